This is an optimization exercise on Yosys and OpenROAD, whose aim is small area, a short achievable clock period and few clock cycles, not a production implementation. At most, simulation tests tie the RTL to the original design; equivalence was not proved. The runs stand in the order in which they began. Some may have run side by side, so a run need not build on the results above it, and the first need not be the original design. Not every run is shown, and edits may drop behaviour that the tests do not exercise. Only the layout flow was run in runs 1 to 9; the RTL was not checked for function there. Power figures rest on the tool's default switching activity, not on a simulated workload.

### config.mk
export PLATFORM = sky130hd
export DESIGN_NAME = proc
export DESIGN_NICKNAME = proc
export VERILOG_FILES = /design/flow/design.v
export SDC_FILE = /design/flow/constraint.sdc
export NUM_CORES = 4
export LEC_CHECK = 0
export CAP_MARGIN = 20
export CORE_MARGIN = 2
export CORE_UTILIZATION = 40
export SLEW_MARGIN = 20
### constraint.sdc
create_clock -name core_clock -period 12.0 [get_ports {clk}]
set_input_delay 2.4000 -clock core_clock [delete_from_list [all_inputs] [get_ports {clk}]]
set_output_delay 2.4000 -clock core_clock [all_outputs]
set_load 0.01 [all_outputs]
### design.v
`default_nettype none
module dff (q, d, clk, rst);
    output wire        q;
    input wire         d;
    input wire         clk;
    input wire         rst;
    reg            state;
    assign q = state;
    always @(posedge clk) begin
      state <= rst? 1'b0 : d;
    end
endmodule
`default_nettype wire
module and2 (out,in1,in2);
    output out;
    input in1,in2;
    assign out = (in1 & in2);
endmodule
module dec3_to_8 (in, out);
    input [2:0] in;
    output [7:0] out;
    assign out = (in == 3'b000) ? 8'b00000001 :
	         (in == 3'b001) ? 8'b00000010 :
		 (in == 3'b010) ? 8'b00000100 :
		 (in == 3'b011) ? 8'b00001000 :
	  	 (in == 3'b100) ? 8'b00010000 :
		 (in == 3'b101) ? 8'b00100000 :
		 (in == 3'b110) ? 8'b01000000 :
		 (in == 3'b111) ? 8'b10000000 :
		 8'bxxxxxxxx;
endmodule
module mux8_1_16b(out, in1, in2, in3, in4, in5, in6, in7, in8, s);
    parameter N = 16;
    output [N-1:0]  out;
    input [N-1:0]   in1, in2, in3, in4, in5, in6, in7, in8;
    input [2:0]     s;
    assign out = (s == 3'b000) ? in1 :
	         (s == 3'b001) ? in2 :
		 (s == 3'b010) ? in3 :
		 (s == 3'b011) ? in4 :
		 (s == 3'b100) ? in5 :
		 (s == 3'b101) ? in6 :
		 (s == 3'b110) ? in7 :
		 (s == 3'b111) ? in8 :
		 16'b0000000000000000;
endmodule
module reg_16b (q_16b, d_16b, clk, rst, write);
    parameter N = 16;
    output [N - 1:0] q_16b;
    input [N -1:0] d_16b;
    input clk, rst, write;
    wire new_clk, not_clk2, new_clk2;
    wire [15:0] write_d;
    assign write_d = write ? d_16b : q_16b;
    dff flop0(.q(q_16b[0]), .d(write_d[0]), .clk(clk), .rst(rst));
    dff flop1(.q(q_16b[1]), .d(write_d[1]), .clk(clk), .rst(rst));
    dff flop2(.q(q_16b[2]), .d(write_d[2]), .clk(clk), .rst(rst));
    dff flop3(.q(q_16b[3]), .d(write_d[3]), .clk(clk), .rst(rst));
    dff flop4(.q(q_16b[4]), .d(write_d[4]), .clk(clk), .rst(rst));
    dff flop5(.q(q_16b[5]), .d(write_d[5]), .clk(clk), .rst(rst));
    dff flop6(.q(q_16b[6]), .d(write_d[6]), .clk(clk), .rst(rst));
    dff flop7(.q(q_16b[7]), .d(write_d[7]), .clk(clk), .rst(rst));
    dff flop8(.q(q_16b[8]), .d(write_d[8]), .clk(clk), .rst(rst));
    dff flop9(.q(q_16b[9]), .d(write_d[9]), .clk(clk), .rst(rst));
    dff flop10(.q(q_16b[10]), .d(write_d[10]), .clk(clk), .rst(rst));
    dff flop11(.q(q_16b[11]), .d(write_d[11]), .clk(clk), .rst(rst));
    dff flop12(.q(q_16b[12]), .d(write_d[12]), .clk(clk), .rst(rst));
    dff flop13(.q(q_16b[13]), .d(write_d[13]), .clk(clk), .rst(rst));
    dff flop14(.q(q_16b[14]), .d(write_d[14]), .clk(clk), .rst(rst));
    dff flop15(.q(q_16b[15]), .d(write_d[15]), .clk(clk), .rst(rst));
endmodule
module regFile (
                read1Data, read2Data, err,
                clk, rst, read1RegSel, read2RegSel, writeRegSel, writeData, writeEn
                );
   input        clk, rst;
   input [2:0]  read1RegSel;
   input [2:0]  read2RegSel;
   input [2:0]  writeRegSel;
   input [15:0] writeData;
   input        writeEn;
   output [15:0] read1Data;
   output [15:0] read2Data;
   output        err;
   wire [7:0] one_hot_sel;
   dec3_to_8 write_dec(.in(writeRegSel), .out(one_hot_sel));
   wire w_reg0, w_reg1, w_reg2, w_reg3, w_reg4, w_reg5, w_reg6, w_reg7;
   and2 reg0_and(.out(w_reg0), .in1(one_hot_sel[0]), .in2(writeEn));
   and2 reg1_and(.out(w_reg1), .in1(one_hot_sel[1]), .in2(writeEn));
   and2 reg2_and(.out(w_reg2), .in1(one_hot_sel[2]), .in2(writeEn));
   and2 reg3_and(.out(w_reg3), .in1(one_hot_sel[3]), .in2(writeEn));
   and2 reg4_and(.out(w_reg4), .in1(one_hot_sel[4]), .in2(writeEn));
   and2 reg5_and(.out(w_reg5), .in1(one_hot_sel[5]), .in2(writeEn));
   and2 reg6_and(.out(w_reg6), .in1(one_hot_sel[6]), .in2(writeEn));
   and2 reg7_and(.out(w_reg7), .in1(one_hot_sel[7]), .in2(writeEn));  
   wire [15:0] reg0_q, reg1_q, reg2_q, reg3_q, reg4_q, reg5_q, reg6_q, reg7_q;
   reg_16b reg0(.q_16b(reg0_q), .d_16b(writeData), .clk(clk), .rst(rst), .write(w_reg0));
   reg_16b reg1(.q_16b(reg1_q), .d_16b(writeData), .clk(clk), .rst(rst), .write(w_reg1));
   reg_16b reg2(.q_16b(reg2_q), .d_16b(writeData), .clk(clk), .rst(rst), .write(w_reg2));
   reg_16b reg3(.q_16b(reg3_q), .d_16b(writeData), .clk(clk), .rst(rst), .write(w_reg3));
   reg_16b reg4(.q_16b(reg4_q), .d_16b(writeData), .clk(clk), .rst(rst), .write(w_reg4));
   reg_16b reg5(.q_16b(reg5_q), .d_16b(writeData), .clk(clk), .rst(rst), .write(w_reg5));
   reg_16b reg6(.q_16b(reg6_q), .d_16b(writeData), .clk(clk), .rst(rst), .write(w_reg6));
   reg_16b reg7(.q_16b(reg7_q), .d_16b(writeData), .clk(clk), .rst(rst), .write(w_reg7));
   mux8_1_16b read1_mux(.out(read1Data), .in1(reg0_q), .in2(reg1_q), .in3(reg2_q), .in4(reg3_q), .in5(reg4_q), .in6(reg5_q), .in7(reg6_q), .in8(reg7_q), .s(read1RegSel));
   mux8_1_16b read2_mux(.out(read2Data), .in1(reg0_q), .in2(reg1_q), .in3(reg2_q), .in4(reg3_q), .in5(reg4_q), .in6(reg5_q), .in7(reg6_q), .in8(reg7_q), .s(read2RegSel));
endmodule
`default_nettype none
module fullAdder_1b(s, c_out, p, g, a, b, c_in);
    output wire s;
    output wire c_out, p, g;
    input  wire a, b;
    input  wire c_in;
    assign s = (a ^ b ^ c_in);
    assign c_out = ~( (~(a&b)) & (~((a^b)&c_in)) );
    assign p = a | b;
    assign g = a & b;
endmodule
`default_nettype wire
`default_nettype none
module carrylogic(c_in, c_in1, c_in2, c_in3, c_out, p0, p1, p2, p3, g0, g1, g2, g3);
    input  wire c_in, p0, p1, p2, p3, g0, g1, g2, g3;
    output wire c_in1, c_in2, c_in3, c_out;
    assign c_in1 = g0 | (p0 & c_in);
    assign c_in2 = g1 | (g0 & p1) | (p1 & p0 & c_in);
    assign c_in3 = g2 | (g1 & p2) | (g0 & p2 & p1) |(p2 & p1 & p0 & c_in);
    assign c_out = g3 | (g2 & p3) | (g1 & p3 & p2) | (g0 & p3 & p2 & p1) |(p3 & p2 & p1 & p0 & c_in);
endmodule
`default_nettype wire
`default_nettype none
module cla_4b(sum, c_out, G, P, a, b, c_in);
    parameter   N = 4;
    output wire [N-1:0] sum;
    output wire         c_out, G, P;
    input  wire [N-1:0] a, b;
    input  wire         c_in;
    wire c_in1, c_in2, c_in3;
    wire p0, p1, p2, p3;
    wire g0, g1, g2, g3;
    carrylogic carryBlock(  .c_in(c_in), .c_in1(c_in1), .c_in2(c_in2), .c_in3(c_in3), .c_out(c_out),
                            .p0(p0), .p1(p1), .p2(p2), .p3(p3), 
                            .g0(g0), .g1(g1), .g2(g2), .g3(g3));
    fullAdder_1b fa0( .s(sum[0]), .c_out(), .p(p0), .g(g0), .a(a[0]), .b(b[0]), .c_in(c_in));
    fullAdder_1b fa1( .s(sum[1]), .c_out(), .p(p1), .g(g1), .a(a[1]), .b(b[1]), .c_in(c_in1));
    fullAdder_1b fa2( .s(sum[2]), .c_out(), .p(p2), .g(g2), .a(a[2]), .b(b[2]), .c_in(c_in2));
    fullAdder_1b fa3( .s(sum[3]), .c_out(), .p(p3), .g(g3), .a(a[3]), .b(b[3]), .c_in(c_in3));
    assign G = g3 | (p3 & g2) | (p3 & p2 & g1) | (p3 & p2 & p1 & g0);
    assign P = p3 & p2 & p1 & p0;
endmodule
`default_nettype wire
`default_nettype none
module cla_16b(sum, c_out, a, b, c_in);
    parameter   N = 16;
    output wire [N-1:0] sum;
    output wire         c_out;
    input  wire [N-1:0] a, b;
    input  wire         c_in;
    wire C_in1, C_in2, C_in3;
    wire G0, G1, G2, G3;
    wire P0, P1, P2, P3;
    carrylogic carryBlock(  .c_in(c_in), .c_in1(C_in1), .c_in2(C_in2), .c_in3(C_in3), .c_out(c_out),
                            .p0(P0), .p1(P1), .p2(P2), .p3(P3), 
                            .g0(G0), .g1(G1), .g2(G2), .g3(G3));
    cla_4b cla0_3  ( .sum(sum[3:0]),   .c_out(),      .G(G0), .P(P0), .a(a[3:0]),   .b(b[3:0]),   .c_in(c_in) );
    cla_4b cla4_7  ( .sum(sum[7:4]),   .c_out(),      .G(G1), .P(P1), .a(a[7:4]),   .b(b[7:4]),   .c_in(C_in1) );
    cla_4b cla8_11 ( .sum(sum[11:8]),  .c_out(),      .G(G2), .P(P2), .a(a[11:8]),  .b(b[11:8]),  .c_in(C_in2) );
    cla_4b cla12_15( .sum(sum[15:12]), .c_out(c_out), .G(G3), .P(P3), .a(a[15:12]), .b(b[15:12]), .c_in(C_in3) );
endmodule
`default_nettype wire
module alu (InA, InB, Cin, Oper, invA, invB, sign, Out, Zero, Ofl, Neg, Cout);
    parameter OPERAND_WIDTH = 16;    
    parameter NUM_OPERATIONS = 3;
    input  [OPERAND_WIDTH -1:0] InA ;  
    input  [OPERAND_WIDTH -1:0] InB ;  
    input                       Cin ;  
    input  [NUM_OPERATIONS-1:0] Oper;  
    input                       invA;  
    input                       invB;  
    input                       sign;  
    output [OPERAND_WIDTH -1:0] Out ;  
    output                      Ofl ;  
    output                      Zero;  
    output 			Neg;
    output 			Cout;
    wire [15:0] newA, newB, ArotL, AshftL, ArotR, AshftR, AsumB, AandB, AorB, AxorB;
    wire Cout, Neg, Ofl;
    assign newA = (invA) ? ~InA : InA;
    assign newB = (invB) ? ~InB : InB;
    wire [15:0] tmpLR[2:0];
    assign tmpLR[2] = newB[3] ? { newA[7:0], newA[15:8] } : newA;
    assign tmpLR[1] = newB[2] ? { tmpLR[2][11:0], tmpLR[2][15:12] } : tmpLR[2];
    assign tmpLR[0] = newB[1] ? { tmpLR[1][13:0], tmpLR[1][15:14] } : tmpLR[1];
    assign ArotL  = newB[0] ? { tmpLR[0][14:0], tmpLR[0][15] } : tmpLR[0];
    wire [15:0] tmpLS[2:0];
    assign tmpLS[2] = newB[3] ? { newA[7:0], 8'h00 } : newA;
    assign tmpLS[1] = newB[2] ? { tmpLS[2][11:0], 4'h0 } : tmpLS[2];
    assign tmpLS[0] = newB[1] ? { tmpLS[1][13:0], 2'b00 } : tmpLS[1];
    assign AshftL  = newB[0] ? { tmpLS[0][14:0], 1'b0 } : tmpLS[0];
    wire [15:0] tmpRR[2:0];
    assign tmpRR[2] = newB[3] ? { newA[7:0], newA[15:8] } : newA;
    assign tmpRR[1] = newB[2] ? { tmpRR[2][3:0], tmpRR[2][15:4] } : tmpRR[2];
    assign tmpRR[0] = newB[1] ? { tmpRR[1][1:0], tmpRR[1][15:2] } : tmpRR[1];
    assign ArotR  = newB[0] ? { tmpRR[0][0], tmpRR[0][15:1] } : tmpRR[0];
    wire [15:0] tmpRS[2:0];
    assign tmpRS[2] = newB[3] ? { 8'h00, newA[15:8] } : newA;
    assign tmpRS[1] = newB[2] ? { 4'h0, tmpRS[2][15:4] } : tmpRS[2];
    assign tmpRS[0] = newB[1] ? { 2'b00, tmpRS[1][15:2] } : tmpRS[1];
    assign AshftR  = newB[0] ? { 1'b0, tmpRS[0][15:1] } : tmpRS[0];
    cla_16b adder(.sum(AsumB), .c_out(Cout), .a(newA), .b(newB), .c_in(Cin));
    assign AandB = newA & newB;
    assign AorB = newA | newB;
    assign AxorB = newA ^ newB;
    assign Out = (Oper == 3'b000) ? ArotL :
	         (Oper == 3'b001) ? AshftL :
	         (Oper == 3'b010) ? ArotR :
	         (Oper == 3'b011) ? AshftR :
	         (Oper == 3'b100) ? AsumB :
	         (Oper == 3'b101) ? AandB :
	         (Oper == 3'b110) ? AorB :
	         (Oper == 3'b111) ? AxorB:
		 16'h0000;
    assign Zero = ~|Out;
    assign Neg = Out[15];
    assign Ofl = (Oper != 3'b100) ? 1'b0 :
	         (sign) ? ((Out[15] & ~newA[15] & ~newB[15]) | (~Out[15] & newA[15] & newB[15])) : Cout;  
endmodule
module control(inst_op, inst_op2,
               RegDst, ReadData2_sel, RegWrite, PC_cntrl, Imm_cntrl, Link_cntrl,
	       AluSrc1, AluSrc2, inv1, inv2, Cin, Branch, Jump, AluOp, R_sel, B_sel, shft_cntrl, BTR_signal,
	       MemWrite, MemRead, MemReg, Set_cntrl, halt);
  input [4:0] inst_op;     
  input [1:0] inst_op2;
  output reg [1:0] RegDst;
  output reg ReadData2_sel;
  output reg RegWrite;
  output reg PC_cntrl;
  output reg [2:0] Imm_cntrl;   
  output reg Link_cntrl;
  output reg AluSrc1;
  output reg AluSrc2;
  output reg Branch;
  output reg Jump;
  output reg Cin;
  output reg inv1;
  output reg inv2;
  output reg [2:0] AluOp;
  output reg R_sel;
  output reg [1:0] B_sel;
  output reg shft_cntrl;
  output reg BTR_signal;
  output reg MemWrite;
  output reg MemRead;
  output reg MemReg;
  output reg [2:0] Set_cntrl;
  output reg halt;
  wire [6:0] full_inst;
  assign full_inst = {inst_op, inst_op2};
  always @(full_inst)
  begin
    RegDst   = 2'b00;
    ReadData2_sel  = 1'b0;
    RegWrite = 1'b1;
    Imm_cntrl = 3'b000;
    PC_cntrl = 1'b0;
    Link_cntrl = 1'b0;
    AluSrc1 = 1'b0;
    AluSrc2 = 1'b0;
    Branch  = 1'b0;
    Jump    = 1'b0;
    Cin     = 1'b0;
    inv1    = 1'b0;
    inv2    = 1'b0;
    AluOp   = 3'b100;    
    R_sel = 1'b0;
    B_sel = 2'b00;
    shft_cntrl = 1'b0;
    BTR_signal = 1'b0;
    MemWrite = 1'b0;
    MemRead  = 1'b0;
    MemReg   = 1'b0;
    Set_cntrl = 3'b000;
    halt = 1'b0;
    casex(full_inst)
      7'b00000xx:  
        begin
          halt = 1'b1;
	  PC_cntrl = 1'b1;
	  RegWrite = 1'b0;
        end
      7'b00001xx:  
        begin
          RegWrite = 1'b0;
        end
      7'b01000xx:  
        begin
	  RegDst = 2'b01;
	  Imm_cntrl = 3'b000;
	  AluSrc2 = 1'b1;
        end
      7'b01001xx:  
        begin
          RegDst = 2'b01;
	  Imm_cntrl = 3'b000;
	  AluSrc2 = 1'b1;
	  Cin = 1'b1;
	  inv1 = 1'b1;   
        end
      7'b01010xx:  
        begin
          RegDst = 2'b01;
          Imm_cntrl = 3'b001;
          AluSrc2 = 1'b1;
	  AluOp = 3'b111;
        end
      7'b01011xx:  
        begin
          RegDst = 2'b01;
          Imm_cntrl = 3'b001;
          AluSrc2 = 1'b1;
	  inv2 = 1'b1;
	  AluOp = 3'b101;
        end
      7'b10100xx:  
        begin
          RegDst = 2'b01;
          Imm_cntrl = 3'b001;
          AluSrc2 = 1'b1;
	  AluOp = 3'b000;
        end
      7'b10101xx:  
        begin
          RegDst = 2'b01;
          Imm_cntrl = 3'b001;
          AluSrc2 = 1'b1;
          AluOp = 3'b001;
        end
      7'b10110xx:  
        begin
          RegDst = 2'b01;
          Imm_cntrl = 3'b001;
          AluSrc2 = 1'b1;
          AluOp = 3'b010;
        end
      7'b10111xx:  
        begin
          RegDst = 2'b01;
          Imm_cntrl = 3'b001;
          AluSrc2 = 1'b1;
          AluOp = 3'b011;
        end
      7'b10000xx:  
        begin
          RegWrite = 1'b0;
	  Imm_cntrl = 3'b000;
	  AluSrc2 = 1'b1;
          MemWrite = 1'b1;
        end
      7'b10001xx:  
        begin
	  RegDst = 2'b01;
          Imm_cntrl = 3'b000;
	  AluSrc2 = 1'b1;
	  MemRead = 1'b1;
	  MemReg = 1'b1;
        end
      7'b10011xx:  
        begin
          RegDst = 2'b10;
	  Imm_cntrl = 3'b000;
	  AluSrc2 = 1'b1;
	  MemWrite = 1'b1;
        end
      7'b11001xx:  
        begin
	  BTR_signal = 1'b1;
        end
      7'b1101100:  
        begin
          AluOp = 3'b100;
        end
      7'b1101101:  
        begin
          Cin = 1'b1;
	  inv1 = 1'b1;  
        end
      7'b1101110:  
        begin
          AluOp = 3'b111;
        end
      7'b1101111:  
        begin
          AluOp = 3'b101;
	  inv2 = 1'b1;  
        end
      7'b1101000:  
        begin
	  AluOp = 3'b000;
        end
      7'b1101001:  
        begin
          AluOp = 3'b001;
        end
      7'b1101010:  
        begin
          AluOp = 3'b010;
        end
      7'b1101011:  
        begin
          AluOp = 3'b011;
        end
      7'b11100xx:  
        begin
          Cin = 1'b1;
	  inv2 = 1'b1;
	  Set_cntrl = 3'b001;
        end
      7'b11101xx:  
        begin
          Cin = 1'b1;
	  inv2 = 1'b1;
          Set_cntrl = 3'b010;
        end
      7'b11110xx:  
        begin
          Cin = 1'b1;
	  inv2 = 1'b1;
	  Set_cntrl = 3'b011;
        end
      7'b11111xx:  
        begin
	  Set_cntrl = 3'b100;
        end
      7'b01100xx:  
        begin
          Branch = 1'b1;
	  ReadData2_sel = 1'b1;
	  Imm_cntrl = 3'b010;
	  AluOp = 3'b101;
	  B_sel = 2'b00;
	  RegWrite = 1'b0;
        end
      7'b01101xx:  
        begin
          Branch = 1'b1;
	  ReadData2_sel = 1'b1;
	  Imm_cntrl = 3'b010;
	  AluOp = 3'b101;
	  B_sel = 2'b01;
          RegWrite = 1'b0;
        end
      7'b01110xx:  
        begin
          Branch = 1'b1;
	  ReadData2_sel = 1'b1;
	  Imm_cntrl = 3'b010;
	  AluOp = 3'b101;
	  B_sel = 2'b10;
	  RegWrite = 1'b0;
        end
      7'b01111xx:  
        begin
          Branch = 1'b1;
	  ReadData2_sel = 1'b1;
	  Imm_cntrl = 3'b010;
	  AluOp = 3'b101;
	  B_sel = 2'b11;
	  RegWrite = 1'b0;
        end
      7'b11000xx:  
        begin
	  RegDst = 2'b10;
	  shft_cntrl = 1'b1;
	  Imm_cntrl = 3'b010;
	  AluSrc1 = 1'b1;
	  AluSrc2 = 1'b1;
        end
      7'b10010xx:  
        begin
          RegDst = 2'b10;
	  Imm_cntrl = 3'b011;
	  AluSrc1 = 1'b1;
	  AluSrc2 = 1'b1;
	  AluOp = 3'b110;
        end
      7'b00100xx:  
        begin
          Jump = 1'b1;
	  Imm_cntrl = 3'b100;
	  RegWrite = 1'b0;
        end
      7'b00101xx:  
        begin
	  AluSrc2 = 1'b1;
          Jump = 1'b1;
	  Imm_cntrl = 3'b010;
	  R_sel = 1'b1;
	  RegWrite = 1'b0;
        end
      7'b00110xx:  
        begin
          Jump = 1'b1;
          RegDst = 2'b11;
	  Imm_cntrl = 3'b100;
	  Link_cntrl = 1'b1;
        end
      7'b00111xx:  
        begin
          AluSrc2 = 1'b1;
	  Jump = 1'b1;
          RegDst = 2'b11;
	  Imm_cntrl = 3'b010;
	  Link_cntrl = 1'b1;
          R_sel = 1'b1;
        end
      7'b00010xx:  
        begin
        end
      7'b00011xx:  
        begin
        end
      default:
        begin
        end
    endcase
  end
endmodule
`default_nettype none
module fetch (pc_in, clk, rst, halt, inst, pc_out, pc_inc, imem_data);  
   input wire [15:0] pc_in;
   input wire clk, rst, halt;
   output wire [15:0] inst, pc_out, pc_inc;
   input wire [15:0] imem_data;   
   dff pc_b0(.q(pc_out[0]), .d(pc_in[0]), .clk(clk), .rst(rst));
   dff pc_b1(.q(pc_out[1]), .d(pc_in[1]), .clk(clk), .rst(rst));
   dff pc_b2(.q(pc_out[2]), .d(pc_in[2]), .clk(clk), .rst(rst));
   dff pc_b3(.q(pc_out[3]), .d(pc_in[3]), .clk(clk), .rst(rst));
   dff pc_b4(.q(pc_out[4]), .d(pc_in[4]), .clk(clk), .rst(rst));
   dff pc_b5(.q(pc_out[5]), .d(pc_in[5]), .clk(clk), .rst(rst));
   dff pc_b6(.q(pc_out[6]), .d(pc_in[6]), .clk(clk), .rst(rst));
   dff pc_b7(.q(pc_out[7]), .d(pc_in[7]), .clk(clk), .rst(rst));
   dff pc_b8(.q(pc_out[8]), .d(pc_in[8]), .clk(clk), .rst(rst));
   dff pc_b9(.q(pc_out[9]), .d(pc_in[9]), .clk(clk), .rst(rst));
   dff pc_b10(.q(pc_out[10]), .d(pc_in[10]), .clk(clk), .rst(rst));
   dff pc_b11(.q(pc_out[11]), .d(pc_in[11]), .clk(clk), .rst(rst));
   dff pc_b12(.q(pc_out[12]), .d(pc_in[12]), .clk(clk), .rst(rst));
   dff pc_b13(.q(pc_out[13]), .d(pc_in[13]), .clk(clk), .rst(rst));
   dff pc_b14(.q(pc_out[14]), .d(pc_in[14]), .clk(clk), .rst(rst));
   dff pc_b15(.q(pc_out[15]), .d(pc_in[15]), .clk(clk), .rst(rst));
   wire [15:0] two;
   wire cin;
   assign two = 16'h0002;
   assign cin = 1'b0;
   wire err;
   cla_16b adder(.sum(pc_inc), .c_out(err), .a(pc_out), .b(two), .c_in(cin));
   assign inst = imem_data;
endmodule
`default_nettype wire
`default_nettype none
module decode (clk, rst,
	       curr_PC, inc_PC, inst,   
	       WB_out,		        
	       RegDst, RegWrite, PC_cntrl, Imm_cntrl, Link_cntrl, RD2_sel,  
	       ReadData1, ReadData2, Imm, PC_cntrl_out); 	   
    input wire clk, rst;
    input wire [15:0] curr_PC, inc_PC, inst, WB_out;  
    input wire [1:0] RegDst;
    input wire RegWrite, PC_cntrl, Link_cntrl, RD2_sel;
    input wire [2:0] Imm_cntrl;
    output wire [15:0] ReadData1, ReadData2, Imm, PC_cntrl_out;
    assign PC_cntrl_out = PC_cntrl ? curr_PC : inc_PC;
    wire [15:0] WriteData;
    wire [2:0]  WriteReg;
    assign WriteData = Link_cntrl ? PC_cntrl_out : WB_out;
    assign WriteReg = (RegDst == 2'b00) ? inst[4:2] :  
	              (RegDst == 2'b01) ? inst[7:5] :  
		      (RegDst == 2'b10) ? inst[10:8] :  
		      (RegDst == 2'b11) ? 3'b111 :   
		      3'bxxx;
    wire [2:0] read2_sel, read1_sel;
    assign read2_sel = (RD2_sel) ? inst[10:8] : inst[7:5];
    assign read1_sel = inst[10:8];
    wire err;   
    regFile RegiterFile(.read1Data(ReadData1), .read2Data(ReadData2), .err(err), .clk(clk), .rst(rst), .writeEn(RegWrite),
	                .read1RegSel(read1_sel), .read2RegSel(read2_sel), .writeRegSel(WriteReg), .writeData(WriteData));
    wire [15:0] s_ext_11b, s_ext_8b, z_ext_8b, s_ext_5b, z_ext_5b;
    assign s_ext_11b = { {5{inst[10]}}, inst[10:0] };
    assign s_ext_8b = { {8{inst[7]}}, inst[7:0] };
    assign z_ext_8b = { {8{1'b0}}, inst[7:0] };
    assign s_ext_5b = { {11{inst[4]}}, inst[4:0] };
    assign z_ext_5b = { {11{1'b0}}, inst[4:0] };
   assign Imm = (Imm_cntrl == 3'b000) ? s_ext_5b :
	        (Imm_cntrl == 3'b001) ? z_ext_5b :
	        (Imm_cntrl == 3'b010) ? s_ext_8b :
	        (Imm_cntrl == 3'b011) ? z_ext_8b :
	        (Imm_cntrl == 3'b100) ? s_ext_11b :
	        16'b0000000000000000;	
endmodule
`default_nettype wire
`default_nettype none
module execute (clk, rst,
	        ReadData1, ReadData2, Imm, PC_cntrl_out,    
		AluSrc1, AluSrc2, Branch, Jump, AluOp, Cin, inv1, inv2, B_sel, R_sel, shft_cntrl, BTR_signal,      
		PC_out, Alu_out, c_out, zero, neg, ltz, ovf);   
   input wire clk, rst;
   input wire [15:0] ReadData1, ReadData2, Imm, PC_cntrl_out;
   input wire AluSrc1, AluSrc2, shft_cntrl, Branch, Jump, Cin, inv1, inv2, R_sel, BTR_signal;
   input wire [1:0] B_sel;
   input wire [2:0] AluOp;
   output wire [15:0] PC_out, Alu_out;
   output wire c_out, zero, neg, ltz, ovf;  
   wire [15:0] RD1_lshift, Alu_in1, Alu_in2;
   assign RD1_lshift = shft_cntrl ? {16'h0000} : {ReadData1[7:0], 8'h00};  
   assign Alu_in1 = AluSrc1 ? RD1_lshift : ReadData1;
   assign Alu_in2 = AluSrc2 ? Imm : ReadData2;
   wire [15:0] temp_Alu_out, BTR_val; 
   assign BTR_val = {ReadData1[0], ReadData1[1], ReadData1[2], ReadData1[3], ReadData1[4], ReadData1[5], ReadData1[6], ReadData1[7],
	         ReadData1[8], ReadData1[9], ReadData1[10], ReadData1[11], ReadData1[12], ReadData1[13], ReadData1[14], ReadData1[15]};
   alu ALU(.InA(Alu_in1), .InB(Alu_in2), .Cin(Cin), .Oper(AluOp), .invA(inv1), .invB(inv2), .sign(1'b1), .Out(temp_Alu_out), .Zero(zero), .Ofl(ovf), .Neg(neg), .Cout(c_out));
   assign Alu_out = (BTR_signal) ? BTR_val : temp_Alu_out;
   assign ltz = (ovf & (Alu_out[15] ^ (Alu_in1[15] ^ inv1))) ? ~neg : neg;
   wire [15:0] PC_Imm;
   wire useless;
   cla_16b PC_plus_Imm(.sum(PC_Imm), .c_out(useless), .a(PC_cntrl_out), .b(Imm), .c_in(1'b0));
   wire [1:0] PC_sel;
   wire b_out, BorJ;
   assign b_out = (B_sel == 2'b00) ? Branch & zero :
	          (B_sel == 2'b01) ? Branch & ~zero :
		  (B_sel == 2'b10) ? Branch & neg :
		  (B_sel == 2'b11) ? Branch & (!neg | zero) :
		  1'b0;
   assign BorJ = b_out | Jump;
   assign PC_sel = {R_sel, BorJ}; 
   assign PC_out = (PC_sel == 2'b00) ? PC_cntrl_out :
	           (PC_sel == 2'b01) ? PC_Imm : 
		   (PC_sel == 2'b10) ? Alu_out:
		   (PC_sel == 2'b11) ? Alu_out:
		   2'b00;
endmodule
`default_nettype wire
`default_nettype none
module memory (clk, rst,
	       Addr, WriteData, zero, neg, c_out, ltz, ovf,  
	       MemWrite, MemRead, MemReg, Set_cntrl, halt,  
               WB_out, dmem_rdata);
   input wire clk, rst;
   input wire [15:0] Addr, WriteData;
   input wire zero, neg, c_out, ltz, ovf;  
   input wire MemWrite, MemRead, MemReg, halt;
   input wire [2:0] Set_cntrl;
   output wire [15:0] WB_out;
   input wire [15:0] dmem_rdata;   
   wire [15:0] mem_out;
   wire MemReadorWrite;
   assign MemReadorWrite = MemRead | MemWrite;
   assign mem_out = (MemReadorWrite & ~MemWrite) ? dmem_rdata : 16'h0000;
   wire [15:0] WB_temp;
   assign WB_temp = MemReg ? mem_out : Addr;
   assign WB_out = (Set_cntrl == 3'b000) ? WB_temp :
	           (Set_cntrl == 3'b001) ? { 15'h0000, zero} :
		   (Set_cntrl == 3'b010) ? { 15'h0000, ltz} :
		   (Set_cntrl == 3'b011) ? { 15'h0000, zero | ltz } : 
		   (Set_cntrl == 3'b100) ? { 15'h0000, c_out} :
		   16'hxxxx;
endmodule
`default_nettype wire
`default_nettype none
module proc ( 
   imem_addr, dmem_addr, dmem_wdata, dmem_wr, halt,
   clk, rst, imem_data, dmem_rdata
   );
   input wire clk;
   input wire rst;
   output wire [15:0] imem_addr;
   input wire [15:0]  imem_data;
   output wire [15:0] dmem_addr;
   output wire [15:0] dmem_wdata;
   output wire        dmem_wr;
   input wire [15:0]  dmem_rdata;
   output wire        halt;
   wire ReadData2_sel, RegWrite, PC_cntrl, Link_cntrl;
   wire [1:0] RegDst;
   wire [2:0] Imm_cntrl;
   wire AluSrc1, AluSrc2, Branch, Jump, Cin, inv1, inv2, R_sel, shft_cntrl, BTR_signal;
   wire [1:0] B_sel;
   wire [2:0] AluOp;
   wire MemWrite, MemRead, MemReg;
   wire [2:0] Set_cntrl;
   wire [15:0] inst, pc_f_out, pc_inc;
   wire [15:0] ReadData1, ReadData2, Imm, PC_cntrl_out;
   wire [15:0] PC_out, Alu_out;
   wire c_out, zero, neg, ltz, ovf;  
   wire [15:0] WB_out;
   fetch IF(.pc_in(PC_out), .clk(clk), .rst(rst), .halt(halt),  
	    .inst(inst), .pc_out(pc_f_out), .pc_inc(pc_inc), .imem_data(imem_data));   
   decode ID(.clk(clk), .rst(rst), .curr_PC(pc_f_out), .inc_PC(pc_inc), .inst(inst), .WB_out(WB_out),   
	     .RegDst(RegDst), .RegWrite(RegWrite), .PC_cntrl(PC_cntrl), .Imm_cntrl(Imm_cntrl), .Link_cntrl(Link_cntrl), .RD2_sel(ReadData2_sel),  
	     .ReadData1(ReadData1), .ReadData2(ReadData2), .Imm(Imm), .PC_cntrl_out(PC_cntrl_out));   
   execute EX(.clk(clk), .rst(rst), .ReadData1(ReadData1), .ReadData2(ReadData2), .Imm(Imm), .PC_cntrl_out(PC_cntrl_out),  
	      .AluSrc1(AluSrc1), .AluSrc2(AluSrc2), .Branch(Branch), .Jump(Jump), .AluOp(AluOp), .Cin(Cin), .inv1(inv1), .inv2(inv2), .B_sel(B_sel), .R_sel(R_sel), .shft_cntrl(shft_cntrl), .BTR_signal(BTR_signal), 
	      .PC_out(PC_out), .Alu_out(Alu_out), .c_out(c_out), .zero(zero), .neg(neg), .ltz(ltz), .ovf(ovf)); 
   memory MEMWB(.clk(clk), .rst(rst), .Addr(Alu_out), .WriteData(ReadData2), .zero(zero), .neg(neg), .c_out(c_out), .ltz(ltz), .ovf(ovf),  
	        .MemWrite(MemWrite), .MemRead(MemRead), .MemReg(MemReg), .Set_cntrl(Set_cntrl), .halt(halt), 
		.WB_out(WB_out), .dmem_rdata(dmem_rdata));   
   control CNTRL(.inst_op(inst[15:11]), .inst_op2(inst[1:0]),  
	         .RegDst(RegDst), .ReadData2_sel(ReadData2_sel), .RegWrite(RegWrite), .PC_cntrl(PC_cntrl), .Imm_cntrl(Imm_cntrl), .Link_cntrl(Link_cntrl),  
		 .AluSrc1(AluSrc1), .AluSrc2(AluSrc2), .inv1(inv1), .inv2(inv2), .Cin(Cin), .Branch(Branch), .Jump(Jump), .AluOp(AluOp), .R_sel(R_sel), .B_sel(B_sel), .shft_cntrl(shft_cntrl), .BTR_signal(BTR_signal),  
	         .MemWrite(MemWrite), .MemRead(MemRead), .MemReg(MemReg), .Set_cntrl(Set_cntrl), .halt(halt));   
   assign imem_addr  = pc_f_out;
   assign dmem_addr  = Alu_out;
   assign dmem_wdata = ReadData2;
   assign dmem_wr    = MemWrite;
endmodule  
`default_nettype wire
### run.sh
#!/bin/bash
# synth_recipe.tcl (not shown) runs the flow's synth.tcl, then flattens the netlist and writes it again
# the make line also repeats each setting of config.mk as NAME=value (left out here)
make -C /OpenROAD-flow-scripts/flow DESIGN_CONFIG=/design/flow/config.mk WORK_HOME=/design/flow/orfs CLKGATE_MAP_FILE= SYNTH_SCRIPT=/design/flow/synth_recipe.tcl finish
==> impl_metrics.prom, run 1 <==
# TYPE chip_impl_metric gauge
chip_impl_metric{name="syn2layout_area_growth",unit="%"} 13.5
chip_impl_metric{name="synth.net_count",unit=""} 2323
chip_impl_metric{name="syn-mean-instance-area",unit="um2"} 7.32
chip_impl_metric{name="maxcap_violations",unit=""} 0
chip_impl_metric{name="detailroute.via_count",unit=""} 19200
chip_impl_metric{name="fin_total_pwr",unit="mW"} 2.81
chip_impl_metric{name="antenna_violating_nets_post_route",unit=""} 0
chip_impl_metric{name="start_util",unit="%"} 40.6
chip_impl_info{name="hold_path_startpoint",value="ID.RegiterFile.reg4.flop8.state"} 1
chip_impl_metric{name="period_minus_slack",unit="ns"} 11.65
chip_impl_metric{name="period_utilization_post_route",unit="%"} 97.1
chip_impl_metric{name="setup-violations-final",unit=""} 0
chip_impl_metric{name="largest_net_degree_at_the_start_of_global_routing",unit=""} 101
chip_impl_metric{name="die_x",unit="um"} 205
chip_impl_metric{name="clk_latency",unit="ns"} 0.46
chip_impl_info{name="rsz_0062_raised_after_global_routing",value="no"} 1
chip_impl_info{name="tritoncts_clock_tree",value="done"} 1
chip_impl_metric{name="holdPathStages",unit=""} 2
chip_impl_info{name="status",value="timing/DRC/antenna clean"} 1
chip_impl_metric{name="cts_h_tree_depth",unit=""} 4
chip_impl_metric{name="synth_area",unit="um2"} 16200
chip_impl_metric{name="port-buffer-count",unit=""} 83
chip_impl_metric{name="holdWs",unit="ns"} 0.496
chip_impl_metric{name="cts.reportedPaths.clkPinSlew",unit="ns"} 0.06
chip_impl_metric{name="first_global_vias",unit=""} 17600
chip_impl_metric{name="p_leak",unit="nW"} 6.96
chip_impl_metric{name="multi_input_comb_area",unit="um2"} 12100
chip_impl_metric{name="clkSinkCount",unit=""} 144
chip_impl_metric{name="detailedRoute.firstPassIterationCount",unit=""} 6
chip_impl_metric{name="number_of_endpoints_with_negative_hold_slack_in_the_final_report",unit=""} 0
chip_impl_info{name="r2r-start",value="ID.RegiterFile.reg5.flop1.state"} 1
chip_impl_info{name="synth_top_flop_cell",value="sky130_fd_sc_hd__dfxtp_1"} 1
chip_impl_metric{name="grt_overflow_total",unit=""} 0
chip_impl_metric{name="detailed_place_hpwl",unit="mm"} 63.3
chip_impl_metric{name="design_area",unit="um2"} 18400
chip_impl_metric{name="postSynthRegisterBits",unit=""} 144
chip_impl_metric{name="ctsLongestPathBuffers",unit=""} 2
chip_impl_info{name="worstReg2RegEnd",value="IF.pc_b15.state"} 1
chip_impl_metric{name="antenna_found_initial",unit=""} 3
chip_impl_metric{name="post_cts.repair.setup_buffers",unit=""} 0
chip_impl_metric{name="first_iter_violations",unit=""} 3060
chip_impl_metric{name="die_height",unit="um"} 205
chip_impl_metric{name="worst_ir_drop_on_vdd",unit="V"} 0.000135
chip_impl_metric{name="worst_slew_pin_slew",unit="ns"} 1.24
chip_impl_metric{name="timing.critical_path.fanout_max",unit=""} 20
chip_impl_metric{name="design.die.area",unit="um2"} 42200
chip_impl_metric{name="setup_tns",unit="ns"} 0
chip_impl_info{name="timing.critical_path.slowest_stage_cell",value="sky130_fd_sc_hd__clkdlybuf4s50_1"} 1
chip_impl_metric{name="drc",unit=""} 0
chip_impl_metric{name="async_reset_ff_share",unit="%"} 0
chip_impl_metric{name="max_stage_delay",unit="ns"} 0.75
chip_impl_metric{name="routed_wl",unit="mm"} 82.3
chip_impl_metric{name="grt_usage",unit="%"} 38.5
chip_impl_metric{name="synthesis.yosys.warnings",unit=""} 4
chip_impl_metric{name="layout.nets",unit=""} 2364
chip_impl_metric{name="design.core.area",unit="um2"} 39900
chip_impl_metric{name="crit_arrival",unit="ns"} 9.25
chip_impl_metric{name="antenna_cells",unit=""} 0
chip_impl_metric{name="routed_via_density",unit=""} 6.86
chip_impl_metric{name="placement.cell_area",unit="um2"} 17800
chip_impl_metric{name="synth-edff-count",unit=""} 0
chip_impl_info{name="layout_common_cells",value="sky130_fd_sc_hd__nand2_1, sky130_fd_sc_hd__nor2_1, sky130_fd_sc_hd__a21oi_1"} 1
chip_impl_metric{name="layout-drive-gt1-share",unit="%"} 13.3
chip_impl_metric{name="timing.critical_path.required",unit="ns"} 9.60
chip_impl_info{name="worstSetupEndpointType",value="primary output"} 1
chip_impl_metric{name="timing.reg2reg.worst_path_depth",unit=""} 24
chip_impl_metric{name="slew_headroom",unit="%"} 16.9
chip_impl_metric{name="design.portCount",unit=""} 84
chip_impl_metric{name="clock-skew-final",unit="ns"} 0.0160
chip_impl_metric{name="globalplace.congestion",unit=""} 1.06
chip_impl_info{name="startpoint_type",value="input port"} 1
chip_impl_metric{name="postSynthCellCount",unit=""} 2216
chip_impl_info{name="critPathMostFrequentCell",value="sky130_fd_sc_hd__a21oi_1"} 1
chip_impl_info{name="cts.root.buffer_cell",value="sky130_fd_sc_hd__clkbuf_16"} 1
chip_impl_info{name="hp-class",value="flop to flop"} 1
chip_impl_metric{name="routed_wire_length_per_instance",unit="um"} 29.4
chip_impl_metric{name="num_rows",unit=""} 73
chip_impl_metric{name="synth_cell_types",unit=""} 113
chip_impl_info{name="critPathKind",value="input port to primary output"} 1
chip_impl_info{name="layout_commonest_cell",value="sky130_fd_sc_hd__nand2_1"} 1
chip_impl_metric{name="max_freq",unit="MHz"} 85.8
chip_impl_metric{name="nFillCells",unit=""} 4054
chip_impl_metric{name="synth_sequential_area_ratio",unit="%"} 17.8
chip_impl_info{name="holdPathEnd",value="ID.RegiterFile.reg4.flop8.state"} 1
chip_impl_metric{name="sequential_area",unit="um2"} 2880
chip_impl_metric{name="num_cts_buffers",unit=""} 17
chip_impl_metric{name="ff2ff_setup_slack",unit="ns"} 4.83
chip_impl_metric{name="grt_pass1_wl",unit="mm"} 120
chip_impl_metric{name="power_per_standard_cell_area",unit="nW/um2"} 153
chip_impl_metric{name="maxSlewViolCount",unit=""} 0
metal layers:
| layer | wire, um | GRT usage, % | up-vias |
|---|---|---|---|
| met1 | 32000 | 49.4 | 9148 |
| met2 | 35700 | 59.1 | 1408 |
| met3 | 9670 | 9.66 | 271 |
| li1 | - | - | 8338 |
| met4 | 4900 | 20.7 | 2 |
| met5 | 13 | 0 | - |
final cells by class:
class,count,area share [%]
Tap cell,525,3.57
Multi-Input combinational cell,1793,65.7
Timing Repair Buffer,214,9.83
Inverter,87,1.77
Clock buffer,17,2.31
Clock inverter,15,1.13
Sequential cell,144,15.7
where the power goes:
group          switching [mW]  leakage [nW]  internal [mW]
logic                    1.10          5.48          0.559
clock network           0.237         0.309          0.351
registers              0.0427          1.17          0.520
total                    1.38          6.96           1.43
repair_timing:
item	in CTS	in global routing
gates resized for setup	0	1
setup endpoints to repair	0	1
hold buffers	0	0
worst max-delay path: cells and delay by family:
kind / cells / cell delay, ns
adder cells (fa/ha/maj): 1 / 0.22
buffers and inverters: 6 / 2.02
AO/OA/AOI/OAI: 12 / 2.00
XOR/XNOR: 2 / 0.47
multiplexers: 1 / 0.22
AND/OR/NAND/NOR: 7 / 1.90
cell families after synthesis:
kind of cell               share of synthesized area, %
muxes                                              9.41
buffers and inverters                              8.01
and+or+nand+nor                                    21.8
AOI/OAI and AO/OA                                  33.5
adders and majority gates                          5.96
xor gates and xnor gates                           3.58
DFF                                                17.8
metrics by stage:
step	utilization (%)	std cells	worst slack (ns)
global route	46.1	2795	0.0386
finish	46.1	2795	0.350
detailed placement	44.5	2763	0.680
global placement	44.5	2763	0.714
floorplan	-	2216	1.99
CTS	46.1	2795	0.639
synth_stat cells, types with 11 or more instances:
cell / n / share of area [%]
sky130_fd_sc_hd__nand2_1: 231 / 5.3
sky130_fd_sc_hd__nor2_1: 217 / 5.0
sky130_fd_sc_hd__a21oi_1: 170 / 5.2
sky130_fd_sc_hd__o21ai_0: 157 / 4.8
sky130_fd_sc_hd__dfxtp_1: 144 / 18
sky130_fd_sc_hd__mux2i_1: 90 / 5.6
sky130_fd_sc_hd__clkbuf_1: 89 / 2.1
sky130_fd_sc_hd__a211oi_1: 86 / 4.0
sky130_fd_sc_hd__inv_1: 77 / 1.8
sky130_fd_sc_hd__ha_1: 66 / 5.1
sky130_fd_sc_hd__nand3_1: 63 / 1.9
sky130_fd_sc_hd__nor3_1: 56 / 1.7
sky130_fd_sc_hd__o22ai_1: 46 / 1.8
sky130_fd_sc_hd__buf_2: 45 / 1.4
sky130_fd_sc_hd__xnor2_1: 41 / 2.2
sky130_fd_sc_hd__buf_4: 29 / 1.3
sky130_fd_sc_hd__mux2_2: 26 / 1.8
sky130_fd_sc_hd__o211ai_1: 26 / 1.2
sky130_fd_sc_hd__a221oi_1: 22 / 1.2
sky130_fd_sc_hd__nand2b_1: 21 / 0.81
sky130_fd_sc_hd__a31oi_1: 20 / 0.77
sky130_fd_sc_hd__o21ai_1: 20 / 0.62
sky130_fd_sc_hd__and2_1: 18 / 0.69
sky130_fd_sc_hd__buf_1: 18 / 0.42
sky130_fd_sc_hd__a22oi_1: 17 / 0.79
sky130_fd_sc_hd__nor2b_1: 17 / 0.66
sky130_fd_sc_hd__xor2_1: 16 / 0.86
sky130_fd_sc_hd__o21a_1: 15 / 0.69
sky130_fd_sc_hd__nand4_1: 14 / 0.54
sky130_fd_sc_hd__o221ai_1: 14 / 0.76
sky130_fd_sc_hd__a32oi_1: 13 / 0.70
sky130_fd_sc_hd__and3_1: 13 / 0.50
sky130_fd_sc_hd__a311oi_1: 11 / 0.59
sky130_fd_sc_hd__mux4_2: 11 / 1.5
worst max path at each step:
stage | from | endpoint | slack [ns]
floorplan | imem_data[15] | dmem_addr[13] | 1.99
global placement | imem_data[14] | dmem_addr[8] | 0.71
detailed placement | imem_data[14] | dmem_addr[8] | 0.68
CTS | imem_data[14] | dmem_addr[8] | 0.64
global route | imem_data[14] | dmem_addr[8] | 0.04
finish | imem_data[14] | dmem_addr[10] | 0.35
==> run 2, diff against run 1 <==
==> design.v (replaced) <==
`default_nettype none
module regFile (clk, rst, ra, rb, rdata_a, rdata_b, we, waddr, wdata);
   input wire        clk, rst;
   input wire [2:0]  ra, rb;
   output wire [15:0] rdata_a, rdata_b;
   input wire        we;
   input wire [2:0]  waddr;
   input wire [15:0] wdata;
   reg [7:0]  valid;
   wire [7:0] wsel = we ? (8'd1 << waddr) : 8'd0;
   wire [15:0] r [0:7];
   genvar g;
   generate
      for (g = 0; g < 8; g = g + 1) begin : rg
         reg [15:0] q;
         always @(posedge clk)
            if (wsel[g]) q <= wdata;
         assign r[g] = q;
      end
   endgenerate
   always @(posedge clk)
      if (rst) valid <= 8'd0;
      else     valid <= valid | wsel;
   wire [7:0] sa = (8'd1 << ra) & valid;
   wire [7:0] sb = (8'd1 << rb) & valid;
   reg [15:0] oa, ob;
   integer i;
   always @(*) begin
      oa = 16'd0; ob = 16'd0;
      for (i = 0; i < 8; i = i + 1) begin
         oa = oa | ({16{sa[i]}} & r[i]);
         ob = ob | ({16{sb[i]}} & r[i]);
      end
   end
   assign rdata_a = oa;
   assign rdata_b = ob;
endmodule
`default_nettype wire
`default_nettype none
module alu (a, b, inv_a, sh_op, sel_add, sel_xor, sel_andn, sel_sh, sel_set,
            set_op, sum, res);
   input wire [15:0] a;        
   input wire [15:0] b;        
   input wire        inv_a;    
   input wire [1:0]  sh_op;    
   input wire        sel_add, sel_xor, sel_andn, sel_sh, sel_set;
   input wire [1:0]  set_op;   
   output wire [15:0] sum;
   output wire [15:0] res;
   wire [15:0] x = a ^ {16{inv_a}};
   wire [16:0] s17 = {1'b0, x} + {1'b0, b} + {16'd0, inv_a};
   assign sum = s17[15:0];
   wire cout = s17[16];
   wire b_ge_a = (a[15] ^ b[15]) ? b[15] == 1'b0 : ~sum[15];
   wire eq = (a == b);
   wire setbit = (set_op == 2'b00) ? eq :
                 (set_op == 2'b01) ? (b_ge_a & ~eq) :
                 (set_op == 2'b10) ? b_ge_a :
                                     cout;
   wire [3:0] s = b[3:0];
   wire       right = sh_op[1];
   wire [3:0] amt = right ? (4'd0 - s) : s;
   wire [15:0] r0 = amt[0] ? {a[14:0], a[15]}     : a;
   wire [15:0] r1 = amt[1] ? {r0[13:0], r0[15:14]} : r0;
   wire [15:0] r2 = amt[2] ? {r1[11:0], r1[15:12]} : r1;
   wire [15:0] r3 = amt[3] ? {r2[7:0], r2[15:8]}   : r2;
   reg [15:0] keep_l;    
   integer i;
   always @(*)
      for (i = 0; i < 16; i = i + 1) keep_l[i] = (i >= s);
   wire [15:0] keep_r;   
   genvar g;
   generate for (g = 0; g < 16; g = g + 1) begin : rv
      assign keep_r[g] = keep_l[15 - g];
   end endgenerate
   wire [15:0] mask = ~sh_op[0] ? 16'hffff : right ? keep_r : keep_l;
   wire [15:0] shres = r3 & mask;
   assign res = ({16{sel_add}}  & sum) |
                ({16{sel_xor}}  & (a ^ b)) |
                ({16{sel_andn}} & (a & ~b)) |
                ({16{sel_sh}}   & shres) |
                {15'd0, sel_set & setbit};
endmodule
`default_nettype wire
`default_nettype none
module proc ( 
   imem_addr, dmem_addr, dmem_wdata, dmem_wr, halt,
   clk, rst, imem_data, dmem_rdata
   );
   input wire clk;
   input wire rst;
   output wire [15:0] imem_addr;
   input wire [15:0]  imem_data;
   output wire [15:0] dmem_addr;
   output wire [15:0] dmem_wdata;
   output wire        dmem_wr;
   input wire [15:0]  dmem_rdata;
   output wire        halt;
   reg [15:0] pc;         
   reg [15:0] ir;         
   reg        ev;         
   reg        halted;
   reg [15:0] m_addr, m_wdata;
   reg        m_wr, m_ld;
   reg [2:0]  m_rd;
   wire [4:0] op = ir[15:11];
   wire [1:0] fn = ir[1:0];
   wire [2:0] rs = ir[10:8];
   wire [2:0] rt = ir[7:5];
   wire [2:0] rd = ir[4:2];
   wire is_halt = (op == 5'b00000);
   wire is_j    = (op == 5'b00100);
   wire is_jr   = (op == 5'b00101);
   wire is_jal  = (op == 5'b00110);
   wire is_jalr = (op == 5'b00111);
   wire is_alui = (op[4:2] == 3'b010);
   wire is_br   = (op[4:2] == 3'b011);
   wire is_st   = (op == 5'b10000);
   wire is_ld   = (op == 5'b10001);
   wire is_slbi = (op == 5'b10010);
   wire is_stu  = (op == 5'b10011);
   wire is_shi  = (op[4:2] == 3'b101);
   wire is_lbi  = (op == 5'b11000);
   wire is_btr  = (op == 5'b11001);
   wire is_shr  = (op == 5'b11010);
   wire is_alur = (op == 5'b11011);
   wire is_set  = (op[4:2] == 3'b111);
   wire [1:0] aop = is_alur ? fn : op[1:0];    
   wire alu_grp = is_alui | is_alur;
   wire wr_rt = is_alui | is_shi | is_ld;
   wire wr_rs = is_lbi | is_slbi | is_stu;
   wire wr_rd = is_btr | is_shr | is_alur | is_set;
   wire wr_r7 = is_jal | is_jalr;
   wire e_we  = ev & (wr_rt | wr_rs | wr_rd | wr_r7) & ~is_ld;
   wire [2:0] e_dst = wr_rt ? rt : wr_rs ? rs : wr_rd ? rd : 3'd7;
   wire use_imm = ~(op[4] & op[3]);
   wire sx5 = (is_alui & ~op[1]) | (op[4:2] == 3'b100);    
   wire ihi = sx5 & ir[4];
   wire is_jrx = is_jr | is_jalr;
   wire [15:0] imm = is_jrx ? {{8{ir[7]}}, ir[7:0]} : {{11{ihi}}, ir[4:0]};
   wire [15:0] ra_d, rb_d;
   wire        rf_we;
   wire [2:0]  rf_wa;
   wire [15:0] rf_wd;
   regFile RF(.clk(clk), .rst(rst), .ra(rs), .rb(rt), .rdata_a(ra_d), .rdata_b(rb_d),
              .we(rf_we), .waddr(rf_wa), .wdata(rf_wd));
   wire [15:0] opb = use_imm ? imm : rb_d;
   wire inv_a = (alu_grp & (aop == 2'b01)) | (is_set & (op[1] ^ op[0]));
   wire [1:0] sh_op = is_shi ? op[1:0] : fn;
   wire sel_add = (alu_grp & (aop == 2'b00)) | (alu_grp & (aop == 2'b01)) | is_stu;
   wire sel_xor = alu_grp & (aop == 2'b10);
   wire sel_andn = alu_grp & (aop == 2'b11);
   wire sel_sh  = is_shi | is_shr;
   wire [15:0] sum, alu_res;
   alu ALU(.a(ra_d), .b(opb), .inv_a(inv_a), .sh_op(sh_op), .sel_add(sel_add),
           .sel_xor(sel_xor), .sel_andn(sel_andn), .sel_sh(sel_sh), .sel_set(is_set),
           .set_op(op[1:0]), .sum(sum), .res(alu_res));
   wire [15:0] btr;
   genvar g;
   generate for (g = 0; g < 16; g = g + 1) begin : bt
      assign btr[g] = ra_d[15 - g];
   end endgenerate
   wire [15:0] e_res = alu_res |
                       ({16{is_btr}}  & btr) |
                       ({16{is_lbi}}  & {{8{ir[7]}}, ir[7:0]}) |
                       ({16{is_slbi}} & {ra_d[7:0], ir[7:0]}) |
                       ({16{wr_r7}}   & pc);
   wire zero = (ra_d == 16'd0);
   wire cond = (op[1:0] == 2'b00) ? zero :
               (op[1:0] == 2'b01) ? ~zero :
               (op[1:0] == 2'b10) ? ra_d[15] : ~ra_d[15];
   wire taken = ev & (is_j | is_jal | is_jrx | (is_br & cond));
   wire [15:0] boff = (is_j | is_jal) ? {{5{ir[10]}}, ir[10:0]} : {{8{ir[7]}}, ir[7:0]};
   wire [15:0] btgt = pc + boff;
   wire [15:0] target = is_jrx ? sum : btgt;
   wire e_halt = ev & is_halt;
   wire replay = ev & is_ld;
   wire stop   = replay | e_halt | halted;
   assign rf_we = m_ld | e_we;
   assign rf_wa = m_ld ? m_rd : e_dst;
   assign rf_wd = m_ld ? dmem_rdata : e_res;
   always @(posedge clk) begin
      ir     <= imem_data;
      m_addr <= sum;
      m_wdata <= rb_d;
      m_rd   <= rt;
      if (rst) begin
         pc     <= 16'd0;
         ev     <= 1'b0;
         halted <= 1'b0;
         m_wr   <= 1'b0;
         m_ld   <= 1'b0;
      end else begin
         pc     <= taken ? target : pc + {14'd0, ~stop, 1'b0};
         ev     <= ~taken & ~stop;
         halted <= halted | e_halt;
         m_wr   <= ev & (is_st | is_stu);
         m_ld   <= ev & is_ld;
      end
   end
   assign imem_addr  = pc;
   assign dmem_addr  = m_addr;
   assign dmem_wdata = m_wdata;
   assign dmem_wr    = m_wr;
   assign halt       = e_halt | halted;
endmodule  
`default_nettype wire
==> run 2 against run 1 <==
Net effect: still clean; via count down 41%; combinational power down 77%; synthesized area down 22%; sequential power up 48%; sequential share of layout area up 21 points; first-iteration DRC count down 54%; critical endpoint is now RF.rg[4].q[10].
==> impl_metrics.prom, run 2 <==
# TYPE chip_impl_metric gauge
chip_impl_metric{name="num_cts_buffers",unit=""} 23
chip_impl_metric{name="worst_slew_pin_slew",unit="ns"} 1.13
chip_impl_metric{name="p_leak",unit="nW"} 5.59
chip_impl_metric{name="grt_pass1_wl",unit="mm"} 68.9
chip_impl_metric{name="power_per_standard_cell_area",unit="nW/um2"} 129
chip_impl_metric{name="routed_via_density",unit=""} 6.37
chip_impl_info{name="post-synth-top-count-cell",value="sky130_fd_sc_hd__edfxtp_1"} 1
chip_impl_metric{name="detailed_place_hpwl",unit="mm"} 33.4
chip_impl_metric{name="timing.final.ws_setup",unit="ns"} 6.13
chip_impl_metric{name="synth_cell_types",unit=""} 82
chip_impl_metric{name="yosys.area.top_type_share",unit="%"} 30.4
chip_impl_metric{name="synth.net_count",unit=""} 1399
chip_impl_metric{name="design.die.area",unit="um2"} 33100
chip_impl_metric{name="design_area",unit="um2"} 14800
chip_impl_info{name="post_synth_main_area_contributors",value="sky130_fd_sc_hd__edfxtp_1, sky130_fd_sc_hd__dfxtp_1, sky130_fd_sc_hd__a22oi_1"} 1
chip_impl_info{name="status",value="timing/DRC/antenna clean"} 1
chip_impl_metric{name="async_reset_ff_share",unit="%"} 0
chip_impl_metric{name="cts.reportedPaths.clkPinSlew",unit="ns"} 0.06
chip_impl_metric{name="largest_reg_flops",unit=""} 128
chip_impl_metric{name="antenna_violating_nets_post_route",unit=""} 0
chip_impl_metric{name="die_x",unit="um"} 182
chip_impl_info{name="synth_common_cells",value="sky130_fd_sc_hd__edfxtp_1, sky130_fd_sc_hd__nor2_1, sky130_fd_sc_hd__a22oi_1, sky130_fd_sc_hd__nand2_1, sky130_fd_sc_hd__dfxtp_1"} 1
chip_impl_metric{name="placed_cells",unit=""} 1748
chip_impl_metric{name="antenna_found_initial",unit=""} 0
chip_impl_metric{name="synth_area",unit="um2"} 12700
chip_impl_info{name="launch_point_of_the_worst_path",value="ir[14]"} 1
chip_impl_metric{name="routed_wire_length_per_instance",unit="um"} 26.5
chip_impl_metric{name="clkSinkCount",unit=""} 207
chip_impl_metric{name="detailroute.via_count",unit=""} 11400
chip_impl_metric{name="synth-compound-area-share",unit="%"} 23.7
chip_impl_metric{name="design.core.area",unit="um2"} 31300
chip_impl_metric{name="syn2layout_area_growth",unit="%"} 16.8
chip_impl_metric{name="design.portCount",unit=""} 84
chip_impl_info{name="worstSetupEndpointType",value="flop"} 1
chip_impl_metric{name="start_util",unit="%"} 40.4
chip_impl_info{name="r2r-start",value="ir[14]"} 1
chip_impl_metric{name="die_height",unit="um"} 182
chip_impl_metric{name="synthesis.yosys.warnings",unit=""} 3
chip_impl_metric{name="yosys.area_share.simple",unit="%"} 14.8
chip_impl_metric{name="clock-skew-final",unit="ns"} 0.0233
chip_impl_info{name="tritoncts_clock_tree",value="done"} 1
chip_impl_metric{name="layout.nets",unit=""} 1462
chip_impl_metric{name="setup-violations-final",unit=""} 0
chip_impl_metric{name="first_iter_violations",unit=""} 1400
chip_impl_metric{name="nFillCells",unit=""} 2927
chip_impl_metric{name="timing.critical_path.required",unit="ns"} 12.21
chip_impl_metric{name="holdWs",unit="ns"} 0.490
chip_impl_metric{name="syn-mean-instance-area",unit="um2"} 9.67
chip_impl_info{name="hp-class",value="flop to flop"} 1
chip_impl_metric{name="postCtsHoldBufs",unit=""} 0
chip_impl_metric{name="drc",unit=""} 0
chip_impl_metric{name="period_utilization_post_route",unit="%"} 48.9
chip_impl_metric{name="ff2ff_setup_slack",unit="ns"} 6.13
chip_impl_metric{name="grt_usage",unit="%"} 27.9
chip_impl_info{name="worstReg2RegEnd",value="RF.rg[4].q[10]"} 1
chip_impl_metric{name="synth_sequential_area_ratio",unit="%"} 42.9
chip_impl_metric{name="detailedRoute.firstPassIterationCount",unit=""} 6
chip_impl_info{name="worstSetupEndpoint",value="RF.rg[4].q[10]"} 1
chip_impl_metric{name="postLayoutCoreUtil",unit="%"} 47.2
chip_impl_metric{name="fin_total_pwr",unit="mW"} 1.91
chip_impl_metric{name="maxcap_violations",unit=""} 0
chip_impl_metric{name="antenna_cells",unit=""} 0
chip_impl_metric{name="largest_net_degree_at_the_start_of_global_routing",unit=""} 34
chip_impl_metric{name="maxSlewViolCount",unit=""} 0
chip_impl_metric{name="postSynthCellCount",unit=""} 1308
chip_impl_metric{name="post_cts_resized",unit=""} 0
chip_impl_metric{name="share_of_synthesized_area_spent_on_multiplexers",unit="%"} 4.46
chip_impl_metric{name="synthAdderAreaFrac",unit="%"} 5.76
chip_impl_metric{name="crit_arrival",unit="ns"} 6.08
chip_impl_metric{name="synthXorXnorAreaFrac",unit="%"} 3.93
chip_impl_metric{name="cts_h_tree_depth",unit=""} 1
chip_impl_metric{name="routed_wl",unit="mm"} 47.5
chip_impl_info{name="layout_common_cells",value="sky130_fd_sc_hd__edfxtp_1, sky130_fd_sc_hd__a22oi_1, sky130_fd_sc_hd__nand2_1"} 1
chip_impl_metric{name="placement.cell_area",unit="um2"} 14000
chip_impl_info{name="layout_commonest_cell",value="sky130_fd_sc_hd__edfxtp_1"} 1
chip_impl_metric{name="number_of_endpoints_with_negative_hold_slack_in_the_final_report",unit=""} 0
chip_impl_metric{name="port-buffer-count",unit=""} 83
chip_impl_metric{name="setup_tns",unit="ns"} 0
chip_impl_metric{name="post_cts.repair.setup_buffers",unit=""} 0
chip_impl_metric{name="synth-edff-count",unit=""} 128
chip_impl_info{name="startpoint_type",value="flop"} 1
chip_impl_metric{name="final_cell_count_no_fill",unit=""} 1789
chip_impl_metric{name="globalplace.congestion",unit=""} 0.992
chip_impl_info{name="critPathKind",value="flop to flop"} 1
chip_impl_metric{name="dpl_worst_slack",unit="ns"} 6.33
chip_impl_metric{name="worst_ir_drop_on_vdd",unit="V"} 0.000131
chip_impl_info{name="cts.root.buffer_cell",value="sky130_fd_sc_hd__clkbuf_16"} 1
chip_impl_metric{name="num_rows",unit=""} 65
chip_impl_metric{name="grt_overflow_total",unit=""} 0
chip_impl_metric{name="period_minus_slack",unit="ns"} 5.87
chip_impl_metric{name="max_freq",unit="MHz"} 170
chip_impl_info{name="synth_top_flop_cell",value="sky130_fd_sc_hd__edfxtp_1"} 1
chip_impl_metric{name="ctsLongestPathBuffers",unit=""} 3
chip_impl_metric{name="first_global_vias",unit=""} 10700
chip_impl_metric{name="postSynthRegisterBits",unit=""} 207
chip_impl_info{name="rsz_0062_raised_after_global_routing",value="no"} 1
chip_impl_metric{name="timing.reg2reg.worst_path_depth",unit=""} 17
chip_impl_info{name="synthDominantAreaCellType",value="sky130_fd_sc_hd__edfxtp_1"} 1
chip_impl_info{name="largest_register",value="RF.rg.q"} 1
chip_impl_info{name="synth_top_family_by_area",value="compound AO/OA/AOI/OAI gates"} 1
chip_impl_metric{name="timing.critical_path.fanout_max",unit=""} 33
chip_impl_metric{name="layout-drive-gt1-share",unit="%"} 9.59
chip_impl_metric{name="clk_latency",unit="ns"} 0.54
chip_impl_metric{name="slew_headroom",unit="%"} 25.0
run 2: changes by cell type after synthesis, sizes merged, moves of 46 or more:
cell,delta
nor3,-46
o21ai,-128
a211oi,-66
dfxtp,-65
edfxtp,+128
a22oi,+94
nand3,-49
mux2i,-50
buf,-79
nor2,-109
nand2,-124
a21oi,-95
run 2: worst max-delay path, cell delays in order, from the launching register on:
cell	delay (ns)
sky130_fd_sc_hd__dfxtp_1	0.54
sky130_fd_sc_hd__nor2b_1	0.45
sky130_fd_sc_hd__nand3_1	0.14
sky130_fd_sc_hd__mux2_2	0.70
sky130_fd_sc_hd__a21oi_2	0.14
sky130_fd_sc_hd__buf_4	0.26
sky130_fd_sc_hd__mux2i_2	0.25
sky130_fd_sc_hd__inv_1	0.08
sky130_fd_sc_hd__fa_1	0.41
sky130_fd_sc_hd__nor2b_1	0.11
sky130_fd_sc_hd__o21ai_0	0.10
sky130_fd_sc_hd__a21boi_0	0.42
sky130_fd_sc_hd__nor2_1	0.12
sky130_fd_sc_hd__o31ai_1	0.28
sky130_fd_sc_hd__a21oi_1	0.12
sky130_fd_sc_hd__xnor2_1	0.48
sky130_fd_sc_hd__a211oi_1	0.23
sky130_fd_sc_hd__a2bb2oi_1	0.69
run 2: worst min path at each step:
stage | from | slack, ns | end | cells after the start
6_report | RF.valid[0] | 0.49 | RF.valid[0] | 1
3_3_place_gp | RF.valid[7] | 0.48 | RF.valid[7] | 1
5_1_grt | RF.valid[7] | 0.53 | RF.valid[7] | 1
4_1_cts | RF.valid[0] | 0.49 | RF.valid[0] | 1
3_5_place_dp | RF.valid[0] | 0.48 | RF.valid[0] | 1
2_1_floorplan | ir[5] | 0.36 | m_rd[0] | 0
run 2: final cells by class:
type | count | area (um2) | area share (%)
multi-input cells | 962 | 6770 | 45.8
flip-flops and latches | 207 | 5430 | 36.7
repair buffers | 121 | 1120 | 7.55
clock buffers | 33 | 647 | 4.38
well taps | 402 | 503 | 3.40
inverters | 56 | 210 | 1.42
clock inverters | 8 | 104 | 0.703
run 2: cell families (layout without fill, tap and decap cells):
family / count (synthesis) / in the layout
AOI/OAI and AO/OA: 423 / 423
xor gates and xnor gates: 55 / 55
adders and majority gates: 57 / 57
buffers and inverters: 139 / 218
DFF: 207 / 207
muxes: 52 / 52
and+or+nand+nor: 375 / 375
run 2: report_power, final:
part	total (mW)	switching, mW	leakage (nW)	internal (mW)
clock	0.709	0.290	0.367	0.419
combinational	0.374	0.228	3.38	0.146
sequential	0.829	0.0315	1.84	0.797
total	1.91	0.549	5.59	1.36
run 2: per-layer routing:
layer / share of wire [%] / up-vias / global-route usage [%] / routed length (um)
met5: 0 / - / 0 / 0
li1: - / 5099 / - / -
met1: 41 / 5503 / 37.5 / 19600
met2: 46 / 654 / 45.2 / 21900
met3: 7.9 / 133 / 3.43 / 3740
met4: 4.9 / 0 / 12.4 / 2310
==> run 3, diff against run 2 <==
--- a/design.v
+++ b/design.v
@@ -102,5 +102,2 @@
    reg        halted;
-   reg [15:0] m_addr, m_wdata;
-   reg        m_wr, m_ld;
-   reg [2:0]  m_rd;
    wire [4:0] op = ir[15:11];
@@ -133,3 +130,3 @@
    wire wr_r7 = is_jal | is_jalr;
-   wire e_we  = ev & (wr_rt | wr_rs | wr_rd | wr_r7) & ~is_ld;
+   wire e_we  = ev & (wr_rt | wr_rs | wr_rd | wr_r7) & 1'b1;
    wire [2:0] e_dst = wr_rt ? rt : wr_rs ? rs : wr_rd ? rd : 3'd7;
@@ -176,12 +173,8 @@
    wire e_halt = ev & is_halt;
-   wire replay = ev & is_ld;
-   wire stop   = replay | e_halt | halted;
-   assign rf_we = m_ld | e_we;
-   assign rf_wa = m_ld ? m_rd : e_dst;
-   assign rf_wd = m_ld ? dmem_rdata : e_res;
+   wire stop   = e_halt | halted;
+   assign rf_we = e_we;
+   assign rf_wa = e_dst;
+   assign rf_wd = is_ld ? dmem_rdata : e_res;
    always @(posedge clk) begin
       ir     <= imem_data;
-      m_addr <= sum;
-      m_wdata <= rb_d;
-      m_rd   <= rt;
       if (rst) begin
@@ -190,4 +183,2 @@
          halted <= 1'b0;
-         m_wr   <= 1'b0;
-         m_ld   <= 1'b0;
       end else begin
@@ -196,4 +187,2 @@
          halted <= halted | e_halt;
-         m_wr   <= ev & (is_st | is_stu);
-         m_ld   <= ev & is_ld;
       end
@@ -201,5 +190,5 @@
    assign imem_addr  = pc;
-   assign dmem_addr  = m_addr;
-   assign dmem_wdata = m_wdata;
-   assign dmem_wr    = m_wr;
+   assign dmem_addr  = sum;
+   assign dmem_wdata = rb_d;
+   assign dmem_wr    = ev & (is_st | is_stu);
    assign halt       = e_halt | halted;
==> run 3 against run 2 <==
Net effect: worst hold slack better by 0.011 ns; total power is 12% lower; synthesized cell count is 1.1% lower; highest routed layer is now met5; synthesized area is 4.1% lower; critical path type is now flop to primary output; critical endpoint is now dmem_addr[14]; global-route usage is 0.087 points lower.
==> impl_metrics.prom, run 3 <==
# TYPE chip_impl_metric gauge
chip_impl_info{name="status",value="timing/DRC/antenna clean"} 1
chip_impl_metric{name="globalplace.congestion",unit=""} 1.02
chip_impl_metric{name="num_cts_buffers",unit=""} 17
chip_impl_info{name="synth_top_flop_cell",value="sky130_fd_sc_hd__edfxtp_1"} 1
chip_impl_metric{name="post_cts.repair.setup_buffers",unit=""} 0
chip_impl_metric{name="grt_usage",unit="%"} 27.8
chip_impl_metric{name="cts_h_tree_depth",unit=""} 4
chip_impl_metric{name="multi_input_comb_area",unit="um2"} 6890
chip_impl_metric{name="period_minus_slack",unit="ns"} 8.32
chip_impl_info{name="layout_common_cells",value="sky130_fd_sc_hd__edfxtp_1, sky130_fd_sc_hd__nor2_1, sky130_fd_sc_hd__a22oi_1"} 1
chip_impl_info{name="cts.root.buffer_cell",value="sky130_fd_sc_hd__clkbuf_16"} 1
chip_impl_metric{name="largest_reg_flops",unit=""} 128
chip_impl_metric{name="max_freq",unit="MHz"} 120
chip_impl_metric{name="design.portCount",unit=""} 84
chip_impl_metric{name="routed_wire_length_per_instance",unit="um"} 25.8
chip_impl_metric{name="setup_tns",unit="ns"} 0
chip_impl_metric{name="clkSinkCount",unit=""} 170
chip_impl_metric{name="layout-drive-gt1-share",unit="%"} 9.83
chip_impl_metric{name="holdWs",unit="ns"} 0.501
chip_impl_info{name="reg.largest.list",value="RF.rg.q (128), ir (16), pc (16)"} 1
chip_impl_metric{name="detailed_place_hpwl",unit="mm"} 32.1
chip_impl_metric{name="post_cts_resized",unit=""} 0
chip_impl_metric{name="antenna_violating_nets_post_route",unit=""} 0
chip_impl_metric{name="wl_met2",unit="mm"} 20.5
chip_impl_metric{name="first_global_vias",unit=""} 10200
chip_impl_info{name="post-synth-top-count-cell",value="sky130_fd_sc_hd__edfxtp_1"} 1
chip_impl_metric{name="grt_pass1_wl",unit="mm"} 65.1
chip_impl_info{name="worstSetupEndpointType",value="primary output"} 1
chip_impl_metric{name="detailedRoute.firstPassIterationCount",unit=""} 8
chip_impl_metric{name="route.met3.wl",unit="mm"} 4.06
chip_impl_metric{name="route.layer.met1.wl",unit="mm"} 18.4
chip_impl_info{name="synth_common_cells",value="sky130_fd_sc_hd__edfxtp_1, sky130_fd_sc_hd__nor2_1, sky130_fd_sc_hd__a22oi_1, sky130_fd_sc_hd__nand2_1, sky130_fd_sc_hd__a21oi_1"} 1
chip_impl_metric{name="worst_slew_pin_slew",unit="ns"} 1.20
chip_impl_metric{name="async_reset_ff_share",unit="%"} 0
chip_impl_metric{name="postSynthRegisterBits",unit=""} 170
chip_impl_metric{name="worst_ir_drop_on_vdd",unit="V"} 0.000106
chip_impl_metric{name="routed_via_density",unit=""} 6.46
chip_impl_info{name="startpoint_type",value="flop"} 1
chip_impl_metric{name="postCtsHoldBufs",unit=""} 0
chip_impl_metric{name="largest_net_degree_at_the_start_of_global_routing",unit=""} 34
chip_impl_metric{name="postSynthCellCount",unit=""} 1293
chip_impl_metric{name="cts.reportedPaths.clkPinSlew",unit="ns"} 0.07
chip_impl_metric{name="first_iter_violations",unit=""} 1454
chip_impl_metric{name="detailroute.via_count",unit=""} 11200
chip_impl_metric{name="synth.net_count",unit=""} 1384
chip_impl_metric{name="number_of_endpoints_with_negative_hold_slack_in_the_final_report",unit=""} 0
chip_impl_metric{name="p_leak",unit="nW"} 5.11
chip_impl_metric{name="synthesis.yosys.warnings",unit=""} 3
chip_impl_metric{name="period_utilization_post_route",unit="%"} 69.3
chip_impl_metric{name="maxSlewViolCount",unit=""} 0
chip_impl_metric{name="design.die.area",unit="um2"} 31700
chip_impl_info{name="hp-class",value="flop to flop"} 1
chip_impl_metric{name="synth_cell_types",unit=""} 88
chip_impl_metric{name="start_util",unit="%"} 40.8
chip_impl_metric{name="timing.critical_path.required",unit="ns"} 9.60
chip_impl_metric{name="num_rows",unit=""} 63
chip_impl_info{name="rsz_0062_raised_after_global_routing",value="no"} 1
chip_impl_metric{name="placed_cells",unit=""} 1701
chip_impl_metric{name="timing.critical_path.fanout_max",unit=""} 21
chip_impl_metric{name="synth_sequential_area_ratio",unit="%"} 38.6
chip_impl_info{name="tritoncts_clock_tree",value="done"} 1
chip_impl_info{name="post_synth_main_area_contributors",value="sky130_fd_sc_hd__edfxtp_1, sky130_fd_sc_hd__dfxtp_1, sky130_fd_sc_hd__a22oi_1"} 1
chip_impl_metric{name="routed_wl",unit="mm"} 44.7
chip_impl_metric{name="nFillCells",unit=""} 2797
chip_impl_metric{name="drc",unit=""} 0
chip_impl_metric{name="maxcap_violations",unit=""} 0
chip_impl_info{name="critPathKind",value="flop to primary output"} 1
chip_impl_metric{name="yosys.area.top_type_share",unit="%"} 31.7
chip_impl_metric{name="layout.nets",unit=""} 1421
chip_impl_metric{name="antenna_found_initial",unit=""} 1
chip_impl_metric{name="slew_headroom",unit="%"} 19.8
chip_impl_metric{name="power_per_standard_cell_area",unit="nW/um2"} 121
chip_impl_metric{name="design.core.area",unit="um2"} 29700
chip_impl_metric{name="placement.cell_area",unit="um2"} 13300
chip_impl_metric{name="ctsLongestPathBuffers",unit=""} 2
chip_impl_metric{name="port-buffer-count",unit=""} 83
chip_impl_metric{name="synth_area",unit="um2"} 12100
chip_impl_metric{name="syn2layout_area_growth",unit="%"} 14.7
chip_impl_info{name="synthDominantAreaCellType",value="sky130_fd_sc_hd__edfxtp_1"} 1
chip_impl_info{name="layout_commonest_cell",value="sky130_fd_sc_hd__edfxtp_1"} 1
chip_impl_info{name="highest_layer",value="met5"} 1
chip_impl_metric{name="setup-violations-final",unit=""} 0
chip_impl_metric{name="clock-skew-final",unit="ns"} 0.0268
chip_impl_metric{name="synth-edff-count",unit=""} 128
chip_impl_metric{name="final_cell_count_no_fill",unit=""} 1734
chip_impl_metric{name="sequential_area",unit="um2"} 4680
chip_impl_metric{name="clk_latency",unit="ns"} 0.45
chip_impl_metric{name="grt_overflow_total",unit=""} 0
chip_impl_metric{name="crit_arrival",unit="ns"} 5.92
chip_impl_info{name="largest_register",value="RF.rg.q"} 1
chip_impl_metric{name="die_height",unit="um"} 178
chip_impl_metric{name="syn-mean-instance-area",unit="um2"} 9.38
chip_impl_metric{name="design_area",unit="um2"} 13900
chip_impl_metric{name="die_x",unit="um"} 178
[run 3: cell count changes in the layout (fill, tap and decap cells not counted), moves of 11 or more]
cell | before | now
sky130_fd_sc_hd__nor2_1 | 104 | 118
sky130_fd_sc_hd__a21oi_1 | 77 | 96
sky130_fd_sc_hd__dfxtp_1 | 79 | 42
sky130_fd_sc_hd__mux2i_1 | 39 | 20
sky130_fd_sc_hd__o21a_1 | 29 | 12
sky130_fd_sc_hd__buf_4 | 38 | 27
[run 3: cell type report]
cell class / count / share of cell area, %
clock inverters: 15 / 1.38
clock buffers: 17 / 3.06
flip-flops and latches: 170 / 33.7
repair buffers: 110 / 7.43
inverters: 53 / 1.43
diodes: 1 / 0.0180
multi-input cells: 978 / 49.5
well taps: 390 / 3.51
[run 3: worst paths after layout]
kind	start	endpoint	slack [ns]	cells past startpoint
max	ir[7]	dmem_addr[14]	3.68	13
max reg2reg	ir[7]	RF.rg[5].q[13]	5.20	14
min	halted	halted	0.50	2
min reg2reg	halted	halted	0.50	2
[run 3: stage by stage]
stage | worst slack, ns | power, mW | utilization [%]
after floorplan | 5.61 | 0.963 | -
after global placement | 4.49 | 1.11 | 44.7
after detailed placement | 4.38 | 1.11 | 44.7
after CTS | 3.87 | 1.68 | 46.8
after global routing | 3.32 | 1.74 | 46.8
final | 3.68 | 1.68 | 46.8
[run 3: power breakdown]
part	leakage (nW)	switching, mW	internal [mW]
logic	3.29	0.257	0.159
clock network	0.298	0.288	0.285
registers	1.52	0.0262	0.665
total	5.11	0.571	1.11
[run 3: kinds of logic after synthesis]
group / after synthesis / share of synthesized area, %
adders and majority gates: 57 / 6.00
muxes: 33 / 3.41
buffers and inverters: 145 / 5.48
xor gates and xnor gates: 55 / 4.27
AOI/OAI and AO/OA: 457 / 26.7
and+or+nand+nor: 376 / 15.5
DFF: 170 / 38.6
[run 3: layer usage]
layer	GRT usage [%]	vias up
met5	0	-
met4	10.6	2
met3	4.90	96
met2	44.6	670
met1	37.4	5390
li1	-	5036
[run 3: critical path, cell delays in order, from the launching register on]
cell and delay (ns):
sky130_fd_sc_hd__dfxtp_1 0.76, sky130_fd_sc_hd__and4_1 0.92, sky130_fd_sc_hd__a22o_1 0.26, sky130_fd_sc_hd__a221oi_1 0.07, sky130_fd_sc_hd__a31oi_2 0.98, sky130_fd_sc_hd__ha_1 0.46, sky130_fd_sc_hd__nand3_1 0.11, sky130_fd_sc_hd__o221ai_1 0.15
sky130_fd_sc_hd__a21oi_1 0.24, sky130_fd_sc_hd__o21bai_1 0.11, sky130_fd_sc_hd__a2111oi_0 0.41, sky130_fd_sc_hd__nor2_1 0.13, sky130_fd_sc_hd__xor2_1 0.31, sky130_fd_sc_hd__clkdlybuf4s50_1 0.60
==> run 4, diff against run 3 <==
--- a/design.v
+++ b/design.v
@@ -102,2 +102,5 @@
    reg        halted;
+   reg [15:0] m_addr, m_wdata;
+   reg        m_wr, m_ld;
+   reg [2:0]  m_rd;
    wire [4:0] op = ir[15:11];
@@ -130,3 +133,3 @@
    wire wr_r7 = is_jal | is_jalr;
-   wire e_we  = ev & (wr_rt | wr_rs | wr_rd | wr_r7) & 1'b1;
+   wire e_we  = ev & (wr_rt | wr_rs | wr_rd | wr_r7) & ~is_ld;
    wire [2:0] e_dst = wr_rt ? rt : wr_rs ? rs : wr_rd ? rd : 3'd7;
@@ -173,8 +176,12 @@
    wire e_halt = ev & is_halt;
-   wire stop   = e_halt | halted;
-   assign rf_we = e_we;
-   assign rf_wa = e_dst;
-   assign rf_wd = is_ld ? dmem_rdata : e_res;
+   wire replay = ev & is_ld;
+   wire stop   = replay | e_halt | halted;
+   assign rf_we = m_ld | e_we;
+   assign rf_wa = m_ld ? m_rd : e_dst;
+   assign rf_wd = m_ld ? dmem_rdata : e_res;
    always @(posedge clk) begin
       ir     <= imem_data;
+      m_addr <= sum;
+      m_wdata <= rb_d;
+      m_rd   <= rt;
       if (rst) begin
@@ -183,2 +190,4 @@
          halted <= 1'b0;
+         m_wr   <= 1'b0;
+         m_ld   <= 1'b0;
       end else begin
@@ -187,2 +196,4 @@
          halted <= halted | e_halt;
+         m_wr   <= ev & (is_st | is_stu);
+         m_ld   <= ev & is_ld;
       end
@@ -190,5 +201,5 @@
    assign imem_addr  = pc;
-   assign dmem_addr  = sum;
-   assign dmem_wdata = rb_d;
-   assign dmem_wr    = ev & (is_st | is_stu);
+   assign dmem_addr  = m_addr;
+   assign dmem_wdata = m_wdata;
+   assign dmem_wr    = m_wr;
    assign halt       = e_halt | halted;
--- a/config.mk
+++ b/config.mk
@@ -7,2 +7,3 @@
 export LEC_CHECK = 0
+export ABC_AREA = 1
 export CAP_MARGIN = 20
==> run 4 against run 3 <==
Net effect: register-to-register slack better by 0.93 ns; routed wire length rose by 15%; largest power group unchanged; clock skew fell by 0.011 ns; design area grew 7.4%; synthesized area grew 6.1%; critical path depth up 7; utilization up 0.43 points; still clean; sequential power is about 20% higher; critical endpoint is now RF.rg[3].q[15]; synthesized cell count is 26% higher; flip-flop and latch count up 37.
==> impl_metrics.prom, run 4 <==
# TYPE chip_impl_metric gauge
chip_impl_info{name="status",value="timing/DRC/antenna clean"} 1
chip_impl_info{name="layout_common_cells",value="sky130_fd_sc_hd__nand2_1, sky130_fd_sc_hd__inv_1, sky130_fd_sc_hd__nor2_1"} 1
chip_impl_metric{name="timing.critical_path.required",unit="ns"} 12.26
chip_impl_metric{name="holdPathStages",unit=""} 2
chip_impl_metric{name="die_height",unit="um"} 183
chip_impl_metric{name="maxSlewViolCount",unit=""} 0
chip_impl_metric{name="routed_wire_length_per_instance",unit="um"} 24.1
chip_impl_metric{name="largest_net_degree_at_the_start_of_global_routing",unit=""} 28
chip_impl_metric{name="max_freq",unit="MHz"} 170
chip_impl_metric{name="synth-edff-count",unit=""} 128
chip_impl_metric{name="power_per_standard_cell_area",unit="nW/um2"} 132
chip_impl_metric{name="cts.reportedPaths.clkPinSlew",unit="ns"} 0.06
chip_impl_metric{name="first_global_vias",unit=""} 11900
chip_impl_info{name="worstSetupEndpointType",value="flop"} 1
chip_impl_info{name="largest_register",value="RF.rg.q"} 1
chip_impl_metric{name="clk_latency",unit="ns"} 0.55
chip_impl_metric{name="synth_cell_types",unit=""} 60
chip_impl_info{name="synth_common_cells",value="sky130_fd_sc_hd__nand2_1, sky130_fd_sc_hd__inv_1, sky130_fd_sc_hd__nor2_1, sky130_fd_sc_hd__edfxtp_1, sky130_fd_sc_hd__o21ai_0"} 1
chip_impl_metric{name="clock-skew-final",unit="ns"} 0.0161
chip_impl_metric{name="grt_pass1_wl",unit="mm"} 75.7
chip_impl_metric{name="worst_ir_drop_on_vdd",unit="V"} 0.000133
chip_impl_metric{name="postSynthRegisterBits",unit=""} 207
chip_impl_metric{name="first_iter_violations",unit=""} 1699
chip_impl_metric{name="number_of_endpoints_with_negative_hold_slack_in_the_final_report",unit=""} 0
chip_impl_metric{name="drc",unit=""} 0
chip_impl_metric{name="design.portCount",unit=""} 84
chip_impl_metric{name="design.core.area",unit="um2"} 31600
chip_impl_metric{name="p_leak",unit="nW"} 6.54
chip_impl_metric{name="design.die.area",unit="um2"} 33600
chip_impl_metric{name="grt_overflow_total",unit=""} 0
chip_impl_metric{name="sequential_area",unit="um2"} 5430
chip_impl_metric{name="post_cts.repair.setup_buffers",unit=""} 0
chip_impl_metric{name="antenna_found_initial",unit=""} 3
chip_impl_info{name="synthDominantAreaCellType",value="sky130_fd_sc_hd__edfxtp_1"} 1
chip_impl_metric{name="fin_total_pwr",unit="mW"} 1.98
chip_impl_metric{name="yosys.area.top_type_share",unit="%"} 29.8
chip_impl_metric{name="cts_h_tree_depth",unit=""} 1
chip_impl_metric{name="maxcap_violations",unit=""} 0
chip_impl_info{name="layout_commonest_cell",value="sky130_fd_sc_hd__nand2_1"} 1
chip_impl_metric{name="multi_input_comb_area",unit="um2"} 6290
chip_impl_metric{name="detailroute.via_count",unit=""} 12500
chip_impl_metric{name="period_utilization_post_route",unit="%"} 48.9
chip_impl_metric{name="num_rows",unit=""} 65
chip_impl_info{name="hp-class",value="flop to flop"} 1
chip_impl_metric{name="period_minus_slack",unit="ns"} 5.87
chip_impl_metric{name="timing.critical_path.fanout_max",unit=""} 11
chip_impl_metric{name="clkSinkCount",unit=""} 207
chip_impl_metric{name="port-buffer-count",unit=""} 83
chip_impl_info{name="post-synth-top-count-cell",value="sky130_fd_sc_hd__nand2_1"} 1
chip_impl_metric{name="ctsLongestPathBuffers",unit=""} 3
chip_impl_metric{name="num_cts_buffers",unit=""} 23
chip_impl_metric{name="postLayoutCoreUtil",unit="%"} 47.3
chip_impl_metric{name="detailedRoute.firstPassIterationCount",unit=""} 6
chip_impl_metric{name="synth_sequential_area_ratio",unit="%"} 42.1
chip_impl_info{name="rsz_0062_raised_after_global_routing",value="no"} 1
chip_impl_info{name="post_synth_main_area_contributors",value="sky130_fd_sc_hd__edfxtp_1, sky130_fd_sc_hd__dfxtp_1, sky130_fd_sc_hd__nand2_1"} 1
chip_impl_metric{name="worst_slew_pin_slew",unit="ns"} 1.12
chip_impl_metric{name="synth.net_count",unit=""} 1719
chip_impl_metric{name="layout.nets",unit=""} 1806
chip_impl_metric{name="grt_usage",unit="%"} 30.5
chip_impl_metric{name="synthesis.yosys.warnings",unit=""} 3
chip_impl_metric{name="post_cts_resized",unit=""} 0
chip_impl_metric{name="detailed_place_hpwl",unit="mm"} 38.3
chip_impl_metric{name="setup-violations-final",unit=""} 0
chip_impl_metric{name="syn-mean-instance-area",unit="um2"} 7.91
chip_impl_info{name="startpoint_type",value="flop"} 1
chip_impl_metric{name="nFillCells",unit=""} 3096
chip_impl_metric{name="globalplace.congestion",unit=""} 1.04
chip_impl_info{name="cts.root.buffer_cell",value="sky130_fd_sc_hd__clkbuf_16"} 1
chip_impl_metric{name="crit_arrival",unit="ns"} 6.12
chip_impl_metric{name="slew_headroom",unit="%"} 23.4
chip_impl_metric{name="postSynthCellCount",unit=""} 1628
chip_impl_metric{name="routed_wl",unit="mm"} 51.4
chip_impl_metric{name="antenna_violating_nets_post_route",unit=""} 0
chip_impl_metric{name="syn2layout_area_growth",unit="%"} 16.1
chip_impl_info{name="critPathKind",value="flop to flop"} 1
chip_impl_metric{name="largest_reg_flops",unit=""} 128
chip_impl_metric{name="die_x",unit="um"} 183
chip_impl_metric{name="timing.reg2reg.worst_path_depth",unit=""} 20
chip_impl_metric{name="postCtsHoldBufs",unit=""} 0
chip_impl_metric{name="async_reset_ff_share",unit="%"} 0
chip_impl_info{name="synth_top_flop_cell",value="sky130_fd_sc_hd__edfxtp_1"} 1
chip_impl_metric{name="routed_via_density",unit=""} 5.83
chip_impl_metric{name="layout-drive-gt1-share",unit="%"} 8.37
chip_impl_info{name="tritoncts_clock_tree",value="done"} 1
chip_impl_metric{name="synth_area",unit="um2"} 12900
chip_impl_metric{name="setup_tns",unit="ns"} 0
chip_impl_metric{name="start_util",unit="%"} 40.7
[run 4: cell count changes in the layout (fill, tap and decap cells not counted), sizes merged, moves of 17 or more]
cell / before / now
a211oi: 38 / 15
a22oi: 108 / 1
and3: 18 / 0
dfxtp: 42 / 79
inv: 59 / 244
mux2i: 20 / 0
nand2: 103 / 358
nand3: 27 / 89
nor2: 122 / 165
o21ai: 61 / 136
o22ai: 16 / 56
xnor2: 32 / 11
xor2: 22 / 39
[run 4: final timing paths]
check / startpoint / to / slack, ns
min reg2reg: halted / halted / 0.47
max: ir[6] / RF.rg[3].q[15] / 6.13
min: halted / halted / 0.47
max reg2reg: ir[6] / RF.rg[3].q[15] / 6.13
[run 4: report_power, final]
part	total, mW	internal [mW]	leakage (nW)	switching [mW]
clock	0.773	0.462	0.401	0.312
sequential	0.827	0.800	1.83	0.0268
combinational	0.377	0.127	4.31	0.250
[run 4: layer usage]
layer | GRT usage (%) | wire (um)
met5 | 0 | 0
met3 | 6.22 | 5290
met4 | 11.0 | 2020
met2 | 46.4 | 22200
met1 | 43.0 | 21900
[run 4: logic make-up after synthesis]
group	after synthesis	share of synthesized area, %
xor+xnor	50	3.46
fa+ha+maj	57	5.65
simple gates	664	22.4
buf+inv	285	9.05
compound gates	365	17.3
flops	207	42.1
[run 4: critical path, cell delays in order (launching register included)]
cell,delay (ns)
sky130_fd_sc_hd__dfxtp_1,0.67
sky130_fd_sc_hd__inv_2,0.08
sky130_fd_sc_hd__nor2_2,0.54
sky130_fd_sc_hd__nand2_1,0.55
sky130_fd_sc_hd__inv_1,0.52
sky130_fd_sc_hd__a221oi_1,0.17
sky130_fd_sc_hd__nand3_1,0.09
sky130_fd_sc_hd__a31oi_1,0.05
sky130_fd_sc_hd__nand3_1,0.16
sky130_fd_sc_hd__nand2_1,0.10
sky130_fd_sc_hd__inv_1,0.10
sky130_fd_sc_hd__ha_1,0.30
sky130_fd_sc_hd__nand2_1,0.14
sky130_fd_sc_hd__inv_1,0.09
sky130_fd_sc_hd__nand2_1,0.07
sky130_fd_sc_hd__a21oi_1,0.05
sky130_fd_sc_hd__a2111oi_0,0.88
sky130_fd_sc_hd__nand3_1,0.20
sky130_fd_sc_hd__nand2_1,0.16
sky130_fd_sc_hd__nand2_1,0.06
sky130_fd_sc_hd__a31oi_1,0.58
[run 4: through the flow]
stage	setup WS (ns)	cells	hold slack [ns]	instance area, um2
2_1_floorplan	8.17	1628	0.379	12900
3_3_place_gp	6.47	2092	0.445	14100
3_5_place_dp	6.38	2092	0.465	14100
4_1_cts	6.33	2134	0.479	14900
5_1_grt	5.92	2134	0.504	14900
6_report	6.13	2136	0.471	14900
[run 4: final cells by class]
class	count	share of cell area, %
Timing Repair Buffer	102	6.51
Clock buffer	28	4.18
Multi-Input combinational cell	1136	42.1
Clock inverter	14	1.32
Inverter	245	6.22
Sequential cell	207	36.3
Tap cell	402	3.36
Antenna cell	2	0.0335
==> run 5, diff against run 4 <==
--- a/config.mk
+++ b/config.mk
@@ -7,6 +7,5 @@
 export LEC_CHECK = 0
-export ABC_AREA = 1
-export CAP_MARGIN = 20
+export CAP_MARGIN = 60
 export CORE_MARGIN = 2
 export CORE_UTILIZATION = 40
-export SLEW_MARGIN = 20
+export SLEW_MARGIN = 80
==> run 5 against run 4 <==
Net effect: critical path depth is 2 lower; final cell count is 13% lower; register-to-register slack better by 0.69 ns; routed wire length decreased by 6.2%; clock skew grew 0.0098 ns; non-clock buffer count up 92; synthesized area shrank 1.8%; global-route usage is 2.2 points lower; sequential power rose by 0.6%; design area increased by 11%; combinational power increased by 22%.
==> impl_metrics.prom, run 5 <==
# TYPE chip_impl_metric gauge
chip_impl_metric{name="die_height",unit="um"} 182
chip_impl_metric{name="antenna_found_initial",unit=""} 0
chip_impl_info{name="synth_top_flop_cell",value="sky130_fd_sc_hd__edfxtp_1"} 1
chip_impl_metric{name="number_of_endpoints_with_negative_hold_slack_in_the_final_report",unit=""} 0
chip_impl_metric{name="maxSlewViolCount",unit=""} 0
chip_impl_metric{name="postSynthCellCount",unit=""} 1308
chip_impl_metric{name="design.portCount",unit=""} 84
chip_impl_metric{name="design.core.area",unit="um2"} 31300
chip_impl_metric{name="detailed_place_hpwl",unit="mm"} 34.4
chip_impl_info{name="global_route.peak_usage_layer",value="met2"} 1
chip_impl_metric{name="use_met1",unit="%"} 37.0
chip_impl_metric{name="power_frac_seq",unit="%"} 40.6
chip_impl_info{name="layout_commonest_cell",value="sky130_fd_sc_hd__edfxtp_1"} 1
chip_impl_metric{name="max_freq",unit="MHz"} 193
chip_impl_metric{name="async_reset_ff_share",unit="%"} 0
chip_impl_metric{name="num_cts_buffers",unit=""} 24
chip_impl_metric{name="grt_pass1_wl",unit="mm"} 70.8
chip_impl_metric{name="antenna_violating_nets_post_route",unit=""} 0
chip_impl_metric{name="clkSinkCount",unit=""} 207
chip_impl_info{name="timing.critical_path.slowest_stage_cell",value="sky130_fd_sc_hd__dfxtp_4"} 1
chip_impl_metric{name="setup_tns",unit="ns"} 0
chip_impl_info{name="critical_path.cell_chain",value="and4b_1, buf_4, a22oi_1, nand2_1, o31ai_4, buf_8, buf_12, ha_1, and2_1, a31oi_4, nand2_4, mux2i_1, mux2i_1, nor2_1, a2111oi_4, clkdlybuf4s50_1, clkdlybuf4s50_1, o32a_2"} 1
chip_impl_metric{name="largest_reg_flops",unit=""} 128
chip_impl_metric{name="slew_headroom",unit="%"} 74.7
chip_impl_metric{name="antenna_cells",unit=""} 0
chip_impl_metric{name="globalplace.congestion",unit=""} 0.992
chip_impl_metric{name="first_iter_violations",unit=""} 1264
chip_impl_metric{name="design.die.area",unit="um2"} 33100
chip_impl_metric{name="detailroute.via_count",unit=""} 11800
chip_impl_metric{name="switching_power_as_a_share_of_total_power",unit="%"} 28.9
chip_impl_info{name="hold_path_startpoint",value="RF.valid[0]"} 1
chip_impl_metric{name="syn-mean-instance-area",unit="um2"} 9.67
chip_impl_metric{name="timing.critical_path.fanout_max",unit=""} 20
chip_impl_info{name="cts.root.buffer_cell",value="sky130_fd_sc_hd__clkbuf_16"} 1
chip_impl_metric{name="drc",unit=""} 0
chip_impl_info{name="holdPathEnd",value="RF.valid[0]"} 1
chip_impl_metric{name="total_switching_power",unit="mW"} 0.592
chip_impl_metric{name="setup-violations-final",unit=""} 0
chip_impl_info{name="rsz_0062_raised_after_global_routing",value="no"} 1
chip_impl_info{name="worstSetupEndpointType",value="flop"} 1
chip_impl_info{name="post_synth_main_area_contributors",value="sky130_fd_sc_hd__edfxtp_1, sky130_fd_sc_hd__dfxtp_1, sky130_fd_sc_hd__a22oi_1"} 1
chip_impl_metric{name="post_cts_resized",unit=""} 0
chip_impl_metric{name="nFillCells",unit=""} 2727
chip_impl_metric{name="layout-drive-gt1-share",unit="%"} 23.3
chip_impl_metric{name="synth-edff-count",unit=""} 128
chip_impl_info{name="largest_register",value="RF.rg.q"} 1
chip_impl_metric{name="use_met2",unit="%"} 45.3
chip_impl_metric{name="ctsLongestPathBuffers",unit=""} 3
chip_impl_metric{name="period_minus_slack",unit="ns"} 5.17
chip_impl_metric{name="routed_wl",unit="mm"} 48.2
chip_impl_info{name="launch_point_of_the_worst_path",value="ir[7]"} 1
chip_impl_metric{name="synth_sequential_area_ratio",unit="%"} 42.9
chip_impl_metric{name="power_report.internal_total",unit="mW"} 1.45
chip_impl_metric{name="clk_latency",unit="ns"} 0.54
chip_impl_metric{name="maxcap_violations",unit=""} 0
chip_impl_metric{name="period_utilization_post_route",unit="%"} 43.1
chip_impl_metric{name="synth.net_count",unit=""} 1399
chip_impl_metric{name="grt_overflow_total",unit=""} 0
chip_impl_metric{name="crit_arrival",unit="ns"} 5.41
chip_impl_metric{name="routed_via_density",unit=""} 6.35
chip_impl_metric{name="synth_cell_types",unit=""} 82
chip_impl_metric{name="timing.critical_path.required",unit="ns"} 12.24
chip_impl_info{name="synthDominantAreaCellType",value="sky130_fd_sc_hd__edfxtp_1"} 1
chip_impl_info{name="tritoncts_clock_tree",value="done"} 1
chip_impl_metric{name="grt_usage",unit="%"} 28.3
chip_impl_info{name="status",value="timing/DRC/antenna clean"} 1
chip_impl_metric{name="clock_power_share",unit="%"} 36.9
chip_impl_metric{name="worst_slew_pin_slew",unit="ns"} 0.376
chip_impl_metric{name="max_stage_delay",unit="ns"} 0.50
chip_impl_metric{name="cts.reportedPaths.clkPinSlew",unit="ns"} 0.06
chip_impl_metric{name="ff2ff_setup_slack",unit="ns"} 6.83
chip_impl_metric{name="timing.final.ws_setup",unit="ns"} 6.83
chip_impl_info{name="layout_common_cells",value="sky130_fd_sc_hd__edfxtp_1, sky130_fd_sc_hd__a22oi_1, sky130_fd_sc_hd__nand2_1"} 1
chip_impl_metric{name="grt_use_met3",unit="%"} 5.09
chip_impl_metric{name="postSynthRegisterBits",unit=""} 207
chip_impl_metric{name="die_x",unit="um"} 182
chip_impl_metric{name="first_global_vias",unit=""} 11100
chip_impl_info{name="hp-class",value="flop to flop"} 1
chip_impl_metric{name="synthesis.yosys.warnings",unit=""} 3
chip_impl_metric{name="detailedRoute.firstPassIterationCount",unit=""} 6
chip_impl_metric{name="p_leak",unit="nW"} 6.16
chip_impl_metric{name="port-buffer-count",unit=""} 83
chip_impl_metric{name="largest_net_degree_at_the_start_of_global_routing",unit=""} 34
chip_impl_metric{name="power_per_standard_cell_area",unit="nW/um2"} 123
chip_impl_metric{name="worst_ir_drop_on_vdd",unit="V"} 0.000120
chip_impl_metric{name="layout.nets",unit=""} 1536
chip_impl_metric{name="yosys.area.top_type_share",unit="%"} 30.4
chip_impl_info{name="worstReg2RegEnd",value="RF.rg[6].q[2]"} 1
chip_impl_metric{name="routed_wire_length_per_instance",unit="um"} 25.9
chip_impl_metric{name="clock-skew-final",unit="ns"} 0.0259
chip_impl_metric{name="dpl_worst_slack",unit="ns"} 6.94
chip_impl_metric{name="start_util",unit="%"} 40.4
chip_impl_metric{name="num_rows",unit=""} 65
chip_impl_info{name="synth_common_cells",value="sky130_fd_sc_hd__edfxtp_1, sky130_fd_sc_hd__nor2_1, sky130_fd_sc_hd__a22oi_1, sky130_fd_sc_hd__nand2_1, sky130_fd_sc_hd__dfxtp_1"} 1
chip_impl_info{name="post-synth-top-count-cell",value="sky130_fd_sc_hd__edfxtp_1"} 1
chip_impl_metric{name="power_frac_comb",unit="%"} 22.4
chip_impl_metric{name="timing.reg2reg.worst_path_depth",unit=""} 18
chip_impl_info{name="r2r-start",value="ir[7]"} 1
chip_impl_info{name="critPathKind",value="flop to flop"} 1
chip_impl_metric{name="post_cts.repair.setup_buffers",unit=""} 0
chip_impl_metric{name="synth_area",unit="um2"} 12700
chip_impl_info{name="startpoint_type",value="flop"} 1
chip_impl_metric{name="syn2layout_area_growth",unit="%"} 31.3
chip_impl_metric{name="holdPathStages",unit=""} 1
chip_impl_metric{name="postCtsHoldBufs",unit=""} 0
chip_impl_metric{name="cts_h_tree_depth",unit=""} 1
==> run 5: cell types whose count changed after synthesis, moves of 50 or more <==
cell                      before  now
sky130_fd_sc_hd__nand2_1     338  107
sky130_fd_sc_hd__o21ai_0     100   47
sky130_fd_sc_hd__nand3_1      83   17
sky130_fd_sc_hd__a22oi_1       1  111
sky130_fd_sc_hd__o22ai_1      56    6
sky130_fd_sc_hd__inv_1       220   54
==> run 5: stage by stage <==
stage | hold slack [ns] | power (mW) | instances | cell area [um2] | utilization (%)
2_1_floorplan | 0.360 | 1.06 | 1308 | 12700 | -
3_3_place_gp | 0.477 | 1.21 | 1748 | 14000 | 44.8
3_5_place_dp | 0.478 | 1.27 | 1802 | 15400 | 49.1
4_1_cts | 0.491 | 2.03 | 1845 | 16200 | 51.8
5_1_grt | 0.506 | 2.12 | 1864 | 16600 | 53.1
6_report | 0.488 | 2.05 | 1864 | 16600 | 53.1
==> run 5: critical path, delay by kind of cell (launching register included) <==
| kind | cells | cell delay [ns] |
|---|---|---|
| AO/OA/AOI/OAI | 5 | 1.19 |
| buffers and inverters | 5 | 1.51 |
| adder cells (fa/ha/maj) | 1 | 0.27 |
| AND/OR/NAND/NOR | 5 | 0.95 |
| flip-flops | 1 | 0.50 |
| multiplexers | 2 | 0.44 |
==> run 5: cells by family (layout without fill, tap and decap cells) <==
| kind of cell | after synthesis | count (layout) | share of synthesized area [%] |
|---|---|---|---|
| compound gates | 423 | 423 | 23.7 |
| simple gates | 375 | 375 | 14.8 |
| flops | 207 | 207 | 42.9 |
| buf+inv | 139 | 293 | 4.55 |
| fa+ha+maj | 57 | 57 | 5.76 |
| xor+xnor | 55 | 55 | 3.93 |
| mux | 52 | 52 | 4.46 |
==> run 5: layout make-up <==
cell class                      count  area, um2  share of cell area (%)
Timing Repair Buffer              194       1640                    9.87
Multi-Input combinational cell    962       7940                    47.8
Tap cell                          402        503                    3.03
Inverter                           56        218                    1.31
Clock inverter                      6       90.1                   0.542
Clock buffer                       37        733                    4.41
Sequential cell                   207       5490                    33.0
==> run 5: worst max-delay path by stage <==
stage,to,slack (ns),cells past startpoint
after global placement,RF.rg[7].q[10],6.34,17
after global routing,RF.rg[6].q[0],6.67,17
final,RF.rg[6].q[2],6.83,18
after CTS,RF.rg[7].q[2],6.90,17
after detailed placement,RF.rg[3].q[2],6.94,17
after floorplan,RF.rg[0].q[0],7.54,16
==> run 5: power groups by stage <==
stage                     sequential (mW)  combinational, mW  clock (mW)
after floorplan                     0.836              0.223           0
after global placement              0.843              0.365           0
after detailed placement            0.846              0.428           0
after CTS                           0.831              0.430       0.767
after global routing                0.834              0.487       0.797
final                               0.832              0.459       0.756
==> run 5: layer usage <==
metal	up-vias	part of all wire (%)
li1	5258	-
met1	5716	40
met2	706	46
met3	156	9.0
met4	0	5.5
met5	-	0
==> run 6, diff against run 5 <==
--- a/design.v
+++ b/design.v
@@ -102,41 +102,70 @@
    reg        halted;
-   reg [15:0] m_addr, m_wdata;
-   reg        m_wr, m_ld;
+   reg [15:0] m_res, m_wdata;    
+   reg        m_wr, m_ld, m_we;
    reg [2:0]  m_rd;
-   wire [4:0] op = ir[15:11];
-   wire [1:0] fn = ir[1:0];
+   wire [4:0] op = imem_data[15:11];
+   wire [1:0] fn = imem_data[1:0];
+   wire f_halt = (op == 5'b00000);
+   wire f_jmp  = (op == 5'b00100) | (op == 5'b00110);    
+   wire f_jrx  = (op == 5'b00101) | (op == 5'b00111);    
+   wire f_link = (op == 5'b00110) | (op == 5'b00111);    
+   wire f_alui = (op[4:2] == 3'b010);
+   wire f_br   = (op[4:2] == 3'b011);
+   wire f_st   = (op == 5'b10000) | (op == 5'b10011);    
+   wire f_ld   = (op == 5'b10001);
+   wire f_slbi = (op == 5'b10010);
+   wire f_stu  = (op == 5'b10011);
+   wire f_shi  = (op[4:2] == 3'b101);
+   wire f_lbi  = (op == 5'b11000);
+   wire f_btr  = (op == 5'b11001);
+   wire f_shr  = (op == 5'b11010);
+   wire f_alur = (op == 5'b11011);
+   wire f_set  = (op[4:2] == 3'b111);
+   wire [1:0] f_aop = f_alur ? fn : op[1:0];    
+   wire f_alu = f_alui | f_alur;
+   wire f_wr_rt = f_alui | f_shi;
+   wire f_wr_rs = f_lbi | f_slbi | f_stu;
+   wire f_wr_rd = f_btr | f_shr | f_alur | f_set;
+   wire [2:0] f_dst = f_wr_rt ? imem_data[7:5] : f_wr_rs ? imem_data[10:8] :
+                      f_wr_rd ? imem_data[4:2] : 3'd7;
+   wire f_sx5 = (f_alui & ~op[1]) | (op[4:2] == 3'b100);    
+   wire f_ihi = f_sx5 & imem_data[4];
+   reg        d_use_imm, d_inv_a, d_add, d_xor, d_andn, d_sh, d_set, d_btr, d_lbi,
+              d_slbi, d_link, d_we, d_ld, d_st, d_halt, d_br, d_jmp, d_jrx;
+   reg [1:0]  d_sh_op;
+   reg [2:0]  d_dst;
+   reg [2:0]  d_imm75;    
+   reg        d_imms;     
+   reg [2:0]  d_bo108;    
+   reg        d_bos;      
+   always @(posedge clk) begin
+      ir        <= imem_data;
+      d_use_imm <= ~(op[4] & op[3]);
+      d_inv_a   <= (f_alu & (f_aop == 2'b01)) | (f_set & (op[1] ^ op[0]));
+      d_add     <= (f_alu & ~f_aop[1]) | (op[4:2] == 3'b100 & ~(op[1] & ~op[0]));
+      d_xor     <= f_alu & (f_aop == 2'b10);
+      d_andn    <= f_alu & (f_aop == 2'b11);
+      d_sh      <= f_shi | f_shr;
+      d_sh_op   <= f_shi ? op[1:0] : fn;
+      d_set     <= f_set;
+      d_btr     <= f_btr;
+      d_lbi     <= f_lbi;
+      d_slbi    <= f_slbi;
+      d_link    <= f_link;
+      d_we      <= f_wr_rt | f_wr_rs | f_wr_rd | f_link | f_ld;
+      d_dst     <= f_ld ? imem_data[7:5] : f_dst;
+      d_ld      <= f_ld;
+      d_st      <= f_st;
+      d_halt    <= f_halt;
+      d_br      <= f_br;
+      d_jmp     <= f_jmp;
+      d_jrx     <= f_jrx;
+      d_imm75   <= f_jrx ? imem_data[7:5] : {3{f_ihi}};
+      d_imms    <= f_jrx ? imem_data[7] : f_ihi;
+      d_bo108   <= f_jmp ? imem_data[10:8] : {3{imem_data[7]}};
+      d_bos     <= f_jmp ? imem_data[10] : imem_data[7];
+   end
    wire [2:0] rs = ir[10:8];
    wire [2:0] rt = ir[7:5];
-   wire [2:0] rd = ir[4:2];
-   wire is_halt = (op == 5'b00000);
-   wire is_j    = (op == 5'b00100);
-   wire is_jr   = (op == 5'b00101);
-   wire is_jal  = (op == 5'b00110);
-   wire is_jalr = (op == 5'b00111);
-   wire is_alui = (op[4:2] == 3'b010);
-   wire is_br   = (op[4:2] == 3'b011);
-   wire is_st   = (op == 5'b10000);
-   wire is_ld   = (op == 5'b10001);
-   wire is_slbi = (op == 5'b10010);
-   wire is_stu  = (op == 5'b10011);
-   wire is_shi  = (op[4:2] == 3'b101);
-   wire is_lbi  = (op == 5'b11000);
-   wire is_btr  = (op == 5'b11001);
-   wire is_shr  = (op == 5'b11010);
-   wire is_alur = (op == 5'b11011);
-   wire is_set  = (op[4:2] == 3'b111);
-   wire [1:0] aop = is_alur ? fn : op[1:0];    
-   wire alu_grp = is_alui | is_alur;
-   wire wr_rt = is_alui | is_shi | is_ld;
-   wire wr_rs = is_lbi | is_slbi | is_stu;
-   wire wr_rd = is_btr | is_shr | is_alur | is_set;
-   wire wr_r7 = is_jal | is_jalr;
-   wire e_we  = ev & (wr_rt | wr_rs | wr_rd | wr_r7) & ~is_ld;
-   wire [2:0] e_dst = wr_rt ? rt : wr_rs ? rs : wr_rd ? rd : 3'd7;
-   wire use_imm = ~(op[4] & op[3]);
-   wire sx5 = (is_alui & ~op[1]) | (op[4:2] == 3'b100);    
-   wire ihi = sx5 & ir[4];
-   wire is_jrx = is_jr | is_jalr;
-   wire [15:0] imm = is_jrx ? {{8{ir[7]}}, ir[7:0]} : {{11{ihi}}, ir[4:0]};
-   wire [15:0] ra_d, rb_d;
+   wire [15:0] rfa, rfb;
    wire        rf_we;
@@ -144,15 +173,14 @@
    wire [15:0] rf_wd;
-   regFile RF(.clk(clk), .rst(rst), .ra(rs), .rb(rt), .rdata_a(ra_d), .rdata_b(rb_d),
+   regFile RF(.clk(clk), .rst(rst), .ra(rs), .rb(rt), .rdata_a(rfa), .rdata_b(rfb),
               .we(rf_we), .waddr(rf_wa), .wdata(rf_wd));
-   wire [15:0] opb = use_imm ? imm : rb_d;
-   wire inv_a = (alu_grp & (aop == 2'b01)) | (is_set & (op[1] ^ op[0]));
-   wire [1:0] sh_op = is_shi ? op[1:0] : fn;
-   wire sel_add = (alu_grp & (aop == 2'b00)) | (alu_grp & (aop == 2'b01)) | is_stu;
-   wire sel_xor = alu_grp & (aop == 2'b10);
-   wire sel_andn = alu_grp & (aop == 2'b11);
-   wire sel_sh  = is_shi | is_shr;
+   wire fwd_a = m_we & ~m_ld & (m_rd == rs);
+   wire fwd_b = m_we & ~m_ld & (m_rd == rt);
+   wire [15:0] ra_d = fwd_a ? m_res : rfa;
+   wire [15:0] rb_d = fwd_b ? m_res : rfb;
+   wire [15:0] imm = {{8{d_imms}}, d_imm75, ir[4:0]};
+   wire [15:0] opb = d_use_imm ? imm : rb_d;
    wire [15:0] sum, alu_res;
-   alu ALU(.a(ra_d), .b(opb), .inv_a(inv_a), .sh_op(sh_op), .sel_add(sel_add),
-           .sel_xor(sel_xor), .sel_andn(sel_andn), .sel_sh(sel_sh), .sel_set(is_set),
-           .set_op(op[1:0]), .sum(sum), .res(alu_res));
+   alu ALU(.a(ra_d), .b(opb), .inv_a(d_inv_a), .sh_op(d_sh_op), .sel_add(d_add),
+           .sel_xor(d_xor), .sel_andn(d_andn), .sel_sh(d_sh), .sel_set(d_set),
+           .set_op(ir[12:11]), .sum(sum), .res(alu_res));
    wire [15:0] btr;
@@ -163,25 +191,25 @@
    wire [15:0] e_res = alu_res |
-                       ({16{is_btr}}  & btr) |
-                       ({16{is_lbi}}  & {{8{ir[7]}}, ir[7:0]}) |
-                       ({16{is_slbi}} & {ra_d[7:0], ir[7:0]}) |
-                       ({16{wr_r7}}   & pc);
+                       ({16{d_btr}}  & btr) |
+                       ({16{d_lbi}}  & {{8{ir[7]}}, ir[7:0]}) |
+                       ({16{d_slbi}} & {ra_d[7:0], ir[7:0]}) |
+                       ({16{d_link}} & pc);
    wire zero = (ra_d == 16'd0);
-   wire cond = (op[1:0] == 2'b00) ? zero :
-               (op[1:0] == 2'b01) ? ~zero :
-               (op[1:0] == 2'b10) ? ra_d[15] : ~ra_d[15];
-   wire taken = ev & (is_j | is_jal | is_jrx | (is_br & cond));
-   wire [15:0] boff = (is_j | is_jal) ? {{5{ir[10]}}, ir[10:0]} : {{8{ir[7]}}, ir[7:0]};
+   wire cond = (ir[12:11] == 2'b00) ? zero :
+               (ir[12:11] == 2'b01) ? ~zero :
+               (ir[12:11] == 2'b10) ? ra_d[15] : ~ra_d[15];
+   wire taken = ev & (d_jmp | d_jrx | (d_br & cond));
+   wire [15:0] boff = {{5{d_bos}}, d_bo108, ir[7:0]};
    wire [15:0] btgt = pc + boff;
-   wire [15:0] target = is_jrx ? sum : btgt;
-   wire e_halt = ev & is_halt;
-   wire replay = ev & is_ld;
-   wire stop   = replay | e_halt | halted;
-   assign rf_we = m_ld | e_we;
-   assign rf_wa = m_ld ? m_rd : e_dst;
-   assign rf_wd = m_ld ? dmem_rdata : e_res;
+   wire [15:0] target = d_jrx ? sum : btgt;
+   wire e_halt = ev & d_halt;
+   wire f_hz = (imem_data[10:8] == rt) | (imem_data[7:5] == rt);
+   wire stop = (ev & ((d_ld & f_hz) | d_halt)) | halted;
+   wire [15:0] pc_inc = pc + 16'd2;
+   assign rf_we = m_we;
+   assign rf_wa = m_rd;
+   assign rf_wd = m_ld ? dmem_rdata : m_res;
    always @(posedge clk) begin
-      ir     <= imem_data;
-      m_addr <= sum;
+      m_res   <= e_res;
       m_wdata <= rb_d;
-      m_rd   <= rt;
+      m_rd    <= d_dst;
       if (rst) begin
@@ -192,8 +220,10 @@
          m_ld   <= 1'b0;
+         m_we   <= 1'b0;
       end else begin
-         pc     <= taken ? target : pc + {14'd0, ~stop, 1'b0};
+         pc     <= taken ? target : stop ? pc : pc_inc;
          ev     <= ~taken & ~stop;
          halted <= halted | e_halt;
-         m_wr   <= ev & (is_st | is_stu);
-         m_ld   <= ev & is_ld;
+         m_wr   <= ev & d_st;
+         m_ld   <= ev & d_ld;
+         m_we   <= ev & d_we;
       end
@@ -201,3 +231,3 @@
    assign imem_addr  = pc;
-   assign dmem_addr  = m_addr;
+   assign dmem_addr  = m_res;
    assign dmem_wdata = m_wdata;
--- a/config.mk
+++ b/config.mk
@@ -7,5 +7,5 @@
 export LEC_CHECK = 0
-export CAP_MARGIN = 60
+export CAP_MARGIN = 20
 export CORE_MARGIN = 2
 export CORE_UTILIZATION = 40
-export SLEW_MARGIN = 80
+export SLEW_MARGIN = 20
==> run 6 against run 5 <==
Net effect: largest cell class unchanged; largest power group unchanged; still clean on timing, DRC and antenna; non-clock buffer count shrank 85; sequential share of layout area grew 5.2 points; first-iteration DRC count grew 8.1%; setup slack lost 0.37 ns; maximum frequency shrank 6.6%.
==> impl_metrics.prom, run 6 <==
# TYPE chip_impl_metric gauge
chip_impl_info{name="post-synth-top-count-cell",value="sky130_fd_sc_hd__edfxtp_1"} 1
chip_impl_metric{name="maxcap_violations",unit=""} 0
chip_impl_metric{name="cts.reportedPaths.clkPinSlew",unit="ns"} 0.06
chip_impl_metric{name="largest_net_degree_at_the_start_of_global_routing",unit=""} 36
chip_impl_metric{name="routed_via_density",unit=""} 6.32
chip_impl_metric{name="synth-edff-count",unit=""} 128
chip_impl_metric{name="post_cts_resized",unit=""} 0
chip_impl_metric{name="detailedRoute.firstPassIterationCount",unit=""} 8
chip_impl_metric{name="design.portCount",unit=""} 84
chip_impl_metric{name="max_stage_delay",unit="ns"} 0.80
chip_impl_metric{name="design.die.area",unit="um2"} 35000
chip_impl_info{name="post_synth_main_area_contributors",value="sky130_fd_sc_hd__edfxtp_1, sky130_fd_sc_hd__dfxtp_1, sky130_fd_sc_hd__ha_1"} 1
chip_impl_metric{name="placement.cell_area",unit="um2"} 14700
chip_impl_metric{name="worst_slew_pin_slew",unit="ns"} 1.03
chip_impl_metric{name="antenna_found_initial",unit=""} 1
chip_impl_metric{name="syn-mean-instance-area",unit="um2"} 10.4
chip_impl_info{name="largest_register",value="RF.rg.q"} 1
chip_impl_info{name="timing.critical_path.max_delay_family",value="compound AO/OA/AOI/OAI gates"} 1
chip_impl_info{name="timing.critical_path.slowest_stage_cell",value="sky130_fd_sc_hd__dfxtp_1"} 1
chip_impl_metric{name="die_x",unit="um"} 187
chip_impl_metric{name="grt_usage",unit="%"} 26.5
chip_impl_metric{name="clk_latency",unit="ns"} 0.56
chip_impl_metric{name="globalplace.congestion",unit=""} 0.960
chip_impl_info{name="startpoint_type",value="flop"} 1
chip_impl_metric{name="layout.nets",unit=""} 1438
chip_impl_info{name="critical_path.cell_chain",value="and4b_1, a22o_1, a221oi_1, a41oi_1, mux2i_2, inv_1, ha_1, nand4_1, a211oi_1, o21ai_1, a21oi_1, o31ai_2, o21ai_0, a211o_1, o211ai_1"} 1
chip_impl_metric{name="port-buffer-count",unit=""} 83
chip_impl_info{name="cts.root.buffer_cell",value="sky130_fd_sc_hd__clkbuf_16"} 1
chip_impl_metric{name="worst_ir_drop_on_vdd",unit="V"} 0.000117
chip_impl_metric{name="cts_h_tree_depth",unit=""} 1
chip_impl_metric{name="period_utilization_post_route",unit="%"} 46.2
chip_impl_metric{name="synth.net_count",unit=""} 1384
chip_impl_metric{name="num_cts_buffers",unit=""} 27
chip_impl_metric{name="design_area",unit="um2"} 15600
chip_impl_metric{name="routed_wire_length_per_instance",unit="um"} 26.2
chip_impl_metric{name="timing.critical_path.required",unit="ns"} 12.48
chip_impl_info{name="synth_common_cells",value="sky130_fd_sc_hd__edfxtp_1, sky130_fd_sc_hd__dfxtp_1, sky130_fd_sc_hd__nor2_1, sky130_fd_sc_hd__a22oi_1, sky130_fd_sc_hd__nand2_1"} 1
chip_impl_info{name="rsz_0062_raised_after_global_routing",value="no"} 1
chip_impl_metric{name="async_reset_ff_share",unit="%"} 0
chip_impl_metric{name="postCtsHoldBufs",unit=""} 0
chip_impl_info{name="tritoncts_clock_tree",value="done"} 1
chip_impl_metric{name="power_per_standard_cell_area",unit="nW/um2"} 131
chip_impl_metric{name="post_cts.repair.setup_buffers",unit=""} 0
chip_impl_metric{name="detailroute.via_count",unit=""} 11500
chip_impl_metric{name="grt_pass1_wl",unit="mm"} 70.6
chip_impl_metric{name="p_leak",unit="nW"} 5.91
chip_impl_metric{name="period_minus_slack",unit="ns"} 5.54
chip_impl_metric{name="number_of_endpoints_with_negative_hold_slack_in_the_final_report",unit=""} 0
chip_impl_metric{name="postSynthCellCount",unit=""} 1294
chip_impl_metric{name="postSynthRegisterBits",unit=""} 234
chip_impl_metric{name="maxSlewViolCount",unit=""} 0
chip_impl_metric{name="yosys.area.top_type_share",unit="%"} 28.6
chip_impl_info{name="critPathKind",value="flop to flop"} 1
chip_impl_metric{name="num_rows",unit=""} 67
chip_impl_info{name="status",value="timing/DRC/antenna clean"} 1
chip_impl_metric{name="grt_overflow_total",unit=""} 0
chip_impl_metric{name="synth_cell_types",unit=""} 85
chip_impl_info{name="layout_commonest_cell",value="sky130_fd_sc_hd__edfxtp_1"} 1
chip_impl_info{name="synthDominantAreaCellType",value="sky130_fd_sc_hd__edfxtp_1"} 1
chip_impl_metric{name="max_freq",unit="MHz"} 181
chip_impl_metric{name="clock-skew-final",unit="ns"} 0.0286
chip_impl_metric{name="first_global_vias",unit=""} 11100
chip_impl_metric{name="first_iter_violations",unit=""} 1366
chip_impl_metric{name="design.core.area",unit="um2"} 33300
chip_impl_metric{name="timing.critical_path.fanout_max",unit=""} 19
chip_impl_metric{name="clkSinkCount",unit=""} 234
chip_impl_info{name="synth_top_flop_cell",value="sky130_fd_sc_hd__edfxtp_1"} 1
chip_impl_metric{name="fin_total_pwr",unit="mW"} 2.05
chip_impl_metric{name="synth_sequential_area_ratio",unit="%"} 44.5
chip_impl_info{name="worstSetupEndpointType",value="flop"} 1
chip_impl_metric{name="crit_arrival",unit="ns"} 6.01
chip_impl_metric{name="ctsLongestPathBuffers",unit=""} 3
chip_impl_metric{name="slew_headroom",unit="%"} 30.8
chip_impl_metric{name="syn2layout_area_growth",unit="%"} 16.4
chip_impl_metric{name="drc",unit=""} 0
chip_impl_metric{name="routed_wl",unit="mm"} 47.5
chip_impl_metric{name="synthesis.yosys.warnings",unit=""} 3
chip_impl_metric{name="detailed_place_hpwl",unit="mm"} 34.0
chip_impl_metric{name="layout-drive-gt1-share",unit="%"} 9.28
chip_impl_metric{name="synth_area",unit="um2"} 13400
chip_impl_metric{name="start_util",unit="%"} 40.3
chip_impl_info{name="layout_common_cells",value="sky130_fd_sc_hd__edfxtp_1, sky130_fd_sc_hd__dfxtp_1, sky130_fd_sc_hd__nor2_1"} 1
chip_impl_metric{name="die_height",unit="um"} 187
chip_impl_metric{name="setup-violations-final",unit=""} 0
chip_impl_metric{name="cp.buffers_inverters",unit=""} 1
chip_impl_info{name="hp-class",value="flop to flop"} 1
chip_impl_metric{name="setup_tns",unit="ns"} 0
chip_impl_metric{name="largest_reg_flops",unit=""} 128
chip_impl_metric{name="antenna_violating_nets_post_route",unit=""} 0
run 6: cell types whose count changed after synthesis, moves of 13 or more:
cell / change
sky130_fd_sc_hd__dfxtp_1: +27
sky130_fd_sc_hd__mux2_2: +13
sky130_fd_sc_hd__a21oi_1: -15
sky130_fd_sc_hd__nor2_1: -16
sky130_fd_sc_hd__xnor2_1: +14
sky130_fd_sc_hd__nand2_1: -36
sky130_fd_sc_hd__o21a_1: -21
sky130_fd_sc_hd__a222oi_1: +17
sky130_fd_sc_hd__mux2i_1: +18
sky130_fd_sc_hd__a22oi_1: -38
run 6: worst reg2reg max path, cell delays in order (launching register included):
cell and delay (ns):
sky130_fd_sc_hd__dfxtp_1 0.80, sky130_fd_sc_hd__and4b_1 0.60, sky130_fd_sc_hd__a22o_1 0.32, sky130_fd_sc_hd__a221oi_1 0.21, sky130_fd_sc_hd__a41oi_1 0.25, sky130_fd_sc_hd__mux2i_2 0.79, sky130_fd_sc_hd__inv_1 0.21, sky130_fd_sc_hd__ha_1 0.41
sky130_fd_sc_hd__nand4_1 0.17, sky130_fd_sc_hd__a211oi_1 0.07, sky130_fd_sc_hd__o21ai_1 0.27, sky130_fd_sc_hd__a21oi_1 0.19, sky130_fd_sc_hd__o31ai_2 0.53, sky130_fd_sc_hd__o21ai_0 0.24, sky130_fd_sc_hd__a211o_1 0.34, sky130_fd_sc_hd__o211ai_1 0.08
run 6: final timing paths:
check	from	end	slack [ns]	depth (start not counted)
setup reg to reg	ir[5]	m_res[0]	6.46	15
setup / recovery	ir[5]	m_res[0]	6.46	15
hold / removal	d_dst[0]	m_rd[0]	0.32	0
hold reg to reg	d_dst[0]	m_rd[0]	0.32	0
run 6: cell type report:
| cell class | instances | area, um2 |
|---|---|---|
| sequential | 234 | 5970 |
| multi-input combinational | 924 | 6980 |
| inverter | 52 | 198 |
| clock buffer | 38 | 738 |
| tap | 448 | 561 |
| clock inverter | 11 | 139 |
| timing repair buffer | 109 | 1030 |
| antenna | 1 | 2.50 |
| fill | 3150 | 17700 |
run 6: routing by layer:
| layer | wire length (um) | global-route usage (%) | vias to the layer above |
|---|---|---|---|
| li1 | - | - | 5104 |
| met1 | 20400 | 37.3 | 5564 |
| met2 | 20700 | 40.6 | 702 |
| met3 | 4910 | 6.14 | 119 |
| met4 | 1450 | 8.03 | 0 |
| met5 | 0 | 0 | - |
run 6: stage by stage:
stage	worst slack [ns]	util [%]	hold slack [ns]	std cells
floorplan	7.81	-	0.310	1294
global placement	6.55	44.2	0.310	1765
detailed placement	6.50	44.3	0.313	1766
CTS	6.48	46.9	0.325	1815
global route	6.18	46.9	0.330	1816
finish	6.46	46.9	0.320	1817
run 6: kinds of logic after synthesis:
kind of cell | share of synthesized area [%]
xor+xnor | 4.56
mux | 7.54
fa+ha+maj | 5.33
simple gates | 12.3
compound gates | 21.5
flops | 44.5
buf+inv | 4.26
run 6: power by group:
| part | internal [mW] | total, mW | switching [mW] |
|---|---|---|---|
| combinational | 0.129 | 0.309 | 0.180 |
| clock | 0.492 | 0.817 | 0.325 |
| sequential | 0.878 | 0.926 | 0.0484 |
| total | 1.50 | 2.05 | 0.553 |
==> run 7, diff against run 6 <==
==> flow/run.sh (new file) <==
#!/bin/bash
# Own layout flow: the standard layout (standard.sh, unchanged synthesis,
# floorplan, power grid and routing), with two settings changed:
#  - the port buffers are buf_2 cells (the standard flow picks clkdlybuf4s50_1);
#  - timing repair aims for SETUP_MARGIN ns of setup slack at the design's
#    clock period (the constraints themselves are unchanged).
# The make output goes to flow_make.log; each ORFS step logs under orfs/logs.
set -euo pipefail
SETUP_MARGIN=$(cat flow/margin.txt)
bash standard.sh "BUFFER_PORTS_ARGS=-buffer_cell sky130_fd_sc_hd__buf_2" \
     "SETUP_SLACK_MARGIN=$SETUP_MARGIN" finish > flow_make.log 2>&1
==> flow/margin.txt (new file) <==
7.5
==> standard.sh (new file) <==
#!/bin/bash
# synth_recipe.tcl (not shown) runs the flow's synth.tcl, then flattens the netlist and writes it again
# the make line also repeats each setting of config.mk as NAME=value (left out here)
make -C /OpenROAD-flow-scripts/flow DESIGN_CONFIG=/design/flow/config.mk WORK_HOME=/design/flow/orfs CLKGATE_MAP_FILE= SYNTH_SCRIPT=/design/flow/synth_recipe.tcl "${@:-finish}"
removed: run.sh
==> run 7 against run 6 <==
Net effect: maximum frequency increased by 26%; die area unchanged; largest power group unchanged; setup slack improved by 1.2 ns; non-clock buffer count increased by 17; critical endpoint unchanged; still clean.
==> impl_metrics.prom, run 7 <==
# TYPE chip_impl_metric gauge
chip_impl_info{name="status",value="timing/DRC/antenna clean"} 1
chip_impl_metric{name="antenna_violating_nets_post_route",unit=""} 0
chip_impl_metric{name="timing.reg2reg.worst_path_depth",unit=""} 16
chip_impl_info{name="layout_common_cells",value="sky130_fd_sc_hd__edfxtp_1, sky130_fd_sc_hd__dfxtp_1, sky130_fd_sc_hd__nor2_1"} 1
chip_impl_metric{name="setup-violations-final",unit=""} 0
chip_impl_info{name="worstSetupEndpoint",value="m_res[0]"} 1
chip_impl_metric{name="drc",unit=""} 0
chip_impl_metric{name="layout.nets",unit=""} 1455
chip_impl_metric{name="power_per_standard_cell_area",unit="nW/um2"} 133
chip_impl_metric{name="number_of_endpoints_with_negative_hold_slack_in_the_final_report",unit=""} 0
chip_impl_metric{name="synth.net_count",unit=""} 1384
chip_impl_info{name="worstReg2RegEnd",value="m_res[0]"} 1
chip_impl_info{name="synth_common_cells",value="sky130_fd_sc_hd__edfxtp_1, sky130_fd_sc_hd__dfxtp_1, sky130_fd_sc_hd__nor2_1, sky130_fd_sc_hd__a22oi_1, sky130_fd_sc_hd__nand2_1"} 1
chip_impl_metric{name="die_x",unit="um"} 187
chip_impl_metric{name="cts_h_tree_depth",unit=""} 1
chip_impl_metric{name="postSynthCellCount",unit=""} 1294
chip_impl_info{name="launch_point_of_the_worst_path",value="ir[7]"} 1
chip_impl_metric{name="setup_tns",unit="ns"} 0
chip_impl_metric{name="nFillCells",unit=""} 3099
chip_impl_info{name="startpoint_type",value="flop"} 1
chip_impl_metric{name="grt_usage",unit="%"} 26.4
chip_impl_info{name="synthDominantAreaCellType",value="sky130_fd_sc_hd__edfxtp_1"} 1
chip_impl_metric{name="clkSinkCount",unit=""} 234
chip_impl_info{name="worstSetupEndpointType",value="flop"} 1
chip_impl_metric{name="die_height",unit="um"} 187
chip_impl_metric{name="grt_overflow_total",unit=""} 0
chip_impl_metric{name="num_rows",unit=""} 67
chip_impl_info{name="post_synth_main_area_contributors",value="sky130_fd_sc_hd__edfxtp_1, sky130_fd_sc_hd__dfxtp_1, sky130_fd_sc_hd__ha_1"} 1
chip_impl_metric{name="postSynthRegisterBits",unit=""} 234
chip_impl_info{name="synth_top_flop_cell",value="sky130_fd_sc_hd__edfxtp_1"} 1
chip_impl_info{name="largest_register",value="RF.rg.q"} 1
chip_impl_metric{name="globalplace.congestion",unit=""} 0.990
chip_impl_metric{name="maxSlewViolCount",unit=""} 0
chip_impl_metric{name="first_global_vias",unit=""} 11100
chip_impl_metric{name="syn2layout_area_growth",unit="%"} 15.9
chip_impl_metric{name="port-buffer-count",unit=""} 83
chip_impl_metric{name="maxcap_violations",unit=""} 0
chip_impl_metric{name="largest_reg_flops",unit=""} 128
chip_impl_metric{name="first_iter_violations",unit=""} 1299
chip_impl_metric{name="syn-mean-instance-area",unit="um2"} 10.4
chip_impl_metric{name="slew_headroom",unit="%"} 46.1
chip_impl_metric{name="clk_latency",unit="ns"} 0.56
chip_impl_metric{name="antenna_cells",unit=""} 0
chip_impl_metric{name="clock-skew-final",unit="ns"} 0.0273
chip_impl_metric{name="num_cts_buffers",unit=""} 27
chip_impl_metric{name="dpl_worst_slack",unit="ns"} 6.55
chip_impl_metric{name="grt_pass1_wl",unit="mm"} 71.0
chip_impl_info{name="r2r-start",value="ir[7]"} 1
chip_impl_metric{name="max_freq",unit="MHz"} 228
chip_impl_metric{name="worst_ir_drop_on_vdd",unit="V"} 0.0000968
chip_impl_metric{name="layout-drive-gt1-share",unit="%"} 18.8
chip_impl_metric{name="crit_arrival",unit="ns"} 4.81
chip_impl_metric{name="detailroute.via_count",unit=""} 11600
chip_impl_metric{name="async_reset_ff_share",unit="%"} 0
chip_impl_metric{name="antenna_found_initial",unit=""} 0
chip_impl_info{name="post-synth-top-count-cell",value="sky130_fd_sc_hd__edfxtp_1"} 1
chip_impl_metric{name="timing.critical_path.required",unit="ns"} 12.43
chip_impl_metric{name="start_util",unit="%"} 40.3
chip_impl_metric{name="holdWs",unit="ns"} 0.328
chip_impl_metric{name="synth_area",unit="um2"} 13400
chip_impl_metric{name="period_utilization_post_route",unit="%"} 36.6
chip_impl_info{name="critPathKind",value="flop to flop"} 1
chip_impl_metric{name="timing.critical_path.fanout_max",unit=""} 16
chip_impl_metric{name="postCtsHoldBufs",unit=""} 0
chip_impl_metric{name="synth_sequential_area_ratio",unit="%"} 44.5
chip_impl_metric{name="routed_via_density",unit=""} 6.33
chip_impl_metric{name="routed_wire_length_per_instance",unit="um"} 25.8
chip_impl_metric{name="worst_slew_pin_slew",unit="ns"} 0.808
chip_impl_info{name="tritoncts_clock_tree",value="done"} 1
chip_impl_metric{name="synth-edff-count",unit=""} 128
chip_impl_info{name="rsz_0062_raised_after_global_routing",value="yes"} 1
chip_impl_metric{name="cts.reportedPaths.clkPinSlew",unit="ns"} 0.07
chip_impl_metric{name="ctsLongestPathBuffers",unit=""} 3
chip_impl_metric{name="largest_net_degree_at_the_start_of_global_routing",unit=""} 37
chip_impl_metric{name="routed_wl",unit="mm"} 47.4
chip_impl_info{name="hp-class",value="flop to flop"} 1
chip_impl_metric{name="p_leak",unit="nW"} 6.11
chip_impl_metric{name="timing.final.ws_setup",unit="ns"} 7.61
chip_impl_metric{name="yosys.area.top_type_share",unit="%"} 28.6
chip_impl_info{name="layout_commonest_cell",value="sky130_fd_sc_hd__edfxtp_1"} 1
chip_impl_info{name="cts.root.buffer_cell",value="sky130_fd_sc_hd__clkbuf_16"} 1
chip_impl_metric{name="design.portCount",unit=""} 84
chip_impl_metric{name="synth_cell_types",unit=""} 85
chip_impl_metric{name="detailedRoute.firstPassIterationCount",unit=""} 6
chip_impl_metric{name="design.core.area",unit="um2"} 33300
chip_impl_metric{name="period_minus_slack",unit="ns"} 4.39
chip_impl_metric{name="design.die.area",unit="um2"} 35000
chip_impl_metric{name="ff2ff_setup_slack",unit="ns"} 7.61
chip_impl_metric{name="synthesis.yosys.warnings",unit=""} 3
chip_impl_metric{name="detailed_place_hpwl",unit="mm"} 33.0
-- run 7: cell types whose count changed in the layout (fill, tap and decap cells not counted), moves of 4 or more --
cell                              previous run  this run
sky130_fd_sc_hd__and4b_1                     6         0
sky130_fd_sc_hd__and4b_4                     0         6
sky130_fd_sc_hd__buf_2                       0        83
sky130_fd_sc_hd__buf_4                      24        36
sky130_fd_sc_hd__clkdlybuf4s50_1            83         0
sky130_fd_sc_hd__dfxtp_1                   106        99
sky130_fd_sc_hd__dfxtp_4                     0         6
sky130_fd_sc_hd__inv_6                       1         5
sky130_fd_sc_hd__mux2i_1                    57        53
sky130_fd_sc_hd__nor2_1                     94        90
sky130_fd_sc_hd__nor2_2                      2         6
-- run 7: power by group --
group	total [mW]	leakage, nW	switching, mW	internal [mW]
logic	0.304	3.60	0.183	0.121
clock network	0.841	0.451	0.349	0.492
registers	0.925	2.06	0.0483	0.877
-- run 7: layer usage --
| layer | part of all wire [%] | wire length, um | track usage [%] | vias up |
|---|---|---|---|---|
| met1 | 43 | 20300 | 37.2 | 5599 |
| met2 | 43 | 20200 | 39.9 | 729 |
| met4 | 3.8 | 1790 | 9.49 | 0 |
| met5 | 0 | 0 | 0 | - |
| li1 | - | - | - | 5157 |
| met3 | 11 | 5000 | 5.95 | 128 |
-- run 7: logic make-up after synthesis --
group	Yosys count	share of synthesized area, %
adder cells (fa/ha/maj)	56	5.33
AND/OR/NAND/NOR	320	12.3
buffers and inverters	136	4.26
XOR/XNOR	69	4.56
AO/OA/AOI/OAI	391	21.5
multiplexers	88	7.54
flip-flops	234	44.5
-- run 7: worst max-delay path: stages, from the launching register on --
cell and delay [ns]:
sky130_fd_sc_hd__dfxtp_4 0.50, sky130_fd_sc_hd__nor4bb_4 0.37, sky130_fd_sc_hd__buf_6 0.26, sky130_fd_sc_hd__a22o_1 0.17, sky130_fd_sc_hd__a221oi_1 0.04, sky130_fd_sc_hd__a41oi_1 0.46, sky130_fd_sc_hd__mux2i_4 0.16, sky130_fd_sc_hd__buf_4 0.20
sky130_fd_sc_hd__ha_1 0.31, sky130_fd_sc_hd__nand4_1 0.11, sky130_fd_sc_hd__or4_1 0.57, sky130_fd_sc_hd__and3b_1 0.21, sky130_fd_sc_hd__o21ai_0 0.27, sky130_fd_sc_hd__or3_1 0.15, sky130_fd_sc_hd__o311ai_0 0.11, sky130_fd_sc_hd__a221oi_1 0.23
sky130_fd_sc_hd__o211ai_1 0.13
-- run 7: per-stage QoR --
stage | total power [mW] | utilization, % | std cells | area [um2]
after detailed placement | 1.23 | 43.0 | 1765 | 14300
after floorplan | 1.12 | - | 1294 | 13400
final | 2.07 | 46.7 | 1834 | 15600
after CTS | 2.06 | 46.2 | 1824 | 15400
after global routing | 2.14 | 46.7 | 1834 | 15600
after global placement | 1.23 | 43.0 | 1765 | 14300
-- run 7: layout make-up --
type                       instances  area, um2  share of cell area, %
sequential                       234       5990                   38.5
multi-input combinational        924       7110                   45.7
timing repair buffer             126        782                   5.03
tap                              448        561                   3.60
clock buffer                      38        800                   5.14
clock inverter                    12        116                  0.748
inverter                          52        198                   1.27
-- run 7: worst min path at each step --
stage | start | endpoint | slack [ns] | cells past startpoint
CTS | d_dst[0] | m_rd[0] | 0.33 | 0
global route | d_dst[0] | m_rd[0] | 0.33 | 0
finish | d_dst[0] | m_rd[0] | 0.33 | 0
global placement | d_dst[2] | m_rd[2] | 0.31 | 0
floorplan | d_dst[0] | m_rd[0] | 0.31 | 0
detailed placement | d_dst[0] | m_rd[0] | 0.31 | 0
-- run 7: what timing repair did --
action                                  4_1_cts  5_1_grt
pin swaps                                     2        4
gates resized for setup                      27       22
endpoints found under the setup margin       29       19
buffers inserted                              9       10
==> run 8, diff against run 7 <==
==> flow/margin.txt (replaced) <==
9.5
==> run 8 against run 7 <==
Net effect: design area is 22% higher; final cell count rose by 8.2%; clock power grew 6.8%; die area did not move; critical path type unchanged; largest cell class unchanged.
==> impl_metrics.prom, run 8 <==
# TYPE chip_impl_metric gauge
chip_impl_info{name="status",value="timing/DRC/antenna clean"} 1
chip_impl_metric{name="synthesis.yosys.warnings",unit=""} 3
chip_impl_metric{name="worst_ir_drop_on_vdd",unit="V"} 0.0000963
chip_impl_metric{name="p_leak",unit="nW"} 7.35
chip_impl_metric{name="max_freq",unit="MHz"} 245
chip_impl_metric{name="grt_overflow_total",unit=""} 0
chip_impl_metric{name="start_util",unit="%"} 40.3
chip_impl_metric{name="postLayoutCoreUtil",unit="%"} 57.0
chip_impl_metric{name="clock-skew-final",unit="ns"} 0.0129
chip_impl_metric{name="design_area",unit="um2"} 19000
chip_impl_metric{name="cp_num_cells",unit=""} 19
chip_impl_metric{name="fin_total_pwr",unit="mW"} 2.26
chip_impl_metric{name="dpl_worst_slack",unit="ns"} 6.78
chip_impl_metric{name="power_per_standard_cell_area",unit="nW/um2"} 119
chip_impl_metric{name="synth_cell_types",unit=""} 85
chip_impl_info{name="hold_path_startpoint",value="d_dst[1]"} 1
chip_impl_metric{name="detailedRoute.firstPassIterationCount",unit=""} 6
chip_impl_info{name="layout_commonest_cell",value="sky130_fd_sc_hd__buf_4"} 1
chip_impl_metric{name="synth_area",unit="um2"} 13400
chip_impl_metric{name="globalplace.congestion",unit=""} 0.969
chip_impl_info{name="hp-class",value="flop to flop"} 1
chip_impl_metric{name="ff2ff_setup_slack",unit="ns"} 7.92
chip_impl_metric{name="final_cell_count_no_fill",unit=""} 1985
chip_impl_metric{name="largest_reg_flops",unit=""} 128
chip_impl_metric{name="num_rows",unit=""} 67
chip_impl_info{name="synthDominantAreaCellType",value="sky130_fd_sc_hd__edfxtp_1"} 1
chip_impl_metric{name="max_stage_delay",unit="ns"} 0.39
chip_impl_metric{name="number_of_endpoints_with_negative_hold_slack_in_the_final_report",unit=""} 0
chip_impl_info{name="layout_common_cells",value="sky130_fd_sc_hd__buf_4, sky130_fd_sc_hd__edfxtp_1, sky130_fd_sc_hd__buf_6"} 1
chip_impl_metric{name="maxcap_violations",unit=""} 0
chip_impl_metric{name="largest_net_degree_at_the_start_of_global_routing",unit=""} 37
chip_impl_metric{name="synth.net_count",unit=""} 1384
chip_impl_metric{name="grt_usage",unit="%"} 29.1
chip_impl_metric{name="timing.critical_path.fanout_max",unit=""} 6
chip_impl_metric{name="power_frac_seq",unit="%"} 40.4
chip_impl_metric{name="first_iter_violations",unit=""} 1481
chip_impl_metric{name="clkSinkCount",unit=""} 234
chip_impl_info{name="cts.root.buffer_cell",value="sky130_fd_sc_hd__clkbuf_16"} 1
chip_impl_metric{name="die_height",unit="um"} 187
chip_impl_metric{name="antenna_violating_nets_post_route",unit=""} 0
chip_impl_metric{name="timing.reg2reg.worst_path_depth",unit=""} 19
chip_impl_metric{name="holdWs",unit="ns"} 0.327
chip_impl_info{name="timing.critical_path.max_delay_family",value="compound AO/OA/AOI/OAI gates"} 1
chip_impl_metric{name="routed_wl",unit="mm"} 53.1
chip_impl_info{name="largest_register",value="RF.rg.q"} 1
chip_impl_metric{name="worst_slew_pin_slew",unit="ns"} 0.823
chip_impl_metric{name="total_switching_power",unit="mW"} 0.627
chip_impl_metric{name="crit_arrival",unit="ns"} 4.50
chip_impl_metric{name="syn-mean-instance-area",unit="um2"} 10.4
chip_impl_info{name="synth_top_flop_cell",value="sky130_fd_sc_hd__edfxtp_1"} 1
chip_impl_info{name="holdPathEnd",value="m_rd[1]"} 1
chip_impl_metric{name="routed_via_density",unit=""} 6.27
chip_impl_metric{name="timing.final.ws_setup",unit="ns"} 7.92
chip_impl_info{name="worstReg2RegEnd",value="m_res[13]"} 1
chip_impl_metric{name="ctsLongestPathBuffers",unit=""} 3
chip_impl_metric{name="die_x",unit="um"} 187
chip_impl_metric{name="placement.cell_area",unit="um2"} 14900
chip_impl_metric{name="num_cts_buffers",unit=""} 26
chip_impl_metric{name="period_utilization_post_route",unit="%"} 34.0
chip_impl_metric{name="cts.reportedPaths.clkPinSlew",unit="ns"} 0.06
chip_impl_metric{name="switching_power_as_a_share_of_total_power",unit="%"} 27.7
chip_impl_metric{name="slew_headroom",unit="%"} 45.1
chip_impl_metric{name="power_frac_comb",unit="%"} 19.9
chip_impl_metric{name="synth-edff-count",unit=""} 128
chip_impl_metric{name="first_global_vias",unit=""} 12100
chip_impl_metric{name="grt_pass1_wl",unit="mm"} 77.3
chip_impl_metric{name="antenna_cells",unit=""} 0
chip_impl_metric{name="synth_sequential_area_ratio",unit="%"} 44.5
chip_impl_metric{name="maxSlewViolCount",unit=""} 0
chip_impl_metric{name="design.die.area",unit="um2"} 35000
chip_impl_metric{name="syn2layout_area_growth",unit="%"} 41.4
chip_impl_info{name="post_synth_main_area_contributors",value="sky130_fd_sc_hd__edfxtp_1, sky130_fd_sc_hd__dfxtp_1, sky130_fd_sc_hd__ha_1"} 1
chip_impl_metric{name="antenna_found_initial",unit=""} 0
chip_impl_metric{name="postSynthRegisterBits",unit=""} 234
chip_impl_metric{name="clock_power_share",unit="%"} 39.7
chip_impl_metric{name="period_minus_slack",unit="ns"} 4.08
chip_impl_info{name="post-synth-top-count-cell",value="sky130_fd_sc_hd__edfxtp_1"} 1
chip_impl_metric{name="layout.nets",unit=""} 1609
chip_impl_metric{name="setup-violations-final",unit=""} 0
chip_impl_info{name="r2r-start",value="ir[5]"} 1
chip_impl_info{name="tritoncts_clock_tree",value="done"} 1
chip_impl_info{name="critPathKind",value="flop to flop"} 1
chip_impl_metric{name="port-buffer-count",unit=""} 83
chip_impl_info{name="timing.critical_path.slowest_stage_cell",value="sky130_fd_sc_hd__a221oi_2"} 1
chip_impl_metric{name="design.core.area",unit="um2"} 33300
chip_impl_metric{name="cp.buffers_inverters",unit=""} 5
chip_impl_metric{name="cts_h_tree_depth",unit=""} 1
chip_impl_metric{name="holdPathStages",unit=""} 0
chip_impl_metric{name="placed_cells",unit=""} 1765
chip_impl_metric{name="design.portCount",unit=""} 84
chip_impl_metric{name="power_report.internal_total",unit="mW"} 1.63
chip_impl_metric{name="async_reset_ff_share",unit="%"} 0
chip_impl_metric{name="detailroute.via_count",unit=""} 12400
chip_impl_metric{name="postSynthCellCount",unit=""} 1294
chip_impl_metric{name="setup_tns",unit="ns"} 0
chip_impl_info{name="rsz_0062_raised_after_global_routing",value="yes"} 1
chip_impl_info{name="synth_common_cells",value="sky130_fd_sc_hd__edfxtp_1, sky130_fd_sc_hd__dfxtp_1, sky130_fd_sc_hd__nor2_1, sky130_fd_sc_hd__a22oi_1, sky130_fd_sc_hd__nand2_1"} 1
chip_impl_metric{name="drc",unit=""} 0
chip_impl_metric{name="timing.critical_path.required",unit="ns"} 12.42
chip_impl_metric{name="layout-drive-gt1-share",unit="%"} 41.4
chip_impl_info{name="worstSetupEndpointType",value="flop"} 1
chip_impl_metric{name="yosys.area.top_type_share",unit="%"} 28.6
chip_impl_metric{name="detailed_place_hpwl",unit="mm"} 34.3
chip_impl_metric{name="postCtsHoldBufs",unit=""} 0
chip_impl_metric{name="clk_latency",unit="ns"} 0.56
chip_impl_info{name="critical_path.cell_chain",value="buf_6, nor4bb_4, buf_4, buf_8, a22o_1, a221oi_2, a41oi_2, mux2i_4, inv_2, ha_4, buf_6, nand4_1, a211oi_2, o21ai_2, a21oi_4, o31ai_4, xnor2_2, a221oi_2, nand3_1"} 1
chip_impl_info{name="startpoint_type",value="flop"} 1
chip_impl_metric{name="routed_wire_length_per_instance",unit="um"} 26.8
[run 8: cell counts after synthesis]
Identical to the previous run, type by type.
[run 8: kinds of logic (layout without fill, tap and decap cells)]
family	count (synthesis)	count (layout)	share of synthesized area [%]
XOR/XNOR	69	69	4.56
buffers and inverters	136	378	4.26
adder cells (fa/ha/maj)	56	56	5.33
multiplexers	88	88	7.54
AND/OR/NAND/NOR	320	321	12.3
flip-flops	234	234	44.5
AO/OA/AOI/OAI	391	391	21.5
[run 8: per-layer routing]
| layer | share of wire [%] | global-route usage (%) | up-vias |
|---|---|---|---|
| li1 | - | - | 5468 |
| met1 | 42 | 41.0 | 6052 |
| met2 | 45 | 45.5 | 772 |
| met3 | 10 | 4.97 | 153 |
| met4 | 3.5 | 9.55 | 0 |
| met5 | 0 | 0 | - |
[run 8: final cells by class]
cell class	count	area, um2
fill	2757	14300
multi-input combinational	925	8360
sequential	234	6140
timing repair buffer	280	2700
clock buffer	32	716
tap	448	561
clock inverter	14	250
inverter	52	244
[run 8: worst max path at each step]
stage | start | end | slack [ns]
CTS | ir[7] | m_res[0] | 8.00
detailed placement | ir[5] | m_res[13] | 6.78
global route | ir[7] | m_res[0] | 7.78
global placement | ir[5] | m_res[13] | 6.75
floorplan | imem_data[9] | pc[15] | 8.02
finish | ir[5] | m_res[13] | 7.92
[run 8: power by group through the flow]
| stage | Sequential, mW | Clock [mW] | Combinational, mW |
|---|---|---|---|
| after floorplan | 0.920 | 0 | 0.225 |
| after global placement | 0.943 | 0 | 0.306 |
| after detailed placement | 0.944 | 0 | 0.306 |
| after CTS | 0.913 | 0.903 | 0.404 |
| after global routing | 0.915 | 0.936 | 0.475 |
| final | 0.913 | 0.898 | 0.450 |
[run 8: worst register-to-register path, cell delays in order, from the launching register on]
cell and delay (ns):
sky130_fd_sc_hd__dfxtp_4 0.37, sky130_fd_sc_hd__buf_6 0.14, sky130_fd_sc_hd__nor4bb_4 0.15, sky130_fd_sc_hd__buf_4 0.17, sky130_fd_sc_hd__buf_8 0.15, sky130_fd_sc_hd__a22o_1 0.23, sky130_fd_sc_hd__a221oi_2 0.19, sky130_fd_sc_hd__a41oi_2 0.20
sky130_fd_sc_hd__mux2i_4 0.23, sky130_fd_sc_hd__inv_2 0.08, sky130_fd_sc_hd__ha_4 0.33, sky130_fd_sc_hd__buf_6 0.12, sky130_fd_sc_hd__nand4_1 0.15, sky130_fd_sc_hd__a211oi_2 0.22, sky130_fd_sc_hd__o21ai_2 0.16, sky130_fd_sc_hd__a21oi_4 0.25
sky130_fd_sc_hd__o31ai_4 0.10, sky130_fd_sc_hd__xnor2_2 0.18, sky130_fd_sc_hd__a221oi_2 0.39, sky130_fd_sc_hd__nand3_1 0.15
[run 8: repair_timing]
item / CTS / global route
pin swaps: 78 / 70
gates cloned: 4 / 1
endpoints found under the hold margin: 0 / 0
endpoints found under the setup margin: 131 / 163
gates resized for setup: 261 / 105
buffers inserted: 123 / 46
==> run 9, diff against run 8 <==
==> flow/margin.txt (replaced) <==
8.5
==> run 9 against run 8 <==
Net effect: final cell count decreased by 1.5%; design area fell by 7.5%; critical endpoint is now m_res[0]; register-to-register slack about the same; largest cell class unchanged; via count down 1.2%; critical path depth fell by 1; worst hold slack hardly changed.
==> impl_metrics.prom, run 9 <==
# TYPE chip_impl_metric gauge
chip_impl_info{name="status",value="timing/DRC/antenna clean"} 1
chip_impl_metric{name="routed_via_density",unit=""} 6.29
chip_impl_metric{name="globalplace.congestion",unit=""} 0.957
chip_impl_info{name="layout_common_cells",value="sky130_fd_sc_hd__buf_4, sky130_fd_sc_hd__edfxtp_1, sky130_fd_sc_hd__nor2_1"} 1
chip_impl_info{name="synth_top_flop_cell",value="sky130_fd_sc_hd__edfxtp_1"} 1
chip_impl_metric{name="timing.critical_path.required",unit="ns"} 12.42
chip_impl_metric{name="detailroute.via_count",unit=""} 12300
chip_impl_metric{name="synthesis.yosys.warnings",unit=""} 3
chip_impl_metric{name="first_iter_violations",unit=""} 1570
chip_impl_metric{name="antenna_found_initial",unit=""} 1
chip_impl_metric{name="grt_usage",unit="%"} 28.2
chip_impl_info{name="hp-class",value="flop to flop"} 1
chip_impl_metric{name="multi_input_comb_area",unit="um2"} 7860
chip_impl_info{name="synthDominantAreaCellType",value="sky130_fd_sc_hd__edfxtp_1"} 1
chip_impl_info{name="worstSetupEndpointType",value="flop"} 1
chip_impl_metric{name="holdPathStages",unit=""} 0
chip_impl_metric{name="synth_area",unit="um2"} 13400
chip_impl_metric{name="start_util",unit="%"} 40.3
chip_impl_info{name="highest_layer",value="met5"} 1
chip_impl_info{name="cts.root.buffer_cell",value="sky130_fd_sc_hd__clkbuf_16"} 1
chip_impl_metric{name="largest_reg_flops",unit=""} 128
chip_impl_info{name="largest_register",value="RF.rg.q"} 1
chip_impl_metric{name="nFillCells",unit=""} 2938
chip_impl_metric{name="async_reset_ff_share",unit="%"} 0
chip_impl_metric{name="antenna_violating_nets_post_route",unit=""} 0
chip_impl_metric{name="period_utilization_post_route",unit="%"} 33.9
chip_impl_info{name="post-synth-top-count-cell",value="sky130_fd_sc_hd__edfxtp_1"} 1
chip_impl_metric{name="cts.reportedPaths.clkPinSlew",unit="ns"} 0.07
chip_impl_metric{name="route.layer.met1.wl",unit="mm"} 21.5
chip_impl_info{name="holdPathEnd",value="m_rd[2]"} 1
chip_impl_metric{name="grt_overflow_total",unit=""} 0
chip_impl_metric{name="design.core.area",unit="um2"} 33300
chip_impl_metric{name="maxSlewViolCount",unit=""} 0
chip_impl_metric{name="synth.net_count",unit=""} 1384
chip_impl_metric{name="ff2ff_setup_slack",unit="ns"} 7.93
chip_impl_metric{name="fin_total_pwr",unit="mW"} 2.11
chip_impl_metric{name="worst_ir_drop_on_vdd",unit="V"} 0.000103
chip_impl_metric{name="wl_met2",unit="mm"} 22.3
chip_impl_metric{name="postLayoutCoreUtil",unit="%"} 52.7
chip_impl_metric{name="detailed_place_hpwl",unit="mm"} 33.7
chip_impl_metric{name="slew_headroom",unit="%"} 40.2
chip_impl_metric{name="synth_cell_types",unit=""} 85
chip_impl_info{name="tritoncts_clock_tree",value="done"} 1
chip_impl_info{name="post_synth_main_area_contributors",value="sky130_fd_sc_hd__edfxtp_1, sky130_fd_sc_hd__dfxtp_1, sky130_fd_sc_hd__ha_1"} 1
chip_impl_info{name="startpoint_type",value="flop"} 1
chip_impl_metric{name="drc",unit=""} 0
chip_impl_info{name="layout_commonest_cell",value="sky130_fd_sc_hd__buf_4"} 1
chip_impl_metric{name="die_height",unit="um"} 187
chip_impl_metric{name="yosys.area.top_type_share",unit="%"} 28.6
chip_impl_metric{name="detailedRoute.firstPassIterationCount",unit=""} 6
chip_impl_metric{name="synth-edff-count",unit=""} 128
chip_impl_metric{name="first_global_vias",unit=""} 11800
chip_impl_info{name="synth_common_cells",value="sky130_fd_sc_hd__edfxtp_1, sky130_fd_sc_hd__dfxtp_1, sky130_fd_sc_hd__nor2_1, sky130_fd_sc_hd__a22oi_1, sky130_fd_sc_hd__nand2_1"} 1
chip_impl_metric{name="antenna_cells",unit=""} 0
chip_impl_metric{name="postSynthCellCount",unit=""} 1294
chip_impl_metric{name="postSynthRegisterBits",unit=""} 234
chip_impl_metric{name="layout.nets",unit=""} 1579
chip_impl_info{name="critPathKind",value="flop to flop"} 1
chip_impl_metric{name="p_leak",unit="nW"} 6.91
chip_impl_metric{name="die_x",unit="um"} 187
chip_impl_metric{name="clock-skew-final",unit="ns"} 0.0305
chip_impl_info{name="worstReg2RegEnd",value="m_res[0]"} 1
chip_impl_metric{name="clkSinkCount",unit=""} 234
chip_impl_metric{name="number_of_endpoints_with_negative_hold_slack_in_the_final_report",unit=""} 0
chip_impl_metric{name="clk_latency",unit="ns"} 0.57
chip_impl_metric{name="num_cts_buffers",unit=""} 26
chip_impl_metric{name="syn2layout_area_growth",unit="%"} 30.8
chip_impl_info{name="rsz_0062_raised_after_global_routing",value="yes"} 1
chip_impl_metric{name="crit_arrival",unit="ns"} 4.49
chip_impl_metric{name="power_per_standard_cell_area",unit="nW/um2"} 120
chip_impl_metric{name="routed_wire_length_per_instance",unit="um"} 26.0
chip_impl_info{name="r2r-start",value="ir[5]"} 1
chip_impl_metric{name="timing.reg2reg.worst_path_depth",unit=""} 18
chip_impl_metric{name="design.die.area",unit="um2"} 35000
chip_impl_metric{name="setup_tns",unit="ns"} 0
chip_impl_metric{name="max_freq",unit="MHz"} 246
chip_impl_metric{name="ctsLongestPathBuffers",unit=""} 3
chip_impl_metric{name="route.met3.wl",unit="mm"} 4.83
chip_impl_metric{name="sequential_area",unit="um2"} 6110
chip_impl_metric{name="synth_sequential_area_ratio",unit="%"} 44.5
chip_impl_metric{name="syn-mean-instance-area",unit="um2"} 10.4
chip_impl_metric{name="period_minus_slack",unit="ns"} 4.07
chip_impl_metric{name="dpl_worst_slack",unit="ns"} 6.78
chip_impl_metric{name="cts_h_tree_depth",unit=""} 1
chip_impl_metric{name="layout-drive-gt1-share",unit="%"} 35.5
chip_impl_metric{name="port-buffer-count",unit=""} 83
chip_impl_info{name="hold_path_startpoint",value="d_dst[2]"} 1
chip_impl_metric{name="worst_slew_pin_slew",unit="ns"} 0.896
chip_impl_metric{name="timing.final.ws_setup",unit="ns"} 7.93
chip_impl_metric{name="num_rows",unit=""} 67
chip_impl_metric{name="timing.critical_path.fanout_max",unit=""} 11
chip_impl_metric{name="setup-violations-final",unit=""} 0
chip_impl_metric{name="maxcap_violations",unit=""} 0
chip_impl_metric{name="largest_net_degree_at_the_start_of_global_routing",unit=""} 37
chip_impl_metric{name="design.portCount",unit=""} 84
chip_impl_metric{name="grt_pass1_wl",unit="mm"} 75.5
chip_impl_metric{name="holdWs",unit="ns"} 0.327
chip_impl_metric{name="routed_wl",unit="mm"} 50.8
==> run 9: repair_timing <==
| item | in CTS | in global routing |
|---|---|---|
| setup buffers | 122 | 22 |
| gates cloned | 1 | 0 |
| pin swaps | 59 | 43 |
| resized for setup | 207 | 53 |
| setup endpoints to repair | 66 | 44 |
| hold buffers | 0 | 0 |
==> run 9: layer usage <==
metal | global-route usage, % | vias to the layer above
li1 | - | 5382
met1 | 40.0 | 5972
met2 | 42.9 | 791
met3 | 4.71 | 150
met4 | 11.7 | 2
met5 | 0 | -
==> run 9: critical path: stages (launching register included) <==
cell	delay, ns
sky130_fd_sc_hd__dfxtp_4	0.39
sky130_fd_sc_hd__buf_6	0.13
sky130_fd_sc_hd__and4b_4	0.23
sky130_fd_sc_hd__buf_12	0.15
sky130_fd_sc_hd__a222oi_1	0.26
sky130_fd_sc_hd__nand3_1	0.13
sky130_fd_sc_hd__a21oi_2	0.21
sky130_fd_sc_hd__a21oi_1	0.13
sky130_fd_sc_hd__a21o_1	0.26
sky130_fd_sc_hd__ha_1	0.40
sky130_fd_sc_hd__and2_1	0.25
sky130_fd_sc_hd__a21boi_2	0.18
sky130_fd_sc_hd__a311oi_2	0.13
sky130_fd_sc_hd__o21ai_1	0.22
sky130_fd_sc_hd__a21oi_1	0.11
sky130_fd_sc_hd__o211ai_1	0.18
sky130_fd_sc_hd__o31ai_1	0.10
sky130_fd_sc_hd__a221oi_1	0.32
sky130_fd_sc_hd__o211ai_1	0.13
==> run 9: report_power, final <==
| group | switching (mW) | total [mW] | internal (mW) |
|---|---|---|---|
| logic | 0.231 | 0.396 | 0.165 |
| clock network | 0.343 | 0.804 | 0.461 |
| registers | 0.0357 | 0.913 | 0.877 |
| total | 0.610 | 2.11 | 1.50 |
==> run 9: worst max path at each step <==
stage                       startpoint   endpoint  slack, ns  cells past startpoint
final                            ir[5]   m_res[0]       7.93                     18
after CTS                        ir[5]  m_res[13]       8.08                     18
after global placement           ir[7]  m_res[13]       6.68                     16
after detailed placement         ir[5]  m_res[13]       6.78                     15
after floorplan           imem_data[9]     pc[15]       8.00                     10
after global routing             ir[6]     pc[12]       7.84                     21
==> run 9: cell families after synthesis <==
logic type	synth area share [%]
flops	44.5
xor+xnor	4.56
mux	7.54
fa+ha+maj	5.33
simple gates	12.3
compound gates	21.5
buf+inv	4.26
==> run 9: area by class of cell <==
class                           instances  share of cell area, %
Tap cell                              448                   3.19
Inverter                               52                   1.16
Timing Repair Buffer                  251                   11.2
Multi-Input combinational cell        924                   44.8
Clock buffer                           36                   4.04
Clock inverter                         10                  0.784
Sequential cell                       234                   34.8
==> run 9: metrics by stage <==
| step | instances | area (um2) |
|---|---|---|
| 6_report | 1955 | 17600 |
| 5_1_grt | 1955 | 17600 |
| 4_1_cts | 1933 | 17100 |
| 3_5_place_dp | 1764 | 14500 |
| 3_3_place_gp | 1762 | 14500 |
| 2_1_floorplan | 1294 | 13700 |
==> run 10, diff against run 9 <==
--- a/design.v
+++ b/design.v
@@ -1,5 +1,5 @@
 `default_nettype none
-module regFile (clk, rst, ra, rb, rdata_a, rdata_b, we, waddr, wdata);
+module regFile (clk, rst, sa, sb, rdata_a, rdata_b, we, waddr, wdata);
    input wire        clk, rst;
-   input wire [2:0]  ra, rb;
+   input wire [7:0]  sa, sb;
    output wire [15:0] rdata_a, rdata_b;
@@ -8,4 +8,4 @@
    input wire [15:0] wdata;
-   reg [7:0]  valid;
-   wire [7:0] wsel = we ? (8'd1 << waddr) : 8'd0;
+   wire [7:0]  wsel = we ? (8'd1 << waddr) : 8'd0;
+   wire [15:0] wd = rst ? 16'd0 : wdata;
    wire [15:0] r [0:7];
@@ -16,3 +16,3 @@
          always @(posedge clk)
-            if (wsel[g]) q <= wdata;
+            if (wsel[g] | rst) q <= wd;
          assign r[g] = q;
@@ -20,7 +20,2 @@
    endgenerate
-   always @(posedge clk)
-      if (rst) valid <= 8'd0;
-      else     valid <= valid | wsel;
-   wire [7:0] sa = (8'd1 << ra) & valid;
-   wire [7:0] sb = (8'd1 << rb) & valid;
    reg [15:0] oa, ob;
@@ -61,4 +56,5 @@
    wire       right = sh_op[1];
-   wire [3:0] amt = right ? (4'd0 - s) : s;
-   wire [15:0] r0 = amt[0] ? {a[14:0], a[15]}     : a;
+   wire [15:0] a1 = right ? {a[14:0], a[15]} : a;
+   wire [3:0] amt = s ^ {4{right}};
+   wire [15:0] r0 = amt[0] ? {a1[14:0], a1[15]}   : a1;
    wire [15:0] r1 = amt[1] ? {r0[13:0], r0[15:14]} : r0;
@@ -132,10 +128,19 @@
    wire f_ihi = f_sx5 & imem_data[4];
+   wire f_ctl = f_jmp | f_jrx | f_br;    
+   wire f_apc = f_jmp | f_br;            
+   wire [2:0] f_rs = imem_data[10:8];
+   wire [2:0] f_rb = f_br ? imem_data[10:8] : imem_data[7:5];
+   wire f_fw = ev & d_we & ~d_ld;
+   wire f_fa = f_fw & (d_dst == f_rs);
+   wire f_fb = f_fw & (d_dst == f_rb);
    reg        d_use_imm, d_inv_a, d_add, d_xor, d_andn, d_sh, d_set, d_btr, d_lbi,
-              d_slbi, d_link, d_we, d_ld, d_st, d_halt, d_br, d_jmp, d_jrx;
+              d_slbi, d_link, d_we, d_ld, d_st, d_halt, d_br, d_jmp, d_jrx, d_apc;
    reg [1:0]  d_sh_op;
    reg [2:0]  d_dst;
+   reg [2:0]  d_rb;       
+   reg [7:0]  d_sa, d_sb;   
+   reg        d_fa, d_fb;   
    reg [2:0]  d_imm75;    
+   reg [2:0]  d_imm108;   
    reg        d_imms;     
-   reg [2:0]  d_bo108;    
-   reg        d_bos;      
    always @(posedge clk) begin
@@ -162,8 +167,12 @@
       d_jrx     <= f_jrx;
-      d_imm75   <= f_jrx ? imem_data[7:5] : {3{f_ihi}};
-      d_imms    <= f_jrx ? imem_data[7] : f_ihi;
-      d_bo108   <= f_jmp ? imem_data[10:8] : {3{imem_data[7]}};
-      d_bos     <= f_jmp ? imem_data[10] : imem_data[7];
+      d_apc     <= f_apc;
+      d_rb      <= f_rb;
+      d_sa      <= (8'd1 << f_rs) & {8{~f_fa & ~f_apc}};
+      d_sb      <= (8'd1 << f_rb) & {8{~f_fb}};
+      d_fa      <= f_fa & ~f_apc;
+      d_fb      <= f_fb;
+      d_imm75   <= f_ctl ? imem_data[7:5] : {3{f_ihi}};
+      d_imm108  <= f_jmp ? imem_data[10:8] : f_ctl ? {3{imem_data[7]}} : {3{f_ihi}};
+      d_imms    <= f_jmp ? imem_data[10] : f_ctl ? imem_data[7] : f_ihi;
    end
-   wire [2:0] rs = ir[10:8];
    wire [2:0] rt = ir[7:5];
@@ -173,9 +182,7 @@
    wire [15:0] rf_wd;
-   regFile RF(.clk(clk), .rst(rst), .ra(rs), .rb(rt), .rdata_a(rfa), .rdata_b(rfb),
+   regFile RF(.clk(clk), .rst(rst), .sa(d_sa), .sb(d_sb), .rdata_a(rfa), .rdata_b(rfb),
               .we(rf_we), .waddr(rf_wa), .wdata(rf_wd));
-   wire fwd_a = m_we & ~m_ld & (m_rd == rs);
-   wire fwd_b = m_we & ~m_ld & (m_rd == rt);
-   wire [15:0] ra_d = fwd_a ? m_res : rfa;
-   wire [15:0] rb_d = fwd_b ? m_res : rfb;
-   wire [15:0] imm = {{8{d_imms}}, d_imm75, ir[4:0]};
+   wire [15:0] ra_d = rfa | ({16{d_fa}} & m_res) | ({16{d_apc}} & pc);
+   wire [15:0] rb_d = rfb | ({16{d_fb}} & m_res);
+   wire [15:0] imm = {{5{d_imms}}, d_imm108, d_imm75, ir[4:0]};
    wire [15:0] opb = d_use_imm ? imm : rb_d;
@@ -195,10 +202,8 @@
                        ({16{d_link}} & pc);
-   wire zero = (ra_d == 16'd0);
+   wire zero = (rb_d == 16'd0);
    wire cond = (ir[12:11] == 2'b00) ? zero :
                (ir[12:11] == 2'b01) ? ~zero :
-               (ir[12:11] == 2'b10) ? ra_d[15] : ~ra_d[15];
+               (ir[12:11] == 2'b10) ? rb_d[15] : ~rb_d[15];
    wire taken = ev & (d_jmp | d_jrx | (d_br & cond));
-   wire [15:0] boff = {{5{d_bos}}, d_bo108, ir[7:0]};
-   wire [15:0] btgt = pc + boff;
-   wire [15:0] target = d_jrx ? sum : btgt;
+   wire [15:0] target = sum;
    wire e_halt = ev & d_halt;
==> flow/margin.txt (replaced) <==
7.0
==> run 10 against run 9 <==
Net effect: register-to-register slack got worse by 0.37 ns; synthesized cell count fell by 6.6%; setup slack got worse by 0.37 ns; clock power fell by 0.5%; non-clock buffer count fell by 146; synthesized area fell by 3.5%; flip-flop and latch count rose by 8; critical path depth fell by 4; clock skew fell by 0.012 ns.
==> impl_metrics.prom, run 10 <==
# TYPE chip_impl_metric gauge
chip_impl_info{name="status",value="timing/DRC/antenna clean"} 1
chip_impl_metric{name="port-buffer-count",unit=""} 83
chip_impl_info{name="rsz_0062_raised_after_global_routing",value="no"} 1
chip_impl_metric{name="routed_wire_length_per_instance",unit="um"} 28.0
chip_impl_info{name="critPathKind",value="flop to flop"} 1
chip_impl_metric{name="routed_wl",unit="mm"} 47.0
chip_impl_metric{name="async_reset_ff_share",unit="%"} 0
chip_impl_metric{name="globalplace.congestion",unit=""} 0.989
chip_impl_metric{name="num_rows",unit=""} 65
chip_impl_metric{name="antenna_violating_nets_post_route",unit=""} 0
chip_impl_metric{name="detailed_place_hpwl",unit="mm"} 32.6
chip_impl_info{name="cts.root.buffer_cell",value="sky130_fd_sc_hd__clkbuf_16"} 1
chip_impl_info{name="post-synth-top-count-cell",value="sky130_fd_sc_hd__edfxtp_1"} 1
chip_impl_metric{name="postSynthCellCount",unit=""} 1208
chip_impl_metric{name="worst_slew_pin_slew",unit="ns"} 1.10
chip_impl_info{name="synthDominantAreaCellType",value="sky130_fd_sc_hd__edfxtp_1"} 1
chip_impl_metric{name="design_area",unit="um2"} 14500
chip_impl_metric{name="num_cts_buffers",unit=""} 25
chip_impl_metric{name="design.die.area",unit="um2"} 33800
chip_impl_metric{name="sequential_area",unit="um2"} 6130
chip_impl_metric{name="holdPathStages",unit=""} 0
chip_impl_metric{name="yosys.area.top_type_share",unit="%"} 29.7
chip_impl_metric{name="synth.net_count",unit=""} 1279
chip_impl_info{name="timing.critical_path.max_delay_family",value="compound AO/OA/AOI/OAI gates"} 1
chip_impl_metric{name="clock-skew-final",unit="ns"} 0.0189
chip_impl_metric{name="placement.cell_area",unit="um2"} 13600
chip_impl_metric{name="grt_overflow_total",unit=""} 0
chip_impl_metric{name="clkSinkCount",unit=""} 242
chip_impl_metric{name="detailedRoute.firstPassIterationCount",unit=""} 8
chip_impl_metric{name="start_util",unit="%"} 40.8
chip_impl_info{name="critPathMostFrequentCell",value="sky130_fd_sc_hd__a21o_1"} 1
chip_impl_metric{name="setup_tns",unit="ns"} 0
chip_impl_metric{name="maxSlewViolCount",unit=""} 0
chip_impl_metric{name="cts.reportedPaths.clkPinSlew",unit="ns"} 0.07
chip_impl_metric{name="design.portCount",unit=""} 84
chip_impl_metric{name="synthesis.yosys.warnings",unit=""} 3
chip_impl_metric{name="period_utilization_post_route",unit="%"} 37.0
chip_impl_metric{name="largest_reg_flops",unit=""} 128
chip_impl_metric{name="multi_input_comb_area",unit="um2"} 6230
chip_impl_metric{name="cts_h_tree_depth",unit=""} 1
chip_impl_metric{name="post_cts_resized",unit=""} 0
chip_impl_metric{name="synth_area",unit="um2"} 12900
chip_impl_metric{name="antenna_found_initial",unit=""} 0
chip_impl_metric{name="timing.critical_path.fanout_max",unit=""} 16
chip_impl_metric{name="timing.reg2reg.worst_path_depth",unit=""} 14
chip_impl_metric{name="drc",unit=""} 0
chip_impl_metric{name="maxcap_violations",unit=""} 0
chip_impl_info{name="tritoncts_clock_tree",value="done"} 1
chip_impl_info{name="worstSetupEndpointType",value="flop"} 1
chip_impl_info{name="startpoint_type",value="flop"} 1
chip_impl_metric{name="power_per_standard_cell_area",unit="nW/um2"} 173
chip_impl_metric{name="p_leak",unit="nW"} 5.72
chip_impl_metric{name="ctsLongestPathBuffers",unit=""} 3
chip_impl_metric{name="antenna_cells",unit=""} 0
chip_impl_metric{name="die_x",unit="um"} 184
chip_impl_metric{name="layout-drive-gt1-share",unit="%"} 17.3
chip_impl_metric{name="syn-mean-instance-area",unit="um2"} 10.7
chip_impl_metric{name="first_iter_violations",unit=""} 1638
chip_impl_metric{name="fin_total_pwr",unit="mW"} 2.50
chip_impl_metric{name="timing.critical_path.required",unit="ns"} 12.33
chip_impl_info{name="layout_commonest_cell",value="sky130_fd_sc_hd__edfxtp_1"} 1
chip_impl_metric{name="number_of_endpoints_with_negative_hold_slack_in_the_final_report",unit=""} 0
chip_impl_info{name="timing.critical_path.slowest_stage_cell",value="sky130_fd_sc_hd__dfxtp_1"} 1
chip_impl_info{name="synth_common_cells",value="sky130_fd_sc_hd__edfxtp_1, sky130_fd_sc_hd__dfxtp_1, sky130_fd_sc_hd__nor2_1, sky130_fd_sc_hd__nand2_1"} 1
chip_impl_metric{name="layout.nets",unit=""} 1327
chip_impl_info{name="hp-class",value="flop to flop"} 1
chip_impl_metric{name="slew_headroom",unit="%"} 26.3
chip_impl_metric{name="grt_usage",unit="%"} 27.1
chip_impl_info{name="layout_common_cells",value="sky130_fd_sc_hd__edfxtp_1, sky130_fd_sc_hd__dfxtp_1, sky130_fd_sc_hd__nor2_1"} 1
chip_impl_metric{name="worst_ir_drop_on_vdd",unit="V"} 0.000110
chip_impl_info{name="largest_register",value="RF.rg.q"} 1
chip_impl_metric{name="largest_net_degree_at_the_start_of_global_routing",unit=""} 44
chip_impl_info{name="synth_top_flop_cell",value="sky130_fd_sc_hd__edfxtp_1"} 1
chip_impl_info{name="post_synth_main_area_contributors",value="sky130_fd_sc_hd__edfxtp_1, sky130_fd_sc_hd__dfxtp_1, sky130_fd_sc_hd__mux2i_1"} 1
chip_impl_metric{name="postCtsHoldBufs",unit=""} 0
chip_impl_metric{name="routed_via_density",unit=""} 6.43
chip_impl_metric{name="die_height",unit="um"} 184
chip_impl_metric{name="postSynthRegisterBits",unit=""} 242
chip_impl_metric{name="cp.buffers_inverters",unit=""} 1
chip_impl_metric{name="detailroute.via_count",unit=""} 10800
chip_impl_metric{name="crit_arrival",unit="ns"} 4.77
chip_impl_metric{name="design.core.area",unit="um2"} 31700
chip_impl_metric{name="period_minus_slack",unit="ns"} 4.44
chip_impl_metric{name="first_global_vias",unit=""} 10200
chip_impl_metric{name="clk_latency",unit="ns"} 0.53
chip_impl_metric{name="syn2layout_area_growth",unit="%"} 11.8
chip_impl_metric{name="synth_cell_types",unit=""} 75
chip_impl_metric{name="post_cts.repair.setup_buffers",unit=""} 0
chip_impl_info{name="critical_path.cell_chain",value="a22oi_1, and3_1, a31o_2, inv_1, ha_1, a21o_1, a21o_1, a21oi_1, o21ai_2, o2111ai_1, a31oi_2, a31oi_1, xor2_1, o221ai_1"} 1
chip_impl_metric{name="grt_pass1_wl",unit="mm"} 67.0
chip_impl_metric{name="max_stage_delay",unit="ns"} 0.96
chip_impl_metric{name="cp_num_cells",unit=""} 14
chip_impl_metric{name="postLayoutCoreUtil",unit="%"} 45.6
chip_impl_metric{name="setup-violations-final",unit=""} 0
chip_impl_metric{name="max_freq",unit="MHz"} 225
chip_impl_metric{name="nFillCells",unit=""} 2986
chip_impl_metric{name="synth_sequential_area_ratio",unit="%"} 47.3
chip_impl_metric{name="synth-edff-count",unit=""} 128
-- run 10: cell count changes in the layout (fill, tap and decap cells not counted), moves of 11 or more --
cell	previous run	this run
sky130_fd_sc_hd__dfxtp_4	36	0
sky130_fd_sc_hd__buf_4	133	22
sky130_fd_sc_hd__a41o_2	11	0
sky130_fd_sc_hd__nand2_1	69	82
sky130_fd_sc_hd__buf_6	20	0
sky130_fd_sc_hd__a22o_1	13	30
sky130_fd_sc_hd__dfxtp_1	63	114
sky130_fd_sc_hd__nand4_1	23	7
sky130_fd_sc_hd__a21oi_2	22	2
sky130_fd_sc_hd__mux2i_1	42	76
sky130_fd_sc_hd__a211oi_2	14	0
sky130_fd_sc_hd__a221oi_1	18	30
sky130_fd_sc_hd__ha_1	47	36
sky130_fd_sc_hd__buf_12	12	0
-- run 10: kinds of logic after synthesis --
kind of cell | after synthesis | share of synthesized area [%]
adders and majority gates | 37 | 3.64
AOI/OAI and AO/OA | 335 | 19.9
and+or+nand+nor | 300 | 11.7
xor gates and xnor gates | 60 | 4.26
DFF | 242 | 47.3
muxes | 104 | 8.52
buffers and inverters | 130 | 4.59
-- run 10: final timing paths --
path            start        end  slack, ns
max reg2reg   d_sb[3]  m_res[13]       7.56
min reg2reg  d_dst[0]    m_rd[0]       0.42
max           d_sb[3]  m_res[13]       7.56
min          d_dst[0]    m_rd[0]       0.42
-- run 10: per-stage QoR --
| stage | cells | setup WS, ns | hold slack [ns] |
|---|---|---|---|
| 2_1_floorplan | 1208 | 7.86 | 0.374 |
| 3_3_place_gp | 1631 | 7.58 | 0.412 |
| 3_5_place_dp | 1631 | 7.56 | 0.418 |
| 4_1_cts | 1677 | 7.70 | 0.425 |
| 5_1_grt | 1677 | 7.45 | 0.427 |
| 6_report | 1677 | 7.56 | 0.424 |
-- run 10: final cells by class --
cell class / instances / share of cell area [%]
multi-input combinational: 836 / 43.1
sequential: 242 / 42.3
clock buffer: 37 / 5.35
timing repair buffer: 105 / 4.01
tap: 402 / 3.48
inverter: 46 / 1.19
clock inverter: 9 / 0.562
-- run 10: routing by layer --
metal,up-vias,wire length (um),part of all wire [%],GRT usage (%)
li1,4697,-,-,-
met1,5179,19500,42,38.1
met2,757,19400,41,39.6
met3,150,5520,12,6.12
met4,0,2490,5.3,12.7
met5,-,0,0,0
-- run 10: where the power goes --
| part | leakage, nW | switching (mW) | internal, mW |
|---|---|---|---|
| sequential | 2.26 | 0.0912 | 0.975 |
| clock | 0.419 | 0.330 | 0.470 |
| combinational | 3.04 | 0.411 | 0.222 |
-- run 10: worst register-to-register path, stage by stage (launching register included) --
cell and delay (ns):
sky130_fd_sc_hd__dfxtp_1 0.96, sky130_fd_sc_hd__a22oi_1 0.15, sky130_fd_sc_hd__and3_1 0.24, sky130_fd_sc_hd__a31o_2 0.36, sky130_fd_sc_hd__inv_1 0.17, sky130_fd_sc_hd__ha_1 0.31
sky130_fd_sc_hd__a21o_1 0.21, sky130_fd_sc_hd__a21o_1 0.17, sky130_fd_sc_hd__a21oi_1 0.16, sky130_fd_sc_hd__o21ai_2 0.09, sky130_fd_sc_hd__o2111ai_1 0.25, sky130_fd_sc_hd__a31oi_2 0.21
sky130_fd_sc_hd__a31oi_1 0.26, sky130_fd_sc_hd__xor2_1 0.39, sky130_fd_sc_hd__o221ai_1 0.30
Testbench counts for the RTL of run 10, summed over its fixed seeds: cycles 68,275.
==> run 11, diff against run 10 <==
==> flow/margin.txt (replaced) <==
7.5
==> run 11 against run 10 <==
Net effect: worst hold slack gained 0.0026 ns; synthesized cell count unchanged; register-to-register slack gained 0.04 ns; highest routed layer unchanged.
==> impl_metrics.prom, run 11 <==
# TYPE chip_impl_metric gauge
chip_impl_metric{name="cp.buffers_inverters",unit=""} 0
chip_impl_metric{name="grt_pass1_wl",unit="mm"} 67.0
chip_impl_metric{name="period_utilization_post_route",unit="%"} 36.7
chip_impl_metric{name="layout.nets",unit=""} 1330
chip_impl_metric{name="grt_usage",unit="%"} 27.1
chip_impl_info{name="critPathKind",value="flop to flop"} 1
chip_impl_metric{name="grt_overflow_total",unit=""} 0
chip_impl_info{name="hp-class",value="flop to flop"} 1
chip_impl_metric{name="postSynthCellCount",unit=""} 1208
chip_impl_metric{name="antenna_violating_nets_post_route",unit=""} 0
chip_impl_metric{name="first_global_vias",unit=""} 10200
chip_impl_metric{name="num_rows",unit=""} 65
chip_impl_metric{name="detailedRoute.firstPassIterationCount",unit=""} 6
chip_impl_metric{name="maxcap_violations",unit=""} 0
chip_impl_metric{name="async_reset_ff_share",unit="%"} 0
chip_impl_metric{name="routed_via_density",unit=""} 6.48
chip_impl_metric{name="p_leak",unit="nW"} 5.73
chip_impl_metric{name="design.portCount",unit=""} 84
chip_impl_metric{name="worst_ir_drop_on_vdd",unit="V"} 0.000110
chip_impl_info{name="critPathMostFrequentCell",value="sky130_fd_sc_hd__xor2_1"} 1
chip_impl_metric{name="cts_h_tree_depth",unit=""} 1
chip_impl_metric{name="setup_tns",unit="ns"} 0
chip_impl_info{name="rsz_0062_raised_after_global_routing",value="no"} 1
chip_impl_metric{name="synth_area",unit="um2"} 12900
chip_impl_metric{name="antenna_found_initial",unit=""} 0
chip_impl_metric{name="max_freq",unit="MHz"} 227
chip_impl_info{name="timing.critical_path.max_delay_family",value="compound AO/OA/AOI/OAI gates"} 1
chip_impl_metric{name="num_cts_buffers",unit=""} 25
chip_impl_metric{name="timing.critical_path.fanout_max",unit=""} 16
chip_impl_metric{name="synth-edff-count",unit=""} 128
chip_impl_info{name="global_route.peak_usage_layer",value="met2"} 1
chip_impl_metric{name="die_height",unit="um"} 184
chip_impl_info{name="worstSetupEndpointType",value="flop"} 1
chip_impl_metric{name="largest_reg_flops",unit=""} 128
chip_impl_info{name="layout_commonest_cell",value="sky130_fd_sc_hd__edfxtp_1"} 1
chip_impl_metric{name="postCtsHoldBufs",unit=""} 0
chip_impl_metric{name="design.die.area",unit="um2"} 33800
chip_impl_metric{name="routed_wl",unit="mm"} 47.0
chip_impl_metric{name="period_minus_slack",unit="ns"} 4.41
chip_impl_info{name="status",value="timing/DRC/antenna clean"} 1
chip_impl_metric{name="power_per_standard_cell_area",unit="nW/um2"} 173
chip_impl_metric{name="number_of_endpoints_with_negative_hold_slack_in_the_final_report",unit=""} 0
chip_impl_metric{name="clkSinkCount",unit=""} 242
chip_impl_info{name="largest_register",value="RF.rg.q"} 1
chip_impl_metric{name="slew_headroom",unit="%"} 26.7
chip_impl_metric{name="detailed_place_hpwl",unit="mm"} 32.6
chip_impl_metric{name="ctsLongestPathBuffers",unit=""} 3
chip_impl_metric{name="crit_arrival",unit="ns"} 4.74
chip_impl_metric{name="routed_wire_length_per_instance",unit="um"} 27.9
chip_impl_metric{name="first_iter_violations",unit=""} 1688
chip_impl_metric{name="setup-violations-final",unit=""} 0
chip_impl_metric{name="start_util",unit="%"} 40.8
chip_impl_metric{name="maxSlewViolCount",unit=""} 0
chip_impl_metric{name="die_x",unit="um"} 184
chip_impl_metric{name="drc",unit=""} 0
chip_impl_metric{name="port-buffer-count",unit=""} 83
chip_impl_metric{name="worst_slew_pin_slew",unit="ns"} 1.10
chip_impl_metric{name="use_met1",unit="%"} 38.1
chip_impl_info{name="synthDominantAreaCellType",value="sky130_fd_sc_hd__edfxtp_1"} 1
chip_impl_metric{name="use_met2",unit="%"} 39.6
chip_impl_info{name="tritoncts_clock_tree",value="done"} 1
chip_impl_metric{name="timing.critical_path.required",unit="ns"} 12.33
chip_impl_info{name="layout_common_cells",value="sky130_fd_sc_hd__edfxtp_1, sky130_fd_sc_hd__dfxtp_1, sky130_fd_sc_hd__nor2_1"} 1
chip_impl_info{name="synth_common_cells",value="sky130_fd_sc_hd__edfxtp_1, sky130_fd_sc_hd__dfxtp_1, sky130_fd_sc_hd__nor2_1, sky130_fd_sc_hd__nand2_1"} 1
chip_impl_metric{name="cts.reportedPaths.clkPinSlew",unit="ns"} 0.06
chip_impl_info{name="cts.root.buffer_cell",value="sky130_fd_sc_hd__clkbuf_16"} 1
chip_impl_metric{name="synth_cell_types",unit=""} 75
chip_impl_metric{name="detailroute.via_count",unit=""} 10900
chip_impl_metric{name="synthesis.yosys.warnings",unit=""} 3
chip_impl_metric{name="grt_use_met3",unit="%"} 6.12
chip_impl_metric{name="clock-skew-final",unit="ns"} 0.0180
chip_impl_info{name="synth_top_flop_cell",value="sky130_fd_sc_hd__edfxtp_1"} 1
chip_impl_info{name="startpoint_type",value="flop"} 1
chip_impl_metric{name="synth.net_count",unit=""} 1279
chip_impl_metric{name="design.core.area",unit="um2"} 31700
chip_impl_info{name="timing.critical_path.slowest_stage_cell",value="sky130_fd_sc_hd__dfxtp_1"} 1
chip_impl_metric{name="max_stage_delay",unit="ns"} 0.67
chip_impl_metric{name="globalplace.congestion",unit=""} 0.989
chip_impl_metric{name="syn-mean-instance-area",unit="um2"} 10.7
chip_impl_info{name="post-synth-top-count-cell",value="sky130_fd_sc_hd__edfxtp_1"} 1
chip_impl_metric{name="postSynthRegisterBits",unit=""} 242
chip_impl_metric{name="holdWs",unit="ns"} 0.427
chip_impl_metric{name="nFillCells",unit=""} 2988
chip_impl_metric{name="yosys.area.top_type_share",unit="%"} 29.7
chip_impl_metric{name="layout-drive-gt1-share",unit="%"} 17.5
chip_impl_metric{name="synth_sequential_area_ratio",unit="%"} 47.3
chip_impl_info{name="post_synth_main_area_contributors",value="sky130_fd_sc_hd__edfxtp_1, sky130_fd_sc_hd__dfxtp_1, sky130_fd_sc_hd__mux2i_1"} 1
chip_impl_metric{name="syn2layout_area_growth",unit="%"} 12.0
chip_impl_metric{name="largest_net_degree_at_the_start_of_global_routing",unit=""} 44
chip_impl_metric{name="clk_latency",unit="ns"} 0.53
chip_impl_info{name="critical_path.cell_chain",value="a22o_1, a221oi_2, nand4_2, xor2_1, ha_1, and3_1, nand2_1, nor3_1, o2111ai_1, a31oi_2, a31oi_1, xor2_1, o221ai_1"} 1
-- run 11: cell counts after synthesis --
Identical to the previous run, type by type.
-- run 11: power breakdown --
group          internal, mW  total, mW  switching (mW)
Combinational         0.224      0.636           0.412
Clock                 0.470      0.799           0.330
Sequential            0.975       1.07          0.0911
Total                  1.67       2.50           0.833
-- run 11: worst register-to-register path, delay by kind of cell, from the launching register on --
kind	cells	cell delay, ns
xor gates and xnor gates	2	0.68
adders and majority gates	1	0.38
and+or+nand+nor	4	0.91
AOI/OAI and AO/OA	6	1.56
DFF	1	0.67
-- run 11: repair_timing --
item                       in CTS  in global routing
setup endpoints to repair       0                  1
setup buffers                   0                  3
resized for setup               0                  1
-- run 11: cell families (layout without fill, tap and decap cells) --
group	count (synthesis)	in the layout	synth area share, %
flip-flops	242	242	47.3
adder cells (fa/ha/maj)	37	37	3.64
AO/OA/AOI/OAI	335	335	19.9
buffers and inverters	130	200	4.59
AND/OR/NAND/NOR	300	300	11.7
XOR/XNOR	60	60	4.26
multiplexers	104	104	8.52
other	0	1	0
-- run 11: worst paths after layout --
path / cells after the start / endpoint / start / slack, ns
min reg2reg: 0 / m_rd[1] / d_dst[1] / 0.43
max: 13 / m_res[13] / d_sa[6] / 7.59
min: 0 / m_rd[1] / d_dst[1] / 0.43
max reg2reg: 13 / m_res[13] / d_sa[6] / 7.59
-- run 11: area by class of cell --
type | instances | area (um2) | share of cell area [%]
clock inverter | 9 | 81.3 | 0.561
clock buffer | 37 | 773 | 5.34
sequential | 242 | 6130 | 42.3
inverter | 46 | 173 | 1.19
tap | 402 | 503 | 3.47
multi-input combinational | 836 | 6230 | 43.0
timing repair buffer | 108 | 603 | 4.16
antenna | 1 | 2.50 | 0.0173
-- run 11: layer usage --
layer,up-vias,share of wire (%)
met5,-,0
met4,0,5.1
met3,158,11
met2,762,42
met1,5255,41
li1,4713,-
-- run 11: through the flow --
step | std cells | total power [mW] | instance area [um2] | worst slack [ns] | utilization (%)
2_1_floorplan | 1208 | 1.44 | 12900 | 7.86 | -
3_3_place_gp | 1631 | 1.69 | 13600 | 7.58 | 42.9
3_5_place_dp | 1631 | 1.69 | 13600 | 7.56 | 42.9
4_1_cts | 1677 | 2.48 | 14500 | 7.70 | 45.6
5_1_grt | 1680 | 2.57 | 14500 | 7.54 | 45.7
6_report | 1681 | 2.50 | 14500 | 7.59 | 45.7
==> run 12, diff against run 11 <==
==> flow/margin.txt (replaced) <==
8.0
==> run 12 against run 11 <==
Net effect: sequential share of layout area down 0.45 points; design area grew 1.1%; synthesized cell count did not move; sequential power about the same; die area stayed put; combinational power rose by 0.8%.
==> impl_metrics.prom, run 12 <==
# TYPE chip_impl_metric gauge
chip_impl_info{name="post-synth-top-count-cell",value="sky130_fd_sc_hd__edfxtp_1"} 1
chip_impl_metric{name="crit_arrival",unit="ns"} 4.31
chip_impl_info{name="layout_commonest_cell",value="sky130_fd_sc_hd__edfxtp_1"} 1
chip_impl_metric{name="grt_overflow_total",unit=""} 0
chip_impl_info{name="post_synth_main_area_contributors",value="sky130_fd_sc_hd__edfxtp_1, sky130_fd_sc_hd__dfxtp_1, sky130_fd_sc_hd__mux2i_1"} 1
chip_impl_info{name="status",value="timing/DRC/antenna clean"} 1
chip_impl_metric{name="detailroute.via_count",unit=""} 10900
chip_impl_metric{name="clock-skew-final",unit="ns"} 0.0137
chip_impl_info{name="rsz_0062_raised_after_global_routing",value="yes"} 1
chip_impl_metric{name="design.die.area",unit="um2"} 33800
chip_impl_metric{name="worst_slew_pin_slew",unit="ns"} 1.13
chip_impl_metric{name="ctsLongestPathBuffers",unit=""} 3
chip_impl_metric{name="detailed_place_hpwl",unit="mm"} 32.3
chip_impl_metric{name="timing.final.ws_setup",unit="ns"} 8.12
chip_impl_info{name="tritoncts_clock_tree",value="done"} 1
chip_impl_metric{name="die_height",unit="um"} 184
chip_impl_metric{name="routed_wl",unit="mm"} 46.6
chip_impl_metric{name="largest_net_degree_at_the_start_of_global_routing",unit=""} 44
chip_impl_metric{name="period_minus_slack",unit="ns"} 3.88
chip_impl_metric{name="design.core.area",unit="um2"} 31700
chip_impl_info{name="synth_common_cells",value="sky130_fd_sc_hd__edfxtp_1, sky130_fd_sc_hd__dfxtp_1, sky130_fd_sc_hd__nor2_1, sky130_fd_sc_hd__nand2_1"} 1
chip_impl_metric{name="syn-mean-instance-area",unit="um2"} 10.7
chip_impl_metric{name="maxSlewViolCount",unit=""} 0
chip_impl_metric{name="nFillCells",unit=""} 2963
chip_impl_metric{name="first_global_vias",unit=""} 10200
chip_impl_metric{name="synth.net_count",unit=""} 1279
chip_impl_metric{name="timing.critical_path.required",unit="ns"} 12.42
chip_impl_metric{name="num_rows",unit=""} 65
chip_impl_metric{name="p_leak",unit="nW"} 5.81
chip_impl_metric{name="dpl_worst_slack",unit="ns"} 7.57
chip_impl_metric{name="globalplace.congestion",unit=""} 0.974
chip_impl_metric{name="cts_h_tree_depth",unit=""} 1
chip_impl_metric{name="setup_tns",unit="ns"} 0
chip_impl_info{name="cts.root.buffer_cell",value="sky130_fd_sc_hd__clkbuf_16"} 1
chip_impl_metric{name="worst_ir_drop_on_vdd",unit="V"} 0.000105
chip_impl_metric{name="synth-edff-count",unit=""} 128
chip_impl_info{name="largest_register",value="RF.rg.q"} 1
chip_impl_metric{name="first_iter_violations",unit=""} 1492
chip_impl_info{name="layout_common_cells",value="sky130_fd_sc_hd__edfxtp_1, sky130_fd_sc_hd__dfxtp_1, sky130_fd_sc_hd__nor2_1"} 1
chip_impl_info{name="synthDominantAreaCellType",value="sky130_fd_sc_hd__edfxtp_1"} 1
chip_impl_info{name="hp-class",value="flop to flop"} 1
chip_impl_metric{name="fin_total_pwr",unit="mW"} 2.51
chip_impl_metric{name="synth_sequential_area_ratio",unit="%"} 47.3
chip_impl_metric{name="design.portCount",unit=""} 84
chip_impl_metric{name="async_reset_ff_share",unit="%"} 0
chip_impl_metric{name="grt_pass1_wl",unit="mm"} 66.8
chip_impl_metric{name="synth_area",unit="um2"} 12900
chip_impl_metric{name="holdWs",unit="ns"} 0.410
chip_impl_metric{name="postSynthCellCount",unit=""} 1208
chip_impl_metric{name="port-buffer-count",unit=""} 83
chip_impl_metric{name="drc",unit=""} 0
chip_impl_metric{name="antenna_found_initial",unit=""} 1
chip_impl_info{name="synth_top_flop_cell",value="sky130_fd_sc_hd__edfxtp_1"} 1
chip_impl_info{name="critPathKind",value="flop to flop"} 1
chip_impl_metric{name="number_of_endpoints_with_negative_hold_slack_in_the_final_report",unit=""} 0
chip_impl_metric{name="postSynthRegisterBits",unit=""} 242
chip_impl_metric{name="routed_via_density",unit=""} 6.46
chip_impl_info{name="worstSetupEndpointType",value="flop"} 1
chip_impl_metric{name="layout.nets",unit=""} 1337
chip_impl_metric{name="num_cts_buffers",unit=""} 25
chip_impl_metric{name="max_freq",unit="MHz"} 258
chip_impl_metric{name="maxcap_violations",unit=""} 0
chip_impl_metric{name="routed_wire_length_per_instance",unit="um"} 27.6
chip_impl_metric{name="largest_reg_flops",unit=""} 128
chip_impl_metric{name="slew_headroom",unit="%"} 24.5
chip_impl_metric{name="clkSinkCount",unit=""} 242
chip_impl_metric{name="syn2layout_area_growth",unit="%"} 13.3
chip_impl_metric{name="timing.critical_path.fanout_max",unit=""} 16
chip_impl_metric{name="antenna_cells",unit=""} 0
chip_impl_metric{name="power_per_standard_cell_area",unit="nW/um2"} 171
chip_impl_metric{name="detailedRoute.firstPassIterationCount",unit=""} 8
chip_impl_metric{name="period_utilization_post_route",unit="%"} 32.4
chip_impl_metric{name="synth_cell_types",unit=""} 75
chip_impl_info{name="startpoint_type",value="flop"} 1
chip_impl_metric{name="antenna_violating_nets_post_route",unit=""} 0
chip_impl_metric{name="die_x",unit="um"} 184
chip_impl_metric{name="setup-violations-final",unit=""} 0
chip_impl_metric{name="start_util",unit="%"} 40.8
chip_impl_metric{name="synthesis.yosys.warnings",unit=""} 3
chip_impl_metric{name="yosys.area.top_type_share",unit="%"} 29.7
chip_impl_metric{name="clk_latency",unit="ns"} 0.53
chip_impl_metric{name="layout-drive-gt1-share",unit="%"} 19.3
chip_impl_metric{name="grt_usage",unit="%"} 26.9
chip_impl_metric{name="cts.reportedPaths.clkPinSlew",unit="ns"} 0.07
==> run 12: cell counts after synthesis <==
Identical to the previous run, type by type.
==> run 12: path summary, 6_finish.rpt <==
check / start / endpoint / slack, ns / cells past startpoint
max: d_sa[4] / m_res[0] / 8.12 / 14
min: d_dst[2] / m_rd[2] / 0.41 / 0
max reg2reg: d_sa[4] / m_res[0] / 8.12 / 14
min reg2reg: d_dst[2] / m_rd[2] / 0.41 / 0
==> run 12: metrics by stage <==
step | std cells | utilization, % | cell area [um2]
3_3_place_gp | 1630 | 42.9 | 13600
6_report | 1687 | 46.2 | 14700
3_5_place_dp | 1630 | 42.9 | 13600
4_1_cts | 1679 | 45.7 | 14500
5_1_grt | 1687 | 46.2 | 14700
2_1_floorplan | 1208 | - | 12900
==> run 12: cell families after synthesis <==
kind of cell / after synthesis / share of synthesized area [%]
compound gates: 335 / 19.9
simple gates: 300 / 11.7
flops: 242 / 47.3
buf+inv: 130 / 4.59
mux: 104 / 8.52
xor+xnor: 60 / 4.26
fa+ha+maj: 37 / 3.64
==> run 12: metal layers <==
layer,vias up,GRT usage [%],part of all wire [%]
met1,5265,37.6,42
li1,4731,-,-
met4,2,10.8,4.1
met5,-,0,0.021
met3,138,6.64,12
met2,758,39.9,42
==> run 12: repair_timing <==
action                     4_1_cts  5_1_grt
setup endpoints to repair       10       18
hold buffers                     0        0
setup buffers                    3        8
pin swaps                        1        5
resized for setup                5       22
==> run 12: cell type report <==
cell class | instances | area, um2 | area share, %
clock inverter | 11 | 111 | 0.760
inverter | 46 | 173 | 1.18
clock buffer | 35 | 746 | 5.09
timing repair buffer | 115 | 668 | 4.56
sequential | 242 | 6130 | 41.8
tap | 402 | 503 | 3.43
multi-input combinational | 836 | 6320 | 43.2
==> run 12: critical path, cell delays in order (launching register included) <==
cell and delay, ns:
sky130_fd_sc_hd__dfxtp_1 0.30, sky130_fd_sc_hd__buf_4 0.23, sky130_fd_sc_hd__a22o_1 0.28, sky130_fd_sc_hd__a221oi_2 0.20, sky130_fd_sc_hd__nand4_2 0.41, sky130_fd_sc_hd__xor2_1 0.27
sky130_fd_sc_hd__ha_1 0.39, sky130_fd_sc_hd__and3_1 0.22, sky130_fd_sc_hd__nand3_1 0.10, sky130_fd_sc_hd__o21ai_2 0.18, sky130_fd_sc_hd__o2111ai_1 0.15, sky130_fd_sc_hd__a31oi_2 0.37
sky130_fd_sc_hd__a221oi_2 0.11, sky130_fd_sc_hd__xor2_1 0.21, sky130_fd_sc_hd__a311o_1 0.33
==> run 12: report_power, final <==
| part | switching [mW] | total, mW | internal (mW) |
|---|---|---|---|
| clock network | 0.325 | 0.802 | 0.477 |
| logic | 0.408 | 0.641 | 0.233 |
| registers | 0.0934 | 1.07 | 0.975 |
| total | 0.827 | 2.51 | 1.69 |
==> run 13, diff against run 12 <==
--- a/design.v
+++ b/design.v
@@ -56,5 +56,4 @@
    wire       right = sh_op[1];
-   wire [15:0] a1 = right ? {a[14:0], a[15]} : a;
-   wire [3:0] amt = s ^ {4{right}};
-   wire [15:0] r0 = amt[0] ? {a1[14:0], a1[15]}   : a1;
+   wire [3:0] amt = right ? (4'd0 - s) : s;
+   wire [15:0] r0 = amt[0] ? {a[14:0], a[15]}     : a;
    wire [15:0] r1 = amt[1] ? {r0[13:0], r0[15:14]} : r0;
@@ -128,3 +127,3 @@
    wire f_ihi = f_sx5 & imem_data[4];
-   wire f_ctl = f_jmp | f_jrx | f_br;    
+   wire f_ctl = f_jmp | f_jrx | f_br | f_lbi;    
    wire f_apc = f_jmp | f_br;            
@@ -135,3 +134,3 @@
    wire f_fb = f_fw & (d_dst == f_rb);
-   reg        d_use_imm, d_inv_a, d_add, d_xor, d_andn, d_sh, d_set, d_btr, d_lbi,
+   reg        d_use_imm, d_inv_a, d_add, d_xor, d_andn, d_sh, d_set, d_btr,
               d_slbi, d_link, d_we, d_ld, d_st, d_halt, d_br, d_jmp, d_jrx, d_apc;
@@ -147,5 +146,5 @@
       ir        <= imem_data;
-      d_use_imm <= ~(op[4] & op[3]);
+      d_use_imm <= ~(op[4] & op[3]) | f_lbi;
       d_inv_a   <= (f_alu & (f_aop == 2'b01)) | (f_set & (op[1] ^ op[0]));
-      d_add     <= (f_alu & ~f_aop[1]) | (op[4:2] == 3'b100 & ~(op[1] & ~op[0]));
+      d_add     <= (f_alu & ~f_aop[1]) | (op[4:2] == 3'b100 & ~(op[1] & ~op[0])) | f_lbi;
       d_xor     <= f_alu & (f_aop == 2'b10);
@@ -156,3 +155,2 @@
       d_btr     <= f_btr;
-      d_lbi     <= f_lbi;
       d_slbi    <= f_slbi;
@@ -169,5 +167,5 @@
       d_rb      <= f_rb;
-      d_sa      <= (8'd1 << f_rs) & {8{~f_fa & ~f_apc}};
+      d_sa      <= (8'd1 << f_rs) & {8{~f_fa & ~f_apc & ~f_lbi}};
       d_sb      <= (8'd1 << f_rb) & {8{~f_fb}};
-      d_fa      <= f_fa & ~f_apc;
+      d_fa      <= f_fa & ~f_apc & ~f_lbi;
       d_fb      <= f_fb;
@@ -199,3 +197,2 @@
                        ({16{d_btr}}  & btr) |
-                       ({16{d_lbi}}  & {{8{ir[7]}}, ir[7:0]}) |
                        ({16{d_slbi}} & {ra_d[7:0], ir[7:0]}) |
==> flow/margin.txt (replaced) <==
8.5
==> run 13 against run 12 <==
Net effect: critical path type is now flop to primary output; final cell count up 5.6%; setup slack better by 0.28 ns; sequential share of layout area down 3.2 points; worst hold slack better by 0.017 ns; count of clock-buffer cells in the layout down 5; first-iteration DRC count up 19%; die area down 1.2%; largest cell class unchanged.
==> impl_metrics.prom, run 13 <==
# TYPE chip_impl_metric gauge
chip_impl_metric{name="synth_area",unit="um2"} 12800
chip_impl_metric{name="drc",unit=""} 0
chip_impl_metric{name="largest_reg_flops",unit=""} 128
chip_impl_metric{name="antenna_violating_nets_post_route",unit=""} 0
chip_impl_metric{name="cp.buffers_inverters",unit=""} 2
chip_impl_metric{name="period_minus_slack",unit="ns"} 3.60
chip_impl_metric{name="nFillCells",unit=""} 2754
chip_impl_metric{name="postSynthRegisterBits",unit=""} 241
chip_impl_metric{name="detailroute.via_count",unit=""} 11400
chip_impl_metric{name="cts_h_tree_depth",unit=""} 1
chip_impl_metric{name="period_utilization_post_route",unit="%"} 30.0
chip_impl_info{name="layout_commonest_cell",value="sky130_fd_sc_hd__edfxtp_1"} 1
chip_impl_info{name="startpoint_type",value="flop"} 1
chip_impl_metric{name="multi_input_comb_area",unit="um2"} 6810
chip_impl_metric{name="antenna_cells",unit=""} 0
chip_impl_metric{name="timing.final.ws_setup",unit="ns"} 8.40
chip_impl_info{name="synth_top_flop_cell",value="sky130_fd_sc_hd__edfxtp_1"} 1
chip_impl_info{name="post-synth-top-count-cell",value="sky130_fd_sc_hd__edfxtp_1"} 1
chip_impl_metric{name="detailed_place_hpwl",unit="mm"} 32.7
chip_impl_info{name="worstSetupEndpointType",value="primary output"} 1
chip_impl_metric{name="grt_usage",unit="%"} 28.4
chip_impl_metric{name="power_per_standard_cell_area",unit="nW/um2"} 167
chip_impl_metric{name="maxcap_violations",unit=""} 0
chip_impl_metric{name="clkSinkCount",unit=""} 241
chip_impl_metric{name="setup_tns",unit="ns"} 0
chip_impl_metric{name="layout.nets",unit=""} 1435
chip_impl_metric{name="dpl_worst_slack",unit="ns"} 7.62
chip_impl_info{name="largest_register",value="RF.rg.q"} 1
chip_impl_metric{name="sequential_area",unit="um2"} 6250
chip_impl_metric{name="start_util",unit="%"} 40.5
chip_impl_metric{name="synth.net_count",unit=""} 1296
chip_impl_metric{name="globalplace.congestion",unit=""} 0.918
chip_impl_metric{name="crit_arrival",unit="ns"} 1.20
chip_impl_metric{name="design.die.area",unit="um2"} 33400
chip_impl_metric{name="design.portCount",unit=""} 84
chip_impl_info{name="hp-class",value="flop to flop"} 1
chip_impl_metric{name="die_x",unit="um"} 183
chip_impl_metric{name="worst_ir_drop_on_vdd",unit="V"} 0.0000975
chip_impl_info{name="rsz_0062_raised_after_global_routing",value="yes"} 1
chip_impl_info{name="critical_path.cell_chain",value="a21oi_4, inv_1, buf_2"} 1
chip_impl_metric{name="max_freq",unit="MHz"} 277
chip_impl_info{name="tritoncts_clock_tree",value="done"} 1
chip_impl_info{name="layout_common_cells",value="sky130_fd_sc_hd__edfxtp_1, sky130_fd_sc_hd__buf_4, sky130_fd_sc_hd__nand2_1"} 1
chip_impl_metric{name="number_of_endpoints_with_negative_hold_slack_in_the_final_report",unit=""} 0
chip_impl_metric{name="grt_pass1_wl",unit="mm"} 70.0
chip_impl_metric{name="routed_wire_length_per_instance",unit="um"} 27.3
chip_impl_metric{name="num_rows",unit=""} 65
chip_impl_info{name="synth_common_cells",value="sky130_fd_sc_hd__edfxtp_1, sky130_fd_sc_hd__dfxtp_1, sky130_fd_sc_hd__nand2_1, sky130_fd_sc_hd__nor2_1, sky130_fd_sc_hd__a22oi_1"} 1
chip_impl_metric{name="yosys.area.top_type_share",unit="%"} 30.1
chip_impl_metric{name="maxSlewViolCount",unit=""} 0
chip_impl_metric{name="clock-skew-final",unit="ns"} 0.0237
chip_impl_metric{name="synth_cell_types",unit=""} 70
chip_impl_metric{name="postSynthCellCount",unit=""} 1222
chip_impl_info{name="critPathKind",value="flop to primary output"} 1
chip_impl_metric{name="detailedRoute.firstPassIterationCount",unit=""} 9
chip_impl_metric{name="placed_cells",unit=""} 1635
chip_impl_metric{name="first_iter_violations",unit=""} 1782
chip_impl_metric{name="fin_total_pwr",unit="mW"} 2.70
chip_impl_metric{name="holdWs",unit="ns"} 0.427
chip_impl_metric{name="layout-drive-gt1-share",unit="%"} 32.5
chip_impl_info{name="timing.critical_path.max_delay_family",value="flip-flops"} 1
chip_impl_metric{name="routed_wl",unit="mm"} 48.7
chip_impl_metric{name="max_stage_delay",unit="ns"} 0.33
chip_impl_metric{name="timing.critical_path.required",unit="ns"} 9.60
chip_impl_metric{name="ctsLongestPathBuffers",unit=""} 3
chip_impl_metric{name="port-buffer-count",unit=""} 83
chip_impl_metric{name="p_leak",unit="nW"} 6.49
chip_impl_metric{name="syn-mean-instance-area",unit="um2"} 10.5
chip_impl_metric{name="worst_slew_pin_slew",unit="ns"} 0.853
chip_impl_metric{name="design.core.area",unit="um2"} 31600
chip_impl_metric{name="slew_headroom",unit="%"} 43.0
chip_impl_info{name="status",value="timing/DRC/antenna clean"} 1
chip_impl_metric{name="first_global_vias",unit=""} 10400
chip_impl_metric{name="async_reset_ff_share",unit="%"} 0
chip_impl_metric{name="num_cts_buffers",unit=""} 25
chip_impl_metric{name="die_height",unit="um"} 183
chip_impl_metric{name="cts.reportedPaths.clkPinSlew",unit="ns"} 0.06
chip_impl_metric{name="grt_overflow_total",unit=""} 0
chip_impl_metric{name="routed_via_density",unit=""} 6.41
chip_impl_info{name="timing.critical_path.slowest_stage_cell",value="sky130_fd_sc_hd__dfxtp_2"} 1
chip_impl_metric{name="antenna_found_initial",unit=""} 1
chip_impl_metric{name="synth-edff-count",unit=""} 128
chip_impl_metric{name="synth_sequential_area_ratio",unit="%"} 47.8
chip_impl_info{name="post_synth_main_area_contributors",value="sky130_fd_sc_hd__edfxtp_1, sky130_fd_sc_hd__dfxtp_1, sky130_fd_sc_hd__mux2i_1"} 1
chip_impl_info{name="cts.root.buffer_cell",value="sky130_fd_sc_hd__clkbuf_16"} 1
chip_impl_metric{name="timing.critical_path.fanout_max",unit=""} 2
chip_impl_metric{name="syn2layout_area_growth",unit="%"} 26.4
chip_impl_metric{name="final_cell_count_no_fill",unit=""} 1782
chip_impl_metric{name="largest_net_degree_at_the_start_of_global_routing",unit=""} 44
chip_impl_metric{name="clk_latency",unit="ns"} 0.55
chip_impl_metric{name="setup-violations-final",unit=""} 0
chip_impl_info{name="synthDominantAreaCellType",value="sky130_fd_sc_hd__edfxtp_1"} 1
chip_impl_metric{name="synthesis.yosys.warnings",unit=""} 3
[run 13: what timing repair did]
action / in CTS / in global routing
hold buffers: 0 / 0
buffers inserted: 50 / 48
gates resized for setup: 165 / 97
pin swaps: 30 / 52
setup endpoints to repair: 181 / 45
cloned: 3 / 0
[run 13: cell families (layout without fill, tap and decap cells)]
group | count (synthesis) | in the layout | share of synthesized area [%]
xor+xnor | 59 | 59 | 4.04
mux | 88 | 88 | 7.43
buf+inv | 139 | 297 | 4.48
simple gates | 305 | 305 | 11.8
flops | 241 | 241 | 47.8
fa+ha+maj | 40 | 40 | 3.97
compound gates | 350 | 350 | 20.6
[run 13: routing by layer]
layer | vias to the layer above | routed length (um) | GRT usage, % | share of wire, %
met4 | 2 | 2500 | 11.7 | 5.1
met3 | 176 | 5690 | 7.05 | 12
met1 | 5506 | 20000 | 39.7 | 41
li1 | 4939 | - | - | -
met5 | - | 11 | 0 | 0.023
met2 | 807 | 20600 | 42.1 | 42
[run 13: cell type report]
class,count,share of cell area (%)
clock buffer,30,4.24
clock inverter,16,0.975
inverter,49,1.26
multi-input combinational,842,42.1
sequential,241,38.7
tap,402,3.11
timing repair buffer,202,9.64
[run 13: final timing paths]
kind / start / endpoint / slack (ns) / cells after the start
worst max-delay path: d_halt / halt / 8.40 / 3
worst max register to register: d_sb[1] / m_res[15] / 8.45 / 15
worst min register to register: d_dst[0] / m_rd[0] / 0.43 / 0
worst min-delay path: d_dst[0] / m_rd[0] / 0.43 / 0
[run 13: where the power goes]
| part | internal (mW) | switching [mW] |
|---|---|---|
| combinational | 0.334 | 0.486 |
| sequential | 0.983 | 0.102 |
| clock | 0.455 | 0.339 |
| total | 1.77 | 0.927 |
[run 13: metrics by stage]
stage	instance area, um2	utilization [%]
detailed placement	13600	43.0
floorplan	13000	-
finish	16200	51.2
global placement	13600	43.0
global route	16200	51.2
CTS	15400	48.7
Testbench counts for the RTL of run 13, summed over its fixed seeds: cycles 68,275.
==> run 14, diff against run 13 <==
--- a/config.mk
+++ b/config.mk
@@ -10,2 +10,3 @@
 export CORE_UTILIZATION = 40
+export CTS_BUF_LIST = sky130_fd_sc_hd__clkbuf_4 sky130_fd_sc_hd__clkbuf_8
 export SLEW_MARGIN = 20
==> run 14 against run 13 <==
Net effect: synthesized cell count did not move; synthesized area did not move; sequential power barely moved; maximum frequency rose by 0.25%; count of clock-buffer cells in the layout rose by 29; clock skew barely moved; flip-flop and latch count did not move; design area rose by 1.2%; utilization rose by 0.63 points; routed wire length rose by 0.90%; critical path type unchanged.
==> impl_metrics.prom, run 14 <==
# TYPE chip_impl_metric gauge
chip_impl_info{name="status",value="timing/DRC/antenna clean"} 1
chip_impl_info{name="timing.critical_path.max_delay_family",value="flip-flops"} 1
chip_impl_metric{name="design.core.area",unit="um2"} 31600
chip_impl_info{name="rsz_0062_raised_after_global_routing",value="yes"} 1
chip_impl_metric{name="largest_reg_flops",unit=""} 128
chip_impl_metric{name="yosys.area.top_type_share",unit="%"} 30.1
chip_impl_metric{name="holdPathStages",unit=""} 0
chip_impl_metric{name="routed_wl",unit="mm"} 49.2
chip_impl_metric{name="first_global_vias",unit=""} 10700
chip_impl_info{name="synthDominantAreaCellType",value="sky130_fd_sc_hd__edfxtp_1"} 1
chip_impl_metric{name="number_of_endpoints_with_negative_hold_slack_in_the_final_report",unit=""} 0
chip_impl_info{name="critPathKind",value="flop to primary output"} 1
chip_impl_metric{name="period_utilization_post_route",unit="%"} 30.0
chip_impl_metric{name="syn-mean-instance-area",unit="um2"} 10.5
chip_impl_metric{name="setup_tns",unit="ns"} 0
chip_impl_metric{name="max_stage_delay",unit="ns"} 0.33
chip_impl_metric{name="slew_headroom",unit="%"} 41.0
chip_impl_metric{name="timing.critical_path.fanout_max",unit=""} 2
chip_impl_info{name="post-synth-top-count-cell",value="sky130_fd_sc_hd__edfxtp_1"} 1
chip_impl_metric{name="synth_area",unit="um2"} 12800
chip_impl_info{name="cts.root.buffer_cell",value="sky130_fd_sc_hd__clkbuf_8"} 1
chip_impl_info{name="r2r-start",value="d_sb[6]"} 1
chip_impl_info{name="tritoncts_clock_tree",value="done"} 1
chip_impl_metric{name="detailed_place_hpwl",unit="mm"} 32.7
chip_impl_metric{name="synth.net_count",unit=""} 1296
chip_impl_metric{name="num_rows",unit=""} 65
chip_impl_metric{name="design.die.area",unit="um2"} 33400
chip_impl_metric{name="globalplace.congestion",unit=""} 0.918
chip_impl_metric{name="postLayoutCoreUtil",unit="%"} 51.9
chip_impl_metric{name="clkSinkCount",unit=""} 241
chip_impl_metric{name="num_cts_buffers",unit=""} 40
chip_impl_metric{name="die_height",unit="um"} 183
chip_impl_metric{name="postCtsHoldBufs",unit=""} 0
chip_impl_metric{name="largest_net_degree_at_the_start_of_global_routing",unit=""} 44
chip_impl_metric{name="grt_usage",unit="%"} 28.7
chip_impl_metric{name="layout-drive-gt1-share",unit="%"} 33.6
chip_impl_info{name="hp-class",value="flop to flop"} 1
chip_impl_metric{name="design.portCount",unit=""} 84
chip_impl_info{name="critical_path.cell_chain",value="a21oi_4, inv_1, buf_2"} 1
chip_impl_metric{name="async_reset_ff_share",unit="%"} 0
chip_impl_metric{name="ff2ff_setup_slack",unit="ns"} 8.41
chip_impl_metric{name="ctsLongestPathBuffers",unit=""} 3
chip_impl_metric{name="routed_via_density",unit=""} 6.38
chip_impl_info{name="timing.critical_path.slowest_stage_cell",value="sky130_fd_sc_hd__dfxtp_2"} 1
chip_impl_info{name="post_synth_main_area_contributors",value="sky130_fd_sc_hd__edfxtp_1, sky130_fd_sc_hd__dfxtp_1, sky130_fd_sc_hd__mux2i_1"} 1
chip_impl_info{name="layout_common_cells",value="sky130_fd_sc_hd__edfxtp_1, sky130_fd_sc_hd__buf_4, sky130_fd_sc_hd__nand2_1"} 1
chip_impl_metric{name="worst_slew_pin_slew",unit="ns"} 0.884
chip_impl_metric{name="cts_h_tree_depth",unit=""} 2
chip_impl_metric{name="timing.reg2reg.worst_path_depth",unit=""} 15
chip_impl_metric{name="antenna_violating_nets_post_route",unit=""} 0
chip_impl_metric{name="synth-edff-count",unit=""} 128
chip_impl_metric{name="synth_sequential_area_ratio",unit="%"} 47.8
chip_impl_metric{name="period_minus_slack",unit="ns"} 3.60
chip_impl_info{name="synth_top_flop_cell",value="sky130_fd_sc_hd__edfxtp_1"} 1
chip_impl_metric{name="crit_arrival",unit="ns"} 1.20
chip_impl_metric{name="cts.reportedPaths.clkPinSlew",unit="ns"} 0.06
chip_impl_info{name="worstReg2RegEnd",value="m_res[15]"} 1
chip_impl_metric{name="postSynthRegisterBits",unit=""} 241
chip_impl_info{name="startpoint_type",value="flop"} 1
chip_impl_metric{name="first_iter_violations",unit=""} 1635
chip_impl_metric{name="clock-skew-final",unit="ns"} 0.0241
chip_impl_metric{name="die_x",unit="um"} 183
chip_impl_metric{name="postSynthCellCount",unit=""} 1222
chip_impl_metric{name="maxSlewViolCount",unit=""} 0
chip_impl_metric{name="synth_cell_types",unit=""} 70
chip_impl_metric{name="clk_latency",unit="ns"} 0.55
chip_impl_info{name="largest_register",value="RF.rg.q"} 1
chip_impl_metric{name="start_util",unit="%"} 40.5
chip_impl_metric{name="grt_pass1_wl",unit="mm"} 70.7
chip_impl_metric{name="detailedRoute.firstPassIterationCount",unit=""} 8
chip_impl_metric{name="routed_wire_length_per_instance",unit="um"} 27.1
chip_impl_metric{name="syn2layout_area_growth",unit="%"} 28.0
chip_impl_info{name="synth_common_cells",value="sky130_fd_sc_hd__edfxtp_1, sky130_fd_sc_hd__dfxtp_1, sky130_fd_sc_hd__nand2_1, sky130_fd_sc_hd__nor2_1, sky130_fd_sc_hd__a22oi_1"} 1
chip_impl_metric{name="antenna_found_initial",unit=""} 0
chip_impl_metric{name="setup-violations-final",unit=""} 0
chip_impl_metric{name="power_per_standard_cell_area",unit="nW/um2"} 169
chip_impl_metric{name="max_freq",unit="MHz"} 278
chip_impl_metric{name="cp.buffers_inverters",unit=""} 2
chip_impl_metric{name="worst_ir_drop_on_vdd",unit="V"} 0.000108
chip_impl_metric{name="holdWs",unit="ns"} 0.416
chip_impl_metric{name="synthesis.yosys.warnings",unit=""} 3
chip_impl_metric{name="maxcap_violations",unit=""} 0
chip_impl_info{name="holdPathEnd",value="m_rd[1]"} 1
chip_impl_metric{name="layout.nets",unit=""} 1454
chip_impl_info{name="hold_path_startpoint",value="d_dst[1]"} 1
chip_impl_metric{name="drc",unit=""} 0
chip_impl_info{name="layout_commonest_cell",value="sky130_fd_sc_hd__edfxtp_1"} 1
chip_impl_metric{name="timing.critical_path.required",unit="ns"} 9.60
chip_impl_metric{name="detailroute.via_count",unit=""} 11600
chip_impl_info{name="worstSetupEndpointType",value="primary output"} 1
chip_impl_metric{name="p_leak",unit="nW"} 6.60
chip_impl_metric{name="port-buffer-count",unit=""} 83
chip_impl_metric{name="grt_overflow_total",unit=""} 0
[run 14: cell counts after synthesis]
Identical to the previous run, type by type.
[run 14: worst max-delay path by stage]
stage	startpoint	slack, ns	to	cells after the start
after floorplan	imem_data[10]	8.11	pc[13]	10
after CTS	ev	8.36	halt	3
after global routing	d_sa[3]	8.34	m_res[11]	16
after global placement	rst	7.65	RF.rg[5].q[11]	2
final	d_halt	8.40	halt	3
after detailed placement	rst	7.62	RF.rg[5].q[11]	2
[run 14: worst register-to-register path: stages (launching register included)]
cell and delay, ns:
sky130_fd_sc_hd__dfxtp_4 0.37, sky130_fd_sc_hd__buf_12 0.15, sky130_fd_sc_hd__a222oi_1 0.40, sky130_fd_sc_hd__nand3_2 0.24, sky130_fd_sc_hd__mux2_4 0.36, sky130_fd_sc_hd__ha_4 0.26
sky130_fd_sc_hd__a21o_1 0.18, sky130_fd_sc_hd__a21o_1 0.18, sky130_fd_sc_hd__a21o_1 0.18, sky130_fd_sc_hd__a21o_1 0.19, sky130_fd_sc_hd__nor3_2 0.22, sky130_fd_sc_hd__a31oi_4 0.14
sky130_fd_sc_hd__a21oi_2 0.18, sky130_fd_sc_hd__xor2_1 0.16, sky130_fd_sc_hd__buf_4 0.16, sky130_fd_sc_hd__o221ai_2 0.09
[run 14: through the flow]
stage	instance area, um2	total power [mW]	instances	setup WS [ns]
final	16400	2.77	1814	8.40
after global routing	16400	2.86	1813	8.34
after global placement	13600	1.72	1635	7.65
after floorplan	13000	1.47	1222	8.11
after detailed placement	13600	1.72	1635	7.62
after CTS	15500	2.67	1764	8.36
[run 14: cells by family after synthesis]
group / after synthesis / share of synthesized area [%]
muxes: 88 / 7.43
DFF: 241 / 47.8
and+or+nand+nor: 305 / 11.8
xor gates and xnor gates: 59 / 4.04
buffers and inverters: 139 / 4.48
adders and majority gates: 40 / 3.97
AOI/OAI and AO/OA: 350 / 20.6
[run 14: layer usage]
metal | part of all wire [%] | GRT usage (%) | vias to the layer above | routed length [um]
met4 | 4.3 | 11.4 | 0 | 2130
met2 | 42 | 42.9 | 875 | 20900
met3 | 13 | 7.74 | 160 | 6320
met5 | 0 | 0 | - | 0
li1 | - | - | 4983 | -
met1 | 40 | 39.7 | 5550 | 19800
[run 14: layout make-up]
| cell class | count | area, um2 |
|---|---|---|
| Fill cell | 2735 | 15200 |
| Antenna cell | 1 | 2.50 |
| Clock inverter | 14 | 191 |
| Multi-Input combinational cell | 842 | 6820 |
| Sequential cell | 241 | 6260 |
| Clock buffer | 59 | 749 |
| Timing Repair Buffer | 206 | 1640 |
| Tap cell | 402 | 503 |
| Inverter | 49 | 204 |
[run 14: repair_timing]
item	4_1_cts	5_1_grt
gates cloned	3	0
gates resized for setup	175	93
pin swaps	38	56
setup endpoints to repair	181	47
hold endpoints to repair	0	0
buffers inserted	53	49
[run 14: power breakdown]
part	internal (mW)	total (mW)	leakage, nW	switching (mW)
Clock	0.509	0.849	0.491	0.340
Combinational	0.340	0.833	3.83	0.493
Sequential	0.984	1.08	2.28	0.100
==> run 15, diff against run 14 <==
==> flow/margin.txt (replaced) <==
8.0
--- a/config.mk
+++ b/config.mk
@@ -10,3 +10,2 @@
 export CORE_UTILIZATION = 40
-export CTS_BUF_LIST = sky130_fd_sc_hd__clkbuf_4 sky130_fd_sc_hd__clkbuf_8
 export SLEW_MARGIN = 20
==> run 15 against run 14 <==
Net effect: still clean; clock skew is 0.013 ns lower; die area stayed put; count of clock-buffer cells in the layout is 26 lower; utilization is 5.8 points lower; critical path depth is 12 higher; synthesized area stayed put; combinational power is 22% lower; non-clock buffer count is 99 lower; global-route usage is 1.7 points lower; largest cell class unchanged; largest power group unchanged.
==> impl_metrics.prom, run 15 <==
# TYPE chip_impl_metric gauge
chip_impl_info{name="status",value="timing/DRC/antenna clean"} 1
chip_impl_metric{name="synth_cell_types",unit=""} 70
chip_impl_info{name="rsz_0062_raised_after_global_routing",value="yes"} 1
chip_impl_info{name="tritoncts_clock_tree",value="done"} 1
chip_impl_metric{name="max_stage_delay",unit="ns"} 0.45
chip_impl_info{name="post_synth_main_area_contributors",value="sky130_fd_sc_hd__edfxtp_1, sky130_fd_sc_hd__dfxtp_1, sky130_fd_sc_hd__mux2i_1"} 1
chip_impl_metric{name="num_rows",unit=""} 65
chip_impl_metric{name="design.core.area",unit="um2"} 31600
chip_impl_info{name="cts.root.buffer_cell",value="sky130_fd_sc_hd__clkbuf_16"} 1
chip_impl_info{name="synth_common_cells",value="sky130_fd_sc_hd__edfxtp_1, sky130_fd_sc_hd__dfxtp_1, sky130_fd_sc_hd__nand2_1, sky130_fd_sc_hd__nor2_1, sky130_fd_sc_hd__a22oi_1"} 1
chip_impl_metric{name="async_reset_ff_share",unit="%"} 0
chip_impl_metric{name="timing.critical_path.required",unit="ns"} 12.38
chip_impl_metric{name="grt_usage",unit="%"} 27.0
chip_impl_metric{name="cts.reportedPaths.clkPinSlew",unit="ns"} 0.06
chip_impl_metric{name="routed_wl",unit="mm"} 45.9
chip_impl_metric{name="num_cts_buffers",unit=""} 25
chip_impl_metric{name="drc",unit=""} 0
chip_impl_metric{name="synth-edff-count",unit=""} 128
chip_impl_info{name="critical_path.cell_chain",value="a222oi_1, nand4_2, mux2i_4, buf_8, nor2_1, a21oi_1, fa_1, nor2b_1, o21a_1, o21ai_1, a21oi_1, a21oi_2, xnor2_1, a221oi_2, o21ai_0"} 1
chip_impl_metric{name="maxSlewViolCount",unit=""} 0
chip_impl_info{name="timing.critical_path.slowest_stage_cell",value="sky130_fd_sc_hd__dfxtp_2"} 1
chip_impl_metric{name="design.die.area",unit="um2"} 33400
chip_impl_metric{name="clock-skew-final",unit="ns"} 0.0108
chip_impl_metric{name="design_area",unit="um2"} 14500
chip_impl_metric{name="antenna_cells",unit=""} 0
chip_impl_metric{name="power_per_standard_cell_area",unit="nW/um2"} 177
chip_impl_metric{name="first_iter_violations",unit=""} 1621
chip_impl_info{name="startpoint_type",value="flop"} 1
chip_impl_metric{name="dpl_worst_slack",unit="ns"} 7.57
chip_impl_metric{name="placement.cell_area",unit="um2"} 13400
chip_impl_metric{name="clkSinkCount",unit=""} 241
chip_impl_info{name="critPathKind",value="flop to flop"} 1
chip_impl_metric{name="layout-drive-gt1-share",unit="%"} 17.6
chip_impl_info{name="largest_register",value="RF.rg.q"} 1
chip_impl_metric{name="start_util",unit="%"} 40.5
chip_impl_metric{name="slew_headroom",unit="%"} 29.2
chip_impl_metric{name="detailroute.via_count",unit=""} 10800
chip_impl_info{name="layout_commonest_cell",value="sky130_fd_sc_hd__edfxtp_1"} 1
chip_impl_metric{name="cts_h_tree_depth",unit=""} 1
chip_impl_info{name="hold_path_startpoint",value="d_dst[1]"} 1
chip_impl_metric{name="setup-violations-final",unit=""} 0
chip_impl_metric{name="fin_total_pwr",unit="mW"} 2.57
chip_impl_metric{name="grt_pass1_wl",unit="mm"} 67.1
chip_impl_metric{name="synth.net_count",unit=""} 1296
chip_impl_metric{name="routed_wire_length_per_instance",unit="um"} 27.2
chip_impl_metric{name="holdWs",unit="ns"} 0.394
chip_impl_info{name="r2r-start",value="d_sb[1]"} 1
chip_impl_info{name="worstSetupEndpointType",value="flop"} 1
chip_impl_metric{name="worst_slew_pin_slew",unit="ns"} 1.06
chip_impl_metric{name="postSynthCellCount",unit=""} 1222
chip_impl_metric{name="timing.final.ws_setup",unit="ns"} 8.10
chip_impl_metric{name="antenna_found_initial",unit=""} 1
chip_impl_metric{name="largest_reg_flops",unit=""} 128
chip_impl_metric{name="detailedRoute.firstPassIterationCount",unit=""} 6
chip_impl_metric{name="clk_latency",unit="ns"} 0.54
chip_impl_metric{name="number_of_endpoints_with_negative_hold_slack_in_the_final_report",unit=""} 0
chip_impl_metric{name="globalplace.congestion",unit=""} 0.963
chip_impl_info{name="launch_point_of_the_worst_path",value="d_sb[1]"} 1
chip_impl_metric{name="max_freq",unit="MHz"} 256
chip_impl_metric{name="syn-mean-instance-area",unit="um2"} 10.5
chip_impl_metric{name="postSynthRegisterBits",unit=""} 241
chip_impl_metric{name="antenna_violating_nets_post_route",unit=""} 0
chip_impl_metric{name="ctsLongestPathBuffers",unit=""} 3
chip_impl_metric{name="p_leak",unit="nW"} 5.80
chip_impl_metric{name="port-buffer-count",unit=""} 83
chip_impl_info{name="layout_common_cells",value="sky130_fd_sc_hd__edfxtp_1, sky130_fd_sc_hd__dfxtp_1, sky130_fd_sc_hd__buf_2"} 1
chip_impl_metric{name="synth_sequential_area_ratio",unit="%"} 47.8
chip_impl_info{name="synth_top_flop_cell",value="sky130_fd_sc_hd__edfxtp_1"} 1
chip_impl_metric{name="maxcap_violations",unit=""} 0
chip_impl_metric{name="period_utilization_post_route",unit="%"} 32.5
chip_impl_metric{name="synthesis.yosys.warnings",unit=""} 3
chip_impl_metric{name="syn2layout_area_growth",unit="%"} 13.6
chip_impl_info{name="post-synth-top-count-cell",value="sky130_fd_sc_hd__edfxtp_1"} 1
chip_impl_metric{name="largest_net_degree_at_the_start_of_global_routing",unit=""} 44
chip_impl_metric{name="detailed_place_hpwl",unit="mm"} 32.6
chip_impl_metric{name="timing.critical_path.fanout_max",unit=""} 25
chip_impl_metric{name="crit_arrival",unit="ns"} 4.28
chip_impl_info{name="hp-class",value="flop to flop"} 1
chip_impl_info{name="critPathMostFrequentCell",value="sky130_fd_sc_hd__a21oi_1"} 1
chip_impl_metric{name="setup_tns",unit="ns"} 0
chip_impl_metric{name="die_height",unit="um"} 183
chip_impl_metric{name="die_x",unit="um"} 183
chip_impl_metric{name="nFillCells",unit=""} 2940
chip_impl_metric{name="grt_overflow_total",unit=""} 0
chip_impl_metric{name="routed_via_density",unit=""} 6.42
chip_impl_metric{name="first_global_vias",unit=""} 10100
chip_impl_metric{name="worst_ir_drop_on_vdd",unit="V"} 0.000132
chip_impl_metric{name="design.portCount",unit=""} 84
chip_impl_metric{name="synth_area",unit="um2"} 12800
chip_impl_info{name="synthDominantAreaCellType",value="sky130_fd_sc_hd__edfxtp_1"} 1
chip_impl_metric{name="yosys.area.top_type_share",unit="%"} 30.1
chip_impl_metric{name="layout.nets",unit=""} 1341
chip_impl_metric{name="period_minus_slack",unit="ns"} 3.90
[run 15: report_power, final]
| group | internal, mW | total [mW] | switching [mW] |
|---|---|---|---|
| Clock | 0.484 | 0.827 | 0.343 |
| Sequential | 0.979 | 1.10 | 0.117 |
| Combinational | 0.243 | 0.647 | 0.405 |
| Total | 1.71 | 2.57 | 0.864 |
[run 15: worst max-delay path, delay by kind of cell (launching register included)]
| family | cells | cell delay (ns) |
|---|---|---|
| mux | 1 | 0.20 |
| flops | 1 | 0.45 |
| simple gates | 3 | 0.38 |
| fa+ha+maj | 1 | 0.27 |
| compound gates | 8 | 2.00 |
| xor+xnor | 1 | 0.19 |
| buf+inv | 1 | 0.25 |
[run 15: cells by family after synthesis]
| logic type | after synthesis | synth area share (%) |
|---|---|---|
| buffers and inverters | 139 | 4.48 |
| AO/OA/AOI/OAI | 350 | 20.6 |
| XOR/XNOR | 59 | 4.04 |
| AND/OR/NAND/NOR | 305 | 11.8 |
| flip-flops | 241 | 47.8 |
| adder cells (fa/ha/maj) | 40 | 3.97 |
| multiplexers | 88 | 7.43 |
[run 15: per-stage QoR]
step	std cells	utilization (%)
global route	1688	46.0
global placement	1627	42.5
finish	1688	46.0
floorplan	1222	-
CTS	1673	45.5
detailed placement	1627	42.5
[run 15: final timing paths]
check / endpoint / slack [ns] / cells after the start
worst max-delay path: m_res[8] / 8.10 / 15
worst min-delay path: m_rd[1] / 0.39 / 0
worst max register to register: m_res[8] / 8.10 / 15
worst min register to register: m_rd[1] / 0.39 / 0
[run 15: repair_timing]
item,in CTS,in global routing
resized for setup,11,21
setup endpoints to repair,10,27
hold buffers,0,0
cloned,0,1
pin swaps,0,6
buffers inserted,0,14
[run 15: routing by layer]
layer / global-route usage, % / vias to the layer above / share of wire (%)
li1: - / 4751 / -
met2: 41.0 / 716 / 43
met3: 6.43 / 152 / 11
met5: 0 / - / 0.035
met1: 38.0 / 5209 / 42
met4: 9.18 / 2 / 4.0
[run 15: cell type report]
class / instances / area, um2 / area share, %
well taps: 402 / 503 / 3.46
flip-flops and latches: 241 / 6130 / 42.2
inverters: 49 / 185 / 1.27
clock inverters: 13 / 111 / 0.766
clock buffers: 33 / 781 / 5.37
repair buffers: 107 / 606 / 4.17
multi-input cells: 843 / 6220 / 42.8
==> run 16, diff against run 15 <==
--- a/config.mk
+++ b/config.mk
@@ -9,3 +9,3 @@
 export CORE_MARGIN = 2
-export CORE_UTILIZATION = 40
+export CORE_UTILIZATION = 60
 export SLEW_MARGIN = 20
==> run 16 against run 15 <==
Net effect: sequential share of layout area up 0.77 points; critical path depth shrank 3; final cell count decreased by 8.0%.
==> impl_metrics.prom, run 16 <==
# TYPE chip_impl_metric gauge
chip_impl_info{name="synth_top_flop_cell",value="sky130_fd_sc_hd__edfxtp_1"} 1
chip_impl_metric{name="largest_reg_flops",unit=""} 128
chip_impl_info{name="cts.root.buffer_cell",value="sky130_fd_sc_hd__clkbuf_16"} 1
chip_impl_metric{name="period_utilization_post_route",unit="%"} 32.4
chip_impl_metric{name="max_freq",unit="MHz"} 257
chip_impl_metric{name="globalplace.congestion",unit=""} 1.01
chip_impl_metric{name="cp.buffers_inverters",unit=""} 0
chip_impl_info{name="worstReg2RegEnd",value="m_res[0]"} 1
chip_impl_metric{name="cts.reportedPaths.clkPinSlew",unit="ns"} 0.06
chip_impl_metric{name="postSynthCellCount",unit=""} 1222
chip_impl_metric{name="clock-skew-final",unit="ns"} 0.0164
chip_impl_metric{name="maxcap_violations",unit=""} 0
chip_impl_info{name="status",value="timing/DRC/antenna clean"} 1
chip_impl_metric{name="num_cts_buffers",unit=""} 25
chip_impl_info{name="tritoncts_clock_tree",value="done"} 1
chip_impl_metric{name="synth_sequential_area_ratio",unit="%"} 47.8
chip_impl_metric{name="port-buffer-count",unit=""} 83
chip_impl_metric{name="worst_ir_drop_on_vdd",unit="V"} 0.000141
chip_impl_metric{name="p_leak",unit="nW"} 5.73
chip_impl_metric{name="route.met3.wl",unit="mm"} 6.13
chip_impl_metric{name="routed_wire_length_per_instance",unit="um"} 28.3
chip_impl_metric{name="syn2layout_area_growth",unit="%"} 11.6
chip_impl_info{name="r2r-start",value="d_apc"} 1
chip_impl_metric{name="design.die.area",unit="um2"} 22500
chip_impl_metric{name="synth_cell_types",unit=""} 70
chip_impl_metric{name="drc",unit=""} 0
chip_impl_info{name="timing.critical_path.max_delay_family",value="compound AO/OA/AOI/OAI gates"} 1
chip_impl_info{name="synth_common_cells",value="sky130_fd_sc_hd__edfxtp_1, sky130_fd_sc_hd__dfxtp_1, sky130_fd_sc_hd__nand2_1, sky130_fd_sc_hd__nor2_1, sky130_fd_sc_hd__a22oi_1"} 1
chip_impl_metric{name="crit_arrival",unit="ns"} 4.29
chip_impl_metric{name="final_cell_count_no_fill",unit=""} 1553
chip_impl_info{name="post-synth-top-count-cell",value="sky130_fd_sc_hd__edfxtp_1"} 1
chip_impl_metric{name="max_stage_delay",unit="ns"} 0.85
chip_impl_info{name="hold_path_startpoint",value="d_dst[0]"} 1
chip_impl_metric{name="num_rows",unit=""} 53
chip_impl_info{name="layout_common_cells",value="sky130_fd_sc_hd__edfxtp_1, sky130_fd_sc_hd__dfxtp_1, sky130_fd_sc_hd__buf_2"} 1
chip_impl_metric{name="start_util",unit="%"} 61.0
chip_impl_metric{name="slew_headroom",unit="%"} 30.3
chip_impl_metric{name="placed_cells",unit=""} 1500
chip_impl_info{name="critPathKind",value="flop to flop"} 1
chip_impl_info{name="layout_commonest_cell",value="sky130_fd_sc_hd__edfxtp_1"} 1
chip_impl_metric{name="ff2ff_setup_slack",unit="ns"} 8.11
chip_impl_metric{name="holdPathStages",unit=""} 0
chip_impl_metric{name="antenna_cells",unit=""} 0
chip_impl_metric{name="postSynthRegisterBits",unit=""} 241
chip_impl_metric{name="first_iter_violations",unit=""} 1669
chip_impl_info{name="launch_point_of_the_worst_path",value="d_apc"} 1
chip_impl_metric{name="routed_wl",unit="mm"} 43.9
chip_impl_metric{name="number_of_endpoints_with_negative_hold_slack_in_the_final_report",unit=""} 0
chip_impl_metric{name="routed_via_density",unit=""} 7.05
chip_impl_info{name="hp-class",value="flop to flop"} 1
chip_impl_metric{name="synth-edff-count",unit=""} 128
chip_impl_metric{name="maxSlewViolCount",unit=""} 0
chip_impl_metric{name="detailed_place_hpwl",unit="mm"} 30.5
chip_impl_metric{name="grt_overflow_total",unit=""} 0
chip_impl_info{name="worstSetupEndpointType",value="flop"} 1
chip_impl_metric{name="synth_area",unit="um2"} 12800
chip_impl_metric{name="timing.critical_path.fanout_max",unit=""} 16
chip_impl_metric{name="yosys.area.top_type_share",unit="%"} 30.1
chip_impl_metric{name="setup-violations-final",unit=""} 0
chip_impl_metric{name="clkSinkCount",unit=""} 241
chip_impl_metric{name="detailedRoute.firstPassIterationCount",unit=""} 6
chip_impl_info{name="startpoint_type",value="flop"} 1
chip_impl_metric{name="die_x",unit="um"} 150
chip_impl_metric{name="wl_met2",unit="mm"} 18.7
chip_impl_metric{name="timing.critical_path.required",unit="ns"} 12.40
chip_impl_metric{name="synthesis.yosys.warnings",unit=""} 3
chip_impl_metric{name="design.portCount",unit=""} 84
chip_impl_metric{name="detailroute.via_count",unit=""} 11000
chip_impl_metric{name="async_reset_ff_share",unit="%"} 0
chip_impl_metric{name="layout-drive-gt1-share",unit="%"} 17.1
chip_impl_metric{name="design.core.area",unit="um2"} 21000
chip_impl_metric{name="nFillCells",unit=""} 1684
chip_impl_info{name="holdPathEnd",value="m_rd[0]"} 1
chip_impl_info{name="rsz_0062_raised_after_global_routing",value="no"} 1
chip_impl_metric{name="cts_h_tree_depth",unit=""} 1
chip_impl_info{name="critPathMostFrequentCell",value="sky130_fd_sc_hd__a21o_1"} 1
chip_impl_info{name="timing.critical_path.slowest_stage_cell",value="sky130_fd_sc_hd__dfxtp_1"} 1
chip_impl_metric{name="grt_pass1_wl",unit="mm"} 64.0
chip_impl_metric{name="fin_total_pwr",unit="mW"} 2.51
chip_impl_metric{name="antenna_violating_nets_post_route",unit=""} 0
chip_impl_metric{name="route.layer.met1.wl",unit="mm"} 16.9
chip_impl_metric{name="synth.net_count",unit=""} 1296
chip_impl_metric{name="grt_usage",unit="%"} 38.8
chip_impl_metric{name="setup_tns",unit="ns"} 0
chip_impl_metric{name="worst_slew_pin_slew",unit="ns"} 1.05
chip_impl_metric{name="layout.nets",unit=""} 1334
chip_impl_metric{name="antenna_found_initial",unit=""} 1
chip_impl_metric{name="first_global_vias",unit=""} 9981
chip_impl_info{name="critical_path.cell_chain",value="a22oi_1, and4_1, xnor2_1, ha_1, a21o_1, a21o_1, a21o_1, a21o_1, o21a_1, nor3_1, o21ai_0, a221o_1"} 1
chip_impl_metric{name="largest_net_degree_at_the_start_of_global_routing",unit=""} 44
chip_impl_metric{name="ctsLongestPathBuffers",unit=""} 3
chip_impl_metric{name="power_per_standard_cell_area",unit="nW/um2"} 176
chip_impl_info{name="post_synth_main_area_contributors",value="sky130_fd_sc_hd__edfxtp_1, sky130_fd_sc_hd__dfxtp_1, sky130_fd_sc_hd__mux2i_1"} 1
chip_impl_metric{name="timing.reg2reg.worst_path_depth",unit=""} 12
chip_impl_metric{name="period_minus_slack",unit="ns"} 3.89
chip_impl_info{name="largest_register",value="RF.rg.q"} 1
chip_impl_metric{name="clk_latency",unit="ns"} 0.54
chip_impl_info{name="highest_layer",value="met4"} 1
chip_impl_metric{name="postCtsHoldBufs",unit=""} 0
chip_impl_metric{name="syn-mean-instance-area",unit="um2"} 10.5
chip_impl_metric{name="die_height",unit="um"} 150
chip_impl_info{name="synthDominantAreaCellType",value="sky130_fd_sc_hd__edfxtp_1"} 1
-- run 16: cell counts after synthesis --
No cell type changed its count.
-- run 16: worst max-delay path by stage --
stage | depth (start not counted) | endpoint | slack [ns]
final | 12 | m_res[0] | 8.11
after detailed placement | 9 | d_sb[0] | 7.55
after global placement | 9 | d_sb[2] | 7.68
after CTS | 14 | m_res[8] | 7.97
after floorplan | 9 | d_sb[0] | 8.01
after global routing | 16 | m_res[13] | 7.97
-- run 16: stage by stage --
stage / worst slack, ns / util [%] / area (um2) / hold WS (ns)
final: 8.11 / 68.1 / 14300 / 0.409
after detailed placement: 7.55 / 63.3 / 13300 / 0.405
after global placement: 7.68 / 63.3 / 13300 / 0.401
after global routing: 7.97 / 68.1 / 14300 / 0.421
after floorplan: 8.01 / - / 12800 / 0.374
after CTS: 7.97 / 67.4 / 14100 / 0.409
-- run 16: cell families (layout without fill, tap and decap cells) --
logic type,count (synthesis),count (layout),synth area share (%)
buffers and inverters,139,195,4.48
AND/OR/NAND/NOR,305,305,11.8
XOR/XNOR,59,59,4.04
adder cells (fa/ha/maj),40,40,3.97
AO/OA/AOI/OAI,350,350,20.6
multiplexers,88,88,7.43
flip-flops,241,241,47.8
-- run 16: where the power goes --
part           internal, mW  switching (mW)  total (mW)
clock network         0.447           0.330       0.777
registers             0.979           0.116        1.10
logic                 0.237           0.399       0.636
total                  1.66           0.845        2.51
-- run 16: final cells by class --
class	instances	area [um2]	share of cell area (%)
Multi-Input combinational cell	842	6230	43.7
Sequential cell	241	6130	42.9
Clock buffer	37	767	5.38
Timing Repair Buffer	101	554	3.88
Tap cell	275	344	2.41
Inverter	49	185	1.30
Clock inverter	8	63.8	0.447
-- run 16: what timing repair did --
| action | 4_1_cts | 5_1_grt |
|---|---|---|
| endpoints found under the setup margin | 10 | 27 |
| setup buffers | 0 | 8 |
| gates resized for setup | 13 | 22 |
| pin swaps | 0 | 7 |
-- run 16: layer usage --
layer  global-route usage, %  vias up
met4                    14.8        0
li1                        -     4742
met5                       0        -
met2                    57.1      881
met3                    9.30      166
met1                    55.7     5167
==> run 17, diff against run 16 <==
==> flow/margin.txt (replaced) <==
8.25
--- a/config.mk
+++ b/config.mk
@@ -9,3 +9,3 @@
 export CORE_MARGIN = 2
-export CORE_UTILIZATION = 60
+export CORE_UTILIZATION = 70
 export SLEW_MARGIN = 20
==> run 17 against run 16 <==
Net effect: register-to-register slack better by 0.13 ns; setup slack better by 0.075 ns; global-route usage is 5.4 points higher; total power is 1.2% higher; flip-flop and latch count stayed put; clock power is 2% lower; first-iteration DRC count is 43% higher; die area is 14% lower; count of clock-buffer cells in the layout is 4 lower.
==> impl_metrics.prom, run 17 <==
# TYPE chip_impl_metric gauge
chip_impl_info{name="status",value="timing/DRC/antenna clean"} 1
chip_impl_info{name="critPathKind",value="flop to primary output"} 1
chip_impl_metric{name="antenna_cells",unit=""} 0
chip_impl_metric{name="maxSlewViolCount",unit=""} 0
chip_impl_metric{name="routed_wl",unit="mm"} 44.9
chip_impl_metric{name="async_reset_ff_share",unit="%"} 0
chip_impl_info{name="timing.critical_path.max_delay_family",value="flip-flops"} 1
chip_impl_metric{name="slew_headroom",unit="%"} 23.7
chip_impl_metric{name="port-buffer-count",unit=""} 83
chip_impl_metric{name="synth-edff-count",unit=""} 128
chip_impl_info{name="startpoint_type",value="flop"} 1
chip_impl_metric{name="start_util",unit="%"} 71.2
chip_impl_metric{name="cts.reportedPaths.clkPinSlew",unit="ns"} 0.06
chip_impl_info{name="largest_register",value="RF.rg.q"} 1
chip_impl_metric{name="yosys.area.top_type_share",unit="%"} 30.1
chip_impl_metric{name="maxcap_violations",unit=""} 0
chip_impl_metric{name="synth.net_count",unit=""} 1296
chip_impl_metric{name="synth_area",unit="um2"} 12800
chip_impl_metric{name="setup-violations-final",unit=""} 0
chip_impl_metric{name="crit_arrival",unit="ns"} 1.41
chip_impl_metric{name="detailedRoute.firstPassIterationCount",unit=""} 10
chip_impl_metric{name="design.die.area",unit="um2"} 19400
chip_impl_metric{name="clkSinkCount",unit=""} 241
chip_impl_metric{name="layout.nets",unit=""} 1350
chip_impl_metric{name="timing.critical_path.required",unit="ns"} 9.60
chip_impl_info{name="synth_top_flop_cell",value="sky130_fd_sc_hd__edfxtp_1"} 1
chip_impl_metric{name="routed_wire_length_per_instance",unit="um"} 29.4
chip_impl_info{name="timing.critical_path.slowest_stage_cell",value="sky130_fd_sc_hd__dfxtp_1"} 1
chip_impl_metric{name="worst_ir_drop_on_vdd",unit="V"} 0.000167
chip_impl_metric{name="detailroute.via_count",unit=""} 11500
chip_impl_metric{name="postSynthRegisterBits",unit=""} 241
chip_impl_metric{name="grt_pass1_wl",unit="mm"} 64.6
chip_impl_metric{name="postCtsHoldBufs",unit=""} 0
chip_impl_metric{name="largest_reg_flops",unit=""} 128
chip_impl_metric{name="routed_via_density",unit=""} 7.55
chip_impl_info{name="cts.root.buffer_cell",value="sky130_fd_sc_hd__clkbuf_16"} 1
chip_impl_metric{name="grt_overflow_total",unit=""} 0
chip_impl_info{name="critical_path.cell_chain",value="buf_2"} 1
chip_impl_info{name="layout_common_cells",value="sky130_fd_sc_hd__edfxtp_1, sky130_fd_sc_hd__dfxtp_1, sky130_fd_sc_hd__nand2_1"} 1
chip_impl_metric{name="cp.buffers_inverters",unit=""} 1
chip_impl_metric{name="clk_latency",unit="ns"} 0.55
chip_impl_metric{name="design.core.area",unit="um2"} 18000
chip_impl_metric{name="grt_usage",unit="%"} 44.2
chip_impl_metric{name="detailed_place_hpwl",unit="mm"} 29.9
chip_impl_metric{name="antenna_violating_nets_post_route",unit=""} 0
chip_impl_metric{name="power_per_standard_cell_area",unit="nW/um2"} 175
chip_impl_metric{name="die_height",unit="um"} 139
chip_impl_metric{name="period_minus_slack",unit="ns"} 3.81
chip_impl_metric{name="synth_cell_types",unit=""} 70
chip_impl_info{name="hp-class",value="flop to flop"} 1
chip_impl_metric{name="holdWs",unit="ns"} 0.427
chip_impl_info{name="tritoncts_clock_tree",value="done"} 1
chip_impl_metric{name="ctsLongestPathBuffers",unit=""} 3
chip_impl_metric{name="synthesis.yosys.warnings",unit=""} 3
chip_impl_info{name="worstSetupEndpointType",value="primary output"} 1
chip_impl_metric{name="cts_h_tree_depth",unit=""} 1
chip_impl_info{name="post_synth_main_area_contributors",value="sky130_fd_sc_hd__edfxtp_1, sky130_fd_sc_hd__dfxtp_1, sky130_fd_sc_hd__mux2i_1"} 1
chip_impl_metric{name="drc",unit=""} 0
chip_impl_metric{name="postLayoutCoreUtil",unit="%"} 80.7
chip_impl_metric{name="design.portCount",unit=""} 84
chip_impl_info{name="layout_commonest_cell",value="sky130_fd_sc_hd__edfxtp_1"} 1
chip_impl_metric{name="first_global_vias",unit=""} 10600
chip_impl_metric{name="fin_total_pwr",unit="mW"} 2.54
chip_impl_info{name="rsz_0062_raised_after_global_routing",value="yes"} 1
chip_impl_metric{name="syn-mean-instance-area",unit="um2"} 10.5
chip_impl_metric{name="p_leak",unit="nW"} 5.84
chip_impl_metric{name="globalplace.congestion",unit=""} 1.03
chip_impl_metric{name="first_iter_violations",unit=""} 2394
chip_impl_metric{name="number_of_endpoints_with_negative_hold_slack_in_the_final_report",unit=""} 0
chip_impl_metric{name="clock-skew-final",unit="ns"} 0.0297
chip_impl_metric{name="setup_tns",unit="ns"} 0
chip_impl_metric{name="timing.critical_path.fanout_max",unit=""} 6
chip_impl_metric{name="period_utilization_post_route",unit="%"} 31.8
chip_impl_metric{name="die_x",unit="um"} 139
chip_impl_metric{name="syn2layout_area_growth",unit="%"} 13.4
chip_impl_metric{name="postSynthCellCount",unit=""} 1222
chip_impl_metric{name="synth_sequential_area_ratio",unit="%"} 47.8
chip_impl_metric{name="placement.cell_area",unit="um2"} 13200
chip_impl_metric{name="max_freq",unit="MHz"} 262
chip_impl_info{name="synthDominantAreaCellType",value="sky130_fd_sc_hd__edfxtp_1"} 1
chip_impl_metric{name="worst_slew_pin_slew",unit="ns"} 1.14
chip_impl_metric{name="layout-drive-gt1-share",unit="%"} 20.4
chip_impl_metric{name="antenna_found_initial",unit=""} 1
chip_impl_metric{name="design_area",unit="um2"} 14500
chip_impl_info{name="post-synth-top-count-cell",value="sky130_fd_sc_hd__edfxtp_1"} 1
chip_impl_metric{name="max_stage_delay",unit="ns"} 0.66
chip_impl_metric{name="num_rows",unit=""} 49
chip_impl_info{name="synth_common_cells",value="sky130_fd_sc_hd__edfxtp_1, sky130_fd_sc_hd__dfxtp_1, sky130_fd_sc_hd__nand2_1, sky130_fd_sc_hd__nor2_1, sky130_fd_sc_hd__a22oi_1"} 1
chip_impl_metric{name="num_cts_buffers",unit=""} 25
chip_impl_metric{name="largest_net_degree_at_the_start_of_global_routing",unit=""} 44
-- run 17: final cells by class --
| class | instances | area [um2] |
|---|---|---|
| clock buffer | 33 | 707 |
| clock inverter | 13 | 105 |
| fill | 1106 | 3460 |
| inverter | 49 | 190 |
| multi-input combinational | 843 | 6380 |
| sequential | 241 | 6140 |
| tap | 229 | 287 |
| timing repair buffer | 116 | 688 |
-- run 17: power by group --
group,total (mW),internal [mW],switching (mW)
sequential,1.10,0.979,0.118
combinational,0.678,0.259,0.420
clock,0.764,0.439,0.325
-- run 17: metrics by stage --
step	instances	setup slack, ns
2_1_floorplan	1222	8.11
6_report	1524	8.19
5_1_grt	1524	8.17
4_1_cts	1511	8.25
3_3_place_gp	1454	7.73
3_5_place_dp	1454	7.58
-- run 17: kinds of logic (layout without fill, tap and decap cells) --
group	count (synthesis)	count (layout)	share of synthesized area, %
AO/OA/AOI/OAI	350	350	20.6
XOR/XNOR	59	59	4.04
adder cells (fa/ha/maj)	40	40	3.97
buffers and inverters	139	211	4.48
flip-flops	241	241	47.8
multiplexers	88	89	7.43
AND/OR/NAND/NOR	305	305	11.8
-- run 17: path summary, 6_finish.rpt --
kind	end	from	depth (start not counted)	slack (ns)
max reg2reg	m_res[15]	d_sb[5]	14	8.24
min reg2reg	m_rd[2]	d_dst[2]	0	0.43
min	m_rd[2]	d_dst[2]	0	0.43
max	imem_addr[3]	pc[3]	1	8.19
-- run 17: layer usage --
metal,track usage (%),vias to the layer above,share of wire (%)
met4,21.8,2,6.8
li1,-,4770,-
met3,10.9,266,16
met1,61.1,5326,35
met2,65.6,1137,43
met5,0,-,0.036
-- run 17: timing repair --
item	in CTS	in global routing
pin swaps	8	22
setup buffers	10	13
gates cloned	1	0
resized for setup	34	50
setup endpoints to repair	86	32
==> run 18, diff against run 17 <==
==> flow/margin.txt (replaced) <==
8.0
--- a/config.mk
+++ b/config.mk
@@ -9,3 +9,5 @@
 export CORE_MARGIN = 2
-export CORE_UTILIZATION = 70
+export CORE_UTILIZATION = 60
+export CTS_CLUSTER_DIAMETER = 100
+export CTS_CLUSTER_SIZE = 25
 export SLEW_MARGIN = 20
==> run 18 against run 17 <==
Net effect: largest cell class unchanged; worst hold slack lost 0.012 ns; highest routed layer is now met4; clock skew is 0.0018 ns higher; synthesized cell count unchanged; final cell count up 0.66%; design area fell by 4.3%.
==> impl_metrics.prom, run 18 <==
# TYPE chip_impl_metric gauge
chip_impl_info{name="launch_point_of_the_worst_path",value="imem_data[8]"} 1
chip_impl_metric{name="cts.reportedPaths.clkPinSlew",unit="ns"} 0.09
chip_impl_metric{name="synth_cell_types",unit=""} 70
chip_impl_metric{name="syn2layout_area_growth",unit="%"} 8.59
chip_impl_metric{name="slew_headroom",unit="%"} 29.0
chip_impl_metric{name="synth-edff-count",unit=""} 128
chip_impl_metric{name="ctsLongestPathBuffers",unit=""} 3
chip_impl_metric{name="holdPathStages",unit=""} 0
chip_impl_metric{name="antenna_found_initial",unit=""} 1
chip_impl_metric{name="largest_reg_flops",unit=""} 128
chip_impl_metric{name="dpl_worst_slack",unit="ns"} 7.55
chip_impl_metric{name="async_reset_ff_share",unit="%"} 0
chip_impl_info{name="rsz_0062_raised_after_global_routing",value="no"} 1
chip_impl_metric{name="cp.buffers_inverters",unit=""} 1
chip_impl_metric{name="antenna_cells",unit=""} 0
chip_impl_metric{name="cts_h_tree_depth",unit=""} 1
chip_impl_info{name="layout_commonest_cell",value="sky130_fd_sc_hd__edfxtp_1"} 1
chip_impl_metric{name="layout-drive-gt1-share",unit="%"} 15.8
chip_impl_metric{name="synth_sequential_area_ratio",unit="%"} 47.8
chip_impl_metric{name="first_global_vias",unit=""} 9849
chip_impl_metric{name="postLayoutCoreUtil",unit="%"} 66.3
chip_impl_metric{name="grt_overflow_total",unit=""} 0
chip_impl_metric{name="max_stage_delay",unit="ns"} 0.33
chip_impl_info{name="critical_path.cell_chain",value="buf_2, xor2_1, nor3_1, o211ai_1, and4_1, and2_1, nand3_1, xnor2_1, nor2_1, a211oi_1"} 1
chip_impl_metric{name="ff2ff_setup_slack",unit="ns"} 8.10
chip_impl_metric{name="clkSinkCount",unit=""} 241
chip_impl_info{name="critPathKind",value="input port to flop"} 1
chip_impl_metric{name="max_freq",unit="MHz"} 253
chip_impl_metric{name="design.die.area",unit="um2"} 22500
chip_impl_metric{name="grt_pass1_wl",unit="mm"} 63.1
chip_impl_info{name="hold_path_startpoint",value="d_dst[0]"} 1
chip_impl_info{name="status",value="timing/DRC/antenna clean"} 1
chip_impl_info{name="synthDominantAreaCellType",value="sky130_fd_sc_hd__edfxtp_1"} 1
chip_impl_metric{name="routed_wl",unit="mm"} 43.6
chip_impl_info{name="startpoint_type",value="input port"} 1
chip_impl_info{name="post_synth_main_area_contributors",value="sky130_fd_sc_hd__edfxtp_1, sky130_fd_sc_hd__dfxtp_1, sky130_fd_sc_hd__mux2i_1"} 1
chip_impl_info{name="cts.root.buffer_cell",value="sky130_fd_sc_hd__clkbuf_16"} 1
chip_impl_metric{name="design.portCount",unit=""} 84
chip_impl_metric{name="postSynthCellCount",unit=""} 1222
chip_impl_metric{name="p_leak",unit="nW"} 5.53
chip_impl_info{name="post-synth-top-count-cell",value="sky130_fd_sc_hd__edfxtp_1"} 1
chip_impl_info{name="largest_register",value="RF.rg.q"} 1
chip_impl_metric{name="num_rows",unit=""} 53
chip_impl_metric{name="clock-skew-final",unit="ns"} 0.0316
chip_impl_metric{name="synth_area",unit="um2"} 12800
chip_impl_metric{name="port-buffer-count",unit=""} 83
chip_impl_metric{name="design_area",unit="um2"} 13900
chip_impl_metric{name="first_iter_violations",unit=""} 1376
chip_impl_info{name="synth_common_cells",value="sky130_fd_sc_hd__edfxtp_1, sky130_fd_sc_hd__dfxtp_1, sky130_fd_sc_hd__nand2_1, sky130_fd_sc_hd__nor2_1, sky130_fd_sc_hd__a22oi_1"} 1
chip_impl_metric{name="syn-mean-instance-area",unit="um2"} 10.5
chip_impl_metric{name="synth.net_count",unit=""} 1296
chip_impl_info{name="layout_common_cells",value="sky130_fd_sc_hd__edfxtp_1, sky130_fd_sc_hd__dfxtp_1, sky130_fd_sc_hd__buf_2"} 1
chip_impl_metric{name="routed_wire_length_per_instance",unit="um"} 28.4
chip_impl_metric{name="timing.reg2reg.worst_path_depth",unit=""} 12
chip_impl_metric{name="num_cts_buffers",unit=""} 14
chip_impl_metric{name="antenna_violating_nets_post_route",unit=""} 0
chip_impl_info{name="timing.critical_path.slowest_stage_cell",value="sky130_fd_sc_hd__and4_1"} 1
chip_impl_info{name="worstSetupEndpointType",value="flop"} 1
chip_impl_info{name="hp-class",value="flop to flop"} 1
chip_impl_metric{name="setup-violations-final",unit=""} 0
chip_impl_metric{name="drc",unit=""} 0
chip_impl_metric{name="number_of_endpoints_with_negative_hold_slack_in_the_final_report",unit=""} 0
chip_impl_metric{name="start_util",unit="%"} 61.0
chip_impl_metric{name="crit_arrival",unit="ns"} 4.35
chip_impl_metric{name="power_per_standard_cell_area",unit="nW/um2"} 162
chip_impl_metric{name="synthesis.yosys.warnings",unit=""} 3
chip_impl_metric{name="detailroute.via_count",unit=""} 10800
chip_impl_metric{name="grt_usage",unit="%"} 38.3
chip_impl_metric{name="largest_net_degree_at_the_start_of_global_routing",unit=""} 44
chip_impl_metric{name="worst_ir_drop_on_vdd",unit="V"} 0.000120
chip_impl_metric{name="period_utilization_post_route",unit="%"} 32.9
chip_impl_metric{name="layout.nets",unit=""} 1325
chip_impl_metric{name="timing.final.ws_setup",unit="ns"} 8.05
chip_impl_metric{name="nFillCells",unit=""} 1722
chip_impl_metric{name="worst_slew_pin_slew",unit="ns"} 1.07
chip_impl_metric{name="period_minus_slack",unit="ns"} 3.95
chip_impl_metric{name="maxSlewViolCount",unit=""} 0
chip_impl_metric{name="yosys.area.top_type_share",unit="%"} 30.1
chip_impl_info{name="synth_top_flop_cell",value="sky130_fd_sc_hd__edfxtp_1"} 1
chip_impl_metric{name="routed_via_density",unit=""} 7.06
chip_impl_metric{name="placement.cell_area",unit="um2"} 13300
chip_impl_metric{name="postSynthRegisterBits",unit=""} 241
chip_impl_metric{name="timing.critical_path.fanout_max",unit=""} 10
chip_impl_metric{name="timing.critical_path.required",unit="ns"} 12.40
chip_impl_metric{name="clk_latency",unit="ns"} 0.51
chip_impl_metric{name="detailedRoute.firstPassIterationCount",unit=""} 8
chip_impl_info{name="r2r-start",value="d_apc"} 1
chip_impl_metric{name="postCtsHoldBufs",unit=""} 0
chip_impl_metric{name="design.core.area",unit="um2"} 21000
chip_impl_info{name="worstReg2RegEnd",value="m_res[0]"} 1
chip_impl_metric{name="die_x",unit="um"} 150
chip_impl_info{name="holdPathEnd",value="m_rd[0]"} 1
chip_impl_metric{name="globalplace.congestion",unit=""} 1.01
chip_impl_metric{name="setup_tns",unit="ns"} 0
chip_impl_metric{name="die_height",unit="um"} 150
chip_impl_info{name="tritoncts_clock_tree",value="done"} 1
chip_impl_metric{name="detailed_place_hpwl",unit="mm"} 30.5
chip_impl_info{name="timing.critical_path.max_delay_family",value="simple AND/OR/NAND/NOR gates"} 1
chip_impl_metric{name="maxcap_violations",unit=""} 0
[run 18: kinds of logic after synthesis]
family | share of synthesized area (%)
simple gates | 11.8
mux | 7.43
flops | 47.8
xor+xnor | 4.04
compound gates | 20.6
fa+ha+maj | 3.97
buf+inv | 4.48
[run 18: area by class of cell]
type	instances	area (um2)	share of cell area, %
flip-flops and latches	241	6130	44.1
clock buffers	20	373	2.69
multi-input cells	842	6230	44.9
well taps	275	344	2.48
clock inverters	4	57.6	0.415
repair buffers	103	569	4.10
inverters	49	185	1.33
[run 18: per-stage QoR]
stage / std cells / hold slack (ns) / power (mW)
finish: 1534 / 0.414 / 2.25
global placement: 1500 / 0.401 / 1.70
global route: 1534 / 0.431 / 2.32
floorplan: 1222 / 0.374 / 1.46
detailed placement: 1500 / 0.405 / 1.70
CTS: 1524 / 0.415 / 2.20
[run 18: worst max path at each step]
stage	to	cells after the start
finish	pc[15]	10
global route	pc[13]	17
CTS	m_res[8]	15
detailed placement	d_sb[0]	9
global placement	d_sb[2]	9
floorplan	d_sb[0]	9
[run 18: power breakdown]
part | switching, mW | internal, mW | leakage (nW)
clock network | 0.286 | 0.229 | 0.205
registers | 0.116 | 0.977 | 2.26
logic | 0.397 | 0.241 | 3.06
total | 0.799 | 1.45 | 5.53
[run 18: routing by layer]
metal  vias up  global-route usage [%]  wire, um
li1       4703                       -         -
met1      5123                    55.6     17100
met2       867                    56.1     18300
met3       144                    8.02      6050
met4         0                    15.3      2150
met5         -                       0         0
[run 18: what timing repair did]
| item | 4_1_cts | 5_1_grt |
|---|---|---|
| pin swaps | 0 | 10 |
| endpoints found under the setup margin | 11 | 25 |
| gates resized for setup | 15 | 21 |
| buffers inserted | 0 | 10 |
==> run 19, diff against run 18 <==
==> flow/run.sh (replaced) <==
#!/bin/bash
# Own layout flow: the standard layout (standard.sh, unchanged synthesis,
# floorplan, power grid and routing), with two settings changed:
#  - the port buffers are the cell named in flow/iobuf.txt (the standard flow
#    picks clkdlybuf4s50_1);
set -euo pipefail
SETUP_MARGIN=$(cat flow/margin.txt)
IOBUF=$(cat flow/iobuf.txt)
bash standard.sh "BUFFER_PORTS_ARGS=-buffer_cell $IOBUF" \
     "SETUP_SLACK_MARGIN=$SETUP_MARGIN" finish > flow_make.log 2>&1
==> flow/iobuf.txt (new file) <==
sky130_fd_sc_hd__buf_1
==> flow/margin.txt (replaced) <==
8.25
--- a/config.mk
+++ b/config.mk
@@ -9,3 +9,3 @@
 export CORE_MARGIN = 2
-export CORE_UTILIZATION = 60
+export CORE_UTILIZATION = 70
 export CTS_CLUSTER_DIAMETER = 100
==> run 19 against run 18 <==
Net effect: worst hold slack worse by 0.0021 ns; largest power group unchanged; die area down 14%; sequential share of layout area down 0.48 points; register-to-register slack better by 0.14 ns; still clean on timing, DRC and antenna; flip-flop and latch count unchanged.
==> impl_metrics.prom, run 19 <==
# TYPE chip_impl_metric gauge
chip_impl_info{name="status",value="timing/DRC/antenna clean"} 1
chip_impl_metric{name="first_iter_violations",unit=""} 2084
chip_impl_info{name="synth_common_cells",value="sky130_fd_sc_hd__edfxtp_1, sky130_fd_sc_hd__dfxtp_1, sky130_fd_sc_hd__nand2_1, sky130_fd_sc_hd__nor2_1, sky130_fd_sc_hd__a22oi_1"} 1
chip_impl_info{name="startpoint_type",value="flop"} 1
chip_impl_metric{name="routed_wl",unit="mm"} 43.7
chip_impl_metric{name="detailroute.via_count",unit=""} 11400
chip_impl_metric{name="globalplace.congestion",unit=""} 1.02
chip_impl_metric{name="nFillCells",unit=""} 1209
chip_impl_metric{name="largest_net_degree_at_the_start_of_global_routing",unit=""} 44
chip_impl_metric{name="die_x",unit="um"} 139
chip_impl_metric{name="num_rows",unit=""} 49
chip_impl_metric{name="synth-compound-area-share",unit="%"} 20.6
chip_impl_metric{name="switching_power_as_a_share_of_total_power",unit="%"} 35.9
chip_impl_metric{name="setup_tns",unit="ns"} 0
chip_impl_info{name="post_synth_main_area_contributors",value="sky130_fd_sc_hd__edfxtp_1, sky130_fd_sc_hd__dfxtp_1, sky130_fd_sc_hd__mux2i_1"} 1
chip_impl_metric{name="max_freq",unit="MHz"} 266
chip_impl_metric{name="syn-mean-instance-area",unit="um2"} 10.5
chip_impl_metric{name="synthAdderAreaFrac",unit="%"} 3.97
chip_impl_metric{name="grt_usage",unit="%"} 43.4
chip_impl_info{name="layout_commonest_cell",value="sky130_fd_sc_hd__edfxtp_1"} 1
chip_impl_metric{name="design.core.area",unit="um2"} 18000
chip_impl_metric{name="synth_area",unit="um2"} 12800
chip_impl_metric{name="layout-drive-gt1-share",unit="%"} 13.9
chip_impl_metric{name="layout.nets",unit=""} 1352
chip_impl_metric{name="yosys.area_share.simple",unit="%"} 11.8
chip_impl_metric{name="antenna_cells",unit=""} 0
chip_impl_metric{name="antenna_found_initial",unit=""} 1
chip_impl_metric{name="timing.critical_path.fanout_max",unit=""} 16
chip_impl_metric{name="synth.net_count",unit=""} 1296
chip_impl_metric{name="die_height",unit="um"} 139
chip_impl_info{name="rsz_0062_raised_after_global_routing",value="yes"} 1
chip_impl_metric{name="timing.critical_path.required",unit="ns"} 12.37
chip_impl_metric{name="clock_power_share",unit="%"} 21.0
chip_impl_metric{name="grt_pass1_wl",unit="mm"} 63.7
chip_impl_metric{name="detailed_place_hpwl",unit="mm"} 29.9
chip_impl_metric{name="syn2layout_area_growth",unit="%"} 10.0
chip_impl_metric{name="placement.cell_area",unit="um2"} 13100
chip_impl_metric{name="design.portCount",unit=""} 84
chip_impl_metric{name="routed_via_density",unit=""} 7.52
chip_impl_metric{name="crit_arrival",unit="ns"} 4.13
chip_impl_metric{name="yosys.area.top_type_share",unit="%"} 30.1
chip_impl_metric{name="power_report.internal_total",unit="mW"} 1.44
chip_impl_metric{name="p_leak",unit="nW"} 5.42
chip_impl_metric{name="ctsLongestPathBuffers",unit=""} 3
chip_impl_metric{name="setup-violations-final",unit=""} 0
chip_impl_metric{name="postSynthCellCount",unit=""} 1222
chip_impl_metric{name="async_reset_ff_share",unit="%"} 0
chip_impl_metric{name="total_switching_power",unit="mW"} 0.806
chip_impl_metric{name="number_of_endpoints_with_negative_hold_slack_in_the_final_report",unit=""} 0
chip_impl_metric{name="design_area",unit="um2"} 14100
chip_impl_info{name="synth_top_family_by_area",value="compound AO/OA/AOI/OAI gates"} 1
chip_impl_metric{name="worst_slew_pin_slew",unit="ns"} 1.02
chip_impl_metric{name="period_utilization_post_route",unit="%"} 31.4
chip_impl_metric{name="period_minus_slack",unit="ns"} 3.76
chip_impl_metric{name="port-buffer-count",unit=""} 83
chip_impl_info{name="layout_common_cells",value="sky130_fd_sc_hd__edfxtp_1, sky130_fd_sc_hd__dfxtp_1, sky130_fd_sc_hd__nand2_1"} 1
chip_impl_metric{name="clock-skew-final",unit="ns"} 0.0271
chip_impl_info{name="hp-class",value="flop to flop"} 1
chip_impl_metric{name="postCtsHoldBufs",unit=""} 0
chip_impl_metric{name="design.die.area",unit="um2"} 19400
chip_impl_metric{name="detailedRoute.firstPassIterationCount",unit=""} 6
chip_impl_info{name="worstSetupEndpointType",value="flop"} 1
chip_impl_metric{name="power_frac_seq",unit="%"} 48.7
chip_impl_metric{name="routed_wire_length_per_instance",unit="um"} 28.9
chip_impl_info{name="largest_register",value="RF.rg.q"} 1
chip_impl_metric{name="drc",unit=""} 0
chip_impl_info{name="synthDominantAreaCellType",value="sky130_fd_sc_hd__edfxtp_1"} 1
chip_impl_metric{name="clkSinkCount",unit=""} 241
chip_impl_metric{name="num_cts_buffers",unit=""} 13
chip_impl_metric{name="cts.reportedPaths.clkPinSlew",unit="ns"} 0.10
chip_impl_metric{name="synthXorXnorAreaFrac",unit="%"} 4.04
chip_impl_metric{name="grt_overflow_total",unit=""} 0
chip_impl_info{name="tritoncts_clock_tree",value="done"} 1
chip_impl_info{name="post-synth-top-count-cell",value="sky130_fd_sc_hd__edfxtp_1"} 1
chip_impl_info{name="cts.root.buffer_cell",value="sky130_fd_sc_hd__clkbuf_16"} 1
chip_impl_metric{name="share_of_synthesized_area_spent_on_multiplexers",unit="%"} 7.43
chip_impl_metric{name="synth-edff-count",unit=""} 128
chip_impl_metric{name="maxcap_violations",unit=""} 0
chip_impl_metric{name="clk_latency",unit="ns"} 0.50
chip_impl_metric{name="synthesis.yosys.warnings",unit=""} 3
chip_impl_metric{name="power_per_standard_cell_area",unit="nW/um2"} 160
chip_impl_metric{name="largest_reg_flops",unit=""} 128
chip_impl_metric{name="cts_h_tree_depth",unit=""} 1
chip_impl_metric{name="synth_cell_types",unit=""} 70
chip_impl_metric{name="postSynthRegisterBits",unit=""} 241
chip_impl_metric{name="start_util",unit="%"} 71.2
chip_impl_metric{name="first_global_vias",unit=""} 10400
chip_impl_metric{name="worst_ir_drop_on_vdd",unit="V"} 0.000190
chip_impl_info{name="synth_top_flop_cell",value="sky130_fd_sc_hd__edfxtp_1"} 1
chip_impl_metric{name="antenna_violating_nets_post_route",unit=""} 0
chip_impl_metric{name="slew_headroom",unit="%"} 32.0
chip_impl_metric{name="power_frac_comb",unit="%"} 30.3
chip_impl_metric{name="maxSlewViolCount",unit=""} 0
chip_impl_metric{name="synth_sequential_area_ratio",unit="%"} 47.8
chip_impl_info{name="critPathKind",value="flop to flop"} 1
run 19: what timing repair did:
item                       4_1_cts  5_1_grt
setup buffers                   14       22
pin swaps                        7       18
resized for setup               37       45
setup endpoints to repair       38       38
cloned                           1        0
run 19: cell families after synthesis:
logic type / Yosys count
buf+inv: 139
xor+xnor: 59
mux: 88
flops: 241
simple gates: 305
compound gates: 350
fa+ha+maj: 40
run 19: path summary, 6_finish.rpt:
kind	endpoint	start	cells past startpoint	slack, ns
hold / removal	m_rd[1]	d_dst[1]	0	0.41
setup reg to reg	pc[15]	d_sb[0]	15	8.24
hold reg to reg	m_rd[1]	d_dst[1]	0	0.41
setup / recovery	pc[15]	d_sb[0]	15	8.24
run 19: critical path, cell delays in order (launching register included):
cell and delay (ns):
sky130_fd_sc_hd__dfxtp_2 0.48, sky130_fd_sc_hd__a22o_1 0.26, sky130_fd_sc_hd__a221oi_1 0.30, sky130_fd_sc_hd__nand3_1 0.26, sky130_fd_sc_hd__mux2_2 0.37, sky130_fd_sc_hd__ha_1 0.22, sky130_fd_sc_hd__a21o_1 0.16, sky130_fd_sc_hd__a21o_1 0.16
sky130_fd_sc_hd__a21o_1 0.20, sky130_fd_sc_hd__a21o_1 0.21, sky130_fd_sc_hd__nor3_2 0.19, sky130_fd_sc_hd__a31oi_4 0.14, sky130_fd_sc_hd__a21oi_2 0.21, sky130_fd_sc_hd__xor2_2 0.26, sky130_fd_sc_hd__buf_4 0.16, sky130_fd_sc_hd__a211oi_1 0.05
run 19: layout make-up:
class | instances | area (um2) | area share [%]
repair buffers | 130 | 684 | 4.86
well taps | 229 | 287 | 2.04
inverters | 49 | 191 | 1.36
clock inverters | 3 | 22.5 | 0.160
flip-flops and latches | 241 | 6140 | 43.6
multi-input cells | 843 | 6400 | 45.5
clock buffers | 19 | 348 | 2.47
run 19: layer usage:
layer,global-route usage [%],share of wire [%]
met3,10.3,16
met2,66.3,42
met1,59.7,35
met5,0,0.016
met4,19.2,6.7
run 19: per-stage QoR:
| step | util [%] | hold slack (ns) | instances | power, mW | worst slack, ns |
|---|---|---|---|---|---|
| 5_1_grt | 78.3 | 0.430 | 1514 | 2.29 | 8.15 |
| 3_5_place_dp | 73.2 | 0.402 | 1455 | 1.69 | 7.55 |
| 3_3_place_gp | 73.2 | 0.410 | 1455 | 1.68 | 7.66 |
| 6_report | 78.3 | 0.412 | 1514 | 2.24 | 8.24 |
| 4_1_cts | 76.4 | 0.421 | 1492 | 2.16 | 8.21 |
| 2_1_floorplan | - | 0.374 | 1222 | 1.47 | 8.11 |
run 19: power by group through the flow:
stage          Combinational (mW)  Sequential (mW)  Clock, mW
2_1_floorplan               0.412             1.05          0
3_3_place_gp                0.582             1.10          0
3_5_place_dp                0.591             1.10          0
4_1_cts                     0.618             1.08      0.463
5_1_grt                     0.711             1.10      0.487
6_report                    0.680             1.09      0.470
==> run 20, diff against run 19 <==
==> flow/iobuf.txt (replaced) <==
sky130_fd_sc_hd__buf_2
==> run 20 against run 19 <==
Net effect: total power about the same; combinational power is 0.9% lower; still clean; final cell count fell by 0.86%; sequential share of layout area down 0.10 points; critical path type is now input port to flop; design area rose by 0.26%; utilization increased by 0.20 points.
==> impl_metrics.prom, run 20 <==
# TYPE chip_impl_metric gauge
chip_impl_metric{name="syn2layout_area_growth",unit="%"} 10.3
chip_impl_metric{name="worst_ir_drop_on_vdd",unit="V"} 0.000194
chip_impl_metric{name="synth.net_count",unit=""} 1296
chip_impl_metric{name="timing.critical_path.required",unit="ns"} 12.12
chip_impl_metric{name="grt_pass1_wl",unit="mm"} 63.5
chip_impl_metric{name="synth_area",unit="um2"} 12800
chip_impl_metric{name="holdPathStages",unit=""} 0
chip_impl_metric{name="slew_headroom",unit="%"} 29.1
chip_impl_info{name="launch_point_of_the_worst_path",value="rst"} 1
chip_impl_info{name="post-synth-top-count-cell",value="sky130_fd_sc_hd__edfxtp_1"} 1
chip_impl_metric{name="setup_tns",unit="ns"} 0
chip_impl_info{name="synth_top_flop_cell",value="sky130_fd_sc_hd__edfxtp_1"} 1
chip_impl_info{name="largest_register",value="RF.rg.q"} 1
chip_impl_metric{name="clock-skew-final",unit="ns"} 0.0256
chip_impl_info{name="worstSetupEndpoint",value="RF.rg[4].q[4]"} 1
chip_impl_metric{name="maxSlewViolCount",unit=""} 0
chip_impl_info{name="timing.critical_path.slowest_stage_cell",value="sky130_fd_sc_hd__buf_2"} 1
chip_impl_metric{name="die_height",unit="um"} 139
chip_impl_info{name="timing.critical_path.max_delay_family",value="buffers and inverters"} 1
chip_impl_info{name="r2r-start",value="d_sb[5]"} 1
chip_impl_metric{name="drc",unit=""} 0
chip_impl_metric{name="synthesis.yosys.warnings",unit=""} 3
chip_impl_metric{name="cp.buffers_inverters",unit=""} 1
chip_impl_metric{name="num_cts_buffers",unit=""} 13
chip_impl_metric{name="grt_usage",unit="%"} 43.4
chip_impl_metric{name="power_per_standard_cell_area",unit="nW/um2"} 159
chip_impl_metric{name="ctsLongestPathBuffers",unit=""} 3
chip_impl_info{name="tritoncts_clock_tree",value="done"} 1
chip_impl_metric{name="synth_sequential_area_ratio",unit="%"} 47.8
chip_impl_info{name="post_synth_main_area_contributors",value="sky130_fd_sc_hd__edfxtp_1, sky130_fd_sc_hd__dfxtp_1, sky130_fd_sc_hd__mux2i_1"} 1
chip_impl_metric{name="max_freq",unit="MHz"} 264
chip_impl_info{name="critPathKind",value="input port to flop"} 1
chip_impl_metric{name="largest_reg_flops",unit=""} 128
chip_impl_metric{name="antenna_violating_nets_post_route",unit=""} 0
chip_impl_info{name="rsz_0062_raised_after_global_routing",value="yes"} 1
chip_impl_metric{name="routed_wl",unit="mm"} 44.1
chip_impl_metric{name="first_global_vias",unit=""} 10400
chip_impl_metric{name="detailedRoute.firstPassIterationCount",unit=""} 7
chip_impl_metric{name="syn-mean-instance-area",unit="um2"} 10.5
chip_impl_metric{name="yosys.area.top_type_share",unit="%"} 30.1
chip_impl_metric{name="first_iter_violations",unit=""} 2299
chip_impl_metric{name="num_rows",unit=""} 49
chip_impl_metric{name="setup-violations-final",unit=""} 0
chip_impl_metric{name="grt_overflow_total",unit=""} 0
chip_impl_metric{name="cts_h_tree_depth",unit=""} 1
chip_impl_info{name="synth_common_cells",value="sky130_fd_sc_hd__edfxtp_1, sky130_fd_sc_hd__dfxtp_1, sky130_fd_sc_hd__nand2_1, sky130_fd_sc_hd__nor2_1, sky130_fd_sc_hd__a22oi_1"} 1
chip_impl_metric{name="detailroute.via_count",unit=""} 11400
chip_impl_metric{name="detailed_place_hpwl",unit="mm"} 29.9
chip_impl_metric{name="holdWs",unit="ns"} 0.433
chip_impl_info{name="status",value="timing/DRC/antenna clean"} 1
chip_impl_metric{name="clk_latency",unit="ns"} 0.50
chip_impl_metric{name="clkSinkCount",unit=""} 241
chip_impl_info{name="layout_common_cells",value="sky130_fd_sc_hd__edfxtp_1, sky130_fd_sc_hd__dfxtp_1, sky130_fd_sc_hd__nand2_1"} 1
chip_impl_metric{name="postSynthCellCount",unit=""} 1222
chip_impl_metric{name="design.core.area",unit="um2"} 18000
chip_impl_info{name="layout_commonest_cell",value="sky130_fd_sc_hd__edfxtp_1"} 1
chip_impl_metric{name="postSynthRegisterBits",unit=""} 241
chip_impl_metric{name="synth_cell_types",unit=""} 70
chip_impl_metric{name="period_minus_slack",unit="ns"} 3.78
chip_impl_metric{name="p_leak",unit="nW"} 5.62
chip_impl_metric{name="layout.nets",unit=""} 1339
chip_impl_metric{name="timing.critical_path.fanout_max",unit=""} 43
chip_impl_info{name="critical_path.cell_chain",value="buf_2, a31o_2"} 1
chip_impl_info{name="cts.root.buffer_cell",value="sky130_fd_sc_hd__clkbuf_16"} 1
chip_impl_info{name="worstReg2RegEnd",value="m_res[13]"} 1
chip_impl_metric{name="cts.reportedPaths.clkPinSlew",unit="ns"} 0.10
chip_impl_metric{name="start_util",unit="%"} 71.2
chip_impl_metric{name="design.portCount",unit=""} 84
chip_impl_metric{name="design.die.area",unit="um2"} 19400
chip_impl_info{name="worstSetupEndpointType",value="flop"} 1
chip_impl_metric{name="number_of_endpoints_with_negative_hold_slack_in_the_final_report",unit=""} 0
chip_impl_info{name="synthDominantAreaCellType",value="sky130_fd_sc_hd__edfxtp_1"} 1
chip_impl_metric{name="maxcap_violations",unit=""} 0
chip_impl_metric{name="layout-drive-gt1-share",unit="%"} 18.9
chip_impl_metric{name="largest_net_degree_at_the_start_of_global_routing",unit=""} 44
chip_impl_metric{name="die_x",unit="um"} 139
chip_impl_metric{name="antenna_found_initial",unit=""} 0
chip_impl_metric{name="synth-edff-count",unit=""} 128
chip_impl_metric{name="crit_arrival",unit="ns"} 3.90
chip_impl_metric{name="routed_via_density",unit=""} 7.59
chip_impl_metric{name="globalplace.congestion",unit=""} 1.03
chip_impl_metric{name="worst_slew_pin_slew",unit="ns"} 1.06
chip_impl_metric{name="ff2ff_setup_slack",unit="ns"} 8.24
chip_impl_metric{name="async_reset_ff_share",unit="%"} 0
chip_impl_info{name="hp-class",value="flop to flop"} 1
chip_impl_metric{name="period_utilization_post_route",unit="%"} 31.5
chip_impl_metric{name="cp_num_cells",unit=""} 2
chip_impl_info{name="startpoint_type",value="input port"} 1
chip_impl_metric{name="port-buffer-count",unit=""} 83
chip_impl_metric{name="max_stage_delay",unit="ns"} 0.79
chip_impl_metric{name="routed_wire_length_per_instance",unit="um"} 29.4
chip_impl_metric{name="timing.reg2reg.worst_path_depth",unit=""} 14
[run 20: what timing repair did]
item                                   CTS  global route
buffers inserted                        10            14
cloned                                   1             0
pin swaps                               10            31
setup endpoints to repair               91            32
hold buffers                             0             0
resized for setup                       33            64
endpoints found under the hold margin    0             0
[run 20: logic make-up after synthesis]
kind of cell,after synthesis,synth area share (%)
compound gates,350,20.6
xor+xnor,59,4.04
fa+ha+maj,40,3.97
buf+inv,139,4.48
flops,241,47.8
mux,88,7.43
simple gates,305,11.8
[run 20: final cells by class]
type | count | area, um2
fillers | 1169 | 3860
clock inverters | 2 | 20.0
repair buffers | 117 | 739
multi-input cells | 843 | 6380
flip-flops and latches | 241 | 6140
diodes | 1 | 2.50
clock buffers | 19 | 348
inverters | 49 | 190
well taps | 229 | 287
[run 20: per-layer routing]
metal  part of all wire (%)  up-vias  track usage, %
met5                      0        -               0
met1                     35     5277            60.4
met3                     16      219            11.4
met4                    6.3        0            19.5
met2                     42     1163            64.6
li1                       -     4739               -
[run 20: worst min-delay path by stage]
stage,from,endpoint,slack (ns)
2_1_floorplan,d_dst[0],m_rd[0],0.37
3_3_place_gp,d_dst[0],m_rd[0],0.42
3_5_place_dp,d_st,m_wr,0.42
4_1_cts,d_dst[0],m_rd[0],0.43
5_1_grt,d_dst[2],m_rd[2],0.44
6_report,d_dst[0],m_rd[0],0.43
[run 20: power by group]
group | internal, mW | switching (mW)
Sequential | 0.977 | 0.118
Combinational | 0.258 | 0.416
Clock | 0.208 | 0.267
Total | 1.44 | 0.801
[run 20: metrics by stage]
step | worst slack [ns] | cells | instance area, um2 | util (%) | power (mW)
2_1_floorplan | 8.11 | 1222 | 12900 | - | 1.47
3_3_place_gp | 7.73 | 1454 | 13200 | 73.7 | 1.68
3_5_place_dp | 7.58 | 1454 | 13200 | 73.7 | 1.69
4_1_cts | 8.24 | 1486 | 13800 | 76.7 | 2.16
5_1_grt | 8.16 | 1500 | 14100 | 78.5 | 2.30
6_report | 8.22 | 1501 | 14100 | 78.5 | 2.24
==> run 21, diff against run 20 <==
==> flow/margin.txt (replaced) <==
8.5
==> run 21 against run 20 <==
Net effect: still clean; first-iteration DRC count rose by 2.1%; combinational power rose by 18%; die area did not move; sequential share of layout area fell by 3.2 points; synthesized area did not move; register-to-register slack barely moved; critical path type unchanged; critical endpoint is now pc[13]; highest routed layer is now met5.
==> impl_metrics.prom, run 21 <==
# TYPE chip_impl_metric gauge
chip_impl_info{name="status",value="timing/DRC/antenna clean"} 1
chip_impl_metric{name="ctsLongestPathBuffers",unit=""} 3
chip_impl_metric{name="design.core.area",unit="um2"} 18000
chip_impl_info{name="critPathKind",value="input port to flop"} 1
chip_impl_metric{name="syn2layout_area_growth",unit="%"} 20.8
chip_impl_metric{name="timing.critical_path.required",unit="ns"} 12.43
chip_impl_metric{name="detailroute.via_count",unit=""} 12300
chip_impl_metric{name="detailed_place_hpwl",unit="mm"} 30.0
chip_impl_metric{name="synth_area",unit="um2"} 12800
chip_impl_metric{name="detailedRoute.firstPassIterationCount",unit=""} 19
chip_impl_metric{name="layout-drive-gt1-share",unit="%"} 30.6
chip_impl_metric{name="postSynthCellCount",unit=""} 1222
chip_impl_metric{name="die_x",unit="um"} 139
chip_impl_metric{name="layout.nets",unit=""} 1409
chip_impl_info{name="cts.root.buffer_cell",value="sky130_fd_sc_hd__clkbuf_16"} 1
chip_impl_metric{name="antenna_violating_nets_post_route",unit=""} 0
chip_impl_metric{name="first_global_vias",unit=""} 11100
chip_impl_metric{name="grt_overflow_total",unit=""} 0
chip_impl_metric{name="start_util",unit="%"} 71.2
chip_impl_metric{name="p_leak",unit="nW"} 6.23
chip_impl_metric{name="synthesis.yosys.warnings",unit=""} 3
chip_impl_metric{name="synth-edff-count",unit=""} 128
chip_impl_metric{name="cts_h_tree_depth",unit=""} 1
chip_impl_metric{name="async_reset_ff_share",unit="%"} 0
chip_impl_metric{name="die_height",unit="um"} 139
chip_impl_info{name="startpoint_type",value="input port"} 1
chip_impl_metric{name="max_freq",unit="MHz"} 254
chip_impl_metric{name="period_minus_slack",unit="ns"} 3.93
chip_impl_info{name="rsz_0062_raised_after_global_routing",value="yes"} 1
chip_impl_info{name="synthDominantAreaCellType",value="sky130_fd_sc_hd__edfxtp_1"} 1
chip_impl_metric{name="drc",unit=""} 0
chip_impl_metric{name="grt_pass1_wl",unit="mm"} 68.8
chip_impl_metric{name="routed_wire_length_per_instance",unit="um"} 32.2
chip_impl_metric{name="worst_ir_drop_on_vdd",unit="V"} 0.000140
chip_impl_metric{name="slew_headroom",unit="%"} 44.4
chip_impl_metric{name="grt_usage",unit="%"} 47.1
chip_impl_metric{name="design.portCount",unit=""} 84
chip_impl_metric{name="synth.net_count",unit=""} 1296
chip_impl_metric{name="clkSinkCount",unit=""} 241
chip_impl_metric{name="maxSlewViolCount",unit=""} 0
chip_impl_metric{name="design.die.area",unit="um2"} 19400
chip_impl_metric{name="synth_sequential_area_ratio",unit="%"} 47.8
chip_impl_metric{name="first_iter_violations",unit=""} 2348
chip_impl_info{name="layout_common_cells",value="sky130_fd_sc_hd__edfxtp_1, sky130_fd_sc_hd__buf_4, sky130_fd_sc_hd__nand2_1, sky130_fd_sc_hd__nor2_1, sky130_fd_sc_hd__buf_2"} 1
chip_impl_metric{name="placement.cell_area",unit="um2"} 13300
chip_impl_metric{name="nFillCells",unit=""} 871
chip_impl_metric{name="antenna_found_initial",unit=""} 1
chip_impl_metric{name="yosys.area.top_type_share",unit="%"} 30.1
chip_impl_metric{name="fin_total_pwr",unit="mW"} 2.43
chip_impl_info{name="hp-class",value="flop to flop"} 1
chip_impl_metric{name="design_area",unit="um2"} 15400
chip_impl_metric{name="timing.critical_path.fanout_max",unit=""} 7
chip_impl_metric{name="period_utilization_post_route",unit="%"} 32.8
chip_impl_metric{name="clk_latency",unit="ns"} 0.52
chip_impl_metric{name="power_per_standard_cell_area",unit="nW/um2"} 157
chip_impl_metric{name="final_cell_count_no_fill",unit=""} 1570
chip_impl_info{name="layout_commonest_cell",value="sky130_fd_sc_hd__edfxtp_1"} 1
chip_impl_metric{name="syn-mean-instance-area",unit="um2"} 10.5
chip_impl_metric{name="maxcap_violations",unit=""} 0
chip_impl_metric{name="globalplace.congestion",unit=""} 1.03
chip_impl_metric{name="num_rows",unit=""} 49
chip_impl_info{name="tritoncts_clock_tree",value="done"} 1
chip_impl_info{name="post-synth-top-count-cell",value="sky130_fd_sc_hd__edfxtp_1"} 1
chip_impl_info{name="synth_common_cells",value="sky130_fd_sc_hd__edfxtp_1, sky130_fd_sc_hd__dfxtp_1, sky130_fd_sc_hd__nand2_1, sky130_fd_sc_hd__nor2_1, sky130_fd_sc_hd__a22oi_1"} 1
chip_impl_metric{name="synth_cell_types",unit=""} 70
chip_impl_metric{name="ff2ff_setup_slack",unit="ns"} 8.23
chip_impl_metric{name="postLayoutCoreUtil",unit="%"} 86.0
chip_impl_info{name="largest_register",value="RF.rg.q"} 1
chip_impl_metric{name="largest_reg_flops",unit=""} 128
chip_impl_metric{name="routed_via_density",unit=""} 7.84
chip_impl_metric{name="number_of_endpoints_with_negative_hold_slack_in_the_final_report",unit=""} 0
chip_impl_metric{name="setup_tns",unit="ns"} 0
chip_impl_metric{name="routed_wl",unit="mm"} 50.6
chip_impl_metric{name="holdWs",unit="ns"} 0.417
chip_impl_metric{name="placed_cells",unit=""} 1455
chip_impl_info{name="post_synth_main_area_contributors",value="sky130_fd_sc_hd__edfxtp_1, sky130_fd_sc_hd__dfxtp_1, sky130_fd_sc_hd__mux2i_1"} 1
chip_impl_metric{name="num_cts_buffers",unit=""} 14
chip_impl_metric{name="postSynthRegisterBits",unit=""} 241
chip_impl_metric{name="timing.final.ws_setup",unit="ns"} 8.07
chip_impl_metric{name="dpl_worst_slack",unit="ns"} 7.67
chip_impl_metric{name="port-buffer-count",unit=""} 83
chip_impl_metric{name="postCtsHoldBufs",unit=""} 0
chip_impl_metric{name="antenna_cells",unit=""} 0
chip_impl_metric{name="worst_slew_pin_slew",unit="ns"} 0.832
chip_impl_info{name="synth_top_flop_cell",value="sky130_fd_sc_hd__edfxtp_1"} 1
chip_impl_metric{name="clock-skew-final",unit="ns"} 0.0490
chip_impl_metric{name="largest_net_degree_at_the_start_of_global_routing",unit=""} 44
chip_impl_metric{name="setup-violations-final",unit=""} 0
chip_impl_info{name="worstSetupEndpointType",value="flop"} 1
chip_impl_metric{name="crit_arrival",unit="ns"} 4.37
chip_impl_metric{name="cts.reportedPaths.clkPinSlew",unit="ns"} 0.10
[run 21: cell counts after synthesis]
Identical to the previous run, type by type.
[run 21: cells by family (layout without fill, tap and decap cells)]
logic type	after synthesis	after routing	share of synthesized area, %
AO/OA/AOI/OAI	350	350	20.6
XOR/XNOR	59	59	4.04
adder cells (fa/ha/maj)	40	40	3.97
buffers and inverters	139	258	4.48
flip-flops	241	241	47.8
multiplexers	88	88	7.43
AND/OR/NAND/NOR	305	305	11.8
[run 21: worst max-delay path, cell delays in order]
cell	delay, ns
sky130_fd_sc_hd__buf_12	0.12
sky130_fd_sc_hd__xor2_2	0.19
sky130_fd_sc_hd__nor3_2	0.08
sky130_fd_sc_hd__o211ai_1	0.42
sky130_fd_sc_hd__and4_4	0.31
sky130_fd_sc_hd__and2_4	0.14
sky130_fd_sc_hd__nand4_1	0.16
sky130_fd_sc_hd__xnor2_1	0.25
sky130_fd_sc_hd__nor2_1	0.09
sky130_fd_sc_hd__a211oi_1	0.19
[run 21: final timing paths]
path / start / end / depth (start not counted)
max: imem_data[9] / pc[13] / 10
min: d_dst[0] / m_rd[0] / 0
max reg2reg: d_sb[5] / m_res[15] / 16
min reg2reg: d_dst[0] / m_rd[0] / 0
[run 21: where the power goes]
part / total, mW / internal [mW] / switching (mW)
Combinational: 0.797 / 0.320 / 0.477
Sequential: 1.10 / 0.981 / 0.120
Clock: 0.527 / 0.233 / 0.294
Total: 2.43 / 1.53 / 0.892
[run 21: area by class of cell]
| type | count | area (um2) | area share, % |
|---|---|---|---|
| Clock inverter | 3 | 57.6 | 0.373 |
| Inverter | 49 | 201 | 1.30 |
| Clock buffer | 19 | 379 | 2.45 |
| Tap cell | 229 | 287 | 1.85 |
| Multi-Input combinational cell | 842 | 6830 | 44.2 |
| Sequential cell | 241 | 6240 | 40.4 |
| Timing Repair Buffer | 187 | 1460 | 9.45 |
[run 21: metal layers]
| layer | up-vias | share of wire, % | GRT usage [%] |
|---|---|---|---|
| met5 | - | 0.030 | 0 |
| met4 | 2 | 9.4 | 23.3 |
| met3 | 425 | 17 | 16.9 |
| met2 | 1401 | 42 | 71.0 |
| met1 | 5603 | 32 | 60.5 |
| li1 | 4874 | - | - |
[run 21: what timing repair did]
| item | CTS | global route |
|---|---|---|
| endpoints found under the setup margin | 182 | 49 |
| gates cloned | 2 | 0 |
| pin swaps | 36 | 64 |
| buffers inserted | 39 | 52 |
| endpoints found under the hold margin | 0 | 0 |
| gates resized for setup | 159 | 100 |
==> run 22, diff against run 21 <==
--- a/config.mk
+++ b/config.mk
@@ -13 +13,2 @@
 export SLEW_MARGIN = 20
+export TNS_END_PERCENT = 10
==> run 22 against run 21 <==
Net effect: register-to-register slack better by 0.10 ns; final cell count fell by 2.2%; global-route usage is 3.4 points lower; still clean on timing, DRC and antenna; clock power decreased by 8.5%; sequential power hardly changed; critical path type is now flop to primary output; combinational power decreased by 9.0%; count of clock-buffer cells in the layout is 1 higher.
==> impl_metrics.prom, run 22 <==
# TYPE chip_impl_metric gauge
chip_impl_info{name="status",value="timing/DRC/antenna clean"} 1
chip_impl_metric{name="setup-violations-final",unit=""} 0
chip_impl_metric{name="setup_tns",unit="ns"} 0
chip_impl_metric{name="postSynthCellCount",unit=""} 1222
chip_impl_metric{name="cts_h_tree_depth",unit=""} 1
chip_impl_info{name="layout_commonest_cell",value="sky130_fd_sc_hd__edfxtp_1"} 1
chip_impl_info{name="layout_common_cells",value="sky130_fd_sc_hd__edfxtp_1, sky130_fd_sc_hd__dfxtp_1, sky130_fd_sc_hd__nand2_1"} 1
chip_impl_metric{name="die_x",unit="um"} 139
chip_impl_metric{name="final_cell_count_no_fill",unit=""} 1535
chip_impl_metric{name="syn-mean-instance-area",unit="um2"} 10.5
chip_impl_info{name="synth_top_flop_cell",value="sky130_fd_sc_hd__edfxtp_1"} 1
chip_impl_metric{name="slew_headroom",unit="%"} 29.3
chip_impl_metric{name="worst_slew_pin_slew",unit="ns"} 1.06
chip_impl_metric{name="period_minus_slack",unit="ns"} 3.78
chip_impl_info{name="timing.critical_path.max_delay_family",value="flip-flops"} 1
chip_impl_metric{name="syn2layout_area_growth",unit="%"} 13.8
chip_impl_metric{name="first_iter_violations",unit=""} 2265
chip_impl_metric{name="antenna_violating_nets_post_route",unit=""} 0
chip_impl_info{name="critical_path.cell_chain",value="buf_2"} 1
chip_impl_metric{name="first_global_vias",unit=""} 10500
chip_impl_metric{name="postSynthRegisterBits",unit=""} 241
chip_impl_metric{name="ctsLongestPathBuffers",unit=""} 3
chip_impl_metric{name="design_area",unit="um2"} 14600
chip_impl_info{name="worstSetupEndpointType",value="primary output"} 1
chip_impl_metric{name="layout-drive-gt1-share",unit="%"} 21.5
chip_impl_metric{name="layout.nets",unit=""} 1371
chip_impl_info{name="largest_register",value="RF.rg.q"} 1
chip_impl_metric{name="clk_latency",unit="ns"} 0.50
chip_impl_metric{name="design.core.area",unit="um2"} 18000
chip_impl_metric{name="detailroute.via_count",unit=""} 11500
chip_impl_metric{name="maxcap_violations",unit=""} 0
chip_impl_metric{name="route.layer.met1.wl",unit="mm"} 15.3
chip_impl_metric{name="cp.buffers_inverters",unit=""} 1
chip_impl_metric{name="cts.reportedPaths.clkPinSlew",unit="ns"} 0.09
chip_impl_info{name="tritoncts_clock_tree",value="done"} 1
chip_impl_metric{name="worst_ir_drop_on_vdd",unit="V"} 0.000199
chip_impl_info{name="highest_layer",value="met4"} 1
chip_impl_metric{name="async_reset_ff_share",unit="%"} 0
chip_impl_metric{name="design.die.area",unit="um2"} 19400
chip_impl_metric{name="power_per_standard_cell_area",unit="nW/um2"} 158
chip_impl_metric{name="start_util",unit="%"} 71.2
chip_impl_metric{name="drc",unit=""} 0
chip_impl_metric{name="number_of_endpoints_with_negative_hold_slack_in_the_final_report",unit=""} 0
chip_impl_info{name="timing.critical_path.slowest_stage_cell",value="sky130_fd_sc_hd__dfxtp_1"} 1
chip_impl_metric{name="grt_usage",unit="%"} 43.7
chip_impl_info{name="cts.root.buffer_cell",value="sky130_fd_sc_hd__clkbuf_16"} 1
chip_impl_metric{name="max_freq",unit="MHz"} 265
chip_impl_metric{name="clkSinkCount",unit=""} 241
chip_impl_metric{name="nFillCells",unit=""} 1083
chip_impl_metric{name="p_leak",unit="nW"} 5.85
chip_impl_metric{name="total_switching_power",unit="mW"} 0.814
chip_impl_metric{name="power_frac_seq",unit="%"} 47.4
chip_impl_metric{name="port-buffer-count",unit=""} 83
chip_impl_info{name="synth_common_cells",value="sky130_fd_sc_hd__edfxtp_1, sky130_fd_sc_hd__dfxtp_1, sky130_fd_sc_hd__nand2_1, sky130_fd_sc_hd__nor2_1, sky130_fd_sc_hd__a22oi_1"} 1
chip_impl_metric{name="period_utilization_post_route",unit="%"} 31.5
chip_impl_metric{name="num_cts_buffers",unit=""} 13
chip_impl_info{name="critPathKind",value="flop to primary output"} 1
chip_impl_metric{name="maxSlewViolCount",unit=""} 0
chip_impl_metric{name="crit_arrival",unit="ns"} 1.38
chip_impl_info{name="hp-class",value="flop to flop"} 1
chip_impl_metric{name="wl_met2",unit="mm"} 18.8
chip_impl_metric{name="max_stage_delay",unit="ns"} 0.66
chip_impl_metric{name="grt_pass1_wl",unit="mm"} 64.0
chip_impl_metric{name="antenna_found_initial",unit=""} 2
chip_impl_metric{name="route.met3.wl",unit="mm"} 7.25
chip_impl_metric{name="power_report.internal_total",unit="mW"} 1.48
chip_impl_metric{name="placement.cell_area",unit="um2"} 13300
chip_impl_metric{name="num_rows",unit=""} 49
chip_impl_metric{name="synth-edff-count",unit=""} 128
chip_impl_metric{name="synth_area",unit="um2"} 12800
chip_impl_metric{name="largest_reg_flops",unit=""} 128
chip_impl_info{name="rsz_0062_raised_after_global_routing",value="yes"} 1
chip_impl_metric{name="synth.net_count",unit=""} 1296
chip_impl_metric{name="synthesis.yosys.warnings",unit=""} 3
chip_impl_metric{name="synth_sequential_area_ratio",unit="%"} 47.8
chip_impl_metric{name="routed_wl",unit="mm"} 44.4
chip_impl_metric{name="globalplace.congestion",unit=""} 1.06
chip_impl_info{name="post-synth-top-count-cell",value="sky130_fd_sc_hd__edfxtp_1"} 1
chip_impl_info{name="synthDominantAreaCellType",value="sky130_fd_sc_hd__edfxtp_1"} 1
chip_impl_metric{name="detailed_place_hpwl",unit="mm"} 29.3
chip_impl_metric{name="power_frac_comb",unit="%"} 31.6
chip_impl_metric{name="switching_power_as_a_share_of_total_power",unit="%"} 35.4
chip_impl_metric{name="placed_cells",unit=""} 1458
chip_impl_metric{name="clock_power_share",unit="%"} 21.0
chip_impl_metric{name="largest_net_degree_at_the_start_of_global_routing",unit=""} 44
chip_impl_metric{name="timing.critical_path.required",unit="ns"} 9.60
chip_impl_metric{name="grt_overflow_total",unit=""} 0
chip_impl_metric{name="yosys.area.top_type_share",unit="%"} 30.1
chip_impl_metric{name="routed_via_density",unit=""} 7.48
chip_impl_info{name="post_synth_main_area_contributors",value="sky130_fd_sc_hd__edfxtp_1, sky130_fd_sc_hd__dfxtp_1, sky130_fd_sc_hd__mux2i_1"} 1
chip_impl_metric{name="design.portCount",unit=""} 84
chip_impl_metric{name="synth_cell_types",unit=""} 70
chip_impl_metric{name="detailedRoute.firstPassIterationCount",unit=""} 13
chip_impl_metric{name="clock-skew-final",unit="ns"} 0.0288
chip_impl_metric{name="timing.critical_path.fanout_max",unit=""} 7
chip_impl_metric{name="routed_wire_length_per_instance",unit="um"} 28.9
chip_impl_metric{name="die_height",unit="um"} 139
chip_impl_info{name="startpoint_type",value="flop"} 1
-- run 22: layout make-up --
class                      instances  area [um2]  share of cell area, %
antenna                            2        5.00                 0.0344
clock buffer                      20         373                   2.56
clock inverter                     2        16.3                  0.112
inverter                          49         191                   1.32
multi-input combinational        843        6520                   44.8
sequential                       241        6130                   42.1
tap                              229         287                   1.97
timing repair buffer             149        1030                   7.06
-- run 22: power groups by stage --
stage / logic [mW] / registers [mW] / clock network [mW]
finish: 0.725 / 1.09 / 0.482
global route: 0.758 / 1.09 / 0.503
CTS: 0.648 / 1.08 / 0.475
detailed placement: 0.595 / 1.10 / 0
global placement: 0.585 / 1.09 / 0
floorplan: 0.412 / 1.05 / 0
-- run 22: path summary, 6_finish.rpt --
| path | from | end | slack [ns] | depth (start not counted) |
|---|---|---|---|---|
| hold / removal | d_dst[2] | m_rd[2] | 0.45 | 0 |
| setup / recovery | pc[11] | imem_addr[11] | 8.22 | 1 |
| setup reg to reg | d_sa[3] | m_res[14] | 8.33 | 17 |
| hold reg to reg | d_dst[2] | m_rd[2] | 0.45 | 0 |
-- run 22: what timing repair did --
| item | 4_1_cts | 5_1_grt |
|---|---|---|
| cloned | 1 | 1 |
| buffers inserted | 27 | 24 |
| pin swaps | 18 | 28 |
| hold buffers | 0 | 0 |
| gates resized for setup | 64 | 49 |
| endpoints found under the setup margin | 132 | 133 |
-- run 22: logic make-up (layout without fill, tap and decap cells) --
logic type | after synthesis | count (layout) | share of synthesized area (%)
compound gates | 350 | 350 | 20.6
xor+xnor | 59 | 59 | 4.04
fa+ha+maj | 40 | 40 | 3.97
buf+inv | 139 | 220 | 4.48
flops | 241 | 241 | 47.8
mux | 88 | 89 | 7.43
other cells | 0 | 2 | 0
simple gates | 305 | 305 | 11.8
-- run 22: stage by stage --
| step | hold WS, ns | util (%) | worst slack, ns | total power, mW |
|---|---|---|---|---|
| finish | 0.454 | 81.0 | 8.22 | 2.30 |
| global route | 0.456 | 81.0 | 8.21 | 2.35 |
| CTS | 0.449 | 78.5 | 8.28 | 2.20 |
| detailed placement | 0.419 | 73.8 | 7.67 | 1.69 |
| global placement | 0.421 | 73.8 | 7.76 | 1.68 |
| floorplan | 0.374 | - | 8.11 | 1.47 |
-- run 22: routing by layer --
metal / vias up / GRT usage (%)
met4: 0 / 20.9
met1: 5330 / 58.8
li1: 4795 / -
met2: 1095 / 65.1
met5: - / 0
met3: 259 / 13.3
==> run 23, diff against run 22 <==
==> flow/margin.txt (replaced) <==
8.25
--- a/config.mk
+++ b/config.mk
@@ -9,3 +9,3 @@
 export CORE_MARGIN = 2
-export CORE_UTILIZATION = 70
+export CORE_UTILIZATION = 80
 export CTS_CLUSTER_DIAMETER = 100
@@ -13,2 +13 @@
 export SLEW_MARGIN = 20
-export TNS_END_PERCENT = 10
==> run 23 against run 22 <==
Net effect: the run now fails in global routing; synthesized cell count is the same; synthesized area unchanged.
==> impl_metrics.prom, run 23 <==
# TYPE chip_impl_metric gauge
chip_impl_info{name="status",value="aborted with a tool error"} 1
chip_impl_info{name="failing_step",value="global routing"} 1
chip_impl_info{name="tool.error",value="[ERROR GRT-0232] Routing congestion too high. Check the congestion heatmap in the GUI."} 1
chip_impl_metric{name="synth.net_count",unit=""} 1296
chip_impl_metric{name="grt_usage",unit="%"} 77.6
chip_impl_metric{name="design.portCount",unit=""} 84
chip_impl_info{name="worst-ep-kind",value="register input"} 1
chip_impl_metric{name="synth_cell_types",unit=""} 70
chip_impl_metric{name="postSynthRegisterBits",unit=""} 241
chip_impl_metric{name="num_rows",unit=""} 46
chip_impl_metric{name="grt_overflow_total",unit=""} 71
chip_impl_metric{name="yosys.area.top_type_share",unit="%"} 30.1
chip_impl_metric{name="ctsLongestPathBuffers",unit=""} 3
chip_impl_metric{name="die_height",unit="um"} 130
chip_impl_metric{name="syn-mean-instance-area",unit="um2"} 10.5
chip_impl_metric{name="start_util",unit="%"} 81.1
chip_impl_metric{name="async_reset_ff_share",unit="%"} 0
chip_impl_info{name="synth_top_flop_cell",value="sky130_fd_sc_hd__edfxtp_1"} 1
chip_impl_metric{name="synth_area",unit="um2"} 12800
chip_impl_metric{name="largest_net_degree_at_the_start_of_global_routing",unit=""} 44
chip_impl_metric{name="postSynthCellCount",unit=""} 1222
chip_impl_metric{name="detailed_place_hpwl",unit="mm"} 30.4
chip_impl_info{name="cts.root.buffer_cell",value="sky130_fd_sc_hd__clkbuf_16"} 1
chip_impl_metric{name="cts_h_tree_depth",unit=""} 1
chip_impl_metric{name="globalplace.congestion",unit=""} 1.02
chip_impl_metric{name="synth_sequential_area_ratio",unit="%"} 47.8
chip_impl_info{name="synthDominantAreaCellType",value="sky130_fd_sc_hd__edfxtp_1"} 1
chip_impl_metric{name="port-buffer-count",unit=""} 83
chip_impl_info{name="grt-worst-endpoint",value="d_imm108[1]$_DFF_P_/D"} 1
chip_impl_info{name="post-synth-top-count-cell",value="sky130_fd_sc_hd__edfxtp_1"} 1
chip_impl_metric{name="placed_cells",unit=""} 1435
chip_impl_info{name="post_synth_main_area_contributors",value="sky130_fd_sc_hd__edfxtp_1, sky130_fd_sc_hd__dfxtp_1, sky130_fd_sc_hd__mux2i_1"} 1
chip_impl_metric{name="synth-edff-count",unit=""} 128
chip_impl_metric{name="synthesis.yosys.warnings",unit=""} 3
chip_impl_metric{name="die_x",unit="um"} 130
chip_impl_metric{name="num_cts_buffers",unit=""} 13
chip_impl_info{name="synth_common_cells",value="sky130_fd_sc_hd__edfxtp_1, sky130_fd_sc_hd__dfxtp_1, sky130_fd_sc_hd__nand2_1, sky130_fd_sc_hd__nor2_1, sky130_fd_sc_hd__a22oi_1"} 1
chip_impl_metric{name="clkSinkCount",unit=""} 241
## run 23: cell counts after synthesis
No cell type changed its count.
## run 23: cells by family after synthesis
logic type	Yosys count	synth area share [%]
buffers and inverters	139	4.48
AOI/OAI and AO/OA	350	20.6
xor gates and xnor gates	59	4.04
adders and majority gates	40	3.97
and+or+nand+nor	305	11.8
DFF	241	47.8
muxes	88	7.43
## run 23: per-stage QoR
stage	worst slack, ns	area (um2)	util (%)
after detailed placement	7.63	13200	83.6
after global placement	7.70	13200	83.5
after CTS	8.20	13900	87.8
after floorplan	8.11	12900	-
## run 23: what timing repair did
item / 4_1_cts
gates resized for setup: 55
setup buffers: 16
hold buffers: 0
setup endpoints to repair: 102
pin swaps: 13
gates cloned: 1
## run 23: worst max-delay path by stage
stage                           endpoint     startpoint
after floorplan                   pc[13]  imem_data[10]
after global placement    RF.rg[5].q[11]            rst
after detailed placement   RF.rg[5].q[6]            rst
after CTS                         pc[14]        d_sb[3]
## run 23: routing by layer
metal  track usage (%)  GRT overflow
met3              63.6             1
met1              79.9             3
met4              75.8            32
met2              92.0            35
met5              25.6             0
## run 23: power groups by stage
stage	Combinational (mW)	Sequential (mW)	Clock, mW
after floorplan	0.412	1.05	0
after global placement	0.574	1.10	0
after detailed placement	0.591	1.10	0
after CTS	0.625	1.09	0.463
==> run 24, diff against run 23 <==
==> flow/margin.txt (replaced) <==
8.0
--- a/config.mk
+++ b/config.mk
@@ -9,3 +9,3 @@
 export CORE_MARGIN = 2
-export CORE_UTILIZATION = 80
+export CORE_UTILIZATION = 70
 export CTS_CLUSTER_DIAMETER = 100
==> run 24 against run 23 <==
Net effect: the run now finishes clean; synthesized cell count unchanged; synthesized area unchanged.
==> impl_metrics.prom, run 24 <==
# TYPE chip_impl_metric gauge
chip_impl_info{name="timing.critical_path.slowest_stage_cell",value="sky130_fd_sc_hd__a41o_1"} 1
chip_impl_info{name="largest_register",value="RF.rg.q"} 1
chip_impl_metric{name="synth_cell_types",unit=""} 70
chip_impl_metric{name="cts.reportedPaths.clkPinSlew",unit="ns"} 0.10
chip_impl_metric{name="timing.final.ws_setup",unit="ns"} 8.06
chip_impl_info{name="status",value="timing/DRC/antenna clean"} 1
chip_impl_metric{name="cp_num_cells",unit=""} 2
chip_impl_metric{name="async_reset_ff_share",unit="%"} 0
chip_impl_metric{name="timing.reg2reg.worst_path_depth",unit=""} 12
chip_impl_metric{name="clkSinkCount",unit=""} 241
chip_impl_info{name="worstReg2RegEnd",value="m_res[11]"} 1
chip_impl_metric{name="design.core.area",unit="um2"} 18000
chip_impl_metric{name="detailroute.via_count",unit=""} 11300
chip_impl_metric{name="holdWs",unit="ns"} 0.422
chip_impl_info{name="launch_point_of_the_worst_path",value="rst"} 1
chip_impl_metric{name="largest_net_degree_at_the_start_of_global_routing",unit=""} 44
chip_impl_info{name="timing.critical_path.max_delay_family",value="compound AO/OA/AOI/OAI gates"} 1
chip_impl_metric{name="synth_area",unit="um2"} 12800
chip_impl_metric{name="nFillCells",unit=""} 1202
chip_impl_metric{name="power_per_standard_cell_area",unit="nW/um2"} 163
chip_impl_metric{name="globalplace.congestion",unit=""} 1.05
chip_impl_metric{name="postSynthCellCount",unit=""} 1222
chip_impl_metric{name="detailed_place_hpwl",unit="mm"} 29.9
chip_impl_metric{name="worst_ir_drop_on_vdd",unit="V"} 0.000191
chip_impl_info{name="critical_path.cell_chain",value="buf_2, a41o_1"} 1
chip_impl_metric{name="maxcap_violations",unit=""} 0
chip_impl_metric{name="port-buffer-count",unit=""} 83
chip_impl_metric{name="number_of_endpoints_with_negative_hold_slack_in_the_final_report",unit=""} 0
chip_impl_metric{name="period_minus_slack",unit="ns"} 3.94
chip_impl_metric{name="design.portCount",unit=""} 84
chip_impl_metric{name="cts_h_tree_depth",unit=""} 1
chip_impl_metric{name="layout-drive-gt1-share",unit="%"} 15.4
chip_impl_metric{name="grt_overflow_total",unit=""} 0
chip_impl_metric{name="fin_total_pwr",unit="mW"} 2.25
chip_impl_info{name="hp-class",value="flop to flop"} 1
chip_impl_metric{name="slew_headroom",unit="%"} 27.1
chip_impl_info{name="r2r-start",value="d_sa[2]"} 1
chip_impl_metric{name="syn2layout_area_growth",unit="%"} 7.81
chip_impl_metric{name="routed_wire_length_per_instance",unit="um"} 29.6
chip_impl_info{name="tritoncts_clock_tree",value="done"} 1
chip_impl_metric{name="detailedRoute.firstPassIterationCount",unit=""} 7
chip_impl_metric{name="syn-mean-instance-area",unit="um2"} 10.5
chip_impl_info{name="worstSetupEndpointType",value="flop"} 1
chip_impl_metric{name="crit_arrival",unit="ns"} 4.06
chip_impl_metric{name="largest_reg_flops",unit=""} 128
chip_impl_info{name="layout_commonest_cell",value="sky130_fd_sc_hd__edfxtp_1"} 1
chip_impl_metric{name="grt_pass1_wl",unit="mm"} 64.1
chip_impl_info{name="synth_top_flop_cell",value="sky130_fd_sc_hd__edfxtp_1"} 1
chip_impl_metric{name="drc",unit=""} 0
chip_impl_metric{name="synthesis.yosys.warnings",unit=""} 3
chip_impl_info{name="cts.root.buffer_cell",value="sky130_fd_sc_hd__clkbuf_16"} 1
chip_impl_metric{name="synth-edff-count",unit=""} 128
chip_impl_metric{name="grt_usage",unit="%"} 43.8
chip_impl_metric{name="antenna_cells",unit=""} 0
chip_impl_metric{name="cp.buffers_inverters",unit=""} 1
chip_impl_metric{name="antenna_violating_nets_post_route",unit=""} 0
chip_impl_metric{name="timing.critical_path.fanout_max",unit=""} 43
chip_impl_metric{name="postLayoutCoreUtil",unit="%"} 76.7
chip_impl_metric{name="wl_met2",unit="mm"} 18.9
chip_impl_info{name="layout_common_cells",value="sky130_fd_sc_hd__edfxtp_1, sky130_fd_sc_hd__dfxtp_1, sky130_fd_sc_hd__buf_2"} 1
chip_impl_metric{name="worst_slew_pin_slew",unit="ns"} 1.09
chip_impl_metric{name="routed_wl",unit="mm"} 43.7
chip_impl_metric{name="design.die.area",unit="um2"} 19400
chip_impl_metric{name="synth.net_count",unit=""} 1296
chip_impl_info{name="post_synth_main_area_contributors",value="sky130_fd_sc_hd__edfxtp_1, sky130_fd_sc_hd__dfxtp_1, sky130_fd_sc_hd__mux2i_1"} 1
chip_impl_metric{name="start_util",unit="%"} 71.2
chip_impl_info{name="post-synth-top-count-cell",value="sky130_fd_sc_hd__edfxtp_1"} 1
chip_impl_metric{name="max_stage_delay",unit="ns"} 0.84
chip_impl_metric{name="synth_sequential_area_ratio",unit="%"} 47.8
chip_impl_metric{name="clock-skew-final",unit="ns"} 0.0264
chip_impl_metric{name="die_height",unit="um"} 139
chip_impl_metric{name="timing.critical_path.required",unit="ns"} 12.12
chip_impl_metric{name="route.met3.wl",unit="mm"} 7.02
chip_impl_metric{name="period_utilization_post_route",unit="%"} 32.9
chip_impl_metric{name="first_iter_violations",unit=""} 2088
chip_impl_info{name="critPathKind",value="input port to flop"} 1
chip_impl_metric{name="route.layer.met1.wl",unit="mm"} 15.1
chip_impl_metric{name="routed_via_density",unit=""} 7.62
chip_impl_metric{name="antenna_found_initial",unit=""} 0
chip_impl_info{name="synthDominantAreaCellType",value="sky130_fd_sc_hd__edfxtp_1"} 1
chip_impl_metric{name="first_global_vias",unit=""} 10600
chip_impl_metric{name="setup_tns",unit="ns"} 0
chip_impl_metric{name="ctsLongestPathBuffers",unit=""} 3
chip_impl_metric{name="ff2ff_setup_slack",unit="ns"} 8.07
chip_impl_metric{name="die_x",unit="um"} 139
chip_impl_metric{name="setup-violations-final",unit=""} 0
chip_impl_metric{name="num_rows",unit=""} 49
chip_impl_metric{name="yosys.area.top_type_share",unit="%"} 30.1
chip_impl_metric{name="num_cts_buffers",unit=""} 14
chip_impl_metric{name="dpl_worst_slack",unit="ns"} 7.63
chip_impl_info{name="rsz_0062_raised_after_global_routing",value="yes"} 1
chip_impl_metric{name="p_leak",unit="nW"} 5.48
chip_impl_info{name="highest_layer",value="met4"} 1
chip_impl_metric{name="clk_latency",unit="ns"} 0.51
chip_impl_metric{name="postSynthRegisterBits",unit=""} 241
chip_impl_info{name="synth_common_cells",value="sky130_fd_sc_hd__edfxtp_1, sky130_fd_sc_hd__dfxtp_1, sky130_fd_sc_hd__nand2_1, sky130_fd_sc_hd__nor2_1, sky130_fd_sc_hd__a22oi_1"} 1
chip_impl_info{name="worstSetupEndpoint",value="RF.rg[7].q[11]"} 1
chip_impl_metric{name="max_freq",unit="MHz"} 254
chip_impl_metric{name="layout.nets",unit=""} 1314
chip_impl_info{name="startpoint_type",value="input port"} 1
chip_impl_metric{name="maxSlewViolCount",unit=""} 0
==> run 24: cell counts after synthesis <==
Identical to the previous run, type by type.
==> run 24: cells by family after synthesis <==
logic type | Yosys count | share of synthesized area (%)
buffers and inverters | 139 | 4.48
adders and majority gates | 40 | 3.97
muxes | 88 | 7.43
and+or+nand+nor | 305 | 11.8
xor gates and xnor gates | 59 | 4.04
AOI/OAI and AO/OA | 350 | 20.6
DFF | 241 | 47.8
==> run 24: how the worst min path moves through the flow <==
stage / startpoint / to / slack (ns) / depth (start not counted)
floorplan: d_dst[0] / m_rd[0] / 0.37 / 0
global placement: d_dst[0] / m_rd[0] / 0.41 / 0
detailed placement: d_dst[1] / m_rd[1] / 0.41 / 0
CTS: d_dst[1] / m_rd[1] / 0.43 / 0
global route: d_dst[1] / m_rd[1] / 0.43 / 0
finish: d_dst[1] / m_rd[1] / 0.42 / 0
==> run 24: where the power goes <==
| group | internal [mW] | total [mW] | switching (mW) |
|---|---|---|---|
| clock network | 0.229 | 0.517 | 0.288 |
| registers | 0.977 | 1.09 | 0.117 |
| logic | 0.236 | 0.635 | 0.399 |
==> run 24: layout make-up <==
cell class,count,area [um2],area share (%)
clock buffer,20,373,2.70
clock inverter,3,52.6,0.381
multi-input combinational,842,6240,45.3
tap,229,287,2.08
sequential,241,6150,44.6
inverter,49,185,1.34
timing repair buffer,92,495,3.59
==> run 24: metal layers <==
metal | vias up | GRT usage [%]
li1 | 4677 | -
met4 | 0 | 20.9
met5 | - | 0
met2 | 1109 | 65.3
met1 | 5228 | 58.8
met3 | 236 | 13.5
==> run 24: through the flow <==
stage / instance area, um2 / std cells
6_report: 13800 / 1476
5_1_grt: 13800 / 1476
4_1_cts: 13700 / 1474
3_5_place_dp: 13200 / 1449
3_3_place_gp: 13200 / 1449
2_1_floorplan: 12800 / 1222
==> run 24: what timing repair did <==
action	4_1_cts	5_1_grt
pin swaps	2	3
hold buffers	0	0
resized for setup	26	25
buffers inserted	2	2
endpoints found under the setup margin	16	22
==> run 25, diff against run 24 <==
==> flow/margin.txt (replaced) <==
8.25
--- a/config.mk
+++ b/config.mk
@@ -7,3 +7,3 @@
 export LEC_CHECK = 0
-export CAP_MARGIN = 20
+export CAP_MARGIN = 0
 export CORE_MARGIN = 2
@@ -12,2 +12,2 @@
 export CTS_CLUSTER_SIZE = 25
-export SLEW_MARGIN = 20
+export SLEW_MARGIN = 0
==> run 25 against run 24 <==
Net effect: register-to-register slack improved by 0.17 ns; highest routed layer unchanged; synthesized area unchanged; critical path type unchanged; routed wire length is 0.92% higher; via count rose by 1.1%; still clean; critical endpoint is now RF.rg[4].q[6]; largest cell class unchanged.
==> impl_metrics.prom, run 25 <==
# TYPE chip_impl_metric gauge
chip_impl_metric{name="synth-edff-count",unit=""} 128
chip_impl_metric{name="period_minus_slack",unit="ns"} 3.78
chip_impl_metric{name="synth_cell_types",unit=""} 70
chip_impl_info{name="synthDominantAreaCellType",value="sky130_fd_sc_hd__edfxtp_1"} 1
chip_impl_info{name="hold_path_startpoint",value="d_dst[0]"} 1
chip_impl_metric{name="layout.nets",unit=""} 1339
chip_impl_metric{name="antenna_found_initial",unit=""} 0
chip_impl_info{name="post-synth-top-count-cell",value="sky130_fd_sc_hd__edfxtp_1"} 1
chip_impl_metric{name="grt_usage",unit="%"} 43.4
chip_impl_metric{name="antenna_cells",unit=""} 0
chip_impl_metric{name="cts.reportedPaths.clkPinSlew",unit="ns"} 0.09
chip_impl_metric{name="syn2layout_area_growth",unit="%"} 10.2
chip_impl_metric{name="first_iter_violations",unit=""} 2425
chip_impl_metric{name="ctsLongestPathBuffers",unit=""} 3
chip_impl_info{name="timing.critical_path.slowest_stage_cell",value="sky130_fd_sc_hd__buf_2"} 1
chip_impl_metric{name="clkSinkCount",unit=""} 241
chip_impl_metric{name="port-buffer-count",unit=""} 83
chip_impl_metric{name="globalplace.congestion",unit=""} 1.03
chip_impl_metric{name="power_per_standard_cell_area",unit="nW/um2"} 159
chip_impl_info{name="status",value="timing/DRC/antenna clean"} 1
chip_impl_info{name="global_route.peak_usage_layer",value="met2"} 1
chip_impl_metric{name="cp.buffers_inverters",unit=""} 1
chip_impl_metric{name="timing.critical_path.required",unit="ns"} 12.11
chip_impl_metric{name="number_of_endpoints_with_negative_hold_slack_in_the_final_report",unit=""} 0
chip_impl_metric{name="postLayoutCoreUtil",unit="%"} 78.5
chip_impl_metric{name="grt_use_met3",unit="%"} 11.4
chip_impl_info{name="critPathKind",value="input port to flop"} 1
chip_impl_metric{name="yosys.area.top_type_share",unit="%"} 30.1
chip_impl_metric{name="detailed_place_hpwl",unit="mm"} 29.9
chip_impl_metric{name="ff2ff_setup_slack",unit="ns"} 8.24
chip_impl_metric{name="first_global_vias",unit=""} 10400
chip_impl_metric{name="largest_net_degree_at_the_start_of_global_routing",unit=""} 44
chip_impl_metric{name="start_util",unit="%"} 71.2
chip_impl_metric{name="max_freq",unit="MHz"} 265
chip_impl_metric{name="synth_sequential_area_ratio",unit="%"} 47.8
chip_impl_metric{name="slew_headroom",unit="%"} 21.5
chip_impl_metric{name="max_stage_delay",unit="ns"} 0.77
chip_impl_metric{name="postSynthRegisterBits",unit=""} 241
chip_impl_info{name="post_synth_main_area_contributors",value="sky130_fd_sc_hd__edfxtp_1, sky130_fd_sc_hd__dfxtp_1, sky130_fd_sc_hd__mux2i_1"} 1
chip_impl_info{name="launch_point_of_the_worst_path",value="rst"} 1
chip_impl_metric{name="crit_arrival",unit="ns"} 3.89
chip_impl_metric{name="design.core.area",unit="um2"} 18000
chip_impl_info{name="r2r-start",value="d_sb[5]"} 1
chip_impl_metric{name="detailroute.via_count",unit=""} 11400
chip_impl_metric{name="synth.net_count",unit=""} 1296
chip_impl_metric{name="worst_slew_pin_slew",unit="ns"} 1.17
chip_impl_metric{name="die_height",unit="um"} 139
chip_impl_metric{name="design.die.area",unit="um2"} 19400
chip_impl_info{name="layout_commonest_cell",value="sky130_fd_sc_hd__edfxtp_1"} 1
chip_impl_metric{name="routed_via_density",unit=""} 7.59
chip_impl_info{name="largest_register",value="RF.rg.q"} 1
chip_impl_metric{name="num_cts_buffers",unit=""} 13
chip_impl_metric{name="synth_area",unit="um2"} 12800
chip_impl_info{name="synth_common_cells",value="sky130_fd_sc_hd__edfxtp_1, sky130_fd_sc_hd__dfxtp_1, sky130_fd_sc_hd__nand2_1, sky130_fd_sc_hd__nor2_1, sky130_fd_sc_hd__a22oi_1"} 1
chip_impl_metric{name="postCtsHoldBufs",unit=""} 0
chip_impl_metric{name="async_reset_ff_share",unit="%"} 0
chip_impl_metric{name="routed_wl",unit="mm"} 44.1
chip_impl_info{name="rsz_0062_raised_after_global_routing",value="yes"} 1
chip_impl_info{name="worstSetupEndpointType",value="flop"} 1
chip_impl_metric{name="drc",unit=""} 0
chip_impl_metric{name="setup-violations-final",unit=""} 0
chip_impl_metric{name="clk_latency",unit="ns"} 0.49
chip_impl_metric{name="maxSlewViolCount",unit=""} 0
chip_impl_metric{name="detailedRoute.firstPassIterationCount",unit=""} 6
chip_impl_metric{name="syn-mean-instance-area",unit="um2"} 10.5
chip_impl_info{name="critical_path.cell_chain",value="buf_2, a31o_2"} 1
chip_impl_metric{name="p_leak",unit="nW"} 5.62
chip_impl_metric{name="clock-skew-final",unit="ns"} 0.0256
chip_impl_metric{name="use_met1",unit="%"} 60.4
chip_impl_metric{name="postSynthCellCount",unit=""} 1222
chip_impl_info{name="tritoncts_clock_tree",value="done"} 1
chip_impl_metric{name="worst_ir_drop_on_vdd",unit="V"} 0.000193
chip_impl_info{name="layout_common_cells",value="sky130_fd_sc_hd__edfxtp_1, sky130_fd_sc_hd__dfxtp_1, sky130_fd_sc_hd__nand2_1"} 1
chip_impl_metric{name="grt_pass1_wl",unit="mm"} 63.5
chip_impl_info{name="cts.root.buffer_cell",value="sky130_fd_sc_hd__clkbuf_16"} 1
chip_impl_metric{name="synthesis.yosys.warnings",unit=""} 3
chip_impl_metric{name="largest_reg_flops",unit=""} 128
chip_impl_metric{name="dpl_worst_slack",unit="ns"} 7.58
chip_impl_metric{name="antenna_violating_nets_post_route",unit=""} 0
chip_impl_metric{name="setup_tns",unit="ns"} 0
chip_impl_metric{name="maxcap_violations",unit=""} 0
chip_impl_metric{name="use_met2",unit="%"} 64.6
chip_impl_metric{name="grt_overflow_total",unit=""} 0
chip_impl_info{name="timing.critical_path.max_delay_family",value="buffers and inverters"} 1
chip_impl_metric{name="timing.critical_path.fanout_max",unit=""} 43
chip_impl_metric{name="num_rows",unit=""} 49
chip_impl_metric{name="period_utilization_post_route",unit="%"} 31.5
chip_impl_metric{name="layout-drive-gt1-share",unit="%"} 18.8
chip_impl_metric{name="timing.final.ws_setup",unit="ns"} 8.22
chip_impl_metric{name="routed_wire_length_per_instance",unit="um"} 29.4
chip_impl_metric{name="design.portCount",unit=""} 84
chip_impl_metric{name="cts_h_tree_depth",unit=""} 1
chip_impl_info{name="hp-class",value="flop to flop"} 1
chip_impl_info{name="synth_top_flop_cell",value="sky130_fd_sc_hd__edfxtp_1"} 1
chip_impl_metric{name="die_x",unit="um"} 139
chip_impl_info{name="startpoint_type",value="input port"} 1
run 25: cell counts after synthesis:
No cell type changed its count.
run 25: cell families (layout without fill, tap and decap cells):
kind of cell	after synthesis	after routing	share of synthesized area (%)
compound gates	350	350	20.6
simple gates	305	305	11.8
mux	88	89	7.43
buf+inv	139	187	4.48
fa+ha+maj	40	40	3.97
flops	241	241	47.8
xor+xnor	59	59	4.04
run 25: repair_timing:
item | CTS | global route
pin swaps | 10 | 31
buffers inserted | 10 | 14
cloned | 1 | 0
endpoints found under the setup margin | 91 | 32
resized for setup | 33 | 64
run 25: power breakdown:
| part | internal, mW | leakage [nW] | switching [mW] |
|---|---|---|---|
| Sequential | 0.977 | 2.26 | 0.116 |
| Combinational | 0.258 | 3.18 | 0.418 |
| Clock | 0.208 | 0.178 | 0.264 |
run 25: routing by layer:
layer,routed length [um],share of wire (%),vias up
li1,-,-,4738
met1,15400,35,5279
met2,18900,43,1146
met3,7020,16,216
met4,2790,6.3,0
met5,0,0,-
run 25: worst paths after layout:
check                  end  cells after the start
max          RF.rg[4].q[6]                      2
min                m_rd[0]                      0
max reg2reg      m_res[13]                     14
min reg2reg        m_rd[0]                      0
run 25: cell type report:
type                            count  area (um2)
Inverter                           49         190
Sequential cell                   241        6140
Timing Repair Buffer              117         739
Clock inverter                      2        20.0
Tap cell                          229         287
Multi-Input combinational cell    843        6370
Fill cell                        1168        3870
Clock buffer                       19         348
run 25: stage by stage:
| stage | power (mW) | hold slack (ns) | cell area (um2) | std cells |
|---|---|---|---|---|
| floorplan | 1.47 | 0.374 | 12900 | 1222 |
| global placement | 1.68 | 0.416 | 13200 | 1454 |
| detailed placement | 1.69 | 0.419 | 13200 | 1454 |
| CTS | 2.16 | 0.432 | 13800 | 1486 |
| global route | 2.30 | 0.438 | 14100 | 1500 |
| finish | 2.24 | 0.432 | 14100 | 1500 |

==> what the ideal ports hide <==
The flow's constraints put no driver on any port. The routed layouts listed below were extracted and timed again, unchanged, in two steps. Step 1, drivers: a clkbuf_16 drives clk and a buf_2 each remaining input, both assumed. Step 2 also shifts input and output timing later by t, the mid clock arrival at the registers, as if the neighbouring blocks saw the same clock. Slacks: ideal / step 1 / step 2; pairs: ideal / step 1.
| run | shift t [ns] | slack for setup (ns) | hold slack, ns | slew at the worst register clock pin (ns) | pins driven straight from the clock port |
|---|---|---|---|---|---|
| run 1 | 0.507 | 0.350 / 0.311 / 0.311 | 0.496 / 0.496 / 0.496 | 0.07 / 0.07 | 1 |
| run 2 | 0.577 | 6.132 / 6.132 / 6.132 | 0.490 / 0.490 / 0.490 | 0.07 / 0.07 | 1 |
| run 3 | 0.483 | 3.679 / 3.627 / 4.111 | 0.501 / 0.501 / 0.501 | 0.09 / 0.09 | 1 |
| run 4 | 0.593 | 6.134 / 6.134 / 6.134 | 0.471 / 0.471 / 0.471 | 0.07 / 0.07 | 1 |
| run 5 | 0.574 | 6.829 / 6.829 / 6.829 | 0.488 / 0.488 / 0.488 | 0.07 / 0.07 | 1 |
| run 6 | 0.593 | 6.461 / 6.461 / 6.461 | 0.320 / 0.320 / 0.320 | 0.06 / 0.06 | 1 |
| run 7 | 0.601 | 7.613 / 7.613 / 7.613 | 0.328 / 0.328 / 0.328 | 0.07 / 0.07 | 1 |
| run 8 | 0.611 | 7.920 / 7.920 / 7.792 | 0.327 / 0.327 / 0.327 | 0.07 / 0.07 | 1 |
| run 9 | 0.605 | 7.929 / 7.929 / 7.807 | 0.327 / 0.327 / 0.327 | 0.07 / 0.07 | 1 |
| run 10 | 0.575 | 7.557 / 7.557 / 7.502 | 0.424 / 0.424 / 0.424 | 0.08 / 0.08 | 1 |
| run 11 | 0.575 | 7.592 / 7.592 / 7.489 | 0.427 / 0.427 / 0.427 | 0.08 / 0.08 | 1 |
| run 12 | 0.574 | 8.117 / 8.117 / 7.635 | 0.410 / 0.410 / 0.410 | 0.07 / 0.07 | 1 |
| run 13 | 0.588 | 8.396 / 8.345 / 7.883 | 0.427 / 0.427 / 0.427 | 0.07 / 0.07 | 1 |
| run 14 | 0.585 | 8.405 / 8.356 / 7.898 | 0.416 / 0.416 / 0.416 | 0.07 / 0.07 | 1 |
| run 15 | 0.587 | 8.100 / 8.079 / 7.618 | 0.394 / 0.394 / 0.394 | 0.07 / 0.07 | 1 |
| run 16 | 0.583 | 8.111 / 8.109 / 7.563 | 0.409 / 0.409 / 0.409 | 0.07 / 0.07 | 1 |
| run 17 | 0.583 | 8.186 / 8.138 / 7.687 | 0.427 / 0.427 / 0.427 | 0.07 / 0.07 | 1 |
| run 18 | 0.546 | 8.051 / 8.005 / 7.533 | 0.414 / 0.414 / 0.414 | 0.10 / 0.10 | 1 |
| run 19 | 0.532 | 8.238 / 8.203 / 7.735 | 0.412 / 0.412 / 0.412 | 0.10 / 0.10 | 1 |
| run 20 | 0.535 | 8.215 / 8.209 / 7.705 | 0.433 / 0.433 / 0.433 | 0.11 / 0.11 | 1 |
| run 21 | 0.549 | 8.067 / 8.052 / 7.502 | 0.417 / 0.417 / 0.417 | 0.11 / 0.11 | 1 |
| run 22 | 0.533 | 8.221 / 8.174 / 7.721 | 0.454 / 0.454 / 0.454 | 0.11 / 0.11 | 1 |
| run 24 | 0.547 | 8.057 / 8.045 / 7.533 | 0.422 / 0.422 / 0.422 | 0.11 / 0.11 | 1 |
| run 25 | 0.527 | 8.221 / 8.207 / 7.719 | 0.432 / 0.432 / 0.432 | 0.11 / 0.11 | 1 |
After both steps setup and hold are still met in every run listed. For run 21, which loses most, drivers alone change the setup slack by -0.015 ns; drivers and shift together by -0.565 ns.
